This design comes from an exercise in tuning for small area on the open sky130 flow, not from production work.
At most, simulation tests tie the RTL to the original design; equivalence was not proved.
Order is by start time. A run may have started before the one above it ended, and the first run may already hold edits.
Not every run is shown, and edits may drop behaviour that the tests do not exercise.
No functional check of the RTL was part of runs 1, 8, 12, 19 and 21.
No activity file was given, so power comes from the tool's default toggle rates.

<file path="design/flow/run.sh">
#!/bin/bash
# synth_recipe.tcl (not shown) runs the flow's synth.tcl, then flattens the netlist and writes it again
# the make line also repeats each setting of config.mk as NAME=value (left out here)
make -C /OpenROAD-flow-scripts/flow DESIGN_CONFIG=/design/flow/config.mk WORK_HOME=/design/flow/orfs CLKGATE_MAP_FILE= SYNTH_SCRIPT=/design/flow/synth_recipe.tcl finish
</file>
<file path="design/flow/config.mk">
export PLATFORM = sky130hd
export DESIGN_NAME = VectorDivTop
export DESIGN_NICKNAME = VectorDivTop
export VERILOG_FILES = /design/flow/design.v
export SDC_FILE = /design/flow/constraint.sdc
export NUM_CORES = 4
export LEC_CHECK = 0
export CAP_MARGIN = 20
export CORE_AREA = 5 5 195 195
export DIE_AREA = 0 0 200 200
export SLEW_MARGIN = 20
</file>
<file path="design/flow/constraint.sdc">
create_clock -name core_clock -period 6.0 [get_ports {clock}]
set_input_delay 1.2000 -clock core_clock [delete_from_list [all_inputs] [get_ports {clock}]]
set_output_delay 1.2000 -clock core_clock [all_outputs]
set_load 0.01 [all_outputs]
</file>
<file path="design/flow/design.v">
module Complex(
  input         clock,
  input         reset,
  input  [31:0] io_instr,
  input  [2:0]  io_vlmul,
  input         io_isComplex_1,
  input         io_isComplex_2,
  input         io_isComplex_3,
  input         io_isComplex_4,
  input         io_isComplex_5,
  output [2:0]  io_vecCtrl_0_srcType_0,
  output [2:0]  io_vecCtrl_0_srcType_1,
  output [5:0]  io_vecCtrl_0_lsrc_0,
  output [5:0]  io_vecCtrl_0_lsrc_1,
  output [5:0]  io_vecCtrl_0_ldest,
  output [4:0]  io_vecCtrl_0_fuType,
  output [7:0]  io_vecCtrl_0_fuOpType,
  output        io_vecCtrl_0_vecWen,
  output [19:0] io_vecCtrl_0_imm,
  output [2:0]  io_vecCtrl_1_srcType_0,
  output [2:0]  io_vecCtrl_1_srcType_1,
  output [5:0]  io_vecCtrl_1_lsrc_0,
  output [5:0]  io_vecCtrl_1_lsrc_1,
  output [5:0]  io_vecCtrl_1_ldest,
  output [4:0]  io_vecCtrl_1_fuType,
  output [7:0]  io_vecCtrl_1_fuOpType,
  output        io_vecCtrl_1_vecWen,
  output [19:0] io_vecCtrl_1_imm,
  output [2:0]  io_vecCtrl_2_srcType_0,
  output [2:0]  io_vecCtrl_2_srcType_1,
  output [5:0]  io_vecCtrl_2_lsrc_0,
  output [5:0]  io_vecCtrl_2_lsrc_1,
  output [5:0]  io_vecCtrl_2_ldest,
  output [4:0]  io_vecCtrl_2_fuType,
  output [7:0]  io_vecCtrl_2_fuOpType,
  output        io_vecCtrl_2_vecWen,
  output [19:0] io_vecCtrl_2_imm,
  output [2:0]  io_vecCtrl_3_srcType_0,
  output [2:0]  io_vecCtrl_3_srcType_1,
  output [5:0]  io_vecCtrl_3_lsrc_0,
  output [5:0]  io_vecCtrl_3_lsrc_1,
  output [5:0]  io_vecCtrl_3_ldest,
  output [4:0]  io_vecCtrl_3_fuType,
  output [7:0]  io_vecCtrl_3_fuOpType,
  output        io_vecCtrl_3_vecWen,
  output [19:0] io_vecCtrl_3_imm,
  output [2:0]  io_vecCtrl_4_srcType_0,
  output [2:0]  io_vecCtrl_4_srcType_1,
  output [5:0]  io_vecCtrl_4_lsrc_0,
  output [5:0]  io_vecCtrl_4_lsrc_1,
  output [5:0]  io_vecCtrl_4_ldest,
  output [4:0]  io_vecCtrl_4_fuType,
  output [7:0]  io_vecCtrl_4_fuOpType,
  output        io_vecCtrl_4_vecWen,
  output [19:0] io_vecCtrl_4_imm,
  output [2:0]  io_vecCtrl_5_srcType_0,
  output [2:0]  io_vecCtrl_5_srcType_1,
  output [5:0]  io_vecCtrl_5_lsrc_0,
  output [5:0]  io_vecCtrl_5_lsrc_1,
  output [5:0]  io_vecCtrl_5_ldest,
  output [4:0]  io_vecCtrl_5_fuType,
  output [7:0]  io_vecCtrl_5_fuOpType,
  output        io_vecCtrl_5_vecWen,
  output [19:0] io_vecCtrl_5_imm,
  output [2:0]  io_num,
  output        io_offset_0,
  output        io_offset_1,
  output        io_offset_2,
  output        io_offset_3,
  output        io_offset_4,
  output        io_offset_5,
  output [2:0]  io_strIndex
);
  wire [3:0] _GEN_0 = io_vlmul == 3'h3 ? 4'h8 : 4'h1;  
  wire [3:0] _GEN_1 = io_vlmul == 3'h2 ? 4'h4 : _GEN_0;  
  wire [3:0] numOfUop = io_vlmul == 3'h1 ? 4'h2 : _GEN_1;  
  wire  _T_8 = 6'h0 == io_instr[31:26];  
  wire [5:0] _vecCtrlBundle_0_lsrc_0_T_1 = {{1'd0}, io_instr[19:15]};  
  wire [5:0] _vecCtrlBundle_0_lsrc_1_T_1 = {{1'd0}, io_instr[24:20]};  
  wire [5:0] _vecCtrlBundle_0_ldest_T_1 = {{1'd0}, io_instr[11:7]};  
  wire [11:0] vecCtrlBundle_0_imm_minBits_1 = {io_instr[31:25],io_instr[11:7]};  
  wire [19:0] _vecCtrlBundle_0_imm_T_20 = {{8'd0}, vecCtrlBundle_0_imm_minBits_1};  
  wire [4:0] _vecCtrlBundle_1_lsrc_0_T_2 = io_instr[19:15] + 5'h1;  
  wire [4:0] _vecCtrlBundle_1_lsrc_1_T_2 = io_instr[24:20] + 5'h1;  
  wire [4:0] _vecCtrlBundle_1_ldest_T_2 = io_instr[11:7] + 5'h1;  
  wire [4:0] _vecCtrlBundle_2_lsrc_0_T_2 = io_instr[19:15] + 5'h2;  
  wire [4:0] _vecCtrlBundle_2_lsrc_1_T_2 = io_instr[24:20] + 5'h2;  
  wire [4:0] _vecCtrlBundle_2_ldest_T_2 = io_instr[11:7] + 5'h2;  
  wire [4:0] _vecCtrlBundle_3_lsrc_0_T_2 = io_instr[19:15] + 5'h3;  
  wire [4:0] _vecCtrlBundle_3_lsrc_1_T_2 = io_instr[24:20] + 5'h3;  
  wire [4:0] _vecCtrlBundle_3_ldest_T_2 = io_instr[11:7] + 5'h3;  
  wire [4:0] _vecCtrlBundle_4_lsrc_0_T_2 = io_instr[19:15] + 5'h4;  
  wire [4:0] _vecCtrlBundle_4_lsrc_1_T_2 = io_instr[24:20] + 5'h4;  
  wire [4:0] _vecCtrlBundle_4_ldest_T_2 = io_instr[11:7] + 5'h4;  
  wire [4:0] _vecCtrlBundle_5_lsrc_0_T_2 = io_instr[19:15] + 5'h5;  
  wire [4:0] _vecCtrlBundle_5_lsrc_1_T_2 = io_instr[24:20] + 5'h5;  
  wire [4:0] _vecCtrlBundle_5_ldest_T_2 = io_instr[11:7] + 5'h5;  
  wire [4:0] _vecCtrlBundle_6_lsrc_0_T_2 = io_instr[19:15] + 5'h6;  
  wire [4:0] _vecCtrlBundle_6_lsrc_1_T_2 = io_instr[24:20] + 5'h6;  
  wire [4:0] _vecCtrlBundle_6_ldest_T_2 = io_instr[11:7] + 5'h6;  
  wire [4:0] _vecCtrlBundle_7_lsrc_0_T_2 = io_instr[19:15] + 5'h7;  
  wire [4:0] _vecCtrlBundle_7_lsrc_1_T_2 = io_instr[24:20] + 5'h7;  
  wire [4:0] _vecCtrlBundle_7_ldest_T_2 = io_instr[11:7] + 5'h7;  
  wire [2:0] _GEN_3 = 6'h0 == io_instr[31:26] ? 3'h4 : 3'h0;  
  wire [4:0] _GEN_5 = 6'h0 == io_instr[31:26] ? _vecCtrlBundle_0_lsrc_0_T_1[4:0] : 5'h0;  
  wire [4:0] _GEN_6 = 6'h0 == io_instr[31:26] ? _vecCtrlBundle_0_lsrc_1_T_1[4:0] : 5'h0;  
  wire [4:0] _GEN_7 = 6'h0 == io_instr[31:26] ? _vecCtrlBundle_0_ldest_T_1[4:0] : 5'h0;  
  wire [4:0] _GEN_8 = 6'h0 == io_instr[31:26] ? 5'h18 : 5'h0;  
  wire [6:0] _GEN_9 = 6'h0 == io_instr[31:26] ? 7'hf : 7'h0;  
  wire [19:0] _GEN_11 = 6'h0 == io_instr[31:26] ? _vecCtrlBundle_0_imm_T_20 : 20'h0;  
  wire [4:0] _GEN_12 = 6'h0 == io_instr[31:26] ? _vecCtrlBundle_1_lsrc_0_T_2 : 5'h0;  
  wire [4:0] _GEN_13 = 6'h0 == io_instr[31:26] ? _vecCtrlBundle_1_lsrc_1_T_2 : 5'h0;  
  wire [4:0] _GEN_14 = 6'h0 == io_instr[31:26] ? _vecCtrlBundle_1_ldest_T_2 : 5'h0;  
  wire [4:0] _GEN_16 = 6'h0 == io_instr[31:26] ? _vecCtrlBundle_2_lsrc_0_T_2 : 5'h0;  
  wire [4:0] _GEN_17 = 6'h0 == io_instr[31:26] ? _vecCtrlBundle_2_lsrc_1_T_2 : 5'h0;  
  wire [4:0] _GEN_18 = 6'h0 == io_instr[31:26] ? _vecCtrlBundle_2_ldest_T_2 : 5'h0;  
  wire [4:0] _GEN_20 = 6'h0 == io_instr[31:26] ? _vecCtrlBundle_3_lsrc_0_T_2 : 5'h0;  
  wire [4:0] _GEN_21 = 6'h0 == io_instr[31:26] ? _vecCtrlBundle_3_lsrc_1_T_2 : 5'h0;  
  wire [4:0] _GEN_22 = 6'h0 == io_instr[31:26] ? _vecCtrlBundle_3_ldest_T_2 : 5'h0;  
  wire [4:0] _GEN_24 = 6'h0 == io_instr[31:26] ? _vecCtrlBundle_4_lsrc_0_T_2 : 5'h0;  
  wire [4:0] _GEN_25 = 6'h0 == io_instr[31:26] ? _vecCtrlBundle_4_lsrc_1_T_2 : 5'h0;  
  wire [4:0] _GEN_26 = 6'h0 == io_instr[31:26] ? _vecCtrlBundle_4_ldest_T_2 : 5'h0;  
  wire [4:0] _GEN_28 = 6'h0 == io_instr[31:26] ? _vecCtrlBundle_5_lsrc_0_T_2 : 5'h0;  
  wire [4:0] _GEN_29 = 6'h0 == io_instr[31:26] ? _vecCtrlBundle_5_lsrc_1_T_2 : 5'h0;  
  wire [4:0] _GEN_30 = 6'h0 == io_instr[31:26] ? _vecCtrlBundle_5_ldest_T_2 : 5'h0;  
  wire [4:0] _GEN_32 = 6'h0 == io_instr[31:26] ? _vecCtrlBundle_6_lsrc_0_T_2 : 5'h0;  
  wire [4:0] _GEN_33 = 6'h0 == io_instr[31:26] ? _vecCtrlBundle_6_lsrc_1_T_2 : 5'h0;  
  wire [4:0] _GEN_34 = 6'h0 == io_instr[31:26] ? _vecCtrlBundle_6_ldest_T_2 : 5'h0;  
  wire [4:0] _GEN_36 = 6'h0 == io_instr[31:26] ? _vecCtrlBundle_7_lsrc_0_T_2 : 5'h0;  
  wire [4:0] _GEN_37 = 6'h0 == io_instr[31:26] ? _vecCtrlBundle_7_lsrc_1_T_2 : 5'h0;  
  wire [4:0] _GEN_38 = 6'h0 == io_instr[31:26] ? _vecCtrlBundle_7_ldest_T_2 : 5'h0;  
  wire [2:0] _GEN_40 = 3'h0 == io_instr[14:12] ? _GEN_3 : 3'h0;  
  wire [4:0] _GEN_42 = 3'h0 == io_instr[14:12] ? _GEN_5 : 5'h0;  
  wire [4:0] _GEN_43 = 3'h0 == io_instr[14:12] ? _GEN_6 : 5'h0;  
  wire [4:0] _GEN_44 = 3'h0 == io_instr[14:12] ? _GEN_7 : 5'h0;  
  wire [4:0] _GEN_45 = 3'h0 == io_instr[14:12] ? _GEN_8 : 5'h0;  
  wire [6:0] _GEN_46 = 3'h0 == io_instr[14:12] ? _GEN_9 : 7'h0;  
  wire  _GEN_47 = 3'h0 == io_instr[14:12] & _T_8;  
  wire [19:0] _GEN_48 = 3'h0 == io_instr[14:12] ? _GEN_11 : 20'h0;  
  wire [4:0] _GEN_49 = 3'h0 == io_instr[14:12] ? _GEN_12 : 5'h0;  
  wire [4:0] _GEN_50 = 3'h0 == io_instr[14:12] ? _GEN_13 : 5'h0;  
  wire [4:0] _GEN_51 = 3'h0 == io_instr[14:12] ? _GEN_14 : 5'h0;  
  wire [4:0] _GEN_53 = 3'h0 == io_instr[14:12] ? _GEN_16 : 5'h0;  
  wire [4:0] _GEN_54 = 3'h0 == io_instr[14:12] ? _GEN_17 : 5'h0;  
  wire [4:0] _GEN_55 = 3'h0 == io_instr[14:12] ? _GEN_18 : 5'h0;  
  wire [4:0] _GEN_57 = 3'h0 == io_instr[14:12] ? _GEN_20 : 5'h0;  
  wire [4:0] _GEN_58 = 3'h0 == io_instr[14:12] ? _GEN_21 : 5'h0;  
  wire [4:0] _GEN_59 = 3'h0 == io_instr[14:12] ? _GEN_22 : 5'h0;  
  wire [4:0] _GEN_61 = 3'h0 == io_instr[14:12] ? _GEN_24 : 5'h0;  
  wire [4:0] _GEN_62 = 3'h0 == io_instr[14:12] ? _GEN_25 : 5'h0;  
  wire [4:0] _GEN_63 = 3'h0 == io_instr[14:12] ? _GEN_26 : 5'h0;  
  wire [4:0] _GEN_65 = 3'h0 == io_instr[14:12] ? _GEN_28 : 5'h0;  
  wire [4:0] _GEN_66 = 3'h0 == io_instr[14:12] ? _GEN_29 : 5'h0;  
  wire [4:0] _GEN_67 = 3'h0 == io_instr[14:12] ? _GEN_30 : 5'h0;  
  wire [4:0] _GEN_69 = 3'h0 == io_instr[14:12] ? _GEN_32 : 5'h0;  
  wire [4:0] _GEN_70 = 3'h0 == io_instr[14:12] ? _GEN_33 : 5'h0;  
  wire [4:0] _GEN_71 = 3'h0 == io_instr[14:12] ? _GEN_34 : 5'h0;  
  wire [4:0] _GEN_73 = 3'h0 == io_instr[14:12] ? _GEN_36 : 5'h0;  
  wire [4:0] _GEN_74 = 3'h0 == io_instr[14:12] ? _GEN_37 : 5'h0;  
  wire [4:0] _GEN_75 = 3'h0 == io_instr[14:12] ? _GEN_38 : 5'h0;  
  wire [2:0] vecCtrlBundle_0_srcType_0 = 7'h57 == io_instr[6:0] ? _GEN_40 : 3'h0;  
  wire [4:0] _GEN_79 = 7'h57 == io_instr[6:0] ? _GEN_42 : 5'h0;  
  wire [4:0] _GEN_80 = 7'h57 == io_instr[6:0] ? _GEN_43 : 5'h0;  
  wire [4:0] _GEN_81 = 7'h57 == io_instr[6:0] ? _GEN_44 : 5'h0;  
  wire [4:0] vecCtrlBundle_0_fuType = 7'h57 == io_instr[6:0] ? _GEN_45 : 5'h0;  
  wire [6:0] _GEN_83 = 7'h57 == io_instr[6:0] ? _GEN_46 : 7'h0;  
  wire  vecCtrlBundle_0_vecWen = 7'h57 == io_instr[6:0] & _GEN_47;  
  wire [19:0] vecCtrlBundle_0_imm = 7'h57 == io_instr[6:0] ? _GEN_48 : 20'h0;  
  wire [4:0] _GEN_86 = 7'h57 == io_instr[6:0] ? _GEN_49 : 5'h0;  
  wire [4:0] _GEN_87 = 7'h57 == io_instr[6:0] ? _GEN_50 : 5'h0;  
  wire [4:0] _GEN_88 = 7'h57 == io_instr[6:0] ? _GEN_51 : 5'h0;  
  wire [4:0] _GEN_90 = 7'h57 == io_instr[6:0] ? _GEN_53 : 5'h0;  
  wire [4:0] _GEN_91 = 7'h57 == io_instr[6:0] ? _GEN_54 : 5'h0;  
  wire [4:0] _GEN_92 = 7'h57 == io_instr[6:0] ? _GEN_55 : 5'h0;  
  wire [4:0] _GEN_94 = 7'h57 == io_instr[6:0] ? _GEN_57 : 5'h0;  
  wire [4:0] _GEN_95 = 7'h57 == io_instr[6:0] ? _GEN_58 : 5'h0;  
  wire [4:0] _GEN_96 = 7'h57 == io_instr[6:0] ? _GEN_59 : 5'h0;  
  wire [4:0] _GEN_98 = 7'h57 == io_instr[6:0] ? _GEN_61 : 5'h0;  
  wire [4:0] _GEN_99 = 7'h57 == io_instr[6:0] ? _GEN_62 : 5'h0;  
  wire [4:0] _GEN_100 = 7'h57 == io_instr[6:0] ? _GEN_63 : 5'h0;  
  wire [4:0] _GEN_102 = 7'h57 == io_instr[6:0] ? _GEN_65 : 5'h0;  
  wire [4:0] _GEN_103 = 7'h57 == io_instr[6:0] ? _GEN_66 : 5'h0;  
  wire [4:0] _GEN_104 = 7'h57 == io_instr[6:0] ? _GEN_67 : 5'h0;  
  wire [4:0] _GEN_106 = 7'h57 == io_instr[6:0] ? _GEN_69 : 5'h0;  
  wire [4:0] _GEN_107 = 7'h57 == io_instr[6:0] ? _GEN_70 : 5'h0;  
  wire [4:0] _GEN_108 = 7'h57 == io_instr[6:0] ? _GEN_71 : 5'h0;  
  wire [4:0] _GEN_110 = 7'h57 == io_instr[6:0] ? _GEN_73 : 5'h0;  
  wire [4:0] _GEN_111 = 7'h57 == io_instr[6:0] ? _GEN_74 : 5'h0;  
  wire [4:0] _GEN_112 = 7'h57 == io_instr[6:0] ? _GEN_75 : 5'h0;  
  reg [2:0] vecCtrlReg_0_srcType_0;  
  reg [2:0] vecCtrlReg_0_srcType_1;  
  reg [5:0] vecCtrlReg_0_lsrc_0;  
  reg [5:0] vecCtrlReg_0_lsrc_1;  
  reg [5:0] vecCtrlReg_0_ldest;  
  reg [4:0] vecCtrlReg_0_fuType;  
  reg [7:0] vecCtrlReg_0_fuOpType;  
  reg  vecCtrlReg_0_vecWen;  
  reg [19:0] vecCtrlReg_0_imm;  
  reg [2:0] vecCtrlReg_1_srcType_0;  
  reg [2:0] vecCtrlReg_1_srcType_1;  
  reg [5:0] vecCtrlReg_1_lsrc_0;  
  reg [5:0] vecCtrlReg_1_lsrc_1;  
  reg [5:0] vecCtrlReg_1_ldest;  
  reg [4:0] vecCtrlReg_1_fuType;  
  reg [7:0] vecCtrlReg_1_fuOpType;  
  reg  vecCtrlReg_1_vecWen;  
  reg [19:0] vecCtrlReg_1_imm;  
  reg [2:0] vecCtrlReg_2_srcType_0;  
  reg [2:0] vecCtrlReg_2_srcType_1;  
  reg [5:0] vecCtrlReg_2_lsrc_0;  
  reg [5:0] vecCtrlReg_2_lsrc_1;  
  reg [5:0] vecCtrlReg_2_ldest;  
  reg [4:0] vecCtrlReg_2_fuType;  
  reg [7:0] vecCtrlReg_2_fuOpType;  
  reg  vecCtrlReg_2_vecWen;  
  reg [19:0] vecCtrlReg_2_imm;  
  reg [2:0] vecCtrlReg_3_srcType_0;  
  reg [2:0] vecCtrlReg_3_srcType_1;  
  reg [5:0] vecCtrlReg_3_lsrc_0;  
  reg [5:0] vecCtrlReg_3_lsrc_1;  
  reg [5:0] vecCtrlReg_3_ldest;  
  reg [4:0] vecCtrlReg_3_fuType;  
  reg [7:0] vecCtrlReg_3_fuOpType;  
  reg  vecCtrlReg_3_vecWen;  
  reg [19:0] vecCtrlReg_3_imm;  
  reg [2:0] vecCtrlReg_4_srcType_0;  
  reg [2:0] vecCtrlReg_4_srcType_1;  
  reg [5:0] vecCtrlReg_4_lsrc_0;  
  reg [5:0] vecCtrlReg_4_lsrc_1;  
  reg [5:0] vecCtrlReg_4_ldest;  
  reg [4:0] vecCtrlReg_4_fuType;  
  reg [7:0] vecCtrlReg_4_fuOpType;  
  reg  vecCtrlReg_4_vecWen;  
  reg [19:0] vecCtrlReg_4_imm;  
  reg [2:0] vecCtrlReg_5_srcType_0;  
  reg [2:0] vecCtrlReg_5_srcType_1;  
  reg [5:0] vecCtrlReg_5_lsrc_0;  
  reg [5:0] vecCtrlReg_5_lsrc_1;  
  reg [5:0] vecCtrlReg_5_ldest;  
  reg [4:0] vecCtrlReg_5_fuType;  
  reg [7:0] vecCtrlReg_5_fuOpType;  
  reg  vecCtrlReg_5_vecWen;  
  reg [19:0] vecCtrlReg_5_imm;  
  reg  stateReg;  
  wire  _T_9 = ~stateReg;  
  wire  _T_10 = numOfUop <= 4'h6;  
  wire [5:0] vecCtrlBundle_0_lsrc_0 = {{1'd0}, _GEN_79};  
  wire [5:0] vecCtrlBundle_0_lsrc_1 = {{1'd0}, _GEN_80};  
  wire [5:0] vecCtrlBundle_0_ldest = {{1'd0}, _GEN_81};  
  wire [7:0] vecCtrlBundle_0_fuOpType = {{1'd0}, _GEN_83};  
  wire [5:0] vecCtrlBundle_1_lsrc_0 = {{1'd0}, _GEN_86};  
  wire [5:0] vecCtrlBundle_1_lsrc_1 = {{1'd0}, _GEN_87};  
  wire [5:0] vecCtrlBundle_1_ldest = {{1'd0}, _GEN_88};  
  wire [5:0] vecCtrlBundle_2_lsrc_0 = {{1'd0}, _GEN_90};  
  wire [5:0] vecCtrlBundle_2_lsrc_1 = {{1'd0}, _GEN_91};  
  wire [5:0] vecCtrlBundle_2_ldest = {{1'd0}, _GEN_92};  
  wire [5:0] vecCtrlBundle_3_lsrc_0 = {{1'd0}, _GEN_94};  
  wire [5:0] vecCtrlBundle_3_lsrc_1 = {{1'd0}, _GEN_95};  
  wire [5:0] vecCtrlBundle_3_ldest = {{1'd0}, _GEN_96};  
  wire [5:0] vecCtrlBundle_4_lsrc_0 = {{1'd0}, _GEN_98};  
  wire [5:0] vecCtrlBundle_4_lsrc_1 = {{1'd0}, _GEN_99};  
  wire [5:0] vecCtrlBundle_4_ldest = {{1'd0}, _GEN_100};  
  wire [5:0] vecCtrlBundle_5_lsrc_0 = {{1'd0}, _GEN_102};  
  wire [5:0] vecCtrlBundle_5_lsrc_1 = {{1'd0}, _GEN_103};  
  wire [5:0] vecCtrlBundle_5_ldest = {{1'd0}, _GEN_104};  
  wire [5:0] vecCtrlBundle_6_lsrc_0 = {{1'd0}, _GEN_106};  
  wire [5:0] vecCtrlBundle_6_lsrc_1 = {{1'd0}, _GEN_107};  
  wire [5:0] vecCtrlBundle_6_ldest = {{1'd0}, _GEN_108};  
  wire [5:0] vecCtrlBundle_7_lsrc_0 = {{1'd0}, _GEN_110};  
  wire [5:0] vecCtrlBundle_7_lsrc_1 = {{1'd0}, _GEN_111};  
  wire [5:0] vecCtrlBundle_7_ldest = {{1'd0}, _GEN_112};  
  wire  _T_14 = _T_9 & _T_10;  
  wire  _T_17 = _T_9 & numOfUop > 4'h6;  
  wire [3:0] _num_T_1 = numOfUop - 4'h6;  
  wire [3:0] _GEN_481 = stateReg ? _num_T_1 : 4'h6;  
  wire [3:0] _GEN_482 = _T_9 & numOfUop > 4'h6 ? 4'h6 : _GEN_481;  
  wire [3:0] _GEN_483 = _T_9 & _T_10 ? numOfUop : _GEN_482;  
  reg [2:0] io_num_REG;  
  wire  _offset_2_T_1 = ~io_isComplex_1;  
  wire  _offset_3_T_3 = ~io_isComplex_2;  
  wire  _offset_4_T_5 = ~io_isComplex_3;  
  wire  _offset_5_T_7 = ~io_isComplex_4;  
  wire  _offset_3_T_14 = _offset_2_T_1 & _offset_3_T_3;  
  wire  _GEN_484 = stateReg ? 1'h0 : 1'h1;  
  wire  _GEN_485 = stateReg & io_isComplex_1;  
  wire  _GEN_486 = stateReg & (_offset_2_T_1 & io_isComplex_2);  
  wire  _GEN_487 = stateReg & (_offset_2_T_1 & _offset_3_T_3 & io_isComplex_3);  
  wire  _GEN_488 = stateReg & (_offset_3_T_14 & _offset_4_T_5 & io_isComplex_4);  
  wire  _GEN_489 = stateReg & (numOfUop == 4'h8 & _offset_2_T_1 & _offset_3_T_3 & _offset_4_T_5 & _offset_5_T_7 |
    numOfUop < 4'h8 & io_isComplex_5 & _offset_5_T_7 & _offset_4_T_5 & _offset_3_T_3 & _offset_2_T_1);  
  wire  _GEN_490 = _T_17 | _GEN_484;  
  wire  _GEN_491 = _T_17 ? 1'h0 : _GEN_485;  
  wire  _GEN_492 = _T_17 ? 1'h0 : _GEN_486;  
  wire  _GEN_493 = _T_17 ? 1'h0 : _GEN_487;  
  wire  _GEN_494 = _T_17 ? 1'h0 : _GEN_488;  
  wire  _GEN_495 = _T_17 ? 1'h0 : _GEN_489;  
  wire  offset_0 = _T_14 ? 1'h0 : _GEN_490;  
  wire  offset_1 = _T_14 ? numOfUop == 4'h6 | numOfUop < 4'h6 & io_isComplex_1 : _GEN_491;  
  wire  offset_2 = _T_14 ? numOfUop == 4'h5 & ~io_isComplex_1 | numOfUop < 4'h5 & io_isComplex_2 & ~io_isComplex_1 :
    _GEN_492;  
  wire  offset_3 = _T_14 ? numOfUop == 4'h4 & _offset_2_T_1 & ~io_isComplex_2 | numOfUop < 4'h4 & io_isComplex_3 & ~
    io_isComplex_2 & _offset_2_T_1 : _GEN_493;  
  wire  offset_4 = _T_14 ? numOfUop == 4'h3 & _offset_2_T_1 & _offset_3_T_3 & ~io_isComplex_3 | numOfUop < 4'h3 &
    io_isComplex_4 & ~io_isComplex_3 & _offset_3_T_3 & _offset_2_T_1 : _GEN_494;  
  wire  offset_5 = _T_14 ? numOfUop == 4'h2 & _offset_2_T_1 & _offset_3_T_3 & _offset_4_T_5 & ~io_isComplex_4 | numOfUop
     < 4'h2 & io_isComplex_5 & ~io_isComplex_4 & _offset_4_T_5 & _offset_3_T_3 & _offset_2_T_1 : _GEN_495;  
  reg  REG_0;  
  reg  REG_1;  
  reg  REG_2;  
  reg  REG_3;  
  reg  REG_4;  
  reg  REG_5;  
  wire [2:0] _GEN_502 = offset_5 ? 3'h5 : 3'h6;  
  wire [2:0] _GEN_503 = offset_4 ? 3'h4 : _GEN_502;  
  wire [2:0] _GEN_504 = offset_3 ? 3'h3 : _GEN_503;  
  wire [2:0] _GEN_505 = offset_2 ? 3'h2 : _GEN_504;  
  wire [2:0] _GEN_506 = offset_1 ? 3'h1 : _GEN_505;  
  assign io_vecCtrl_0_srcType_0 = vecCtrlReg_0_srcType_0;  
  assign io_vecCtrl_0_srcType_1 = vecCtrlReg_0_srcType_1;  
  assign io_vecCtrl_0_lsrc_0 = vecCtrlReg_0_lsrc_0;  
  assign io_vecCtrl_0_lsrc_1 = vecCtrlReg_0_lsrc_1;  
  assign io_vecCtrl_0_ldest = vecCtrlReg_0_ldest;  
  assign io_vecCtrl_0_fuType = vecCtrlReg_0_fuType;  
  assign io_vecCtrl_0_fuOpType = vecCtrlReg_0_fuOpType;  
  assign io_vecCtrl_0_vecWen = vecCtrlReg_0_vecWen;  
  assign io_vecCtrl_0_imm = vecCtrlReg_0_imm;  
  assign io_vecCtrl_1_srcType_0 = vecCtrlReg_1_srcType_0;  
  assign io_vecCtrl_1_srcType_1 = vecCtrlReg_1_srcType_1;  
  assign io_vecCtrl_1_lsrc_0 = vecCtrlReg_1_lsrc_0;  
  assign io_vecCtrl_1_lsrc_1 = vecCtrlReg_1_lsrc_1;  
  assign io_vecCtrl_1_ldest = vecCtrlReg_1_ldest;  
  assign io_vecCtrl_1_fuType = vecCtrlReg_1_fuType;  
  assign io_vecCtrl_1_fuOpType = vecCtrlReg_1_fuOpType;  
  assign io_vecCtrl_1_vecWen = vecCtrlReg_1_vecWen;  
  assign io_vecCtrl_1_imm = vecCtrlReg_1_imm;  
  assign io_vecCtrl_2_srcType_0 = vecCtrlReg_2_srcType_0;  
  assign io_vecCtrl_2_srcType_1 = vecCtrlReg_2_srcType_1;  
  assign io_vecCtrl_2_lsrc_0 = vecCtrlReg_2_lsrc_0;  
  assign io_vecCtrl_2_lsrc_1 = vecCtrlReg_2_lsrc_1;  
  assign io_vecCtrl_2_ldest = vecCtrlReg_2_ldest;  
  assign io_vecCtrl_2_fuType = vecCtrlReg_2_fuType;  
  assign io_vecCtrl_2_fuOpType = vecCtrlReg_2_fuOpType;  
  assign io_vecCtrl_2_vecWen = vecCtrlReg_2_vecWen;  
  assign io_vecCtrl_2_imm = vecCtrlReg_2_imm;  
  assign io_vecCtrl_3_srcType_0 = vecCtrlReg_3_srcType_0;  
  assign io_vecCtrl_3_srcType_1 = vecCtrlReg_3_srcType_1;  
  assign io_vecCtrl_3_lsrc_0 = vecCtrlReg_3_lsrc_0;  
  assign io_vecCtrl_3_lsrc_1 = vecCtrlReg_3_lsrc_1;  
  assign io_vecCtrl_3_ldest = vecCtrlReg_3_ldest;  
  assign io_vecCtrl_3_fuType = vecCtrlReg_3_fuType;  
  assign io_vecCtrl_3_fuOpType = vecCtrlReg_3_fuOpType;  
  assign io_vecCtrl_3_vecWen = vecCtrlReg_3_vecWen;  
  assign io_vecCtrl_3_imm = vecCtrlReg_3_imm;  
  assign io_vecCtrl_4_srcType_0 = vecCtrlReg_4_srcType_0;  
  assign io_vecCtrl_4_srcType_1 = vecCtrlReg_4_srcType_1;  
  assign io_vecCtrl_4_lsrc_0 = vecCtrlReg_4_lsrc_0;  
  assign io_vecCtrl_4_lsrc_1 = vecCtrlReg_4_lsrc_1;  
  assign io_vecCtrl_4_ldest = vecCtrlReg_4_ldest;  
  assign io_vecCtrl_4_fuType = vecCtrlReg_4_fuType;  
  assign io_vecCtrl_4_fuOpType = vecCtrlReg_4_fuOpType;  
  assign io_vecCtrl_4_vecWen = vecCtrlReg_4_vecWen;  
  assign io_vecCtrl_4_imm = vecCtrlReg_4_imm;  
  assign io_vecCtrl_5_srcType_0 = vecCtrlReg_5_srcType_0;  
  assign io_vecCtrl_5_srcType_1 = vecCtrlReg_5_srcType_1;  
  assign io_vecCtrl_5_lsrc_0 = vecCtrlReg_5_lsrc_0;  
  assign io_vecCtrl_5_lsrc_1 = vecCtrlReg_5_lsrc_1;  
  assign io_vecCtrl_5_ldest = vecCtrlReg_5_ldest;  
  assign io_vecCtrl_5_fuType = vecCtrlReg_5_fuType;  
  assign io_vecCtrl_5_fuOpType = vecCtrlReg_5_fuOpType;  
  assign io_vecCtrl_5_vecWen = vecCtrlReg_5_vecWen;  
  assign io_vecCtrl_5_imm = vecCtrlReg_5_imm;  
  assign io_num = io_num_REG;  
  assign io_offset_0 = REG_0;  
  assign io_offset_1 = REG_1;  
  assign io_offset_2 = REG_2;  
  assign io_offset_3 = REG_3;  
  assign io_offset_4 = REG_4;  
  assign io_offset_5 = REG_5;  
  assign io_strIndex = offset_0 ? 3'h0 : _GEN_506;  
  always @(posedge clock) begin
    if (~stateReg) begin  
      vecCtrlReg_0_srcType_0 <= vecCtrlBundle_0_srcType_0;
    end else if (stateReg) begin  
      vecCtrlReg_0_srcType_0 <= vecCtrlBundle_0_srcType_0;  
    end
    if (~stateReg) begin  
      vecCtrlReg_0_srcType_1 <= vecCtrlBundle_0_srcType_0;
    end else if (stateReg) begin  
      vecCtrlReg_0_srcType_1 <= vecCtrlBundle_0_srcType_0;  
    end
    if (~stateReg) begin  
      vecCtrlReg_0_lsrc_0 <= vecCtrlBundle_0_lsrc_0;
    end else if (stateReg) begin  
      vecCtrlReg_0_lsrc_0 <= vecCtrlBundle_6_lsrc_0;  
    end
    if (~stateReg) begin  
      vecCtrlReg_0_lsrc_1 <= vecCtrlBundle_0_lsrc_1;
    end else if (stateReg) begin  
      vecCtrlReg_0_lsrc_1 <= vecCtrlBundle_6_lsrc_1;  
    end
    if (~stateReg) begin  
      vecCtrlReg_0_ldest <= vecCtrlBundle_0_ldest;
    end else if (stateReg) begin  
      vecCtrlReg_0_ldest <= vecCtrlBundle_6_ldest;  
    end
    if (~stateReg) begin  
      vecCtrlReg_0_fuType <= vecCtrlBundle_0_fuType;
    end else if (stateReg) begin  
      vecCtrlReg_0_fuType <= vecCtrlBundle_0_fuType;  
    end
    if (~stateReg) begin  
      vecCtrlReg_0_fuOpType <= vecCtrlBundle_0_fuOpType;
    end else if (stateReg) begin  
      vecCtrlReg_0_fuOpType <= vecCtrlBundle_0_fuOpType;  
    end
    if (~stateReg) begin  
      vecCtrlReg_0_vecWen <= vecCtrlBundle_0_vecWen;
    end else if (stateReg) begin  
      vecCtrlReg_0_vecWen <= vecCtrlBundle_0_vecWen;  
    end
    if (~stateReg) begin  
      vecCtrlReg_0_imm <= vecCtrlBundle_0_imm;
    end else if (stateReg) begin  
      vecCtrlReg_0_imm <= vecCtrlBundle_0_imm;  
    end
    if (~stateReg) begin  
      vecCtrlReg_1_srcType_0 <= vecCtrlBundle_0_srcType_0;
    end else if (stateReg) begin  
      vecCtrlReg_1_srcType_0 <= vecCtrlBundle_0_srcType_0;  
    end
    if (~stateReg) begin  
      vecCtrlReg_1_srcType_1 <= vecCtrlBundle_0_srcType_0;
    end else if (stateReg) begin  
      vecCtrlReg_1_srcType_1 <= vecCtrlBundle_0_srcType_0;  
    end
    if (~stateReg) begin  
      vecCtrlReg_1_lsrc_0 <= vecCtrlBundle_1_lsrc_0;
    end else if (stateReg) begin  
      vecCtrlReg_1_lsrc_0 <= vecCtrlBundle_7_lsrc_0;  
    end
    if (~stateReg) begin  
      vecCtrlReg_1_lsrc_1 <= vecCtrlBundle_1_lsrc_1;
    end else if (stateReg) begin  
      vecCtrlReg_1_lsrc_1 <= vecCtrlBundle_7_lsrc_1;  
    end
    if (~stateReg) begin  
      vecCtrlReg_1_ldest <= vecCtrlBundle_1_ldest;
    end else if (stateReg) begin  
      vecCtrlReg_1_ldest <= vecCtrlBundle_7_ldest;  
    end
    if (~stateReg) begin  
      vecCtrlReg_1_fuType <= vecCtrlBundle_0_fuType;
    end else if (stateReg) begin  
      vecCtrlReg_1_fuType <= vecCtrlBundle_0_fuType;  
    end
    if (~stateReg) begin  
      vecCtrlReg_1_fuOpType <= vecCtrlBundle_0_fuOpType;
    end else if (stateReg) begin  
      vecCtrlReg_1_fuOpType <= vecCtrlBundle_0_fuOpType;  
    end
    if (~stateReg) begin  
      vecCtrlReg_1_vecWen <= vecCtrlBundle_0_vecWen;
    end else if (stateReg) begin  
      vecCtrlReg_1_vecWen <= vecCtrlBundle_0_vecWen;  
    end
    if (~stateReg) begin  
      vecCtrlReg_1_imm <= vecCtrlBundle_0_imm;
    end else if (stateReg) begin  
      vecCtrlReg_1_imm <= vecCtrlBundle_0_imm;  
    end
    if (~stateReg) begin  
      if (7'h57 == io_instr[6:0]) begin  
        if (3'h0 == io_instr[14:12]) begin  
          if (6'h0 == io_instr[31:26]) begin  
            vecCtrlReg_2_srcType_0 <= 3'h4;  
          end else begin
            vecCtrlReg_2_srcType_0 <= 3'h0;  
          end
        end else begin
          vecCtrlReg_2_srcType_0 <= 3'h0;  
        end
      end else begin
        vecCtrlReg_2_srcType_0 <= 3'h0;  
      end
    end
    if (~stateReg) begin  
      if (7'h57 == io_instr[6:0]) begin  
        if (3'h0 == io_instr[14:12]) begin  
          if (6'h0 == io_instr[31:26]) begin  
            vecCtrlReg_2_srcType_1 <= 3'h4;  
          end else begin
            vecCtrlReg_2_srcType_1 <= 3'h0;  
          end
        end else begin
          vecCtrlReg_2_srcType_1 <= 3'h0;  
        end
      end else begin
        vecCtrlReg_2_srcType_1 <= 3'h0;  
      end
    end
    if (~stateReg) begin  
      vecCtrlReg_2_lsrc_0 <= vecCtrlBundle_2_lsrc_0;
    end
    if (~stateReg) begin  
      vecCtrlReg_2_lsrc_1 <= vecCtrlBundle_2_lsrc_1;
    end
    if (~stateReg) begin  
      vecCtrlReg_2_ldest <= vecCtrlBundle_2_ldest;
    end
    if (~stateReg) begin  
      if (7'h57 == io_instr[6:0]) begin  
        if (3'h0 == io_instr[14:12]) begin  
          if (6'h0 == io_instr[31:26]) begin  
            vecCtrlReg_2_fuType <= 5'h18;  
          end else begin
            vecCtrlReg_2_fuType <= 5'h0;  
          end
        end else begin
          vecCtrlReg_2_fuType <= 5'h0;  
        end
      end else begin
        vecCtrlReg_2_fuType <= 5'h0;  
      end
    end
    if (~stateReg) begin  
      vecCtrlReg_2_fuOpType <= vecCtrlBundle_0_fuOpType;
    end
    if (~stateReg) begin  
      vecCtrlReg_2_vecWen <= vecCtrlBundle_0_vecWen;
    end
    if (~stateReg) begin  
      if (7'h57 == io_instr[6:0]) begin  
        if (3'h0 == io_instr[14:12]) begin  
          if (6'h0 == io_instr[31:26]) begin  
            vecCtrlReg_2_imm <= _vecCtrlBundle_0_imm_T_20;  
          end else begin
            vecCtrlReg_2_imm <= 20'h0;  
          end
        end else begin
          vecCtrlReg_2_imm <= 20'h0;  
        end
      end else begin
        vecCtrlReg_2_imm <= 20'h0;  
      end
    end
    if (~stateReg) begin  
      if (7'h57 == io_instr[6:0]) begin  
        if (3'h0 == io_instr[14:12]) begin  
          if (6'h0 == io_instr[31:26]) begin  
            vecCtrlReg_3_srcType_0 <= 3'h4;  
          end else begin
            vecCtrlReg_3_srcType_0 <= 3'h0;  
          end
        end else begin
          vecCtrlReg_3_srcType_0 <= 3'h0;  
        end
      end else begin
        vecCtrlReg_3_srcType_0 <= 3'h0;  
      end
    end
    if (~stateReg) begin  
      if (7'h57 == io_instr[6:0]) begin  
        if (3'h0 == io_instr[14:12]) begin  
          if (6'h0 == io_instr[31:26]) begin  
            vecCtrlReg_3_srcType_1 <= 3'h4;  
          end else begin
            vecCtrlReg_3_srcType_1 <= 3'h0;  
          end
        end else begin
          vecCtrlReg_3_srcType_1 <= 3'h0;  
        end
      end else begin
        vecCtrlReg_3_srcType_1 <= 3'h0;  
      end
    end
    if (~stateReg) begin  
      vecCtrlReg_3_lsrc_0 <= vecCtrlBundle_3_lsrc_0;
    end
    if (~stateReg) begin  
      vecCtrlReg_3_lsrc_1 <= vecCtrlBundle_3_lsrc_1;
    end
    if (~stateReg) begin  
      vecCtrlReg_3_ldest <= vecCtrlBundle_3_ldest;
    end
    if (~stateReg) begin  
      if (7'h57 == io_instr[6:0]) begin  
        if (3'h0 == io_instr[14:12]) begin  
          if (6'h0 == io_instr[31:26]) begin  
            vecCtrlReg_3_fuType <= 5'h18;  
          end else begin
            vecCtrlReg_3_fuType <= 5'h0;  
          end
        end else begin
          vecCtrlReg_3_fuType <= 5'h0;  
        end
      end else begin
        vecCtrlReg_3_fuType <= 5'h0;  
      end
    end
    if (~stateReg) begin  
      vecCtrlReg_3_fuOpType <= vecCtrlBundle_0_fuOpType;
    end
    if (~stateReg) begin  
      vecCtrlReg_3_vecWen <= vecCtrlBundle_0_vecWen;
    end
    if (~stateReg) begin  
      if (7'h57 == io_instr[6:0]) begin  
        if (3'h0 == io_instr[14:12]) begin  
          if (6'h0 == io_instr[31:26]) begin  
            vecCtrlReg_3_imm <= _vecCtrlBundle_0_imm_T_20;  
          end else begin
            vecCtrlReg_3_imm <= 20'h0;  
          end
        end else begin
          vecCtrlReg_3_imm <= 20'h0;  
        end
      end else begin
        vecCtrlReg_3_imm <= 20'h0;  
      end
    end
    if (~stateReg) begin  
      if (7'h57 == io_instr[6:0]) begin  
        if (3'h0 == io_instr[14:12]) begin  
          if (6'h0 == io_instr[31:26]) begin  
            vecCtrlReg_4_srcType_0 <= 3'h4;  
          end else begin
            vecCtrlReg_4_srcType_0 <= 3'h0;  
          end
        end else begin
          vecCtrlReg_4_srcType_0 <= 3'h0;  
        end
      end else begin
        vecCtrlReg_4_srcType_0 <= 3'h0;  
      end
    end
    if (~stateReg) begin  
      if (7'h57 == io_instr[6:0]) begin  
        if (3'h0 == io_instr[14:12]) begin  
          if (6'h0 == io_instr[31:26]) begin  
            vecCtrlReg_4_srcType_1 <= 3'h4;  
          end else begin
            vecCtrlReg_4_srcType_1 <= 3'h0;  
          end
        end else begin
          vecCtrlReg_4_srcType_1 <= 3'h0;  
        end
      end else begin
        vecCtrlReg_4_srcType_1 <= 3'h0;  
      end
    end
    if (~stateReg) begin  
      vecCtrlReg_4_lsrc_0 <= vecCtrlBundle_4_lsrc_0;
    end
    if (~stateReg) begin  
      vecCtrlReg_4_lsrc_1 <= vecCtrlBundle_4_lsrc_1;
    end
    if (~stateReg) begin  
      vecCtrlReg_4_ldest <= vecCtrlBundle_4_ldest;
    end
    if (~stateReg) begin  
      if (7'h57 == io_instr[6:0]) begin  
        if (3'h0 == io_instr[14:12]) begin  
          if (6'h0 == io_instr[31:26]) begin  
            vecCtrlReg_4_fuType <= 5'h18;  
          end else begin
            vecCtrlReg_4_fuType <= 5'h0;  
          end
        end else begin
          vecCtrlReg_4_fuType <= 5'h0;  
        end
      end else begin
        vecCtrlReg_4_fuType <= 5'h0;  
      end
    end
    if (~stateReg) begin  
      vecCtrlReg_4_fuOpType <= vecCtrlBundle_0_fuOpType;
    end
    if (~stateReg) begin  
      vecCtrlReg_4_vecWen <= vecCtrlBundle_0_vecWen;
    end
    if (~stateReg) begin  
      if (7'h57 == io_instr[6:0]) begin  
        if (3'h0 == io_instr[14:12]) begin  
          if (6'h0 == io_instr[31:26]) begin  
            vecCtrlReg_4_imm <= _vecCtrlBundle_0_imm_T_20;  
          end else begin
            vecCtrlReg_4_imm <= 20'h0;  
          end
        end else begin
          vecCtrlReg_4_imm <= 20'h0;  
        end
      end else begin
        vecCtrlReg_4_imm <= 20'h0;  
      end
    end
    if (~stateReg) begin  
      if (7'h57 == io_instr[6:0]) begin  
        if (3'h0 == io_instr[14:12]) begin  
          if (6'h0 == io_instr[31:26]) begin  
            vecCtrlReg_5_srcType_0 <= 3'h4;  
          end else begin
            vecCtrlReg_5_srcType_0 <= 3'h0;  
          end
        end else begin
          vecCtrlReg_5_srcType_0 <= 3'h0;  
        end
      end else begin
        vecCtrlReg_5_srcType_0 <= 3'h0;  
      end
    end
    if (~stateReg) begin  
      if (7'h57 == io_instr[6:0]) begin  
        if (3'h0 == io_instr[14:12]) begin  
          if (6'h0 == io_instr[31:26]) begin  
            vecCtrlReg_5_srcType_1 <= 3'h4;  
          end else begin
            vecCtrlReg_5_srcType_1 <= 3'h0;  
          end
        end else begin
          vecCtrlReg_5_srcType_1 <= 3'h0;  
        end
      end else begin
        vecCtrlReg_5_srcType_1 <= 3'h0;  
      end
    end
    if (~stateReg) begin  
      vecCtrlReg_5_lsrc_0 <= vecCtrlBundle_5_lsrc_0;
    end
    if (~stateReg) begin  
      vecCtrlReg_5_lsrc_1 <= vecCtrlBundle_5_lsrc_1;
    end
    if (~stateReg) begin  
      vecCtrlReg_5_ldest <= vecCtrlBundle_5_ldest;
    end
    if (~stateReg) begin  
      if (7'h57 == io_instr[6:0]) begin  
        if (3'h0 == io_instr[14:12]) begin  
          if (6'h0 == io_instr[31:26]) begin  
            vecCtrlReg_5_fuType <= 5'h18;  
          end else begin
            vecCtrlReg_5_fuType <= 5'h0;  
          end
        end else begin
          vecCtrlReg_5_fuType <= 5'h0;  
        end
      end else begin
        vecCtrlReg_5_fuType <= 5'h0;  
      end
    end
    if (~stateReg) begin  
      vecCtrlReg_5_fuOpType <= vecCtrlBundle_0_fuOpType;
    end
    if (~stateReg) begin  
      vecCtrlReg_5_vecWen <= vecCtrlBundle_0_vecWen;
    end
    if (~stateReg) begin  
      if (7'h57 == io_instr[6:0]) begin  
        if (3'h0 == io_instr[14:12]) begin  
          if (6'h0 == io_instr[31:26]) begin  
            vecCtrlReg_5_imm <= _vecCtrlBundle_0_imm_T_20;  
          end else begin
            vecCtrlReg_5_imm <= 20'h0;  
          end
        end else begin
          vecCtrlReg_5_imm <= 20'h0;  
        end
      end else begin
        vecCtrlReg_5_imm <= 20'h0;  
      end
    end
    if (reset) begin  
      stateReg <= 1'h0;  
    end else if (~stateReg) begin  
      if (numOfUop <= 4'h6) begin  
        stateReg <= 1'h0;  
      end else begin
        stateReg <= 1'h1;  
      end
    end else if (stateReg) begin  
      stateReg <= 1'h0;  
    end
    io_num_REG <= _GEN_483[2:0];  
    if (_T_14) begin  
      REG_0 <= 1'h0;  
    end else begin
      REG_0 <= _GEN_490;
    end
    if (_T_14) begin  
      REG_1 <= numOfUop == 4'h6 | numOfUop < 4'h6 & io_isComplex_1;  
    end else if (_T_17) begin  
      REG_1 <= 1'h0;  
    end else begin
      REG_1 <= _GEN_485;
    end
    if (_T_14) begin  
      REG_2 <= numOfUop == 4'h5 & ~io_isComplex_1 | numOfUop < 4'h5 & io_isComplex_2 & ~io_isComplex_1;  
    end else if (_T_17) begin  
      REG_2 <= 1'h0;  
    end else begin
      REG_2 <= _GEN_486;
    end
    if (_T_14) begin  
      REG_3 <= numOfUop == 4'h4 & _offset_2_T_1 & ~io_isComplex_2 | numOfUop < 4'h4 & io_isComplex_3 & ~io_isComplex_2
         & _offset_2_T_1;  
    end else if (_T_17) begin  
      REG_3 <= 1'h0;  
    end else begin
      REG_3 <= _GEN_487;
    end
    if (_T_14) begin  
      REG_4 <= numOfUop == 4'h3 & _offset_2_T_1 & _offset_3_T_3 & ~io_isComplex_3 | numOfUop < 4'h3 & io_isComplex_4 & ~
        io_isComplex_3 & _offset_3_T_3 & _offset_2_T_1;  
    end else if (_T_17) begin  
      REG_4 <= 1'h0;  
    end else begin
      REG_4 <= _GEN_488;
    end
    if (_T_14) begin  
      REG_5 <= numOfUop == 4'h2 & _offset_2_T_1 & _offset_3_T_3 & _offset_4_T_5 & ~io_isComplex_4 | numOfUop < 4'h2 &
        io_isComplex_5 & ~io_isComplex_4 & _offset_4_T_5 & _offset_3_T_3 & _offset_2_T_1;  
    end else if (_T_17) begin  
      REG_5 <= 1'h0;  
    end else begin
      REG_5 <= _GEN_489;
    end
  end
endmodule
module Simple(
  input         clock,
  input  [31:0] io_instr,
  output [2:0]  io_vecCtrl_srcType_0,
  output [2:0]  io_vecCtrl_srcType_1,
  output [5:0]  io_vecCtrl_lsrc_0,
  output [5:0]  io_vecCtrl_lsrc_1,
  output [5:0]  io_vecCtrl_ldest,
  output [4:0]  io_vecCtrl_fuType,
  output [7:0]  io_vecCtrl_fuOpType,
  output        io_vecCtrl_vecWen,
  output [19:0] io_vecCtrl_imm
);
  wire  _T_5 = 6'h0 == io_instr[31:26];  
  wire [11:0] vecCtrl_imm_minBits_1 = {io_instr[31:25],io_instr[11:7]};  
  wire [19:0] _vecCtrl_imm_T_20 = {{8'd0}, vecCtrl_imm_minBits_1};  
  wire [4:0] _GEN_2 = 6'h0 == io_instr[31:26] ? io_instr[19:15] : 5'h0;  
  wire [4:0] _GEN_3 = 6'h0 == io_instr[31:26] ? io_instr[24:20] : 5'h0;  
  wire [4:0] _GEN_4 = 6'h0 == io_instr[31:26] ? io_instr[11:7] : 5'h0;  
  wire [6:0] _GEN_6 = 6'h0 == io_instr[31:26] ? 7'hf : 7'h0;  
  wire [4:0] _GEN_11 = 3'h0 == io_instr[14:12] ? _GEN_2 : 5'h0;  
  wire [4:0] _GEN_12 = 3'h0 == io_instr[14:12] ? _GEN_3 : 5'h0;  
  wire [4:0] _GEN_13 = 3'h0 == io_instr[14:12] ? _GEN_4 : 5'h0;  
  wire [6:0] _GEN_15 = 3'h0 == io_instr[14:12] ? _GEN_6 : 7'h0;  
  wire  _GEN_16 = 3'h0 == io_instr[14:12] & _T_5;  
  wire [4:0] _GEN_20 = 7'h57 == io_instr[6:0] ? _GEN_11 : 5'h0;  
  wire [4:0] _GEN_21 = 7'h57 == io_instr[6:0] ? _GEN_12 : 5'h0;  
  wire [4:0] _GEN_22 = 7'h57 == io_instr[6:0] ? _GEN_13 : 5'h0;  
  wire [6:0] _GEN_24 = 7'h57 == io_instr[6:0] ? _GEN_15 : 7'h0;  
  reg [2:0] ctrlReg_srcType_0;  
  reg [2:0] ctrlReg_srcType_1;  
  reg [5:0] ctrlReg_lsrc_0;  
  reg [5:0] ctrlReg_lsrc_1;  
  reg [5:0] ctrlReg_ldest;  
  reg [4:0] ctrlReg_fuType;  
  reg [7:0] ctrlReg_fuOpType;  
  reg  ctrlReg_vecWen;  
  reg [19:0] ctrlReg_imm;  
  assign io_vecCtrl_srcType_0 = ctrlReg_srcType_0;  
  assign io_vecCtrl_srcType_1 = ctrlReg_srcType_1;  
  assign io_vecCtrl_lsrc_0 = ctrlReg_lsrc_0;  
  assign io_vecCtrl_lsrc_1 = ctrlReg_lsrc_1;  
  assign io_vecCtrl_ldest = ctrlReg_ldest;  
  assign io_vecCtrl_fuType = ctrlReg_fuType;  
  assign io_vecCtrl_fuOpType = ctrlReg_fuOpType;  
  assign io_vecCtrl_vecWen = ctrlReg_vecWen;  
  assign io_vecCtrl_imm = ctrlReg_imm;  
  always @(posedge clock) begin
    if (7'h57 == io_instr[6:0]) begin  
      if (3'h0 == io_instr[14:12]) begin  
        if (6'h0 == io_instr[31:26]) begin  
          ctrlReg_srcType_0 <= 3'h4;  
        end else begin
          ctrlReg_srcType_0 <= 3'h0;  
        end
      end else begin
        ctrlReg_srcType_0 <= 3'h0;  
      end
    end else begin
      ctrlReg_srcType_0 <= 3'h0;  
    end
    if (7'h57 == io_instr[6:0]) begin  
      if (3'h0 == io_instr[14:12]) begin  
        if (6'h0 == io_instr[31:26]) begin  
          ctrlReg_srcType_1 <= 3'h4;  
        end else begin
          ctrlReg_srcType_1 <= 3'h0;  
        end
      end else begin
        ctrlReg_srcType_1 <= 3'h0;  
      end
    end else begin
      ctrlReg_srcType_1 <= 3'h0;  
    end
    ctrlReg_lsrc_0 <= {{1'd0}, _GEN_20};  
    ctrlReg_lsrc_1 <= {{1'd0}, _GEN_21};  
    ctrlReg_ldest <= {{1'd0}, _GEN_22};  
    if (7'h57 == io_instr[6:0]) begin  
      if (3'h0 == io_instr[14:12]) begin  
        if (6'h0 == io_instr[31:26]) begin  
          ctrlReg_fuType <= 5'h18;  
        end else begin
          ctrlReg_fuType <= 5'h0;  
        end
      end else begin
        ctrlReg_fuType <= 5'h0;  
      end
    end else begin
      ctrlReg_fuType <= 5'h0;  
    end
    ctrlReg_fuOpType <= {{1'd0}, _GEN_24};  
    ctrlReg_vecWen <= 7'h57 == io_instr[6:0] & _GEN_16;  
    if (7'h57 == io_instr[6:0]) begin  
      if (3'h0 == io_instr[14:12]) begin  
        if (6'h0 == io_instr[31:26]) begin  
          ctrlReg_imm <= _vecCtrl_imm_T_20;  
        end else begin
          ctrlReg_imm <= 20'h0;  
        end
      end else begin
        ctrlReg_imm <= 20'h0;  
      end
    end else begin
      ctrlReg_imm <= 20'h0;  
    end
  end
endmodule
module VectorDiv(
  input         clock,
  input         reset,
  input  [31:0] io_instr_0,
  input  [31:0] io_instr_1,
  input  [31:0] io_instr_2,
  input  [31:0] io_instr_3,
  input  [31:0] io_instr_4,
  input  [31:0] io_instr_5,
  input  [2:0]  io_vlmul_0,
  input  [2:0]  io_vlmul_1,
  input  [2:0]  io_vlmul_2,
  input  [2:0]  io_vlmul_3,
  input  [2:0]  io_vlmul_4,
  input  [2:0]  io_vlmul_5,
  output [2:0]  io_outCtrlSignals_0_srcType_0,
  output [2:0]  io_outCtrlSignals_0_srcType_1,
  output [2:0]  io_outCtrlSignals_0_srcType_2,
  output [2:0]  io_outCtrlSignals_0_srcType_3,
  output [5:0]  io_outCtrlSignals_0_lsrc_0,
  output [5:0]  io_outCtrlSignals_0_lsrc_1,
  output [5:0]  io_outCtrlSignals_0_lsrc_2,
  output [5:0]  io_outCtrlSignals_0_lsrc_3,
  output [5:0]  io_outCtrlSignals_0_ldest,
  output [4:0]  io_outCtrlSignals_0_fuType,
  output [7:0]  io_outCtrlSignals_0_fuOpType,
  output        io_outCtrlSignals_0_rfWen,
  output        io_outCtrlSignals_0_fpWen,
  output        io_outCtrlSignals_0_vecWen,
  output        io_outCtrlSignals_0_mWen,
  output        io_outCtrlSignals_0_vxsatWen,
  output        io_outCtrlSignals_0_isXSTrap,
  output        io_outCtrlSignals_0_noSpecExec,
  output        io_outCtrlSignals_0_blockBackward,
  output        io_outCtrlSignals_0_flushPipe,
  output [3:0]  io_outCtrlSignals_0_selImm,
  output [19:0] io_outCtrlSignals_0_imm,
  output [2:0]  io_outCtrlSignals_0_commitType,
  output        io_outCtrlSignals_0_isMove,
  output        io_outCtrlSignals_0_singleStep,
  output        io_outCtrlSignals_0_replayInst,
  output [2:0]  io_outCtrlSignals_1_srcType_0,
  output [2:0]  io_outCtrlSignals_1_srcType_1,
  output [2:0]  io_outCtrlSignals_1_srcType_2,
  output [2:0]  io_outCtrlSignals_1_srcType_3,
  output [5:0]  io_outCtrlSignals_1_lsrc_0,
  output [5:0]  io_outCtrlSignals_1_lsrc_1,
  output [5:0]  io_outCtrlSignals_1_lsrc_2,
  output [5:0]  io_outCtrlSignals_1_lsrc_3,
  output [5:0]  io_outCtrlSignals_1_ldest,
  output [4:0]  io_outCtrlSignals_1_fuType,
  output [7:0]  io_outCtrlSignals_1_fuOpType,
  output        io_outCtrlSignals_1_rfWen,
  output        io_outCtrlSignals_1_fpWen,
  output        io_outCtrlSignals_1_vecWen,
  output        io_outCtrlSignals_1_mWen,
  output        io_outCtrlSignals_1_vxsatWen,
  output        io_outCtrlSignals_1_isXSTrap,
  output        io_outCtrlSignals_1_noSpecExec,
  output        io_outCtrlSignals_1_blockBackward,
  output        io_outCtrlSignals_1_flushPipe,
  output [3:0]  io_outCtrlSignals_1_selImm,
  output [19:0] io_outCtrlSignals_1_imm,
  output [2:0]  io_outCtrlSignals_1_commitType,
  output        io_outCtrlSignals_1_isMove,
  output        io_outCtrlSignals_1_singleStep,
  output        io_outCtrlSignals_1_replayInst,
  output [2:0]  io_outCtrlSignals_2_srcType_0,
  output [2:0]  io_outCtrlSignals_2_srcType_1,
  output [2:0]  io_outCtrlSignals_2_srcType_2,
  output [2:0]  io_outCtrlSignals_2_srcType_3,
  output [5:0]  io_outCtrlSignals_2_lsrc_0,
  output [5:0]  io_outCtrlSignals_2_lsrc_1,
  output [5:0]  io_outCtrlSignals_2_lsrc_2,
  output [5:0]  io_outCtrlSignals_2_lsrc_3,
  output [5:0]  io_outCtrlSignals_2_ldest,
  output [4:0]  io_outCtrlSignals_2_fuType,
  output [7:0]  io_outCtrlSignals_2_fuOpType,
  output        io_outCtrlSignals_2_rfWen,
  output        io_outCtrlSignals_2_fpWen,
  output        io_outCtrlSignals_2_vecWen,
  output        io_outCtrlSignals_2_mWen,
  output        io_outCtrlSignals_2_vxsatWen,
  output        io_outCtrlSignals_2_isXSTrap,
  output        io_outCtrlSignals_2_noSpecExec,
  output        io_outCtrlSignals_2_blockBackward,
  output        io_outCtrlSignals_2_flushPipe,
  output [3:0]  io_outCtrlSignals_2_selImm,
  output [19:0] io_outCtrlSignals_2_imm,
  output [2:0]  io_outCtrlSignals_2_commitType,
  output        io_outCtrlSignals_2_isMove,
  output        io_outCtrlSignals_2_singleStep,
  output        io_outCtrlSignals_2_replayInst,
  output [2:0]  io_outCtrlSignals_3_srcType_0,
  output [2:0]  io_outCtrlSignals_3_srcType_1,
  output [2:0]  io_outCtrlSignals_3_srcType_2,
  output [2:0]  io_outCtrlSignals_3_srcType_3,
  output [5:0]  io_outCtrlSignals_3_lsrc_0,
  output [5:0]  io_outCtrlSignals_3_lsrc_1,
  output [5:0]  io_outCtrlSignals_3_lsrc_2,
  output [5:0]  io_outCtrlSignals_3_lsrc_3,
  output [5:0]  io_outCtrlSignals_3_ldest,
  output [4:0]  io_outCtrlSignals_3_fuType,
  output [7:0]  io_outCtrlSignals_3_fuOpType,
  output        io_outCtrlSignals_3_rfWen,
  output        io_outCtrlSignals_3_fpWen,
  output        io_outCtrlSignals_3_vecWen,
  output        io_outCtrlSignals_3_mWen,
  output        io_outCtrlSignals_3_vxsatWen,
  output        io_outCtrlSignals_3_isXSTrap,
  output        io_outCtrlSignals_3_noSpecExec,
  output        io_outCtrlSignals_3_blockBackward,
  output        io_outCtrlSignals_3_flushPipe,
  output [3:0]  io_outCtrlSignals_3_selImm,
  output [19:0] io_outCtrlSignals_3_imm,
  output [2:0]  io_outCtrlSignals_3_commitType,
  output        io_outCtrlSignals_3_isMove,
  output        io_outCtrlSignals_3_singleStep,
  output        io_outCtrlSignals_3_replayInst,
  output [2:0]  io_outCtrlSignals_4_srcType_0,
  output [2:0]  io_outCtrlSignals_4_srcType_1,
  output [2:0]  io_outCtrlSignals_4_srcType_2,
  output [2:0]  io_outCtrlSignals_4_srcType_3,
  output [5:0]  io_outCtrlSignals_4_lsrc_0,
  output [5:0]  io_outCtrlSignals_4_lsrc_1,
  output [5:0]  io_outCtrlSignals_4_lsrc_2,
  output [5:0]  io_outCtrlSignals_4_lsrc_3,
  output [5:0]  io_outCtrlSignals_4_ldest,
  output [4:0]  io_outCtrlSignals_4_fuType,
  output [7:0]  io_outCtrlSignals_4_fuOpType,
  output        io_outCtrlSignals_4_rfWen,
  output        io_outCtrlSignals_4_fpWen,
  output        io_outCtrlSignals_4_vecWen,
  output        io_outCtrlSignals_4_mWen,
  output        io_outCtrlSignals_4_vxsatWen,
  output        io_outCtrlSignals_4_isXSTrap,
  output        io_outCtrlSignals_4_noSpecExec,
  output        io_outCtrlSignals_4_blockBackward,
  output        io_outCtrlSignals_4_flushPipe,
  output [3:0]  io_outCtrlSignals_4_selImm,
  output [19:0] io_outCtrlSignals_4_imm,
  output [2:0]  io_outCtrlSignals_4_commitType,
  output        io_outCtrlSignals_4_isMove,
  output        io_outCtrlSignals_4_singleStep,
  output        io_outCtrlSignals_4_replayInst,
  output [2:0]  io_outCtrlSignals_5_srcType_0,
  output [2:0]  io_outCtrlSignals_5_srcType_1,
  output [2:0]  io_outCtrlSignals_5_srcType_2,
  output [2:0]  io_outCtrlSignals_5_srcType_3,
  output [5:0]  io_outCtrlSignals_5_lsrc_0,
  output [5:0]  io_outCtrlSignals_5_lsrc_1,
  output [5:0]  io_outCtrlSignals_5_lsrc_2,
  output [5:0]  io_outCtrlSignals_5_lsrc_3,
  output [5:0]  io_outCtrlSignals_5_ldest,
  output [4:0]  io_outCtrlSignals_5_fuType,
  output [7:0]  io_outCtrlSignals_5_fuOpType,
  output        io_outCtrlSignals_5_rfWen,
  output        io_outCtrlSignals_5_fpWen,
  output        io_outCtrlSignals_5_vecWen,
  output        io_outCtrlSignals_5_mWen,
  output        io_outCtrlSignals_5_vxsatWen,
  output        io_outCtrlSignals_5_isXSTrap,
  output        io_outCtrlSignals_5_noSpecExec,
  output        io_outCtrlSignals_5_blockBackward,
  output        io_outCtrlSignals_5_flushPipe,
  output [3:0]  io_outCtrlSignals_5_selImm,
  output [19:0] io_outCtrlSignals_5_imm,
  output [2:0]  io_outCtrlSignals_5_commitType,
  output        io_outCtrlSignals_5_isMove,
  output        io_outCtrlSignals_5_singleStep,
  output        io_outCtrlSignals_5_replayInst,
  output        io_valid_0,
  output        io_valid_1,
  output        io_valid_2,
  output        io_valid_3,
  output        io_valid_4,
  output        io_valid_5,
  output [2:0]  io_strIndex
);
  wire  decoder0_clock;  
  wire  decoder0_reset;  
  wire [31:0] decoder0_io_instr;  
  wire [2:0] decoder0_io_vlmul;  
  wire  decoder0_io_isComplex_1;  
  wire  decoder0_io_isComplex_2;  
  wire  decoder0_io_isComplex_3;  
  wire  decoder0_io_isComplex_4;  
  wire  decoder0_io_isComplex_5;  
  wire [2:0] decoder0_io_vecCtrl_0_srcType_0;  
  wire [2:0] decoder0_io_vecCtrl_0_srcType_1;  
  wire [5:0] decoder0_io_vecCtrl_0_lsrc_0;  
  wire [5:0] decoder0_io_vecCtrl_0_lsrc_1;  
  wire [5:0] decoder0_io_vecCtrl_0_ldest;  
  wire [4:0] decoder0_io_vecCtrl_0_fuType;  
  wire [7:0] decoder0_io_vecCtrl_0_fuOpType;  
  wire  decoder0_io_vecCtrl_0_vecWen;  
  wire [19:0] decoder0_io_vecCtrl_0_imm;  
  wire [2:0] decoder0_io_vecCtrl_1_srcType_0;  
  wire [2:0] decoder0_io_vecCtrl_1_srcType_1;  
  wire [5:0] decoder0_io_vecCtrl_1_lsrc_0;  
  wire [5:0] decoder0_io_vecCtrl_1_lsrc_1;  
  wire [5:0] decoder0_io_vecCtrl_1_ldest;  
  wire [4:0] decoder0_io_vecCtrl_1_fuType;  
  wire [7:0] decoder0_io_vecCtrl_1_fuOpType;  
  wire  decoder0_io_vecCtrl_1_vecWen;  
  wire [19:0] decoder0_io_vecCtrl_1_imm;  
  wire [2:0] decoder0_io_vecCtrl_2_srcType_0;  
  wire [2:0] decoder0_io_vecCtrl_2_srcType_1;  
  wire [5:0] decoder0_io_vecCtrl_2_lsrc_0;  
  wire [5:0] decoder0_io_vecCtrl_2_lsrc_1;  
  wire [5:0] decoder0_io_vecCtrl_2_ldest;  
  wire [4:0] decoder0_io_vecCtrl_2_fuType;  
  wire [7:0] decoder0_io_vecCtrl_2_fuOpType;  
  wire  decoder0_io_vecCtrl_2_vecWen;  
  wire [19:0] decoder0_io_vecCtrl_2_imm;  
  wire [2:0] decoder0_io_vecCtrl_3_srcType_0;  
  wire [2:0] decoder0_io_vecCtrl_3_srcType_1;  
  wire [5:0] decoder0_io_vecCtrl_3_lsrc_0;  
  wire [5:0] decoder0_io_vecCtrl_3_lsrc_1;  
  wire [5:0] decoder0_io_vecCtrl_3_ldest;  
  wire [4:0] decoder0_io_vecCtrl_3_fuType;  
  wire [7:0] decoder0_io_vecCtrl_3_fuOpType;  
  wire  decoder0_io_vecCtrl_3_vecWen;  
  wire [19:0] decoder0_io_vecCtrl_3_imm;  
  wire [2:0] decoder0_io_vecCtrl_4_srcType_0;  
  wire [2:0] decoder0_io_vecCtrl_4_srcType_1;  
  wire [5:0] decoder0_io_vecCtrl_4_lsrc_0;  
  wire [5:0] decoder0_io_vecCtrl_4_lsrc_1;  
  wire [5:0] decoder0_io_vecCtrl_4_ldest;  
  wire [4:0] decoder0_io_vecCtrl_4_fuType;  
  wire [7:0] decoder0_io_vecCtrl_4_fuOpType;  
  wire  decoder0_io_vecCtrl_4_vecWen;  
  wire [19:0] decoder0_io_vecCtrl_4_imm;  
  wire [2:0] decoder0_io_vecCtrl_5_srcType_0;  
  wire [2:0] decoder0_io_vecCtrl_5_srcType_1;  
  wire [5:0] decoder0_io_vecCtrl_5_lsrc_0;  
  wire [5:0] decoder0_io_vecCtrl_5_lsrc_1;  
  wire [5:0] decoder0_io_vecCtrl_5_ldest;  
  wire [4:0] decoder0_io_vecCtrl_5_fuType;  
  wire [7:0] decoder0_io_vecCtrl_5_fuOpType;  
  wire  decoder0_io_vecCtrl_5_vecWen;  
  wire [19:0] decoder0_io_vecCtrl_5_imm;  
  wire [2:0] decoder0_io_num;  
  wire  decoder0_io_offset_0;  
  wire  decoder0_io_offset_1;  
  wire  decoder0_io_offset_2;  
  wire  decoder0_io_offset_3;  
  wire  decoder0_io_offset_4;  
  wire  decoder0_io_offset_5;  
  wire [2:0] decoder0_io_strIndex;  
  wire  decoders_0_clock;  
  wire [31:0] decoders_0_io_instr;  
  wire [2:0] decoders_0_io_vecCtrl_srcType_0;  
  wire [2:0] decoders_0_io_vecCtrl_srcType_1;  
  wire [5:0] decoders_0_io_vecCtrl_lsrc_0;  
  wire [5:0] decoders_0_io_vecCtrl_lsrc_1;  
  wire [5:0] decoders_0_io_vecCtrl_ldest;  
  wire [4:0] decoders_0_io_vecCtrl_fuType;  
  wire [7:0] decoders_0_io_vecCtrl_fuOpType;  
  wire  decoders_0_io_vecCtrl_vecWen;  
  wire [19:0] decoders_0_io_vecCtrl_imm;  
  wire  decoders_1_clock;  
  wire [31:0] decoders_1_io_instr;  
  wire [2:0] decoders_1_io_vecCtrl_srcType_0;  
  wire [2:0] decoders_1_io_vecCtrl_srcType_1;  
  wire [5:0] decoders_1_io_vecCtrl_lsrc_0;  
  wire [5:0] decoders_1_io_vecCtrl_lsrc_1;  
  wire [5:0] decoders_1_io_vecCtrl_ldest;  
  wire [4:0] decoders_1_io_vecCtrl_fuType;  
  wire [7:0] decoders_1_io_vecCtrl_fuOpType;  
  wire  decoders_1_io_vecCtrl_vecWen;  
  wire [19:0] decoders_1_io_vecCtrl_imm;  
  wire  decoders_2_clock;  
  wire [31:0] decoders_2_io_instr;  
  wire [2:0] decoders_2_io_vecCtrl_srcType_0;  
  wire [2:0] decoders_2_io_vecCtrl_srcType_1;  
  wire [5:0] decoders_2_io_vecCtrl_lsrc_0;  
  wire [5:0] decoders_2_io_vecCtrl_lsrc_1;  
  wire [5:0] decoders_2_io_vecCtrl_ldest;  
  wire [4:0] decoders_2_io_vecCtrl_fuType;  
  wire [7:0] decoders_2_io_vecCtrl_fuOpType;  
  wire  decoders_2_io_vecCtrl_vecWen;  
  wire [19:0] decoders_2_io_vecCtrl_imm;  
  wire  decoders_3_clock;  
  wire [31:0] decoders_3_io_instr;  
  wire [2:0] decoders_3_io_vecCtrl_srcType_0;  
  wire [2:0] decoders_3_io_vecCtrl_srcType_1;  
  wire [5:0] decoders_3_io_vecCtrl_lsrc_0;  
  wire [5:0] decoders_3_io_vecCtrl_lsrc_1;  
  wire [5:0] decoders_3_io_vecCtrl_ldest;  
  wire [4:0] decoders_3_io_vecCtrl_fuType;  
  wire [7:0] decoders_3_io_vecCtrl_fuOpType;  
  wire  decoders_3_io_vecCtrl_vecWen;  
  wire [19:0] decoders_3_io_vecCtrl_imm;  
  wire  decoders_4_clock;  
  wire [31:0] decoders_4_io_instr;  
  wire [2:0] decoders_4_io_vecCtrl_srcType_0;  
  wire [2:0] decoders_4_io_vecCtrl_srcType_1;  
  wire [5:0] decoders_4_io_vecCtrl_lsrc_0;  
  wire [5:0] decoders_4_io_vecCtrl_lsrc_1;  
  wire [5:0] decoders_4_io_vecCtrl_ldest;  
  wire [4:0] decoders_4_io_vecCtrl_fuType;  
  wire [7:0] decoders_4_io_vecCtrl_fuOpType;  
  wire  decoders_4_io_vecCtrl_vecWen;  
  wire [19:0] decoders_4_io_vecCtrl_imm;  
  wire [5:0] offset = {decoder0_io_offset_5,decoder0_io_offset_4,decoder0_io_offset_3,decoder0_io_offset_2,
    decoder0_io_offset_1,decoder0_io_offset_0};  
  wire [2:0] num = decoder0_io_num;  
  wire  _T_33 = 3'h1 == num;  
  wire  _T_34 = 3'h2 == num;  
  wire  _T_35 = 3'h3 == num;  
  wire  _T_36 = 3'h4 == num;  
  wire  _T_37 = 3'h5 == num;  
  wire [2:0] ctrlComplex_1_srcType_0 = decoder0_io_vecCtrl_1_srcType_0;  
  wire [2:0] ctrlComplex_1_srcType_1 = decoder0_io_vecCtrl_1_srcType_1;  
  wire [5:0] ctrlComplex_1_lsrc_0 = decoder0_io_vecCtrl_1_lsrc_0;  
  wire [5:0] ctrlComplex_1_lsrc_1 = decoder0_io_vecCtrl_1_lsrc_1;  
  wire [5:0] ctrlComplex_1_ldest = decoder0_io_vecCtrl_1_ldest;  
  wire [4:0] ctrlComplex_1_fuType = decoder0_io_vecCtrl_1_fuType;  
  wire [7:0] ctrlComplex_1_fuOpType = decoder0_io_vecCtrl_1_fuOpType;  
  wire  ctrlComplex_1_vecWen = decoder0_io_vecCtrl_1_vecWen;  
  wire [19:0] ctrlComplex_1_imm = decoder0_io_vecCtrl_1_imm;  
  wire [2:0] ctrlComplex_2_srcType_0 = decoder0_io_vecCtrl_2_srcType_0;  
  wire [2:0] ctrlComplex_2_srcType_1 = decoder0_io_vecCtrl_2_srcType_1;  
  wire [5:0] ctrlComplex_2_lsrc_0 = decoder0_io_vecCtrl_2_lsrc_0;  
  wire [5:0] ctrlComplex_2_lsrc_1 = decoder0_io_vecCtrl_2_lsrc_1;  
  wire [5:0] ctrlComplex_2_ldest = decoder0_io_vecCtrl_2_ldest;  
  wire [4:0] ctrlComplex_2_fuType = decoder0_io_vecCtrl_2_fuType;  
  wire [7:0] ctrlComplex_2_fuOpType = decoder0_io_vecCtrl_2_fuOpType;  
  wire  ctrlComplex_2_vecWen = decoder0_io_vecCtrl_2_vecWen;  
  wire [19:0] ctrlComplex_2_imm = decoder0_io_vecCtrl_2_imm;  
  wire [2:0] ctrlComplex_3_srcType_0 = decoder0_io_vecCtrl_3_srcType_0;  
  wire [2:0] ctrlComplex_3_srcType_1 = decoder0_io_vecCtrl_3_srcType_1;  
  wire [5:0] ctrlComplex_3_lsrc_0 = decoder0_io_vecCtrl_3_lsrc_0;  
  wire [5:0] ctrlComplex_3_lsrc_1 = decoder0_io_vecCtrl_3_lsrc_1;  
  wire [5:0] ctrlComplex_3_ldest = decoder0_io_vecCtrl_3_ldest;  
  wire [4:0] ctrlComplex_3_fuType = decoder0_io_vecCtrl_3_fuType;  
  wire [7:0] ctrlComplex_3_fuOpType = decoder0_io_vecCtrl_3_fuOpType;  
  wire  ctrlComplex_3_vecWen = decoder0_io_vecCtrl_3_vecWen;  
  wire [19:0] ctrlComplex_3_imm = decoder0_io_vecCtrl_3_imm;  
  wire [2:0] ctrlComplex_4_srcType_0 = decoder0_io_vecCtrl_4_srcType_0;  
  wire [2:0] ctrlComplex_4_srcType_1 = decoder0_io_vecCtrl_4_srcType_1;  
  wire [5:0] ctrlComplex_4_lsrc_0 = decoder0_io_vecCtrl_4_lsrc_0;  
  wire [5:0] ctrlComplex_4_lsrc_1 = decoder0_io_vecCtrl_4_lsrc_1;  
  wire [5:0] ctrlComplex_4_ldest = decoder0_io_vecCtrl_4_ldest;  
  wire [4:0] ctrlComplex_4_fuType = decoder0_io_vecCtrl_4_fuType;  
  wire [7:0] ctrlComplex_4_fuOpType = decoder0_io_vecCtrl_4_fuOpType;  
  wire  ctrlComplex_4_vecWen = decoder0_io_vecCtrl_4_vecWen;  
  wire [19:0] ctrlComplex_4_imm = decoder0_io_vecCtrl_4_imm;  
  wire [2:0] ctrlComplex_5_srcType_0 = decoder0_io_vecCtrl_5_srcType_0;  
  wire [2:0] ctrlComplex_5_srcType_1 = decoder0_io_vecCtrl_5_srcType_1;  
  wire [5:0] ctrlComplex_5_lsrc_0 = decoder0_io_vecCtrl_5_lsrc_0;  
  wire [5:0] ctrlComplex_5_lsrc_1 = decoder0_io_vecCtrl_5_lsrc_1;  
  wire [5:0] ctrlComplex_5_ldest = decoder0_io_vecCtrl_5_ldest;  
  wire [4:0] ctrlComplex_5_fuType = decoder0_io_vecCtrl_5_fuType;  
  wire [7:0] ctrlComplex_5_fuOpType = decoder0_io_vecCtrl_5_fuOpType;  
  wire  ctrlComplex_5_vecWen = decoder0_io_vecCtrl_5_vecWen;  
  wire [19:0] ctrlComplex_5_imm = decoder0_io_vecCtrl_5_imm;  
  wire  _GEN_293 = 3'h5 == num | 3'h6 == num;  
  wire  _GEN_294 = 3'h5 == num ? 1'h0 : 3'h6 == num;  
  wire  _GEN_425 = 3'h4 == num | _GEN_293;  
  wire  _GEN_426 = 3'h4 == num ? 1'h0 : _GEN_293;  
  wire  _GEN_427 = 3'h4 == num ? 1'h0 : _GEN_294;  
  wire  _GEN_558 = 3'h3 == num | _GEN_425;  
  wire  _GEN_559 = 3'h3 == num ? 1'h0 : _GEN_425;  
  wire  _GEN_560 = 3'h3 == num ? 1'h0 : _GEN_426;  
  wire  _GEN_561 = 3'h3 == num ? 1'h0 : _GEN_427;  
  wire  _GEN_692 = 3'h2 == num | _GEN_558;  
  wire  _GEN_693 = 3'h2 == num ? 1'h0 : _GEN_558;  
  wire  _GEN_694 = 3'h2 == num ? 1'h0 : _GEN_559;  
  wire  _GEN_695 = 3'h2 == num ? 1'h0 : _GEN_560;  
  wire  _GEN_696 = 3'h2 == num ? 1'h0 : _GEN_561;  
  wire  _GEN_827 = 3'h1 == num | _GEN_692;  
  wire  _GEN_828 = 3'h1 == num ? 1'h0 : _GEN_692;  
  wire  _GEN_829 = 3'h1 == num ? 1'h0 : _GEN_693;  
  wire  _GEN_830 = 3'h1 == num ? 1'h0 : _GEN_694;  
  wire  _GEN_831 = 3'h1 == num ? 1'h0 : _GEN_695;  
  wire  _GEN_832 = 3'h1 == num ? 1'h0 : _GEN_696;  
  wire [2:0] ctrlSimple_0_srcType_0 = decoders_0_io_vecCtrl_srcType_0;  
  wire [2:0] _GEN_1093 = _T_37 ? ctrlSimple_0_srcType_0 : ctrlComplex_5_srcType_0;  
  wire [2:0] ctrlSimple_0_srcType_1 = decoders_0_io_vecCtrl_srcType_1;  
  wire [2:0] _GEN_1094 = _T_37 ? ctrlSimple_0_srcType_1 : ctrlComplex_5_srcType_1;  
  wire [5:0] ctrlSimple_0_lsrc_0 = decoders_0_io_vecCtrl_lsrc_0;  
  wire [5:0] _GEN_1097 = _T_37 ? ctrlSimple_0_lsrc_0 : ctrlComplex_5_lsrc_0;  
  wire [5:0] ctrlSimple_0_lsrc_1 = decoders_0_io_vecCtrl_lsrc_1;  
  wire [5:0] _GEN_1098 = _T_37 ? ctrlSimple_0_lsrc_1 : ctrlComplex_5_lsrc_1;  
  wire [5:0] ctrlSimple_0_ldest = decoders_0_io_vecCtrl_ldest;  
  wire [5:0] _GEN_1101 = _T_37 ? ctrlSimple_0_ldest : ctrlComplex_5_ldest;  
  wire [4:0] ctrlSimple_0_fuType = decoders_0_io_vecCtrl_fuType;  
  wire [4:0] _GEN_1102 = _T_37 ? ctrlSimple_0_fuType : ctrlComplex_5_fuType;  
  wire [7:0] ctrlSimple_0_fuOpType = decoders_0_io_vecCtrl_fuOpType;  
  wire [7:0] _GEN_1103 = _T_37 ? ctrlSimple_0_fuOpType : ctrlComplex_5_fuOpType;  
  wire  ctrlSimple_0_vecWen = decoders_0_io_vecCtrl_vecWen;  
  wire  _GEN_1106 = _T_37 ? ctrlSimple_0_vecWen : ctrlComplex_5_vecWen;  
  wire [19:0] ctrlSimple_0_imm = decoders_0_io_vecCtrl_imm;  
  wire [19:0] _GEN_1114 = _T_37 ? ctrlSimple_0_imm : ctrlComplex_5_imm;  
  wire [2:0] _GEN_1224 = _T_36 ? ctrlSimple_0_srcType_0 : ctrlComplex_4_srcType_0;  
  wire [2:0] _GEN_1225 = _T_36 ? ctrlSimple_0_srcType_1 : ctrlComplex_4_srcType_1;  
  wire [5:0] _GEN_1228 = _T_36 ? ctrlSimple_0_lsrc_0 : ctrlComplex_4_lsrc_0;  
  wire [5:0] _GEN_1229 = _T_36 ? ctrlSimple_0_lsrc_1 : ctrlComplex_4_lsrc_1;  
  wire [5:0] _GEN_1232 = _T_36 ? ctrlSimple_0_ldest : ctrlComplex_4_ldest;  
  wire [4:0] _GEN_1233 = _T_36 ? ctrlSimple_0_fuType : ctrlComplex_4_fuType;  
  wire [7:0] _GEN_1234 = _T_36 ? ctrlSimple_0_fuOpType : ctrlComplex_4_fuOpType;  
  wire  _GEN_1237 = _T_36 ? ctrlSimple_0_vecWen : ctrlComplex_4_vecWen;  
  wire [19:0] _GEN_1245 = _T_36 ? ctrlSimple_0_imm : ctrlComplex_4_imm;  
  wire  _GEN_1250 = _T_36 | _T_37;  
  wire  _GEN_1251 = _T_36 ? 1'h0 : _T_37;  
  wire [2:0] _GEN_1252 = _T_36 ? ctrlComplex_5_srcType_0 : _GEN_1093;  
  wire [2:0] _GEN_1253 = _T_36 ? ctrlComplex_5_srcType_1 : _GEN_1094;  
  wire [5:0] _GEN_1256 = _T_36 ? ctrlComplex_5_lsrc_0 : _GEN_1097;  
  wire [5:0] _GEN_1257 = _T_36 ? ctrlComplex_5_lsrc_1 : _GEN_1098;  
  wire [5:0] _GEN_1260 = _T_36 ? ctrlComplex_5_ldest : _GEN_1101;  
  wire [4:0] _GEN_1261 = _T_36 ? ctrlComplex_5_fuType : _GEN_1102;  
  wire [7:0] _GEN_1262 = _T_36 ? ctrlComplex_5_fuOpType : _GEN_1103;  
  wire  _GEN_1265 = _T_36 ? ctrlComplex_5_vecWen : _GEN_1106;  
  wire [19:0] _GEN_1273 = _T_36 ? ctrlComplex_5_imm : _GEN_1114;  
  wire [2:0] _GEN_1356 = _T_35 ? ctrlSimple_0_srcType_0 : ctrlComplex_3_srcType_0;  
  wire [2:0] _GEN_1357 = _T_35 ? ctrlSimple_0_srcType_1 : ctrlComplex_3_srcType_1;  
  wire [5:0] _GEN_1360 = _T_35 ? ctrlSimple_0_lsrc_0 : ctrlComplex_3_lsrc_0;  
  wire [5:0] _GEN_1361 = _T_35 ? ctrlSimple_0_lsrc_1 : ctrlComplex_3_lsrc_1;  
  wire [5:0] _GEN_1364 = _T_35 ? ctrlSimple_0_ldest : ctrlComplex_3_ldest;  
  wire [4:0] _GEN_1365 = _T_35 ? ctrlSimple_0_fuType : ctrlComplex_3_fuType;  
  wire [7:0] _GEN_1366 = _T_35 ? ctrlSimple_0_fuOpType : ctrlComplex_3_fuOpType;  
  wire  _GEN_1369 = _T_35 ? ctrlSimple_0_vecWen : ctrlComplex_3_vecWen;  
  wire [19:0] _GEN_1377 = _T_35 ? ctrlSimple_0_imm : ctrlComplex_3_imm;  
  wire  _GEN_1382 = _T_35 | _GEN_1250;  
  wire  _GEN_1383 = _T_35 ? 1'h0 : _GEN_1250;  
  wire  _GEN_1384 = _T_35 ? 1'h0 : _GEN_1251;  
  wire [2:0] _GEN_1385 = _T_35 ? ctrlComplex_4_srcType_0 : _GEN_1224;  
  wire [2:0] _GEN_1386 = _T_35 ? ctrlComplex_4_srcType_1 : _GEN_1225;  
  wire [5:0] _GEN_1389 = _T_35 ? ctrlComplex_4_lsrc_0 : _GEN_1228;  
  wire [5:0] _GEN_1390 = _T_35 ? ctrlComplex_4_lsrc_1 : _GEN_1229;  
  wire [5:0] _GEN_1393 = _T_35 ? ctrlComplex_4_ldest : _GEN_1232;  
  wire [4:0] _GEN_1394 = _T_35 ? ctrlComplex_4_fuType : _GEN_1233;  
  wire [7:0] _GEN_1395 = _T_35 ? ctrlComplex_4_fuOpType : _GEN_1234;  
  wire  _GEN_1398 = _T_35 ? ctrlComplex_4_vecWen : _GEN_1237;  
  wire [19:0] _GEN_1406 = _T_35 ? ctrlComplex_4_imm : _GEN_1245;  
  wire [2:0] _GEN_1411 = _T_35 ? ctrlComplex_5_srcType_0 : _GEN_1252;  
  wire [2:0] _GEN_1412 = _T_35 ? ctrlComplex_5_srcType_1 : _GEN_1253;  
  wire [5:0] _GEN_1415 = _T_35 ? ctrlComplex_5_lsrc_0 : _GEN_1256;  
  wire [5:0] _GEN_1416 = _T_35 ? ctrlComplex_5_lsrc_1 : _GEN_1257;  
  wire [5:0] _GEN_1419 = _T_35 ? ctrlComplex_5_ldest : _GEN_1260;  
  wire [4:0] _GEN_1420 = _T_35 ? ctrlComplex_5_fuType : _GEN_1261;  
  wire [7:0] _GEN_1421 = _T_35 ? ctrlComplex_5_fuOpType : _GEN_1262;  
  wire  _GEN_1424 = _T_35 ? ctrlComplex_5_vecWen : _GEN_1265;  
  wire [19:0] _GEN_1432 = _T_35 ? ctrlComplex_5_imm : _GEN_1273;  
  wire [2:0] _GEN_1489 = _T_34 ? ctrlSimple_0_srcType_0 : ctrlComplex_2_srcType_0;  
  wire [2:0] _GEN_1490 = _T_34 ? ctrlSimple_0_srcType_1 : ctrlComplex_2_srcType_1;  
  wire [5:0] _GEN_1493 = _T_34 ? ctrlSimple_0_lsrc_0 : ctrlComplex_2_lsrc_0;  
  wire [5:0] _GEN_1494 = _T_34 ? ctrlSimple_0_lsrc_1 : ctrlComplex_2_lsrc_1;  
  wire [5:0] _GEN_1497 = _T_34 ? ctrlSimple_0_ldest : ctrlComplex_2_ldest;  
  wire [4:0] _GEN_1498 = _T_34 ? ctrlSimple_0_fuType : ctrlComplex_2_fuType;  
  wire [7:0] _GEN_1499 = _T_34 ? ctrlSimple_0_fuOpType : ctrlComplex_2_fuOpType;  
  wire  _GEN_1502 = _T_34 ? ctrlSimple_0_vecWen : ctrlComplex_2_vecWen;  
  wire [19:0] _GEN_1510 = _T_34 ? ctrlSimple_0_imm : ctrlComplex_2_imm;  
  wire  _GEN_1515 = _T_34 | _GEN_1382;  
  wire  _GEN_1516 = _T_34 ? 1'h0 : _GEN_1382;  
  wire  _GEN_1517 = _T_34 ? 1'h0 : _GEN_1383;  
  wire  _GEN_1518 = _T_34 ? 1'h0 : _GEN_1384;  
  wire [2:0] _GEN_1519 = _T_34 ? ctrlComplex_3_srcType_0 : _GEN_1356;  
  wire [2:0] _GEN_1520 = _T_34 ? ctrlComplex_3_srcType_1 : _GEN_1357;  
  wire [5:0] _GEN_1523 = _T_34 ? ctrlComplex_3_lsrc_0 : _GEN_1360;  
  wire [5:0] _GEN_1524 = _T_34 ? ctrlComplex_3_lsrc_1 : _GEN_1361;  
  wire [5:0] _GEN_1527 = _T_34 ? ctrlComplex_3_ldest : _GEN_1364;  
  wire [4:0] _GEN_1528 = _T_34 ? ctrlComplex_3_fuType : _GEN_1365;  
  wire [7:0] _GEN_1529 = _T_34 ? ctrlComplex_3_fuOpType : _GEN_1366;  
  wire  _GEN_1532 = _T_34 ? ctrlComplex_3_vecWen : _GEN_1369;  
  wire [19:0] _GEN_1540 = _T_34 ? ctrlComplex_3_imm : _GEN_1377;  
  wire [2:0] _GEN_1545 = _T_34 ? ctrlComplex_4_srcType_0 : _GEN_1385;  
  wire [2:0] _GEN_1546 = _T_34 ? ctrlComplex_4_srcType_1 : _GEN_1386;  
  wire [5:0] _GEN_1549 = _T_34 ? ctrlComplex_4_lsrc_0 : _GEN_1389;  
  wire [5:0] _GEN_1550 = _T_34 ? ctrlComplex_4_lsrc_1 : _GEN_1390;  
  wire [5:0] _GEN_1553 = _T_34 ? ctrlComplex_4_ldest : _GEN_1393;  
  wire [4:0] _GEN_1554 = _T_34 ? ctrlComplex_4_fuType : _GEN_1394;  
  wire [7:0] _GEN_1555 = _T_34 ? ctrlComplex_4_fuOpType : _GEN_1395;  
  wire  _GEN_1558 = _T_34 ? ctrlComplex_4_vecWen : _GEN_1398;  
  wire [19:0] _GEN_1566 = _T_34 ? ctrlComplex_4_imm : _GEN_1406;  
  wire [2:0] _GEN_1571 = _T_34 ? ctrlComplex_5_srcType_0 : _GEN_1411;  
  wire [2:0] _GEN_1572 = _T_34 ? ctrlComplex_5_srcType_1 : _GEN_1412;  
  wire [5:0] _GEN_1575 = _T_34 ? ctrlComplex_5_lsrc_0 : _GEN_1415;  
  wire [5:0] _GEN_1576 = _T_34 ? ctrlComplex_5_lsrc_1 : _GEN_1416;  
  wire [5:0] _GEN_1579 = _T_34 ? ctrlComplex_5_ldest : _GEN_1419;  
  wire [4:0] _GEN_1580 = _T_34 ? ctrlComplex_5_fuType : _GEN_1420;  
  wire [7:0] _GEN_1581 = _T_34 ? ctrlComplex_5_fuOpType : _GEN_1421;  
  wire  _GEN_1584 = _T_34 ? ctrlComplex_5_vecWen : _GEN_1424;  
  wire [19:0] _GEN_1592 = _T_34 ? ctrlComplex_5_imm : _GEN_1432;  
  wire [2:0] _GEN_1623 = _T_33 ? ctrlSimple_0_srcType_0 : ctrlComplex_1_srcType_0;  
  wire [2:0] _GEN_1624 = _T_33 ? ctrlSimple_0_srcType_1 : ctrlComplex_1_srcType_1;  
  wire [5:0] _GEN_1627 = _T_33 ? ctrlSimple_0_lsrc_0 : ctrlComplex_1_lsrc_0;  
  wire [5:0] _GEN_1628 = _T_33 ? ctrlSimple_0_lsrc_1 : ctrlComplex_1_lsrc_1;  
  wire [5:0] _GEN_1631 = _T_33 ? ctrlSimple_0_ldest : ctrlComplex_1_ldest;  
  wire [4:0] _GEN_1632 = _T_33 ? ctrlSimple_0_fuType : ctrlComplex_1_fuType;  
  wire [7:0] _GEN_1633 = _T_33 ? ctrlSimple_0_fuOpType : ctrlComplex_1_fuOpType;  
  wire  _GEN_1636 = _T_33 ? ctrlSimple_0_vecWen : ctrlComplex_1_vecWen;  
  wire [19:0] _GEN_1644 = _T_33 ? ctrlSimple_0_imm : ctrlComplex_1_imm;  
  wire  _GEN_1649 = _T_33 | _GEN_1515;  
  wire  _GEN_1650 = _T_33 ? 1'h0 : _GEN_1515;  
  wire  _GEN_1651 = _T_33 ? 1'h0 : _GEN_1516;  
  wire  _GEN_1652 = _T_33 ? 1'h0 : _GEN_1517;  
  wire  _GEN_1653 = _T_33 ? 1'h0 : _GEN_1518;  
  wire [2:0] _GEN_1654 = _T_33 ? ctrlComplex_2_srcType_0 : _GEN_1489;  
  wire [2:0] _GEN_1655 = _T_33 ? ctrlComplex_2_srcType_1 : _GEN_1490;  
  wire [5:0] _GEN_1658 = _T_33 ? ctrlComplex_2_lsrc_0 : _GEN_1493;  
  wire [5:0] _GEN_1659 = _T_33 ? ctrlComplex_2_lsrc_1 : _GEN_1494;  
  wire [5:0] _GEN_1662 = _T_33 ? ctrlComplex_2_ldest : _GEN_1497;  
  wire [4:0] _GEN_1663 = _T_33 ? ctrlComplex_2_fuType : _GEN_1498;  
  wire [7:0] _GEN_1664 = _T_33 ? ctrlComplex_2_fuOpType : _GEN_1499;  
  wire  _GEN_1667 = _T_33 ? ctrlComplex_2_vecWen : _GEN_1502;  
  wire [19:0] _GEN_1675 = _T_33 ? ctrlComplex_2_imm : _GEN_1510;  
  wire [2:0] _GEN_1680 = _T_33 ? ctrlComplex_3_srcType_0 : _GEN_1519;  
  wire [2:0] _GEN_1681 = _T_33 ? ctrlComplex_3_srcType_1 : _GEN_1520;  
  wire [5:0] _GEN_1684 = _T_33 ? ctrlComplex_3_lsrc_0 : _GEN_1523;  
  wire [5:0] _GEN_1685 = _T_33 ? ctrlComplex_3_lsrc_1 : _GEN_1524;  
  wire [5:0] _GEN_1688 = _T_33 ? ctrlComplex_3_ldest : _GEN_1527;  
  wire [4:0] _GEN_1689 = _T_33 ? ctrlComplex_3_fuType : _GEN_1528;  
  wire [7:0] _GEN_1690 = _T_33 ? ctrlComplex_3_fuOpType : _GEN_1529;  
  wire  _GEN_1693 = _T_33 ? ctrlComplex_3_vecWen : _GEN_1532;  
  wire [19:0] _GEN_1701 = _T_33 ? ctrlComplex_3_imm : _GEN_1540;  
  wire [2:0] _GEN_1706 = _T_33 ? ctrlComplex_4_srcType_0 : _GEN_1545;  
  wire [2:0] _GEN_1707 = _T_33 ? ctrlComplex_4_srcType_1 : _GEN_1546;  
  wire [5:0] _GEN_1710 = _T_33 ? ctrlComplex_4_lsrc_0 : _GEN_1549;  
  wire [5:0] _GEN_1711 = _T_33 ? ctrlComplex_4_lsrc_1 : _GEN_1550;  
  wire [5:0] _GEN_1714 = _T_33 ? ctrlComplex_4_ldest : _GEN_1553;  
  wire [4:0] _GEN_1715 = _T_33 ? ctrlComplex_4_fuType : _GEN_1554;  
  wire [7:0] _GEN_1716 = _T_33 ? ctrlComplex_4_fuOpType : _GEN_1555;  
  wire  _GEN_1719 = _T_33 ? ctrlComplex_4_vecWen : _GEN_1558;  
  wire [19:0] _GEN_1727 = _T_33 ? ctrlComplex_4_imm : _GEN_1566;  
  wire [2:0] _GEN_1732 = _T_33 ? ctrlComplex_5_srcType_0 : _GEN_1571;  
  wire [2:0] _GEN_1733 = _T_33 ? ctrlComplex_5_srcType_1 : _GEN_1572;  
  wire [5:0] _GEN_1736 = _T_33 ? ctrlComplex_5_lsrc_0 : _GEN_1575;  
  wire [5:0] _GEN_1737 = _T_33 ? ctrlComplex_5_lsrc_1 : _GEN_1576;  
  wire [5:0] _GEN_1740 = _T_33 ? ctrlComplex_5_ldest : _GEN_1579;  
  wire [4:0] _GEN_1741 = _T_33 ? ctrlComplex_5_fuType : _GEN_1580;  
  wire [7:0] _GEN_1742 = _T_33 ? ctrlComplex_5_fuOpType : _GEN_1581;  
  wire  _GEN_1745 = _T_33 ? ctrlComplex_5_vecWen : _GEN_1584;  
  wire [19:0] _GEN_1753 = _T_33 ? ctrlComplex_5_imm : _GEN_1592;  
  wire [2:0] ctrlSimple_1_srcType_0 = decoders_1_io_vecCtrl_srcType_0;  
  wire [2:0] _GEN_1888 = _T_36 ? ctrlSimple_1_srcType_0 : ctrlComplex_5_srcType_0;  
  wire [2:0] ctrlSimple_1_srcType_1 = decoders_1_io_vecCtrl_srcType_1;  
  wire [2:0] _GEN_1889 = _T_36 ? ctrlSimple_1_srcType_1 : ctrlComplex_5_srcType_1;  
  wire [5:0] ctrlSimple_1_lsrc_0 = decoders_1_io_vecCtrl_lsrc_0;  
  wire [5:0] _GEN_1892 = _T_36 ? ctrlSimple_1_lsrc_0 : ctrlComplex_5_lsrc_0;  
  wire [5:0] ctrlSimple_1_lsrc_1 = decoders_1_io_vecCtrl_lsrc_1;  
  wire [5:0] _GEN_1893 = _T_36 ? ctrlSimple_1_lsrc_1 : ctrlComplex_5_lsrc_1;  
  wire [5:0] ctrlSimple_1_ldest = decoders_1_io_vecCtrl_ldest;  
  wire [5:0] _GEN_1896 = _T_36 ? ctrlSimple_1_ldest : ctrlComplex_5_ldest;  
  wire [4:0] ctrlSimple_1_fuType = decoders_1_io_vecCtrl_fuType;  
  wire [4:0] _GEN_1897 = _T_36 ? ctrlSimple_1_fuType : ctrlComplex_5_fuType;  
  wire [7:0] ctrlSimple_1_fuOpType = decoders_1_io_vecCtrl_fuOpType;  
  wire [7:0] _GEN_1898 = _T_36 ? ctrlSimple_1_fuOpType : ctrlComplex_5_fuOpType;  
  wire  ctrlSimple_1_vecWen = decoders_1_io_vecCtrl_vecWen;  
  wire  _GEN_1901 = _T_36 ? ctrlSimple_1_vecWen : ctrlComplex_5_vecWen;  
  wire [19:0] ctrlSimple_1_imm = decoders_1_io_vecCtrl_imm;  
  wire [19:0] _GEN_1909 = _T_36 ? ctrlSimple_1_imm : ctrlComplex_5_imm;  
  wire [2:0] _GEN_2019 = _T_35 ? ctrlSimple_1_srcType_0 : _GEN_1224;  
  wire [2:0] _GEN_2020 = _T_35 ? ctrlSimple_1_srcType_1 : _GEN_1225;  
  wire [5:0] _GEN_2023 = _T_35 ? ctrlSimple_1_lsrc_0 : _GEN_1228;  
  wire [5:0] _GEN_2024 = _T_35 ? ctrlSimple_1_lsrc_1 : _GEN_1229;  
  wire [5:0] _GEN_2027 = _T_35 ? ctrlSimple_1_ldest : _GEN_1232;  
  wire [4:0] _GEN_2028 = _T_35 ? ctrlSimple_1_fuType : _GEN_1233;  
  wire [7:0] _GEN_2029 = _T_35 ? ctrlSimple_1_fuOpType : _GEN_1234;  
  wire  _GEN_2032 = _T_35 ? ctrlSimple_1_vecWen : _GEN_1237;  
  wire [19:0] _GEN_2040 = _T_35 ? ctrlSimple_1_imm : _GEN_1245;  
  wire  _GEN_2045 = _T_35 | _T_36;  
  wire  _GEN_2046 = _T_35 ? 1'h0 : _T_36;  
  wire [2:0] _GEN_2047 = _T_35 ? ctrlComplex_5_srcType_0 : _GEN_1888;  
  wire [2:0] _GEN_2048 = _T_35 ? ctrlComplex_5_srcType_1 : _GEN_1889;  
  wire [5:0] _GEN_2051 = _T_35 ? ctrlComplex_5_lsrc_0 : _GEN_1892;  
  wire [5:0] _GEN_2052 = _T_35 ? ctrlComplex_5_lsrc_1 : _GEN_1893;  
  wire [5:0] _GEN_2055 = _T_35 ? ctrlComplex_5_ldest : _GEN_1896;  
  wire [4:0] _GEN_2056 = _T_35 ? ctrlComplex_5_fuType : _GEN_1897;  
  wire [7:0] _GEN_2057 = _T_35 ? ctrlComplex_5_fuOpType : _GEN_1898;  
  wire  _GEN_2060 = _T_35 ? ctrlComplex_5_vecWen : _GEN_1901;  
  wire [19:0] _GEN_2068 = _T_35 ? ctrlComplex_5_imm : _GEN_1909;  
  wire [2:0] _GEN_2151 = _T_34 ? ctrlSimple_1_srcType_0 : _GEN_1356;  
  wire [2:0] _GEN_2152 = _T_34 ? ctrlSimple_1_srcType_1 : _GEN_1357;  
  wire [5:0] _GEN_2155 = _T_34 ? ctrlSimple_1_lsrc_0 : _GEN_1360;  
  wire [5:0] _GEN_2156 = _T_34 ? ctrlSimple_1_lsrc_1 : _GEN_1361;  
  wire [5:0] _GEN_2159 = _T_34 ? ctrlSimple_1_ldest : _GEN_1364;  
  wire [4:0] _GEN_2160 = _T_34 ? ctrlSimple_1_fuType : _GEN_1365;  
  wire [7:0] _GEN_2161 = _T_34 ? ctrlSimple_1_fuOpType : _GEN_1366;  
  wire  _GEN_2164 = _T_34 ? ctrlSimple_1_vecWen : _GEN_1369;  
  wire [19:0] _GEN_2172 = _T_34 ? ctrlSimple_1_imm : _GEN_1377;  
  wire  _GEN_2177 = _T_34 | _GEN_2045;  
  wire  _GEN_2178 = _T_34 ? 1'h0 : _GEN_2045;  
  wire  _GEN_2179 = _T_34 ? 1'h0 : _GEN_2046;  
  wire [2:0] _GEN_2180 = _T_34 ? ctrlComplex_4_srcType_0 : _GEN_2019;  
  wire [2:0] _GEN_2181 = _T_34 ? ctrlComplex_4_srcType_1 : _GEN_2020;  
  wire [5:0] _GEN_2184 = _T_34 ? ctrlComplex_4_lsrc_0 : _GEN_2023;  
  wire [5:0] _GEN_2185 = _T_34 ? ctrlComplex_4_lsrc_1 : _GEN_2024;  
  wire [5:0] _GEN_2188 = _T_34 ? ctrlComplex_4_ldest : _GEN_2027;  
  wire [4:0] _GEN_2189 = _T_34 ? ctrlComplex_4_fuType : _GEN_2028;  
  wire [7:0] _GEN_2190 = _T_34 ? ctrlComplex_4_fuOpType : _GEN_2029;  
  wire  _GEN_2193 = _T_34 ? ctrlComplex_4_vecWen : _GEN_2032;  
  wire [19:0] _GEN_2201 = _T_34 ? ctrlComplex_4_imm : _GEN_2040;  
  wire [2:0] _GEN_2206 = _T_34 ? ctrlComplex_5_srcType_0 : _GEN_2047;  
  wire [2:0] _GEN_2207 = _T_34 ? ctrlComplex_5_srcType_1 : _GEN_2048;  
  wire [5:0] _GEN_2210 = _T_34 ? ctrlComplex_5_lsrc_0 : _GEN_2051;  
  wire [5:0] _GEN_2211 = _T_34 ? ctrlComplex_5_lsrc_1 : _GEN_2052;  
  wire [5:0] _GEN_2214 = _T_34 ? ctrlComplex_5_ldest : _GEN_2055;  
  wire [4:0] _GEN_2215 = _T_34 ? ctrlComplex_5_fuType : _GEN_2056;  
  wire [7:0] _GEN_2216 = _T_34 ? ctrlComplex_5_fuOpType : _GEN_2057;  
  wire  _GEN_2219 = _T_34 ? ctrlComplex_5_vecWen : _GEN_2060;  
  wire [19:0] _GEN_2227 = _T_34 ? ctrlComplex_5_imm : _GEN_2068;  
  wire [2:0] _GEN_2284 = _T_33 ? ctrlSimple_1_srcType_0 : _GEN_1489;  
  wire [2:0] _GEN_2285 = _T_33 ? ctrlSimple_1_srcType_1 : _GEN_1490;  
  wire [5:0] _GEN_2288 = _T_33 ? ctrlSimple_1_lsrc_0 : _GEN_1493;  
  wire [5:0] _GEN_2289 = _T_33 ? ctrlSimple_1_lsrc_1 : _GEN_1494;  
  wire [5:0] _GEN_2292 = _T_33 ? ctrlSimple_1_ldest : _GEN_1497;  
  wire [4:0] _GEN_2293 = _T_33 ? ctrlSimple_1_fuType : _GEN_1498;  
  wire [7:0] _GEN_2294 = _T_33 ? ctrlSimple_1_fuOpType : _GEN_1499;  
  wire  _GEN_2297 = _T_33 ? ctrlSimple_1_vecWen : _GEN_1502;  
  wire [19:0] _GEN_2305 = _T_33 ? ctrlSimple_1_imm : _GEN_1510;  
  wire  _GEN_2310 = _T_33 | _GEN_2177;  
  wire  _GEN_2311 = _T_33 ? 1'h0 : _GEN_2177;  
  wire  _GEN_2312 = _T_33 ? 1'h0 : _GEN_2178;  
  wire  _GEN_2313 = _T_33 ? 1'h0 : _GEN_2179;  
  wire [2:0] _GEN_2314 = _T_33 ? ctrlComplex_3_srcType_0 : _GEN_2151;  
  wire [2:0] _GEN_2315 = _T_33 ? ctrlComplex_3_srcType_1 : _GEN_2152;  
  wire [5:0] _GEN_2318 = _T_33 ? ctrlComplex_3_lsrc_0 : _GEN_2155;  
  wire [5:0] _GEN_2319 = _T_33 ? ctrlComplex_3_lsrc_1 : _GEN_2156;  
  wire [5:0] _GEN_2322 = _T_33 ? ctrlComplex_3_ldest : _GEN_2159;  
  wire [4:0] _GEN_2323 = _T_33 ? ctrlComplex_3_fuType : _GEN_2160;  
  wire [7:0] _GEN_2324 = _T_33 ? ctrlComplex_3_fuOpType : _GEN_2161;  
  wire  _GEN_2327 = _T_33 ? ctrlComplex_3_vecWen : _GEN_2164;  
  wire [19:0] _GEN_2335 = _T_33 ? ctrlComplex_3_imm : _GEN_2172;  
  wire [2:0] _GEN_2340 = _T_33 ? ctrlComplex_4_srcType_0 : _GEN_2180;  
  wire [2:0] _GEN_2341 = _T_33 ? ctrlComplex_4_srcType_1 : _GEN_2181;  
  wire [5:0] _GEN_2344 = _T_33 ? ctrlComplex_4_lsrc_0 : _GEN_2184;  
  wire [5:0] _GEN_2345 = _T_33 ? ctrlComplex_4_lsrc_1 : _GEN_2185;  
  wire [5:0] _GEN_2348 = _T_33 ? ctrlComplex_4_ldest : _GEN_2188;  
  wire [4:0] _GEN_2349 = _T_33 ? ctrlComplex_4_fuType : _GEN_2189;  
  wire [7:0] _GEN_2350 = _T_33 ? ctrlComplex_4_fuOpType : _GEN_2190;  
  wire  _GEN_2353 = _T_33 ? ctrlComplex_4_vecWen : _GEN_2193;  
  wire [19:0] _GEN_2361 = _T_33 ? ctrlComplex_4_imm : _GEN_2201;  
  wire [2:0] _GEN_2366 = _T_33 ? ctrlComplex_5_srcType_0 : _GEN_2206;  
  wire [2:0] _GEN_2367 = _T_33 ? ctrlComplex_5_srcType_1 : _GEN_2207;  
  wire [5:0] _GEN_2370 = _T_33 ? ctrlComplex_5_lsrc_0 : _GEN_2210;  
  wire [5:0] _GEN_2371 = _T_33 ? ctrlComplex_5_lsrc_1 : _GEN_2211;  
  wire [5:0] _GEN_2374 = _T_33 ? ctrlComplex_5_ldest : _GEN_2214;  
  wire [4:0] _GEN_2375 = _T_33 ? ctrlComplex_5_fuType : _GEN_2215;  
  wire [7:0] _GEN_2376 = _T_33 ? ctrlComplex_5_fuOpType : _GEN_2216;  
  wire  _GEN_2379 = _T_33 ? ctrlComplex_5_vecWen : _GEN_2219;  
  wire [19:0] _GEN_2387 = _T_33 ? ctrlComplex_5_imm : _GEN_2227;  
  wire [2:0] _GEN_2496 = _T_35 ? ctrlSimple_1_srcType_0 : ctrlComplex_4_srcType_0;  
  wire [2:0] _GEN_2497 = _T_35 ? ctrlSimple_1_srcType_1 : ctrlComplex_4_srcType_1;  
  wire [5:0] _GEN_2500 = _T_35 ? ctrlSimple_1_lsrc_0 : ctrlComplex_4_lsrc_0;  
  wire [5:0] _GEN_2501 = _T_35 ? ctrlSimple_1_lsrc_1 : ctrlComplex_4_lsrc_1;  
  wire [5:0] _GEN_2504 = _T_35 ? ctrlSimple_1_ldest : ctrlComplex_4_ldest;  
  wire [4:0] _GEN_2505 = _T_35 ? ctrlSimple_1_fuType : ctrlComplex_4_fuType;  
  wire [7:0] _GEN_2506 = _T_35 ? ctrlSimple_1_fuOpType : ctrlComplex_4_fuOpType;  
  wire  _GEN_2509 = _T_35 ? ctrlSimple_1_vecWen : ctrlComplex_4_vecWen;  
  wire [19:0] _GEN_2517 = _T_35 ? ctrlSimple_1_imm : ctrlComplex_4_imm;  
  wire [2:0] ctrlSimple_2_srcType_0 = decoders_2_io_vecCtrl_srcType_0;  
  wire [2:0] _GEN_2522 = _T_35 ? ctrlSimple_2_srcType_0 : ctrlComplex_5_srcType_0;  
  wire [2:0] ctrlSimple_2_srcType_1 = decoders_2_io_vecCtrl_srcType_1;  
  wire [2:0] _GEN_2523 = _T_35 ? ctrlSimple_2_srcType_1 : ctrlComplex_5_srcType_1;  
  wire [5:0] ctrlSimple_2_lsrc_0 = decoders_2_io_vecCtrl_lsrc_0;  
  wire [5:0] _GEN_2526 = _T_35 ? ctrlSimple_2_lsrc_0 : ctrlComplex_5_lsrc_0;  
  wire [5:0] ctrlSimple_2_lsrc_1 = decoders_2_io_vecCtrl_lsrc_1;  
  wire [5:0] _GEN_2527 = _T_35 ? ctrlSimple_2_lsrc_1 : ctrlComplex_5_lsrc_1;  
  wire [5:0] ctrlSimple_2_ldest = decoders_2_io_vecCtrl_ldest;  
  wire [5:0] _GEN_2530 = _T_35 ? ctrlSimple_2_ldest : ctrlComplex_5_ldest;  
  wire [4:0] ctrlSimple_2_fuType = decoders_2_io_vecCtrl_fuType;  
  wire [4:0] _GEN_2531 = _T_35 ? ctrlSimple_2_fuType : ctrlComplex_5_fuType;  
  wire [7:0] ctrlSimple_2_fuOpType = decoders_2_io_vecCtrl_fuOpType;  
  wire [7:0] _GEN_2532 = _T_35 ? ctrlSimple_2_fuOpType : ctrlComplex_5_fuOpType;  
  wire  ctrlSimple_2_vecWen = decoders_2_io_vecCtrl_vecWen;  
  wire  _GEN_2535 = _T_35 ? ctrlSimple_2_vecWen : ctrlComplex_5_vecWen;  
  wire [19:0] ctrlSimple_2_imm = decoders_2_io_vecCtrl_imm;  
  wire [19:0] _GEN_2543 = _T_35 ? ctrlSimple_2_imm : ctrlComplex_5_imm;  
  wire [2:0] _GEN_2653 = _T_34 ? ctrlSimple_2_srcType_0 : _GEN_2496;  
  wire [2:0] _GEN_2654 = _T_34 ? ctrlSimple_2_srcType_1 : _GEN_2497;  
  wire [5:0] _GEN_2657 = _T_34 ? ctrlSimple_2_lsrc_0 : _GEN_2500;  
  wire [5:0] _GEN_2658 = _T_34 ? ctrlSimple_2_lsrc_1 : _GEN_2501;  
  wire [5:0] _GEN_2661 = _T_34 ? ctrlSimple_2_ldest : _GEN_2504;  
  wire [4:0] _GEN_2662 = _T_34 ? ctrlSimple_2_fuType : _GEN_2505;  
  wire [7:0] _GEN_2663 = _T_34 ? ctrlSimple_2_fuOpType : _GEN_2506;  
  wire  _GEN_2666 = _T_34 ? ctrlSimple_2_vecWen : _GEN_2509;  
  wire [19:0] _GEN_2674 = _T_34 ? ctrlSimple_2_imm : _GEN_2517;  
  wire  _GEN_2679 = _T_34 | _T_35;  
  wire  _GEN_2680 = _T_34 ? 1'h0 : _T_35;  
  wire [2:0] _GEN_2681 = _T_34 ? ctrlComplex_5_srcType_0 : _GEN_2522;  
  wire [2:0] _GEN_2682 = _T_34 ? ctrlComplex_5_srcType_1 : _GEN_2523;  
  wire [5:0] _GEN_2685 = _T_34 ? ctrlComplex_5_lsrc_0 : _GEN_2526;  
  wire [5:0] _GEN_2686 = _T_34 ? ctrlComplex_5_lsrc_1 : _GEN_2527;  
  wire [5:0] _GEN_2689 = _T_34 ? ctrlComplex_5_ldest : _GEN_2530;  
  wire [4:0] _GEN_2690 = _T_34 ? ctrlComplex_5_fuType : _GEN_2531;  
  wire [7:0] _GEN_2691 = _T_34 ? ctrlComplex_5_fuOpType : _GEN_2532;  
  wire  _GEN_2694 = _T_34 ? ctrlComplex_5_vecWen : _GEN_2535;  
  wire [19:0] _GEN_2702 = _T_34 ? ctrlComplex_5_imm : _GEN_2543;  
  wire [2:0] _GEN_2785 = _T_33 ? ctrlSimple_2_srcType_0 : _GEN_2151;  
  wire [2:0] _GEN_2786 = _T_33 ? ctrlSimple_2_srcType_1 : _GEN_2152;  
  wire [5:0] _GEN_2789 = _T_33 ? ctrlSimple_2_lsrc_0 : _GEN_2155;  
  wire [5:0] _GEN_2790 = _T_33 ? ctrlSimple_2_lsrc_1 : _GEN_2156;  
  wire [5:0] _GEN_2793 = _T_33 ? ctrlSimple_2_ldest : _GEN_2159;  
  wire [4:0] _GEN_2794 = _T_33 ? ctrlSimple_2_fuType : _GEN_2160;  
  wire [7:0] _GEN_2795 = _T_33 ? ctrlSimple_2_fuOpType : _GEN_2161;  
  wire  _GEN_2798 = _T_33 ? ctrlSimple_2_vecWen : _GEN_2164;  
  wire [19:0] _GEN_2806 = _T_33 ? ctrlSimple_2_imm : _GEN_2172;  
  wire  _GEN_2811 = _T_33 | _GEN_2679;  
  wire  _GEN_2812 = _T_33 ? 1'h0 : _GEN_2679;  
  wire  _GEN_2813 = _T_33 ? 1'h0 : _GEN_2680;  
  wire [2:0] _GEN_2814 = _T_33 ? ctrlComplex_4_srcType_0 : _GEN_2653;  
  wire [2:0] _GEN_2815 = _T_33 ? ctrlComplex_4_srcType_1 : _GEN_2654;  
  wire [5:0] _GEN_2818 = _T_33 ? ctrlComplex_4_lsrc_0 : _GEN_2657;  
  wire [5:0] _GEN_2819 = _T_33 ? ctrlComplex_4_lsrc_1 : _GEN_2658;  
  wire [5:0] _GEN_2822 = _T_33 ? ctrlComplex_4_ldest : _GEN_2661;  
  wire [4:0] _GEN_2823 = _T_33 ? ctrlComplex_4_fuType : _GEN_2662;  
  wire [7:0] _GEN_2824 = _T_33 ? ctrlComplex_4_fuOpType : _GEN_2663;  
  wire  _GEN_2827 = _T_33 ? ctrlComplex_4_vecWen : _GEN_2666;  
  wire [19:0] _GEN_2835 = _T_33 ? ctrlComplex_4_imm : _GEN_2674;  
  wire [2:0] _GEN_2840 = _T_33 ? ctrlComplex_5_srcType_0 : _GEN_2681;  
  wire [2:0] _GEN_2841 = _T_33 ? ctrlComplex_5_srcType_1 : _GEN_2682;  
  wire [5:0] _GEN_2844 = _T_33 ? ctrlComplex_5_lsrc_0 : _GEN_2685;  
  wire [5:0] _GEN_2845 = _T_33 ? ctrlComplex_5_lsrc_1 : _GEN_2686;  
  wire [5:0] _GEN_2848 = _T_33 ? ctrlComplex_5_ldest : _GEN_2689;  
  wire [4:0] _GEN_2849 = _T_33 ? ctrlComplex_5_fuType : _GEN_2690;  
  wire [7:0] _GEN_2850 = _T_33 ? ctrlComplex_5_fuOpType : _GEN_2691;  
  wire  _GEN_2853 = _T_33 ? ctrlComplex_5_vecWen : _GEN_2694;  
  wire [19:0] _GEN_2861 = _T_33 ? ctrlComplex_5_imm : _GEN_2702;  
  wire [2:0] _GEN_2944 = _T_34 ? ctrlSimple_1_srcType_0 : ctrlComplex_3_srcType_0;  
  wire [2:0] _GEN_2945 = _T_34 ? ctrlSimple_1_srcType_1 : ctrlComplex_3_srcType_1;  
  wire [5:0] _GEN_2948 = _T_34 ? ctrlSimple_1_lsrc_0 : ctrlComplex_3_lsrc_0;  
  wire [5:0] _GEN_2949 = _T_34 ? ctrlSimple_1_lsrc_1 : ctrlComplex_3_lsrc_1;  
  wire [5:0] _GEN_2952 = _T_34 ? ctrlSimple_1_ldest : ctrlComplex_3_ldest;  
  wire [4:0] _GEN_2953 = _T_34 ? ctrlSimple_1_fuType : ctrlComplex_3_fuType;  
  wire [7:0] _GEN_2954 = _T_34 ? ctrlSimple_1_fuOpType : ctrlComplex_3_fuOpType;  
  wire  _GEN_2957 = _T_34 ? ctrlSimple_1_vecWen : ctrlComplex_3_vecWen;  
  wire [19:0] _GEN_2965 = _T_34 ? ctrlSimple_1_imm : ctrlComplex_3_imm;  
  wire [2:0] _GEN_2970 = _T_34 ? ctrlSimple_2_srcType_0 : ctrlComplex_4_srcType_0;  
  wire [2:0] _GEN_2971 = _T_34 ? ctrlSimple_2_srcType_1 : ctrlComplex_4_srcType_1;  
  wire [5:0] _GEN_2974 = _T_34 ? ctrlSimple_2_lsrc_0 : ctrlComplex_4_lsrc_0;  
  wire [5:0] _GEN_2975 = _T_34 ? ctrlSimple_2_lsrc_1 : ctrlComplex_4_lsrc_1;  
  wire [5:0] _GEN_2978 = _T_34 ? ctrlSimple_2_ldest : ctrlComplex_4_ldest;  
  wire [4:0] _GEN_2979 = _T_34 ? ctrlSimple_2_fuType : ctrlComplex_4_fuType;  
  wire [7:0] _GEN_2980 = _T_34 ? ctrlSimple_2_fuOpType : ctrlComplex_4_fuOpType;  
  wire  _GEN_2983 = _T_34 ? ctrlSimple_2_vecWen : ctrlComplex_4_vecWen;  
  wire [19:0] _GEN_2991 = _T_34 ? ctrlSimple_2_imm : ctrlComplex_4_imm;  
  wire [2:0] ctrlSimple_3_srcType_0 = decoders_3_io_vecCtrl_srcType_0;  
  wire [2:0] _GEN_2996 = _T_34 ? ctrlSimple_3_srcType_0 : ctrlComplex_5_srcType_0;  
  wire [2:0] ctrlSimple_3_srcType_1 = decoders_3_io_vecCtrl_srcType_1;  
  wire [2:0] _GEN_2997 = _T_34 ? ctrlSimple_3_srcType_1 : ctrlComplex_5_srcType_1;  
  wire [5:0] ctrlSimple_3_lsrc_0 = decoders_3_io_vecCtrl_lsrc_0;  
  wire [5:0] _GEN_3000 = _T_34 ? ctrlSimple_3_lsrc_0 : ctrlComplex_5_lsrc_0;  
  wire [5:0] ctrlSimple_3_lsrc_1 = decoders_3_io_vecCtrl_lsrc_1;  
  wire [5:0] _GEN_3001 = _T_34 ? ctrlSimple_3_lsrc_1 : ctrlComplex_5_lsrc_1;  
  wire [5:0] ctrlSimple_3_ldest = decoders_3_io_vecCtrl_ldest;  
  wire [5:0] _GEN_3004 = _T_34 ? ctrlSimple_3_ldest : ctrlComplex_5_ldest;  
  wire [4:0] ctrlSimple_3_fuType = decoders_3_io_vecCtrl_fuType;  
  wire [4:0] _GEN_3005 = _T_34 ? ctrlSimple_3_fuType : ctrlComplex_5_fuType;  
  wire [7:0] ctrlSimple_3_fuOpType = decoders_3_io_vecCtrl_fuOpType;  
  wire [7:0] _GEN_3006 = _T_34 ? ctrlSimple_3_fuOpType : ctrlComplex_5_fuOpType;  
  wire  ctrlSimple_3_vecWen = decoders_3_io_vecCtrl_vecWen;  
  wire  _GEN_3009 = _T_34 ? ctrlSimple_3_vecWen : ctrlComplex_5_vecWen;  
  wire [19:0] ctrlSimple_3_imm = decoders_3_io_vecCtrl_imm;  
  wire [19:0] _GEN_3017 = _T_34 ? ctrlSimple_3_imm : ctrlComplex_5_imm;  
  wire [2:0] _GEN_3101 = _T_33 ? ctrlSimple_2_srcType_0 : _GEN_2944;  
  wire [2:0] _GEN_3102 = _T_33 ? ctrlSimple_2_srcType_1 : _GEN_2945;  
  wire [5:0] _GEN_3105 = _T_33 ? ctrlSimple_2_lsrc_0 : _GEN_2948;  
  wire [5:0] _GEN_3106 = _T_33 ? ctrlSimple_2_lsrc_1 : _GEN_2949;  
  wire [5:0] _GEN_3109 = _T_33 ? ctrlSimple_2_ldest : _GEN_2952;  
  wire [4:0] _GEN_3110 = _T_33 ? ctrlSimple_2_fuType : _GEN_2953;  
  wire [7:0] _GEN_3111 = _T_33 ? ctrlSimple_2_fuOpType : _GEN_2954;  
  wire  _GEN_3114 = _T_33 ? ctrlSimple_2_vecWen : _GEN_2957;  
  wire [19:0] _GEN_3122 = _T_33 ? ctrlSimple_2_imm : _GEN_2965;  
  wire [2:0] _GEN_3127 = _T_33 ? ctrlSimple_3_srcType_0 : _GEN_2970;  
  wire [2:0] _GEN_3128 = _T_33 ? ctrlSimple_3_srcType_1 : _GEN_2971;  
  wire [5:0] _GEN_3131 = _T_33 ? ctrlSimple_3_lsrc_0 : _GEN_2974;  
  wire [5:0] _GEN_3132 = _T_33 ? ctrlSimple_3_lsrc_1 : _GEN_2975;  
  wire [5:0] _GEN_3135 = _T_33 ? ctrlSimple_3_ldest : _GEN_2978;  
  wire [4:0] _GEN_3136 = _T_33 ? ctrlSimple_3_fuType : _GEN_2979;  
  wire [7:0] _GEN_3137 = _T_33 ? ctrlSimple_3_fuOpType : _GEN_2980;  
  wire  _GEN_3140 = _T_33 ? ctrlSimple_3_vecWen : _GEN_2983;  
  wire [19:0] _GEN_3148 = _T_33 ? ctrlSimple_3_imm : _GEN_2991;  
  wire  _GEN_3153 = _T_33 | _T_34;  
  wire  _GEN_3154 = _T_33 ? 1'h0 : _T_34;  
  wire [2:0] _GEN_3155 = _T_33 ? ctrlComplex_5_srcType_0 : _GEN_2996;  
  wire [2:0] _GEN_3156 = _T_33 ? ctrlComplex_5_srcType_1 : _GEN_2997;  
  wire [5:0] _GEN_3159 = _T_33 ? ctrlComplex_5_lsrc_0 : _GEN_3000;  
  wire [5:0] _GEN_3160 = _T_33 ? ctrlComplex_5_lsrc_1 : _GEN_3001;  
  wire [5:0] _GEN_3163 = _T_33 ? ctrlComplex_5_ldest : _GEN_3004;  
  wire [4:0] _GEN_3164 = _T_33 ? ctrlComplex_5_fuType : _GEN_3005;  
  wire [7:0] _GEN_3165 = _T_33 ? ctrlComplex_5_fuOpType : _GEN_3006;  
  wire  _GEN_3168 = _T_33 ? ctrlComplex_5_vecWen : _GEN_3009;  
  wire [19:0] _GEN_3176 = _T_33 ? ctrlComplex_5_imm : _GEN_3017;  
  wire [2:0] _GEN_3207 = 6'h20 == offset ? _GEN_1623 : ctrlComplex_1_srcType_0;  
  wire [2:0] _GEN_3208 = 6'h20 == offset ? _GEN_1624 : ctrlComplex_1_srcType_1;  
  wire [5:0] _GEN_3211 = 6'h20 == offset ? _GEN_1627 : ctrlComplex_1_lsrc_0;  
  wire [5:0] _GEN_3212 = 6'h20 == offset ? _GEN_1628 : ctrlComplex_1_lsrc_1;  
  wire [5:0] _GEN_3215 = 6'h20 == offset ? _GEN_1631 : ctrlComplex_1_ldest;  
  wire [4:0] _GEN_3216 = 6'h20 == offset ? _GEN_1632 : ctrlComplex_1_fuType;  
  wire [7:0] _GEN_3217 = 6'h20 == offset ? _GEN_1633 : ctrlComplex_1_fuOpType;  
  wire  _GEN_3220 = 6'h20 == offset ? _GEN_1636 : ctrlComplex_1_vecWen;  
  wire [19:0] _GEN_3228 = 6'h20 == offset ? _GEN_1644 : ctrlComplex_1_imm;  
  wire [2:0] _GEN_3233 = 6'h20 == offset ? _GEN_2284 : ctrlComplex_2_srcType_0;  
  wire [2:0] _GEN_3234 = 6'h20 == offset ? _GEN_2285 : ctrlComplex_2_srcType_1;  
  wire [5:0] _GEN_3237 = 6'h20 == offset ? _GEN_2288 : ctrlComplex_2_lsrc_0;  
  wire [5:0] _GEN_3238 = 6'h20 == offset ? _GEN_2289 : ctrlComplex_2_lsrc_1;  
  wire [5:0] _GEN_3241 = 6'h20 == offset ? _GEN_2292 : ctrlComplex_2_ldest;  
  wire [4:0] _GEN_3242 = 6'h20 == offset ? _GEN_2293 : ctrlComplex_2_fuType;  
  wire [7:0] _GEN_3243 = 6'h20 == offset ? _GEN_2294 : ctrlComplex_2_fuOpType;  
  wire  _GEN_3246 = 6'h20 == offset ? _GEN_2297 : ctrlComplex_2_vecWen;  
  wire [19:0] _GEN_3254 = 6'h20 == offset ? _GEN_2305 : ctrlComplex_2_imm;  
  wire [2:0] _GEN_3259 = 6'h20 == offset ? _GEN_3101 : ctrlComplex_3_srcType_0;  
  wire [2:0] _GEN_3260 = 6'h20 == offset ? _GEN_3102 : ctrlComplex_3_srcType_1;  
  wire [5:0] _GEN_3263 = 6'h20 == offset ? _GEN_3105 : ctrlComplex_3_lsrc_0;  
  wire [5:0] _GEN_3264 = 6'h20 == offset ? _GEN_3106 : ctrlComplex_3_lsrc_1;  
  wire [5:0] _GEN_3267 = 6'h20 == offset ? _GEN_3109 : ctrlComplex_3_ldest;  
  wire [4:0] _GEN_3268 = 6'h20 == offset ? _GEN_3110 : ctrlComplex_3_fuType;  
  wire [7:0] _GEN_3269 = 6'h20 == offset ? _GEN_3111 : ctrlComplex_3_fuOpType;  
  wire  _GEN_3272 = 6'h20 == offset ? _GEN_3114 : ctrlComplex_3_vecWen;  
  wire [19:0] _GEN_3280 = 6'h20 == offset ? _GEN_3122 : ctrlComplex_3_imm;  
  wire [2:0] _GEN_3285 = 6'h20 == offset ? _GEN_3127 : ctrlComplex_4_srcType_0;  
  wire [2:0] _GEN_3286 = 6'h20 == offset ? _GEN_3128 : ctrlComplex_4_srcType_1;  
  wire [5:0] _GEN_3289 = 6'h20 == offset ? _GEN_3131 : ctrlComplex_4_lsrc_0;  
  wire [5:0] _GEN_3290 = 6'h20 == offset ? _GEN_3132 : ctrlComplex_4_lsrc_1;  
  wire [5:0] _GEN_3293 = 6'h20 == offset ? _GEN_3135 : ctrlComplex_4_ldest;  
  wire [4:0] _GEN_3294 = 6'h20 == offset ? _GEN_3136 : ctrlComplex_4_fuType;  
  wire [7:0] _GEN_3295 = 6'h20 == offset ? _GEN_3137 : ctrlComplex_4_fuOpType;  
  wire  _GEN_3298 = 6'h20 == offset ? _GEN_3140 : ctrlComplex_4_vecWen;  
  wire [19:0] _GEN_3306 = 6'h20 == offset ? _GEN_3148 : ctrlComplex_4_imm;  
  wire  _GEN_3311 = 6'h20 == offset & _GEN_3153;  
  wire  _GEN_3312 = 6'h20 == offset & _GEN_3154;  
  wire [2:0] _GEN_3313 = 6'h20 == offset ? _GEN_3155 : ctrlComplex_5_srcType_0;  
  wire [2:0] _GEN_3314 = 6'h20 == offset ? _GEN_3156 : ctrlComplex_5_srcType_1;  
  wire [5:0] _GEN_3317 = 6'h20 == offset ? _GEN_3159 : ctrlComplex_5_lsrc_0;  
  wire [5:0] _GEN_3318 = 6'h20 == offset ? _GEN_3160 : ctrlComplex_5_lsrc_1;  
  wire [5:0] _GEN_3321 = 6'h20 == offset ? _GEN_3163 : ctrlComplex_5_ldest;  
  wire [4:0] _GEN_3322 = 6'h20 == offset ? _GEN_3164 : ctrlComplex_5_fuType;  
  wire [7:0] _GEN_3323 = 6'h20 == offset ? _GEN_3165 : ctrlComplex_5_fuOpType;  
  wire  _GEN_3326 = 6'h20 == offset ? _GEN_3168 : ctrlComplex_5_vecWen;  
  wire [19:0] _GEN_3334 = 6'h20 == offset ? _GEN_3176 : ctrlComplex_5_imm;  
  wire [2:0] _GEN_3365 = 6'h10 == offset ? _GEN_1623 : _GEN_3207;  
  wire [2:0] _GEN_3366 = 6'h10 == offset ? _GEN_1624 : _GEN_3208;  
  wire [5:0] _GEN_3369 = 6'h10 == offset ? _GEN_1627 : _GEN_3211;  
  wire [5:0] _GEN_3370 = 6'h10 == offset ? _GEN_1628 : _GEN_3212;  
  wire [5:0] _GEN_3373 = 6'h10 == offset ? _GEN_1631 : _GEN_3215;  
  wire [4:0] _GEN_3374 = 6'h10 == offset ? _GEN_1632 : _GEN_3216;  
  wire [7:0] _GEN_3375 = 6'h10 == offset ? _GEN_1633 : _GEN_3217;  
  wire  _GEN_3378 = 6'h10 == offset ? _GEN_1636 : _GEN_3220;  
  wire [19:0] _GEN_3386 = 6'h10 == offset ? _GEN_1644 : _GEN_3228;  
  wire [2:0] _GEN_3391 = 6'h10 == offset ? _GEN_2284 : _GEN_3233;  
  wire [2:0] _GEN_3392 = 6'h10 == offset ? _GEN_2285 : _GEN_3234;  
  wire [5:0] _GEN_3395 = 6'h10 == offset ? _GEN_2288 : _GEN_3237;  
  wire [5:0] _GEN_3396 = 6'h10 == offset ? _GEN_2289 : _GEN_3238;  
  wire [5:0] _GEN_3399 = 6'h10 == offset ? _GEN_2292 : _GEN_3241;  
  wire [4:0] _GEN_3400 = 6'h10 == offset ? _GEN_2293 : _GEN_3242;  
  wire [7:0] _GEN_3401 = 6'h10 == offset ? _GEN_2294 : _GEN_3243;  
  wire  _GEN_3404 = 6'h10 == offset ? _GEN_2297 : _GEN_3246;  
  wire [19:0] _GEN_3412 = 6'h10 == offset ? _GEN_2305 : _GEN_3254;  
  wire [2:0] _GEN_3417 = 6'h10 == offset ? _GEN_2785 : _GEN_3259;  
  wire [2:0] _GEN_3418 = 6'h10 == offset ? _GEN_2786 : _GEN_3260;  
  wire [5:0] _GEN_3421 = 6'h10 == offset ? _GEN_2789 : _GEN_3263;  
  wire [5:0] _GEN_3422 = 6'h10 == offset ? _GEN_2790 : _GEN_3264;  
  wire [5:0] _GEN_3425 = 6'h10 == offset ? _GEN_2793 : _GEN_3267;  
  wire [4:0] _GEN_3426 = 6'h10 == offset ? _GEN_2794 : _GEN_3268;  
  wire [7:0] _GEN_3427 = 6'h10 == offset ? _GEN_2795 : _GEN_3269;  
  wire  _GEN_3430 = 6'h10 == offset ? _GEN_2798 : _GEN_3272;  
  wire [19:0] _GEN_3438 = 6'h10 == offset ? _GEN_2806 : _GEN_3280;  
  wire  _GEN_3443 = 6'h10 == offset ? _GEN_2811 : _GEN_3311;  
  wire  _GEN_3444 = 6'h10 == offset ? _GEN_2812 : _GEN_3311;  
  wire  _GEN_3445 = 6'h10 == offset ? _GEN_2813 : _GEN_3312;  
  wire [2:0] _GEN_3446 = 6'h10 == offset ? _GEN_2814 : _GEN_3285;  
  wire [2:0] _GEN_3447 = 6'h10 == offset ? _GEN_2815 : _GEN_3286;  
  wire [5:0] _GEN_3450 = 6'h10 == offset ? _GEN_2818 : _GEN_3289;  
  wire [5:0] _GEN_3451 = 6'h10 == offset ? _GEN_2819 : _GEN_3290;  
  wire [5:0] _GEN_3454 = 6'h10 == offset ? _GEN_2822 : _GEN_3293;  
  wire [4:0] _GEN_3455 = 6'h10 == offset ? _GEN_2823 : _GEN_3294;  
  wire [7:0] _GEN_3456 = 6'h10 == offset ? _GEN_2824 : _GEN_3295;  
  wire  _GEN_3459 = 6'h10 == offset ? _GEN_2827 : _GEN_3298;  
  wire [19:0] _GEN_3467 = 6'h10 == offset ? _GEN_2835 : _GEN_3306;  
  wire [2:0] _GEN_3472 = 6'h10 == offset ? _GEN_2840 : _GEN_3313;  
  wire [2:0] _GEN_3473 = 6'h10 == offset ? _GEN_2841 : _GEN_3314;  
  wire [5:0] _GEN_3476 = 6'h10 == offset ? _GEN_2844 : _GEN_3317;  
  wire [5:0] _GEN_3477 = 6'h10 == offset ? _GEN_2845 : _GEN_3318;  
  wire [5:0] _GEN_3480 = 6'h10 == offset ? _GEN_2848 : _GEN_3321;  
  wire [4:0] _GEN_3481 = 6'h10 == offset ? _GEN_2849 : _GEN_3322;  
  wire [7:0] _GEN_3482 = 6'h10 == offset ? _GEN_2850 : _GEN_3323;  
  wire  _GEN_3485 = 6'h10 == offset ? _GEN_2853 : _GEN_3326;  
  wire [19:0] _GEN_3493 = 6'h10 == offset ? _GEN_2861 : _GEN_3334;  
  wire [2:0] _GEN_3524 = 6'h8 == offset ? _GEN_1623 : _GEN_3365;  
  wire [2:0] _GEN_3525 = 6'h8 == offset ? _GEN_1624 : _GEN_3366;  
  wire [5:0] _GEN_3528 = 6'h8 == offset ? _GEN_1627 : _GEN_3369;  
  wire [5:0] _GEN_3529 = 6'h8 == offset ? _GEN_1628 : _GEN_3370;  
  wire [5:0] _GEN_3532 = 6'h8 == offset ? _GEN_1631 : _GEN_3373;  
  wire [4:0] _GEN_3533 = 6'h8 == offset ? _GEN_1632 : _GEN_3374;  
  wire [7:0] _GEN_3534 = 6'h8 == offset ? _GEN_1633 : _GEN_3375;  
  wire  _GEN_3537 = 6'h8 == offset ? _GEN_1636 : _GEN_3378;  
  wire [19:0] _GEN_3545 = 6'h8 == offset ? _GEN_1644 : _GEN_3386;  
  wire [2:0] _GEN_3550 = 6'h8 == offset ? _GEN_2284 : _GEN_3391;  
  wire [2:0] _GEN_3551 = 6'h8 == offset ? _GEN_2285 : _GEN_3392;  
  wire [5:0] _GEN_3554 = 6'h8 == offset ? _GEN_2288 : _GEN_3395;  
  wire [5:0] _GEN_3555 = 6'h8 == offset ? _GEN_2289 : _GEN_3396;  
  wire [5:0] _GEN_3558 = 6'h8 == offset ? _GEN_2292 : _GEN_3399;  
  wire [4:0] _GEN_3559 = 6'h8 == offset ? _GEN_2293 : _GEN_3400;  
  wire [7:0] _GEN_3560 = 6'h8 == offset ? _GEN_2294 : _GEN_3401;  
  wire  _GEN_3563 = 6'h8 == offset ? _GEN_2297 : _GEN_3404;  
  wire [19:0] _GEN_3571 = 6'h8 == offset ? _GEN_2305 : _GEN_3412;  
  wire  _GEN_3576 = 6'h8 == offset ? _GEN_2310 : _GEN_3443;  
  wire  _GEN_3577 = 6'h8 == offset ? _GEN_2311 : _GEN_3443;  
  wire  _GEN_3578 = 6'h8 == offset ? _GEN_2312 : _GEN_3444;  
  wire  _GEN_3579 = 6'h8 == offset ? _GEN_2313 : _GEN_3445;  
  wire [2:0] _GEN_3580 = 6'h8 == offset ? _GEN_2314 : _GEN_3417;  
  wire [2:0] _GEN_3581 = 6'h8 == offset ? _GEN_2315 : _GEN_3418;  
  wire [5:0] _GEN_3584 = 6'h8 == offset ? _GEN_2318 : _GEN_3421;  
  wire [5:0] _GEN_3585 = 6'h8 == offset ? _GEN_2319 : _GEN_3422;  
  wire [5:0] _GEN_3588 = 6'h8 == offset ? _GEN_2322 : _GEN_3425;  
  wire [4:0] _GEN_3589 = 6'h8 == offset ? _GEN_2323 : _GEN_3426;  
  wire [7:0] _GEN_3590 = 6'h8 == offset ? _GEN_2324 : _GEN_3427;  
  wire  _GEN_3593 = 6'h8 == offset ? _GEN_2327 : _GEN_3430;  
  wire [19:0] _GEN_3601 = 6'h8 == offset ? _GEN_2335 : _GEN_3438;  
  wire [2:0] _GEN_3606 = 6'h8 == offset ? _GEN_2340 : _GEN_3446;  
  wire [2:0] _GEN_3607 = 6'h8 == offset ? _GEN_2341 : _GEN_3447;  
  wire [5:0] _GEN_3610 = 6'h8 == offset ? _GEN_2344 : _GEN_3450;  
  wire [5:0] _GEN_3611 = 6'h8 == offset ? _GEN_2345 : _GEN_3451;  
  wire [5:0] _GEN_3614 = 6'h8 == offset ? _GEN_2348 : _GEN_3454;  
  wire [4:0] _GEN_3615 = 6'h8 == offset ? _GEN_2349 : _GEN_3455;  
  wire [7:0] _GEN_3616 = 6'h8 == offset ? _GEN_2350 : _GEN_3456;  
  wire  _GEN_3619 = 6'h8 == offset ? _GEN_2353 : _GEN_3459;  
  wire [19:0] _GEN_3627 = 6'h8 == offset ? _GEN_2361 : _GEN_3467;  
  wire [2:0] _GEN_3632 = 6'h8 == offset ? _GEN_2366 : _GEN_3472;  
  wire [2:0] _GEN_3633 = 6'h8 == offset ? _GEN_2367 : _GEN_3473;  
  wire [5:0] _GEN_3636 = 6'h8 == offset ? _GEN_2370 : _GEN_3476;  
  wire [5:0] _GEN_3637 = 6'h8 == offset ? _GEN_2371 : _GEN_3477;  
  wire [5:0] _GEN_3640 = 6'h8 == offset ? _GEN_2374 : _GEN_3480;  
  wire [4:0] _GEN_3641 = 6'h8 == offset ? _GEN_2375 : _GEN_3481;  
  wire [7:0] _GEN_3642 = 6'h8 == offset ? _GEN_2376 : _GEN_3482;  
  wire  _GEN_3645 = 6'h8 == offset ? _GEN_2379 : _GEN_3485;  
  wire [19:0] _GEN_3653 = 6'h8 == offset ? _GEN_2387 : _GEN_3493;  
  wire [2:0] _GEN_3684 = 6'h4 == offset ? _GEN_1623 : _GEN_3524;  
  wire [2:0] _GEN_3685 = 6'h4 == offset ? _GEN_1624 : _GEN_3525;  
  wire [5:0] _GEN_3688 = 6'h4 == offset ? _GEN_1627 : _GEN_3528;  
  wire [5:0] _GEN_3689 = 6'h4 == offset ? _GEN_1628 : _GEN_3529;  
  wire [5:0] _GEN_3692 = 6'h4 == offset ? _GEN_1631 : _GEN_3532;  
  wire [4:0] _GEN_3693 = 6'h4 == offset ? _GEN_1632 : _GEN_3533;  
  wire [7:0] _GEN_3694 = 6'h4 == offset ? _GEN_1633 : _GEN_3534;  
  wire  _GEN_3697 = 6'h4 == offset ? _GEN_1636 : _GEN_3537;  
  wire [19:0] _GEN_3705 = 6'h4 == offset ? _GEN_1644 : _GEN_3545;  
  wire  _GEN_3710 = 6'h4 == offset ? _GEN_1649 : _GEN_3576;  
  wire  _GEN_3711 = 6'h4 == offset ? _GEN_1650 : _GEN_3576;  
  wire  _GEN_3712 = 6'h4 == offset ? _GEN_1651 : _GEN_3577;  
  wire  _GEN_3713 = 6'h4 == offset ? _GEN_1652 : _GEN_3578;  
  wire  _GEN_3714 = 6'h4 == offset ? _GEN_1653 : _GEN_3579;  
  wire [2:0] _GEN_3715 = 6'h4 == offset ? _GEN_1654 : _GEN_3550;  
  wire [2:0] _GEN_3716 = 6'h4 == offset ? _GEN_1655 : _GEN_3551;  
  wire [5:0] _GEN_3719 = 6'h4 == offset ? _GEN_1658 : _GEN_3554;  
  wire [5:0] _GEN_3720 = 6'h4 == offset ? _GEN_1659 : _GEN_3555;  
  wire [5:0] _GEN_3723 = 6'h4 == offset ? _GEN_1662 : _GEN_3558;  
  wire [4:0] _GEN_3724 = 6'h4 == offset ? _GEN_1663 : _GEN_3559;  
  wire [7:0] _GEN_3725 = 6'h4 == offset ? _GEN_1664 : _GEN_3560;  
  wire  _GEN_3728 = 6'h4 == offset ? _GEN_1667 : _GEN_3563;  
  wire [19:0] _GEN_3736 = 6'h4 == offset ? _GEN_1675 : _GEN_3571;  
  wire [2:0] _GEN_3741 = 6'h4 == offset ? _GEN_1680 : _GEN_3580;  
  wire [2:0] _GEN_3742 = 6'h4 == offset ? _GEN_1681 : _GEN_3581;  
  wire [5:0] _GEN_3745 = 6'h4 == offset ? _GEN_1684 : _GEN_3584;  
  wire [5:0] _GEN_3746 = 6'h4 == offset ? _GEN_1685 : _GEN_3585;  
  wire [5:0] _GEN_3749 = 6'h4 == offset ? _GEN_1688 : _GEN_3588;  
  wire [4:0] _GEN_3750 = 6'h4 == offset ? _GEN_1689 : _GEN_3589;  
  wire [7:0] _GEN_3751 = 6'h4 == offset ? _GEN_1690 : _GEN_3590;  
  wire  _GEN_3754 = 6'h4 == offset ? _GEN_1693 : _GEN_3593;  
  wire [19:0] _GEN_3762 = 6'h4 == offset ? _GEN_1701 : _GEN_3601;  
  wire [2:0] _GEN_3767 = 6'h4 == offset ? _GEN_1706 : _GEN_3606;  
  wire [2:0] _GEN_3768 = 6'h4 == offset ? _GEN_1707 : _GEN_3607;  
  wire [5:0] _GEN_3771 = 6'h4 == offset ? _GEN_1710 : _GEN_3610;  
  wire [5:0] _GEN_3772 = 6'h4 == offset ? _GEN_1711 : _GEN_3611;  
  wire [5:0] _GEN_3775 = 6'h4 == offset ? _GEN_1714 : _GEN_3614;  
  wire [4:0] _GEN_3776 = 6'h4 == offset ? _GEN_1715 : _GEN_3615;  
  wire [7:0] _GEN_3777 = 6'h4 == offset ? _GEN_1716 : _GEN_3616;  
  wire  _GEN_3780 = 6'h4 == offset ? _GEN_1719 : _GEN_3619;  
  wire [19:0] _GEN_3788 = 6'h4 == offset ? _GEN_1727 : _GEN_3627;  
  wire [2:0] _GEN_3793 = 6'h4 == offset ? _GEN_1732 : _GEN_3632;  
  wire [2:0] _GEN_3794 = 6'h4 == offset ? _GEN_1733 : _GEN_3633;  
  wire [5:0] _GEN_3797 = 6'h4 == offset ? _GEN_1736 : _GEN_3636;  
  wire [5:0] _GEN_3798 = 6'h4 == offset ? _GEN_1737 : _GEN_3637;  
  wire [5:0] _GEN_3801 = 6'h4 == offset ? _GEN_1740 : _GEN_3640;  
  wire [4:0] _GEN_3802 = 6'h4 == offset ? _GEN_1741 : _GEN_3641;  
  wire [7:0] _GEN_3803 = 6'h4 == offset ? _GEN_1742 : _GEN_3642;  
  wire  _GEN_3806 = 6'h4 == offset ? _GEN_1745 : _GEN_3645;  
  wire [19:0] _GEN_3814 = 6'h4 == offset ? _GEN_1753 : _GEN_3653;  
  wire  _GEN_3845 = 6'h2 == offset ? _GEN_827 : _GEN_3710;  
  wire  _GEN_3846 = 6'h2 == offset ? _GEN_828 : _GEN_3710;  
  wire  _GEN_3847 = 6'h2 == offset ? _GEN_829 : _GEN_3711;  
  wire  _GEN_3848 = 6'h2 == offset ? _GEN_830 : _GEN_3712;  
  wire  _GEN_3849 = 6'h2 == offset ? _GEN_831 : _GEN_3713;  
  wire  _GEN_3850 = 6'h2 == offset ? _GEN_832 : _GEN_3714;  
  wire [2:0] _GEN_3851 = 6'h2 == offset ? ctrlComplex_1_srcType_0 : _GEN_3684;  
  wire [2:0] _GEN_3852 = 6'h2 == offset ? ctrlComplex_1_srcType_1 : _GEN_3685;  
  wire [5:0] _GEN_3855 = 6'h2 == offset ? ctrlComplex_1_lsrc_0 : _GEN_3688;  
  wire [5:0] _GEN_3856 = 6'h2 == offset ? ctrlComplex_1_lsrc_1 : _GEN_3689;  
  wire [5:0] _GEN_3859 = 6'h2 == offset ? ctrlComplex_1_ldest : _GEN_3692;  
  wire [4:0] _GEN_3860 = 6'h2 == offset ? ctrlComplex_1_fuType : _GEN_3693;  
  wire [7:0] _GEN_3861 = 6'h2 == offset ? ctrlComplex_1_fuOpType : _GEN_3694;  
  wire  _GEN_3864 = 6'h2 == offset ? ctrlComplex_1_vecWen : _GEN_3697;  
  wire [19:0] _GEN_3872 = 6'h2 == offset ? ctrlComplex_1_imm : _GEN_3705;  
  wire [2:0] _GEN_3877 = 6'h2 == offset ? ctrlComplex_2_srcType_0 : _GEN_3715;  
  wire [2:0] _GEN_3878 = 6'h2 == offset ? ctrlComplex_2_srcType_1 : _GEN_3716;  
  wire [5:0] _GEN_3881 = 6'h2 == offset ? ctrlComplex_2_lsrc_0 : _GEN_3719;  
  wire [5:0] _GEN_3882 = 6'h2 == offset ? ctrlComplex_2_lsrc_1 : _GEN_3720;  
  wire [5:0] _GEN_3885 = 6'h2 == offset ? ctrlComplex_2_ldest : _GEN_3723;  
  wire [4:0] _GEN_3886 = 6'h2 == offset ? ctrlComplex_2_fuType : _GEN_3724;  
  wire [7:0] _GEN_3887 = 6'h2 == offset ? ctrlComplex_2_fuOpType : _GEN_3725;  
  wire  _GEN_3890 = 6'h2 == offset ? ctrlComplex_2_vecWen : _GEN_3728;  
  wire [19:0] _GEN_3898 = 6'h2 == offset ? ctrlComplex_2_imm : _GEN_3736;  
  wire [2:0] _GEN_3903 = 6'h2 == offset ? ctrlComplex_3_srcType_0 : _GEN_3741;  
  wire [2:0] _GEN_3904 = 6'h2 == offset ? ctrlComplex_3_srcType_1 : _GEN_3742;  
  wire [5:0] _GEN_3907 = 6'h2 == offset ? ctrlComplex_3_lsrc_0 : _GEN_3745;  
  wire [5:0] _GEN_3908 = 6'h2 == offset ? ctrlComplex_3_lsrc_1 : _GEN_3746;  
  wire [5:0] _GEN_3911 = 6'h2 == offset ? ctrlComplex_3_ldest : _GEN_3749;  
  wire [4:0] _GEN_3912 = 6'h2 == offset ? ctrlComplex_3_fuType : _GEN_3750;  
  wire [7:0] _GEN_3913 = 6'h2 == offset ? ctrlComplex_3_fuOpType : _GEN_3751;  
  wire  _GEN_3916 = 6'h2 == offset ? ctrlComplex_3_vecWen : _GEN_3754;  
  wire [19:0] _GEN_3924 = 6'h2 == offset ? ctrlComplex_3_imm : _GEN_3762;  
  wire [2:0] _GEN_3929 = 6'h2 == offset ? ctrlComplex_4_srcType_0 : _GEN_3767;  
  wire [2:0] _GEN_3930 = 6'h2 == offset ? ctrlComplex_4_srcType_1 : _GEN_3768;  
  wire [5:0] _GEN_3933 = 6'h2 == offset ? ctrlComplex_4_lsrc_0 : _GEN_3771;  
  wire [5:0] _GEN_3934 = 6'h2 == offset ? ctrlComplex_4_lsrc_1 : _GEN_3772;  
  wire [5:0] _GEN_3937 = 6'h2 == offset ? ctrlComplex_4_ldest : _GEN_3775;  
  wire [4:0] _GEN_3938 = 6'h2 == offset ? ctrlComplex_4_fuType : _GEN_3776;  
  wire [7:0] _GEN_3939 = 6'h2 == offset ? ctrlComplex_4_fuOpType : _GEN_3777;  
  wire  _GEN_3942 = 6'h2 == offset ? ctrlComplex_4_vecWen : _GEN_3780;  
  wire [19:0] _GEN_3950 = 6'h2 == offset ? ctrlComplex_4_imm : _GEN_3788;  
  wire [2:0] _GEN_3955 = 6'h2 == offset ? ctrlComplex_5_srcType_0 : _GEN_3793;  
  wire [2:0] _GEN_3956 = 6'h2 == offset ? ctrlComplex_5_srcType_1 : _GEN_3794;  
  wire [5:0] _GEN_3959 = 6'h2 == offset ? ctrlComplex_5_lsrc_0 : _GEN_3797;  
  wire [5:0] _GEN_3960 = 6'h2 == offset ? ctrlComplex_5_lsrc_1 : _GEN_3798;  
  wire [5:0] _GEN_3963 = 6'h2 == offset ? ctrlComplex_5_ldest : _GEN_3801;  
  wire [4:0] _GEN_3964 = 6'h2 == offset ? ctrlComplex_5_fuType : _GEN_3802;  
  wire [7:0] _GEN_3965 = 6'h2 == offset ? ctrlComplex_5_fuOpType : _GEN_3803;  
  wire  _GEN_3968 = 6'h2 == offset ? ctrlComplex_5_vecWen : _GEN_3806;  
  wire [19:0] _GEN_3976 = 6'h2 == offset ? ctrlComplex_5_imm : _GEN_3814;  
  wire [2:0] _GEN_4007 = 6'h1 == offset ? ctrlComplex_1_srcType_0 : _GEN_3851;  
  wire [2:0] _GEN_4008 = 6'h1 == offset ? ctrlComplex_1_srcType_1 : _GEN_3852;  
  wire [5:0] _GEN_4011 = 6'h1 == offset ? ctrlComplex_1_lsrc_0 : _GEN_3855;  
  wire [5:0] _GEN_4012 = 6'h1 == offset ? ctrlComplex_1_lsrc_1 : _GEN_3856;  
  wire [5:0] _GEN_4015 = 6'h1 == offset ? ctrlComplex_1_ldest : _GEN_3859;  
  wire [4:0] _GEN_4016 = 6'h1 == offset ? ctrlComplex_1_fuType : _GEN_3860;  
  wire [7:0] _GEN_4017 = 6'h1 == offset ? ctrlComplex_1_fuOpType : _GEN_3861;  
  wire  _GEN_4020 = 6'h1 == offset ? ctrlComplex_1_vecWen : _GEN_3864;  
  wire [19:0] _GEN_4028 = 6'h1 == offset ? ctrlComplex_1_imm : _GEN_3872;  
  wire [2:0] _GEN_4033 = 6'h1 == offset ? ctrlComplex_2_srcType_0 : _GEN_3877;  
  wire [2:0] _GEN_4034 = 6'h1 == offset ? ctrlComplex_2_srcType_1 : _GEN_3878;  
  wire [5:0] _GEN_4037 = 6'h1 == offset ? ctrlComplex_2_lsrc_0 : _GEN_3881;  
  wire [5:0] _GEN_4038 = 6'h1 == offset ? ctrlComplex_2_lsrc_1 : _GEN_3882;  
  wire [5:0] _GEN_4041 = 6'h1 == offset ? ctrlComplex_2_ldest : _GEN_3885;  
  wire [4:0] _GEN_4042 = 6'h1 == offset ? ctrlComplex_2_fuType : _GEN_3886;  
  wire [7:0] _GEN_4043 = 6'h1 == offset ? ctrlComplex_2_fuOpType : _GEN_3887;  
  wire  _GEN_4046 = 6'h1 == offset ? ctrlComplex_2_vecWen : _GEN_3890;  
  wire [19:0] _GEN_4054 = 6'h1 == offset ? ctrlComplex_2_imm : _GEN_3898;  
  wire [2:0] _GEN_4059 = 6'h1 == offset ? ctrlComplex_3_srcType_0 : _GEN_3903;  
  wire [2:0] _GEN_4060 = 6'h1 == offset ? ctrlComplex_3_srcType_1 : _GEN_3904;  
  wire [5:0] _GEN_4063 = 6'h1 == offset ? ctrlComplex_3_lsrc_0 : _GEN_3907;  
  wire [5:0] _GEN_4064 = 6'h1 == offset ? ctrlComplex_3_lsrc_1 : _GEN_3908;  
  wire [5:0] _GEN_4067 = 6'h1 == offset ? ctrlComplex_3_ldest : _GEN_3911;  
  wire [4:0] _GEN_4068 = 6'h1 == offset ? ctrlComplex_3_fuType : _GEN_3912;  
  wire [7:0] _GEN_4069 = 6'h1 == offset ? ctrlComplex_3_fuOpType : _GEN_3913;  
  wire  _GEN_4072 = 6'h1 == offset ? ctrlComplex_3_vecWen : _GEN_3916;  
  wire [19:0] _GEN_4080 = 6'h1 == offset ? ctrlComplex_3_imm : _GEN_3924;  
  wire [2:0] _GEN_4085 = 6'h1 == offset ? ctrlComplex_4_srcType_0 : _GEN_3929;  
  wire [2:0] _GEN_4086 = 6'h1 == offset ? ctrlComplex_4_srcType_1 : _GEN_3930;  
  wire [5:0] _GEN_4089 = 6'h1 == offset ? ctrlComplex_4_lsrc_0 : _GEN_3933;  
  wire [5:0] _GEN_4090 = 6'h1 == offset ? ctrlComplex_4_lsrc_1 : _GEN_3934;  
  wire [5:0] _GEN_4093 = 6'h1 == offset ? ctrlComplex_4_ldest : _GEN_3937;  
  wire [4:0] _GEN_4094 = 6'h1 == offset ? ctrlComplex_4_fuType : _GEN_3938;  
  wire [7:0] _GEN_4095 = 6'h1 == offset ? ctrlComplex_4_fuOpType : _GEN_3939;  
  wire  _GEN_4098 = 6'h1 == offset ? ctrlComplex_4_vecWen : _GEN_3942;  
  wire [19:0] _GEN_4106 = 6'h1 == offset ? ctrlComplex_4_imm : _GEN_3950;  
  wire [2:0] _GEN_4111 = 6'h1 == offset ? ctrlComplex_5_srcType_0 : _GEN_3955;  
  wire [2:0] _GEN_4112 = 6'h1 == offset ? ctrlComplex_5_srcType_1 : _GEN_3956;  
  wire [5:0] _GEN_4115 = 6'h1 == offset ? ctrlComplex_5_lsrc_0 : _GEN_3959;  
  wire [5:0] _GEN_4116 = 6'h1 == offset ? ctrlComplex_5_lsrc_1 : _GEN_3960;  
  wire [5:0] _GEN_4119 = 6'h1 == offset ? ctrlComplex_5_ldest : _GEN_3963;  
  wire [4:0] _GEN_4120 = 6'h1 == offset ? ctrlComplex_5_fuType : _GEN_3964;  
  wire [7:0] _GEN_4121 = 6'h1 == offset ? ctrlComplex_5_fuOpType : _GEN_3965;  
  wire  _GEN_4124 = 6'h1 == offset ? ctrlComplex_5_vecWen : _GEN_3968;  
  wire [19:0] _GEN_4132 = 6'h1 == offset ? ctrlComplex_5_imm : _GEN_3976;  
  wire  _GEN_4137 = 6'h1 == offset | _GEN_3845;  
  wire  _GEN_4138 = 6'h1 == offset | _GEN_3846;  
  wire  _GEN_4139 = 6'h1 == offset | _GEN_3847;  
  wire  _GEN_4140 = 6'h1 == offset | _GEN_3848;  
  wire  _GEN_4141 = 6'h1 == offset | _GEN_3849;  
  wire  _GEN_4142 = 6'h1 == offset | _GEN_3850;  
  wire [2:0] ctrlSimple_4_srcType_0 = decoders_4_io_vecCtrl_srcType_0;  
  wire [2:0] ctrlSimple_4_srcType_1 = decoders_4_io_vecCtrl_srcType_1;  
  wire [5:0] ctrlSimple_4_lsrc_0 = decoders_4_io_vecCtrl_lsrc_0;  
  wire [5:0] ctrlSimple_4_lsrc_1 = decoders_4_io_vecCtrl_lsrc_1;  
  wire [5:0] ctrlSimple_4_ldest = decoders_4_io_vecCtrl_ldest;  
  wire [4:0] ctrlSimple_4_fuType = decoders_4_io_vecCtrl_fuType;  
  wire [7:0] ctrlSimple_4_fuOpType = decoders_4_io_vecCtrl_fuOpType;  
  wire  ctrlSimple_4_vecWen = decoders_4_io_vecCtrl_vecWen;  
  wire [19:0] ctrlSimple_4_imm = decoders_4_io_vecCtrl_imm;  
  Complex decoder0 (  
    .clock(decoder0_clock),
    .reset(decoder0_reset),
    .io_instr(decoder0_io_instr),
    .io_vlmul(decoder0_io_vlmul),
    .io_isComplex_1(decoder0_io_isComplex_1),
    .io_isComplex_2(decoder0_io_isComplex_2),
    .io_isComplex_3(decoder0_io_isComplex_3),
    .io_isComplex_4(decoder0_io_isComplex_4),
    .io_isComplex_5(decoder0_io_isComplex_5),
    .io_vecCtrl_0_srcType_0(decoder0_io_vecCtrl_0_srcType_0),
    .io_vecCtrl_0_srcType_1(decoder0_io_vecCtrl_0_srcType_1),
    .io_vecCtrl_0_lsrc_0(decoder0_io_vecCtrl_0_lsrc_0),
    .io_vecCtrl_0_lsrc_1(decoder0_io_vecCtrl_0_lsrc_1),
    .io_vecCtrl_0_ldest(decoder0_io_vecCtrl_0_ldest),
    .io_vecCtrl_0_fuType(decoder0_io_vecCtrl_0_fuType),
    .io_vecCtrl_0_fuOpType(decoder0_io_vecCtrl_0_fuOpType),
    .io_vecCtrl_0_vecWen(decoder0_io_vecCtrl_0_vecWen),
    .io_vecCtrl_0_imm(decoder0_io_vecCtrl_0_imm),
    .io_vecCtrl_1_srcType_0(decoder0_io_vecCtrl_1_srcType_0),
    .io_vecCtrl_1_srcType_1(decoder0_io_vecCtrl_1_srcType_1),
    .io_vecCtrl_1_lsrc_0(decoder0_io_vecCtrl_1_lsrc_0),
    .io_vecCtrl_1_lsrc_1(decoder0_io_vecCtrl_1_lsrc_1),
    .io_vecCtrl_1_ldest(decoder0_io_vecCtrl_1_ldest),
    .io_vecCtrl_1_fuType(decoder0_io_vecCtrl_1_fuType),
    .io_vecCtrl_1_fuOpType(decoder0_io_vecCtrl_1_fuOpType),
    .io_vecCtrl_1_vecWen(decoder0_io_vecCtrl_1_vecWen),
    .io_vecCtrl_1_imm(decoder0_io_vecCtrl_1_imm),
    .io_vecCtrl_2_srcType_0(decoder0_io_vecCtrl_2_srcType_0),
    .io_vecCtrl_2_srcType_1(decoder0_io_vecCtrl_2_srcType_1),
    .io_vecCtrl_2_lsrc_0(decoder0_io_vecCtrl_2_lsrc_0),
    .io_vecCtrl_2_lsrc_1(decoder0_io_vecCtrl_2_lsrc_1),
    .io_vecCtrl_2_ldest(decoder0_io_vecCtrl_2_ldest),
    .io_vecCtrl_2_fuType(decoder0_io_vecCtrl_2_fuType),
    .io_vecCtrl_2_fuOpType(decoder0_io_vecCtrl_2_fuOpType),
    .io_vecCtrl_2_vecWen(decoder0_io_vecCtrl_2_vecWen),
    .io_vecCtrl_2_imm(decoder0_io_vecCtrl_2_imm),
    .io_vecCtrl_3_srcType_0(decoder0_io_vecCtrl_3_srcType_0),
    .io_vecCtrl_3_srcType_1(decoder0_io_vecCtrl_3_srcType_1),
    .io_vecCtrl_3_lsrc_0(decoder0_io_vecCtrl_3_lsrc_0),
    .io_vecCtrl_3_lsrc_1(decoder0_io_vecCtrl_3_lsrc_1),
    .io_vecCtrl_3_ldest(decoder0_io_vecCtrl_3_ldest),
    .io_vecCtrl_3_fuType(decoder0_io_vecCtrl_3_fuType),
    .io_vecCtrl_3_fuOpType(decoder0_io_vecCtrl_3_fuOpType),
    .io_vecCtrl_3_vecWen(decoder0_io_vecCtrl_3_vecWen),
    .io_vecCtrl_3_imm(decoder0_io_vecCtrl_3_imm),
    .io_vecCtrl_4_srcType_0(decoder0_io_vecCtrl_4_srcType_0),
    .io_vecCtrl_4_srcType_1(decoder0_io_vecCtrl_4_srcType_1),
    .io_vecCtrl_4_lsrc_0(decoder0_io_vecCtrl_4_lsrc_0),
    .io_vecCtrl_4_lsrc_1(decoder0_io_vecCtrl_4_lsrc_1),
    .io_vecCtrl_4_ldest(decoder0_io_vecCtrl_4_ldest),
    .io_vecCtrl_4_fuType(decoder0_io_vecCtrl_4_fuType),
    .io_vecCtrl_4_fuOpType(decoder0_io_vecCtrl_4_fuOpType),
    .io_vecCtrl_4_vecWen(decoder0_io_vecCtrl_4_vecWen),
    .io_vecCtrl_4_imm(decoder0_io_vecCtrl_4_imm),
    .io_vecCtrl_5_srcType_0(decoder0_io_vecCtrl_5_srcType_0),
    .io_vecCtrl_5_srcType_1(decoder0_io_vecCtrl_5_srcType_1),
    .io_vecCtrl_5_lsrc_0(decoder0_io_vecCtrl_5_lsrc_0),
    .io_vecCtrl_5_lsrc_1(decoder0_io_vecCtrl_5_lsrc_1),
    .io_vecCtrl_5_ldest(decoder0_io_vecCtrl_5_ldest),
    .io_vecCtrl_5_fuType(decoder0_io_vecCtrl_5_fuType),
    .io_vecCtrl_5_fuOpType(decoder0_io_vecCtrl_5_fuOpType),
    .io_vecCtrl_5_vecWen(decoder0_io_vecCtrl_5_vecWen),
    .io_vecCtrl_5_imm(decoder0_io_vecCtrl_5_imm),
    .io_num(decoder0_io_num),
    .io_offset_0(decoder0_io_offset_0),
    .io_offset_1(decoder0_io_offset_1),
    .io_offset_2(decoder0_io_offset_2),
    .io_offset_3(decoder0_io_offset_3),
    .io_offset_4(decoder0_io_offset_4),
    .io_offset_5(decoder0_io_offset_5),
    .io_strIndex(decoder0_io_strIndex)
  );
  Simple decoders_0 (  
    .clock(decoders_0_clock),
    .io_instr(decoders_0_io_instr),
    .io_vecCtrl_srcType_0(decoders_0_io_vecCtrl_srcType_0),
    .io_vecCtrl_srcType_1(decoders_0_io_vecCtrl_srcType_1),
    .io_vecCtrl_lsrc_0(decoders_0_io_vecCtrl_lsrc_0),
    .io_vecCtrl_lsrc_1(decoders_0_io_vecCtrl_lsrc_1),
    .io_vecCtrl_ldest(decoders_0_io_vecCtrl_ldest),
    .io_vecCtrl_fuType(decoders_0_io_vecCtrl_fuType),
    .io_vecCtrl_fuOpType(decoders_0_io_vecCtrl_fuOpType),
    .io_vecCtrl_vecWen(decoders_0_io_vecCtrl_vecWen),
    .io_vecCtrl_imm(decoders_0_io_vecCtrl_imm)
  );
  Simple decoders_1 (  
    .clock(decoders_1_clock),
    .io_instr(decoders_1_io_instr),
    .io_vecCtrl_srcType_0(decoders_1_io_vecCtrl_srcType_0),
    .io_vecCtrl_srcType_1(decoders_1_io_vecCtrl_srcType_1),
    .io_vecCtrl_lsrc_0(decoders_1_io_vecCtrl_lsrc_0),
    .io_vecCtrl_lsrc_1(decoders_1_io_vecCtrl_lsrc_1),
    .io_vecCtrl_ldest(decoders_1_io_vecCtrl_ldest),
    .io_vecCtrl_fuType(decoders_1_io_vecCtrl_fuType),
    .io_vecCtrl_fuOpType(decoders_1_io_vecCtrl_fuOpType),
    .io_vecCtrl_vecWen(decoders_1_io_vecCtrl_vecWen),
    .io_vecCtrl_imm(decoders_1_io_vecCtrl_imm)
  );
  Simple decoders_2 (  
    .clock(decoders_2_clock),
    .io_instr(decoders_2_io_instr),
    .io_vecCtrl_srcType_0(decoders_2_io_vecCtrl_srcType_0),
    .io_vecCtrl_srcType_1(decoders_2_io_vecCtrl_srcType_1),
    .io_vecCtrl_lsrc_0(decoders_2_io_vecCtrl_lsrc_0),
    .io_vecCtrl_lsrc_1(decoders_2_io_vecCtrl_lsrc_1),
    .io_vecCtrl_ldest(decoders_2_io_vecCtrl_ldest),
    .io_vecCtrl_fuType(decoders_2_io_vecCtrl_fuType),
    .io_vecCtrl_fuOpType(decoders_2_io_vecCtrl_fuOpType),
    .io_vecCtrl_vecWen(decoders_2_io_vecCtrl_vecWen),
    .io_vecCtrl_imm(decoders_2_io_vecCtrl_imm)
  );
  Simple decoders_3 (  
    .clock(decoders_3_clock),
    .io_instr(decoders_3_io_instr),
    .io_vecCtrl_srcType_0(decoders_3_io_vecCtrl_srcType_0),
    .io_vecCtrl_srcType_1(decoders_3_io_vecCtrl_srcType_1),
    .io_vecCtrl_lsrc_0(decoders_3_io_vecCtrl_lsrc_0),
    .io_vecCtrl_lsrc_1(decoders_3_io_vecCtrl_lsrc_1),
    .io_vecCtrl_ldest(decoders_3_io_vecCtrl_ldest),
    .io_vecCtrl_fuType(decoders_3_io_vecCtrl_fuType),
    .io_vecCtrl_fuOpType(decoders_3_io_vecCtrl_fuOpType),
    .io_vecCtrl_vecWen(decoders_3_io_vecCtrl_vecWen),
    .io_vecCtrl_imm(decoders_3_io_vecCtrl_imm)
  );
  Simple decoders_4 (  
    .clock(decoders_4_clock),
    .io_instr(decoders_4_io_instr),
    .io_vecCtrl_srcType_0(decoders_4_io_vecCtrl_srcType_0),
    .io_vecCtrl_srcType_1(decoders_4_io_vecCtrl_srcType_1),
    .io_vecCtrl_lsrc_0(decoders_4_io_vecCtrl_lsrc_0),
    .io_vecCtrl_lsrc_1(decoders_4_io_vecCtrl_lsrc_1),
    .io_vecCtrl_ldest(decoders_4_io_vecCtrl_ldest),
    .io_vecCtrl_fuType(decoders_4_io_vecCtrl_fuType),
    .io_vecCtrl_fuOpType(decoders_4_io_vecCtrl_fuOpType),
    .io_vecCtrl_vecWen(decoders_4_io_vecCtrl_vecWen),
    .io_vecCtrl_imm(decoders_4_io_vecCtrl_imm)
  );
  assign io_outCtrlSignals_0_srcType_0 = decoder0_io_vecCtrl_0_srcType_0;  
  assign io_outCtrlSignals_0_srcType_1 = decoder0_io_vecCtrl_0_srcType_1;  
  assign io_outCtrlSignals_0_srcType_2 = 3'h0;  
  assign io_outCtrlSignals_0_srcType_3 = 3'h0;  
  assign io_outCtrlSignals_0_lsrc_0 = decoder0_io_vecCtrl_0_lsrc_0;  
  assign io_outCtrlSignals_0_lsrc_1 = decoder0_io_vecCtrl_0_lsrc_1;  
  assign io_outCtrlSignals_0_lsrc_2 = 6'h0;  
  assign io_outCtrlSignals_0_lsrc_3 = 6'h0;  
  assign io_outCtrlSignals_0_ldest = decoder0_io_vecCtrl_0_ldest;  
  assign io_outCtrlSignals_0_fuType = decoder0_io_vecCtrl_0_fuType;  
  assign io_outCtrlSignals_0_fuOpType = decoder0_io_vecCtrl_0_fuOpType;  
  assign io_outCtrlSignals_0_rfWen = 1'h0;  
  assign io_outCtrlSignals_0_fpWen = 1'h0;  
  assign io_outCtrlSignals_0_vecWen = decoder0_io_vecCtrl_0_vecWen;  
  assign io_outCtrlSignals_0_mWen = 1'h0;  
  assign io_outCtrlSignals_0_vxsatWen = 1'h0;  
  assign io_outCtrlSignals_0_isXSTrap = 1'h0;  
  assign io_outCtrlSignals_0_noSpecExec = 1'h0;  
  assign io_outCtrlSignals_0_blockBackward = 1'h0;  
  assign io_outCtrlSignals_0_flushPipe = 1'h0;  
  assign io_outCtrlSignals_0_selImm = 4'h0;  
  assign io_outCtrlSignals_0_imm = decoder0_io_vecCtrl_0_imm;  
  assign io_outCtrlSignals_0_commitType = 3'h0;  
  assign io_outCtrlSignals_0_isMove = 1'h0;  
  assign io_outCtrlSignals_0_singleStep = 1'h0;  
  assign io_outCtrlSignals_0_replayInst = 1'h0;  
  assign io_outCtrlSignals_1_srcType_0 = 6'h0 == offset ? ctrlSimple_0_srcType_0 : _GEN_4007;  
  assign io_outCtrlSignals_1_srcType_1 = 6'h0 == offset ? ctrlSimple_0_srcType_1 : _GEN_4008;  
  assign io_outCtrlSignals_1_srcType_2 = 3'h0;  
  assign io_outCtrlSignals_1_srcType_3 = 3'h0;  
  assign io_outCtrlSignals_1_lsrc_0 = 6'h0 == offset ? ctrlSimple_0_lsrc_0 : _GEN_4011;  
  assign io_outCtrlSignals_1_lsrc_1 = 6'h0 == offset ? ctrlSimple_0_lsrc_1 : _GEN_4012;  
  assign io_outCtrlSignals_1_lsrc_2 = 6'h0;  
  assign io_outCtrlSignals_1_lsrc_3 = 6'h0;  
  assign io_outCtrlSignals_1_ldest = 6'h0 == offset ? ctrlSimple_0_ldest : _GEN_4015;  
  assign io_outCtrlSignals_1_fuType = 6'h0 == offset ? ctrlSimple_0_fuType : _GEN_4016;  
  assign io_outCtrlSignals_1_fuOpType = 6'h0 == offset ? ctrlSimple_0_fuOpType : _GEN_4017;  
  assign io_outCtrlSignals_1_rfWen = 1'h0;  
  assign io_outCtrlSignals_1_fpWen = 1'h0;  
  assign io_outCtrlSignals_1_vecWen = 6'h0 == offset ? ctrlSimple_0_vecWen : _GEN_4020;  
  assign io_outCtrlSignals_1_mWen = 1'h0;  
  assign io_outCtrlSignals_1_vxsatWen = 1'h0;  
  assign io_outCtrlSignals_1_isXSTrap = 1'h0;  
  assign io_outCtrlSignals_1_noSpecExec = 1'h0;  
  assign io_outCtrlSignals_1_blockBackward = 1'h0;  
  assign io_outCtrlSignals_1_flushPipe = 1'h0;  
  assign io_outCtrlSignals_1_selImm = 4'h0;  
  assign io_outCtrlSignals_1_imm = 6'h0 == offset ? ctrlSimple_0_imm : _GEN_4028;  
  assign io_outCtrlSignals_1_commitType = 3'h0;  
  assign io_outCtrlSignals_1_isMove = 1'h0;  
  assign io_outCtrlSignals_1_singleStep = 1'h0;  
  assign io_outCtrlSignals_1_replayInst = 1'h0;  
  assign io_outCtrlSignals_2_srcType_0 = 6'h0 == offset ? ctrlSimple_1_srcType_0 : _GEN_4033;  
  assign io_outCtrlSignals_2_srcType_1 = 6'h0 == offset ? ctrlSimple_1_srcType_1 : _GEN_4034;  
  assign io_outCtrlSignals_2_srcType_2 = 3'h0;  
  assign io_outCtrlSignals_2_srcType_3 = 3'h0;  
  assign io_outCtrlSignals_2_lsrc_0 = 6'h0 == offset ? ctrlSimple_1_lsrc_0 : _GEN_4037;  
  assign io_outCtrlSignals_2_lsrc_1 = 6'h0 == offset ? ctrlSimple_1_lsrc_1 : _GEN_4038;  
  assign io_outCtrlSignals_2_lsrc_2 = 6'h0;  
  assign io_outCtrlSignals_2_lsrc_3 = 6'h0;  
  assign io_outCtrlSignals_2_ldest = 6'h0 == offset ? ctrlSimple_1_ldest : _GEN_4041;  
  assign io_outCtrlSignals_2_fuType = 6'h0 == offset ? ctrlSimple_1_fuType : _GEN_4042;  
  assign io_outCtrlSignals_2_fuOpType = 6'h0 == offset ? ctrlSimple_1_fuOpType : _GEN_4043;  
  assign io_outCtrlSignals_2_rfWen = 1'h0;  
  assign io_outCtrlSignals_2_fpWen = 1'h0;  
  assign io_outCtrlSignals_2_vecWen = 6'h0 == offset ? ctrlSimple_1_vecWen : _GEN_4046;  
  assign io_outCtrlSignals_2_mWen = 1'h0;  
  assign io_outCtrlSignals_2_vxsatWen = 1'h0;  
  assign io_outCtrlSignals_2_isXSTrap = 1'h0;  
  assign io_outCtrlSignals_2_noSpecExec = 1'h0;  
  assign io_outCtrlSignals_2_blockBackward = 1'h0;  
  assign io_outCtrlSignals_2_flushPipe = 1'h0;  
  assign io_outCtrlSignals_2_selImm = 4'h0;  
  assign io_outCtrlSignals_2_imm = 6'h0 == offset ? ctrlSimple_1_imm : _GEN_4054;  
  assign io_outCtrlSignals_2_commitType = 3'h0;  
  assign io_outCtrlSignals_2_isMove = 1'h0;  
  assign io_outCtrlSignals_2_singleStep = 1'h0;  
  assign io_outCtrlSignals_2_replayInst = 1'h0;  
  assign io_outCtrlSignals_3_srcType_0 = 6'h0 == offset ? ctrlSimple_2_srcType_0 : _GEN_4059;  
  assign io_outCtrlSignals_3_srcType_1 = 6'h0 == offset ? ctrlSimple_2_srcType_1 : _GEN_4060;  
  assign io_outCtrlSignals_3_srcType_2 = 3'h0;  
  assign io_outCtrlSignals_3_srcType_3 = 3'h0;  
  assign io_outCtrlSignals_3_lsrc_0 = 6'h0 == offset ? ctrlSimple_2_lsrc_0 : _GEN_4063;  
  assign io_outCtrlSignals_3_lsrc_1 = 6'h0 == offset ? ctrlSimple_2_lsrc_1 : _GEN_4064;  
  assign io_outCtrlSignals_3_lsrc_2 = 6'h0;  
  assign io_outCtrlSignals_3_lsrc_3 = 6'h0;  
  assign io_outCtrlSignals_3_ldest = 6'h0 == offset ? ctrlSimple_2_ldest : _GEN_4067;  
  assign io_outCtrlSignals_3_fuType = 6'h0 == offset ? ctrlSimple_2_fuType : _GEN_4068;  
  assign io_outCtrlSignals_3_fuOpType = 6'h0 == offset ? ctrlSimple_2_fuOpType : _GEN_4069;  
  assign io_outCtrlSignals_3_rfWen = 1'h0;  
  assign io_outCtrlSignals_3_fpWen = 1'h0;  
  assign io_outCtrlSignals_3_vecWen = 6'h0 == offset ? ctrlSimple_2_vecWen : _GEN_4072;  
  assign io_outCtrlSignals_3_mWen = 1'h0;  
  assign io_outCtrlSignals_3_vxsatWen = 1'h0;  
  assign io_outCtrlSignals_3_isXSTrap = 1'h0;  
  assign io_outCtrlSignals_3_noSpecExec = 1'h0;  
  assign io_outCtrlSignals_3_blockBackward = 1'h0;  
  assign io_outCtrlSignals_3_flushPipe = 1'h0;  
  assign io_outCtrlSignals_3_selImm = 4'h0;  
  assign io_outCtrlSignals_3_imm = 6'h0 == offset ? ctrlSimple_2_imm : _GEN_4080;  
  assign io_outCtrlSignals_3_commitType = 3'h0;  
  assign io_outCtrlSignals_3_isMove = 1'h0;  
  assign io_outCtrlSignals_3_singleStep = 1'h0;  
  assign io_outCtrlSignals_3_replayInst = 1'h0;  
  assign io_outCtrlSignals_4_srcType_0 = 6'h0 == offset ? ctrlSimple_3_srcType_0 : _GEN_4085;  
  assign io_outCtrlSignals_4_srcType_1 = 6'h0 == offset ? ctrlSimple_3_srcType_1 : _GEN_4086;  
  assign io_outCtrlSignals_4_srcType_2 = 3'h0;  
  assign io_outCtrlSignals_4_srcType_3 = 3'h0;  
  assign io_outCtrlSignals_4_lsrc_0 = 6'h0 == offset ? ctrlSimple_3_lsrc_0 : _GEN_4089;  
  assign io_outCtrlSignals_4_lsrc_1 = 6'h0 == offset ? ctrlSimple_3_lsrc_1 : _GEN_4090;  
  assign io_outCtrlSignals_4_lsrc_2 = 6'h0;  
  assign io_outCtrlSignals_4_lsrc_3 = 6'h0;  
  assign io_outCtrlSignals_4_ldest = 6'h0 == offset ? ctrlSimple_3_ldest : _GEN_4093;  
  assign io_outCtrlSignals_4_fuType = 6'h0 == offset ? ctrlSimple_3_fuType : _GEN_4094;  
  assign io_outCtrlSignals_4_fuOpType = 6'h0 == offset ? ctrlSimple_3_fuOpType : _GEN_4095;  
  assign io_outCtrlSignals_4_rfWen = 1'h0;  
  assign io_outCtrlSignals_4_fpWen = 1'h0;  
  assign io_outCtrlSignals_4_vecWen = 6'h0 == offset ? ctrlSimple_3_vecWen : _GEN_4098;  
  assign io_outCtrlSignals_4_mWen = 1'h0;  
  assign io_outCtrlSignals_4_vxsatWen = 1'h0;  
  assign io_outCtrlSignals_4_isXSTrap = 1'h0;  
  assign io_outCtrlSignals_4_noSpecExec = 1'h0;  
  assign io_outCtrlSignals_4_blockBackward = 1'h0;  
  assign io_outCtrlSignals_4_flushPipe = 1'h0;  
  assign io_outCtrlSignals_4_selImm = 4'h0;  
  assign io_outCtrlSignals_4_imm = 6'h0 == offset ? ctrlSimple_3_imm : _GEN_4106;  
  assign io_outCtrlSignals_4_commitType = 3'h0;  
  assign io_outCtrlSignals_4_isMove = 1'h0;  
  assign io_outCtrlSignals_4_singleStep = 1'h0;  
  assign io_outCtrlSignals_4_replayInst = 1'h0;  
  assign io_outCtrlSignals_5_srcType_0 = 6'h0 == offset ? ctrlSimple_4_srcType_0 : _GEN_4111;  
  assign io_outCtrlSignals_5_srcType_1 = 6'h0 == offset ? ctrlSimple_4_srcType_1 : _GEN_4112;  
  assign io_outCtrlSignals_5_srcType_2 = 3'h0;  
  assign io_outCtrlSignals_5_srcType_3 = 3'h0;  
  assign io_outCtrlSignals_5_lsrc_0 = 6'h0 == offset ? ctrlSimple_4_lsrc_0 : _GEN_4115;  
  assign io_outCtrlSignals_5_lsrc_1 = 6'h0 == offset ? ctrlSimple_4_lsrc_1 : _GEN_4116;  
  assign io_outCtrlSignals_5_lsrc_2 = 6'h0;  
  assign io_outCtrlSignals_5_lsrc_3 = 6'h0;  
  assign io_outCtrlSignals_5_ldest = 6'h0 == offset ? ctrlSimple_4_ldest : _GEN_4119;  
  assign io_outCtrlSignals_5_fuType = 6'h0 == offset ? ctrlSimple_4_fuType : _GEN_4120;  
  assign io_outCtrlSignals_5_fuOpType = 6'h0 == offset ? ctrlSimple_4_fuOpType : _GEN_4121;  
  assign io_outCtrlSignals_5_rfWen = 1'h0;  
  assign io_outCtrlSignals_5_fpWen = 1'h0;  
  assign io_outCtrlSignals_5_vecWen = 6'h0 == offset ? ctrlSimple_4_vecWen : _GEN_4124;  
  assign io_outCtrlSignals_5_mWen = 1'h0;  
  assign io_outCtrlSignals_5_vxsatWen = 1'h0;  
  assign io_outCtrlSignals_5_isXSTrap = 1'h0;  
  assign io_outCtrlSignals_5_noSpecExec = 1'h0;  
  assign io_outCtrlSignals_5_blockBackward = 1'h0;  
  assign io_outCtrlSignals_5_flushPipe = 1'h0;  
  assign io_outCtrlSignals_5_selImm = 4'h0;  
  assign io_outCtrlSignals_5_imm = 6'h0 == offset ? ctrlSimple_4_imm : _GEN_4132;  
  assign io_outCtrlSignals_5_commitType = 3'h0;  
  assign io_outCtrlSignals_5_isMove = 1'h0;  
  assign io_outCtrlSignals_5_singleStep = 1'h0;  
  assign io_outCtrlSignals_5_replayInst = 1'h0;  
  assign io_valid_0 = 6'h0 == offset | _GEN_4137;  
  assign io_valid_1 = 6'h0 == offset | _GEN_4138;  
  assign io_valid_2 = 6'h0 == offset | _GEN_4139;  
  assign io_valid_3 = 6'h0 == offset | _GEN_4140;  
  assign io_valid_4 = 6'h0 == offset | _GEN_4141;  
  assign io_valid_5 = 6'h0 == offset | _GEN_4142;  
  assign io_strIndex = decoder0_io_strIndex;  
  assign decoder0_clock = clock;
  assign decoder0_reset = reset;
  assign decoder0_io_instr = io_instr_0;  
  assign decoder0_io_vlmul = io_vlmul_0;  
  assign decoder0_io_isComplex_1 = io_vlmul_1 == 3'h1 | io_vlmul_1 == 3'h2 | io_vlmul_1 == 3'h3;  
  assign decoder0_io_isComplex_2 = io_vlmul_2 == 3'h1 | io_vlmul_2 == 3'h2 | io_vlmul_2 == 3'h3;  
  assign decoder0_io_isComplex_3 = io_vlmul_3 == 3'h1 | io_vlmul_3 == 3'h2 | io_vlmul_3 == 3'h3;  
  assign decoder0_io_isComplex_4 = io_vlmul_4 == 3'h1 | io_vlmul_4 == 3'h2 | io_vlmul_4 == 3'h3;  
  assign decoder0_io_isComplex_5 = io_vlmul_5 == 3'h1 | io_vlmul_5 == 3'h2 | io_vlmul_5 == 3'h3;  
  assign decoders_0_clock = clock;
  assign decoders_0_io_instr = io_instr_1;  
  assign decoders_1_clock = clock;
  assign decoders_1_io_instr = io_instr_2;  
  assign decoders_2_clock = clock;
  assign decoders_2_io_instr = io_instr_3;  
  assign decoders_3_clock = clock;
  assign decoders_3_io_instr = io_instr_4;  
  assign decoders_4_clock = clock;
  assign decoders_4_io_instr = io_instr_5;  
endmodule
module VectorDivTop(
  input         clock,
  input         reset,
  input  [31:0] io_instr_0,
  input  [31:0] io_instr_1,
  input  [31:0] io_instr_2,
  input  [31:0] io_instr_3,
  input  [31:0] io_instr_4,
  input  [31:0] io_instr_5,
  input  [2:0]  io_vlmul_0,
  input  [2:0]  io_vlmul_1,
  input  [2:0]  io_vlmul_2,
  input  [2:0]  io_vlmul_3,
  input  [2:0]  io_vlmul_4,
  input  [2:0]  io_vlmul_5,
  output        io_outCtrlSignals_0_vecWen,
  output [4:0]  io_outCtrlSignals_0_lsrc_0,
  output [4:0]  io_outCtrlSignals_0_lsrc_1,
  output [4:0]  io_outCtrlSignals_0_ldest,
  output [5:0]  io_outCtrlSignals_0_imm,
  output        io_valid_0,
  output        io_outCtrlSignals_1_vecWen,
  output [4:0]  io_outCtrlSignals_1_lsrc_0,
  output [4:0]  io_outCtrlSignals_1_lsrc_1,
  output [4:0]  io_outCtrlSignals_1_ldest,
  output [5:0]  io_outCtrlSignals_1_imm,
  output        io_valid_1,
  output        io_outCtrlSignals_2_vecWen,
  output [4:0]  io_outCtrlSignals_2_lsrc_0,
  output [4:0]  io_outCtrlSignals_2_lsrc_1,
  output [4:0]  io_outCtrlSignals_2_ldest,
  output [5:0]  io_outCtrlSignals_2_imm,
  output        io_valid_2,
  output        io_outCtrlSignals_3_vecWen,
  output [4:0]  io_outCtrlSignals_3_lsrc_0,
  output [4:0]  io_outCtrlSignals_3_lsrc_1,
  output [4:0]  io_outCtrlSignals_3_ldest,
  output [5:0]  io_outCtrlSignals_3_imm,
  output        io_valid_3,
  output        io_outCtrlSignals_4_vecWen,
  output [4:0]  io_outCtrlSignals_4_lsrc_0,
  output [4:0]  io_outCtrlSignals_4_lsrc_1,
  output [4:0]  io_outCtrlSignals_4_ldest,
  output [5:0]  io_outCtrlSignals_4_imm,
  output        io_valid_4,
  output        io_outCtrlSignals_5_vecWen,
  output [4:0]  io_outCtrlSignals_5_lsrc_0,
  output [4:0]  io_outCtrlSignals_5_lsrc_1,
  output [4:0]  io_outCtrlSignals_5_ldest,
  output [5:0]  io_outCtrlSignals_5_imm,
  output        io_valid_5,
  output [2:0]  io_strIndex
);
  wire [5:0]  w0_lsrc_0, w0_lsrc_1, w0_ldest;
  wire [19:0] w0_imm;
  wire [5:0]  w1_lsrc_0, w1_lsrc_1, w1_ldest;
  wire [19:0] w1_imm;
  wire [5:0]  w2_lsrc_0, w2_lsrc_1, w2_ldest;
  wire [19:0] w2_imm;
  wire [5:0]  w3_lsrc_0, w3_lsrc_1, w3_ldest;
  wire [19:0] w3_imm;
  wire [5:0]  w4_lsrc_0, w4_lsrc_1, w4_ldest;
  wire [19:0] w4_imm;
  wire [5:0]  w5_lsrc_0, w5_lsrc_1, w5_ldest;
  wire [19:0] w5_imm;
  VectorDiv core (
    .clock(clock),
    .reset(reset),
    .io_instr_0(io_instr_0),
    .io_instr_1(io_instr_1),
    .io_instr_2(io_instr_2),
    .io_instr_3(io_instr_3),
    .io_instr_4(io_instr_4),
    .io_instr_5(io_instr_5),
    .io_vlmul_0(io_vlmul_0),
    .io_vlmul_1(io_vlmul_1),
    .io_vlmul_2(io_vlmul_2),
    .io_vlmul_3(io_vlmul_3),
    .io_vlmul_4(io_vlmul_4),
    .io_vlmul_5(io_vlmul_5),
    .io_outCtrlSignals_0_vecWen(io_outCtrlSignals_0_vecWen),
    .io_outCtrlSignals_0_lsrc_0(w0_lsrc_0),
    .io_outCtrlSignals_0_lsrc_1(w0_lsrc_1),
    .io_outCtrlSignals_0_ldest(w0_ldest),
    .io_outCtrlSignals_0_imm(w0_imm),
    .io_valid_0(io_valid_0),
    .io_outCtrlSignals_1_vecWen(io_outCtrlSignals_1_vecWen),
    .io_outCtrlSignals_1_lsrc_0(w1_lsrc_0),
    .io_outCtrlSignals_1_lsrc_1(w1_lsrc_1),
    .io_outCtrlSignals_1_ldest(w1_ldest),
    .io_outCtrlSignals_1_imm(w1_imm),
    .io_valid_1(io_valid_1),
    .io_outCtrlSignals_2_vecWen(io_outCtrlSignals_2_vecWen),
    .io_outCtrlSignals_2_lsrc_0(w2_lsrc_0),
    .io_outCtrlSignals_2_lsrc_1(w2_lsrc_1),
    .io_outCtrlSignals_2_ldest(w2_ldest),
    .io_outCtrlSignals_2_imm(w2_imm),
    .io_valid_2(io_valid_2),
    .io_outCtrlSignals_3_vecWen(io_outCtrlSignals_3_vecWen),
    .io_outCtrlSignals_3_lsrc_0(w3_lsrc_0),
    .io_outCtrlSignals_3_lsrc_1(w3_lsrc_1),
    .io_outCtrlSignals_3_ldest(w3_ldest),
    .io_outCtrlSignals_3_imm(w3_imm),
    .io_valid_3(io_valid_3),
    .io_outCtrlSignals_4_vecWen(io_outCtrlSignals_4_vecWen),
    .io_outCtrlSignals_4_lsrc_0(w4_lsrc_0),
    .io_outCtrlSignals_4_lsrc_1(w4_lsrc_1),
    .io_outCtrlSignals_4_ldest(w4_ldest),
    .io_outCtrlSignals_4_imm(w4_imm),
    .io_valid_4(io_valid_4),
    .io_outCtrlSignals_5_vecWen(io_outCtrlSignals_5_vecWen),
    .io_outCtrlSignals_5_lsrc_0(w5_lsrc_0),
    .io_outCtrlSignals_5_lsrc_1(w5_lsrc_1),
    .io_outCtrlSignals_5_ldest(w5_ldest),
    .io_outCtrlSignals_5_imm(w5_imm),
    .io_valid_5(io_valid_5),
    .io_strIndex(io_strIndex)
  );
  assign io_outCtrlSignals_0_lsrc_0 = w0_lsrc_0[4:0];
  assign io_outCtrlSignals_0_lsrc_1 = w0_lsrc_1[4:0];
  assign io_outCtrlSignals_0_ldest = w0_ldest[4:0];
  assign io_outCtrlSignals_0_imm = w0_imm[5:0];
  assign io_outCtrlSignals_1_lsrc_0 = w1_lsrc_0[4:0];
  assign io_outCtrlSignals_1_lsrc_1 = w1_lsrc_1[4:0];
  assign io_outCtrlSignals_1_ldest = w1_ldest[4:0];
  assign io_outCtrlSignals_1_imm = w1_imm[5:0];
  assign io_outCtrlSignals_2_lsrc_0 = w2_lsrc_0[4:0];
  assign io_outCtrlSignals_2_lsrc_1 = w2_lsrc_1[4:0];
  assign io_outCtrlSignals_2_ldest = w2_ldest[4:0];
  assign io_outCtrlSignals_2_imm = w2_imm[5:0];
  assign io_outCtrlSignals_3_lsrc_0 = w3_lsrc_0[4:0];
  assign io_outCtrlSignals_3_lsrc_1 = w3_lsrc_1[4:0];
  assign io_outCtrlSignals_3_ldest = w3_ldest[4:0];
  assign io_outCtrlSignals_3_imm = w3_imm[5:0];
  assign io_outCtrlSignals_4_lsrc_0 = w4_lsrc_0[4:0];
  assign io_outCtrlSignals_4_lsrc_1 = w4_lsrc_1[4:0];
  assign io_outCtrlSignals_4_ldest = w4_ldest[4:0];
  assign io_outCtrlSignals_4_imm = w4_imm[5:0];
  assign io_outCtrlSignals_5_lsrc_0 = w5_lsrc_0[4:0];
  assign io_outCtrlSignals_5_lsrc_1 = w5_lsrc_1[4:0];
  assign io_outCtrlSignals_5_ldest = w5_ldest[4:0];
  assign io_outCtrlSignals_5_imm = w5_imm[5:0];
endmodule
</file>
==> flow_summary.yaml, run 1 <==
clock_tree:
  clock-sinks: 193
  htreeDepth: 4
  clk_pin_slew_ns: 0.08
  cts-root-buf: "clkbuf_16"
  tritoncts: "done"
  clockBufferDepth: 2
  clock_latency_ns: 0.46
  cts_inserted_buffers: 17
  post-cts-setup-buffer-count: 0
  cts_hold_buf: 0
  cts-resized-gates: 0
die:
  start_util: 0.375
  rows: 69
  die-area_um2: 40000
  io_pins: 353
  die-width_um: 200
  dieHeight_um: 200
  core-area_um2: 35600
synthesis:
  synth_cell_types: 88
  yosys_warnings: 2
  synth-edff-count: 61
  async_flop_share: 0
  synth_seq_cells: 193
  synthFlopType: "dfxtp_1"
  synth.avg_cell_area_um2: 8.35
  synth-seq-area-share: 0.335
  syn_inst: 1598
  synthesis.area_um2: 13400
routing:
  initialDrtViolationCount: 1841
  vias: 14900
  viasPerCell: 6.29
  drt_first_pass_iters: 6
  postRouteAntennaNets: 0
  post_drt_wl_per_cell_um: 28.9
  drc: 0
  finalWirelength_um: 68500
power:
  ir_drop_uv: 209
  leakage_nw: 6.63
  power-per-cell-area_nw_per_um2: 198
timing:
  timing.hold.ws_ns: 0.639
  slew_headroom: 0.299
  fin_worst_skew_ns: 0.0163
  finalSetupViolCount: 0
  rsz0062_at_grt: "false"
  finalMaxSlewViolations: 0
  fmax_mhz: 186
  final.setup.tns_ns: 0
  worstMarginPinSlew_ns: 1.05
  hold_violations: 0
  post-route-min-period_ns: 5.38
  finalCritPeriodShare: 0.896
grt:
  grt.overflow.total: 0
  grt_use_total: 0.331
  grt_max_degree: 54
  grt_pass1_wl_um: 98400
  grt_pass1_vias: 14700
  antenna_found_initial: 0
setup_path:
  rrSetupSlack_ns: 3.93
  crit_slowest_cell: "dfxtp_1"
  startpoint: "core.decoder0.io_num_REG[2]"
  critical_path_class: "flop to primary output"
  crit_chain: "nand2b_1 > buf_4 > nor3_2 > nor2_1 > buf_4 > a211oi_1 > o31ai_1 > clkdlybuf4s50_1"
  r2r_start: "core.decoder0.stateReg"
  critPathMostFrequentCell: "buf_4"
  cp.required_ns: 4.80
  critPathCaptureType: "primary output"
  endpoint: "io_outCtrlSignals_4_ldest[4]"
  r2r_cells: 7
  start_kind: "flop"
  cp_max_fo: 20
  max_stage_delay_ns: 1.02
  arrival_ns: 4.18
  r2r-end: "core.decoder0.vecCtrlReg_1_lsrc_0[3]"
finish:
  syn_to_final_growth_pct: 34.6
  largestRegisters: "core.decoder0.vecCtrlReg_0_imm (6), core.decoder0.vecCtrlReg_2_imm (6)"
  nets: 2131
  stdcell_count: 2367
  drive_above_1_share: 0.0987
  final_core_util: 0.505
place:
  post-place-cells: 2334
  place_hpwl_um: 50400
  place_congestion: 1.05
  port_buffers: 352
min_path:
  min_path_cells: 3
  worstHoldPathType: "flop to flop"
status:
  status: "finished clean"
flow_run:
  drv_cap: 0
-- cell usage after synthesis, types with 10 or more instances --
master | instances | area share
and2_1 | 90 | 0.042
and3_1 | 17 | 0.0080
xnor2_1 | 28 | 0.018
a211oi_1 | 25 | 0.014
xor2_1 | 25 | 0.016
edfxtp_1 | 61 | 0.14
a31oi_1 | 23 | 0.011
a32oi_1 | 13 | 0.0085
dfxtp_1 | 132 | 0.20
a221oi_1 | 26 | 0.017
o21ai_0 | 66 | 0.025
mux2_2 | 37 | 0.031
ha_1 | 27 | 0.025
a22oi_1 | 22 | 0.012
nor3_1 | 28 | 0.010
a221o_1 | 18 | 0.013
a21oi_1 | 82 | 0.031
nand3_1 | 25 | 0.0094
o31ai_1 | 16 | 0.0090
nor2b_1 | 13 | 0.0061
buf_2 | 50 | 0.019
mux2i_1 | 33 | 0.025
clkbuf_1 | 96 | 0.027
o221ai_1 | 22 | 0.014
nand2_1 | 117 | 0.033
a22o_1 | 10 | 0.0066
o22ai_1 | 37 | 0.017
nor4_1 | 14 | 0.0066
inv_1 | 45 | 0.013
o211ai_1 | 23 | 0.013
nor2_1 | 173 | 0.049
-- per-layer routing --
layer / vias up / part of all wire / wire length (um) / GRT usage
met5: - / 0 / 0 / 0
met4: 0 / 0.050 / 3440 / 0.148
met2: 1050 / 0.44 / 30300 / 0.516
met3: 240 / 0.11 / 7320 / 0.0821
met1: 7048 / 0.40 / 27400 / 0.437
li1: 6555 / - / - / -
-- power breakdown --
part | total [W] | switching [W] | internal, W
registers | 0.00137 | 0.0000224 | 0.00134
logic | 0.00109 | 0.000614 | 0.000478
clock network | 0.00110 | 0.000539 | 0.000561
-- through the flow --
step	instance area (um^2)	setup slack [ns]	total power (W)
final	18000	0.622	0.00356
after global routing	18000	0.533	0.00368
after CTS	18000	0.702	0.00356
after detailed placement	17400	1.24	0.00246
after global placement	17400	1.13	0.00246
after floorplan	13400	2.67	0.00190
-- cell families (layout without fill, tap and decap cells) --
logic type,after synthesis,count (layout),share of synthesized area
and+or+nand+nor,562,562,0.222
other,0,1,0
buffers and inverters,199,506,0.0615
xor gates and xnor gates,53,53,0.0348
adders and majority gates,27,27,0.0253
DFF,193,193,0.335
AOI/OAI and AO/OA,494,494,0.266
muxes,70,70,0.0560
-- worst max-delay path: cells and delay by family (launching register included) --
kind                   cells  cell delay (ns)
DFF                        1             1.02
and+or+nand+nor            3             1.14
AOI/OAI and AO/OA          2             0.41
buffers and inverters      3             1.14
-- cell usage in the layout, fill, tap and decap left out, types with 10 or more instances in the layout --
cell type / n
a211oi_1: 25
a21oi_1: 81
a221o_1: 18
a221oi_1: 26
a22o_1: 10
a22oi_1: 22
a31oi_1: 23
a32oi_1: 13
and2_1: 91
and3_1: 17
buf_4: 77
clkbuf_16: 17
clkdlybuf4s50_1: 352
dfxtp_1: 131
edfxtp_1: 61
ha_1: 27
inv_1: 44
mux2_2: 37
mux2i_1: 33
nand2_1: 116
nand3_1: 25
nor2_1: 173
nor2b_1: 13
nor3_1: 23
nor3_2: 11
nor4_1: 14
o211ai_1: 23
o21ai_0: 66
o221ai_1: 22
o22ai_1: 37
o31ai_1: 16
xnor2_1: 28
xor2_1: 25
-- cell type report --
type                       count  area [um^2]
sequential                   193         4480
timing repair buffer         429         4100
tap                          461          577
multi-input combinational   1206         8110
clock buffer                  23          468
antenna                        1         2.50
fill                        3466        17600
clock inverter                 9         72.6
inverter                      45          169
-- worst min-delay path by stage --
stage                            from                     endpoint
6_report       core.decoder0.stateReg  core.decoder0.io_num_REG[2]
3_3_place_gp   core.decoder0.stateReg  core.decoder0.io_num_REG[1]
2_1_floorplan  core.decoder0.stateReg  core.decoder0.io_num_REG[1]
5_1_grt        core.decoder0.stateReg  core.decoder0.io_num_REG[2]
4_1_cts        core.decoder0.stateReg  core.decoder0.io_num_REG[2]
3_5_place_dp   core.decoder0.stateReg  core.decoder0.io_num_REG[2]
==> run 2: changes to the inputs <==
==> design/flow/design.v (replaced) <==
module VectorDiv(
  input          clock,
  input          reset,
  input  [191:0] io_instr,
  input  [17:0]  io_vlmul,
  output [131:0] io_bundles,
  output [5:0]   io_valid,
  output [2:0]   io_strIndex
);
  reg         stateReg;    
  reg [131:0] bundleReg;
  reg [5:0]   validReg;
  wire [5:0] isV;
  genvar g;
  generate
    for (g = 0; g < 6; g = g + 1) begin : dec
      wire [31:0] in = io_instr[32*g +: 32];
      assign isV[g] = in[6:0] == 7'h57 && in[14:12] == 3'h0 && in[31:26] == 6'h0;
    end
  endgenerate
  wire [21:0] simp [0:4];
  generate
    for (g = 0; g < 5; g = g + 1) begin : sdec
      wire [31:0] in = io_instr[32*(g+1) +: 32];
      assign simp[g] = isV[g+1] ? {1'b1, in[19:15], in[24:20], in[11:7], in[25], in[11:7]} : 22'h0;
    end
  endgenerate
  wire [31:0] in0 = io_instr[31:0];
  wire [21:0] uop [0:7];
  generate
    for (g = 0; g < 8; g = g + 1) begin : cdec
      wire [4:0] a = in0[19:15] + g;
      wire [4:0] b = in0[24:20] + g;
      wire [4:0] d = in0[11:7] + g;
      assign uop[g] = isV[0] ? {1'b1, a, b, d, in0[25], in0[11:7]} : 22'h0;
    end
  endgenerate
  wire [2:0] vl0 = io_vlmul[2:0];
  wire is2 = vl0 == 3'h1;
  wire is4 = vl0 == 3'h2;
  wire is8 = vl0 == 3'h3;
  wire is1 = ~(is2 | is4 | is8);
  wire [5:1] ic;
  generate
    for (g = 1; g < 6; g = g + 1) begin : cx
      assign ic[g] = io_vlmul[3*g+2] == 1'b0 && io_vlmul[3*g +: 2] != 2'b00;
    end
  endgenerate
  wire [5:0] none_;
  assign none_[0] = 1'b1;
  generate
    for (g = 1; g < 6; g = g + 1) begin : nn
      assign none_[g] = none_[g-1] & ~ic[g];
    end
  endgenerate
  wire zeroOff = stateReg & ~is8 & none_[5];
  reg [2:0] nUop;
  reg       ok;
  always @(*) begin
    if (~stateReg) begin
      nUop = is8 ? 3'd6 : is4 ? 3'd4 : is2 ? 3'd2 : 3'd1;
      ok   = 1'b1;
    end else if (zeroOff) begin
      nUop = 3'd1;
      ok   = 1'b1;
    end else begin
      nUop = is8 ? 3'd2 : is4 ? 3'd6 : is2 ? 3'd4 : 3'd3;
      ok   = is8 | (is4 & ic[1]) | (is2 & ~none_[3]) | (is1 & ~none_[4]);
    end
  end
  reg [131:0] nextBundle;
  reg [5:0]   nextValid;
  integer i;
  always @(*) begin
    for (i = 0; i < 6; i = i + 1) begin
      if (~stateReg)
        nextBundle[22*i +: 22] = uop[i];
      else if (i == 0)
        nextBundle[22*i +: 22] = uop[6];
      else if (i == 1)
        nextBundle[22*i +: 22] = uop[7];
      else
        nextBundle[22*i +: 22] = bundleReg[22*i +: 22];
      nextValid[i] = 1'b0;
      if (ok) begin
        if (i < nUop) begin
          nextValid[i] = 1'b1;
        end else if (none_[i - nUop + 1]) begin
          nextValid[i] = 1'b1;
          nextBundle[22*i +: 22] = simp[i - nUop];
        end
      end
    end
  end
  always @(posedge clock) begin
    if (reset)
      stateReg <= 1'b0;
    else
      stateReg <= ~stateReg & is8;
    bundleReg <= nextBundle;
    validReg  <= nextValid;
  end
  assign io_bundles = bundleReg;
  assign io_valid = validReg;
  assign io_strIndex = ~stateReg ? (is8 ? 3'd0 :
                                    is4 ? (ic[1] ? 3'd1 : ic[2] ? 3'd2 : 3'd3) :
                                    is2 ? (ic[1] ? 3'd1 : ic[2] ? 3'd2 : ic[3] ? 3'd3 : ic[4] ? 3'd4 : 3'd5) :
                                          (ic[1] ? 3'd1 : ic[2] ? 3'd2 : ic[3] ? 3'd3 : ic[4] ? 3'd4 : ic[5] ? 3'd5 : 3'd6))
                                 : (ic[1] ? 3'd1 : ic[2] ? 3'd2 : ic[3] ? 3'd3 : ic[4] ? 3'd4 :
                                    (ic[5] | is8) ? 3'd5 : 3'd6);
endmodule
module VectorDivTop(
  input         clock,
  input         reset,
  input  [31:0] io_instr_0,
  input  [31:0] io_instr_1,
  input  [31:0] io_instr_2,
  input  [31:0] io_instr_3,
  input  [31:0] io_instr_4,
  input  [31:0] io_instr_5,
  input  [2:0]  io_vlmul_0,
  input  [2:0]  io_vlmul_1,
  input  [2:0]  io_vlmul_2,
  input  [2:0]  io_vlmul_3,
  input  [2:0]  io_vlmul_4,
  input  [2:0]  io_vlmul_5,
  output        io_outCtrlSignals_0_vecWen,
  output [4:0]  io_outCtrlSignals_0_lsrc_0,
  output [4:0]  io_outCtrlSignals_0_lsrc_1,
  output [4:0]  io_outCtrlSignals_0_ldest,
  output [5:0]  io_outCtrlSignals_0_imm,
  output        io_valid_0,
  output        io_outCtrlSignals_1_vecWen,
  output [4:0]  io_outCtrlSignals_1_lsrc_0,
  output [4:0]  io_outCtrlSignals_1_lsrc_1,
  output [4:0]  io_outCtrlSignals_1_ldest,
  output [5:0]  io_outCtrlSignals_1_imm,
  output        io_valid_1,
  output        io_outCtrlSignals_2_vecWen,
  output [4:0]  io_outCtrlSignals_2_lsrc_0,
  output [4:0]  io_outCtrlSignals_2_lsrc_1,
  output [4:0]  io_outCtrlSignals_2_ldest,
  output [5:0]  io_outCtrlSignals_2_imm,
  output        io_valid_2,
  output        io_outCtrlSignals_3_vecWen,
  output [4:0]  io_outCtrlSignals_3_lsrc_0,
  output [4:0]  io_outCtrlSignals_3_lsrc_1,
  output [4:0]  io_outCtrlSignals_3_ldest,
  output [5:0]  io_outCtrlSignals_3_imm,
  output        io_valid_3,
  output        io_outCtrlSignals_4_vecWen,
  output [4:0]  io_outCtrlSignals_4_lsrc_0,
  output [4:0]  io_outCtrlSignals_4_lsrc_1,
  output [4:0]  io_outCtrlSignals_4_ldest,
  output [5:0]  io_outCtrlSignals_4_imm,
  output        io_valid_4,
  output        io_outCtrlSignals_5_vecWen,
  output [4:0]  io_outCtrlSignals_5_lsrc_0,
  output [4:0]  io_outCtrlSignals_5_lsrc_1,
  output [4:0]  io_outCtrlSignals_5_ldest,
  output [5:0]  io_outCtrlSignals_5_imm,
  output        io_valid_5,
  output [2:0]  io_strIndex
);
  wire [131:0] bundles;
  wire [5:0]   valids;
  VectorDiv core (
    .clock(clock),
    .reset(reset),
    .io_instr({io_instr_5, io_instr_4, io_instr_3, io_instr_2, io_instr_1, io_instr_0}),
    .io_vlmul({io_vlmul_5, io_vlmul_4, io_vlmul_3, io_vlmul_2, io_vlmul_1, io_vlmul_0}),
    .io_bundles(bundles),
    .io_valid(valids),
    .io_strIndex(io_strIndex)
  );
  assign {io_outCtrlSignals_0_vecWen, io_outCtrlSignals_0_lsrc_0, io_outCtrlSignals_0_lsrc_1,
          io_outCtrlSignals_0_ldest, io_outCtrlSignals_0_imm} = bundles[21:0];
  assign {io_outCtrlSignals_1_vecWen, io_outCtrlSignals_1_lsrc_0, io_outCtrlSignals_1_lsrc_1,
          io_outCtrlSignals_1_ldest, io_outCtrlSignals_1_imm} = bundles[43:22];
  assign {io_outCtrlSignals_2_vecWen, io_outCtrlSignals_2_lsrc_0, io_outCtrlSignals_2_lsrc_1,
          io_outCtrlSignals_2_ldest, io_outCtrlSignals_2_imm} = bundles[65:44];
  assign {io_outCtrlSignals_3_vecWen, io_outCtrlSignals_3_lsrc_0, io_outCtrlSignals_3_lsrc_1,
          io_outCtrlSignals_3_ldest, io_outCtrlSignals_3_imm} = bundles[87:66];
  assign {io_outCtrlSignals_4_vecWen, io_outCtrlSignals_4_lsrc_0, io_outCtrlSignals_4_lsrc_1,
          io_outCtrlSignals_4_ldest, io_outCtrlSignals_4_imm} = bundles[109:88];
  assign {io_outCtrlSignals_5_vecWen, io_outCtrlSignals_5_lsrc_0, io_outCtrlSignals_5_lsrc_1,
          io_outCtrlSignals_5_ldest, io_outCtrlSignals_5_imm} = bundles[131:110];
  assign {io_valid_5, io_valid_4, io_valid_3, io_valid_2, io_valid_1, io_valid_0} = valids;
endmodule
==> flow_summary.yaml, run 2 <==
timing:
  post-route-min-period_ns: 5.17
  fmax_mhz: 194
  rsz0062_at_grt: "false"
  slew_headroom: 0.360
  fin_worst_skew_ns: 0.00948
  finalSetupViolCount: 0
  final.setup.tns_ns: 0
  fin_ws_ns: 0.834
  finalMaxSlewViolations: 0
  finalCritPeriodShare: 0.861
  worstMarginPinSlew_ns: 0.955
  hold_violations: 0
clock_tree:
  tritoncts: "done"
  clock-sinks: 138
  cts_inserted_buffers: 17
  post-cts-setup-buffer-count: 0
  htreeDepth: 4
  clockBufferDepth: 2
  cts-root-buf: "clkbuf_16"
  cts-resized-gates: 0
  cts_hold_buf: 0
  clock_latency_ns: 0.44
  clk_pin_slew_ns: 0.07
grt:
  grt_pass1_vias: 12600
  grt.busiest_layer: "met2"
  grt_use_total: 0.284
  gr-usage-met3: 0.0968
  grt.overflow.total: 0
  grt_pass1_wl_um: 85300
  antenna_found_initial: 5
  grtUsageMet1: 0.387
  grt_max_degree: 87
  grt_util_met2: 0.430
finish:
  largestRegisters: "core.bundleReg (131), core.validReg (6), core.stateReg (1)"
  regMostFlops: "core.bundleReg"
  layout_commonest_cell: "clkdlybuf4s50_1"
  largest_register_ff_count: 131
  fillers: 3677
  drive_above_1_share: 0.0743
  layout_common_cells: "clkdlybuf4s50_1, a21oi_1, dfxtp_1, nand2_1, a22oi_1"
  syn_to_final_growth_pct: 44.5
  nets: 1900
routing:
  drc: 0
  post_drt_wl_per_cell_um: 28.1
  vias: 13000
  postRouteAntennaNets: 0
  initialDrtViolationCount: 2042
  drt_first_pass_iters: 8
  viasPerCell: 6.12
  finalWirelength_um: 59600
setup_path:
  critical_path_class: "input pin to flop"
  start_kind: "input pin"
  r2r_start: "core.stateReg"
  rrSetupSlack_ns: 1.86
  arrival_ns: 5.55
  endpoint: "core.bundleReg[1]"
  r2r-end: "core.bundleReg[1]"
  cp_max_fo: 14
  r2r_cells: 13
  critPathCaptureType: "flop"
  startpoint: "io_vlmul_0[1]"
  cp.required_ns: 6.38
die:
  rows: 69
  io_pins: 353
  core-area_um2: 35600
  die-area_um2: 40000
  dieHeight_um: 200
  start_util: 0.291
  die-width_um: 200
power:
  p_sw_frac: 0.353
  pwr-share-comb: 0.310
  ir_drop_uv: 205
  clock_power_share: 0.348
  power-per-cell-area_nw_per_um2: 211
  p_sw_w: 0.00111
  p_total_w: 0.00315
  seq_power_share: 0.341
  p_int_w: 0.00204
  leakage_nw: 5.29
synthesis:
  syn_inst: 1350
  async_flop_share: 0
  yosys_warnings: 1
  synth.top_cells.by_area: "dfxtp_1, a21oi_1, a22oi_1"
  synth_seq_cells: 138
  synthXorXnorAreaFrac: 0.0424
  synthTopCellsByCount: "a21oi_1, dfxtp_1, nand2_1"
  synth-seq-area-share: 0.267
  synth-simple-area-share: 0.197
  synth_top_family_by_area: "compound AO/OA/AOI/OAI gates"
  synth_fa_ha_area_frac: 0.0552
  post-synth-top-area-cell: "dfxtp_1"
  synth_mux_area_frac: 0.00775
  synth-compound-area-share: 0.368
  synthFlopType: "dfxtp_1"
  yosysMostFrequentCell: "a21oi_1"
  synth_cell_types: 76
  synth-edff-count: 0
  synth.avg_cell_area_um2: 7.66
  synthesis.area_um2: 10300
  yosysTopAreaCellShare: 0.267
flow_run:
  drv_cap: 0
place:
  port_buffers: 352
  place_congestion: 0.954
  place_ws_ns: 0.478
  place_hpwl_um: 44600
status:
  status: "finished clean"
min_path:
  worstHoldPathType: "flop to flop"
==> run 2: cell types whose count changed after synthesis, moves of 37 or more <==
cell / previous run / this run
a22oi_1: 22 / 95
mux2_2: 37 / 0
edfxtp_1: 61 / 0
nor2_1: 173 / 66
a21oi_1: 82 / 154
and2_1: 90 / 14
==> run 2: kinds of logic after synthesis <==
kind of cell / Yosys count
flops: 138
simple gates: 402
fa+ha+maj: 45
compound gates: 549
xor+xnor: 50
mux: 8
buf+inv: 158
==> run 2: critical path, cell delays in order <==
cell             delay (ns)
clkdlybuf4s50_1        0.77
nand2b_1               0.24
o22ai_2                0.13
a21oi_2                0.42
inv_2                  0.16
ha_1                   0.25
inv_1                  0.14
ha_1                   0.36
inv_1                  0.16
and3_1                 0.67
a22oi_1                0.18
and3_1                 0.20
a211oi_1               0.47
a31o_2                 0.19
==> run 2: final cells by class <==
class                      count  area, um^2  share of cell area
antenna                        2        5.00            0.000335
clock buffer                  17         425              0.0285
clock inverter                15         173              0.0116
inverter                      27         101             0.00679
multi-input combinational   1054        6960               0.466
sequential                   138        2770               0.185
tap                          461         577              0.0386
timing repair buffer         405        3920               0.263
==> run 2: per-layer routing <==
metal	vias to the layer above	routed length, um	share of wire
met5	-	21	0.00035
met2	921	25600	0.43
met3	140	7580	0.13
met1	6160	24600	0.41
met4	4	1720	0.029
li1	5747	-	-
==> run 2: power groups by stage <==
stage	registers [W]	clock network (W)	logic (W)
finish	0.00108	0.00110	0.000979
global route	0.00108	0.00115	0.00103
CTS	0.00108	0.00111	0.000963
detailed placement	0.00110	0	0.000958
global placement	0.00110	0	0.000958
floorplan	0.00111	0	0.000360
==> run 2: worst min path at each step <==
stage | startpoint | end | slack, ns | cells past startpoint
after floorplan | core.bundleReg[95] | core.bundleReg[95] | 0.49 | 2
after global placement | core.bundleReg[95] | core.bundleReg[95] | 0.45 | 2
after detailed placement | core.bundleReg[89] | core.bundleReg[89] | 0.46 | 2
after CTS | core.bundleReg[89] | core.bundleReg[89] | 0.47 | 2
after global routing | core.bundleReg[95] | core.bundleReg[95] | 0.49 | 2
final | core.bundleReg[89] | core.bundleReg[89] | 0.47 | 2
==> run 2: metrics by stage <==
step	area [um^2]	util	hold slack [ns]	cells
after floorplan	10300	-	0.486	1350
after global placement	14300	0.403	0.454	2085
after detailed placement	14300	0.403	0.462	2085
after CTS	14900	0.420	0.473	2117
after global routing	14900	0.420	0.488	2117
final	14900	0.420	0.468	2119
==> run 3: changes to the inputs <==
--- a/design/flow/design.v
+++ b/design/flow/design.v
@@ -8,31 +8,20 @@
   output [2:0]   io_strIndex
 );
   reg         stateReg;    
-  reg [131:0] bundleReg;
+  reg [16:0]  slotReg [0:5];
   reg [5:0]   validReg;
+  reg         add6Reg;     
+  reg         add1Reg;     
+  reg         add7Reg;     
+  reg [5:2]   addIReg;     
   wire [5:0] isV;
+  wire [16:0] rawF [0:5];
   genvar g;
   generate
     for (g = 0; g < 6; g = g + 1) begin : dec
       wire [31:0] in = io_instr[32*g +: 32];
       assign isV[g] = in[6:0] == 7'h57 && in[14:12] == 3'h0 && in[31:26] == 6'h0;
-    end
-  endgenerate
-  wire [21:0] simp [0:4];
-  generate
-    for (g = 0; g < 5; g = g + 1) begin : sdec
-      wire [31:0] in = io_instr[32*(g+1) +: 32];
-      assign simp[g] = isV[g+1] ? {1'b1, in[19:15], in[24:20], in[11:7], in[25], in[11:7]} : 22'h0;
-    end
-  endgenerate
-  wire [31:0] in0 = io_instr[31:0];
-  wire [21:0] uop [0:7];
-  generate
-    for (g = 0; g < 8; g = g + 1) begin : cdec
-      wire [4:0] a = in0[19:15] + g;
-      wire [4:0] b = in0[24:20] + g;
-      wire [4:0] d = in0[11:7] + g;
-      assign uop[g] = isV[0] ? {1'b1, a, b, d, in0[25], in0[11:7]} : 22'h0;
+      assign rawF[g] = {1'b1, in[19:15], in[24:20], in[11:7], in[25]};
     end
   endgenerate
   wire [2:0] vl0 = io_vlmul[2:0];
@@ -68,28 +57,31 @@
       ok   = is8 | (is4 & ic[1]) | (is2 & ~none_[3]) | (is1 & ~none_[4]);
     end
   end
-  reg [131:0] nextBundle;
-  reg [5:0]   nextValid;
-  integer i;
+  wire [4:1] useN;
+  assign useN[1] = ok & (nUop == 3'd1);
+  assign useN[2] = ok & (nUop == 3'd2);
+  assign useN[3] = ok & (nUop == 3'd3);
+  assign useN[4] = ok & (nUop == 3'd4);
+  reg [5:0]  takeS;
+  reg [5:0]  nextValid;
+  reg [16:0] nextSlot [0:5];
+  reg        sel;
+  integer i, m;
   always @(*) begin
     for (i = 0; i < 6; i = i + 1) begin
-      if (~stateReg)
-        nextBundle[22*i +: 22] = uop[i];
-      else if (i == 0)
-        nextBundle[22*i +: 22] = uop[6];
-      else if (i == 1)
-        nextBundle[22*i +: 22] = uop[7];
+      takeS[i] = 1'b0;
+      nextSlot[i] = 17'h0;
+      for (m = 0; m < 5; m = m + 1)
+        if (i - m >= 1 && i - m <= 4) begin
+          sel = useN[i - m] & none_[m + 1];
+          takeS[i] = takeS[i] | sel;
+          nextSlot[i] = nextSlot[i] | ({17{sel & isV[m + 1]}} & rawF[m + 1]);
+        end
+      if (~stateReg || i < 2)
+        nextSlot[i] = nextSlot[i] | ({17{~takeS[i] & isV[0]}} & rawF[0]);
       else
-        nextBundle[22*i +: 22] = bundleReg[22*i +: 22];
-      nextValid[i] = 1'b0;
-      if (ok) begin
-        if (i < nUop) begin
-          nextValid[i] = 1'b1;
-        end else if (none_[i - nUop + 1]) begin
-          nextValid[i] = 1'b1;
-          nextBundle[22*i +: 22] = simp[i - nUop];
-        end
-      end
+        nextSlot[i] = nextSlot[i] | ({17{~takeS[i]}} & slotReg[i]);
+      nextValid[i] = ok & ((i < nUop) | takeS[i]);
     end
   end
   always @(posedge clock) begin
@@ -97,10 +89,33 @@
       stateReg <= 1'b0;
     else
       stateReg <= ~stateReg & is8;
-    bundleReg <= nextBundle;
-    validReg  <= nextValid;
+    for (i = 0; i < 6; i = i + 1)
+      slotReg[i] <= nextSlot[i];
+    validReg <= nextValid;
+    add6Reg <= stateReg & isV[0];
+    add1Reg <= ~takeS[1] & isV[0];
+    add7Reg <= stateReg & ~takeS[1] & isV[0];
+    for (i = 2; i < 6; i = i + 1)
+      if (takeS[i])
+        addIReg[i] <= 1'b0;
+      else if (~stateReg)
+        addIReg[i] <= isV[0];
   end
-  assign io_bundles = bundleReg;
+  wire [2:0] addv [0:5];
+  assign addv[0] = {add6Reg, add6Reg, 1'b0};
+  assign addv[1] = {add7Reg, add7Reg, add1Reg};
+  generate
+    for (g = 2; g < 6; g = g + 1) begin : av
+      assign addv[g] = addIReg[g] ? g : 3'd0;
+    end
+    for (g = 0; g < 6; g = g + 1) begin : ob
+      wire [16:0] s = slotReg[g];
+      wire [4:0] a = s[15:11] + addv[g];
+      wire [4:0] b = s[10:6] + addv[g];
+      wire [4:0] d = s[5:1] + addv[g];
+      assign io_bundles[22*g +: 22] = {s[16], a, b, d, s[0], s[5:1]};
+    end
+  endgenerate
   assign io_valid = validReg;
   assign io_strIndex = ~stateReg ? (is8 ? 3'd0 :
                                     is4 ? (ic[1] ? 3'd1 : ic[2] ? 3'd2 : 3'd3) :
==> flow_summary.yaml, run 3 <==
synthesis:
  synth.avg_cell_area_um2: 9.05
  yosysTopAreaCellShare: 0.310
  synth-seq-area-share: 0.310
  async_flop_share: 0
  post-synth-top-area-cell: "dfxtp_1"
  synth.top_cells.by_area: "dfxtp_1, ha_1, a222oi_1"
  synth_seq_cells: 116
  yosysMostFrequentCell: "dfxtp_1"
  synthTopCellsByCount: "dfxtp_1, nand2_1, a22oi_1"
  synthFlopType: "dfxtp_1"
  synthesis.area_um2: 7500
  synth-edff-count: 0
  synth_cell_types: 69
  syn_inst: 829
  yosys_warnings: 3
routing:
  post_drt_wl_per_cell_um: 23.7
  initialDrtViolationCount: 793
  vias: 7925
  drc: 0
  drt_first_pass_iters: 9
  viasPerCell: 4.94
  finalWirelength_um: 38000
  postRouteAntennaNets: 0
timing:
  hold_violations: 0
  finalMaxSlewViolations: 0
  worstMarginPinSlew_ns: 1.02
  fmax_mhz: 209
  finalCritPeriodShare: 0.798
  fin_worst_skew_ns: 0.0114
  post-route-min-period_ns: 4.79
  rsz0062_at_grt: "false"
  final.setup.tns_ns: 0
  slew_headroom: 0.315
  finalSetupViolCount: 0
grt:
  grt_max_degree: 65
  grt_pass1_vias: 7971
  antenna_found_initial: 9
  grt_use_total: 0.183
  grt_pass1_wl_um: 54000
  grt.overflow.total: 0
setup_path:
  r2r_start: "core.stateReg"
  r2r-end: "core.slotReg[3][16]"
  critPathCaptureType: "primary output"
  arrival_ns: 3.59
  critPathMostFrequentCell: "clkdlybuf4s50_1"
  crit_chain: "clkdlybuf4s50_1 > nor2b_1 > or4b_1 > a211oi_1 > nor3_1 > clkdlybuf4s50_1"
  critical_path_class: "input pin to primary output"
  rrSetupSlack_ns: 2.81
  max_stage_delay_ns: 0.66
  cp_max_fo: 10
  crit_slowest_cell: "or4b_1"
  r2r_cells: 6
  start_kind: "input pin"
  cp.required_ns: 4.80
finish:
  final_core_util: 0.332
  syn_to_final_growth_pct: 57.2
  regMostFlops: "core.slotReg"
  largest_register_ff_count: 102
  largestRegisters: "core.slotReg (102), core.validReg (6), core.addIReg (4)"
  nets: 1386
  drive_above_1_share: 0.0801
  layout_common_cells: "clkdlybuf4s50_1, dfxtp_1, nand2_1, a22oi_1, a222oi_1"
  layout_commonest_cell: "clkdlybuf4s50_1"
  fillers: 3672
place:
  place_hpwl_um: 30500
  place_congestion: 0.933
  port_buffers: 352
clock_tree:
  cts-root-buf: "clkbuf_16"
  tritoncts: "done"
  clockBufferDepth: 2
  cts_inserted_buffers: 17
  post-cts-setup-buffer-count: 0
  htreeDepth: 4
  cts-resized-gates: 0
  clock-sinks: 116
  clk_pin_slew_ns: 0.05
  clock_latency_ns: 0.43
  cts_hold_buf: 0
flow_run:
  drv_cap: 0
die:
  dieHeight_um: 200
  die-area_um2: 40000
  die-width_um: 200
  io_pins: 353
  rows: 69
  core-area_um2: 35600
  start_util: 0.211
min_path:
  worstHoldPathType: "flop to flop"
  whs_endpoint: "core.slotReg[5][8]"
  min-delay-start: "core.slotReg[5][8]"
  min_path_cells: 2
power:
  leakage_nw: 4.43
  power-per-cell-area_nw_per_um2: 180
  ir_drop_uv: 147
status:
  status: "finished clean"
[run 3: cell type report]
class | count | area, um^2 | area share
sequential | 116 | 2320 | 0.197
antenna | 8 | 20.0 | 0.00170
clock inverter | 13 | 158 | 0.0134
multi-input combinational | 584 | 4480 | 0.380
clock buffer | 19 | 443 | 0.0376
tap | 461 | 577 | 0.0489
inverter | 34 | 128 | 0.0108
timing repair buffer | 370 | 3660 | 0.310
[run 3: worst max-delay path by stage]
stage	startpoint	end	slack [ns]	cells after the start
6_report	io_vlmul_0[1]	io_strIndex[1]	1.21	6
5_1_grt	io_vlmul_0[1]	io_strIndex[1]	1.12	6
4_1_cts	io_vlmul_0[1]	io_strIndex[1]	1.21	6
3_5_place_dp	io_vlmul_0[1]	io_strIndex[1]	1.22	6
3_3_place_gp	io_vlmul_0[1]	io_strIndex[1]	1.25	6
2_1_floorplan	io_vlmul_0[1]	io_strIndex[1]	2.41	6
[run 3: per-layer routing]
metal	wire, um	track usage	vias to the layer above
met5	13	0	-
met4	1070	0.0707	2
met3	2810	0.0421	60
met2	17200	0.276	375
met1	16900	0.253	3790
li1	-	-	3698
[run 3: critical path, delay by kind of cell]
family                 cells  cell delay, ns
buffers and inverters      2            1.10
AND/OR/NAND/NOR            3            1.00
AO/OA/AOI/OAI              1            0.29
[run 3: metrics by stage]
stage	hold WS [ns]	instances	setup slack (ns)	cell area (um^2)	power, W
2_1_floorplan	0.473	829	2.41	7500	0.000864
3_3_place_gp	0.518	1565	1.25	11200	0.00109
3_5_place_dp	0.545	1565	1.22	11200	0.00109
4_1_cts	0.561	1597	1.21	11800	0.00214
5_1_grt	0.599	1605	1.12	11800	0.00219
6_report	0.559	1605	1.21	11800	0.00212
[run 3: cell families after synthesis]
kind of cell / synth area share
AO/OA/AOI/OAI: 0.296
multiplexers: 0.00133
AND/OR/NAND/NOR: 0.155
adder cells (fa/ha/maj): 0.0941
flip-flops: 0.310
XOR/XNOR: 0.0491
buffers and inverters: 0.0948
[run 3: power breakdown]
part	internal, W	switching [W]
Combinational	0.000159	0.000136
Clock	0.000662	0.000385
Sequential	0.000775	0.00000302
==> run 4: changes to the inputs <==
==> design/flow/flow/run.sh (new file) <==
#!/bin/bash
# Standard layout, with plain buf_1 cells as the port buffers.
set -euo pipefail
export BUFFER_PORTS_ARGS="-buffer_cell sky130_fd_sc_hd__buf_1"
bash standard.sh > make_finish.log 2>&1
==> design/flow/standard.sh (new file) <==
#!/bin/bash
# synth_recipe.tcl (not shown) runs the flow's synth.tcl, then flattens the netlist and writes it again
# the make line also repeats each setting of config.mk as NAME=value (left out here)
make -C /OpenROAD-flow-scripts/flow DESIGN_CONFIG=/design/flow/config.mk WORK_HOME=/design/flow/orfs CLKGATE_MAP_FILE= SYNTH_SCRIPT=/design/flow/synth_recipe.tcl "${@:-finish}"
--- a/design/flow/config.mk
+++ b/design/flow/config.mk
@@ -6,6 +6,7 @@
 export NUM_CORES = 4
 export LEC_CHECK = 0
 export CAP_MARGIN = 20
-export CORE_AREA = 5 5 195 195
-export DIE_AREA = 0 0 200 200
+export CORE_AREA = 5 5 135 135
+export CTS_BUF_LIST = sky130_fd_sc_hd__clkbuf_4 sky130_fd_sc_hd__clkbuf_8
+export DIE_AREA = 0 0 140 140
 export SLEW_MARGIN = 20
removed: design/flow/run.sh
==> flow_summary.yaml, run 4 <==
status:
  status: "finished clean"
grt:
  grt_pass1_vias: 7666
  grt_use_total: 0.288
  grt_max_degree: 71
  grt.overflow.total: 0
  grt_pass1_wl_um: 44400
  antenna_found_initial: 0
finish:
  stdcell_count: 1355
  syn_to_final_growth_pct: 21.2
  final_cell_area_um2: 9090
  final-seq-area_um2: 2320
  nets: 1385
  drive_above_1_share: 0.0802
  final_core_util: 0.548
  fillers: 1672
  largestRegisters: "core.slotReg (102), core.validReg (6), core.addIReg (4)"
  regMostFlops: "core.slotReg"
  layout_common_cells: "buf_1, dfxtp_1, nand2_1, a22oi_1, a222oi_1"
  diodes: 0
  multi_input_area_um2: 4480
  layout_commonest_cell: "buf_1"
  largest_register_ff_count: 102
setup_path:
  arrival_ns: 2.83
  start_kind: "input pin"
  critical_path_class: "input pin to primary output"
  cp_max_fo: 10
  cp.required_ns: 4.80
  rrSetupSlack_ns: 2.74
  critPathCaptureType: "primary output"
synthesis:
  synth_seq_cells: 116
  synth.avg_cell_area_um2: 9.05
  synth-edff-count: 0
  yosys_warnings: 3
  syn_inst: 829
  yosysMostFrequentCell: "dfxtp_1"
  synthTopCellsByCount: "dfxtp_1, nand2_1, a22oi_1"
  post-synth-top-area-cell: "dfxtp_1"
  synth.top_cells.by_area: "dfxtp_1, ha_1, a222oi_1"
  synthFlopType: "dfxtp_1"
  synthesis.area_um2: 7500
  synth-seq-area-share: 0.310
  synth_cell_types: 69
  async_flop_share: 0
  yosysTopAreaCellShare: 0.310
power:
  power-per-cell-area_nw_per_um2: 193
  p_int_w: 0.00126
  seq_power_share: 0.442
  clock_power_share: 0.453
  p_sw_frac: 0.285
  pwr-share-comb: 0.105
  leakage_nw: 3.47
  p_sw_w: 0.000500
  ir_drop_uv: 130
clock_tree:
  htreeDepth: 4
  cts_inserted_buffers: 17
  cts-root-buf: "clkbuf_8"
  clock_latency_ns: 0.44
  clock-sinks: 116
  clk_pin_slew_ns: 0.08
  clockBufferDepth: 2
  tritoncts: "done"
  cts-resized-gates: 0
  post-cts-setup-buffer-count: 0
  cts_hold_buf: 0
place:
  post-place-cells: 1323
  placed_area_um2: 8660
  place_hpwl_um: 23300
  place_congestion: 0.961
  port_buffers: 352
die:
  dieHeight_um: 140
  io_pins: 353
  start_util: 0.452
  die-area_um2: 19600
  rows: 47
  die-width_um: 140
  core-area_um2: 16600
routing:
  top_layer: "met4"
  wl_met2_um: 12800
  finalWirelength_um: 29700
  drt_first_pass_iters: 9
  drc: 0
  postRouteAntennaNets: 0
  viasPerCell: 5.81
  post_drt_wl_per_cell_um: 21.9
  initialDrtViolationCount: 991
  wl_met3_um: 3140
  drt-met1-wl_um: 13200
  vias: 7876
timing:
  worstMarginPinSlew_ns: 1.08
  timing.hold.ws_ns: 0.555
  final.setup.tns_ns: 0
  hold_violations: 0
  post-route-min-period_ns: 4.03
  slew_headroom: 0.277
  fmax_mhz: 248
  finalMaxSlewViolations: 0
  finalCritPeriodShare: 0.672
  finalSetupViolCount: 0
  fin_worst_skew_ns: 0.0125
  rsz0062_at_grt: "false"
min_path:
  worstHoldPathType: "flop to flop"
flow_run:
  drv_cap: 0
## run 4: through the flow
stage / power (W) / worst slack (ns)
finish: 0.00176 / 1.97
global route: 0.00182 / 1.89
CTS: 0.00176 / 1.97
detailed placement: 0.000973 / 1.98
global placement: 0.000974 / 2.01
floorplan: 0.000864 / 2.41
## run 4: logic make-up (layout without fill, tap and decap cells)
logic type      after synthesis  count (layout)  share of synthesized area
flops                       116             116                      0.310
xor+xnor                     42              42                     0.0491
fa+ha+maj                    51              51                     0.0941
simple gates                210             210                      0.155
buf+inv                     129             435                     0.0948
mux                           1               1                    0.00133
compound gates              280             280                      0.296
## run 4: cell type report
type	count	area share
Inverter	34	0.0140
Clock buffer	17	0.0258
Multi-Input combinational cell	584	0.494
Sequential cell	116	0.256
Timing Repair Buffer	369	0.159
Tap cell	220	0.0303
Clock inverter	15	0.0212
## run 4: final timing paths
| kind | startpoint | to | depth (start not counted) |
|---|---|---|---|
| worst min-delay path | core.slotReg[4][16] | core.slotReg[4][16] | 2 |
| worst max-delay path | io_vlmul_0[1] | io_strIndex[1] | 6 |
| worst max register to register | core.stateReg | core.slotReg[5][13] | 7 |
| worst min register to register | core.slotReg[4][16] | core.slotReg[4][16] | 2 |
## run 4: metal layers
metal,vias up,track usage
met5,-,0
met4,0,0.0750
met3,46,0.0893
met2,467,0.423
met1,3684,0.411
li1,3679,-
## run 4: worst max-delay path, stage by stage
cell and delay (ns):
buf_1 0.30, nor2b_1 0.14, or4b_1 0.67, a211oi_1 0.30, nor3_1 0.08, buf_1 0.14
## run 4: power by group through the flow
stage / clock network, W / logic, W / registers [W]
global placement: 0 / 0.000180 / 0.000794
floorplan: 0 / 0.0000693 / 0.000795
finish: 0.000795 / 0.000185 / 0.000776
CTS: 0.000804 / 0.000179 / 0.000776
global route: 0.000844 / 0.000198 / 0.000776
detailed placement: 0 / 0.000179 / 0.000794
==> run 5: changes to the inputs <==
==> design/flow/flow/run.sh (replaced) <==
#!/bin/bash
set -euo pipefail
W=$(pwd)
R=$W/orfs/results/$FLOW_PLATFORM/VectorDivTop/base
YOSYS=$FLOW_HOME/../tools/install/yosys/bin/yosys
LIB=$FLOW_HOME/platforms/sky130hd/lib/sky130_fd_sc_hd__tt_025C_1v80.lib
export BUFFER_PORTS_ARGS="-buffer_cell sky130_fd_sc_hd__buf_1"

bash standard.sh synth > make_synth.log 2>&1
cp "$R/1_2_yosys.v" "$W/synth_standard.v"

sub() { sed -e "s#@LIB@#$LIB#g; s#@TOP@#$FLOW_TOP#g; s#@IN@#$W/synth_standard.v#g; s#@OUT@#$W/synth_reopt.v#g; s#@ABC@#$W/flow/reopt.abc#g; s#@GOLD@#$W/synth_standard.v#g; s#@GATE@#$W/synth_reopt.v#g" "$1" > "$2"; }
sub flow/reopt.ys reopt.ys
sub flow/equiv.ys equiv.ys
if "$YOSYS" -s reopt.ys > yosys_reopt.log 2>&1 && "$YOSYS" -s equiv.ys > yosys_equiv.log 2>&1; then
  echo "re-mapped netlist used" > reopt_status.txt
  cp "$W/synth_reopt.v" "$R/1_2_yosys.v"
else
  echo "re-mapped netlist dropped" > reopt_status.txt
fi

bash standard.sh > make_finish.log 2>&1
==> design/flow/flow/equiv.ys (new file) <==
# Check that the re-mapped netlist does what the standard synthesis's netlist does.
read_liberty -ignore_miss_func @LIB@
read_verilog @GOLD@
rename @TOP@ gold
read_verilog @GATE@
rename @TOP@ gate
rename -hide gold/w:_* gold/c:_* gate/w:_* gate/c:_*
flatten gold gate
opt_clean
equiv_make gold gate equiv
hierarchy -top equiv
equiv_simple -seq 2
equiv_induct -seq 2
equiv_status -assert
==> design/flow/flow/reopt.abc (new file) <==
strash
ifraig
dc2
strash
&get -n
&dch -f
&nf -R 1000
&put
==> design/flow/flow/reopt.ys (new file) <==
# Re-map the combinational logic of the standard synthesis for area.
# The flip-flops are kept as they are (same instances, names and cells).
read_liberty -ignore_miss_func @LIB@
read_verilog @IN@
hierarchy -top @TOP@
setattr -mod -set keep_hierarchy 1 sky130_fd_sc_hd__dfxtp_1
setattr -mod -set keep_hierarchy 1 sky130_fd_sc_hd__edfxtp_1
setattr -mod -set keep_hierarchy 1 sky130_fd_sc_hd__dfrtp_1
setattr -mod -set keep_hierarchy 1 sky130_fd_sc_hd__dfstp_1
setattr -mod -set keep_hierarchy 1 sky130_fd_sc_hd__conb_1
flatten
opt_clean
abc -liberty @LIB@ -dont_use sky130_fd_sc_hd__lpflow_bleeder_1 -dont_use sky130_fd_sc_hd__lpflow_clkbufkapwr_1 -dont_use sky130_fd_sc_hd__lpflow_clkbufkapwr_16 -dont_use sky130_fd_sc_hd__lpflow_clkbufkapwr_2 -dont_use sky130_fd_sc_hd__lpflow_clkbufkapwr_4 -dont_use sky130_fd_sc_hd__lpflow_clkbufkapwr_8 -dont_use sky130_fd_sc_hd__lpflow_clkinvkapwr_1 -dont_use sky130_fd_sc_hd__lpflow_clkinvkapwr_16 -dont_use sky130_fd_sc_hd__lpflow_clkinvkapwr_2 -dont_use sky130_fd_sc_hd__lpflow_clkinvkapwr_4 -dont_use sky130_fd_sc_hd__lpflow_clkinvkapwr_8 -dont_use sky130_fd_sc_hd__lpflow_decapkapwr_12 -dont_use sky130_fd_sc_hd__lpflow_decapkapwr_3 -dont_use sky130_fd_sc_hd__lpflow_decapkapwr_4 -dont_use sky130_fd_sc_hd__lpflow_decapkapwr_6 -dont_use sky130_fd_sc_hd__lpflow_decapkapwr_8 -dont_use sky130_fd_sc_hd__lpflow_inputiso0n_1 -dont_use sky130_fd_sc_hd__lpflow_inputiso0p_1 -dont_use sky130_fd_sc_hd__lpflow_inputiso1n_1 -dont_use sky130_fd_sc_hd__lpflow_inputiso1p_1 -dont_use sky130_fd_sc_hd__lpflow_inputisolatch_1 -dont_use sky130_fd_sc_hd__lpflow_isobufsrc_1 -dont_use sky130_fd_sc_hd__lpflow_isobufsrc_16 -dont_use sky130_fd_sc_hd__lpflow_isobufsrc_2 -dont_use sky130_fd_sc_hd__lpflow_isobufsrc_4 -dont_use sky130_fd_sc_hd__lpflow_isobufsrc_8 -dont_use sky130_fd_sc_hd__lpflow_isobufsrckapwr_16 -dont_use sky130_fd_sc_hd__lpflow_lsbuf_lh_hl_isowell_tap_1 -dont_use sky130_fd_sc_hd__lpflow_lsbuf_lh_hl_isowell_tap_2 -dont_use sky130_fd_sc_hd__lpflow_lsbuf_lh_hl_isowell_tap_4 -dont_use sky130_fd_sc_hd__lpflow_lsbuf_lh_isowell_4 -dont_use sky130_fd_sc_hd__lpflow_lsbuf_lh_isowell_tap_1 -dont_use sky130_fd_sc_hd__lpflow_lsbuf_lh_isowell_tap_2 -dont_use sky130_fd_sc_hd__lpflow_lsbuf_lh_isowell_tap_4 -dont_use sky130_fd_sc_hd__probe_p_8 -dont_use sky130_fd_sc_hd__probec_p_8  -script @ABC@
opt_clean -purge
hilomap -singleton -hicell sky130_fd_sc_hd__conb_1 HI -locell sky130_fd_sc_hd__conb_1 LO
insbuf -buf sky130_fd_sc_hd__buf_4 A X
opt_clean -purge
stat -liberty @LIB@
select @TOP@
write_verilog -noattr -nohex -nodec -selected @OUT@
--- a/design/flow/config.mk
+++ b/design/flow/config.mk
@@ -6,7 +6,7 @@
 export NUM_CORES = 4
 export LEC_CHECK = 0
 export CAP_MARGIN = 20
-export CORE_AREA = 5 5 135 135
+export CORE_AREA = 5 5 195 195
 export CTS_BUF_LIST = sky130_fd_sc_hd__clkbuf_4 sky130_fd_sc_hd__clkbuf_8
-export DIE_AREA = 0 0 140 140
+export DIE_AREA = 0 0 200 200
 export SLEW_MARGIN = 20
==> flow_summary.yaml, run 5 <==
setup_path:
  critical_path_class: "input pin to flop"
  crit_chain: "buf_1 > nor2_1 > or2_0 > and2_0 > o21ai_0 > nor2_2 > buf_4 > a31oi_1 > o21ai_0 > nor2_1 > nand2_1 > nor2_1 > a21oi_1 > clkinv_1 > o21ai_0"
  max_stage_delay_ns: 0.54
  crit_buf_inv: 3
  cp.required_ns: 6.35
  crit_slowest_cell: "clkinv_1"
  arrival_ns: 4.64
  r2r_start: "core.stateReg"
  startpoint: "io_vlmul_1[0]"
  crit_family: "compound AO/OA/AOI/OAI gates"
  start_kind: "input pin"
  cp_max_fo: 18
  critPathCaptureType: "flop"
timing:
  finalSetupViolCount: 0
  hold_violations: 0
  fmax_mhz: 234
  worstMarginPinSlew_ns: 1.18
  final.setup.tns_ns: 0
  slew_headroom: 0.209
  rsz0062_at_grt: "false"
  fin_ws_ns: 1.72
  post-route-min-period_ns: 4.28
  finalCritPeriodShare: 0.714
  finalMaxSlewViolations: 0
  fin_worst_skew_ns: 0.0178
clock_tree:
  clk_pin_slew_ns: 0.08
  clockBufferDepth: 2
  tritoncts: "done"
  clock_latency_ns: 0.45
  cts_inserted_buffers: 17
  cts-root-buf: "clkbuf_8"
  post-cts-setup-buffer-count: 0
  cts_hold_buf: 0
  htreeDepth: 4
  clock-sinks: 116
  cts-resized-gates: 0
power:
  seq_power_share: 0.461
  pwr-share-comb: 0.114
  leakage_nw: 2.83
  p_int_w: 0.00122
  p_total_w: 0.00172
  p_sw_w: 0.000497
  p_sw_frac: 0.289
  clock_power_share: 0.426
  power-per-cell-area_nw_per_um2: 201
  ir_drop_uv: 90.9
die:
  io_pins: 353
  core-area_um2: 35600
  start_util: 0.182
  die-width_um: 200
  dieHeight_um: 200
  rows: 69
  die-area_um2: 40000
finish:
  syn_to_final_growth_pct: 31.9
  fillers: 3990
  layout_common_cells: "buf_1, dfxtp_1, o21ai_0, nand2_1, xnor2_1"
  multi_input_area_um2: 3830
  stdcell_count: 1575
  nets: 1305
  drive_above_1_share: 0.0533
  layout_commonest_cell: "buf_1"
  regMostFlops: "core.slotReg"
  final_core_util: 0.241
  final-seq-area_um2: 2320
  largestRegisters: "core.slotReg (102), core.validReg (6), core.addIReg (4)"
  largest_register_ff_count: 102
min_path:
  worstHoldPathType: "flop to flop"
  min-delay-start: "core.slotReg[4][7]"
grt:
  grt_max_degree: 47
  grt_pass1_vias: 7267
  grt_pass1_wl_um: 48400
  antenna_found_initial: 8
  grt.overflow.total: 0
  grt_use_total: 0.165
routing:
  finalWirelength_um: 35100
  drc: 0
  postRouteAntennaNets: 0
  post_drt_wl_per_cell_um: 22.3
  initialDrtViolationCount: 962
  vias: 7668
  drt_first_pass_iters: 8
  viasPerCell: 4.87
place:
  place_hpwl_um: 27000
  post-place-cells: 1534
  port_buffers: 352
  place_congestion: 0.885
  place_ws_ns: 1.33
status:
  status: "finished clean"
synthesis:
  synthesis.area_um2: 6490
  synth.avg_cell_area_um2: 8.53
  yosys_warnings: 3
  syn_inst: 761
flow_run:
  drv_cap: 0
==> run 5: stage by stage <==
stage / area, um^2 / hold slack, ns
CTS: 8530 / 0.513
floorplan: 6490 / 0.466
finish: 8560 / 0.518
global route: 8550 / 0.534
global placement: 8140 / 0.476
detailed placement: 8140 / 0.491
==> run 5: worst paths after layout <==
| check | endpoint | depth (start not counted) | slack, ns |
|---|---|---|---|
| min | core.slotReg[4][7] | 2 | 0.52 |
| max reg2reg | core.slotReg[4][5] | 10 | 2.25 |
| min reg2reg | core.slotReg[4][7] | 2 | 0.52 |
| max | core.slotReg[5][4] | 15 | 1.72 |
==> run 5: area by class of cell <==
cell class | instances | share of cell area
diodes | 8 | 0.00234
clock buffers | 19 | 0.0291
clock inverters | 13 | 0.0158
inverters | 8 | 0.00351
multi-input cells | 589 | 0.448
flip-flops and latches | 116 | 0.271
well taps | 461 | 0.0674
repair buffers | 361 | 0.163
==> run 5: power groups by stage <==
stage | clock network (W) | logic, W | registers [W]
6_report | 0.000732 | 0.000195 | 0.000792
5_1_grt | 0.000785 | 0.000214 | 0.000794
4_1_cts | 0.000752 | 0.000195 | 0.000792
3_5_place_dp | 0 | 0.000194 | 0.000810
3_3_place_gp | 0 | 0.000191 | 0.000810
2_1_floorplan | 0 | 0.0000690 | 0.000810
==> run 5: worst reg2reg max path, cell delays in order (launching register included) <==
cell and delay, ns:
dfxtp_2 0.33, clkinv_1 0.49, nor2_1 0.42, nor3_1 0.14, or2_0 0.30, o21a_1 0.37, nor3_2 0.86, buf_4 0.34
a222oi_1 0.11, a21boi_0 0.18, o21ai_0 0.12
==> run 5: metal layers <==
layer  share of wire  up-vias  global-route usage
li1                -     3555                   -
met1            0.40     3601               0.209
met2            0.46      464               0.262
met3            0.12       44              0.0611
met4           0.019        4              0.0493
met5         0.00063        -                   0
==> run 6: changes to the inputs <==
--- a/design/flow/config.mk
+++ b/design/flow/config.mk
@@ -7,6 +7,8 @@
 export LEC_CHECK = 0
 export CAP_MARGIN = 20
 export CORE_AREA = 5 5 195 195
-export CTS_BUF_LIST = sky130_fd_sc_hd__clkbuf_4 sky130_fd_sc_hd__clkbuf_8
+export CTS_BUF_LIST = sky130_fd_sc_hd__clkbuf_8
+export CTS_CLUSTER_DIAMETER = 100
+export CTS_CLUSTER_SIZE = 30
 export DIE_AREA = 0 0 200 200
 export SLEW_MARGIN = 20
==> flow_summary.yaml, run 6 <==
status:
  status: "finished clean"
finish:
  largestRegisters: "core.slotReg (102), core.validReg (6), core.addIReg (4)"
  layout_common_cells: "buf_1, dfxtp_1, o21ai_0, nand2_1, xnor2_1"
  final_core_util: 0.240
  fillers: 3989
  layout_commonest_cell: "buf_1"
  largest_register_ff_count: 102
  regMostFlops: "core.slotReg"
  final_cell_area_um2: 8550
  drive_above_1_share: 0.0515
  syn_to_final_growth_pct: 31.8
  nets: 1305
clock_tree:
  cts_hold_buf: 0
  clock_latency_ns: 0.45
  tritoncts: "done"
  htreeDepth: 4
  cts-resized-gates: 0
  cts_inserted_buffers: 17
  clockBufferDepth: 2
  post-cts-setup-buffer-count: 0
  clk_pin_slew_ns: 0.08
  clock-sinks: 116
  cts-root-buf: "clkbuf_8"
grt:
  grt_use_total: 0.165
  grt_max_degree: 47
  antenna_found_initial: 8
  grt_pass1_wl_um: 48400
  grt_pass1_vias: 7267
  grt.overflow.total: 0
timing:
  timing.hold.ws_ns: 0.518
  worstMarginPinSlew_ns: 1.18
  finalCritPeriodShare: 0.717
  hold_violations: 0
  rsz0062_at_grt: "false"
  final.setup.tns_ns: 0
  fin_ws_ns: 1.70
  fmax_mhz: 233
  slew_headroom: 0.214
  finalSetupViolCount: 0
  post-route-min-period_ns: 4.30
  fin_worst_skew_ns: 0.0171
  finalMaxSlewViolations: 0
routing:
  finalWirelength_um: 35100
  vias: 7662
  drt_first_pass_iters: 8
  viasPerCell: 4.86
  postRouteAntennaNets: 0
  post_drt_wl_per_cell_um: 22.3
  initialDrtViolationCount: 986
  drc: 0
die:
  die-width_um: 200
  die-area_um2: 40000
  io_pins: 353
  dieHeight_um: 200
  start_util: 0.182
  rows: 69
  core-area_um2: 35600
setup_path:
  rrSetupSlack_ns: 2.23
  start_kind: "input pin"
  cp.required_ns: 4.80
  critPathCaptureType: "primary output"
  max_stage_delay_ns: 0.80
  arrival_ns: 3.10
  crit_family: "simple AND/OR/NAND/NOR gates"
  crit_chain: "buf_1 > clkinv_1 > or4b_1 > a21oi_1 > o21ai_0 > a21oi_1 > buf_1"
  critical_path_class: "input pin to primary output"
  crit_slowest_cell: "or4b_1"
  crit_buf_inv: 3
  cp_max_fo: 10
synthesis:
  yosys_warnings: 3
  synthesis.area_um2: 6490
  synth.avg_cell_area_um2: 8.53
  syn_inst: 761
place:
  place_ws_ns: 1.33
  place_hpwl_um: 27000
  place_congestion: 0.885
  port_buffers: 352
  placed_area_um2: 8140
min_path:
  worstHoldPathType: "flop to flop"
flow_run:
  drv_cap: 0
power:
  power-per-cell-area_nw_per_um2: 199
  leakage_nw: 2.83
  ir_drop_uv: 89.5
-- run 6: final timing paths --
kind                            from                  to  cells past startpoint
setup / recovery       io_vlmul_0[0]      io_strIndex[0]                      7
hold / removal    core.slotReg[4][7]  core.slotReg[4][7]                      2
setup reg to reg       core.stateReg  core.slotReg[4][5]                     10
hold reg to reg   core.slotReg[4][7]  core.slotReg[4][7]                      2
-- run 6: through the flow --
stage / power [W] / std cells
2_1_floorplan: 0.000879 / 761
3_3_place_gp: 0.00100 / 1534
3_5_place_dp: 0.00100 / 1534
4_1_cts: 0.00173 / 1566
5_1_grt: 0.00178 / 1571
6_report: 0.00171 / 1575
-- run 6: final cells by class --
class                      instances  area, um^2  area share
sequential                       116        2320       0.272
clock buffer                      17         234      0.0274
antenna                            8        20.0     0.00234
inverter                           8        30.0     0.00351
timing repair buffer             361        1390       0.163
tap                              461         577      0.0674
clock inverter                    15         143      0.0167
multi-input combinational        589        3830       0.448
-- run 6: metal layers --
metal,wire length [um],track usage,vias to the layer above,share of wire
li1,-,-,3549,-
met2,16100,0.262,441,0.46
met4,680,0.0493,4,0.019
met5,22,0,-,0.00063
met1,14200,0.209,3619,0.40
met3,4110,0.0611,49,0.12
-- run 6: report_power, final --
| group | total, W | switching [W] | internal, W | leakage [nW] |
|---|---|---|---|---|
| Clock | 0.000718 | 0.000354 | 0.000364 | 0.198 |
| Sequential | 0.000792 | 0.0000105 | 0.000782 | 0.939 |
| Combinational | 0.000195 | 0.000132 | 0.0000636 | 1.70 |
-- run 6: worst min-delay path, stage by stage (launching register included) --
cell and delay, ns:
dfxtp_1 0.34, o211ai_1 0.08, nand3_1 0.07
==> run 7: changes to the inputs <==
--- a/design/flow/flow/run.sh
+++ b/design/flow/flow/run.sh
@@ -5,6 +5,7 @@
 YOSYS=$FLOW_HOME/../tools/install/yosys/bin/yosys
 LIB=$FLOW_HOME/platforms/sky130hd/lib/sky130_fd_sc_hd__tt_025C_1v80.lib
 export BUFFER_PORTS_ARGS="-buffer_cell sky130_fd_sc_hd__buf_1"
+export CTS_ARGS="-sink_clustering_enable -repair_clock_nets -sink_clustering_size 30 -sink_clustering_max_diameter 100 -buf_list sky130_fd_sc_hd__clkbuf_8 -dont_use_dummy_load"
 
 bash standard.sh synth > make_synth.log 2>&1
 cp "$R/1_2_yosys.v" "$W/synth_standard.v"
==> flow_summary.yaml, run 7 <==
power:
  power-per-cell-area_nw_per_um2: 182
  leakage_nw: 2.76
  ir_drop_uv: 89.8
  p_total_w: 0.00153
setup_path:
  r2r_start: "core.stateReg"
  cp_max_fo: 18
  arrival_ns: 4.71
  start_kind: "input pin"
  cp.required_ns: 6.34
  startpoint: "io_vlmul_1[0]"
  critPathCaptureType: "flop"
  critical_path_class: "input pin to flop"
routing:
  postRouteAntennaNets: 0
  post_drt_wl_per_cell_um: 22.4
  finalWirelength_um: 34900
  drt_first_pass_iters: 11
  vias: 7565
  drc: 0
  viasPerCell: 4.85
  initialDrtViolationCount: 846
timing:
  worstMarginPinSlew_ns: 1.18
  fin_worst_skew_ns: 0.0286
  fmax_mhz: 229
  slew_headroom: 0.213
  post-route-min-period_ns: 4.37
  hold_violations: 0
  finalMaxSlewViolations: 0
  rsz0062_at_grt: "false"
  finalCritPeriodShare: 0.729
  final.setup.tns_ns: 0
  finalSetupViolCount: 0
finish:
  layout_common_cells: "buf_1, dfxtp_1, o21ai_0, nand2_1, xnor2_1"
  syn_to_final_growth_pct: 29.6
  nets: 1305
  largest_register_ff_count: 102
  layout_commonest_cell: "buf_1"
  largestRegisters: "core.slotReg (102), core.validReg (6), core.addIReg (4)"
  regMostFlops: "core.slotReg"
  fillers: 3997
  drive_above_1_share: 0.0403
die:
  die-area_um2: 40000
  die-width_um: 200
  io_pins: 353
  rows: 69
  dieHeight_um: 200
  start_util: 0.182
  core-area_um2: 35600
grt:
  grt_max_degree: 47
  grt.overflow.total: 0
  grt_use_total: 0.164
  grt_pass1_vias: 7253
  antenna_found_initial: 8
  grt_pass1_wl_um: 48200
flow_run:
  drv_cap: 0
min_path:
  min-delay-start: "core.slotReg[4][12]"
  worstHoldPathType: "flop to flop"
clock_tree:
  cts-root-buf: "clkbuf_8"
  cts-resized-gates: 0
  clk_pin_slew_ns: 0.06
  tritoncts: "done"
  cts_hold_buf: 0
  cts_inserted_buffers: 17
  post-cts-setup-buffer-count: 0
  htreeDepth: 4
  clockBufferDepth: 2
  clock_latency_ns: 0.44
  clock-sinks: 116
status:
  status: "finished clean"
place:
  place_congestion: 0.885
  port_buffers: 352
  place_hpwl_um: 27000
synthesis:
  synth.avg_cell_area_um2: 8.53
  synthesis.area_um2: 6490
  yosys_warnings: 3
  syn_inst: 761
==> run 7: worst paths after layout <==
kind / endpoint / slack, ns / cells after the start
hold / removal: core.slotReg[4][12] / 0.51 / 2
setup reg to reg: core.slotReg[4][5] / 2.30 / 10
setup / recovery: core.slotReg[5][4] / 1.63 / 15
hold reg to reg: core.slotReg[4][12] / 0.51 / 2
==> run 7: final cells by class <==
class                   instances  area [um^2]  share of cell area
diodes                          7         17.5             0.00208
clock buffers                  17          234              0.0278
inverters                       8         30.0             0.00357
multi-input cells             589         3830               0.456
flip-flops and latches        116         2320               0.276
well taps                     461          577              0.0686
repair buffers                361         1390               0.166
==> run 7: through the flow <==
stage	worst slack, ns	area (um^2)	instances	util	hold WS (ns)
after floorplan	1.44	6490	761	-	0.466
after global placement	1.54	8140	1534	0.229	0.476
after detailed placement	1.33	8140	1534	0.229	0.491
after CTS	1.64	8380	1551	0.236	0.509
after global routing	1.30	8400	1556	0.236	0.531
final	1.63	8410	1559	0.236	0.514
==> run 7: critical path, stage by stage <==
cell and delay [ns]:
buf_1 0.07, nor2_1 0.13, or2_0 0.30, and2_0 0.30, o21ai_0 0.32, nor2_2 0.15
buf_4 0.31, a31oi_1 0.06, o21ai_0 0.35, nor2_1 0.07, nand2_1 0.14, nor2_1 0.08
a21oi_1 0.31, clkinv_1 0.54, o21ai_0 0.36
==> run 7: layer usage <==
metal  vias to the layer above  share of wire  GRT usage  routed length, um
li1                       3529              -          -                  -
met1                      3517           0.40      0.209              14000
met2                       465           0.46      0.261              16000
met3                        50           0.12     0.0623               4160
met4                         4          0.021     0.0483                742
met5                         -        0.00063          0                 22
==> run 7: power breakdown <==
| group | switching (W) | total, W | internal (W) |
|---|---|---|---|
| Combinational | 0.000132 | 0.000196 | 0.0000636 |
| Clock | 0.000289 | 0.000538 | 0.000249 |
| Sequential | 0.0000104 | 0.000793 | 0.000783 |
==> run 8: changes to the inputs <==
--- a/design/flow/design.v
+++ b/design/flow/design.v
@@ -62,28 +62,37 @@
   assign useN[2] = ok & (nUop == 3'd2);
   assign useN[3] = ok & (nUop == 3'd3);
   assign useN[4] = ok & (nUop == 3'd4);
-  reg [5:0]  takeS;
+  reg [4:0]  selS [0:5];
+  reg [5:0]  takeS, selC, selH;
   reg [5:0]  nextValid;
-  reg [16:0] nextSlot [0:5];
-  reg        sel;
   integer i, m;
   always @(*) begin
     for (i = 0; i < 6; i = i + 1) begin
       takeS[i] = 1'b0;
-      nextSlot[i] = 17'h0;
-      for (m = 0; m < 5; m = m + 1)
+      for (m = 0; m < 5; m = m + 1) begin
+        selS[i][m] = 1'b0;
         if (i - m >= 1 && i - m <= 4) begin
-          sel = useN[i - m] & none_[m + 1];
-          takeS[i] = takeS[i] | sel;
-          nextSlot[i] = nextSlot[i] | ({17{sel & isV[m + 1]}} & rawF[m + 1]);
+          takeS[i] = takeS[i] | (useN[i - m] & none_[m + 1]);
+          selS[i][m] = useN[i - m] & none_[m + 1] & isV[m + 1];
         end
-      if (~stateReg || i < 2)
-        nextSlot[i] = nextSlot[i] | ({17{~takeS[i] & isV[0]}} & rawF[0]);
-      else
-        nextSlot[i] = nextSlot[i] | ({17{~takeS[i]}} & slotReg[i]);
+      end
+      selC[i] = ~takeS[i] & isV[0] & (~stateReg | (i < 2));
+      selH[i] = ~takeS[i] & stateReg & (i >= 2);
       nextValid[i] = ok & ((i < nUop) | takeS[i]);
     end
   end
+  wire [16:0] nextSlot [0:5];
+  genvar gi;
+  generate
+    for (gi = 0; gi < 6; gi = gi + 1) begin : sm
+      SlotMux #(.IDX(gi)) mux (
+        .selC(selC[gi]), .selH(selH[gi]), .selS(selS[gi]),
+        .cur(rawF[0]), .hold(slotReg[gi]),
+        .s0(rawF[1]), .s1(rawF[2]), .s2(rawF[3]), .s3(rawF[4]), .s4(rawF[5]),
+        .y(nextSlot[gi])
+      );
+    end
+  endgenerate
   always @(posedge clock) begin
     if (reset)
       stateReg <= 1'b0;
@@ -101,19 +110,14 @@
       else if (~stateReg)
         addIReg[i] <= isV[0];
   end
-  wire [2:0] addv [0:5];
-  assign addv[0] = {add6Reg, add6Reg, 1'b0};
-  assign addv[1] = {add7Reg, add7Reg, add1Reg};
-  generate
-    for (g = 2; g < 6; g = g + 1) begin : av
-      assign addv[g] = addIReg[g] ? g : 3'd0;
-    end
-    for (g = 0; g < 6; g = g + 1) begin : ob
-      wire [16:0] s = slotReg[g];
-      wire [4:0] a = s[15:11] + addv[g];
-      wire [4:0] b = s[10:6] + addv[g];
-      wire [4:0] d = s[5:1] + addv[g];
-      assign io_bundles[22*g +: 22] = {s[16], a, b, d, s[0], s[5:1]};
+  generate
+    for (gi = 0; gi < 6; gi = gi + 1) begin : so
+      SlotOut #(.IDX(gi)) out (
+        .s(slotReg[gi]),
+        .addA(gi == 0 ? add6Reg : gi == 1 ? add1Reg : addIReg[gi < 2 ? 2 : gi]),
+        .addB(gi == 1 ? add7Reg : 1'b0),
+        .bundle(io_bundles[22*gi +: 22])
+      );
     end
   endgenerate
   assign io_valid = validReg;
@@ -123,6 +127,43 @@
                                           (ic[1] ? 3'd1 : ic[2] ? 3'd2 : ic[3] ? 3'd3 : ic[4] ? 3'd4 : ic[5] ? 3'd5 : 3'd6))
                                  : (ic[1] ? 3'd1 : ic[2] ? 3'd2 : ic[3] ? 3'd3 : ic[4] ? 3'd4 :
                                     (ic[5] | is8) ? 3'd5 : 3'd6);
+endmodule
+module SlotMux #(parameter IDX = 0) (
+  input         selC,
+  input         selH,
+  input  [4:0]  selS,
+  input  [16:0] cur,
+  input  [16:0] hold,
+  input  [16:0] s0, s1, s2, s3, s4,
+  output [16:0] y
+);
+  wire [16:0] s [0:4];
+  assign s[0] = s0; assign s[1] = s1; assign s[2] = s2; assign s[3] = s3; assign s[4] = s4;
+  reg [16:0] acc;
+  integer m;
+  always @(*) begin
+    acc = {17{selC}} & cur;
+    if (IDX >= 2)
+      acc = acc | ({17{selH}} & hold);
+    for (m = 0; m < 5; m = m + 1)
+      if (IDX - m >= 1 && IDX - m <= 4)
+        acc = acc | ({17{selS[m]}} & s[m]);
+  end
+  assign y = acc;
+endmodule
+module SlotOut #(parameter IDX = 0) (
+  input  [16:0] s,
+  input         addA,
+  input         addB,
+  output [21:0] bundle
+);
+  wire [2:0] addv = IDX == 0 ? {addA, addA, 1'b0} :
+                    IDX == 1 ? {addB, addB, addA} :
+                    (addA ? IDX[2:0] : 3'd0);
+  wire [4:0] a = s[15:11] + addv;
+  wire [4:0] b = s[10:6] + addv;
+  wire [4:0] d = s[5:1] + addv;
+  assign bundle = {s[16], a, b, d, s[0], s[5:1]};
 endmodule
 module VectorDivTop(
   input         clock,
==> design/flow/flow/run.sh (replaced) <==
#!/bin/bash
# Standard layout with these changes:
#  - the combinational logic is mapped for area, module by module (hsynth.ys); the result
#    is used only if it has the standard synthesis's flip-flops (same names and cells) and
#    equiv.ys proves it does what the standard netlist does; otherwise the standard netlist's
#    logic is re-mapped as a whole (reopt.ys) under the same checks, or kept as it is;
#  - the port buffers are plain buf_1 cells;
#  - clock tree synthesis adds no dummy loads.
set -euo pipefail
W=$(pwd)
R=$W/orfs/results/$FLOW_PLATFORM/VectorDivTop/base
YOSYS=$FLOW_HOME/../tools/install/yosys/bin/yosys
LIB=$FLOW_HOME/platforms/sky130hd/lib/sky130_fd_sc_hd__tt_025C_1v80.lib
export BUFFER_PORTS_ARGS="-buffer_cell sky130_fd_sc_hd__buf_1"
export CTS_ARGS="-sink_clustering_enable -repair_clock_nets -sink_clustering_size 30 -sink_clustering_max_diameter 100 -buf_list sky130_fd_sc_hd__clkbuf_8 -dont_use_dummy_load"

bash standard.sh synth > make_synth.log 2>&1
cp "$R/1_2_yosys.v" "$W/synth_standard.v"

sub() { sed -e "s#@LIB@#$LIB#g; s#@TOP@#$FLOW_TOP#g; s#@DESIGN@#$FLOW_DESIGN#g; s#@ABC@#$W/flow/area.abc#g; s#@IN@#$W/synth_standard.v#g; s#@GOLD@#$W/synth_standard.v#g; s#@OUT@#$3#g; s#@GATE@#$3#g" "$1" > "$2"; }
flops() { grep -E '^\s*sky130_fd_sc_hd__(dfxtp|dfxbp|edfxtp|dfrtp|dfrbp|dfstp|dfsbp|dfbbp|sdf|sedf|dl)\S* ' "$1" | awk '{print $1, $2}' | sort; }
try() {  # try NAME SCRIPT: make synth_NAME.v and check it against the standard netlist
  sub "flow/$2" "$1.ys" "$W/synth_$1.v"
  sub flow/equiv.ys "equiv_$1.ys" "$W/synth_$1.v"
  "$YOSYS" -s "$1.ys" > "yosys_$1.log" 2>&1 || return 1
  flops synth_standard.v > flops_standard.txt
  flops "synth_$1.v" > "flops_$1.txt"
  cmp -s flops_standard.txt "flops_$1.txt" || return 1
  "$YOSYS" -s "equiv_$1.ys" > "yosys_equiv_$1.log" 2>&1 || return 1
}
if try hier hsynth.ys; then
  echo "module-by-module netlist used" > netlist_status.txt
  cp "$W/synth_hier.v" "$R/1_2_yosys.v"
elif try reopt reopt.ys; then
  echo "re-mapped netlist used" > netlist_status.txt
  cp "$W/synth_reopt.v" "$R/1_2_yosys.v"
else
  echo "standard netlist used" > netlist_status.txt
fi

bash standard.sh > make_finish.log 2>&1
==> design/flow/flow/area.abc (new file) <==
strash
ifraig
dc2
strash
&get -n
&dch -f
&nf -R 1000
&put
==> design/flow/flow/hsynth.ys (new file) <==
# Synthesis that keeps the design's module hierarchy through technology mapping, so that
# ABC maps each module on its own for area; flattened at the end like the standard synthesis.
read_verilog -sv @DESIGN@
hierarchy -check -top @TOP@
synth -top @TOP@ -nofsm -noshare -run :fine
synth -top @TOP@ -nofsm -noshare -run fine:check
chformal -remove
delete t:$print
rename -wire
opt -purge
dfflibmap -liberty @LIB@ -dont_use sky130_fd_sc_hd__lpflow_bleeder_1 -dont_use sky130_fd_sc_hd__lpflow_clkbufkapwr_1 -dont_use sky130_fd_sc_hd__lpflow_clkbufkapwr_16 -dont_use sky130_fd_sc_hd__lpflow_clkbufkapwr_2 -dont_use sky130_fd_sc_hd__lpflow_clkbufkapwr_4 -dont_use sky130_fd_sc_hd__lpflow_clkbufkapwr_8 -dont_use sky130_fd_sc_hd__lpflow_clkinvkapwr_1 -dont_use sky130_fd_sc_hd__lpflow_clkinvkapwr_16 -dont_use sky130_fd_sc_hd__lpflow_clkinvkapwr_2 -dont_use sky130_fd_sc_hd__lpflow_clkinvkapwr_4 -dont_use sky130_fd_sc_hd__lpflow_clkinvkapwr_8 -dont_use sky130_fd_sc_hd__lpflow_decapkapwr_12 -dont_use sky130_fd_sc_hd__lpflow_decapkapwr_3 -dont_use sky130_fd_sc_hd__lpflow_decapkapwr_4 -dont_use sky130_fd_sc_hd__lpflow_decapkapwr_6 -dont_use sky130_fd_sc_hd__lpflow_decapkapwr_8 -dont_use sky130_fd_sc_hd__lpflow_inputiso0n_1 -dont_use sky130_fd_sc_hd__lpflow_inputiso0p_1 -dont_use sky130_fd_sc_hd__lpflow_inputiso1n_1 -dont_use sky130_fd_sc_hd__lpflow_inputiso1p_1 -dont_use sky130_fd_sc_hd__lpflow_inputisolatch_1 -dont_use sky130_fd_sc_hd__lpflow_isobufsrc_1 -dont_use sky130_fd_sc_hd__lpflow_isobufsrc_16 -dont_use sky130_fd_sc_hd__lpflow_isobufsrc_2 -dont_use sky130_fd_sc_hd__lpflow_isobufsrc_4 -dont_use sky130_fd_sc_hd__lpflow_isobufsrc_8 -dont_use sky130_fd_sc_hd__lpflow_isobufsrckapwr_16 -dont_use sky130_fd_sc_hd__lpflow_lsbuf_lh_hl_isowell_tap_1 -dont_use sky130_fd_sc_hd__lpflow_lsbuf_lh_hl_isowell_tap_2 -dont_use sky130_fd_sc_hd__lpflow_lsbuf_lh_hl_isowell_tap_4 -dont_use sky130_fd_sc_hd__lpflow_lsbuf_lh_isowell_4 -dont_use sky130_fd_sc_hd__lpflow_lsbuf_lh_isowell_tap_1 -dont_use sky130_fd_sc_hd__lpflow_lsbuf_lh_isowell_tap_2 -dont_use sky130_fd_sc_hd__lpflow_lsbuf_lh_isowell_tap_4 -dont_use sky130_fd_sc_hd__probe_p_8 -dont_use sky130_fd_sc_hd__probec_p_8 
opt
setundef -zero
abc -liberty @LIB@ -dont_use sky130_fd_sc_hd__lpflow_bleeder_1 -dont_use sky130_fd_sc_hd__lpflow_clkbufkapwr_1 -dont_use sky130_fd_sc_hd__lpflow_clkbufkapwr_16 -dont_use sky130_fd_sc_hd__lpflow_clkbufkapwr_2 -dont_use sky130_fd_sc_hd__lpflow_clkbufkapwr_4 -dont_use sky130_fd_sc_hd__lpflow_clkbufkapwr_8 -dont_use sky130_fd_sc_hd__lpflow_clkinvkapwr_1 -dont_use sky130_fd_sc_hd__lpflow_clkinvkapwr_16 -dont_use sky130_fd_sc_hd__lpflow_clkinvkapwr_2 -dont_use sky130_fd_sc_hd__lpflow_clkinvkapwr_4 -dont_use sky130_fd_sc_hd__lpflow_clkinvkapwr_8 -dont_use sky130_fd_sc_hd__lpflow_decapkapwr_12 -dont_use sky130_fd_sc_hd__lpflow_decapkapwr_3 -dont_use sky130_fd_sc_hd__lpflow_decapkapwr_4 -dont_use sky130_fd_sc_hd__lpflow_decapkapwr_6 -dont_use sky130_fd_sc_hd__lpflow_decapkapwr_8 -dont_use sky130_fd_sc_hd__lpflow_inputiso0n_1 -dont_use sky130_fd_sc_hd__lpflow_inputiso0p_1 -dont_use sky130_fd_sc_hd__lpflow_inputiso1n_1 -dont_use sky130_fd_sc_hd__lpflow_inputiso1p_1 -dont_use sky130_fd_sc_hd__lpflow_inputisolatch_1 -dont_use sky130_fd_sc_hd__lpflow_isobufsrc_1 -dont_use sky130_fd_sc_hd__lpflow_isobufsrc_16 -dont_use sky130_fd_sc_hd__lpflow_isobufsrc_2 -dont_use sky130_fd_sc_hd__lpflow_isobufsrc_4 -dont_use sky130_fd_sc_hd__lpflow_isobufsrc_8 -dont_use sky130_fd_sc_hd__lpflow_isobufsrckapwr_16 -dont_use sky130_fd_sc_hd__lpflow_lsbuf_lh_hl_isowell_tap_1 -dont_use sky130_fd_sc_hd__lpflow_lsbuf_lh_hl_isowell_tap_2 -dont_use sky130_fd_sc_hd__lpflow_lsbuf_lh_hl_isowell_tap_4 -dont_use sky130_fd_sc_hd__lpflow_lsbuf_lh_isowell_4 -dont_use sky130_fd_sc_hd__lpflow_lsbuf_lh_isowell_tap_1 -dont_use sky130_fd_sc_hd__lpflow_lsbuf_lh_isowell_tap_2 -dont_use sky130_fd_sc_hd__lpflow_lsbuf_lh_isowell_tap_4 -dont_use sky130_fd_sc_hd__probe_p_8 -dont_use sky130_fd_sc_hd__probec_p_8  -script @ABC@
splitnets
opt_clean -purge
flatten
opt_clean -purge
hilomap -singleton -hicell sky130_fd_sc_hd__conb_1 HI -locell sky130_fd_sc_hd__conb_1 LO
insbuf -buf sky130_fd_sc_hd__buf_4 A X
opt_clean -purge
rename -hide w:*$func$*
stat -liberty @LIB@
write_verilog -noattr -nohex -nodec @OUT@
removed: design/flow/flow/reopt.abc
==> flow_summary.yaml, run 8 <==
clock_tree:
  cts-resized-gates: 0
  clk_pin_slew_ns: 0.07
  clock_latency_ns: 0.44
  tritoncts: "done"
  clockBufferDepth: 2
  post-cts-setup-buffer-count: 0
  htreeDepth: 4
  cts_inserted_buffers: 17
  clock-sinks: 116
  cts-root-buf: "clkbuf_8"
  cts_hold_buf: 0
routing:
  drc: 0
  post_drt_wl_per_cell_um: 22.6
  viasPerCell: 4.81
  postRouteAntennaNets: 0
  vias: 7373
  drt_first_pass_iters: 12
  initialDrtViolationCount: 1094
  finalWirelength_um: 34700
flow_run:
  drv_cap: 0
timing:
  slew_headroom: 0.415
  post-route-min-period_ns: 4.70
  finalMaxSlewViolations: 0
  hold_violations: 0
  fmax_mhz: 213
  worstMarginPinSlew_ns: 0.878
  rsz0062_at_grt: "false"
  fin_worst_skew_ns: 0.0152
  final.setup.tns_ns: 0
  finalSetupViolCount: 0
  finalCritPeriodShare: 0.784
die:
  die-area_um2: 40000
  io_pins: 353
  dieHeight_um: 200
  start_util: 0.168
  die-width_um: 200
  rows: 69
  core-area_um2: 35600
setup_path:
  r2r_start: "core.stateReg"
  r2r-end: "core.slotReg[5][3]"
  arrival_ns: 5.02
  max_stage_delay_ns: 0.49
  cp_max_fo: 18
  crit_slowest_cell: "and3b_1"
  critical_path_class: "input pin to flop"
  crit_chain: "buf_1 > nor2_1 > nor2_1 > or3_1 > nor3_1 > o22ai_1 > or2_0 > nor2_1 > o21ai_0 > or2_0 > o2111a_1 > and3b_1 > a222oi_1 > nand2_1"
  rrSetupSlack_ns: 1.90
  start_kind: "input pin"
  r2r_cells: 11
  critPathMostFrequentCell: "nor2_1"
  cp.required_ns: 6.31
  critPathCaptureType: "flop"
grt:
  grt_pass1_wl_um: 48100
  grt_max_degree: 22
  antenna_found_initial: 7
  grt_pass1_vias: 6990
  grt.overflow.total: 0
  grt_use_total: 0.164
synthesis:
  syn_inst: 659
  yosys_warnings: 11
  synth.avg_cell_area_um2: 9.04
  synthesis.area_um2: 5960
finish:
  layout_commonest_cell: "buf_1"
  largestRegisters: "core.slotReg (102), core.validReg (6), core.addIReg (4)"
  layout_common_cells: "buf_1, nand2_1, dfxtp_1, a222oi_1, xnor2_1"
  multi_input_area_um2: 3710
  syn_to_final_growth_pct: 40.2
  fillers: 3993
  final-seq-area_um2: 2320
  largest_register_ff_count: 102
  drive_above_1_share: 0.0441
  regMostFlops: "core.slotReg"
  nets: 1280
min_path:
  worstHoldPathType: "flop to flop"
  whs_endpoint: "core.slotReg[2][6]"
  min_path_cells: 2
  min-delay-start: "core.slotReg[2][6]"
place:
  port_buffers: 352
  place_congestion: 0.856
  place_hpwl_um: 27600
power:
  ir_drop_uv: 97.2
  power-per-cell-area_nw_per_um2: 176
  leakage_nw: 3.12
  p_total_w: 0.00147
status:
  status: "finished clean"
run 8: changes by cell type in the layout (fill, tap and decap cells not counted), moves of 13 or more:
cell	change
a21oi_1	-32
a221o_1	-16
a222oi_1	+50
a22o_1	-15
a22oi_1	+20
buf_4	+15
conb_1	+20
nand2_1	+63
nand3_1	-14
nor2_2	-14
o211ai_1	-13
o21ai_0	-73
run 8: power breakdown:
| group | total (W) | switching, W | internal [W] |
|---|---|---|---|
| logic | 0.000155 | 0.000103 | 0.0000513 |
| registers | 0.000778 | 0.00000256 | 0.000775 |
| clock network | 0.000538 | 0.000290 | 0.000249 |
run 8: metrics by stage:
step	cells	instance area, um^2	setup WS [ns]	utilization	hold slack (ns)
final	1532	8360	1.30	0.235	0.455
after global routing	1531	8360	1.01	0.235	0.499
after CTS	1527	8350	1.33	0.235	0.456
after detailed placement	1510	8110	0.842	0.228	0.444
after floorplan	678	6030	0.783	-	0.440
after global placement	1510	8110	0.993	0.228	0.440
run 8: final cells by class:
class | count | area share
Antenna cell | 5 | 0.00150
Clock buffer | 17 | 0.0280
Inverter | 2 | 0.000898
Multi-Input combinational cell | 556 | 0.444
Sequential cell | 116 | 0.278
Tap cell | 461 | 0.0690
Timing Repair Buffer | 375 | 0.179
run 8: routing by layer:
layer / vias to the layer above / share of wire / wire, um / GRT usage
met3: 45 / 0.091 / 3170 / 0.0458
met2: 388 / 0.45 / 15800 / 0.258
li1: 3418 / - / - / -
met1: 3518 / 0.43 / 14900 / 0.219
met5: - / 0.00078 / 27 / 0
met4: 4 / 0.025 / 851 / 0.0501
run 8: worst max path at each step:
| stage | from | to | slack (ns) | cells after the start |
|---|---|---|---|---|
| global route | io_vlmul_3[1] | core.slotReg[5][9] | 1.01 | 14 |
| global placement | io_vlmul_3[1] | core.slotReg[5][6] | 0.99 | 14 |
| detailed placement | io_vlmul_3[1] | core.slotReg[5][3] | 0.84 | 14 |
| floorplan | io_vlmul_3[1] | core.slotReg[3][0] | 0.78 | 10 |
| finish | io_vlmul_3[1] | core.slotReg[5][3] | 1.30 | 14 |
| CTS | io_vlmul_3[1] | core.slotReg[5][3] | 1.33 | 14 |
run 8: worst max-delay path: cells and delay by family:
family                 cells  cell delay, ns
AOI/OAI and AO/OA          4            1.12
and+or+nand+nor            9            2.58
buffers and inverters      1            0.11
==> run 9: changes to the inputs <==
--- a/design/flow/design.v
+++ b/design/flow/design.v
@@ -85,11 +85,12 @@
   genvar gi;
   generate
     for (gi = 0; gi < 6; gi = gi + 1) begin : sm
+      assign nextSlot[gi][16] = selC[gi] | (selH[gi] & slotReg[gi][16]) | (|selS[gi]);
       SlotMux #(.IDX(gi)) mux (
         .selC(selC[gi]), .selH(selH[gi]), .selS(selS[gi]),
-        .cur(rawF[0]), .hold(slotReg[gi]),
-        .s0(rawF[1]), .s1(rawF[2]), .s2(rawF[3]), .s3(rawF[4]), .s4(rawF[5]),
-        .y(nextSlot[gi])
+        .cur(rawF[0][15:0]), .hold(slotReg[gi][15:0]),
+        .s0(rawF[1][15:0]), .s1(rawF[2][15:0]), .s2(rawF[3][15:0]), .s3(rawF[4][15:0]), .s4(rawF[5][15:0]),
+        .y(nextSlot[gi][15:0])
       );
     end
   endgenerate
@@ -132,22 +133,22 @@
   input         selC,
   input         selH,
   input  [4:0]  selS,
-  input  [16:0] cur,
-  input  [16:0] hold,
-  input  [16:0] s0, s1, s2, s3, s4,
-  output [16:0] y
-);
-  wire [16:0] s [0:4];
+  input  [15:0] cur,
+  input  [15:0] hold,
+  input  [15:0] s0, s1, s2, s3, s4,
+  output [15:0] y
+);
+  wire [15:0] s [0:4];
   assign s[0] = s0; assign s[1] = s1; assign s[2] = s2; assign s[3] = s3; assign s[4] = s4;
-  reg [16:0] acc;
+  reg [15:0] acc;
   integer m;
   always @(*) begin
-    acc = {17{selC}} & cur;
+    acc = {16{selC}} & cur;
     if (IDX >= 2)
-      acc = acc | ({17{selH}} & hold);
+      acc = acc | ({16{selH}} & hold);
     for (m = 0; m < 5; m = m + 1)
       if (IDX - m >= 1 && IDX - m <= 4)
-        acc = acc | ({17{selS[m]}} & s[m]);
+        acc = acc | ({16{selS[m]}} & s[m]);
   end
   assign y = acc;
 endmodule
--- a/design/flow/config.mk
+++ b/design/flow/config.mk
@@ -5,10 +5,10 @@
 export SDC_FILE = /design/flow/constraint.sdc
 export NUM_CORES = 4
 export LEC_CHECK = 0
-export CAP_MARGIN = 20
+export CAP_MARGIN = 5
 export CORE_AREA = 5 5 195 195
 export CTS_BUF_LIST = sky130_fd_sc_hd__clkbuf_8
 export CTS_CLUSTER_DIAMETER = 100
 export CTS_CLUSTER_SIZE = 30
 export DIE_AREA = 0 0 200 200
-export SLEW_MARGIN = 20
+export SLEW_MARGIN = 5
==> flow_summary.yaml, run 9 <==
finish:
  largestRegisters: "core.slotReg (102), core.validReg (6), core.addIReg (4)"
  final_cell_area_um2: 8180
  layout_common_cells: "buf_1, nand2_1, dfxtp_1, a222oi_1, nor2_1"
  final_core_util: 0.230
  regMostFlops: "core.slotReg"
  drive_above_1_share: 0.0353
  largest_register_ff_count: 102
  syn_to_final_growth_pct: 38.2
  fillers: 4030
  nets: 1263
  layout_commonest_cell: "buf_1"
clock_tree:
  clk_pin_slew_ns: 0.07
  post-cts-setup-buffer-count: 0
  htreeDepth: 4
  cts-root-buf: "clkbuf_8"
  cts_hold_buf: 0
  clock-sinks: 116
  clock_latency_ns: 0.45
  tritoncts: "done"
  cts-resized-gates: 0
  cts_inserted_buffers: 17
  clockBufferDepth: 2
status:
  status: "finished clean"
flow_run:
  drv_cap: 0
die:
  die-area_um2: 40000
  rows: 69
  dieHeight_um: 200
  core-area_um2: 35600
  start_util: 0.166
  die-width_um: 200
  io_pins: 353
timing:
  hold_violations: 0
  fin_worst_skew_ns: 0.0254
  timing.hold.ws_ns: 0.473
  fmax_mhz: 209
  finalCritPeriodShare: 0.798
  rsz0062_at_grt: "false"
  worstMarginPinSlew_ns: 1.17
  slew_headroom: 0.220
  final.setup.tns_ns: 0
  finalSetupViolCount: 0
  post-route-min-period_ns: 4.79
  finalMaxSlewViolations: 0
grt:
  grt_pass1_wl_um: 46300
  antenna_found_initial: 7
  grt_max_degree: 19
  grt.overflow.total: 0
  grt_use_total: 0.155
  grt_pass1_vias: 6967
setup_path:
  crit_chain: "buf_1 > o21bai_1 > nor2b_1 > nand2_1 > or2_0 > nand2_1 > nor2_1 > nor2_1 > nand2_1 > nor2_1 > nand3_1 > nor2_1 > nor2_1 > nand2_1 > clkinv_1 > a222oi_1 > nand2_1"
  arrival_ns: 5.09
  max_stage_delay_ns: 0.55
  startpoint: "io_vlmul_2[1]"
  crit_slowest_cell: "a222oi_1"
  critPathCaptureType: "flop"
  cp_max_fo: 17
  cp.depth: 17
  r2r_cells: 14
  crit_family: "simple AND/OR/NAND/NOR gates"
  critical_path_class: "input pin to flop"
  crit_buf_inv: 2
  cp.required_ns: 6.31
  start_kind: "input pin"
  r2r_start: "core.stateReg"
  rrSetupSlack_ns: 2.06
routing:
  drc: 0
  wl_met2_um: 15000
  drt-met1-wl_um: 13500
  vias: 7152
  drt_first_pass_iters: 7
  initialDrtViolationCount: 848
  viasPerCell: 4.71
  postRouteAntennaNets: 0
  post_drt_wl_per_cell_um: 21.3
  wl_met3_um: 3030
  finalWirelength_um: 32300
  top_layer: "met5"
synthesis:
  synth.avg_cell_area_um2: 8.87
  synthesis.area_um2: 5920
  syn_inst: 667
  yosys_warnings: 11
place:
  port_buffers: 352
  place_hpwl_um: 27100
  placed_area_um2: 7930
  place_congestion: 0.928
power:
  leakage_nw: 3.04
  ir_drop_uv: 75.8
  power-per-cell-area_nw_per_um2: 179
min_path:
  min-delay-start: "core.slotReg[2][1]"
  min_path_cells: 2
  worstHoldPathType: "flop to flop"
## run 9: changes by cell type in the layout (fill, tap and decap cells not counted), moves of 3 or more
cell and change:
nand2_1 +9, nand2b_1 -4, nor2b_1 -3, conb_1 -20
nor4_2 -3, buf_4 -6, nand3_1 +6, clkinv_1 +5
nor3_1 -4, a22oi_1 -7, nor2_1 +12
## run 9: final timing paths
path	endpoint
max	core.slotReg[5][11]
min reg2reg	core.slotReg[2][1]
max reg2reg	core.slotReg[5][11]
min	core.slotReg[2][1]
## run 9: power by group
group | switching (W) | total (W) | internal (W)
Clock | 0.000284 | 0.000532 | 0.000248
Sequential | 0.00000192 | 0.000777 | 0.000775
Combinational | 0.000101 | 0.000151 | 0.0000501
Total | 0.000387 | 0.00146 | 0.00107
## run 9: per-stage QoR
step                      instances  power [W]  worst slack, ns
after floorplan                 667   0.000832             1.57
after global placement         1493   0.000945             1.11
after detailed placement       1493   0.000943            0.881
after CTS                      1510    0.00149             1.35
after global routing           1515    0.00153            0.910
final                          1517    0.00146             1.21
## run 9: worst register-to-register path, cell delays in order, from the launching register on
cell	delay, ns
dfxtp_1	0.64
nand3_1	0.20
or2_0	0.28
nand2_1	0.11
nor2_1	0.07
nor2_1	0.28
nand2_1	0.14
nor2_1	0.34
nand3_1	0.24
nor2_1	0.22
nor2_1	0.09
nand2_1	0.10
clkinv_1	0.49
a222oi_1	0.56
nand2_1	0.08
## run 9: cell type report
type | count | area, um^2 | share of cell area
multi-input combinational | 540 | 3560 | 0.435
sequential | 116 | 2320 | 0.284
timing repair buffer | 369 | 1450 | 0.177
tap | 461 | 577 | 0.0705
clock buffer | 17 | 234 | 0.0286
inverter | 7 | 26.3 | 0.00321
antenna | 7 | 17.5 | 0.00214
## run 9: per-layer routing
metal	vias to the layer above	GRT usage
met4	6	0.0511
li1	3382	-
met1	3400	0.202
met2	321	0.243
met3	43	0.0488
met5	-	0
==> run 10: changes to the inputs <==
==> design/flow/flow/run.sh (replaced) <==
#!/bin/bash
# Standard layout with these changes:
#  - the combinational logic is mapped for area, module by module (hsynth.ys, with each ABC
#    script area*.abc; the smallest result is kept). A result is used only if it has the
#    standard synthesis's flip-flops (same names and cells) and equiv.ys proves it does what
#    the standard netlist does. Failing that, the standard netlist's logic is re-mapped as a
#    whole (reopt.ys) under the same checks, or kept as it is;
#  - the port buffers are plain buf_1 cells;
#  - clock tree synthesis adds no dummy loads.
set -euo pipefail
W=$(pwd)
R=$W/orfs/results/$FLOW_PLATFORM/VectorDivTop/base
YOSYS=$FLOW_HOME/../tools/install/yosys/bin/yosys
LIB=$FLOW_HOME/platforms/sky130hd/lib/sky130_fd_sc_hd__tt_025C_1v80.lib
export BUFFER_PORTS_ARGS="-buffer_cell sky130_fd_sc_hd__buf_1"
export CTS_ARGS="-sink_clustering_enable -repair_clock_nets -sink_clustering_size 30 -sink_clustering_max_diameter 100 -buf_list sky130_fd_sc_hd__clkbuf_8 -dont_use_dummy_load"

bash standard.sh synth > make_synth.log 2>&1
cp "$R/1_2_yosys.v" "$W/synth_standard.v"

sub() {  # sub TEMPLATE OUTSCRIPT NETLIST ABCSCRIPT
  sed -e "s#@LIB@#$LIB#g; s#@TOP@#$FLOW_TOP#g; s#@DESIGN@#$FLOW_DESIGN#g; s#@ABC@#$4#g; s#@IN@#$W/synth_standard.v#g; s#@GOLD@#$W/synth_standard.v#g; s#@OUT@#$3#g; s#@GATE@#$3#g" "$1" > "$2"
}
flops() { grep -E '^\s*sky130_fd_sc_hd__(dfxtp|dfxbp|edfxtp|dfrtp|dfrbp|dfstp|dfsbp|dfbbp|sdf|sedf|dl)\S* ' "$1" | awk '{print $1, $2}' | sort; }
flops synth_standard.v > flops_standard.txt
try() {  # try NAME TEMPLATE ABCSCRIPT: make synth_NAME.v and check it against the standard netlist
  sub "flow/$2" "$1.ys" "$W/synth_$1.v" "$3"
  sub flow/equiv.ys "equiv_$1.ys" "$W/synth_$1.v" "$3"
  "$YOSYS" -s "$1.ys" > "yosys_$1.log" 2>&1 || return 1
  flops "synth_$1.v" > "flops_$1.txt"
  cmp -s flops_standard.txt "flops_$1.txt" || return 1
  "$YOSYS" -s "equiv_$1.ys" > "yosys_equiv_$1.log" 2>&1 || return 1
}
area() { grep 'Chip area for' "yosys_$1.log" | tail -1 | awk '{print $NF}'; }

best=""
for s in area1 area2; do
  if try "hier_$s" hsynth.ys "$W/flow/$s.abc"; then
    a=$(area "hier_$s")
    echo "hier_$s: $a" >> netlist_status.txt
    if [[ -z "$best" ]] || awk -v x="$a" -v y="$(area "$best")" 'BEGIN { exit !(x < y) }'; then best="hier_$s"; fi
  else
    echo "hier_$s: refused" >> netlist_status.txt
  fi
done
if [[ -z "$best" ]] && try reopt reopt.ys "$W/flow/area1.abc"; then best=reopt; fi
if [[ -n "$best" ]]; then
  echo "used: $best" >> netlist_status.txt
  cp "$W/synth_$best.v" "$R/1_2_yosys.v"
else
  echo "used: standard netlist" >> netlist_status.txt
fi

bash standard.sh > make_finish.log 2>&1
==> design/flow/flow/area1.abc (new file) <==
strash
ifraig
dc2
strash
&get -n
&dch -f
&nf -R 1000
&put
==> design/flow/flow/area2.abc (new file) <==
strash
ifraig
dc2
strash
&get -n
&dch -f
&nf -R 1000
&put
mfs2
strash
&get -n
&dch -f
&nf -R 1000
&put
==> design/flow/config.mk (replaced) <==
export PLATFORM = sky130hd
export DESIGN_NAME = VectorDivTop
export DESIGN_NICKNAME = VectorDivTop
export VERILOG_FILES = /design/flow/design.v
export SDC_FILE = /design/flow/constraint.sdc
export NUM_CORES = 4
export LEC_CHECK = 0
export CAP_MARGIN = 20
export CORE_AREA = 5 5 195 195
export DIE_AREA = 0 0 200 200
export SLEW_MARGIN = 20
removed: design/flow/flow/area.abc
==> flow_summary.yaml, run 10 <==
routing:
  drc: 0
  initialDrtViolationCount: 948
  finalWirelength_um: 32700
  drt_first_pass_iters: 10
  vias: 7151
  post_drt_wl_per_cell_um: 21.6
  postRouteAntennaNets: 0
  viasPerCell: 4.72
clock_tree:
  tritoncts: "done"
  cts_hold_buf: 0
  cts-root-buf: "clkbuf_8"
  clk_pin_slew_ns: 0.07
  clock_latency_ns: 0.44
  cts-resized-gates: 0
  post-cts-setup-buffer-count: 0
  clockBufferDepth: 2
  cts_inserted_buffers: 17
  clock-sinks: 116
  htreeDepth: 4
setup_path:
  max_stage_delay_ns: 0.48
  crit_family: "simple AND/OR/NAND/NOR gates"
  critPathMostFrequentCell: "nor2_1"
  arrival_ns: 3.97
  r2r_cells: 15
  crit_chain: "buf_1 > nor2_1 > or2_0 > nand2_1 > or3_1 > nand2_1 > nor2_1 > nor2_1 > nand4_1 > nand2b_1 > a211oi_1 > buf_1"
  r2r_start: "core.stateReg"
  start_kind: "input pin"
  critical_path_class: "input pin to primary output"
  critPathCaptureType: "primary output"
  crit_buf_inv: 2
  endpoint: "io_strIndex[1]"
  startpoint: "io_vlmul_1[1]"
  crit_slowest_cell: "or3_1"
  cp_max_fo: 8
  r2r-end: "core.slotReg[5][13]"
  cp.required_ns: 4.80
  cp.depth: 12
  rrSetupSlack_ns: 1.79
synthesis:
  synth.avg_cell_area_um2: 8.85
  syn_inst: 664
  yosys_warnings: 11
  synthesis.area_um2: 5880
finish:
  largest_register_ff_count: 102
  drive_above_1_share: 0.0438
  final_core_util: 0.230
  regMostFlops: "core.slotReg"
  largestRegisters: "core.slotReg (102), core.validReg (6), core.addIReg (4)"
  layout_commonest_cell: "buf_1"
  syn_to_final_growth_pct: 39.5
  final_cell_area_um2: 8200
  nets: 1264
  stdcell_count: 1515
  fillers: 4033
  layout_common_cells: "buf_1, nand2_1, dfxtp_1, a222oi_1, nor2_1"
die:
  start_util: 0.165
  die-area_um2: 40000
  rows: 69
  core-area_um2: 35600
  die-width_um: 200
  dieHeight_um: 200
  io_pins: 353
timing:
  post-route-min-period_ns: 5.17
  hold_violations: 0
  worstMarginPinSlew_ns: 0.823
  final.setup.tns_ns: 0
  rsz0062_at_grt: "false"
  slew_headroom: 0.451
  finalMaxSlewViolations: 0
  finalCritPeriodShare: 0.862
  fmax_mhz: 193
  finalSetupViolCount: 0
  fin_worst_skew_ns: 0.0189
flow_run:
  drv_cap: 0
place:
  place_congestion: 0.930
  post-place-cells: 1494
  port_buffers: 352
  placed_area_um2: 7950
  place_hpwl_um: 26900
grt:
  grt_pass1_vias: 6956
  grt.overflow.total: 0
  grt_use_total: 0.155
  grt_max_degree: 20
  grt_pass1_wl_um: 46100
  antenna_found_initial: 12
status:
  status: "finished clean"
power:
  power-per-cell-area_nw_per_um2: 180
  leakage_nw: 3.04
  ir_drop_uv: 93.2
min_path:
  worstHoldPathType: "flop to flop"
[run 10: cell types whose count changed in the layout (fill, tap and decap cells not counted), sizes merged, moves of 5 or more]
cell / previous run / this run
nand3: 18 / 27
and4b: 6 / 0
nor4bb: 6 / 0
nand2: 130 / 135
nand4b: 1 / 6
nor4: 13 / 18
o21ai: 16 / 11
[run 10: final cells by class]
| class | count | area, um^2 | area share |
|---|---|---|---|
| multi-input cells | 538 | 3550 | 0.433 |
| flip-flops and latches | 116 | 2320 | 0.283 |
| repair buffers | 373 | 1480 | 0.181 |
| well taps | 461 | 577 | 0.0704 |
| clock buffers | 17 | 234 | 0.0285 |
| inverters | 6 | 22.5 | 0.00275 |
| diodes | 4 | 10.0 | 0.00122 |
[run 10: worst min path at each step]
stage                               end  slack, ns                 from  cells past startpoint
global route        core.slotReg[3][16]       0.48  core.slotReg[3][16]                      2
finish              core.slotReg[3][16]       0.44  core.slotReg[3][16]                      2
floorplan            core.slotReg[2][9]       0.45   core.slotReg[2][9]                      2
global placement    core.slotReg[3][16]       0.43  core.slotReg[3][16]                      2
CTS                 core.slotReg[3][16]       0.44  core.slotReg[3][16]                      2
detailed placement  core.slotReg[3][16]       0.43  core.slotReg[3][16]                      2
[run 10: power breakdown]
part	total, W	internal (W)	switching (W)
logic	0.000151	0.0000502	0.000100
registers	0.000777	0.000775	0.00000189
clock network	0.000546	0.000249	0.000298
total	0.00147	0.00107	0.000400
[run 10: layer usage]
metal / track usage / vias up / part of all wire
met5: 0 / - / 0.0028
met4: 0.0501 / 16 / 0.022
met3: 0.0544 / 52 / 0.094
met2: 0.235 / 325 / 0.45
met1: 0.207 / 3381 / 0.43
li1: - / 3377 / -
[run 10: worst register-to-register path: stages, from the launching register on]
cell	delay [ns]
dfxtp_1	0.67
nand2_1	0.08
or3_1	0.41
nand2_1	0.12
nor2_1	0.05
nor2_1	0.35
clkinv_1	0.22
nor3_1	0.22
buf_4	0.18
nand2_1	0.08
nand3_1	0.14
nor2_1	0.08
nand2_1	0.18
clkinv_1	0.54
a222oi_1	0.66
nand2_1	0.11
[run 10: metrics by stage]
step	worst slack, ns	hold slack (ns)	power [W]
floorplan	1.19	0.453	0.000831
global placement	0.612	0.430	0.000942
detailed placement	0.557	0.429	0.000942
CTS	0.859	0.438	0.00150
global route	0.612	0.481	0.00154
finish	0.828	0.437	0.00147
==> run 11: changes to the inputs <==
==> design/flow/flow/run.sh (replaced) <==
#!/bin/bash
# Standard layout with these changes:
#  - the combinational logic is mapped for area, module by module (hsynth.ys); the result
#    is used only if it has the standard synthesis's flip-flops (same names and cells) and
#    equiv.ys proves it does what the standard netlist does; otherwise the standard netlist's
#    logic is re-mapped as a whole (reopt.ys) under the same checks, or kept as it is;
#  - the port buffers are plain buf_1 cells;
#  - clock tree synthesis adds no dummy loads.
set -euo pipefail
W=$(pwd)
R=$W/orfs/results/$FLOW_PLATFORM/VectorDivTop/base
YOSYS=$FLOW_HOME/../tools/install/yosys/bin/yosys
LIB=$FLOW_HOME/platforms/sky130hd/lib/sky130_fd_sc_hd__tt_025C_1v80.lib
export BUFFER_PORTS_ARGS="-buffer_cell sky130_fd_sc_hd__buf_1"
export CTS_ARGS="-sink_clustering_enable -repair_clock_nets -sink_clustering_size 30 -sink_clustering_max_diameter 100 -buf_list sky130_fd_sc_hd__clkbuf_8 -dont_use_dummy_load"

bash standard.sh synth > make_synth.log 2>&1
cp "$R/1_2_yosys.v" "$W/synth_standard.v"

sub() { sed -e "s#@LIB@#$LIB#g; s#@TOP@#$FLOW_TOP#g; s#@DESIGN@#$FLOW_DESIGN#g; s#@ABC@#$W/flow/area.abc#g; s#@IN@#$W/synth_standard.v#g; s#@GOLD@#$W/synth_standard.v#g; s#@OUT@#$3#g; s#@GATE@#$3#g" "$1" > "$2"; }
flops() { grep -E '^\s*sky130_fd_sc_hd__(dfxtp|dfxbp|edfxtp|dfrtp|dfrbp|dfstp|dfsbp|dfbbp|sdf|sedf|dl)\S* ' "$1" | awk '{print $1, $2}' | sort; }
try() {  # try NAME SCRIPT: make synth_NAME.v and check it against the standard netlist
  sub "flow/$2" "$1.ys" "$W/synth_$1.v"
  sub flow/equiv.ys "equiv_$1.ys" "$W/synth_$1.v"
  "$YOSYS" -s "$1.ys" > "yosys_$1.log" 2>&1 || return 1
  flops synth_standard.v > flops_standard.txt
  flops "synth_$1.v" > "flops_$1.txt"
  cmp -s flops_standard.txt "flops_$1.txt" || return 1
  "$YOSYS" -s "equiv_$1.ys" > "yosys_equiv_$1.log" 2>&1 || return 1
}
if try hier hsynth.ys; then
  echo "module-by-module netlist used" > netlist_status.txt
  cp "$W/synth_hier.v" "$R/1_2_yosys.v"
elif try reopt reopt.ys; then
  echo "re-mapped netlist used" > netlist_status.txt
  cp "$W/synth_reopt.v" "$R/1_2_yosys.v"
else
  echo "standard netlist used" > netlist_status.txt
fi

bash standard.sh > make_finish.log 2>&1
==> design/flow/flow/area.abc (new file) <==
strash
ifraig
dc2
strash
&get -n
&dch -f
&nf -R 1000
&put
--- a/design/flow/config.mk
+++ b/design/flow/config.mk
@@ -7,5 +7,8 @@
 export LEC_CHECK = 0
 export CAP_MARGIN = 20
 export CORE_AREA = 5 5 195 195
+export CTS_BUF_LIST = sky130_fd_sc_hd__clkbuf_8
+export CTS_CLUSTER_DIAMETER = 100
+export CTS_CLUSTER_SIZE = 30
 export DIE_AREA = 0 0 200 200
 export SLEW_MARGIN = 20
removed: design/flow/flow/area1.abc
removed: design/flow/flow/area2.abc
==> flow_summary.yaml, run 11 <==
setup_path:
  critPathCaptureType: "flop"
  r2r_cells: 14
  start_kind: "input pin"
  r2r_start: "core.stateReg"
  startpoint: "io_vlmul_2[1]"
  r2r-end: "core.slotReg[5][11]"
  endpoint: "core.slotReg[5][11]"
  cp_max_fo: 17
  arrival_ns: 5.09
  critical_path_class: "input pin to flop"
  cp.required_ns: 6.31
  rrSetupSlack_ns: 2.06
routing:
  post_drt_wl_per_cell_um: 21.3
  postRouteAntennaNets: 0
  vias: 7152
  drt_first_pass_iters: 7
  viasPerCell: 4.71
  drc: 0
  initialDrtViolationCount: 848
  finalWirelength_um: 32300
synthesis:
  yosys_warnings: 11
  synthesis.area_um2: 5920
  synth.avg_cell_area_um2: 8.87
  syn_inst: 667
timing:
  fmax_mhz: 209
  hold_violations: 0
  finalCritPeriodShare: 0.798
  slew_headroom: 0.220
  finalMaxSlewViolations: 0
  fin_ws_ns: 1.21
  final.setup.tns_ns: 0
  rsz0062_at_grt: "false"
  worstMarginPinSlew_ns: 1.17
  fin_worst_skew_ns: 0.0254
  post-route-min-period_ns: 4.79
  finalSetupViolCount: 0
die:
  core-area_um2: 35600
  die-area_um2: 40000
  rows: 69
  io_pins: 353
  start_util: 0.166
  dieHeight_um: 200
  die-width_um: 200
power:
  power-per-cell-area_nw_per_um2: 179
  seq_power_share: 0.532
  p_int_w: 0.00107
  pwr-share-comb: 0.104
  clock_power_share: 0.364
  ir_drop_uv: 75.8
  p_sw_frac: 0.265
  p_sw_w: 0.000387
  leakage_nw: 3.04
place:
  place_hpwl_um: 27100
  placed_area_um2: 7930
  place_congestion: 0.928
  port_buffers: 352
  place_ws_ns: 0.881
clock_tree:
  htreeDepth: 4
  post-cts-setup-buffer-count: 0
  cts-root-buf: "clkbuf_8"
  tritoncts: "done"
  clockBufferDepth: 2
  clock-sinks: 116
  cts-resized-gates: 0
  cts_hold_buf: 0
  clock_latency_ns: 0.45
  clk_pin_slew_ns: 0.07
  cts_inserted_buffers: 17
status:
  status: "finished clean"
finish:
  final_cell_area_um2: 8180
  largest_register_ff_count: 102
  layout_common_cells: "buf_1, nand2_1, dfxtp_1, a222oi_1, nor2_1"
  drive_above_1_share: 0.0353
  largestRegisters: "core.slotReg (102), core.validReg (6), core.addIReg (4)"
  nets: 1263
  syn_to_final_growth_pct: 38.2
  regMostFlops: "core.slotReg"
  layout_commonest_cell: "buf_1"
min_path:
  worstHoldPathType: "flop to flop"
grt:
  antenna_found_initial: 7
  grt_max_degree: 19
  grt_use_total: 0.155
  grt_pass1_wl_um: 46300
  grt_pass1_vias: 6967
  grt.overflow.total: 0
flow_run:
  drv_cap: 0
[run 11: through the flow]
stage | hold slack [ns] | util | instances | total power, W
final | 0.473 | 0.230 | 1517 | 0.00146
after global routing | 0.499 | 0.230 | 1515 | 0.00153
after CTS | 0.477 | 0.230 | 1510 | 0.00149
after detailed placement | 0.458 | 0.223 | 1493 | 0.000943
after global placement | 0.451 | 0.223 | 1493 | 0.000945
after floorplan | 0.453 | - | 667 | 0.000832
[run 11: power by group through the flow]
stage | registers, W | clock network (W) | logic [W]
finish | 0.000777 | 0.000532 | 0.000151
global route | 0.000777 | 0.000590 | 0.000164
CTS | 0.000777 | 0.000559 | 0.000150
detailed placement | 0.000794 | 0 | 0.000149
global placement | 0.000794 | 0 | 0.000151
floorplan | 0.000796 | 0 | 0.0000354
[run 11: routing by layer]
layer	GRT usage	vias up	share of wire
met3	0.0488	43	0.094
met4	0.0511	6	0.024
li1	-	3382	-
met1	0.202	3400	0.42
met5	0	-	0.00087
met2	0.243	321	0.46
[run 11: area by class of cell]
cell class,count,area [um^2]
Antenna cell,7,17.5
Clock buffer,17,234
Fill cell,4030,27400
Inverter,7,26.3
Multi-Input combinational cell,540,3560
Sequential cell,116,2320
Tap cell,461,577
Timing Repair Buffer,369,1450
[run 11: worst min-delay path by stage]
stage                              from                   to  slack (ns)  cells past startpoint
finish               core.slotReg[2][1]   core.slotReg[2][1]        0.47                      2
global route         core.slotReg[2][1]   core.slotReg[2][1]        0.50                      2
CTS                 core.slotReg[4][16]  core.slotReg[4][16]        0.48                      2
detailed placement  core.slotReg[4][16]  core.slotReg[4][16]        0.46                      2
global placement    core.slotReg[4][12]  core.slotReg[4][12]        0.45                      2
floorplan            core.slotReg[2][9]   core.slotReg[2][9]        0.45                      2
[run 11: worst max-delay path: stages]
cell      delay (ns)
buf_1           0.11
o21bai_1        0.47
nor2b_1         0.24
nand2_1         0.09
or2_0           0.27
nand2_1         0.11
nor2_1          0.07
nor2_1          0.28
nand2_1         0.14
nor2_1          0.34
nand3_1         0.24
nor2_1          0.22
nor2_1          0.09
nand2_1         0.10
clkinv_1        0.49
a222oi_1        0.55
nand2_1         0.08
==> run 12: changes to the inputs <==
--- a/design/flow/design.v
+++ b/design/flow/design.v
@@ -161,9 +161,9 @@
   wire [2:0] addv = IDX == 0 ? {addA, addA, 1'b0} :
                     IDX == 1 ? {addB, addB, addA} :
                     (addA ? IDX[2:0] : 3'd0);
-  wire [4:0] a = s[15:11] + addv;
-  wire [4:0] b = s[10:6] + addv;
-  wire [4:0] d = s[5:1] + addv;
+  wire [4:0] a = s[15:11] + {2'b00, addv};
+  wire [4:0] b = s[10:6] + {2'b00, addv};
+  wire [4:0] d = s[5:1] + {2'b00, addv};
   assign bundle = {s[16], a, b, d, s[0], s[5:1]};
 endmodule
 module VectorDivTop(
--- a/design/flow/config.mk
+++ b/design/flow/config.mk
@@ -7,8 +7,7 @@
 export LEC_CHECK = 0
 export CAP_MARGIN = 20
 export CORE_AREA = 5 5 195 195
-export CTS_BUF_LIST = sky130_fd_sc_hd__clkbuf_8
-export CTS_CLUSTER_DIAMETER = 100
-export CTS_CLUSTER_SIZE = 30
 export DIE_AREA = 0 0 200 200
+export GPL_TIMING_DRIVEN = 0
+export PLACE_DENSITY = 0.75
 export SLEW_MARGIN = 20
==> flow_summary.yaml, run 12 <==
power:
  leakage_nw: 3.04
  power-per-cell-area_nw_per_um2: 180
  pwr-share-comb: 0.102
  seq_power_share: 0.524
  ir_drop_uv: 114
  p_sw_w: 0.000409
  p_total_w: 0.00148
  p_int_w: 0.00107
  clock_power_share: 0.374
  p_sw_frac: 0.276
finish:
  regMostFlops: "core.slotReg"
  syn_to_final_growth_pct: 39.2
  drive_above_1_share: 0.0477
  multi_input_area_um2: 3590
  layout_commonest_cell: "buf_1"
  final-seq-area_um2: 2320
  largestRegisters: "core.slotReg (102), core.validReg (6), core.addIReg (4)"
  layout_common_cells: "buf_1, nand2_1, dfxtp_1, a222oi_1, xnor2_1"
  stdcell_count: 1515
  largest_register_ff_count: 102
  nets: 1262
  fillers: 3983
grt:
  grt_pass1_wl_um: 46700
  grt_max_degree: 19
  grt_pass1_vias: 7054
  antenna_found_initial: 10
  grt.overflow.total: 0
  grt_use_total: 0.159
min_path:
  worstHoldPathType: "flop to flop"
  min_path_cells: 2
  min-delay-start: "core.slotReg[2][1]"
synthesis:
  synth.avg_cell_area_um2: 8.87
  synthesis.area_um2: 5920
  syn_inst: 667
  yosys_warnings: 11
clock_tree:
  cts_inserted_buffers: 17
  clock-sinks: 116
  clk_pin_slew_ns: 0.07
  clock_latency_ns: 0.44
  clockBufferDepth: 2
  tritoncts: "done"
  cts-root-buf: "clkbuf_8"
  htreeDepth: 4
flow_run:
  drv_cap: 0
place:
  place_hpwl_um: 27800
  post-place-cells: 1492
  place_congestion: 0.934
  port_buffers: 352
timing:
  finalMaxSlewViolations: 0
  worstMarginPinSlew_ns: 1.17
  post-route-min-period_ns: 5.50
  fmax_mhz: 182
  rsz0062_at_grt: "false"
  hold_violations: 0
  fin_worst_skew_ns: 0.0334
  finalSetupViolCount: 0
  slew_headroom: 0.217
  finalCritPeriodShare: 0.917
setup_path:
  cp.required_ns: 6.27
  startpoint: "io_vlmul_2[1]"
  cp_max_fo: 17
  rrSetupSlack_ns: 1.71
  r2r_start: "core.stateReg"
  critPathCaptureType: "flop"
  arrival_ns: 5.77
  critical_path_class: "input pin to flop"
  start_kind: "input pin"
  endpoint: "core.slotReg[5][6]"
  r2r_cells: 14
  r2r-end: "core.slotReg[5][6]"
routing:
  postRouteAntennaNets: 0
  initialDrtViolationCount: 1069
  finalWirelength_um: 33700
  viasPerCell: 4.81
  post_drt_wl_per_cell_um: 22.3
  vias: 7291
  drc: 0
  drt_first_pass_iters: 9
die:
  die-area_um2: 40000
  die-width_um: 200
  start_util: 0.166
  rows: 69
  core-area_um2: 35600
  dieHeight_um: 200
  io_pins: 353
status:
  status: "finished clean"
[run 12: how the worst min path moves through the flow]
stage	endpoint	slack, ns
final	core.slotReg[2][1]	0.47
after global routing	core.slotReg[2][16]	0.49
after CTS	core.slotReg[2][1]	0.48
after detailed placement	core.slotReg[4][16]	0.46
after global placement	core.slotReg[4][16]	0.45
after floorplan	core.slotReg[2][9]	0.45
[run 12: repair_timing]
| action | 4_1_cts | 5_1_grt |
|---|---|---|
| resized for setup | 0 | 1 |
| endpoints found under the hold margin | 0 | 0 |
| setup buffers | 0 | 0 |
| endpoints found under the setup margin | 0 | 1 |
| hold buffers | 0 | 0 |
[run 12: area by class of cell]
class                   instances  share of cell area
flip-flops and latches        116               0.282
well taps                     461              0.0700
multi-input cells             540               0.435
plain buffers                   4             0.00364
diodes                          6             0.00182
clock buffers                  17              0.0284
inverters                       7             0.00364
repair buffers                364               0.175
[run 12: metrics by stage]
stage	hold slack (ns)	utilization	setup slack, ns	setup TNS (ns)	area, um^2
finish	0.475	0.232	0.497	0	8240
global route	0.490	0.231	0.143	0	8230
CTS	0.476	0.231	0.451	0	8220
detailed placement	0.460	0.224	0.0131	0	7980
global placement	0.454	0.220	-0.622	-9.64	7820
floorplan	0.453	-	1.57	0	5920
[run 12: routing by layer]
metal | global-route usage | part of all wire | vias up
met5 | 0 | 0.0025 | -
met4 | 0.0418 | 0.016 | 12
met3 | 0.0410 | 0.078 | 42
met2 | 0.260 | 0.48 | 346
met1 | 0.209 | 0.43 | 3505
li1 | - | - | 3386
[run 12: worst max-delay path, stage by stage]
cell and delay, ns:
buf_1 0.07, o21bai_1 0.47, nor2b_1 0.56, nand2_1 0.16, or2_0 0.29, nand2_1 0.10
nor2_1 0.06, nor2_1 0.28, nand2_1 0.13, nor2_1 0.42, nand3_1 0.29, nor2_1 0.23
nor2_1 0.10, nand2_1 0.15, clkinvlp_4 0.41, a222oi_1 0.75, nand2_1 0.10
[run 12: power by group through the flow]
| stage | clock network, W | registers, W | logic (W) |
|---|---|---|---|
| after floorplan | 0 | 0.000796 | 0.0000354 |
| after global placement | 0 | 0.000794 | 0.000147 |
| after detailed placement | 0 | 0.000794 | 0.000148 |
| after CTS | 0.000581 | 0.000777 | 0.000149 |
| after global routing | 0.000607 | 0.000777 | 0.000163 |
| final | 0.000554 | 0.000777 | 0.000152 |
==> run 13: changes to the inputs <==
--- a/design/flow/design.v
+++ b/design/flow/design.v
@@ -9,10 +9,9 @@
 );
   reg         stateReg;    
   reg [16:0]  slotReg [0:5];
-  reg [5:0]   validReg;
-  reg         add6Reg;     
+  reg [2:0]   validCnt;    
+  reg         wasSReg;     
   reg         add1Reg;     
-  reg         add7Reg;     
   reg [5:2]   addIReg;     
   wire [5:0] isV;
   wire [16:0] rawF [0:5];
@@ -101,10 +100,11 @@
       stateReg <= ~stateReg & is8;
     for (i = 0; i < 6; i = i + 1)
       slotReg[i] <= nextSlot[i];
-    validReg <= nextValid;
-    add6Reg <= stateReg & isV[0];
+    validCnt <= {nextValid[3],
+                 (nextValid[1] & ~nextValid[3]) | nextValid[5],
+                 (nextValid[0] & ~nextValid[1]) | (nextValid[2] & ~nextValid[3]) | (nextValid[4] & ~nextValid[5])};
+    wasSReg <= stateReg;
     add1Reg <= ~takeS[1] & isV[0];
-    add7Reg <= stateReg & ~takeS[1] & isV[0];
     for (i = 2; i < 6; i = i + 1)
       if (takeS[i])
         addIReg[i] <= 1'b0;
@@ -115,13 +115,14 @@
     for (gi = 0; gi < 6; gi = gi + 1) begin : so
       SlotOut #(.IDX(gi)) out (
         .s(slotReg[gi]),
-        .addA(gi == 0 ? add6Reg : gi == 1 ? add1Reg : addIReg[gi < 2 ? 2 : gi]),
-        .addB(gi == 1 ? add7Reg : 1'b0),
+        .addA(gi == 0 ? wasSReg & slotReg[0][16] : gi == 1 ? add1Reg : addIReg[gi < 2 ? 2 : gi]),
+        .addB(gi == 1 ? wasSReg & add1Reg : 1'b0),
         .bundle(io_bundles[22*gi +: 22])
       );
     end
   endgenerate
-  assign io_valid = validReg;
+  assign io_valid = {validCnt > 3'd5, validCnt > 3'd4, validCnt > 3'd3,
+                     validCnt > 3'd2, validCnt > 3'd1, validCnt > 3'd0};
   assign io_strIndex = ~stateReg ? (is8 ? 3'd0 :
                                     is4 ? (ic[1] ? 3'd1 : ic[2] ? 3'd2 : 3'd3) :
                                     is2 ? (ic[1] ? 3'd1 : ic[2] ? 3'd2 : ic[3] ? 3'd3 : ic[4] ? 3'd4 : 3'd5) :
--- a/design/flow/flow/run.sh
+++ b/design/flow/flow/run.sh
@@ -12,7 +12,7 @@
 YOSYS=$FLOW_HOME/../tools/install/yosys/bin/yosys
 LIB=$FLOW_HOME/platforms/sky130hd/lib/sky130_fd_sc_hd__tt_025C_1v80.lib
 export BUFFER_PORTS_ARGS="-buffer_cell sky130_fd_sc_hd__buf_1"
-export CTS_ARGS="-sink_clustering_enable -repair_clock_nets -sink_clustering_size 30 -sink_clustering_max_diameter 100 -buf_list sky130_fd_sc_hd__clkbuf_8 -dont_use_dummy_load"
+export CTS_ARGS="-sink_clustering_enable -repair_clock_nets -sink_clustering_size 30 -sink_clustering_max_diameter 100 -buf_list sky130_fd_sc_hd__clkbuf_16 -dont_use_dummy_load"
 
 bash standard.sh synth > make_synth.log 2>&1
 cp "$R/1_2_yosys.v" "$W/synth_standard.v"
--- a/design/flow/config.mk
+++ b/design/flow/config.mk
@@ -8,6 +8,4 @@
 export CAP_MARGIN = 20
 export CORE_AREA = 5 5 195 195
 export DIE_AREA = 0 0 200 200
-export GPL_TIMING_DRIVEN = 0
-export PLACE_DENSITY = 0.75
 export SLEW_MARGIN = 20
==> flow_summary.yaml, run 13 <==
die:
  rows: 69
  die-width_um: 200
  die-area_um2: 40000
  io_pins: 353
  start_util: 0.165
  dieHeight_um: 200
  core-area_um2: 35600
power:
  power-per-cell-area_nw_per_um2: 178
  leakage_nw: 3.03
  ir_drop_uv: 115
  p_total_w: 0.00144
timing:
  hold_violations: 0
  fin_worst_skew_ns: 0.0174
  slew_headroom: 0.323
  final.setup.tns_ns: 0
  finalCritPeriodShare: 0.771
  rsz0062_at_grt: "false"
  post-route-min-period_ns: 4.63
  fmax_mhz: 216
  fin_ws_ns: 1.37
  finalMaxSlewViolations: 0
  worstMarginPinSlew_ns: 1.01
  finalSetupViolCount: 0
finish:
  layout_commonest_cell: "buf_1"
  syn_to_final_growth_pct: 38.2
  drive_above_1_share: 0.0309
  largest_register_ff_count: 102
  nets: 1250
  layout_common_cells: "buf_1, nand2_1, dfxtp_1, a222oi_1, xnor2_1"
  largestRegisters: "core.slotReg (102), core.addIReg (4), core.validCnt (3)"
  regMostFlops: "core.slotReg"
  stdcell_count: 1499
  final_core_util: 0.228
clock_tree:
  cts-resized-gates: 0
  cts_hold_buf: 0
  cts_inserted_buffers: 9
  cts-root-buf: "clkbuf_16"
  clk_pin_slew_ns: 0.07
  clockBufferDepth: 2
  post-cts-setup-buffer-count: 0
  tritoncts: "done"
  clock-sinks: 112
  clock_latency_ns: 0.37
  htreeDepth: 3
synthesis:
  syn_inst: 664
  yosys_warnings: 11
  synthesis.area_um2: 5870
  synth.avg_cell_area_um2: 8.85
setup_path:
  critical_path_class: "input pin to flop"
  cp.required_ns: 6.23
  start_kind: "input pin"
  arrival_ns: 4.86
  cp_max_fo: 16
  critPathCaptureType: "flop"
place:
  place_hpwl_um: 27700
  place_ws_ns: 1.10
  place_congestion: 0.900
  port_buffers: 352
  post-place-cells: 1488
routing:
  post_drt_wl_per_cell_um: 22.0
  vias: 7200
  drc: 0
  drt_first_pass_iters: 9
  finalWirelength_um: 33000
  postRouteAntennaNets: 0
  initialDrtViolationCount: 1025
  viasPerCell: 4.80
grt:
  gr-usage-met3: 0.0450
  grt.busiest_layer: "met2"
  grt_pass1_vias: 6979
  antenna_found_initial: 10
  grt.overflow.total: 0
  grt_pass1_wl_um: 46700
  grt_use_total: 0.157
  grt_max_degree: 21
  grtUsageMet1: 0.211
  grt_util_met2: 0.246
status:
  status: "finished clean"
flow_run:
  drv_cap: 0
min_path:
  worstHoldPathType: "flop to flop"
-- run 13: cell count changes in the layout (fill, tap and decap cells not counted), sizes merged, moves of 4 or more --
cell | previous run | this run
diode | 6 | 2
nor2 | 50 | 46
dfxtp | 116 | 112
clkbuf | 17 | 9
a21oi | 14 | 7
-- run 13: power breakdown --
part           switching [W]  leakage [nW]  internal (W)  total, W
Sequential        0.00000560         0.903      0.000747  0.000753
Clock               0.000265         0.111      0.000266  0.000531
Combinational       0.000105          2.01     0.0000540  0.000159
Total               0.000376          3.03       0.00107   0.00144
-- run 13: critical path, cell delays in order --
cell and delay [ns]:
buf_1 0.07, nor2_1 0.20, or2_0 0.35, nand2_1 0.13, nor2_1 0.15, nand2_1 0.12, a31oi_1 0.47, nor4b_1 0.54
nand2_1 0.15, and4_1 0.22, nand2b_1 0.13, clkinv_1 0.47, a222oi_1 0.54, nand2_1 0.09
-- run 13: final cells by class --
class                           count  area [um^2]
Antenna cell                        2         5.00
Clock buffer                        9          225
Fill cell                        4009        27500
Inverter                            4         15.0
Multi-Input combinational cell    543         3610
Sequential cell                   112         2240
Tap cell                          461          577
Timing Repair Buffer              368         1440
-- run 13: final timing paths --
| kind | from | end | slack [ns] | cells past startpoint |
|---|---|---|---|---|
| setup reg to reg | core.stateReg | core.slotReg[5][14] | 2.08 | 11 |
| hold reg to reg | core.slotReg[3][16] | core.slotReg[3][16] | 0.45 | 2 |
| setup / recovery | io_vlmul_1[1] | core.slotReg[5][14] | 1.37 | 14 |
| hold / removal | core.slotReg[3][16] | core.slotReg[3][16] | 0.45 | 2 |
-- run 13: stage by stage --
stage,hold WS [ns],instance area (um^2)
2_1_floorplan,0.453,5870
3_3_place_gp,0.433,7880
3_5_place_dp,0.438,7880
4_1_cts,0.449,8100
5_1_grt,0.481,8120
6_report,0.448,8120
-- run 13: per-layer routing --
layer  vias up  share of wire  routed length (um)
met2       341           0.46               15100
met4        16          0.019                 629
met3        50          0.091                3000
met5         -         0.0029                  95
met1      3434           0.43               14200
li1       3359              -                   -
==> run 14: changes to the inputs <==
==> design/flow/flow/run.sh (replaced) <==
#!/bin/bash
# Standard layout with these changes:
#  - the combinational logic is mapped for area, module by module (hsynth.ys, with each ABC
#    script area*.abc; the smallest result is kept). A result is used only if it has the
#    standard synthesis's flip-flops (same names and cells) and equiv.ys proves it does what
#    the standard netlist does. Failing that, the standard netlist's logic is re-mapped as a
#    whole (reopt.ys) under the same checks, or kept as it is;
#  - the port buffers are plain buf_1 cells;
#  - clock tree synthesis adds no dummy loads.
set -euo pipefail
W=$(pwd)
R=$W/orfs/results/$FLOW_PLATFORM/VectorDivTop/base
YOSYS=$FLOW_HOME/../tools/install/yosys/bin/yosys
LIB=$FLOW_HOME/platforms/sky130hd/lib/sky130_fd_sc_hd__tt_025C_1v80.lib
export BUFFER_PORTS_ARGS="-buffer_cell sky130_fd_sc_hd__buf_1"
export CTS_ARGS="-sink_clustering_enable -repair_clock_nets -sink_clustering_size 30 -sink_clustering_max_diameter 100 -buf_list sky130_fd_sc_hd__clkbuf_16 -dont_use_dummy_load"

bash standard.sh synth > make_synth.log 2>&1
cp "$R/1_2_yosys.v" "$W/synth_standard.v"

sub() {  # sub TEMPLATE OUTSCRIPT NETLIST ABCSCRIPT
  sed -e "s#@LIB@#$LIB#g; s#@TOP@#$FLOW_TOP#g; s#@DESIGN@#$FLOW_DESIGN#g; s#@ABC@#$4#g; s#@IN@#$W/synth_standard.v#g; s#@GOLD@#$W/synth_standard.v#g; s#@OUT@#$3#g; s#@GATE@#$3#g" "$1" > "$2"
}
flops() { grep -E '^\s*sky130_fd_sc_hd__(dfxtp|dfxbp|edfxtp|dfrtp|dfrbp|dfstp|dfsbp|dfbbp|sdf|sedf|dl)\S* ' "$1" | awk '{print $1, $2}' | sort; }
flops synth_standard.v > flops_standard.txt
try() {  # try NAME TEMPLATE ABCSCRIPT: make synth_NAME.v and check it against the standard netlist
  sub "flow/$2" "$1.ys" "$W/synth_$1.v" "$3"
  sub flow/equiv.ys "equiv_$1.ys" "$W/synth_$1.v" "$3"
  "$YOSYS" -s "$1.ys" > "yosys_$1.log" 2>&1 || return 1
  flops "synth_$1.v" > "flops_$1.txt"
  cmp -s flops_standard.txt "flops_$1.txt" || return 1
  "$YOSYS" -s "equiv_$1.ys" > "yosys_equiv_$1.log" 2>&1 || return 1
}
area() { grep 'Chip area for' "yosys_$1.log" | tail -1 | awk '{print $NF}'; }

best=""
for s in area1 area2; do
  if try "hier_$s" hsynth.ys "$W/flow/$s.abc"; then
    a=$(area "hier_$s")
    echo "hier_$s: $a" >> netlist_status.txt
    if [[ -z "$best" ]] || awk -v x="$a" -v y="$(area "$best")" 'BEGIN { exit !(x < y) }'; then best="hier_$s"; fi
  else
    echo "hier_$s: refused" >> netlist_status.txt
  fi
done
if [[ -z "$best" ]] && try reopt reopt.ys "$W/flow/area1.abc"; then best=reopt; fi
if [[ -n "$best" ]]; then
  echo "used: $best" >> netlist_status.txt
  cp "$W/synth_$best.v" "$R/1_2_yosys.v"
else
  echo "used: standard netlist" >> netlist_status.txt
fi

bash standard.sh > make_finish.log 2>&1
==> design/flow/flow/area1.abc (new file) <==
strash
ifraig
dc2
strash
&get -n
&dch -f
&nf -R 1000
&put
==> design/flow/flow/area2.abc (new file) <==
strash
ifraig
dc2
strash
&get -n
&dch -f
&nf -R 1000
&put
mfs2
strash
&get -n
&dch -f
&nf -R 1000
&put
removed: design/flow/flow/area.abc
==> flow_summary.yaml, run 14 <==
status:
  status: "finished clean"
finish:
  drive_above_1_share: 0.0299
  nets: 1251
  fillers: 3997
  regMostFlops: "core.slotReg"
  largest_register_ff_count: 102
  syn_to_final_growth_pct: 38.4
  stdcell_count: 1503
  largestRegisters: "core.slotReg (102), core.addIReg (4), core.validCnt (3)"
  layout_commonest_cell: "buf_1"
  final_core_util: 0.227
  layout_common_cells: "buf_1, nand2_1, dfxtp_1, a222oi_1, nor2_1"
die:
  io_pins: 353
  rows: 69
  die-width_um: 200
  start_util: 0.164
  core-area_um2: 35600
  die-area_um2: 40000
  dieHeight_um: 200
routing:
  drt_first_pass_iters: 7
  drc: 0
  viasPerCell: 4.80
  initialDrtViolationCount: 1101
  finalWirelength_um: 32300
  vias: 7217
  postRouteAntennaNets: 0
  post_drt_wl_per_cell_um: 21.5
grt:
  antenna_found_initial: 8
  grt.overflow.total: 0
  grt_use_total: 0.155
  grt_pass1_wl_um: 46500
  grt_max_degree: 22
  grt_pass1_vias: 7177
setup_path:
  r2r_cells: 12
  critPathCaptureType: "primary output"
  cp.required_ns: 4.80
  cp_max_fo: 6
  start_kind: "input pin"
  critical_path_class: "input pin to primary output"
  crit_buf_inv: 3
  max_stage_delay_ns: 0.47
  arrival_ns: 4.21
  cp.depth: 13
  crit_slowest_cell: "a31oi_1"
  critPathMostFrequentCell: "nor2_1"
  crit_chain: "buf_1 > nor2_1 > or2_0 > o21ai_0 > buf_4 > nor2_1 > nand3_1 > a31oi_1 > nand2_1 > nor2_1 > o21ai_0 > a221oi_1 > buf_1"
  crit_family: "simple AND/OR/NAND/NOR gates"
place:
  post-place-cells: 1489
  port_buffers: 352
  place_hpwl_um: 27100
  place_congestion: 0.939
clock_tree:
  cts_inserted_buffers: 9
  clk_pin_slew_ns: 0.06
  clock-sinks: 112
  tritoncts: "done"
  clockBufferDepth: 2
  cts-resized-gates: 0
  cts-root-buf: "clkbuf_16"
  clock_latency_ns: 0.37
  cts_hold_buf: 0
  htreeDepth: 3
  post-cts-setup-buffer-count: 0
timing:
  finalSetupViolCount: 0
  fmax_mhz: 185
  final.setup.tns_ns: 0
  finalCritPeriodShare: 0.902
  fin_worst_skew_ns: 0.0334
  finalMaxSlewViolations: 0
  rsz0062_at_grt: "false"
  slew_headroom: 0.347
  hold_violations: 0
  post-route-min-period_ns: 5.41
  worstMarginPinSlew_ns: 0.978
power:
  leakage_nw: 2.99
  ir_drop_uv: 112
  p_int_w: 0.00107
  p_sw_frac: 0.258
  p_sw_w: 0.000371
  p_total_w: 0.00144
  pwr-share-comb: 0.112
  seq_power_share: 0.523
  clock_power_share: 0.364
  power-per-cell-area_nw_per_um2: 178
synthesis:
  syn_inst: 667
  yosys_warnings: 11
  synth.avg_cell_area_um2: 8.74
  synthesis.area_um2: 5830
min_path:
  worstHoldPathType: "flop to flop"
  min_path_cells: 2
flow_run:
  drv_cap: 0
-- run 14: metal layers --
metal  vias to the layer above  wire, um  track usage
met1                      3418     13600        0.207
met4                         8       785       0.0430
met3                        46      3080       0.0416
met5                         -        51            0
li1                       3361         -            -
met2                       384     14800        0.248
-- run 14: layout make-up --
type	instances	area, um^2	share of cell area
flip-flops and latches	112	2240	0.278
repair buffers	366	1430	0.177
well taps	461	577	0.0715
inverters	5	18.8	0.00233
diodes	5	12.5	0.00155
clock buffers	9	225	0.0279
multi-input cells	545	3570	0.442
-- run 14: worst paths after layout --
path                         endpoint  slack, ns           startpoint
setup reg to reg   core.slotReg[5][0]       2.04        core.stateReg
setup / recovery       io_strIndex[1]       0.59        io_vlmul_2[0]
hold reg to reg   core.slotReg[2][16]       0.44  core.slotReg[2][16]
hold / removal    core.slotReg[2][16]       0.44  core.slotReg[2][16]
-- run 14: power by group through the flow --
stage	clock network, W	logic (W)	registers [W]
after floorplan	0	0.0000452	0.000767
after global placement	0	0.000161	0.000770
after detailed placement	0	0.000159	0.000770
after CTS	0.000550	0.000159	0.000753
after global routing	0.000573	0.000177	0.000754
final	0.000524	0.000161	0.000753
-- run 14: worst min-delay path, cell delays in order (launching register included) --
cell and delay [ns]:
dfxtp_1 0.31, nand2_1 0.05, nand2_1 0.04
-- run 14: stage by stage --
| step | setup slack [ns] | hold WS [ns] | instance area (um^2) |
|---|---|---|---|
| finish | 0.591 | 0.444 | 8070 |
| global route | 0.334 | 0.493 | 8060 |
| CTS | 0.645 | 0.448 | 8050 |
| detailed placement | 0.655 | 0.433 | 7820 |
| global placement | 0.679 | 0.432 | 7820 |
| floorplan | 1.34 | 0.453 | 5830 |
==> run 15: changes to the inputs <==
==> design/flow/flow/run.sh (replaced) <==
#!/bin/bash
# Standard layout with these changes:
#  - the combinational logic is mapped for area, module by module (hsynth.ys); the result
#    is used only if it has the standard synthesis's flip-flops (same names and cells) and
#    equiv.ys proves it does what the standard netlist does; otherwise the standard netlist's
#    logic is re-mapped as a whole (reopt.ys) under the same checks, or kept as it is;
#  - the port buffers are plain buf_1 cells;
#  - clock tree synthesis adds no dummy loads.
set -euo pipefail
W=$(pwd)
R=$W/orfs/results/$FLOW_PLATFORM/VectorDivTop/base
YOSYS=$FLOW_HOME/../tools/install/yosys/bin/yosys
LIB=$FLOW_HOME/platforms/sky130hd/lib/sky130_fd_sc_hd__tt_025C_1v80.lib
export BUFFER_PORTS_ARGS="-buffer_cell sky130_fd_sc_hd__buf_1"
export CTS_ARGS="-sink_clustering_enable -repair_clock_nets -sink_clustering_size 30 -sink_clustering_max_diameter 100 -buf_list sky130_fd_sc_hd__clkbuf_8 -dont_use_dummy_load"

bash standard.sh synth > make_synth.log 2>&1
cp "$R/1_2_yosys.v" "$W/synth_standard.v"

sub() { sed -e "s#@LIB@#$LIB#g; s#@TOP@#$FLOW_TOP#g; s#@DESIGN@#$FLOW_DESIGN#g; s#@ABC@#$W/flow/area.abc#g; s#@IN@#$W/synth_standard.v#g; s#@GOLD@#$W/synth_standard.v#g; s#@OUT@#$3#g; s#@GATE@#$3#g" "$1" > "$2"; }
flops() { grep -E '^\s*sky130_fd_sc_hd__(dfxtp|dfxbp|edfxtp|dfrtp|dfrbp|dfstp|dfsbp|dfbbp|sdf|sedf|dl)\S* ' "$1" | awk '{print $1, $2}' | sort; }
try() {  # try NAME SCRIPT: make synth_NAME.v and check it against the standard netlist
  sub "flow/$2" "$1.ys" "$W/synth_$1.v"
  sub flow/equiv.ys "equiv_$1.ys" "$W/synth_$1.v"
  "$YOSYS" -s "$1.ys" > "yosys_$1.log" 2>&1 || return 1
  flops synth_standard.v > flops_standard.txt
  flops "synth_$1.v" > "flops_$1.txt"
  cmp -s flops_standard.txt "flops_$1.txt" || return 1
  "$YOSYS" -s "equiv_$1.ys" > "yosys_equiv_$1.log" 2>&1 || return 1
}
if try hier hsynth.ys; then
  echo "module-by-module netlist used" > netlist_status.txt
  cp "$W/synth_hier.v" "$R/1_2_yosys.v"
elif try reopt reopt.ys; then
  echo "re-mapped netlist used" > netlist_status.txt
  cp "$W/synth_reopt.v" "$R/1_2_yosys.v"
else
  echo "standard netlist used" > netlist_status.txt
fi

bash standard.sh > make_finish.log 2>&1
==> design/flow/flow/area.abc (new file) <==
strash
ifraig
dc2
strash
&get -n
&dch -f
&nf -R 1000
&put
--- a/design/flow/config.mk
+++ b/design/flow/config.mk
@@ -6,6 +6,6 @@
 export NUM_CORES = 4
 export LEC_CHECK = 0
 export CAP_MARGIN = 20
-export CORE_AREA = 5 5 195 195
-export DIE_AREA = 0 0 200 200
+export CORE_AREA = 5 5 155 155
+export DIE_AREA = 0 0 160 160
 export SLEW_MARGIN = 20
removed: design/flow/flow/area1.abc
removed: design/flow/flow/area2.abc
==> flow_summary.yaml, run 15 <==
status:
  status: "finished clean"
place:
  place_ws_ns: 1.17
  port_buffers: 352
  place_hpwl_um: 23500
  place_congestion: 0.940
min_path:
  worstHoldPathType: "flop to flop"
  min-delay-start: "core.slotReg[2][16]"
clock_tree:
  cts_hold_buf: 0
  cts-resized-gates: 0
  post-cts-setup-buffer-count: 0
  clockBufferDepth: 2
  htreeDepth: 3
  clk_pin_slew_ns: 0.11
  cts_inserted_buffers: 9
  cts-root-buf: "clkbuf_8"
  clock_latency_ns: 0.39
  tritoncts: "done"
  clock-sinks: 112
timing:
  hold_violations: 0
  slew_headroom: 0.277
  finalSetupViolCount: 0
  fmax_mhz: 217
  final.setup.tns_ns: 0
  fin_ws_ns: 1.38
  timing.hold.ws_ns: 0.474
  post-route-min-period_ns: 4.62
  rsz0062_at_grt: "false"
  worstMarginPinSlew_ns: 1.08
  finalMaxSlewViolations: 0
  finalCritPeriodShare: 0.769
  fin_worst_skew_ns: 0.0227
routing:
  postRouteAntennaNets: 0
  drt-met1-wl_um: 12500
  post_drt_wl_per_cell_um: 21.9
  finalWirelength_um: 28700
  drc: 0
  wl_met2_um: 12600
  drt_first_pass_iters: 10
  viasPerCell: 5.46
  wl_met3_um: 2820
  initialDrtViolationCount: 1125
  top_layer: "met5"
  vias: 7158
power:
  power-per-cell-area_nw_per_um2: 166
  clock_power_share: 0.294
  p_int_w: 0.000937
  p_sw_frac: 0.273
  ir_drop_uv: 67.7
  leakage_nw: 2.96
  p_total_w: 0.00129
  p_sw_w: 0.000352
  seq_power_share: 0.584
  pwr-share-comb: 0.122
setup_path:
  max_stage_delay_ns: 0.58
  cp_max_fo: 16
  crit_slowest_cell: "nor4b_1"
  r2r_start: "core.stateReg"
  critPathCaptureType: "flop"
  cp.required_ns: 6.23
  startpoint: "io_vlmul_3[1]"
  crit_chain: "buf_1 > nor2_1 > nor2_1 > nor2_1 > nand2_1 > nor2_1 > nand2_1 > a31oi_1 > nor4b_1 > nand2_1 > and4_1 > nand2b_1 > clkinv_1 > a222oi_1 > nand2_1"
  arrival_ns: 4.85
  start_kind: "input pin"
  critical_path_class: "input pin to flop"
grt:
  grt_use_total: 0.213
  grt_pass1_wl_um: 43200
  grt_max_degree: 20
  antenna_found_initial: 1
  grt_pass1_vias: 7065
  grt.overflow.total: 0
finish:
  syn_to_final_growth_pct: 32.1
  diodes: 0
  largest_register_ff_count: 102
  regMostFlops: "core.slotReg"
  largestRegisters: "core.slotReg (102), core.addIReg (4), core.validCnt (3)"
  layout_commonest_cell: "buf_1"
  drive_above_1_share: 0.0291
  nets: 1246
  layout_common_cells: "buf_1, nand2_1, dfxtp_1, a222oi_1, xnor2_1"
flow_run:
  drv_cap: 0
die:
  die-area_um2: 25600
  dieHeight_um: 160
  rows: 54
  start_util: 0.267
  core-area_um2: 22000
  die-width_um: 160
  io_pins: 353
synthesis:
  synth.avg_cell_area_um2: 8.85
  yosys_warnings: 11
  synthesis.area_um2: 5870
  syn_inst: 664
## run 15: routing by layer
metal  global-route usage  vias up
met1                0.304     3341
met3               0.0412       49
met5                    0        -
li1                     -     3349
met2                0.320      417
met4               0.0759        2
## run 15: worst paths after layout
check	depth (start not counted)	slack [ns]	endpoint
worst max-delay path	15	1.38	core.slotReg[5][3]
worst max register to register	11	2.12	core.slotReg[5][3]
worst min-delay path	1	0.47	core.slotReg[2][16]
worst min register to register	1	0.47	core.slotReg[2][16]
## run 15: final cells by class
cell class,instances,area (um^2)
Clock buffer,9,124
Inverter,4,15.0
Multi-Input combinational cell,543,3610
Tap cell,280,350
Timing Repair Buffer,364,1410
Sequential cell,112,2240
Fill cell,2393,14200
## run 15: critical path: cells and delay by family
kind	cells	cell delay, ns
compound gates	2	0.92
buf+inv	2	0.57
simple gates	11	2.17
## run 15: through the flow
stage,cell area [um^2],instances,util
floorplan,5870,664,-
global placement,7620,1303,0.347
detailed placement,7620,1303,0.347
CTS,7750,1312,0.353
global route,7760,1312,0.353
finish,7760,1312,0.353
## run 15: power groups by stage
| stage | Sequential (W) | Clock (W) | Combinational, W |
|---|---|---|---|
| after CTS | 0.000753 | 0.000397 | 0.000153 |
| after global placement | 0.000769 | 0 | 0.000155 |
| after floorplan | 0.000767 | 0 | 0.0000458 |
| final | 0.000753 | 0.000379 | 0.000158 |
| after detailed placement | 0.000770 | 0 | 0.000152 |
| after global routing | 0.000754 | 0.000423 | 0.000170 |
==> run 16: changes to the inputs <==
--- a/design/flow/design.v
+++ b/design/flow/design.v
@@ -23,6 +23,7 @@
       assign rawF[g] = {1'b1, in[19:15], in[24:20], in[11:7], in[25]};
     end
   endgenerate
+  wire [16:0] rawF0p1 = {1'b1, io_instr[19:15] + 5'd1, io_instr[24:20] + 5'd1, io_instr[11:7], io_instr[25]};
   wire [2:0] vl0 = io_vlmul[2:0];
   wire is2 = vl0 == 3'h1;
   wire is4 = vl0 == 3'h2;
@@ -87,7 +88,7 @@
       assign nextSlot[gi][16] = selC[gi] | (selH[gi] & slotReg[gi][16]) | (|selS[gi]);
       SlotMux #(.IDX(gi)) mux (
         .selC(selC[gi]), .selH(selH[gi]), .selS(selS[gi]),
-        .cur(rawF[0][15:0]), .hold(slotReg[gi][15:0]),
+        .cur(gi % 2 == 1 ? rawF0p1[15:0] : rawF[0][15:0]), .hold(slotReg[gi][15:0]),
         .s0(rawF[1][15:0]), .s1(rawF[2][15:0]), .s2(rawF[3][15:0]), .s3(rawF[4][15:0]), .s4(rawF[5][15:0]),
         .y(nextSlot[gi][15:0])
       );
@@ -159,12 +160,15 @@
   input         addB,
   output [21:0] bundle
 );
-  wire [2:0] addv = IDX == 0 ? {addA, addA, 1'b0} :
+  wire [2:0] addS = IDX == 0 ? {addA, addA, 1'b0} :
+                    IDX == 1 ? {addB, addB, 1'b0} :
+                    (addA ? IDX[2:0] - IDX[0] : 3'd0);
+  wire [2:0] addD = IDX == 0 ? {addA, addA, 1'b0} :
                     IDX == 1 ? {addB, addB, addA} :
                     (addA ? IDX[2:0] : 3'd0);
-  wire [4:0] a = s[15:11] + {2'b00, addv};
-  wire [4:0] b = s[10:6] + {2'b00, addv};
-  wire [4:0] d = s[5:1] + {2'b00, addv};
+  wire [4:0] a = s[15:11] + {2'b00, addS};
+  wire [4:0] b = s[10:6] + {2'b00, addS};
+  wire [4:0] d = s[5:1] + {2'b00, addD};
   assign bundle = {s[16], a, b, d, s[0], s[5:1]};
 endmodule
 module VectorDivTop(
==> design/flow/flow/run.sh: back to that of run 14 <==
==> design/flow/flow/area1.abc (new file) <==
strash
ifraig
dc2
strash
&get -n
&dch -f
&nf -R 1000
&put
==> design/flow/flow/area2.abc (new file) <==
strash
ifraig
dc2
strash
&get -n
&dch -f
&nf -R 1000
&put
mfs2
strash
&get -n
&dch -f
&nf -R 1000
&put
--- a/design/flow/config.mk
+++ b/design/flow/config.mk
@@ -6,6 +6,6 @@
 export NUM_CORES = 4
 export LEC_CHECK = 0
 export CAP_MARGIN = 20
-export CORE_AREA = 5 5 155 155
-export DIE_AREA = 0 0 160 160
+export CORE_AREA = 5 5 195 195
+export DIE_AREA = 0 0 200 200
 export SLEW_MARGIN = 20
removed: design/flow/flow/area.abc
==> flow_summary.yaml, run 16 <==
timing:
  finalCritPeriodShare: 0.820
  finalMaxSlewViolations: 0
  rsz0062_at_grt: "false"
  hold_violations: 0
  fin_worst_skew_ns: 0.0219
  finalSetupViolCount: 0
  slew_headroom: 0.206
  fmax_mhz: 203
  fin_ws_ns: 1.08
  worstMarginPinSlew_ns: 1.19
  post-route-min-period_ns: 4.92
  final.setup.tns_ns: 0
synthesis:
  syn_inst: 662
  synth.avg_cell_area_um2: 8.73
  synthesis.area_um2: 5780
  yosys_warnings: 11
routing:
  initialDrtViolationCount: 1090
  postRouteAntennaNets: 0
  vias: 7316
  drc: 0
  post_drt_wl_per_cell_um: 23.3
  drt_first_pass_iters: 9
  viasPerCell: 4.88
  finalWirelength_um: 35000
status:
  status: "finished clean"
grt:
  grt_use_total: 0.164
  antenna_found_initial: 5
  grt.overflow.total: 0
  grt_pass1_vias: 7073
  grt_pass1_wl_um: 47700
  grt_max_degree: 23
setup_path:
  critical_path_class: "input pin to flop"
  crit_chain: "buf_1 > o21bai_1 > nand2_1 > nor2_1 > nand2_1 > nand2_1 > nor2_1 > nand3_1 > nor2b_1 > nor3b_1 > nand2_1 > nand4_1 > or2_0 > clkinv_1 > a222oi_1 > nand2_1"
  critPathMostFrequentCell: "nand2_1"
  crit_slowest_cell: "clkinv_1"
  cp_max_fo: 17
  startpoint: "io_vlmul_2[1]"
  arrival_ns: 5.16
  start_kind: "input pin"
  cp.required_ns: 6.24
  critPathCaptureType: "flop"
  max_stage_delay_ns: 0.63
  r2r_start: "core.stateReg"
clock_tree:
  cts-root-buf: "clkbuf_16"
  cts-resized-gates: 0
  post-cts-setup-buffer-count: 0
  htreeDepth: 3
  clock_latency_ns: 0.36
  clock-sinks: 112
  clockBufferDepth: 2
  clk_pin_slew_ns: 0.07
  tritoncts: "done"
  cts_inserted_buffers: 9
  cts_hold_buf: 0
finish:
  drive_above_1_share: 0.0407
  largestRegisters: "core.slotReg (102), core.addIReg (4), core.validCnt (3)"
  nets: 1246
  layout_common_cells: "buf_1, nand2_1, dfxtp_1, a222oi_1, xnor2_1"
  layout_commonest_cell: "buf_1"
  regMostFlops: "core.slotReg"
  syn_to_final_growth_pct: 39.3
  largest_register_ff_count: 102
place:
  place_congestion: 0.837
  port_buffers: 352
  place_hpwl_um: 26900
  place_ws_ns: 0.815
die:
  start_util: 0.163
  dieHeight_um: 200
  die-area_um2: 40000
  io_pins: 353
  rows: 69
  core-area_um2: 35600
  die-width_um: 200
power:
  power-per-cell-area_nw_per_um2: 181
  leakage_nw: 2.95
  ir_drop_uv: 104
flow_run:
  drv_cap: 0
min_path:
  min-delay-start: "core.slotReg[2][16]"
  worstHoldPathType: "flop to flop"
[run 16: path summary, 6_finish.rpt]
path / endpoint / slack [ns] / cells after the start
worst max-delay path: core.slotReg[4][15] / 1.08 / 16
worst min-delay path: core.slotReg[2][16] / 0.44 / 2
worst min register to register: core.slotReg[2][16] / 0.44 / 2
worst max register to register: core.slotReg[4][15] / 2.07 / 14
[run 16: critical path: cells and delay by family]
family          cells  cell delay (ns)
simple gates       12             2.13
compound gates      2             1.12
buf+inv             2             0.70
[run 16: per-layer routing]
layer  track usage  up-vias  wire (um)
li1              -     3349          -
met1         0.195     3428      13200
met2         0.289      485      17000
met3        0.0383       52       3820
met4        0.0553        2        925
met5             0        -         13
[run 16: through the flow]
step                      hold slack (ns)  utilization  instances  total power, W  cell area, um^2
after floorplan                     0.453            -        662        0.000821             5780
after global placement              0.428        0.219       1483        0.000922             7800
after detailed placement            0.430        0.219       1483        0.000925             7800
after CTS                           0.439        0.226       1492         0.00147             8030
after global routing                0.470        0.226       1496         0.00151             8050
final                               0.437        0.227       1498         0.00145             8060
[run 16: layout make-up]
| cell class | count | area [um^2] |
|---|---|---|
| antenna | 5 | 12.5 |
| clock buffer | 9 | 225 |
| fill | 3978 | 27500 |
| inverter | 7 | 26.3 |
| multi-input combinational | 538 | 3540 |
| sequential | 112 | 2240 |
| tap | 461 | 577 |
| timing repair buffer | 366 | 1430 |
[run 16: power breakdown]
group | total (W) | internal, W | switching, W | leakage (nW)
clock | 0.000544 | 0.000267 | 0.000277 | 0.111
sequential | 0.000752 | 0.000747 | 0.00000530 | 0.903
combinational | 0.000159 | 0.0000570 | 0.000102 | 1.93
total | 0.00145 | 0.00107 | 0.000384 | 2.95
==> run 17: changes to the inputs <==
--- a/design/flow/flow/run.sh
+++ b/design/flow/flow/run.sh
@@ -13,7 +13,7 @@
 YOSYS=$FLOW_HOME/../tools/install/yosys/bin/yosys
 LIB=$FLOW_HOME/platforms/sky130hd/lib/sky130_fd_sc_hd__tt_025C_1v80.lib
 export BUFFER_PORTS_ARGS="-buffer_cell sky130_fd_sc_hd__buf_1"
-export CTS_ARGS="-sink_clustering_enable -repair_clock_nets -sink_clustering_size 30 -sink_clustering_max_diameter 100 -buf_list sky130_fd_sc_hd__clkbuf_16 -dont_use_dummy_load"
+export CTS_ARGS="-sink_clustering_enable -repair_clock_nets -sink_clustering_size 30 -sink_clustering_max_diameter 100 -buf_list sky130_fd_sc_hd__clkbuf_8 -dont_use_dummy_load"
 
 bash standard.sh synth > make_synth.log 2>&1
 cp "$R/1_2_yosys.v" "$W/synth_standard.v"
--- a/design/flow/config.mk
+++ b/design/flow/config.mk
@@ -6,6 +6,6 @@
 export NUM_CORES = 4
 export LEC_CHECK = 0
 export CAP_MARGIN = 20
-export CORE_AREA = 5 5 195 195
-export DIE_AREA = 0 0 200 200
+export CORE_AREA = 5 5 155 155
+export DIE_AREA = 0 0 160 160
 export SLEW_MARGIN = 20
==> flow_summary.yaml, run 17 <==
finish:
  final_cell_area_um2: 7690
  regMostFlops: "core.slotReg"
  layout_common_cells: "buf_1, nand2_1, dfxtp_1, a222oi_1, xnor2_1"
  drive_above_1_share: 0.0379
  largest_register_ff_count: 102
  final_core_util: 0.350
  largestRegisters: "core.slotReg (102), core.addIReg (4), core.validCnt (3)"
  layout_commonest_cell: "buf_1"
  nets: 1243
  syn_to_final_growth_pct: 33.0
timing:
  finalSetupViolCount: 0
  finalCritPeriodShare: 0.808
  post-route-min-period_ns: 4.85
  fin_worst_skew_ns: 0.0275
  finalMaxSlewViolations: 0
  final.setup.tns_ns: 0
  rsz0062_at_grt: "false"
  hold_violations: 0
  fmax_mhz: 206
  worstMarginPinSlew_ns: 1.16
  slew_headroom: 0.228
routing:
  drt-met1-wl_um: 11300
  drc: 0
  postRouteAntennaNets: 0
  finalWirelength_um: 30200
  viasPerCell: 5.53
  initialDrtViolationCount: 929
  post_drt_wl_per_cell_um: 23.1
  drt_first_pass_iters: 7
  vias: 7246
  wl_met2_um: 14500
  top_layer: "met4"
  wl_met3_um: 3240
min_path:
  worstHoldPathType: "flop to flop"
  min-delay-start: "core.slotReg[2][16]"
  min_path_cells: 2
  whs_endpoint: "core.slotReg[2][16]"
clock_tree:
  clockBufferDepth: 2
  tritoncts: "done"
  post-cts-setup-buffer-count: 0
  cts-root-buf: "clkbuf_8"
  clock-sinks: 112
  cts-resized-gates: 0
  htreeDepth: 3
  cts_inserted_buffers: 9
  cts_hold_buf: 0
  clk_pin_slew_ns: 0.10
  clock_latency_ns: 0.38
setup_path:
  start_kind: "input pin"
  critical_path_class: "input pin to flop"
  r2r-end: "core.slotReg[5][9]"
  rrSetupSlack_ns: 2.09
  cp.required_ns: 6.26
  r2r_cells: 14
  critPathCaptureType: "flop"
  r2r_start: "core.stateReg"
  arrival_ns: 5.11
  cp_max_fo: 16
place:
  place_congestion: 0.875
  port_buffers: 352
  place_hpwl_um: 22500
  placed_area_um2: 7540
die:
  io_pins: 353
  start_util: 0.263
  die-width_um: 160
  core-area_um2: 22000
  die-area_um2: 25600
  dieHeight_um: 160
  rows: 54
flow_run:
  drv_cap: 0
grt:
  grt_max_degree: 20
  grt_pass1_wl_um: 43400
  grt_use_total: 0.220
  antenna_found_initial: 0
  grt.overflow.total: 0
  grt_pass1_vias: 7194
status:
  status: "finished clean"
power:
  power-per-cell-area_nw_per_um2: 167
  ir_drop_uv: 82.3
  p_total_w: 0.00128
  leakage_nw: 2.88
synthesis:
  synth.avg_cell_area_um2: 8.73
  synthesis.area_um2: 5780
  syn_inst: 662
  yosys_warnings: 11
## run 17: worst max path at each step
stage / start / depth (start not counted) / to / slack (ns)
after detailed placement: io_vlmul_2[1] / 16 / core.slotReg[5][14] / 0.91
after global placement: io_vlmul_2[1] / 16 / core.slotReg[5][14] / 1.05
after floorplan: io_vlmul_2[1] / 13 / core.slotReg[5][0] / 1.48
after CTS: io_vlmul_2[1] / 16 / core.slotReg[5][13] / 1.30
after global routing: io_vlmul_2[1] / 16 / core.slotReg[4][13] / 0.88
final: io_vlmul_2[1] / 16 / core.slotReg[5][9] / 1.15
## run 17: layout make-up
type / count / area, um^2
antenna: 1 / 2.50
timing repair buffer: 363 / 1410
multi-input combinational: 538 / 3530
fill: 2340 / 14300
sequential: 112 / 2240
tap: 280 / 350
inverter: 7 / 26.3
clock buffer: 9 / 124
## run 17: report_power, final
group          switching (W)  leakage [nW]  internal [W]
Combinational      0.0000997          1.92     0.0000572
Clock               0.000241        0.0647      0.000136
Sequential        0.00000419         0.903      0.000747
Total               0.000345          2.88      0.000940
## run 17: critical path, cell delays in order
cell and delay, ns:
buf_1 0.07, o21bai_1 0.50, nand2_1 0.29, nor2_1 0.23, nand2_1 0.07, nand2_1 0.09, nor2_1 0.06, nand3_1 0.09
nor2b_1 0.20, nor3b_1 0.46, nand2_1 0.16, nand4_1 0.19, or2_0 0.21, clkinv_1 0.63, a222oi_1 0.56, nand2_1 0.09
## run 17: per-layer routing
metal	GRT usage	vias to the layer above
li1	-	3333
met1	0.255	3331
met2	0.378	517
met3	0.0621	65
met4	0.101	0
met5	0	-
## run 17: stage by stage
stage          setup WS [ns]  hold slack, ns  cells
2_1_floorplan           1.48           0.453    662
3_3_place_gp            1.05           0.428   1298
3_5_place_dp           0.914           0.438   1298
4_1_cts                 1.30           0.450   1307
5_1_grt                0.878           0.470   1309
6_report                1.15           0.444   1310
==> run 18: changes to the inputs <==
--- a/design/flow/config.mk
+++ b/design/flow/config.mk
@@ -6,6 +6,6 @@
 export NUM_CORES = 4
 export LEC_CHECK = 0
 export CAP_MARGIN = 20
-export CORE_AREA = 5 5 155 155
-export DIE_AREA = 0 0 160 160
+export CORE_AREA = 5 5 135 135
+export DIE_AREA = 0 0 140 140
 export SLEW_MARGIN = 20
==> flow_summary.yaml, run 18 <==
die:
  io_pins: 353
  start_util: 0.349
  rows: 47
  dieHeight_um: 140
  die-area_um2: 19600
  die-width_um: 140
  core-area_um2: 16600
routing:
  drt_first_pass_iters: 9
  drc: 0
  postRouteAntennaNets: 0
  post_drt_wl_per_cell_um: 22.9
  vias: 7282
  finalWirelength_um: 28500
  initialDrtViolationCount: 1158
  viasPerCell: 5.85
setup_path:
  crit_slowest_cell: "clkinv_1"
  max_stage_delay_ns: 0.59
  critPathCaptureType: "flop"
  start_kind: "input pin"
  rrSetupSlack_ns: 2.16
  critical_path_class: "input pin to flop"
  r2r_cells: 14
  r2r_start: "core.stateReg"
  cp.required_ns: 6.25
  crit_chain: "buf_1 > o21bai_1 > nand2_1 > nor2_1 > nand2_1 > nand2_1 > nor2_1 > nand3_1 > nor2b_1 > nor3b_1 > nand2_1 > nand4_1 > or2_0 > clkinv_1 > a222oi_1 > nand2_1"
  arrival_ns: 5.12
  crit_family: "simple AND/OR/NAND/NOR gates"
  crit_buf_inv: 2
  cp_max_fo: 16
  critPathMostFrequentCell: "nand2_1"
  r2r-end: "core.slotReg[5][3]"
finish:
  layout_common_cells: "buf_1, nand2_1, dfxtp_1, a222oi_1, xnor2_1"
  drive_above_1_share: 0.0341
  fillers: 1727
  multi_input_area_um2: 3530
  regMostFlops: "core.slotReg"
  final_core_util: 0.457
  largest_register_ff_count: 102
  largestRegisters: "core.slotReg (102), core.addIReg (4), core.validCnt (3)"
  layout_commonest_cell: "buf_1"
  final-seq-area_um2: 2240
  nets: 1239
  diodes: 0
  syn_to_final_growth_pct: 31.1
  final_cell_area_um2: 7580
timing:
  slew_headroom: 0.235
  rsz0062_at_grt: "false"
  fmax_mhz: 206
  worstMarginPinSlew_ns: 1.15
  fin_worst_skew_ns: 0.0279
  hold_violations: 0
  fin_ws_ns: 1.14
  final.setup.tns_ns: 0
  finalSetupViolCount: 0
  finalMaxSlewViolations: 0
  finalCritPeriodShare: 0.811
  post-route-min-period_ns: 4.86
clock_tree:
  cts-root-buf: "clkbuf_8"
  post-cts-setup-buffer-count: 0
  cts_hold_buf: 0
  clk_pin_slew_ns: 0.09
  cts-resized-gates: 0
  htreeDepth: 3
  tritoncts: "done"
  cts_inserted_buffers: 9
  clock-sinks: 112
  clock_latency_ns: 0.39
  clockBufferDepth: 2
place:
  placed_area_um2: 7440
  place_ws_ns: 0.880
  place_hpwl_um: 21200
  place_congestion: 0.920
  port_buffers: 352
synthesis:
  synth.avg_cell_area_um2: 8.73
  yosys_warnings: 11
  synthesis.area_um2: 5780
  syn_inst: 662
grt:
  grt.overflow.total: 0
  grt_pass1_wl_um: 42600
  antenna_found_initial: 0
  grt_max_degree: 19
  grt_pass1_vias: 7125
  grt_use_total: 0.279
power:
  seq_power_share: 0.586
  clock_power_share: 0.292
  pwr-share-comb: 0.121
  leakage_nw: 2.86
  ir_drop_uv: 86.9
  p_sw_frac: 0.267
  p_sw_w: 0.000342
  p_total_w: 0.00128
  power-per-cell-area_nw_per_um2: 169
  p_int_w: 0.000940
min_path:
  min_path_cells: 2
  whs_endpoint: "core.slotReg[3][16]"
  min-delay-start: "core.slotReg[3][16]"
  worstHoldPathType: "flop to flop"
flow_run:
  drv_cap: 0
status:
  status: "finished clean"
[run 18: cell count changes in the layout (fill, tap and decap cells not counted), sizes merged]
cell | previous run | this run
diode | 1 | 0
buf | 363 | 359
[run 18: power groups by stage]
stage	clock [W]	sequential, W	combinational, W
5_1_grt	0.000414	0.000753	0.000171
3_3_place_gp	0	0.000768	0.000154
6_report	0.000374	0.000751	0.000156
3_5_place_dp	0	0.000769	0.000153
4_1_cts	0.000386	0.000751	0.000153
2_1_floorplan	0	0.000767	0.0000535
[run 18: per-stage QoR]
stage	std cells	hold slack [ns]
final	1245	0.447
after global routing	1245	0.467
after CTS	1244	0.445
after detailed placement	1235	0.434
after global placement	1235	0.427
after floorplan	662	0.453
[run 18: cell type report]
type	count	share of cell area
inverter	7	0.00347
multi-input combinational	538	0.466
timing repair buffer	359	0.182
clock buffer	9	0.0163
sequential	112	0.296
tap	220	0.0363
[run 18: tightest hold or removal path, cell delays in order, from the launching register on]
cell and delay (ns):
dfxtp_1 0.32, nand2_1 0.05, nand2_1 0.04
[run 18: routing by layer]
layer | up-vias | track usage | part of all wire
li1 | 3327 | - | -
met1 | 3395 | 0.339 | 0.37
met2 | 500 | 0.488 | 0.49
met3 | 60 | 0.0433 | 0.10
met4 | 0 | 0.121 | 0.038
met5 | - | 0 | 0
[run 18: worst max path at each step]
| stage | from | end | slack, ns | cells past startpoint |
|---|---|---|---|---|
| floorplan | io_vlmul_2[1] | core.slotReg[5][0] | 1.48 | 13 |
| finish | io_vlmul_2[1] | core.slotReg[5][3] | 1.14 | 16 |
| detailed placement | io_vlmul_2[1] | core.slotReg[5][9] | 0.88 | 16 |
| CTS | io_vlmul_2[1] | core.slotReg[5][9] | 1.30 | 16 |
| global route | io_vlmul_2[1] | core.slotReg[4][0] | 0.81 | 16 |
| global placement | io_vlmul_2[1] | core.slotReg[5][1] | 0.98 | 16 |
==> run 19: changes to the inputs <==
--- a/design/flow/design.v
+++ b/design/flow/design.v
@@ -42,26 +42,20 @@
       assign none_[g] = none_[g-1] & ~ic[g];
     end
   endgenerate
-  wire zeroOff = stateReg & ~is8 & none_[5];
-  reg [2:0] nUop;
-  reg       ok;
-  always @(*) begin
-    if (~stateReg) begin
-      nUop = is8 ? 3'd6 : is4 ? 3'd4 : is2 ? 3'd2 : 3'd1;
-      ok   = 1'b1;
-    end else if (zeroOff) begin
-      nUop = 3'd1;
-      ok   = 1'b1;
-    end else begin
-      nUop = is8 ? 3'd2 : is4 ? 3'd6 : is2 ? 3'd4 : 3'd3;
-      ok   = is8 | (is4 & ic[1]) | (is2 & ~none_[3]) | (is1 & ~none_[4]);
-    end
-  end
+  wire s = stateReg;
   wire [4:1] useN;
-  assign useN[1] = ok & (nUop == 3'd1);
-  assign useN[2] = ok & (nUop == 3'd2);
-  assign useN[3] = ok & (nUop == 3'd3);
-  assign useN[4] = ok & (nUop == 3'd4);
+  assign useN[1] = (~s & is1) | (s & ~is8 & none_[5]);
+  assign useN[2] = (~s & is2) | (s & is8);
+  assign useN[3] = s & is1 & ~none_[4];
+  assign useN[4] = (~s & is4) | (s & is2 & ~none_[3]);
+  wire ok = ~s | is8 | none_[5] | (is4 & ic[1]) | (is2 & ~none_[3]) | (is1 & ~none_[4]);
+  wire [5:0] lead;
+  assign lead[0] = 1'b1;
+  assign lead[1] = ~useN[1];
+  assign lead[2] = ~useN[1] & ~useN[2];
+  assign lead[3] = ~useN[1] & ~useN[2] & ~useN[3];
+  assign lead[4] = (~s & is8) | (s & is4);
+  assign lead[5] = lead[4];
   reg [4:0]  selS [0:5];
   reg [5:0]  takeS, selC, selH;
   reg [5:0]  nextValid;
@@ -78,7 +72,7 @@
       end
       selC[i] = ~takeS[i] & isV[0] & (~stateReg | (i < 2));
       selH[i] = ~takeS[i] & stateReg & (i >= 2);
-      nextValid[i] = ok & ((i < nUop) | takeS[i]);
+      nextValid[i] = ok & (lead[i] | takeS[i]);
     end
   end
   wire [16:0] nextSlot [0:5];
--- a/design/flow/config.mk
+++ b/design/flow/config.mk
@@ -6,6 +6,6 @@
 export NUM_CORES = 4
 export LEC_CHECK = 0
 export CAP_MARGIN = 20
-export CORE_AREA = 5 5 135 135
-export DIE_AREA = 0 0 140 140
+export CORE_AREA = 5 5 145 145
+export DIE_AREA = 0 0 150 150
 export SLEW_MARGIN = 20
==> flow_summary.yaml, run 19 <==
place:
  place_hpwl_um: 22100
  place_congestion: 0.877
  placed_area_um2: 7550
  port_buffers: 352
  place_ws_ns: 1.38
routing:
  viasPerCell: 5.71
  drt_first_pass_iters: 8
  vias: 7324
  initialDrtViolationCount: 1076
  post_drt_wl_per_cell_um: 22.8
  finalWirelength_um: 29300
  postRouteAntennaNets: 0
  drc: 0
min_path:
  whs_endpoint: "core.slotReg[3][16]"
  worstHoldPathType: "flop to flop"
  min_path_cells: 2
  min-delay-start: "core.slotReg[3][16]"
grt:
  grt.overflow.total: 0
  antenna_found_initial: 1
  grt_pass1_wl_um: 41900
  grt_use_total: 0.246
  grt_max_degree: 21
  grt_pass1_vias: 7075
timing:
  rsz0062_at_grt: "false"
  final.setup.tns_ns: 0
  finalSetupViolCount: 0
  fin_ws_ns: 1.69
  finalMaxSlewViolations: 0
  finalCritPeriodShare: 0.719
  worstMarginPinSlew_ns: 1.13
  fmax_mhz: 232
  hold_violations: 0
  fin_worst_skew_ns: 0.0169
  slew_headroom: 0.246
  post-route-min-period_ns: 4.31
die:
  rows: 51
  die-area_um2: 22500
  core-area_um2: 19400
  dieHeight_um: 150
  die-width_um: 150
  start_util: 0.299
  io_pins: 353
setup_path:
  rrSetupSlack_ns: 2.42
  cp.required_ns: 6.25
  r2r_cells: 10
  critPathCaptureType: "flop"
  crit_chain: "buf_1 > nor2_1 > nor2_1 > nor2_1 > nand2_1 > nor2_1 > nand2_1 > o32a_1 > nor2_1 > nand2_1 > nor2_1 > nor4_1 > nand2_1 > clkinv_1 > a222oi_1 > nand2_1"
  critical_path_class: "input pin to flop"
  crit_family: "simple AND/OR/NAND/NOR gates"
  cp_max_fo: 17
  max_stage_delay_ns: 0.64
  startpoint: "io_vlmul_2[1]"
  crit_buf_inv: 2
  critPathMostFrequentCell: "nor2_1"
  start_kind: "input pin"
  r2r_start: "core.stateReg"
  arrival_ns: 4.57
  crit_slowest_cell: "clkinv_1"
  r2r-end: "core.slotReg[4][11]"
power:
  clock_power_share: 0.296
  seq_power_share: 0.583
  power-per-cell-area_nw_per_um2: 168
  p_sw_frac: 0.271
  leakage_nw: 2.88
  pwr-share-comb: 0.121
  ir_drop_uv: 88.5
  p_int_w: 0.000941
  p_sw_w: 0.000351
synthesis:
  synth.avg_cell_area_um2: 8.90
  syn_inst: 651
  yosys_warnings: 11
  synthesis.area_um2: 5800
clock_tree:
  clock-sinks: 112
  cts-root-buf: "clkbuf_8"
  post-cts-setup-buffer-count: 0
  clock_latency_ns: 0.39
  tritoncts: "done"
  clockBufferDepth: 2
  cts_hold_buf: 0
  cts_inserted_buffers: 9
  clk_pin_slew_ns: 0.08
  htreeDepth: 3
  cts-resized-gates: 0
finish:
  layout_common_cells: "buf_1, nand2_1, dfxtp_1, a222oi_1, xnor2_1"
  final_cell_area_um2: 7680
  largest_register_ff_count: 102
  largestRegisters: "core.slotReg (102), core.addIReg (4), core.validCnt (3)"
  layout_commonest_cell: "buf_1"
  nets: 1232
  regMostFlops: "core.slotReg"
  diodes: 0
  syn_to_final_growth_pct: 32.4
  drive_above_1_share: 0.0344
status:
  status: "finished clean"
flow_run:
  drv_cap: 0
==> run 19: cell type report <==
type | instances | area (um^2)
Fill cell | 2110 | 11700
Multi-Input combinational cell | 525 | 3540
Sequential cell | 112 | 2240
Timing Repair Buffer | 363 | 1400
Tap cell | 265 | 332
Clock buffer | 9 | 124
Inverter | 9 | 33.8
==> run 19: layer usage <==
layer	share of wire	GRT usage
met3	0.10	0.0391
met4	0.029	0.0988
met2	0.49	0.428
met1	0.38	0.305
met5	0.00024	0
==> run 19: worst register-to-register path, delay by kind of cell, from the launching register on <==
kind / cells / cell delay (ns)
AOI/OAI and AO/OA: 2 / 0.85
and+or+nand+nor: 7 / 1.20
DFF: 1 / 0.78
buffers and inverters: 1 / 0.64
==> run 19: how the worst max path moves through the flow <==
stage / cells past startpoint / endpoint
3_3_place_gp: 16 / core.slotReg[4][8]
2_1_floorplan: 12 / core.slotReg[4][0]
6_report: 16 / core.slotReg[4][11]
4_1_cts: 15 / core.slotReg[5][9]
5_1_grt: 16 / core.slotReg[4][6]
3_5_place_dp: 15 / core.slotReg[5][9]
==> run 19: through the flow <==
| step | hold WS, ns | total power, W | utilization | instances |
|---|---|---|---|---|
| 6_report | 0.455 | 0.00129 | 0.396 | 1283 |
| 5_1_grt | 0.487 | 0.00134 | 0.396 | 1283 |
| 4_1_cts | 0.459 | 0.00130 | 0.396 | 1283 |
| 3_5_place_dp | 0.441 | 0.000923 | 0.389 | 1274 |
| 3_3_place_gp | 0.432 | 0.000924 | 0.389 | 1274 |
| 2_1_floorplan | 0.453 | 0.000820 | - | 651 |
==> run 19: power by group through the flow <==
stage                     clock, W  sequential, W  combinational (W)
after detailed placement         0       0.000769           0.000154
after floorplan                  0       0.000768          0.0000521
final                     0.000383       0.000752           0.000156
after CTS                 0.000389       0.000752           0.000155
after global placement           0       0.000769           0.000155
after global routing      0.000420       0.000753           0.000171
==> run 20: changes to the inputs <==
--- a/design/flow/design.v
+++ b/design/flow/design.v
@@ -42,20 +42,26 @@
       assign none_[g] = none_[g-1] & ~ic[g];
     end
   endgenerate
-  wire s = stateReg;
+  wire zeroOff = stateReg & ~is8 & none_[5];
+  reg [2:0] nUop;
+  reg       ok;
+  always @(*) begin
+    if (~stateReg) begin
+      nUop = is8 ? 3'd6 : is4 ? 3'd4 : is2 ? 3'd2 : 3'd1;
+      ok   = 1'b1;
+    end else if (zeroOff) begin
+      nUop = 3'd1;
+      ok   = 1'b1;
+    end else begin
+      nUop = is8 ? 3'd2 : is4 ? 3'd6 : is2 ? 3'd4 : 3'd3;
+      ok   = is8 | (is4 & ic[1]) | (is2 & ~none_[3]) | (is1 & ~none_[4]);
+    end
+  end
   wire [4:1] useN;
-  assign useN[1] = (~s & is1) | (s & ~is8 & none_[5]);
-  assign useN[2] = (~s & is2) | (s & is8);
-  assign useN[3] = s & is1 & ~none_[4];
-  assign useN[4] = (~s & is4) | (s & is2 & ~none_[3]);
-  wire ok = ~s | is8 | none_[5] | (is4 & ic[1]) | (is2 & ~none_[3]) | (is1 & ~none_[4]);
-  wire [5:0] lead;
-  assign lead[0] = 1'b1;
-  assign lead[1] = ~useN[1];
-  assign lead[2] = ~useN[1] & ~useN[2];
-  assign lead[3] = ~useN[1] & ~useN[2] & ~useN[3];
-  assign lead[4] = (~s & is8) | (s & is4);
-  assign lead[5] = lead[4];
+  assign useN[1] = ok & (nUop == 3'd1);
+  assign useN[2] = ok & (nUop == 3'd2);
+  assign useN[3] = ok & (nUop == 3'd3);
+  assign useN[4] = ok & (nUop == 3'd4);
   reg [4:0]  selS [0:5];
   reg [5:0]  takeS, selC, selH;
   reg [5:0]  nextValid;
@@ -72,7 +78,7 @@
       end
       selC[i] = ~takeS[i] & isV[0] & (~stateReg | (i < 2));
       selH[i] = ~takeS[i] & stateReg & (i >= 2);
-      nextValid[i] = ok & (lead[i] | takeS[i]);
+      nextValid[i] = ok & ((i < nUop) | takeS[i]);
     end
   end
   wire [16:0] nextSlot [0:5];
==> flow_summary.yaml, run 20 <==
setup_path:
  endpoint: "core.slotReg[5][9]"
  critPathCaptureType: "flop"
  start_kind: "input pin"
  arrival_ns: 5.07
  cp.required_ns: 6.26
  startpoint: "io_vlmul_2[1]"
  r2r-end: "core.slotReg[5][9]"
  critical_path_class: "input pin to flop"
  r2r_start: "core.stateReg"
  rrSetupSlack_ns: 2.12
  r2r_cells: 14
  cp_max_fo: 16
die:
  core-area_um2: 19400
  die-width_um: 150
  rows: 51
  start_util: 0.298
  io_pins: 353
  dieHeight_um: 150
  die-area_um2: 22500
clock_tree:
  cts-root-buf: "clkbuf_8"
  cts_inserted_buffers: 9
  tritoncts: "done"
  clk_pin_slew_ns: 0.10
  post-cts-setup-buffer-count: 0
  clock_latency_ns: 0.37
  htreeDepth: 3
  clock-sinks: 112
  clockBufferDepth: 2
  cts-resized-gates: 0
  cts_hold_buf: 0
finish:
  final_core_util: 0.393
  stdcell_count: 1289
  layout_common_cells: "buf_1, nand2_1, dfxtp_1, a222oi_1, xnor2_1"
  regMostFlops: "core.slotReg"
  nets: 1238
  largestRegisters: "core.slotReg (102), core.addIReg (4), core.validCnt (3)"
  largest_register_ff_count: 102
  drive_above_1_share: 0.0332
  layout_commonest_cell: "buf_1"
  multi_input_area_um2: 3540
  diodes: 0
  fillers: 2093
  final-seq-area_um2: 2240
  syn_to_final_growth_pct: 31.9
routing:
  post_drt_wl_per_cell_um: 22.5
  postRouteAntennaNets: 0
  finalWirelength_um: 29000
  initialDrtViolationCount: 1084
  vias: 7247
  viasPerCell: 5.62
  drc: 0
  drt_first_pass_iters: 9
flow_run:
  drv_cap: 0
grt:
  grt_pass1_wl_um: 41200
  grt_pass1_vias: 7010
  antenna_found_initial: 0
  grt_use_total: 0.244
  grt.overflow.total: 0
  grt_max_degree: 19
timing:
  fmax_mhz: 208
  worstMarginPinSlew_ns: 1.16
  fin_worst_skew_ns: 0.0125
  rsz0062_at_grt: "false"
  finalMaxSlewViolations: 0
  slew_headroom: 0.226
  finalCritPeriodShare: 0.802
  final.setup.tns_ns: 0
  hold_violations: 0
  post-route-min-period_ns: 4.81
  finalSetupViolCount: 0
place:
  place_congestion: 0.875
  post-place-cells: 1280
  port_buffers: 352
  place_hpwl_um: 21200
synthesis:
  synth.avg_cell_area_um2: 8.73
  syn_inst: 662
  yosys_warnings: 11
  synthesis.area_um2: 5780
status:
  status: "finished clean"
power:
  power-per-cell-area_nw_per_um2: 168
  ir_drop_uv: 77.1
  leakage_nw: 2.86
min_path:
  worstHoldPathType: "flop to flop"
  min_path_cells: 2
run 20: report_power, final:
part / total, W / leakage (nW) / internal (W) / switching, W
combinational: 0.000156 / 1.89 / 0.0000570 / 0.0000988
clock: 0.000375 / 0.0647 / 0.000136 / 0.000239
sequential: 0.000751 / 0.903 / 0.000747 / 0.00000417
total: 0.00128 / 2.86 / 0.000940 / 0.000342
run 20: through the flow:
stage               power, W  worst slack [ns]  hold WS [ns]  cell area, um^2
detailed placement  0.000921             0.921         0.434             7500
global placement    0.000922              1.04         0.425             7500
global route         0.00133             0.731         0.472             7630
finish               0.00128              1.19         0.448             7630
CTS                  0.00129              1.31         0.447             7620
floorplan           0.000821              1.48         0.453             5780
run 20: how the worst min path moves through the flow:
stage / startpoint / to
after global placement: core.slotReg[2][16] / core.slotReg[2][16]
after global routing: core.slotReg[3][16] / core.slotReg[3][16]
after CTS: core.slotReg[2][16] / core.slotReg[2][16]
after detailed placement: core.slotReg[2][16] / core.slotReg[2][16]
final: core.slotReg[3][16] / core.slotReg[3][16]
after floorplan: core.slotReg[2][9] / core.slotReg[2][9]
run 20: critical path: stages:
cell	delay, ns
buf_1	0.07
o21bai_1	0.48
nand2_1	0.29
nor2_1	0.24
nand2_1	0.07
nand2_1	0.08
o22ai_1	0.19
nor2_1	0.21
nand2_1	0.13
nor2_1	0.20
nand3_1	0.17
nand4_1	0.22
or2_0	0.20
clkinv_1	0.65
a222oi_1	0.56
nand2_1	0.09
run 20: layout make-up:
type | count | area share
multi-input cells | 538 | 0.464
flip-flops and latches | 112 | 0.294
repair buffers | 358 | 0.179
well taps | 265 | 0.0435
clock buffers | 9 | 0.0162
inverters | 7 | 0.00344
run 20: metal layers:
metal,share of wire,track usage,up-vias
li1,-,-,3315
met1,0.37,0.295,3331
met2,0.48,0.418,533
met3,0.11,0.0500,68
met4,0.035,0.106,0
met5,0,0,-
==> run 21: changes to the inputs <==
--- a/design/flow/design.v
+++ b/design/flow/design.v
@@ -42,26 +42,20 @@
       assign none_[g] = none_[g-1] & ~ic[g];
     end
   endgenerate
-  wire zeroOff = stateReg & ~is8 & none_[5];
-  reg [2:0] nUop;
-  reg       ok;
-  always @(*) begin
-    if (~stateReg) begin
-      nUop = is8 ? 3'd6 : is4 ? 3'd4 : is2 ? 3'd2 : 3'd1;
-      ok   = 1'b1;
-    end else if (zeroOff) begin
-      nUop = 3'd1;
-      ok   = 1'b1;
-    end else begin
-      nUop = is8 ? 3'd2 : is4 ? 3'd6 : is2 ? 3'd4 : 3'd3;
-      ok   = is8 | (is4 & ic[1]) | (is2 & ~none_[3]) | (is1 & ~none_[4]);
-    end
-  end
+  wire s = stateReg;
   wire [4:1] useN;
-  assign useN[1] = ok & (nUop == 3'd1);
-  assign useN[2] = ok & (nUop == 3'd2);
-  assign useN[3] = ok & (nUop == 3'd3);
-  assign useN[4] = ok & (nUop == 3'd4);
+  assign useN[1] = (~s & is1) | (s & ~is8 & none_[5]);
+  assign useN[2] = (~s & is2) | (s & is8);
+  assign useN[3] = s & is1 & ~none_[4];
+  assign useN[4] = (~s & is4) | (s & is2 & ~none_[3]);
+  wire ok = ~s | is8 | none_[5] | (is4 & ic[1]) | (is2 & ~none_[3]) | (is1 & ~none_[4]);
+  wire [5:0] lead;
+  assign lead[0] = 1'b1;
+  assign lead[1] = ~useN[1];
+  assign lead[2] = ~useN[1] & ~useN[2];
+  assign lead[3] = ~useN[1] & ~useN[2] & ~useN[3];
+  assign lead[4] = (~s & is8) | (s & is4);
+  assign lead[5] = lead[4];
   reg [4:0]  selS [0:5];
   reg [5:0]  takeS, selC, selH;
   reg [5:0]  nextValid;
@@ -78,7 +72,7 @@
       end
       selC[i] = ~takeS[i] & isV[0] & (~stateReg | (i < 2));
       selH[i] = ~takeS[i] & stateReg & (i >= 2);
-      nextValid[i] = ok & ((i < nUop) | takeS[i]);
+      nextValid[i] = ok & (lead[i] | takeS[i]);
     end
   end
   wire [16:0] nextSlot [0:5];
--- a/design/flow/config.mk
+++ b/design/flow/config.mk
@@ -6,6 +6,6 @@
 export NUM_CORES = 4
 export LEC_CHECK = 0
 export CAP_MARGIN = 20
-export CORE_AREA = 5 5 145 145
-export DIE_AREA = 0 0 150 150
+export CORE_AREA = 5 5 135 135
+export DIE_AREA = 0 0 140 140
 export SLEW_MARGIN = 20
==> flow_summary.yaml, run 21 <==
min_path:
  worstHoldPathType: "flop to flop"
  whs_endpoint: "core.slotReg[3][16]"
  min-delay-start: "core.slotReg[3][16]"
  min_path_cells: 2
setup_path:
  r2r_start: "core.stateReg"
  crit_chain: "buf_1 > nor2_1 > nor2_1 > nor2_1 > nand2_1 > nor2_1 > nor3_1 > nand3_1 > nor2_1 > o21ai_0 > and4_1 > nand2_1 > clkinv_1 > a222oi_1 > nand2_1"
  critPathMostFrequentCell: "nor2_1"
  rrSetupSlack_ns: 2.60
  critical_path_class: "input pin to flop"
  arrival_ns: 4.62
  start_kind: "input pin"
  r2r-end: "core.slotReg[4][8]"
  cp.depth: 15
  crit_buf_inv: 2
  crit_slowest_cell: "clkinv_1"
  cp.required_ns: 6.26
  r2r_cells: 10
  crit_family: "simple AND/OR/NAND/NOR gates"
  critPathCaptureType: "flop"
  max_stage_delay_ns: 0.58
  cp_max_fo: 16
routing:
  initialDrtViolationCount: 1041
  vias: 7254
  finalWirelength_um: 28800
  post_drt_wl_per_cell_um: 23.3
  drt_first_pass_iters: 9
  postRouteAntennaNets: 0
  drc: 0
  viasPerCell: 5.86
grt:
  antenna_found_initial: 1
  grt.busiest_layer: "met2"
  grt_pass1_wl_um: 42200
  gr-usage-met3: 0.0436
  grt.overflow.total: 0
  grt_max_degree: 21
  grt_util_met2: 0.493
  grt_use_total: 0.279
  grtUsageMet1: 0.336
  grt_pass1_vias: 7125
timing:
  finalSetupViolCount: 0
  finalMaxSlewViolations: 0
  finalCritPeriodShare: 0.726
  post-route-min-period_ns: 4.36
  hold_violations: 0
  worstMarginPinSlew_ns: 1.10
  rsz0062_at_grt: "false"
  final.setup.tns_ns: 0
  fmax_mhz: 230
  fin_worst_skew_ns: 0.0166
  slew_headroom: 0.264
status:
  status: "finished clean"
finish:
  largest_register_ff_count: 102
  regMostFlops: "core.slotReg"
  syn_to_final_growth_pct: 31.4
  layout_common_cells: "buf_1, nand2_1, dfxtp_1, a222oi_1, xnor2_1"
  largestRegisters: "core.slotReg (102), core.addIReg (4), core.validCnt (3)"
  diodes: 0
  drive_above_1_share: 0.0344
  nets: 1232
  layout_commonest_cell: "buf_1"
  stdcell_count: 1238
power:
  power-per-cell-area_nw_per_um2: 169
  leakage_nw: 2.88
  ir_drop_uv: 94.5
place:
  place_hpwl_um: 21500
  port_buffers: 352
  post-place-cells: 1229
  place_congestion: 0.879
clock_tree:
  clock-sinks: 112
  cts-root-buf: "clkbuf_8"
  cts-resized-gates: 0
  clock_latency_ns: 0.39
  cts_hold_buf: 0
  clockBufferDepth: 2
  htreeDepth: 3
  post-cts-setup-buffer-count: 0
  clk_pin_slew_ns: 0.08
  tritoncts: "done"
  cts_inserted_buffers: 9
synthesis:
  syn_inst: 651
  yosys_warnings: 11
  synth.avg_cell_area_um2: 8.90
  synthesis.area_um2: 5800
die:
  dieHeight_um: 140
  core-area_um2: 16600
  io_pins: 353
  start_util: 0.349
  die-area_um2: 19600
  rows: 47
  die-width_um: 140
flow_run:
  drv_cap: 0
==> run 21: final cells by class <==
cell class	count	area [um^2]
multi-input cells	525	3540
repair buffers	363	1400
clock buffers	9	124
fillers	1762	8970
well taps	220	275
inverters	9	33.8
flip-flops and latches	112	2240
==> run 21: power by group <==
group	leakage, nW	internal (W)	switching (W)
registers	0.903	0.000747	0.00000477
clock network	0.0647	0.000136	0.000245
logic	1.91	0.0000576	0.0000995
total	2.88	0.000940	0.000350
==> run 21: metal layers <==
metal / vias to the layer above / routed length, um
met4: 2 / 1020
met3: 66 / 2470
met2: 473 / 14300
met5: - / 15
met1: 3400 / 11000
li1: 3313 / -
==> run 21: worst max-delay path by stage <==
stage | startpoint | to | slack (ns)
after CTS | io_vlmul_2[1] | core.slotReg[5][14] | 1.79
final | io_vlmul_2[1] | core.slotReg[5][13] | 1.64
after floorplan | io_vlmul_2[1] | core.slotReg[4][0] | 2.36
after global routing | io_vlmul_2[0] | core.slotReg[5][3] | 1.31
after detailed placement | io_vlmul_2[0] | core.slotReg[5][8] | 1.37
after global placement | io_vlmul_2[1] | core.slotReg[5][12] | 1.46
==> run 21: worst min-delay path, stage by stage (launching register included) <==
cell	delay (ns)
dfxtp_1	0.32
nand2_1	0.05
nand2_1	0.04
==> run 21: stage by stage <==
stage | setup WS (ns) | cell area [um^2] | hold slack (ns) | util | power, W
after global routing | 1.31 | 7610 | 0.481 | 0.459 | 0.00134
after global placement | 1.46 | 7490 | 0.429 | 0.452 | 0.000924
final | 1.64 | 7610 | 0.452 | 0.459 | 0.00129
after CTS | 1.79 | 7610 | 0.450 | 0.459 | 0.00130
after floorplan | 2.36 | 5800 | 0.453 | - | 0.000820
after detailed placement | 1.37 | 7490 | 0.434 | 0.452 | 0.000923

re-timing with driven ports:
The results above use ideal ports. As a check the final layouts listed here were re-extracted and re-timed, cells and wires unchanged.
Step 1 (the two cells are an assumption about what drives the block):
set clk [get_ports {clock}]
set_driving_cell -lib_cell sky130_fd_sc_hd__clkbuf_16 $clk
set_driving_cell -lib_cell sky130_fd_sc_hd__buf_2 [delete_from_list [all_inputs] $clk]
Step 2 times the ports against the registers' clock, not the clock port: input delays grow and output delays shrink by t, the midpoint of the rising clock arrivals with the driver on.
Slacks: ideal / step 1 / step 2; pairs: ideal / step 1.
run | shift t [ns] | setup WS [ns] | worst setup path after step 2 | cell pins on the clock port's net
run 1 | 0.509 | 0.622 / 0.569 / 1.078 | register to output | 1
run 2 | 0.491 | 0.834 / 0.859 / 0.368 | input to register | 1
run 3 | 0.460 | 1.210 / 1.179 / 1.179 | input to output | 1
run 4 | 0.476 | 1.968 / 1.936 / 1.936 | input to output | 1
run 5 | 0.479 | 1.717 / 1.670 / 1.252 | input to register | 1
run 6 | 0.475 | 1.700 / 1.652 / 1.254 | input to register | 1
run 7 | 0.469 | 1.628 / 1.645 / 1.176 | input to register | 1
run 8 | 0.466 | 1.296 / 1.313 / 0.847 | input to register | 1
run 9 | 0.473 | 1.214 / 1.230 / 0.758 | input to register | 1
run 10 | 0.478 | 0.828 / 0.802 / 0.439 | input to register | 1
run 11 | 0.473 | 1.214 / 1.230 / 0.758 | input to register | 1
run 12 | 0.472 | 0.497 / 0.517 / 0.045 | input to register | 1
run 13 | 0.394 | 1.373 / 1.389 / 0.995 | input to register | 1
run 14 | 0.396 | 0.591 / 0.560 / 0.560 | input to output | 1
run 15 | 0.404 | 1.384 / 1.396 / 0.992 | input to register | 1
run 16 | 0.400 | 1.079 / 1.097 / 0.697 | input to register | 1
run 17 | 0.409 | 1.155 / 1.165 / 0.756 | input to register | 1
run 18 | 0.401 | 1.135 / 1.146 / 0.745 | input to register | 1
run 19 | 0.408 | 1.686 / 1.701 / 1.292 | input to register | 1
run 20 | 0.410 | 1.187 / 1.205 / 0.795 | input to register | 1
run 21 | 0.412 | 1.645 / 1.654 / 1.242 | input to register | 1
After both steps every run listed still meets setup and hold. For run 2, which loses most, drivers alone change the setup slack by +0.025 ns; drivers and shift together by -0.466 ns.
